What follows belongs to an exercise in optimizing a design on an open flow for small area and a short achievable clock period; a production flow would make more cautious choices.
At most, simulation tests tie the RTL to the original design; equivalence was not proved.
The runs stand in the order in which they began. Some may have run side by side, so a run need not build on the results above it, and the first need not be the original design.
The series may have gaps, and a smaller design here may also do less where the tests do not look.
For runs 1 to 9 and 11 to 14, only the layout was checked, not whether the RTL still works.
Power is estimated from default activity; no workload was simulated.

File: design.v
`timescale 1ns / 1ps
module LabFPGA2 #(
	parameter int WIDTH = 24,
	parameter int DIVIDER = 40
)(
	input		logic					clk_i,
										rst_i,
										en_reg_i,
										sw_reg_b_i,
										slct_op_i,
										slct_byte_i,
										slct_sb_i,
	input		logic	[3:0]			cntrl_alu_i,
	input		logic	[3:0]			op_i,		
	output	logic	[3:0]			flag_o,
	output	logic	[41:0]		display_o,
	output	logic	[1:0]			counter_slct_op_o,
										counter_slct_byte_o,
	output 	logic					sb_op_o
);
	logic	[WIDTH-1:0]	reg_a, reg_b, result;
	logic [23:0] display;
	logic [1:0] counter_slct_byte, counter_slct_op;
	logic en_reg, slct_sb, sb_op, slct_byte, slct_op;
	logic en_slct_sb, en_slct_byte;
	assign counter_slct_op_o = counter_slct_op;
	assign counter_slct_byte_o = counter_slct_byte;
	assign sb_op_o = sb_op;
	always_ff @(posedge clk_i) begin
		if(!rst_i) begin counter_slct_byte <= 0; en_slct_sb <= 0; end
		else begin
			if(en_slct_byte) counter_slct_byte <= 0;
			else begin
				if(slct_byte) begin
					en_slct_sb <= 1;
					if(counter_slct_byte == 2) counter_slct_byte <= 0;
					else counter_slct_byte <= counter_slct_byte + 1;
				end else en_slct_sb <= 0;
			end	
		end
	end
	always_ff @(posedge clk_i) begin
		if(!rst_i) begin counter_slct_op <= 0;	en_slct_byte <= 0; end
		else begin
			if(slct_op) begin
				en_slct_byte <=1;
				if(counter_slct_op == 2) counter_slct_op <= 0;
				else counter_slct_op <= counter_slct_op + 1;
			end else en_slct_byte <= 0;
		end
	end
	always_ff @(posedge clk_i) begin
		if(!rst_i) sb_op <= 0;
		else begin
			if(en_slct_sb) sb_op <= 0;
			else if(slct_sb) sb_op <= ~sb_op;
		end
	end
	always_comb begin
		case(counter_slct_op) 
			2'b00: display = reg_a;
			2'b01: display = reg_b;
			2'b10: display = result;
			default: display = 0;
		endcase
	end
	always_ff @(posedge clk_i) begin
		if(!rst_i) begin
			reg_a <= 0;
			reg_b <= 0;
		end else begin
			if(en_reg && counter_slct_op[0] == 1'b0) begin
				case(counter_slct_byte)
					2'b00: reg_a <= sb_op ? {reg_a[23:8], op_i, reg_a[3:0]} : {reg_a[23:4], op_i};
					2'b01: reg_a <= sb_op ? {reg_a[23:16], op_i, reg_a[11:0]} : {reg_a[23:12], op_i, reg_a[7:0]};
					2'b10: reg_a <= sb_op ? {op_i, reg_a[19:0]} : {reg_a[23:20], op_i, reg_a[15:0]};
					default: reg_a <= 0;
				endcase
			end	
			if(en_reg && counter_slct_op[0] == 1'b1) begin
				if(!sw_reg_b_i) begin 
					case(counter_slct_byte)
						2'b00: reg_b <= sb_op ? {reg_b[23:8], op_i, reg_b[3:0]} : {reg_b[23:4], op_i};
						2'b01: reg_b <= sb_op ? {reg_b[23:16], op_i, reg_b[11:0]} : {reg_b[23:12], op_i, reg_b[7:0]};
						2'b10: reg_b <= sb_op ? {op_i, reg_b[19:0]} : {reg_b[23:20], op_i, reg_b[15:0]};
						default: reg_b <= 0;
					endcase
				end else reg_b <= result;
			end
		end
	end
	ALU_DUT #(
		.WIDTH(WIDTH)
	) ALU (
		.cntrl_alu_i(cntrl_alu_i),
		.reg_a_i(reg_a),
		.reg_b_i(reg_b),
		.flag_o(flag_o),
		.result_o(result)	
	);
	seg7_control seg7_crtl (
      .display_i(display),
      .display_o(display_o)
   );
	genvar i;
	generate
	  for (i = 0; i < 4; i++) begin : gen_debounce
		 logic btn_in, btn_out;
		 always_comb begin
			case (i)
			  0: begin btn_in = en_reg_i;      en_reg      = btn_out; end
			  1: begin btn_in = slct_op_i;     slct_op     = btn_out; end
			  2: begin btn_in = slct_byte_i;   slct_byte   = btn_out; end
			  3: begin btn_in = slct_sb_i;     slct_sb     = btn_out; end
			  default: begin btn_in = 1'b0;          end
			endcase
		 end
		 debounce #(.DIVIDER(DIVIDER)) debouncer (
			.clk_i(clk_i),
			.rst_i(rst_i),
			.btn_i(btn_in),
			.btn_o(btn_out)
		 );
	  end
	endgenerate
endmodule
module ALU_DUT #(
	parameter int WIDTH = 8
)(
	input		logic	[3:0]			cntrl_alu_i,
	input		logic	[WIDTH-1:0]	reg_a_i,
										reg_b_i,
	output	logic	[3:0]			flag_o,
	output	logic	[WIDTH-1:0]	result_o								
);
	logic	[WIDTH:0] result;
	always_comb begin
		case(cntrl_alu_i)
			0:	result = reg_a_i + reg_b_i;				 
			1: result = reg_a_i - reg_b_i;             
			2: result = reg_a_i + 1;            		 
			3: result = reg_a_i - 1;						 
         4: result = reg_a_i & reg_b_i;             
         5: result = reg_a_i || reg_b_i;            
			6: result = ~(~reg_a_i);						 
			7: result = ~(reg_b_i);							 
			8:	result = ~(reg_a_i & reg_b_i);			 
			9:	result = reg_a_i ^ reg_b_i;				 
			10: result = reg_a_i ~^ ~reg_b_i;			 
         11: result = reg_a_i << reg_b_i;     		 
         12: result = reg_a_i >> reg_b_i;     		 
         13: begin                              	 
					if(reg_a_i < reg_b_i) result = 1;
               else result = 0;
            end
         14: begin                                
               if(reg_b_i <= reg_a_i ) result = 1;
               else result = 0;
               end
         default : result = 'b0;
		endcase
	end
	always_comb begin
		flag_o[0] = (result == 0);
		flag_o[1] = result[WIDTH-1];   
		flag_o[2] = result[WIDTH];
		flag_o[3] = result[WIDTH];
	end
	always_comb begin
		result_o = result[WIDTH-1:0];
	end
endmodule
module seg7_control(
    input  logic [23:0] display_i,       
    output logic [41:0] display_o        
);
    logic [6:0] segments [5:0];   
    genvar i;
    generate
        for (i = 0; i < 6; i++) begin : display_gen
            seg7_digit decoder (
                .digit_i    (display_i[i*4 +: 4]),
                .segments_o (segments[i])
            );
        end
    endgenerate
    always_comb begin
        display_o = {
            segments[5],
            segments[4],
            segments[3],
            segments[2],
            segments[1],
            segments[0]
        };
    end
endmodule
module seg7_digit(
    input  logic [3:0] digit_i,
    output logic [6:0] segments_o
);
    always_comb begin
        case (digit_i)
			4'h0: segments_o = 7'b100_0000;     
			4'h1: segments_o = 7'b111_1001;     
			4'h2: segments_o = 7'b010_0100;     
			4'h3: segments_o = 7'b011_0000;     
			4'h4: segments_o = 7'b001_1001;     
			4'h5: segments_o = 7'b001_0010;     
			4'h6: segments_o = 7'b000_0010;     
			4'h7: segments_o = 7'b111_1000;     
			4'h8: segments_o = 7'b000_0000;     
			4'h9: segments_o = 7'b001_1000;     
			4'ha: segments_o = 7'b000_1000;     
			4'hb: segments_o = 7'b000_0011;     
			4'hc: segments_o = 7'b100_0110;     
			4'hd: segments_o = 7'b010_0001;     
			4'he: segments_o = 7'b000_0110;     
			4'hf: segments_o = 7'b000_1110;     
			default: segments_o = 7'b100_0000;     
        endcase
    end
endmodule
module debounce #(
	 parameter int DIVIDER = 40
	 )(
    input   logic   clk_i,
                    rst_i,
                    btn_i,
    output  logic   btn_o
 ); 
    logic   [32 : 0]    counter;
    logic               start, send;
    always_ff @(posedge clk_i) begin
        if(!rst_i) begin
            counter	<= 0;
            start		<= 0;
				send		<= 0;
        end else begin
            if(!btn_i && !start) begin
					start	<= 1;
					send	<= 1;	
				end        
            if(start) begin 
                if(counter  == (DIVIDER - 1)) begin
                    counter <= 0;
                    start   <= 0;           
                end else counter <= counter + 1;
					 send	<= 0;	
            end
        end
	 end
    assign btn_o = send;
endmodule
File: run.sh
#!/bin/bash
# synth_recipe.tcl (not shown) runs the flow's synth.tcl, then flattens the netlist and writes it again
# the make line also repeats each setting of config.mk as NAME=value (left out here)
make -C /OpenROAD-flow-scripts/flow DESIGN_CONFIG=/design/flow/config.mk WORK_HOME=/design/flow/orfs CLKGATE_MAP_FILE= SYNTH_SCRIPT=/design/flow/synth_recipe.tcl finish
File: config.mk
export PLATFORM = sky130hd
export DESIGN_NAME = LabFPGA2
export DESIGN_NICKNAME = LabFPGA2
export VERILOG_FILES = /design/flow/design.v
export SDC_FILE = /design/flow/constraint.sdc
export NUM_CORES = 4
export LEC_CHECK = 0
export CAP_MARGIN = 20
export CORE_MARGIN = 2
export CORE_UTILIZATION = 40
export SLEW_MARGIN = 20
File: constraint.sdc
create_clock -name core_clock -period 12.0 [get_ports {clk_i}]
set_input_delay 2.4000 -clock core_clock [delete_from_list [all_inputs] [get_ports {clk_i}]]
set_output_delay 2.4000 -clock core_clock [all_outputs]
set_load 0.01 [all_outputs]
==> run notes, run 1 <==
* Status: timing/DRC/antenna clean
* Worst skew pair latency at 0.51 ns
* Post-cts sizing count at 0
* Static Leakage at 7.62 nW
* Detail Route Antenna Nets at 0
* Synth top area cells: dfxtp_1, ha_1, nor2_1
* Worst Hold Launch: en_slct_sb$_SDFFE_PN0N_
* Final nets at 2569
* Async SR Flop Fraction at 0
* Final WS setup at 0.881 ns
* Clock Sinks at 195
* Number of synthesized flops with an enable pin at 0
* Final hold viol count at 0
* Total wire length at 72700 um
* Setup tns final at 0 ns
* DPL Wire Length at 53000 um
* Peak Freq at 89.9 MHz
* Post-Layout Cell Count at 3066
* CP Capture Type: output port
* Num rows at 79
* Critical Path Source Type: primary input
* Synth Flop Type: dfxtp_1
* Clock transition at the registers of the reported paths at 0.08 ns
* Synth-to-layout area growth at 9.60%
* All-Layer GR Usage at 0.301
* Clock skew at 0.0125 ns
* Tcrit/Tclk final at 0.927
* First-pass GRT wire length at 111000 um
* Max Root-Sink Buffers at 2
* DR DRC count at 0
* Avg Inst Size Synth at 7.53 sq um
* Share of layout cells above drive strength 1 at 0.0777
* Synth unique cells at 92
* # IOs at 66
* Total power at 1.85 mW
* Setup-failing EPs final at 0
* Yosys warning total at 6
* Post-synth top area share at 0.210
* Critical path origin: cntrl_alu_i[2]
* Largest net degree at the start of global routing at 55
* Slew at the pin closest to its max-slew limit at 1.23 ns
* Antenna violations before repair at 3
* Seq/Total Area, Yosys at 0.210
* Largest delay contributor family on the critical path: compound AO/OA/AOI/OAI gates
* WL/cell at 23.7 um
* CTS Hold Bufs at 0
* Worst-path maximum fanout at 24
* Via Count at 19800
* Critical-path cell with the highest stage delay: a211oi_1
* Die Area at 48300 sq um
* Global route overflow at 0
* Core area at 46300 sq um
* PortBufs at 65
* TritonCTS Buffers at 17
* Max H-tree Level at 4
* Max_slew headroom at 0.172
* Gpl congestion at 1.04
* Psw at 0.699 mW
* TritonCTS clock tree: done
* Syn Inst Count at 2473
* Kind of critical path: in2out
* Vias in the first global route at 18500
* Worst EP required at 9.60 ns
* Worst path max stage delay at 0.85 ns
* Internal at 1.15 mW
* CTS root buffer: clkbuf_16
* Clk network pwr share at 0.343
* Tmin final at 11.12 ns
* P per Cell Area at 90.4 nW/um^2
* Worst reg2reg startpoint: reg_b[1]$_SDFFE_PN0P_
* RSZ-0062 raised after global routing: false
* Crit path DAT at 8.72 ns
* Hold crit path type: reg2reg
* Final count of pins violating max slew at 0
* Most frequent cell after synthesis: nor2_1
* Switching portion of total power at 0.379
* VDD IR max at 86.7 uV
* Placed insts at 3033
* Setup Buffers After CTS at 0
* DIE WIDTH at 220 um
* Maxcap violations at 0
* Post-synthesis instance area at 18600 sq um
* Top cells by count, synth: nor2_1, nand2_1, dfxtp_1
* Comb pwr share at 0.292
* Die height at 220 um
* Synth area leader: dfxtp_1
* Initial DRC count at 2078
* Reg power frac at 0.365
* Vias/cell at 6.47
* Pre-CTS setup slack at 1.16 ns
* Initial Utilization at 0.403
* Crit path cell chain: clkdlybuf4s50_1 -> buf_4 -> nor2_1 -> nand3_1 -> o21ai_0 -> ha_1 -> nor2b_1 -> o31a_1 -> nor2_1 -> xor2_1 -> o21ai_0 -> a211oi_1 -> o22ai_1 -> inv_1 -> ha_1 -> inv_1 -> o21ai_0 -> nor2_1 -> a211oi_1 -> clkdlybuf4s50_1
* Router iterations before antenna repair at 5
* Buffers and inverters on the worst path at 5
* Yosys reg bits at 195
## kinds of logic (layout without fill, tap and decap cells)
logic type      after synthesis  count (layout)  synth area share
other cells                   0               1                 0
mux                         147             147             0.107
simple gates                989             989             0.259
compound gates              664             664             0.236
flops                       195             195             0.210
xor+xnor                    125             125            0.0588
buf+inv                     244             229            0.0549
fa+ha+maj                   109             109            0.0740
## worst register-to-register path: stages (launching register included)
cell	delay, ns
dfxtp_4	0.48
nor4_4	0.60
nand3_1	0.35
nor3_1	0.37
nand2_1	0.14
nor4_1	0.35
nand2_1	0.13
nor4_1	0.27
xnor2_1	0.15
o21ai_0	0.11
ha_1	0.36
nor3b_1	0.15
a21oi_1	0.25
o22ai_1	0.12
a211o_1	0.28
a21oi_1	0.16
o211ai_1	0.20
a211o_1	0.39
a21oi_1	0.16
a21oi_1	0.08
## per-stage QoR
stage	util	area (sq um)	hold WS [ns]
6_report	0.441	20400	0.437
5_1_grt	0.441	20400	0.454
4_1_cts	0.441	20400	0.431
3_5_place_dp	0.427	19800	0.417
3_3_place_gp	0.427	19800	0.410
2_1_floorplan	-	18600	0.398
## area by class of cell
type,count,area (sq um)
antenna,1,2.50
clock buffer,17,425
clock inverter,15,228
fill,4823,25800
inverter,78,293
multi-input combinational,2034,13700
sequential,195,3910
tap,607,759
timing repair buffer,119,1060
## final timing paths
path | to | slack (ns) | cells after the start
worst max-delay path | display_o[10] | 0.88 | 20
worst min-delay path | sb_op$_SDFFE_PP0P_ | 0.44 | 1
worst max register to register | reg_b[23]$_SDFFE_PN0P_ | 6.75 | 19
worst min register to register | sb_op$_SDFFE_PP0P_ | 0.44 | 1
## layout by cell type (no fill, tap or decap), types with 44 or more instances in the layout
cell type,Yosys,final
o21ai_0,168,168
dfxtp_1,195,191
inv_1,74,74
nor3_1,53,52
xnor2_1,58,58
and3_1,49,49
nor2_1,288,288
mux2i_1,86,86
clkdlybuf4s50_1,0,65
nand2_1,230,230
xor2_1,67,67
nor4_1,44,44
buf_4,7,54
ha_1,107,107
nand3_1,117,117
a21oi_1,143,141
## state kept, by name, summed over array words and instances, names as in the netlist
register / flops
en_slct_byte: 1
counter_slct_op: 2
en_slct_sb: 1
reg_a: 24
sb_op: 1
counter_slct_byte: 2
gen_debounce.debouncer.start: 4
gen_debounce.debouncer.send: 4
reg_b: 24
gen_debounce.debouncer.counter: 132
## routing by layer
| layer | vias to the layer above | wire, um | global-route usage |
|---|---|---|---|
| met5 | - | 32 | 0 |
| met4 | 4 | 3340 | 0.144 |
| met3 | 199 | 7610 | 0.0709 |
| met2 | 1042 | 30700 | 0.442 |
| met1 | 9526 | 31100 | 0.412 |
| li1 | 9069 | - | - |
## power by group through the flow
stage	registers, mW	logic [mW]	clock network [mW]
2_1_floorplan	0.679	0.358	0
3_3_place_gp	0.688	0.520	0
3_5_place_dp	0.689	0.521	0
4_1_cts	0.674	0.524	0.648
5_1_grt	0.676	0.578	0.670
6_report	0.674	0.540	0.633
==> run 2: changes to the inputs <==
==> design.v (replaced) <==
`timescale 1ns / 1ps
module LabFPGA2 #(
	parameter int WIDTH = 24,
	parameter int DIVIDER = 40
)(
	input		logic					clk_i,
										rst_i,
										en_reg_i,
										sw_reg_b_i,
										slct_op_i,
										slct_byte_i,
										slct_sb_i,
	input		logic	[3:0]			cntrl_alu_i,
	input		logic	[3:0]			op_i,
	output	logic	[3:0]			flag_o,
	output	logic	[41:0]		display_o,
	output	logic	[1:0]			counter_slct_op_o,
										counter_slct_byte_o,
	output 	logic					sb_op_o
);
	logic [23:0] reg_a, reg_b, result, display;
	logic [1:0]  counter_slct_byte, counter_slct_op;
	logic        en_reg, slct_sb, sb_op, slct_byte, slct_op;
	logic        en_slct_sb, en_slct_byte;
	assign counter_slct_op_o   = counter_slct_op;
	assign counter_slct_byte_o = counter_slct_byte;
	assign sb_op_o             = sb_op;
	debounce #(.DIVIDER(DIVIDER)) db_en   (.clk_i(clk_i), .rst_i(rst_i), .btn_i(en_reg_i),    .btn_o(en_reg));
	debounce #(.DIVIDER(DIVIDER)) db_op   (.clk_i(clk_i), .rst_i(rst_i), .btn_i(slct_op_i),   .btn_o(slct_op));
	debounce #(.DIVIDER(DIVIDER)) db_byte (.clk_i(clk_i), .rst_i(rst_i), .btn_i(slct_byte_i), .btn_o(slct_byte));
	debounce #(.DIVIDER(DIVIDER)) db_sb   (.clk_i(clk_i), .rst_i(rst_i), .btn_i(slct_sb_i),   .btn_o(slct_sb));
	always_ff @(posedge clk_i) begin
		if (!rst_i) begin
			counter_slct_byte <= 2'd0;
			en_slct_sb        <= 1'b0;
		end else if (en_slct_byte) begin
			counter_slct_byte <= 2'd0;
		end else if (slct_byte) begin
			en_slct_sb        <= 1'b1;
			counter_slct_byte <= {counter_slct_byte[0], ~counter_slct_byte[1] & ~counter_slct_byte[0]};
		end else begin
			en_slct_sb        <= 1'b0;
		end
	end
	always_ff @(posedge clk_i) begin
		if (!rst_i) begin
			counter_slct_op <= 2'd0;
			en_slct_byte    <= 1'b0;
		end else begin
			en_slct_byte <= slct_op;
			if (slct_op)
				counter_slct_op <= {counter_slct_op[0], ~counter_slct_op[1] & ~counter_slct_op[0]};
		end
	end
	always_ff @(posedge clk_i) begin
		if (!rst_i)          sb_op <= 1'b0;
		else if (en_slct_sb) sb_op <= 1'b0;
		else if (slct_sb)    sb_op <= ~sb_op;
	end
	logic [5:0] nib_sel;
	always_comb begin
		nib_sel[0] = ~counter_slct_byte[1] & ~counter_slct_byte[0] & ~sb_op;
		nib_sel[1] = ~counter_slct_byte[1] & ~counter_slct_byte[0] &  sb_op;
		nib_sel[2] =  counter_slct_byte[0] & ~sb_op;
		nib_sel[3] =  counter_slct_byte[0] &  sb_op;
		nib_sel[4] =  counter_slct_byte[1] & ~sb_op;
		nib_sel[5] =  counter_slct_byte[1] &  sb_op;
	end
	wire we_a  = en_reg & ~counter_slct_op[0];
	wire we_b  = en_reg &  counter_slct_op[0];
	wire ld_br = we_b & sw_reg_b_i;
	always_ff @(posedge clk_i) begin
		if (!rst_i) begin
			reg_a <= 24'd0;
			reg_b <= 24'd0;
		end else begin
			for (int n = 0; n < 6; n++) begin
				if (we_a & nib_sel[n]) reg_a[4*n +: 4] <= op_i;
				if (ld_br)                       reg_b[4*n +: 4] <= result[4*n +: 4];
				else if (we_b & nib_sel[n])      reg_b[4*n +: 4] <= op_i;
			end
		end
	end
	ALU_DUT ALU (
		.cntrl_alu_i(cntrl_alu_i),
		.reg_a_i(reg_a),
		.reg_b_i(reg_b),
		.flag_o(flag_o),
		.result_o(result)
	);
	always_comb begin
		case (counter_slct_op[1:0])
			2'b00:   display = reg_a;
			2'b01:   display = reg_b;
			default: display = result;
		endcase
	end
	genvar i;
	generate
		for (i = 0; i < 6; i++) begin : gen_seg
			seg7_digit decoder (
				.digit_i   (display[i*4 +: 4]),
				.segments_o(display_o[i*7 +: 7])
			);
		end
	endgenerate
endmodule
module ALU_DUT (
	input		logic	[3:0]			cntrl_alu_i,
	input		logic	[23:0]		reg_a_i,
										reg_b_i,
	output	logic	[3:0]			flag_o,
	output	logic	[23:0]		result_o
);
	logic [24:0] r;
	logic [24:0] add, sub, inc, dec, shl, shr;
	logic [23:0] a, b;
	assign a = reg_a_i;
	assign b = reg_b_i;
	assign add = {1'b0, a} + {1'b0, b};
	assign sub = {1'b0, a} - {1'b0, b};
	assign inc = {1'b0, a} + 25'd1;
	assign dec = {1'b0, a} - 25'd1;
	wire big = |b[23:5];
	assign shl = big ? 25'd0 : ({1'b0, a} << b[4:0]);
	assign shr = big ? 25'd0 : ({1'b0, a} >> b[4:0]);
	always_comb begin
		case (cntrl_alu_i)
			4'd0:  r = add;
			4'd1:  r = sub;
			4'd2:  r = inc;
			4'd3:  r = dec;
			4'd4:  r = {1'b0, a & b};
			4'd5:  r = {24'd0, (|a) | (|b)};
			4'd6:  r = {1'b0, a};
			4'd7:  r = {1'b1, ~b};
			4'd8:  r = {1'b1, ~(a & b)};
			4'd9:  r = {1'b0, a ^ b};
			4'd10: r = {1'b0, a ^ b};
			4'd11: r = shl;
			4'd12: r = shr;
			4'd13: r = {24'd0, sub[24]};
			4'd14: r = {24'd0, ~sub[24]};
			default: r = 25'd0;
		endcase
	end
	assign flag_o[0] = (r == 25'd0);
	assign flag_o[1] = r[23];
	assign flag_o[2] = r[24];
	assign flag_o[3] = r[24];
	assign result_o  = r[23:0];
endmodule
module seg7_digit (
	input  logic [3:0] digit_i,
	output logic [6:0] segments_o
);
	always_comb begin
		case (digit_i)
			4'h0: segments_o = 7'b100_0000;
			4'h1: segments_o = 7'b111_1001;
			4'h2: segments_o = 7'b010_0100;
			4'h3: segments_o = 7'b011_0000;
			4'h4: segments_o = 7'b001_1001;
			4'h5: segments_o = 7'b001_0010;
			4'h6: segments_o = 7'b000_0010;
			4'h7: segments_o = 7'b111_1000;
			4'h8: segments_o = 7'b000_0000;
			4'h9: segments_o = 7'b001_1000;
			4'ha: segments_o = 7'b000_1000;
			4'hb: segments_o = 7'b000_0011;
			4'hc: segments_o = 7'b100_0110;
			4'hd: segments_o = 7'b010_0001;
			4'he: segments_o = 7'b000_0110;
			default: segments_o = 7'b000_1110;
		endcase
	end
endmodule
module debounce #(
	parameter int DIVIDER = 40
)(
	input  logic clk_i,
	             rst_i,
	             btn_i,
	output logic btn_o
);
	logic [5:0] cnt;
	wire idle = &cnt;
	always_ff @(posedge clk_i) begin
		if (!rst_i)               cnt <= 6'h3f;
		else if (!idle)           cnt <= cnt - 6'd1;
		else if (!btn_i)          cnt <= 6'(DIVIDER - 1);
	end
	assign btn_o = (cnt == 6'(DIVIDER - 1));
endmodule
==> run 2 against run 1 <==
Routed wire length shrank 17%. Register-to-register slack lost 0.33 ns. Synthesized cell count shrank 24%. Clock power shrank 51%. Still clean on timing, DRC and antenna. Critical path depth shrank 3. Sequential share of layout area shrank 8.4 points. Hold slack lost 0.012 ns.
==> run notes, run 2 <==
* Clock transition at the registers of the reported paths at 0.06 ns (-0.02 ns)
* Psw at 0.437 mW (-37%)
* Tmin final at 11.08 ns (-0.0338 ns)
* Post-cts sizing count at 0 (unchanged)
* Num rows at 67 (-15%)
* Final WS setup at 0.915 ns (+0.0338 ns)
* Total wire length at 60100 um (-17%)
* Worst reg2reg startpoint: reg_b[0]$_SDFFE_PN0P_
* Critical path origin: cntrl_alu_i[2]
* Pre-CTS setup slack at 1.16 ns (+0.0000500 ns)
* Final hold viol count at 0 (unchanged)
* Ant diodes at 0 (-1)
* Kind of critical path: in2out
* Number of synthesized flops with an enable pin at 0 (unchanged)
* VDD IR max at 107 uV (+23%)
* Initial DRC count at 1938 (-6.7%)
* Clock Sinks at 79 (-59%)
* Comb pwr share at 0.409 (+0.117)
* Critical-path cell with the highest stage delay: clkdlybuf4s50_1
* Max H-tree Level at 3 (-1)
* Worst-path maximum fanout at 26 (+8.3%)
* Commonest non-fill, non-tap cell in the layout: nand2_1
* Tcrit/Tclk final at 0.924 (-0.00282)
* Area of the multi-input gates at 11000 sq um (-20%)
* Vias/cell at 6.71 (+3.8%)
* Gpl congestion at 1.04 (-0.18%)
* DIE WIDTH at 188 um (-15%)
* CTS root buffer: clkbuf_16
* TritonCTS clock tree: done
* Synth top area cells: dfxtp_1, ha_1, mux4_2
* Setup-failing EPs final at 0 (unchanged)
* Internal at 0.644 mW (-44%)
* Most frequent cell after synthesis: nand2_1
* Antenna violations before repair at 1 (-2)
* Maxcap violations at 0 (unchanged)
* Fillers at 3501 (-27%)
* Largest net degree at the start of global routing at 56 (+1.8%)
* Post-synthesis instance area at 13500 sq um (-28%)
* Top Registers: reg_a: 24 flops, reg_b: 24 flops
* WL/cell at 26.3 um (+11%)
* Clk network pwr share at 0.285 (-0.058)
* Yosys warning total at 4 (-2)
* Final count of pins violating max slew at 0 (unchanged)
* TritonCTS Buffers at 9 (-8)
* P per Cell Area at 73.2 nW/um^2 (-19%)
* Async SR Flop Fraction at 0 (unchanged)
* Die height at 188 um (-15%)
* Yosys reg bits at 79 (-59%)
* Switching portion of total power at 0.404 (+0.0256)
* Max_slew headroom at 0.248 (+0.0760)
* CP Capture Type: output port
* Final nets at 1959 (-24%)
* # IOs at 66 (unchanged)
* Share of layout cells above drive strength 1 at 0.0838 (+0.00608)
* Via Count at 15400 (-23%)
* Crit path cell chain: clkdlybuf4s50_1 -> buf_4 -> nor2_1 -> nand3_1 -> o21ai_0 -> fa_1 -> a21o_1 -> a221o_1 -> a31o_2 -> o2111ai_1 -> a21boi_1 -> o21ai_0 -> mux2_2 -> o21ai_0 -> nand3_1 -> nor4_1 -> clkdlybuf4s50_1
* Router iterations before antenna repair at 6 (+1)
* Max Root-Sink Buffers at 2 (unchanged)
* Die Area at 35200 sq um (-27%)
* Crit path DAT at 8.68 ns (-0.04 ns)
* Setup Buffers After CTS at 0 (unchanged)
* Synth area leader: dfxtp_1
* CTS Hold Bufs at 0 (unchanged)
* Post-synth top area share at 0.117 (-0.0924)
* All-Layer GR Usage at 0.329 (+0.0285)
* Initial Utilization at 0.405 (+0.00187)
* PortBufs at 65 (unchanged)
* Static Leakage at 5.81 nW (-24%)
* Syn Inst Count at 1871 (-24%)
* Commonest cells after routing, fill and taps aside: nand2_1, a21oi_1, nor2_1, o21ai_0, ha_1
* Global route overflow at 0 (unchanged)
* Seq/Total Area, Yosys at 0.117 (-0.0924)
* Worst Hold Launch: en_slct_sb$_SDFFE_PN0N_
* Avg Inst Size Synth at 7.22 sq um (-4.2%)
* Peak Freq at 90.2 MHz (+0.30%)
* Clock skew at 0.0104 ns (-0.00215 ns)
* Top cells by count, synth: nand2_1, a21oi_1, nor2_1
* First-pass GRT wire length at 89100 um (-20%)
* Worst skew pair latency at 0.34 ns (-0.17 ns)
* DPL Wire Length at 45000 um (-15%)
* Reg power frac at 0.306 (-0.059)
* Synth unique cells at 94 (+2.2%)
* Storage element area at 1590 sq um (-59%)
* Critical Path Source Type: primary input
* Synth-to-layout area growth at 9.40%
* Setup tns final at 0 ns (unchanged)
* Synth Flop Type: dfxtp_1
* DR DRC count at 0 (unchanged)
* Slew at the pin closest to its max-slew limit at 1.12 ns (-0.115 ns)
* Worst EP required at 9.60 ns (about the same)
* Detail Route Antenna Nets at 0 (unchanged)
* Crit-path most repeated cell: o21ai_0
* RSZ-0062 raised after global routing: false
* Worst path max stage delay at 0.65 ns (-0.20 ns)
* Core area at 33400 sq um (-28%)
* Hold crit path type: reg2reg
* Vias in the first global route at 14200 (-23%)
* Status: timing/DRC/antenna clean
==> run 2: cell types whose count changed after synthesis, sizes merged, moves of 33 or more <==
cell / delta
nor2: -136
dfxtp: -116
xor2: -51
nand3: -41
o21ai: -39
nand2: -33
==> run 2: final timing paths <==
check | end | slack, ns | cells past startpoint
worst max-delay path | flag_o[0] | 0.92 | 17
worst min-delay path | sb_op$_SDFFE_PP0N_ | 0.42 | 1
worst max register to register | reg_b[15]$_SDFFE_PN0P_ | 6.42 | 17
worst min register to register | sb_op$_SDFFE_PP0N_ | 0.42 | 1
==> run 2: cell type report <==
cell class                      count  area share
Multi-Input combinational cell   1553       0.744
Sequential cell                    79       0.108
Timing Repair Buffer              109      0.0664
Tap cell                          448      0.0380
Inverter                           81      0.0206
Clock buffer                        9      0.0152
Clock inverter                      7     0.00771
==> run 2: critical path, delay by kind of cell <==
| family | cells | cell delay (ns) |
|---|---|---|
| AO/OA/AOI/OAI | 8 | 2.28 |
| adder cells (fa/ha/maj) | 1 | 0.50 |
| buffers and inverters | 3 | 1.39 |
| multiplexers | 1 | 0.37 |
| AND/OR/NAND/NOR | 4 | 1.75 |
==> run 2: logic make-up after synthesis <==
kind of cell | count (synthesis) | share of synthesized area
buffers and inverters | 239 | 0.0707
AND/OR/NAND/NOR | 662 | 0.236
multiplexers | 160 | 0.162
AO/OA/AOI/OAI | 570 | 0.277
adder cells (fa/ha/maj) | 111 | 0.104
flip-flops | 79 | 0.117
XOR/XNOR | 50 | 0.0324
==> run 2: routing by layer <==
layer,GRT usage,wire (um)
met3,0.0532,6550
met5,0,0
met2,0.498,25500
met4,0.138,2830
met1,0.463,25200
==> run 2: through the flow <==
step | cell area [sq um] | total power [mW] | utilization | std cells | hold WS [ns]
floorplan | 13500 | 0.627 | - | 1871 | 0.402
global placement | 14400 | 0.760 | 0.432 | 2270 | 0.412
detailed placement | 14400 | 0.766 | 0.432 | 2270 | 0.423
CTS | 14800 | 1.08 | 0.442 | 2286 | 0.432
global route | 14800 | 1.15 | 0.443 | 2286 | 0.462
finish | 14800 | 1.08 | 0.443 | 2286 | 0.425
==> run 2: power by group through the flow <==
stage | sequential (mW) | combinational [mW] | clock (mW)
finish | 0.331 | 0.442 | 0.308
global route | 0.337 | 0.484 | 0.325
CTS | 0.330 | 0.432 | 0.313
detailed placement | 0.336 | 0.430 | 0
global placement | 0.336 | 0.425 | 0
floorplan | 0.320 | 0.307 | 0
==> run 3: changes to the inputs <==
--- a/design.v
+++ b/design.v
@@ -115,6 +115,7 @@
 	logic [24:0] r;
 	logic [24:0] add, sub, inc, dec, shl, shr;
 	logic [23:0] a, b;
+	logic [15:0] s;
 	assign a = reg_a_i;
 	assign b = reg_b_i;
 	assign add = {1'b0, a} + {1'b0, b};
@@ -124,26 +125,21 @@
 	wire big = |b[23:5];
 	assign shl = big ? 25'd0 : ({1'b0, a} << b[4:0]);
 	assign shr = big ? 25'd0 : ({1'b0, a} >> b[4:0]);
-	always_comb begin
-		case (cntrl_alu_i)
-			4'd0:  r = add;
-			4'd1:  r = sub;
-			4'd2:  r = inc;
-			4'd3:  r = dec;
-			4'd4:  r = {1'b0, a & b};
-			4'd5:  r = {24'd0, (|a) | (|b)};
-			4'd6:  r = {1'b0, a};
-			4'd7:  r = {1'b1, ~b};
-			4'd8:  r = {1'b1, ~(a & b)};
-			4'd9:  r = {1'b0, a ^ b};
-			4'd10: r = {1'b0, a ^ b};
-			4'd11: r = shl;
-			4'd12: r = shr;
-			4'd13: r = {24'd0, sub[24]};
-			4'd14: r = {24'd0, ~sub[24]};
-			default: r = 25'd0;
-		endcase
-	end
+	always_comb for (int k = 0; k < 16; k++) s[k] = (cntrl_alu_i == k);
+	assign r = ({25{s[0]}} & add)
+	         | ({25{s[1]}} & sub)
+	         | ({25{s[2]}} & inc)
+	         | ({25{s[3]}} & dec)
+	         | ({25{s[4]}} & {1'b0, a & b})
+	         | {24'd0, s[5] & ((|a) | (|b))}
+	         | ({25{s[6]}} & {1'b0, a})
+	         | ({25{s[7]}} & {1'b1, ~b})
+	         | ({25{s[8]}} & {1'b1, ~(a & b)})
+	         | ({25{s[9] | s[10]}} & {1'b0, a ^ b})
+	         | ({25{s[11]}} & shl)
+	         | ({25{s[12]}} & shr)
+	         | {24'd0, s[13] & sub[24]}
+	         | {24'd0, s[14] & ~sub[24]};
 	assign flag_o[0] = (r == 25'd0);
 	assign flag_o[1] = r[23];
 	assign flag_o[2] = r[24];
==> run 3 against run 2 <==
Worst setup slack better by 0.47 ns. Largest cell class unchanged. Critical endpoint unchanged. Register-to-register slack better by 0.58 ns. Fmax is 4.4% higher.
==> run notes, run 3 <==
* Status: timing/DRC/antenna clean
* Share of layout cells above drive strength 1 at 0.0954 (+0.0116)
* Post-cts sizing count at 0 (unchanged)
* TritonCTS Buffers at 9 (unchanged)
* Vias/cell at 6.69 (-0.40%)
* Synth area leader: dfxtp_1
* Post-synthesis adder-cell area fraction at 0.0840 (-0.0199)
* Initial Utilization at 0.406 (+0.00131)
* Crit. path cell count at 12 (-5)
* Mux cell area share after synthesis at 0.148 (-0.0145)
* DPL Wire Length at 43500 um (-3.5%)
* Tcrit/Tclk final at 0.885 (-0.0390)
* R2R cell count at 13 (-4)
* Final core utilization at 0.443 (about the same)
* TritonCTS clock tree: done
* Clock skew at 0.00950 ns (-0.000871 ns)
* Worst R2R Setup Slack at 7.00 ns (+0.58 ns)
* Yosys warning total at 4 (unchanged)
* Largest delay contributor family on the critical path: simple AND/OR/NAND/NOR gates
* Antenna violations before repair at 2 (+1)
* Via Count at 15600 (+1.3%)
* R2r endpoint: reg_b[21]$_SDFFE_PN0P_
* Core area at 33400 sq um (+0.25%)
* Synth unique cells at 87 (-7.4%)
* CTS root buffer: clkbuf_16
* Largest net degree at the start of global routing at 63 (+13%)
* RSZ-0062 raised after global routing: false
* Min Hold Slack at 0.430 ns (+0.00535 ns)
* Post-synthesis instance area at 13600 sq um (+0.57%)
* Hold path depth at 1 (unchanged)
* Final nets at 1977 (+0.92%)
* CP Capture Type: output port
* Synth Flop Type: dfxtp_1
* Buffers and inverters on the worst path at 2 (-1)
* Die height at 188 um (+0.28%)
* CTS Hold Bufs at 0 (unchanged)
* Max H-tree Level at 3 (unchanged)
* Final count of pins violating max slew at 0 (unchanged)
* DR DRC count at 0 (unchanged)
* VDD IR max at 96.3 uV (-9.6%)
* Total wire length at 58900 um (-1.9%)
* Setup tns final at 0 ns (unchanged)
* Max Root-Sink Buffers at 2 (unchanged)
* Slew at the pin closest to its max-slew limit at 1.05 ns (-0.0704 ns)
* Max_slew headroom at 0.295 (+0.0464)
* Total power at 0.921 mW (-15%)
* First-pass GRT wire length at 89500 um (+0.39%)
* Critical Path Source Type: primary input
* Vias in the first global route at 14500 (+2.4%)
* Most frequent cell after synthesis: nand2_1
* Worst Hold Launch: en_slct_sb$_SDFFE_PN0N_
* Hold crit path type: reg2reg
* Top cells by count, synth: nand2_1, nor2_1, a21oi_1
* Post-synth top area share at 0.116 (-0.000669)
* Peak Freq at 94.2 MHz (+4.4%)
* DIE WIDTH at 188 um (+0.28%)
* Gpl congestion at 1.03 (-1.4%)
* Setup-failing EPs final at 0 (unchanged)
* Syn Inst Count at 1911 (+2.1%)
* Worst reg2reg startpoint: reg_b[3]$_SDFFE_PN0P_
* Detail Route Antenna Nets at 0 (unchanged)
* Final design area excluding fillers at 14800 sq um (+0.24%)
* Worst EP required at 9.60 ns (about the same)
* Synth top area cells: dfxtp_1, ha_1, mux4_2
* Top Registers: reg_a: 24 flops, reg_b: 24 flops
* Maxcap violations at 0 (unchanged)
* Clock Sinks at 79 (unchanged)
* Seq/Total Area, Yosys at 0.116 (-0.000669)
* Critical-path cell with the highest stage delay: clkdlybuf4s50_1
* Pre-CTS setup slack at 1.64 ns (+0.476 ns)
* Global route overflow at 0 (unchanged)
* Synth-to-layout area growth at 9.03%
* WHS Endpoint: sb_op$_SDFFE_PP0N_
* Placement Cell Area at 14500 sq um (+0.53%)
* PortBufs at 65 (unchanged)
* # IOs at 66 (unchanged)
* Static Leakage at 5.59 nW (-3.8%)
* Xor/xnor cell area share of the yosys netlist at 0.0271 (-0.00535)
* Placed insts at 2309 (+1.7%)
* Tmin final at 10.62 ns (-0.468 ns)
* Final hold viol count at 0 (unchanged)
* Post-Layout Cell Count at 2326 (+1.7%)
* Num rows at 67 (unchanged)
* Worst skew pair latency at 0.34 ns (about the same)
* Yosys reg bits at 79 (unchanged)
* Die Area at 35400 sq um (+0.56%)
* Avg Inst Size Synth at 7.11 sq um (-1.5%)
* Async SR Flop Fraction at 0 (unchanged)
* Worst-path maximum fanout at 26 (unchanged)
* Worst path max stage delay at 1.09 ns (+0.44 ns)
* WL/cell at 25.3 um (-3.6%)
* Number of synthesized flops with an enable pin at 0 (unchanged)
* Kind of critical path: in2out
* Post-Synth Simple-Gate Area at 0.261 (+0.0245)
* Clock transition at the registers of the reported paths at 0.06 ns (about the same)
* Final WS setup at 1.38 ns (+0.468 ns)
* Crit path DAT at 8.22 ns (-0.46 ns)
* Setup Buffers After CTS at 0 (unchanged)
* Commonest cells after routing, fill and taps aside: nand2_1, nor2_1, a21oi_1, o21ai_0, ha_1
* Largest family of logic cells by synthesized area: compound AO/OA/AOI/OAI gates
* Initial DRC count at 1892 (-2.4%)
* Crit path cell chain: clkdlybuf4s50_1 -> nor2b_1 -> nand2b_1 -> o211ai_1 -> a221o_1 -> a221o_1 -> a211oi_1 -> and4_1 -> nand4_1 -> or4_1 -> nor2_1 -> clkdlybuf4s50_1
* Synth Area in Compound Gates at 0.287 (+0.00938)
* All-Layer GR Usage at 0.324 (-0.00558)
* Router iterations before antenna repair at 5 (-1)
* Commonest non-fill, non-tap cell in the layout: nand2_1
* P per Cell Area at 62.2 nW/um^2 (-15%)
[run 3: layer usage]
metal	vias up	track usage	part of all wire
met5	-	0	0
met4	0	0.148	0.050
met2	920	0.497	0.43
met3	175	0.0514	0.094
met1	7398	0.446	0.42
li1	7063	-	-
[run 3: how the worst max path moves through the flow]
stage	from	end
after floorplan	cntrl_alu_i[2]	display_o[3]
after global placement	cntrl_alu_i[2]	flag_o[0]
after detailed placement	cntrl_alu_i[2]	flag_o[0]
after CTS	cntrl_alu_i[2]	flag_o[0]
after global routing	cntrl_alu_i[0]	display_o[3]
final	cntrl_alu_i[2]	flag_o[0]
[run 3: cell families (layout without fill, tap and decap cells)]
group / Yosys count / after routing
AOI/OAI and AO/OA: 584 / 584
xor gates and xnor gates: 42 / 42
adders and majority gates: 90 / 90
buffers and inverters: 259 / 225
DFF: 79 / 79
muxes: 144 / 144
other: 0 / 1
and+or+nand+nor: 713 / 713
[run 3: layout make-up]
class | instances | area, sq um
Inverter | 90 | 338
Tap cell | 448 | 561
Sequential cell | 79 | 1590
Clock inverter | 6 | 51.3
Antenna cell | 1 | 2.50
Multi-Input combinational cell | 1573 | 11000
Fill cell | 3370 | 18600
Timing Repair Buffer | 119 | 1060
Clock buffer | 10 | 239
[run 3: power breakdown]
part,leakage [nW],internal (mW),switching (mW),total [mW]
combinational,4.81,0.126,0.204,0.330
sequential,0.643,0.290,0.0328,0.322
clock,0.134,0.149,0.120,0.269
total,5.59,0.565,0.357,0.921
==> run 4: changes to the inputs <==
--- a/config.mk
+++ b/config.mk
@@ -8,4 +8,5 @@
 export CAP_MARGIN = 20
 export CORE_MARGIN = 2
 export CORE_UTILIZATION = 40
+export SETUP_SLACK_MARGIN = 3
 export SLEW_MARGIN = 20
==> run 4 against run 3 <==
Highest routed layer unchanged. Combinational power increased by 4%. Sequential share of layout area shrank 0.25 points. Still clean on timing, DRC and antenna. Critical endpoint unchanged. Largest power group unchanged. Final cell count grew 0.73%.
==> run notes, run 4 <==
* Clock Sinks at 79 (unchanged)
* WL/cell at 25.3 um (about the same)
* Post-synthesis instance area at 13600 sq um (unchanged)
* Worst path max stage delay at 0.61 ns (-0.48 ns)
* Clk network pwr share at 0.287 (-0.005)
* R2R cell count at 13 (unchanged)
* Gpl congestion at 1.03 (unchanged)
* Setup tns final at 0 ns (unchanged)
* Synth-to-layout area growth at 11.6%
* Worst skew pair latency at 0.34 ns (about the same)
* Final hold viol count at 0 (unchanged)
* Critical path origin: cntrl_alu_i[3]
* Max Root-Sink Buffers at 2 (unchanged)
* Top cells by count, synth: nand2_1, nor2_1, a21oi_1
* Vias in the first global route at 14500 (+0.29%)
* DPL Wire Length at 43500 um (unchanged)
* Yosys warning total at 4 (unchanged)
* Tcrit/Tclk final at 0.746 (-0.139)
* Psw at 0.361 mW (+1.3%)
* Initial Utilization at 0.406 (unchanged)
* First-pass GRT wire length at 89700 um (+0.24%)
* Synth area leader: dfxtp_1
* Commonest cells after routing, fill and taps aside: nand2_1, nor2_1, a21oi_1, o21ai_0, ha_1
* Number of synthesized flops with an enable pin at 0 (unchanged)
* Synth Flop Type: dfxtp_1
* Worst R2R Setup Slack at 7.02 ns (+0.02 ns)
* Slew at the pin closest to its max-slew limit at 1.03 ns (-0.0197 ns)
* TritonCTS Buffers at 9 (unchanged)
* Vias/cell at 6.71 (+0.37%)
* Fillers at 3367 (-0.089%)
* Reg power frac at 0.346 (-0.004)
* Core area at 33400 sq um (unchanged)
* # IOs at 66 (unchanged)
* Detail Route Antenna Nets at 0 (unchanged)
* Worst Setup EP: flag_o[0]
* Synth top area cells: dfxtp_1, ha_1, mux4_2
* Avg Inst Size Synth at 7.11 sq um (unchanged)
* Router iterations before antenna repair at 6 (+1)
* Tmin final at 8.95 ns (-1.66 ns)
* CTS root buffer: clkbuf_16
* Worst EP required at 9.60 ns (about the same)
* P per Cell Area at 61.5 nW/um^2 (-1.2%)
* Kind of critical path: in2out
* Global route overflow at 0 (unchanged)
* Crit path DAT at 6.55 ns (-1.67 ns)
* Maxcap violations at 0 (unchanged)
* Max_slew headroom at 0.308 (+0.0132)
* All-Layer GR Usage at 0.325 (+0.000929)
* Switching portion of total power at 0.387 (about the same)
* Via Count at 15700 (+1.1%)
* Die Area at 35400 sq um (unchanged)
* Top Registers: reg_a: 24 flops, reg_b: 24 flops
* Num rows at 67 (unchanged)
* Total wire length at 59300 um (+0.66%)
* Crit path cell chain: clkdlybuf4s50_1 -> buf_12 -> nor2b_1 -> a2bb2oi_1 -> a2bb2oi_1 -> o221ai_1 -> or3_1 -> or4_1 -> nor2_1 -> nand4_1 -> or4_1 -> nor2_1 -> clkdlybuf4s50_1
* Final count of pins violating max slew at 0 (unchanged)
* Initial DRC count at 2023 (+6.9%)
* Worst-path maximum fanout at 35 (+35%)
* Most frequent cell after synthesis: nand2_1
* Share of layout cells above drive strength 1 at 0.121 (+0.0255)
* Seq/Total Area, Yosys at 0.116 (unchanged)
* Post-synth top area share at 0.116 (unchanged)
* DR DRC count at 0 (unchanged)
* Final nets at 1994 (+0.86%)
* Commonest non-fill, non-tap cell in the layout: nand2_1
* DIE WIDTH at 188 um (unchanged)
* Peak Freq at 112 MHz (+19%)
* Clock transition at the registers of the reported paths at 0.06 ns (about the same)
* Largest net degree at the start of global routing at 63 (unchanged)
* Syn Inst Count at 1911 (unchanged)
* VDD IR max at 96.4 uV (about the same)
* Synth unique cells at 87 (unchanged)
* RSZ-0062 raised after global routing: true
* Total power at 0.932 mW (+1.2%)
* Status: timing/DRC/antenna clean
* PortBufs at 65 (unchanged)
* Hold crit path type: reg2reg
* Max H-tree Level at 3 (unchanged)
* Critical Path Source Type: primary input
* R2r endpoint: reg_b[23]$_SDFFE_PN0P_
* TritonCTS clock tree: done
* Setup-failing EPs final at 0 (unchanged)
* CTS Hold Bufs at 0 (unchanged)
* Critical-path cell with the highest stage delay: or4_1
* CP Capture Type: output port
* Async SR Flop Fraction at 0 (unchanged)
* Static Leakage at 5.74 nW (+2.8%)
* Die height at 188 um (unchanged)
* Yosys reg bits at 79 (unchanged)
* Worst reg2reg startpoint: reg_b[3]$_SDFFE_PN0P_
* Clock skew at 0.00946 ns (-0.0000389 ns)
* Comb pwr share at 0.367 (+0.008)
* Antenna violations before repair at 1 (-1)
* Internal at 0.571 mW (+1.2%)
-- run 4: cell count changes in the layout (fill, tap and decap cells not counted), moves of 3 or more --
cell,delta
o21ai_0,-5
a21oi_1,-6
a21oi_2,+4
a211oi_1,-4
a211oi_4,+3
clkdlybuf4s50_1,-4
a2111oi_0,-4
o21ai_2,+3
buf_4,+13
-- run 4: per-layer routing --
layer | vias up | GRT usage | part of all wire | routed length (um)
li1 | 7106 | - | - | -
met1 | 7556 | 0.449 | 0.42 | 25200
met2 | 893 | 0.501 | 0.43 | 25600
met3 | 173 | 0.0466 | 0.092 | 5440
met4 | 0 | 0.145 | 0.052 | 3100
met5 | - | 0 | 0 | 0
-- run 4: worst min path at each step --
stage / from / to / slack, ns / cells after the start
final: en_slct_sb$_SDFFE_PN0N_ / sb_op$_SDFFE_PP0N_ / 0.43 / 1
after global routing: en_slct_sb$_SDFFE_PN0N_ / sb_op$_SDFFE_PP0N_ / 0.47 / 1
after global placement: en_slct_sb$_SDFFE_PN0N_ / sb_op$_SDFFE_PP0N_ / 0.41 / 1
after floorplan: en_slct_sb$_SDFFE_PN0N_ / sb_op$_SDFFE_PP0N_ / 0.40 / 1
after detailed placement: en_slct_sb$_SDFFE_PN0N_ / sb_op$_SDFFE_PP0N_ / 0.43 / 1
after CTS: en_slct_sb$_SDFFE_PN0N_ / sb_op$_SDFFE_PP0N_ / 0.43 / 1
-- run 4: power groups by stage --
stage | clock network [mW] | logic, mW | registers [mW]
6_report | 0.268 | 0.342 | 0.322
5_1_grt | 0.285 | 0.378 | 0.326
4_1_cts | 0.274 | 0.331 | 0.322
3_5_place_dp | 0 | 0.321 | 0.328
3_3_place_gp | 0 | 0.319 | 0.327
2_1_floorplan | 0 | 0.228 | 0.319
-- run 4: worst max-delay path: cells and delay by family --
kind,cells,cell delay (ns)
compound gates,3,0.67
simple gates,7,2.18
buf+inv,3,1.30
-- run 4: kinds of logic (layout without fill, tap and decap cells) --
group                      count (synthesis)  in the layout  synth area share
and+or+nand+nor                          713            714             0.261
other                                      0              1                 0
DFF                                       79             79             0.116
muxes                                    144            144             0.148
buffers and inverters                    259            241            0.0772
xor gates and xnor gates                  42             42            0.0271
adders and majority gates                 90             90            0.0840
AOI/OAI and AO/OA                        584            584             0.287
-- run 4: what timing repair did --
action                                  CTS  global route
endpoints found under the hold margin     0             0
resized for setup                        42            36
pin swaps                                 3             6
endpoints found under the setup margin   43            29
cloned                                    0             1
buffers inserted                         14             2
-- run 4: stage by stage --
stage               setup WS (ns)  hold slack, ns  cells   util  area (sq um)
finish                       3.05           0.432   2343  0.453         15200
global route                 2.95           0.473   2342  0.453         15200
CTS                          2.99           0.431   2339  0.449         15000
detailed placement           1.64           0.427   2309  0.434         14500
global placement             1.68           0.410   2309  0.434         14500
floorplan                    3.89           0.402   1911      -         13600
-- run 4: cell type report --
class                   instances  area, sq um  share of cell area
diodes                          1         2.50            0.000165
clock buffers                  10          239              0.0158
clock inverters                 6         51.3             0.00338
inverters                      90          343              0.0226
multi-input cells            1574        11200               0.738
flip-flops and latches         79         1590               0.105
well taps                     448          561              0.0370
repair buffers                135         1190              0.0783
==> run 5: changes to the inputs <==
--- a/design.v
+++ b/design.v
@@ -112,24 +112,413 @@
 	output	logic	[3:0]			flag_o,
 	output	logic	[23:0]		result_o
 );
-	logic [24:0] r;
-	logic [24:0] add, sub, inc, dec, shl, shr;
 	logic [23:0] a, b;
 	logic [15:0] s;
+	logic [24:0] r, shl, shr;
 	assign a = reg_a_i;
 	assign b = reg_b_i;
-	assign add = {1'b0, a} + {1'b0, b};
-	assign sub = {1'b0, a} - {1'b0, b};
-	assign inc = {1'b0, a} + 25'd1;
-	assign dec = {1'b0, a} - 25'd1;
+	always_comb for (int k = 0; k < 16; k++) s[k] = (cntrl_alu_i == k);
+	wire [23:0] nb = ~b;
+	wire [23:0] na = ~a;
+	wire ad_g0 = a[0] & b[0];
+	wire ad_g1 = a[1] & b[1];
+	wire ad_g2 = a[2] & b[2];
+	wire ad_g3 = a[3] & b[3];
+	wire ad_g4 = a[4] & b[4];
+	wire ad_g5 = a[5] & b[5];
+	wire ad_g6 = a[6] & b[6];
+	wire ad_g7 = a[7] & b[7];
+	wire ad_g8 = a[8] & b[8];
+	wire ad_g9 = a[9] & b[9];
+	wire ad_g10 = a[10] & b[10];
+	wire ad_g11 = a[11] & b[11];
+	wire ad_g12 = a[12] & b[12];
+	wire ad_g13 = a[13] & b[13];
+	wire ad_g14 = a[14] & b[14];
+	wire ad_g15 = a[15] & b[15];
+	wire ad_g16 = a[16] & b[16];
+	wire ad_g17 = a[17] & b[17];
+	wire ad_g18 = a[18] & b[18];
+	wire ad_g19 = a[19] & b[19];
+	wire ad_g20 = a[20] & b[20];
+	wire ad_g21 = a[21] & b[21];
+	wire ad_g22 = a[22] & b[22];
+	wire ad_g23 = a[23] & b[23];
+	wire ad_p0 = a[0] ^ b[0];
+	wire ad_p1 = a[1] ^ b[1];
+	wire ad_p2 = a[2] ^ b[2];
+	wire ad_p3 = a[3] ^ b[3];
+	wire ad_p4 = a[4] ^ b[4];
+	wire ad_p5 = a[5] ^ b[5];
+	wire ad_p6 = a[6] ^ b[6];
+	wire ad_p7 = a[7] ^ b[7];
+	wire ad_p8 = a[8] ^ b[8];
+	wire ad_p9 = a[9] ^ b[9];
+	wire ad_p10 = a[10] ^ b[10];
+	wire ad_p11 = a[11] ^ b[11];
+	wire ad_p12 = a[12] ^ b[12];
+	wire ad_p13 = a[13] ^ b[13];
+	wire ad_p14 = a[14] ^ b[14];
+	wire ad_p15 = a[15] ^ b[15];
+	wire ad_p16 = a[16] ^ b[16];
+	wire ad_p17 = a[17] ^ b[17];
+	wire ad_p18 = a[18] ^ b[18];
+	wire ad_p19 = a[19] ^ b[19];
+	wire ad_p20 = a[20] ^ b[20];
+	wire ad_p21 = a[21] ^ b[21];
+	wire ad_p22 = a[22] ^ b[22];
+	wire ad_p23 = a[23] ^ b[23];
+	wire n0 = ad_g1 | (ad_p1 & ad_g0);
+	wire n1 = ad_p1 & ad_p0;
+	wire n2 = ad_g3 | (ad_p3 & ad_g2);
+	wire n3 = ad_p3 & ad_p2;
+	wire n4 = ad_g5 | (ad_p5 & ad_g4);
+	wire n5 = ad_p5 & ad_p4;
+	wire n6 = ad_g7 | (ad_p7 & ad_g6);
+	wire n7 = ad_p7 & ad_p6;
+	wire n8 = ad_g9 | (ad_p9 & ad_g8);
+	wire n9 = ad_p9 & ad_p8;
+	wire n10 = ad_g11 | (ad_p11 & ad_g10);
+	wire n11 = ad_p11 & ad_p10;
+	wire n12 = ad_g13 | (ad_p13 & ad_g12);
+	wire n13 = ad_p13 & ad_p12;
+	wire n14 = ad_g15 | (ad_p15 & ad_g14);
+	wire n15 = ad_p15 & ad_p14;
+	wire n16 = ad_g17 | (ad_p17 & ad_g16);
+	wire n17 = ad_p17 & ad_p16;
+	wire n18 = ad_g19 | (ad_p19 & ad_g18);
+	wire n19 = ad_p19 & ad_p18;
+	wire n20 = ad_g21 | (ad_p21 & ad_g20);
+	wire n21 = ad_p21 & ad_p20;
+	wire n22 = ad_g23 | (ad_p23 & ad_g22);
+	wire n23 = ad_p23 & ad_p22;
+	wire n24 = n2 | (n3 & n0);
+	wire n25 = n3 & n1;
+	wire n26 = n6 | (n7 & n4);
+	wire n27 = n7 & n5;
+	wire n28 = n10 | (n11 & n8);
+	wire n29 = n11 & n9;
+	wire n30 = n14 | (n15 & n12);
+	wire n31 = n15 & n13;
+	wire n32 = n18 | (n19 & n16);
+	wire n33 = n19 & n17;
+	wire n34 = n22 | (n23 & n20);
+	wire n35 = n23 & n21;
+	wire n36 = n26 | (n27 & n24);
+	wire n37 = n27 & n25;
+	wire n38 = n30 | (n31 & n28);
+	wire n39 = n31 & n29;
+	wire n40 = n34 | (n35 & n32);
+	wire n41 = n35 & n33;
+	wire n42 = n38 | (n39 & n36);
+	wire n43 = n39 & n37;
+	wire n44 = n40 | (n41 & n42);
+	wire n45 = n41 & n43;
+	wire n46 = n28 | (n29 & n36);
+	wire n47 = n29 & n37;
+	wire n48 = n32 | (n33 & n42);
+	wire n49 = n33 & n43;
+	wire n50 = n4 | (n5 & n24);
+	wire n51 = n5 & n25;
+	wire n52 = n8 | (n9 & n36);
+	wire n53 = n9 & n37;
+	wire n54 = n12 | (n13 & n46);
+	wire n55 = n13 & n47;
+	wire n56 = n16 | (n17 & n42);
+	wire n57 = n17 & n43;
+	wire n58 = n20 | (n21 & n48);
+	wire n59 = n21 & n49;
+	wire n60 = ad_g2 | (ad_p2 & n0);
+	wire n61 = ad_p2 & n1;
+	wire n62 = ad_g4 | (ad_p4 & n24);
+	wire n63 = ad_p4 & n25;
+	wire n64 = ad_g6 | (ad_p6 & n50);
+	wire n65 = ad_p6 & n51;
+	wire n66 = ad_g8 | (ad_p8 & n36);
+	wire n67 = ad_p8 & n37;
+	wire n68 = ad_g10 | (ad_p10 & n52);
+	wire n69 = ad_p10 & n53;
+	wire n70 = ad_g12 | (ad_p12 & n46);
+	wire n71 = ad_p12 & n47;
+	wire n72 = ad_g14 | (ad_p14 & n54);
+	wire n73 = ad_p14 & n55;
+	wire n74 = ad_g16 | (ad_p16 & n42);
+	wire n75 = ad_p16 & n43;
+	wire n76 = ad_g18 | (ad_p18 & n56);
+	wire n77 = ad_p18 & n57;
+	wire n78 = ad_g20 | (ad_p20 & n48);
+	wire n79 = ad_p20 & n49;
+	wire n80 = ad_g22 | (ad_p22 & n58);
+	wire n81 = ad_p22 & n59;
+	wire ad_s0 = ad_p0 ^ 1'b0;
+	wire ad_s1 = ad_p1 ^ ad_g0;
+	wire ad_s2 = ad_p2 ^ n0;
+	wire ad_s3 = ad_p3 ^ n60;
+	wire ad_s4 = ad_p4 ^ n24;
+	wire ad_s5 = ad_p5 ^ n62;
+	wire ad_s6 = ad_p6 ^ n50;
+	wire ad_s7 = ad_p7 ^ n64;
+	wire ad_s8 = ad_p8 ^ n36;
+	wire ad_s9 = ad_p9 ^ n66;
+	wire ad_s10 = ad_p10 ^ n52;
+	wire ad_s11 = ad_p11 ^ n68;
+	wire ad_s12 = ad_p12 ^ n46;
+	wire ad_s13 = ad_p13 ^ n70;
+	wire ad_s14 = ad_p14 ^ n54;
+	wire ad_s15 = ad_p15 ^ n72;
+	wire ad_s16 = ad_p16 ^ n42;
+	wire ad_s17 = ad_p17 ^ n74;
+	wire ad_s18 = ad_p18 ^ n56;
+	wire ad_s19 = ad_p19 ^ n76;
+	wire ad_s20 = ad_p20 ^ n48;
+	wire ad_s21 = ad_p21 ^ n78;
+	wire ad_s22 = ad_p22 ^ n58;
+	wire ad_s23 = ad_p23 ^ n80;
+	wire sb_g0 = a[0] & nb[0];
+	wire sb_g1 = a[1] & nb[1];
+	wire sb_g2 = a[2] & nb[2];
+	wire sb_g3 = a[3] & nb[3];
+	wire sb_g4 = a[4] & nb[4];
+	wire sb_g5 = a[5] & nb[5];
+	wire sb_g6 = a[6] & nb[6];
+	wire sb_g7 = a[7] & nb[7];
+	wire sb_g8 = a[8] & nb[8];
+	wire sb_g9 = a[9] & nb[9];
+	wire sb_g10 = a[10] & nb[10];
+	wire sb_g11 = a[11] & nb[11];
+	wire sb_g12 = a[12] & nb[12];
+	wire sb_g13 = a[13] & nb[13];
+	wire sb_g14 = a[14] & nb[14];
+	wire sb_g15 = a[15] & nb[15];
+	wire sb_g16 = a[16] & nb[16];
+	wire sb_g17 = a[17] & nb[17];
+	wire sb_g18 = a[18] & nb[18];
+	wire sb_g19 = a[19] & nb[19];
+	wire sb_g20 = a[20] & nb[20];
+	wire sb_g21 = a[21] & nb[21];
+	wire sb_g22 = a[22] & nb[22];
+	wire sb_g23 = a[23] & nb[23];
+	wire sb_p0 = a[0] ^ nb[0];
+	wire sb_p1 = a[1] ^ nb[1];
+	wire sb_p2 = a[2] ^ nb[2];
+	wire sb_p3 = a[3] ^ nb[3];
+	wire sb_p4 = a[4] ^ nb[4];
+	wire sb_p5 = a[5] ^ nb[5];
+	wire sb_p6 = a[6] ^ nb[6];
+	wire sb_p7 = a[7] ^ nb[7];
+	wire sb_p8 = a[8] ^ nb[8];
+	wire sb_p9 = a[9] ^ nb[9];
+	wire sb_p10 = a[10] ^ nb[10];
+	wire sb_p11 = a[11] ^ nb[11];
+	wire sb_p12 = a[12] ^ nb[12];
+	wire sb_p13 = a[13] ^ nb[13];
+	wire sb_p14 = a[14] ^ nb[14];
+	wire sb_p15 = a[15] ^ nb[15];
+	wire sb_p16 = a[16] ^ nb[16];
+	wire sb_p17 = a[17] ^ nb[17];
+	wire sb_p18 = a[18] ^ nb[18];
+	wire sb_p19 = a[19] ^ nb[19];
+	wire sb_p20 = a[20] ^ nb[20];
+	wire sb_p21 = a[21] ^ nb[21];
+	wire sb_p22 = a[22] ^ nb[22];
+	wire sb_p23 = a[23] ^ nb[23];
+	wire sb_g0c = sb_g0 | (sb_p0 & 1'b1);
+	wire n82 = sb_g1 | (sb_p1 & sb_g0c);
+	wire n83 = sb_p1 & sb_p0;
+	wire n84 = sb_g3 | (sb_p3 & sb_g2);
+	wire n85 = sb_p3 & sb_p2;
+	wire n86 = sb_g5 | (sb_p5 & sb_g4);
+	wire n87 = sb_p5 & sb_p4;
+	wire n88 = sb_g7 | (sb_p7 & sb_g6);
+	wire n89 = sb_p7 & sb_p6;
+	wire n90 = sb_g9 | (sb_p9 & sb_g8);
+	wire n91 = sb_p9 & sb_p8;
+	wire n92 = sb_g11 | (sb_p11 & sb_g10);
+	wire n93 = sb_p11 & sb_p10;
+	wire n94 = sb_g13 | (sb_p13 & sb_g12);
+	wire n95 = sb_p13 & sb_p12;
+	wire n96 = sb_g15 | (sb_p15 & sb_g14);
+	wire n97 = sb_p15 & sb_p14;
+	wire n98 = sb_g17 | (sb_p17 & sb_g16);
+	wire n99 = sb_p17 & sb_p16;
+	wire n100 = sb_g19 | (sb_p19 & sb_g18);
+	wire n101 = sb_p19 & sb_p18;
+	wire n102 = sb_g21 | (sb_p21 & sb_g20);
+	wire n103 = sb_p21 & sb_p20;
+	wire n104 = sb_g23 | (sb_p23 & sb_g22);
+	wire n105 = sb_p23 & sb_p22;
+	wire n106 = n84 | (n85 & n82);
+	wire n107 = n85 & n83;
+	wire n108 = n88 | (n89 & n86);
+	wire n109 = n89 & n87;
+	wire n110 = n92 | (n93 & n90);
+	wire n111 = n93 & n91;
+	wire n112 = n96 | (n97 & n94);
+	wire n113 = n97 & n95;
+	wire n114 = n100 | (n101 & n98);
+	wire n115 = n101 & n99;
+	wire n116 = n104 | (n105 & n102);
+	wire n117 = n105 & n103;
+	wire n118 = n108 | (n109 & n106);
+	wire n119 = n109 & n107;
+	wire n120 = n112 | (n113 & n110);
+	wire n121 = n113 & n111;
+	wire n122 = n116 | (n117 & n114);
+	wire n123 = n117 & n115;
+	wire n124 = n120 | (n121 & n118);
+	wire n125 = n121 & n119;
+	wire n126 = n122 | (n123 & n124);
+	wire n127 = n123 & n125;
+	wire n128 = n110 | (n111 & n118);
+	wire n129 = n111 & n119;
+	wire n130 = n114 | (n115 & n124);
+	wire n131 = n115 & n125;
+	wire n132 = n86 | (n87 & n106);
+	wire n133 = n87 & n107;
+	wire n134 = n90 | (n91 & n118);
+	wire n135 = n91 & n119;
+	wire n136 = n94 | (n95 & n128);
+	wire n137 = n95 & n129;
+	wire n138 = n98 | (n99 & n124);
+	wire n139 = n99 & n125;
+	wire n140 = n102 | (n103 & n130);
+	wire n141 = n103 & n131;
+	wire n142 = sb_g2 | (sb_p2 & n82);
+	wire n143 = sb_p2 & n83;
+	wire n144 = sb_g4 | (sb_p4 & n106);
+	wire n145 = sb_p4 & n107;
+	wire n146 = sb_g6 | (sb_p6 & n132);
+	wire n147 = sb_p6 & n133;
+	wire n148 = sb_g8 | (sb_p8 & n118);
+	wire n149 = sb_p8 & n119;
+	wire n150 = sb_g10 | (sb_p10 & n134);
+	wire n151 = sb_p10 & n135;
+	wire n152 = sb_g12 | (sb_p12 & n128);
+	wire n153 = sb_p12 & n129;
+	wire n154 = sb_g14 | (sb_p14 & n136);
+	wire n155 = sb_p14 & n137;
+	wire n156 = sb_g16 | (sb_p16 & n124);
+	wire n157 = sb_p16 & n125;
+	wire n158 = sb_g18 | (sb_p18 & n138);
+	wire n159 = sb_p18 & n139;
+	wire n160 = sb_g20 | (sb_p20 & n130);
+	wire n161 = sb_p20 & n131;
+	wire n162 = sb_g22 | (sb_p22 & n140);
+	wire n163 = sb_p22 & n141;
+	wire sb_s0 = sb_p0 ^ 1'b1;
+	wire sb_s1 = sb_p1 ^ sb_g0c;
+	wire sb_s2 = sb_p2 ^ n82;
+	wire sb_s3 = sb_p3 ^ n142;
+	wire sb_s4 = sb_p4 ^ n106;
+	wire sb_s5 = sb_p5 ^ n144;
+	wire sb_s6 = sb_p6 ^ n132;
+	wire sb_s7 = sb_p7 ^ n146;
+	wire sb_s8 = sb_p8 ^ n118;
+	wire sb_s9 = sb_p9 ^ n148;
+	wire sb_s10 = sb_p10 ^ n134;
+	wire sb_s11 = sb_p11 ^ n150;
+	wire sb_s12 = sb_p12 ^ n128;
+	wire sb_s13 = sb_p13 ^ n152;
+	wire sb_s14 = sb_p14 ^ n136;
+	wire sb_s15 = sb_p15 ^ n154;
+	wire sb_s16 = sb_p16 ^ n124;
+	wire sb_s17 = sb_p17 ^ n156;
+	wire sb_s18 = sb_p18 ^ n138;
+	wire sb_s19 = sb_p19 ^ n158;
+	wire sb_s20 = sb_p20 ^ n130;
+	wire sb_s21 = sb_p21 ^ n160;
+	wire sb_s22 = sb_p22 ^ n140;
+	wire sb_s23 = sb_p23 ^ n162;
+	wire n164 = a[1] & a[0];
+	wire n165 = a[3] & a[2];
+	wire n166 = a[5] & a[4];
+	wire n167 = a[7] & a[6];
+	wire n168 = a[9] & a[8];
+	wire n169 = a[11] & a[10];
+	wire n170 = a[13] & a[12];
+	wire n171 = a[15] & a[14];
+	wire n172 = a[17] & a[16];
+	wire n173 = a[19] & a[18];
+	wire n174 = a[21] & a[20];
+	wire n175 = a[23] & a[22];
+	wire n176 = n165 & n164;
+	wire n177 = n167 & n166;
+	wire n178 = n169 & n168;
+	wire n179 = n171 & n170;
+	wire n180 = n173 & n172;
+	wire n181 = n175 & n174;
+	wire n182 = n177 & n176;
+	wire n183 = n179 & n178;
+	wire n184 = n181 & n180;
+	wire n185 = n183 & n182;
+	wire n186 = n184 & n185;
+	wire n187 = n178 & n182;
+	wire n188 = n180 & n185;
+	wire n189 = n166 & n176;
+	wire n190 = n168 & n182;
+	wire n191 = n170 & n187;
+	wire n192 = n172 & n185;
+	wire n193 = n174 & n188;
+	wire n194 = a[2] & n164;
+	wire n195 = a[4] & n176;
+	wire n196 = a[6] & n189;
+	wire n197 = a[8] & n182;
+	wire n198 = a[10] & n190;
+	wire n199 = a[12] & n187;
+	wire n200 = a[14] & n191;
+	wire n201 = a[16] & n185;
+	wire n202 = a[18] & n192;
+	wire n203 = a[20] & n188;
+	wire n204 = a[22] & n193;
+	wire n205 = na[1] & na[0];
+	wire n206 = na[3] & na[2];
+	wire n207 = na[5] & na[4];
+	wire n208 = na[7] & na[6];
+	wire n209 = na[9] & na[8];
+	wire n210 = na[11] & na[10];
+	wire n211 = na[13] & na[12];
+	wire n212 = na[15] & na[14];
+	wire n213 = na[17] & na[16];
+	wire n214 = na[19] & na[18];
+	wire n215 = na[21] & na[20];
+	wire n216 = na[23] & na[22];
+	wire n217 = n206 & n205;
+	wire n218 = n208 & n207;
+	wire n219 = n210 & n209;
+	wire n220 = n212 & n211;
+	wire n221 = n214 & n213;
+	wire n222 = n216 & n215;
+	wire n223 = n218 & n217;
+	wire n224 = n220 & n219;
+	wire n225 = n222 & n221;
+	wire n226 = n224 & n223;
+	wire n227 = n225 & n226;
+	wire n228 = n219 & n223;
+	wire n229 = n221 & n226;
+	wire n230 = n207 & n217;
+	wire n231 = n209 & n223;
+	wire n232 = n211 & n228;
+	wire n233 = n213 & n226;
+	wire n234 = n215 & n229;
+	wire n235 = na[2] & n205;
+	wire n236 = na[4] & n217;
+	wire n237 = na[6] & n230;
+	wire n238 = na[8] & n223;
+	wire n239 = na[10] & n231;
+	wire n240 = na[12] & n228;
+	wire n241 = na[14] & n232;
+	wire n242 = na[16] & n226;
+	wire n243 = na[18] & n233;
+	wire n244 = na[20] & n229;
+	wire n245 = na[22] & n234;
+	wire [24:0] add = {n44, ad_s23, ad_s22, ad_s21, ad_s20, ad_s19, ad_s18, ad_s17, ad_s16, ad_s15, ad_s14, ad_s13, ad_s12, ad_s11, ad_s10, ad_s9, ad_s8, ad_s7, ad_s6, ad_s5, ad_s4, ad_s3, ad_s2, ad_s1, ad_s0};
+	wire [24:0] sub = {~n126, sb_s23, sb_s22, sb_s21, sb_s20, sb_s19, sb_s18, sb_s17, sb_s16, sb_s15, sb_s14, sb_s13, sb_s12, sb_s11, sb_s10, sb_s9, sb_s8, sb_s7, sb_s6, sb_s5, sb_s4, sb_s3, sb_s2, sb_s1, sb_s0};
+	wire [24:0] inc = {n186, a ^ {n204, n193, n203, n188, n202, n192, n201, n185, n200, n191, n199, n187, n198, n190, n197, n182, n196, n189, n195, n176, n194, n164, a[0], 1'b1}};
+	wire [24:0] dec = {n227, a ^ {n245, n234, n244, n229, n243, n233, n242, n226, n241, n232, n240, n228, n239, n231, n238, n223, n237, n230, n236, n217, n235, n205, na[0], 1'b1}};
 	wire big = |b[23:5];
 	assign shl = big ? 25'd0 : ({1'b0, a} << b[4:0]);
 	assign shr = big ? 25'd0 : ({1'b0, a} >> b[4:0]);
-	always_comb for (int k = 0; k < 16; k++) s[k] = (cntrl_alu_i == k);
-	assign r = ({25{s[0]}} & add)
-	         | ({25{s[1]}} & sub)
-	         | ({25{s[2]}} & inc)
-	         | ({25{s[3]}} & dec)
+	assign r = ({25{s[0]}} & add) | ({25{s[1]}} & sub) | ({25{s[2]}} & inc) | ({25{s[3]}} & dec)
 	         | ({25{s[4]}} & {1'b0, a & b})
 	         | {24'd0, s[5] & ((|a) | (|b))}
 	         | ({25{s[6]}} & {1'b0, a})
--- a/config.mk
+++ b/config.mk
@@ -8,5 +8,5 @@
 export CAP_MARGIN = 20
 export CORE_MARGIN = 2
 export CORE_UTILIZATION = 40
-export SETUP_SLACK_MARGIN = 3
+export SETUP_SLACK_MARGIN = 4
 export SLEW_MARGIN = 20
==> run 5 against run 4 <==
Synthesized area fell by 5.7%. Flip-flop and latch count did not move. Clock power is 3% higher. Core utilization grew 4.6 points. Synthesized cell count fell by 13%.
==> run notes, run 5 <==
* Status: timing/DRC/antenna clean
* Die Area at 33500 sq um (-5.5%)
* Detail Route Antenna Nets at 0 (unchanged)
* Kind of critical path: reg2out
* Vias in the first global route at 13600 (-6.7%)
* Commonest non-fill, non-tap cell in the layout: nand2_1
* Worst Hold Launch: en_slct_sb$_SDFFE_PN0N_
* VDD IR max at 95.1 uV (-1.4%)
* Clock Sinks at 79 (unchanged)
* Antenna violations before repair at 0 (-1)
* CTS Hold Bufs at 0 (unchanged)
* Placed insts at 2047 (-11%)
* Num rows at 65 (-3.0%)
* PortBufs at 65 (unchanged)
* All-Layer GR Usage at 0.334 (+0.00967)
* Seq/Total Area, Yosys at 0.123 (+0.00700)
* Global route overflow at 0 (unchanged)
* WHS Endpoint: sb_op$_SDFFE_PP0N_
* Hold path depth at 1 (unchanged)
* Pre-CTS setup slack at 2.25 ns (+0.610 ns)
* Gpl congestion at 1.01 (-1.6%)
* P per Cell Area at 61.8 nW/um^2 (+0.46%)
* Top cells by count, synth: nand2_1, nor2_1, a21oi_1, ha_1, inv_1
* TritonCTS clock tree: done
* Post-Layout Cell Count at 2147 (-8.4%)
* CP Capture Type: output port
* R2r endpoint: reg_b[22]$_SDFFE_PN0P_
* Post-synth top area share at 0.123 (+0.00700)
* WL/cell at 26.9 um (+6.1%)
* Maxcap violations at 0 (unchanged)
* RSZ-0062 raised after global routing: true
* Synth area leader: dfxtp_1
* Largest net degree at the start of global routing at 52 (-17%)
* # IOs at 66 (unchanged)
* Synth-to-layout area growth at 23.0%
* Max_slew headroom at 0.275 (-0.0328)
* Max Root-Sink Buffers at 2 (unchanged)
* Share of layout cells above drive strength 1 at 0.214 (+0.0928)
* Yosys reg bits at 79 (unchanged)
* Worst skew pair latency at 0.35 ns (about the same)
* Number of synthesized flops with an enable pin at 0 (unchanged)
* Vias/cell at 6.78 (+1.1%)
* Most frequent cell after synthesis: nand2_1
* Worst reg2reg startpoint: reg_b[6]$_SDFFE_PN0P_
* Via Count at 14600 (-7.4%)
* Ant diodes at 0 (-1)
* Crit path DAT at 5.67 ns (-0.88 ns)
* DR DRC count at 0 (unchanged)
* R2R cell count at 17 (+4)
* Synth top area cells: dfxtp_1, ha_1, mux4_2
* Max H-tree Level at 3 (unchanged)
* Fillers at 3063 (-9.0%)
* Setup-failing EPs final at 0 (unchanged)
* Final hold viol count at 0 (unchanged)
* Setup tns final at 0 ns (unchanged)
* Critical Path Source Type: flip-flop
* Post-synthesis instance area at 12800 sq um (-5.7%)
* Final WS setup at 3.93 ns (+0.888 ns)
* Worst R2R Setup Slack at 7.15 ns (+0.13 ns)
* Final count of pins violating max slew at 0 (unchanged)
* Placement Cell Area at 13700 sq um (-5.3%)
* Initial Utilization at 0.406 (about the same)
* Worst EP required at 9.60 ns (about the same)
* Peak Freq at 124 MHz (+11%)
* Worst-path maximum fanout at 8 (-77%)
* Synth unique cells at 93 (+6.9%)
* Hold crit path type: reg2reg
* Commonest cells after routing, fill and taps aside: nand2_1, nor2_1, buf_4, inv_1, a21oi_1
* Async SR Flop Fraction at 0 (unchanged)
* Clock transition at the registers of the reported paths at 0.06 ns (about the same)
* DIE WIDTH at 183 um (-2.8%)
* Clock skew at 0.00817 ns (-0.00129 ns)
* Final nets at 1889 (-5.3%)
* Core area at 31600 sq um (-5.7%)
* Tcrit/Tclk final at 0.672 (-0.0740)
* Top Registers: reg_a: 24 flops, reg_b: 24 flops
* Die height at 183 um (-2.8%)
* DPL Wire Length at 39900 um (-8.3%)
* Slew at the pin closest to its max-slew limit at 1.08 ns (+0.0569 ns)
* Synth Flop Type: dfxtp_1
* Syn Inst Count at 1661 (-13%)
* Min Hold Slack at 0.429 ns (-0.00279 ns)
* Avg Inst Size Synth at 7.71 sq um (+8.5%)
* TritonCTS Buffers at 9 (unchanged)
* Final design area excluding fillers at 15800 sq um (+3.9%)
* Tmin final at 8.07 ns (-0.888 ns)
* Yosys warning total at 4 (unchanged)
* Router iterations before antenna repair at 6 (unchanged)
* Initial DRC count at 1830 (-9.5%)
* CTS root buffer: clkbuf_16
* Total wire length at 57700 um (-2.8%)
* Static Leakage at 6.36 nW (+11%)
* First-pass GRT wire length at 84900 um (-5.4%)
-- run 5: what timing repair did --
action                     in CTS  in global routing
setup endpoints to repair      46                 38
cloned                          4                  3
pin swaps                      30                 29
setup buffers                  54                 24
gates resized for setup       189                 95
-- run 5: how the worst max path moves through the flow --
stage / cells past startpoint / slack [ns] / endpoint / startpoint
floorplan: 14 / 4.24 / display_o[31] / cntrl_alu_i[1]
global placement: 13 / 2.41 / display_o[31] / cntrl_alu_i[2]
detailed placement: 13 / 2.25 / display_o[31] / cntrl_alu_i[2]
CTS: 15 / 3.85 / display_o[10] / cntrl_alu_i[1]
global route: 21 / 3.81 / display_o[38] / reg_a[1]$_SDFFE_PN0P_
finish: 18 / 3.93 / display_o[38] / reg_b[6]$_SDFFE_PN0P_
-- run 5: final cells by class --
type                    count  area [sq um]  area share
multi-input cells        1340         11000       0.699
repair buffers            201          1920       0.122
flip-flops and latches     79          1600       0.102
well taps                 402           503      0.0319
inverters                 109           419      0.0266
clock buffers              10           229      0.0145
clock inverters             5          57.6     0.00365
repair inverters            1          5.00    0.000318
-- run 5: cell families (layout without fill, tap and decap cells) --
group	after synthesis	after routing	synth area share
AND/OR/NAND/NOR	560	560	0.216
AO/OA/AOI/OAI	491	491	0.266
buffers and inverters	242	326	0.0813
multiplexers	146	146	0.162
adder cells (fa/ha/maj)	133	133	0.144
flip-flops	79	79	0.123
XOR/XNOR	10	10	0.00684
-- run 5: metal layers --
metal | track usage | vias to the layer above | wire [um]
met3 | 0.0693 | 261 | 6470
met2 | 0.508 | 986 | 24600
met5 | 0 | - | 0
met4 | 0.217 | 0 | 4480
met1 | 0.431 | 6916 | 22100
li1 | - | 6404 | -
-- run 5: worst max-delay path, stage by stage (launching register included) --
cell and delay (ns):
dfxtp_2 0.49, inv_1 0.18, ha_1 0.31, a2111oi_4 0.47, o211ai_1 0.29, buf_4 0.22
nand4b_1 0.12, nand3_2 0.21, a21o_1 0.24, a21oi_1 0.20, fa_1 0.45, a2111oi_2 0.47
o21bai_1 0.21, o2111a_1 0.24, nand2_1 0.13, o21bai_2 0.14, a211o_1 0.34, o211a_1 0.11
clkdlybuf4s50_1 0.47
-- run 5: report_power, final --
part	internal, mW	switching (mW)
registers	0.289	0.0340
clock network	0.161	0.115
logic	0.157	0.218
total	0.607	0.367
-- run 5: metrics by stage --
| stage | total power, mW | util |
|---|---|---|
| after floorplan | 0.548 | - |
| after global placement | 0.642 | 0.435 |
| after detailed placement | 0.649 | 0.435 |
| after CTS | 0.955 | 0.482 |
| after global routing | 1.03 | 0.499 |
| final | 0.973 | 0.499 |
==> run 6: changes to the inputs <==
--- a/config.mk
+++ b/config.mk
@@ -8,5 +8,5 @@
 export CAP_MARGIN = 20
 export CORE_MARGIN = 2
 export CORE_UTILIZATION = 40
-export SETUP_SLACK_MARGIN = 4
+export SETUP_SLACK_MARGIN = 5
 export SLEW_MARGIN = 20
==> run 6 against run 5 <==
Clock power decreased by 2%. Routed wire length up 9.7%. Final cell count rose by 5.9%. Fmax grew 4.3%. Combinational power up 15%. Count of clock-buffer cells in the layout down 1.
==> run notes, run 6 <==
* Max Root-Sink Buffers at 2 (unchanged)
* Pre-CTS setup slack at 2.59 ns (+0.340 ns)
* Clock Sinks at 79 (unchanged)
* Number of synthesized flops with an enable pin at 0 (unchanged)
* Largest net degree at the start of global routing at 50 (-3.8%)
* Critical-path cell with the highest stage delay: or4b_1
* Router iterations before antenna repair at 6 (unchanged)
* Met3 GRT Util at 0.107 (+0.0379)
* Avg Inst Size Synth at 7.71 sq um (unchanged)
* Crit-path most repeated cell: buf_6
* DPL Wire Length at 39800 um (-0.13%)
* Status: timing/DRC/antenna clean
* Global route overflow at 0 (unchanged)
* First-pass GRT wire length at 94900 um (+12%)
* Placed insts at 2044 (-0.15%)
* Maxcap violations at 0 (unchanged)
* Yosys reg bits at 79 (unchanged)
* Setup-failing EPs final at 0 (unchanged)
* Commonest cells after routing, fill and taps aside: buf_4, nand2_1, nor2_1, a21oi_1, inv_1
* Via Count at 15700 (+7.8%)
* Fillers at 2765 (-9.7%)
* Post-Layout Cell Count at 2274 (+5.9%)
* Kind of critical path: in2out
* Syn Inst Count at 1661 (unchanged)
* Static Leakage at 6.98 nW (+9.8%)
* Share of layout cells above drive strength 1 at 0.352 (+0.138)
* Gpl congestion at 1.07 (+5.9%)
* Slew at the pin closest to its max-slew limit at 1.03 ns (-0.0533 ns)
* TritonCTS Buffers at 9 (unchanged)
* Most frequent cell after synthesis: nand2_1
* WL/cell at 27.8 um (+3.6%)
* Critical Path Source Type: primary input
* Crit path cell chain: buf_6 -> buf_12 -> or4b_4 -> buf_6 -> buf_6 -> o22ai_2 -> or3_1 -> a211oi_2 -> o211ai_1 -> or4b_1 -> nor4_2 -> and4b_1 -> buf_2
* TritonCTS clock tree: done
* Largest family of logic cells by synthesized area: compound AO/OA/AOI/OAI gates
* Synth unique cells at 93 (unchanged)
* Storage element area at 1610 sq um (+0.86%)
* P per Cell Area at 57.8 nW/um^2 (-6.5%)
* Post-synth top area share at 0.123 (unchanged)
* DR DRC count at 0 (unchanged)
* Max H-tree Level at 3 (unchanged)
* Clock transition at the registers of the reported paths at 0.07 ns (about the same)
* VDD IR max at 102 uV (+6.8%)
* Num rows at 65 (unchanged)
* Crit path DAT at 5.33 ns (-0.34 ns)
* Synth Flop Type: dfxtp_1
* Vias in the first global route at 15200 (+12%)
* Final nets at 2015 (+6.7%)
* Post-synthesis instance area at 12800 sq um (unchanged)
* Antenna violations before repair at 1 (+1)
* Final design area excluding fillers at 17700 sq um (+13%)
* Final hold viol count at 0 (unchanged)
* Max_slew headroom at 0.311 (+0.0358)
* Met1 usage at 0.451 (+0.0205)
* Synth-to-layout area growth at 38.5%
* Vias/cell at 6.91 (+1.8%)
* Area of the multi-input gates at 11900 sq um (+7.8%)
* Post-synthesis adder-cell area fraction at 0.144 (unchanged)
* Clock skew at 0.0107 ns (+0.00258 ns)
* Final WS setup at 4.27 ns (+0.331 ns)
* Synth area leader: dfxtp_1
* Die Area at 33500 sq um (unchanged)
* # IOs at 66 (unchanged)
* Synth top area cells: dfxtp_1, ha_1, mux4_2
* Commonest non-fill, non-tap cell in the layout: buf_4
* Yosys warning total at 4 (unchanged)
* Detail Route Antenna Nets at 0 (unchanged)
* Met2 usage at 0.557 (+0.0491)
* Setup tns final at 0 ns (unchanged)
* Peak Freq at 129 MHz (+4.3%)
* Initial DRC count at 2060 (+13%)
* Tmin final at 7.73 ns (-0.331 ns)
* Core area at 31600 sq um (unchanged)
* Seq/Total Area, Yosys at 0.123 (unchanged)
* Mux cell area share after synthesis at 0.162 (unchanged)
* Tcrit/Tclk final at 0.644 (-0.0276)
* Top cells by count, synth: nand2_1, nor2_1, a21oi_1, ha_1, inv_1
* Xor/xnor cell area share of the yosys netlist at 0.00684 (unchanged)
* Async SR Flop Fraction at 0 (unchanged)
* Placement Cell Area at 13900 sq um (+0.90%)
* Top Registers: reg_a: 24 flops, reg_b: 24 flops
* Worst skew pair latency at 0.35 ns (about the same)
* GRT Max-Usage Layer: met2
* Die height at 183 um (unchanged)
* All-Layer GR Usage at 0.369 (+0.0351)
* RSZ-0062 raised after global routing: true
* Worst path max stage delay at 0.60 ns (+0.11 ns)
* Total wire length at 63300 um (+9.7%)
* Final count of pins violating max slew at 0 (unchanged)
* Ant diodes at 0 (unchanged)
* Worst EP required at 9.60 ns (about the same)
* Initial Utilization at 0.406 (unchanged)
* CTS Hold Bufs at 0 (unchanged)
* CP Capture Type: output port
* Post-Synth Simple-Gate Area at 0.216 (unchanged)
* Worst-path maximum fanout at 8 (unchanged)
* Hold crit path type: reg2reg
* Total power at 1.02 mW (+5.3%)
* Synth Area in Compound Gates at 0.266 (unchanged)
* CTS root buffer: clkbuf_16
* PortBufs at 65 (unchanged)
* DIE WIDTH at 183 um (unchanged)
[run 6: cell type report]
type,instances,share of cell area
multi-input combinational,1341,0.669
tap,402,0.0283
sequential,79,0.0909
inverter,109,0.0252
timing repair buffer,326,0.170
timing repair inverter,1,0.000282
clock buffer,9,0.0127
clock inverter,7,0.00345
[run 6: stage by stage]
| step | hold WS, ns | utilization |
|---|---|---|
| after floorplan | 0.402 | - |
| after global placement | 0.417 | 0.439 |
| after detailed placement | 0.414 | 0.439 |
| after CTS | 0.433 | 0.539 |
| after global routing | 0.468 | 0.562 |
| final | 0.444 | 0.562 |
[run 6: layer usage]
metal  wire (um)  vias to the layer above
met5          16                        -
met3        7550                      356
met2       26900                     1152
met1       23200                     7550
li1            -                     6646
met4        5600                        2
[run 6: worst max-delay path: cells and delay by family]
| kind | cells | cell delay [ns] |
|---|---|---|
| buffers and inverters | 5 | 0.65 |
| AOI/OAI and AO/OA | 3 | 0.54 |
| and+or+nand+nor | 5 | 1.74 |
[run 6: final timing paths]
check	from	end	slack (ns)	cells after the start
worst min-delay path	en_slct_sb$_SDFFE_PN0N_	sb_op$_SDFFE_PP0N_	0.44	1
worst max-delay path	cntrl_alu_i[0]	flag_o[0]	4.27	13
worst min register to register	en_slct_sb$_SDFFE_PN0N_	sb_op$_SDFFE_PP0N_	0.44	1
worst max register to register	reg_b[0]$_SDFFE_PN0P_	reg_b[22]$_SDFFE_PN0P_	7.45	19
[run 6: logic make-up (layout without fill, tap and decap cells)]
| family | count (synthesis) | in the layout |
|---|---|---|
| AO/OA/AOI/OAI | 491 | 491 |
| XOR/XNOR | 10 | 10 |
| adder cells (fa/ha/maj) | 133 | 133 |
| buffers and inverters | 242 | 452 |
| flip-flops | 79 | 79 |
| multiplexers | 146 | 146 |
| AND/OR/NAND/NOR | 560 | 561 |
[run 6: timing repair]
| item | in CTS | in global routing |
|---|---|---|
| gates resized for setup | 517 | 115 |
| gates cloned | 14 | 0 |
| endpoints found under the setup margin | 46 | 46 |
| pin swaps | 111 | 84 |
| buffers inserted | 158 | 41 |
[run 6: power by group]
part | internal [mW] | switching, mW | total [mW]
clock network | 0.145 | 0.125 | 0.270
logic | 0.188 | 0.245 | 0.433
registers | 0.288 | 0.0337 | 0.322
==> run 7: changes to the inputs <==
==> design.v (replaced) <==
`timescale 1ns / 1ps
module LabFPGA2 #(
	parameter int WIDTH = 24,
	parameter int DIVIDER = 40
)(
	input		logic					clk_i,
										rst_i,
										en_reg_i,
										sw_reg_b_i,
										slct_op_i,
										slct_byte_i,
										slct_sb_i,
	input		logic	[3:0]			cntrl_alu_i,
	input		logic	[3:0]			op_i,
	output	logic	[3:0]			flag_o,
	output	logic	[41:0]		display_o,
	output	logic	[1:0]			counter_slct_op_o,
										counter_slct_byte_o,
	output 	logic					sb_op_o
);
	logic [23:0] reg_a, reg_b, result, display;
	logic [1:0]  counter_slct_byte, counter_slct_op;
	logic        en_reg, slct_sb, sb_op, slct_byte, slct_op;
	logic        en_slct_sb, en_slct_byte;
	assign counter_slct_op_o   = counter_slct_op;
	assign counter_slct_byte_o = counter_slct_byte;
	assign sb_op_o             = sb_op;
	debounce #(.DIVIDER(DIVIDER)) db_en   (.clk_i(clk_i), .rst_i(rst_i), .btn_i(en_reg_i),    .btn_o(en_reg));
	debounce #(.DIVIDER(DIVIDER)) db_op   (.clk_i(clk_i), .rst_i(rst_i), .btn_i(slct_op_i),   .btn_o(slct_op));
	debounce #(.DIVIDER(DIVIDER)) db_byte (.clk_i(clk_i), .rst_i(rst_i), .btn_i(slct_byte_i), .btn_o(slct_byte));
	debounce #(.DIVIDER(DIVIDER)) db_sb   (.clk_i(clk_i), .rst_i(rst_i), .btn_i(slct_sb_i),   .btn_o(slct_sb));
	always_ff @(posedge clk_i) begin
		if (!rst_i) begin
			counter_slct_byte <= 2'd0;
			en_slct_sb        <= 1'b0;
		end else if (en_slct_byte) begin
			counter_slct_byte <= 2'd0;
		end else if (slct_byte) begin
			en_slct_sb        <= 1'b1;
			counter_slct_byte <= {counter_slct_byte[0], ~counter_slct_byte[1] & ~counter_slct_byte[0]};
		end else begin
			en_slct_sb        <= 1'b0;
		end
	end
	always_ff @(posedge clk_i) begin
		if (!rst_i) begin
			counter_slct_op <= 2'd0;
			en_slct_byte    <= 1'b0;
		end else begin
			en_slct_byte <= slct_op;
			if (slct_op)
				counter_slct_op <= {counter_slct_op[0], ~counter_slct_op[1] & ~counter_slct_op[0]};
		end
	end
	always_ff @(posedge clk_i) begin
		if (!rst_i)          sb_op <= 1'b0;
		else if (en_slct_sb) sb_op <= 1'b0;
		else if (slct_sb)    sb_op <= ~sb_op;
	end
	logic [5:0] nib_sel;
	always_comb begin
		nib_sel[0] = ~counter_slct_byte[1] & ~counter_slct_byte[0] & ~sb_op;
		nib_sel[1] = ~counter_slct_byte[1] & ~counter_slct_byte[0] &  sb_op;
		nib_sel[2] =  counter_slct_byte[0] & ~sb_op;
		nib_sel[3] =  counter_slct_byte[0] &  sb_op;
		nib_sel[4] =  counter_slct_byte[1] & ~sb_op;
		nib_sel[5] =  counter_slct_byte[1] &  sb_op;
	end
	wire we_a  = en_reg & ~counter_slct_op[0];
	wire we_b  = en_reg &  counter_slct_op[0];
	wire ld_br = we_b & sw_reg_b_i;
	always_ff @(posedge clk_i) begin
		if (!rst_i) begin
			reg_a <= 24'd0;
			reg_b <= 24'd0;
		end else begin
			for (int n = 0; n < 6; n++) begin
				if (we_a & nib_sel[n]) reg_a[4*n +: 4] <= op_i;
				if (ld_br)                       reg_b[4*n +: 4] <= result[4*n +: 4];
				else if (we_b & nib_sel[n])      reg_b[4*n +: 4] <= op_i;
			end
		end
	end
	ALU_DUT ALU (
		.cntrl_alu_i(cntrl_alu_i),
		.reg_a_i(reg_a),
		.reg_b_i(reg_b),
		.flag_o(flag_o),
		.result_o(result)
	);
	always_comb begin
		case (counter_slct_op[1:0])
			2'b00:   display = reg_a;
			2'b01:   display = reg_b;
			default: display = result;
		endcase
	end
	genvar i;
	generate
		for (i = 0; i < 6; i++) begin : gen_seg
			seg7_digit decoder (
				.digit_i   (display[i*4 +: 4]),
				.segments_o(display_o[i*7 +: 7])
			);
		end
	endgenerate
endmodule
module ALU_DUT (
	input		logic	[3:0]			cntrl_alu_i,
	input		logic	[23:0]		reg_a_i,
										reg_b_i,
	output	logic	[3:0]			flag_o,
	output	logic	[23:0]		result_o
);
	logic [23:0] a, b;
	logic [15:0] s;
	logic [24:0] r, shl, shr;
	assign a = reg_a_i;
	assign b = reg_b_i;
	always_comb for (int k = 0; k < 16; k++) s[k] = (cntrl_alu_i == k);
	wire ga0 = a[0] & b[0];
	wire ga1 = a[1] & b[1];
	wire ga2 = a[2] & b[2];
	wire ga3 = a[3] & b[3];
	wire ga4 = a[4] & b[4];
	wire ga5 = a[5] & b[5];
	wire ga6 = a[6] & b[6];
	wire ga7 = a[7] & b[7];
	wire ga8 = a[8] & b[8];
	wire ga9 = a[9] & b[9];
	wire ga10 = a[10] & b[10];
	wire ga11 = a[11] & b[11];
	wire ga12 = a[12] & b[12];
	wire ga13 = a[13] & b[13];
	wire ga14 = a[14] & b[14];
	wire ga15 = a[15] & b[15];
	wire ga16 = a[16] & b[16];
	wire ga17 = a[17] & b[17];
	wire ga18 = a[18] & b[18];
	wire ga19 = a[19] & b[19];
	wire ga20 = a[20] & b[20];
	wire ga21 = a[21] & b[21];
	wire ga22 = a[22] & b[22];
	wire ga23 = a[23] & b[23];
	wire pa0 = a[0] ^ b[0];
	wire pa1 = a[1] ^ b[1];
	wire pa2 = a[2] ^ b[2];
	wire pa3 = a[3] ^ b[3];
	wire pa4 = a[4] ^ b[4];
	wire pa5 = a[5] ^ b[5];
	wire pa6 = a[6] ^ b[6];
	wire pa7 = a[7] ^ b[7];
	wire pa8 = a[8] ^ b[8];
	wire pa9 = a[9] ^ b[9];
	wire pa10 = a[10] ^ b[10];
	wire pa11 = a[11] ^ b[11];
	wire pa12 = a[12] ^ b[12];
	wire pa13 = a[13] ^ b[13];
	wire pa14 = a[14] ^ b[14];
	wire pa15 = a[15] ^ b[15];
	wire pa16 = a[16] ^ b[16];
	wire pa17 = a[17] ^ b[17];
	wire pa18 = a[18] ^ b[18];
	wire pa19 = a[19] ^ b[19];
	wire pa20 = a[20] ^ b[20];
	wire pa21 = a[21] ^ b[21];
	wire pa22 = a[22] ^ b[22];
	wire pa23 = a[23] ^ b[23];
	wire t0 = ga1 | (pa1 & ga0);
	wire t1 = pa1 & pa0;
	wire t2 = ga2 | (pa2 & t0);
	wire t3 = pa2 & t1;
	wire t4 = ga3 | (pa3 & t2);
	wire t5 = pa3 & t3;
	wire t6 = ga4 | (pa4 & t4);
	wire t7 = pa4 & t5;
	wire t8 = ga5 | (pa5 & t6);
	wire t9 = pa5 & t7;
	wire t10 = ga6 | (pa6 & t8);
	wire t11 = pa6 & t9;
	wire t12 = ga7 | (pa7 & t10);
	wire t13 = pa7 & t11;
	wire t14 = ga8 | (pa8 & t12);
	wire t15 = pa8 & t13;
	wire t16 = ga9 | (pa9 & t14);
	wire t17 = pa9 & t15;
	wire t18 = ga10 | (pa10 & t16);
	wire t19 = pa10 & t17;
	wire t20 = ga11 | (pa11 & t18);
	wire t21 = pa11 & t19;
	wire t22 = ga12 | (pa12 & t20);
	wire t23 = pa12 & t21;
	wire t24 = ga13 | (pa13 & t22);
	wire t25 = pa13 & t23;
	wire t26 = ga14 | (pa14 & t24);
	wire t27 = pa14 & t25;
	wire t28 = ga15 | (pa15 & t26);
	wire t29 = pa15 & t27;
	wire t30 = ga16 | (pa16 & t28);
	wire t31 = pa16 & t29;
	wire t32 = ga17 | (pa17 & t30);
	wire t33 = pa17 & t31;
	wire t34 = ga18 | (pa18 & t32);
	wire t35 = pa18 & t33;
	wire t36 = ga19 | (pa19 & t34);
	wire t37 = pa19 & t35;
	wire t38 = ga20 | (pa20 & t36);
	wire t39 = pa20 & t37;
	wire t40 = ga21 | (pa21 & t38);
	wire t41 = pa21 & t39;
	wire t42 = ga22 | (pa22 & t40);
	wire t43 = pa22 & t41;
	wire t44 = ga23 | (pa23 & t42);
	wire t45 = pa23 & t43;
	wire gs0 = a[0] | ~b[0];
	wire gs1 = a[1] & ~b[1];
	wire gs2 = a[2] & ~b[2];
	wire gs3 = a[3] & ~b[3];
	wire gs4 = a[4] & ~b[4];
	wire gs5 = a[5] & ~b[5];
	wire gs6 = a[6] & ~b[6];
	wire gs7 = a[7] & ~b[7];
	wire gs8 = a[8] & ~b[8];
	wire gs9 = a[9] & ~b[9];
	wire gs10 = a[10] & ~b[10];
	wire gs11 = a[11] & ~b[11];
	wire gs12 = a[12] & ~b[12];
	wire gs13 = a[13] & ~b[13];
	wire gs14 = a[14] & ~b[14];
	wire gs15 = a[15] & ~b[15];
	wire gs16 = a[16] & ~b[16];
	wire gs17 = a[17] & ~b[17];
	wire gs18 = a[18] & ~b[18];
	wire gs19 = a[19] & ~b[19];
	wire gs20 = a[20] & ~b[20];
	wire gs21 = a[21] & ~b[21];
	wire gs22 = a[22] & ~b[22];
	wire gs23 = a[23] & ~b[23];
	wire ps0 = ~pa0;
	wire ps1 = ~pa1;
	wire ps2 = ~pa2;
	wire ps3 = ~pa3;
	wire ps4 = ~pa4;
	wire ps5 = ~pa5;
	wire ps6 = ~pa6;
	wire ps7 = ~pa7;
	wire ps8 = ~pa8;
	wire ps9 = ~pa9;
	wire ps10 = ~pa10;
	wire ps11 = ~pa11;
	wire ps12 = ~pa12;
	wire ps13 = ~pa13;
	wire ps14 = ~pa14;
	wire ps15 = ~pa15;
	wire ps16 = ~pa16;
	wire ps17 = ~pa17;
	wire ps18 = ~pa18;
	wire ps19 = ~pa19;
	wire ps20 = ~pa20;
	wire ps21 = ~pa21;
	wire ps22 = ~pa22;
	wire ps23 = ~pa23;
	wire t46 = gs1 | (ps1 & gs0);
	wire t47 = ps1 & ps0;
	wire t48 = gs2 | (ps2 & t46);
	wire t49 = ps2 & t47;
	wire t50 = gs3 | (ps3 & t48);
	wire t51 = ps3 & t49;
	wire t52 = gs4 | (ps4 & t50);
	wire t53 = ps4 & t51;
	wire t54 = gs5 | (ps5 & t52);
	wire t55 = ps5 & t53;
	wire t56 = gs6 | (ps6 & t54);
	wire t57 = ps6 & t55;
	wire t58 = gs7 | (ps7 & t56);
	wire t59 = ps7 & t57;
	wire t60 = gs8 | (ps8 & t58);
	wire t61 = ps8 & t59;
	wire t62 = gs9 | (ps9 & t60);
	wire t63 = ps9 & t61;
	wire t64 = gs10 | (ps10 & t62);
	wire t65 = ps10 & t63;
	wire t66 = gs11 | (ps11 & t64);
	wire t67 = ps11 & t65;
	wire t68 = gs12 | (ps12 & t66);
	wire t69 = ps12 & t67;
	wire t70 = gs13 | (ps13 & t68);
	wire t71 = ps13 & t69;
	wire t72 = gs14 | (ps14 & t70);
	wire t73 = ps14 & t71;
	wire t74 = gs15 | (ps15 & t72);
	wire t75 = ps15 & t73;
	wire t76 = gs16 | (ps16 & t74);
	wire t77 = ps16 & t75;
	wire t78 = gs17 | (ps17 & t76);
	wire t79 = ps17 & t77;
	wire t80 = gs18 | (ps18 & t78);
	wire t81 = ps18 & t79;
	wire t82 = gs19 | (ps19 & t80);
	wire t83 = ps19 & t81;
	wire t84 = gs20 | (ps20 & t82);
	wire t85 = ps20 & t83;
	wire t86 = gs21 | (ps21 & t84);
	wire t87 = ps21 & t85;
	wire t88 = gs22 | (ps22 & t86);
	wire t89 = ps22 & t87;
	wire t90 = gs23 | (ps23 & t88);
	wire t91 = ps23 & t89;
	wire t92 = a[1] & a[0];
	wire t93 = a[2] & t92;
	wire t94 = a[3] & t93;
	wire t95 = a[4] & t94;
	wire t96 = a[5] & t95;
	wire t97 = a[6] & t96;
	wire t98 = a[7] & t97;
	wire t99 = a[8] & t98;
	wire t100 = a[9] & t99;
	wire t101 = a[10] & t100;
	wire t102 = a[11] & t101;
	wire t103 = a[12] & t102;
	wire t104 = a[13] & t103;
	wire t105 = a[14] & t104;
	wire t106 = a[15] & t105;
	wire t107 = a[16] & t106;
	wire t108 = a[17] & t107;
	wire t109 = a[18] & t108;
	wire t110 = a[19] & t109;
	wire t111 = a[20] & t110;
	wire t112 = a[21] & t111;
	wire t113 = a[22] & t112;
	wire t114 = a[23] & t113;
	wire t115 = ~a[1] & ~a[0];
	wire t116 = ~a[2] & t115;
	wire t117 = ~a[3] & t116;
	wire t118 = ~a[4] & t117;
	wire t119 = ~a[5] & t118;
	wire t120 = ~a[6] & t119;
	wire t121 = ~a[7] & t120;
	wire t122 = ~a[8] & t121;
	wire t123 = ~a[9] & t122;
	wire t124 = ~a[10] & t123;
	wire t125 = ~a[11] & t124;
	wire t126 = ~a[12] & t125;
	wire t127 = ~a[13] & t126;
	wire t128 = ~a[14] & t127;
	wire t129 = ~a[15] & t128;
	wire t130 = ~a[16] & t129;
	wire t131 = ~a[17] & t130;
	wire t132 = ~a[18] & t131;
	wire t133 = ~a[19] & t132;
	wire t134 = ~a[20] & t133;
	wire t135 = ~a[21] & t134;
	wire t136 = ~a[22] & t135;
	wire t137 = ~a[23] & t136;
	wire [24:0] c_add = {t44, t42, t40, t38, t36, t34, t32, t30, t28, t26, t24, t22, t20, t18, t16, t14, t12, t10, t8, t6, t4, t2, t0, ga0, 1'b0};
	wire [24:0] c_sub = {t90, t88, t86, t84, t82, t80, t78, t76, t74, t72, t70, t68, t66, t64, t62, t60, t58, t56, t54, t52, t50, t48, t46, gs0, 1'b1};
	wire [24:0] c_inc = {t114, t113, t112, t111, t110, t109, t108, t107, t106, t105, t104, t103, t102, t101, t100, t99, t98, t97, t96, t95, t94, t93, t92, a[0], 1'b1};
	wire [24:0] c_dec = ~{t137, t136, t135, t134, t133, t132, t131, t130, t129, t128, t127, t126, t125, t124, t123, t122, t121, t120, t119, t118, t117, t116, t115, ~a[0], 1'b1};
	wire big = |b[23:5];
	logic [24:0] ain, arev, sh0, shrev;
	always_comb for (int k = 0; k < 25; k++) arev[k] = (k == 0) ? 1'b0 : a[24 - k];
	assign ain = s[12] ? arev : {1'b0, a};
	assign sh0 = big ? 25'd0 : (ain << b[4:0]);
	always_comb for (int k = 0; k < 25; k++) shrev[k] = sh0[24 - k];
	assign shl = sh0;
	assign shr = shrev;
	logic [3:0] tt;
	always_comb begin
		case (cntrl_alu_i)
			4'd0, 4'd9, 4'd10: tt = 4'b0110;    
			4'd1:              tt = 4'b1001;    
			4'd2, 4'd6:        tt = 4'b1100;    
			4'd3:              tt = 4'b0011;    
			4'd4:              tt = 4'b1000;    
			4'd7:              tt = 4'b0101;    
			4'd8:              tt = 4'b0111;    
			default:           tt = 4'b0000;
		endcase
	end
	logic [23:0] x, y;
	always_comb for (int k = 0; k < 24; k++) x[k] = tt[{a[k], b[k]}];
	assign y = ({24{s[0]}} & c_add[23:0]) | ({24{s[1]}} & c_sub[23:0])
	         | ({24{s[2]}} & c_inc[23:0]) | ({24{s[3]}} & c_dec[23:0]);
	wire r24 = (s[0] & c_add[24]) | (s[1] & ~c_sub[24]) | (s[2] & c_inc[24]) | (s[3] & ~c_dec[24])
	         | s[7] | s[8] | (s[11] & shl[24]);
	wire lt = ~c_sub[24];
	wire bit0x = (s[5] & ((|a) | (|b))) | (s[13] & lt) | (s[14] & ~lt);
	assign r = {r24, (x ^ y) | ({24{s[11]}} & shl[23:0]) | ({24{s[12]}} & shr[23:0]) | {23'd0, bit0x}};
	assign flag_o[0] = (r == 25'd0);
	assign flag_o[1] = r[23];
	assign flag_o[2] = r[24];
	assign flag_o[3] = r[24];
	assign result_o  = r[23:0];
endmodule
module seg7_digit (
	input  logic [3:0] digit_i,
	output logic [6:0] segments_o
);
	always_comb begin
		case (digit_i)
			4'h0: segments_o = 7'b100_0000;
			4'h1: segments_o = 7'b111_1001;
			4'h2: segments_o = 7'b010_0100;
			4'h3: segments_o = 7'b011_0000;
			4'h4: segments_o = 7'b001_1001;
			4'h5: segments_o = 7'b001_0010;
			4'h6: segments_o = 7'b000_0010;
			4'h7: segments_o = 7'b111_1000;
			4'h8: segments_o = 7'b000_0000;
			4'h9: segments_o = 7'b001_1000;
			4'ha: segments_o = 7'b000_1000;
			4'hb: segments_o = 7'b000_0011;
			4'hc: segments_o = 7'b100_0110;
			4'hd: segments_o = 7'b010_0001;
			4'he: segments_o = 7'b000_0110;
			default: segments_o = 7'b000_1110;
		endcase
	end
endmodule
module debounce #(
	parameter int DIVIDER = 40
)(
	input  logic clk_i,
	             rst_i,
	             btn_i,
	output logic btn_o
);
	logic [5:0] cnt;
	wire idle = &cnt;
	always_ff @(posedge clk_i) begin
		if (!rst_i)               cnt <= 6'h3f;
		else if (!idle)           cnt <= cnt - 6'd1;
		else if (!btn_i)          cnt <= 6'(DIVIDER - 1);
	end
	assign btn_o = (cnt == 6'(DIVIDER - 1));
endmodule
--- a/config.mk
+++ b/config.mk
@@ -5,8 +5,9 @@
 export SDC_FILE = /design/flow/constraint.sdc
 export NUM_CORES = 4
 export LEC_CHECK = 0
+export ABC_AREA = 1
 export CAP_MARGIN = 20
 export CORE_MARGIN = 2
 export CORE_UTILIZATION = 40
-export SETUP_SLACK_MARGIN = 5
+export SETUP_SLACK_MARGIN = 4
 export SLEW_MARGIN = 20
==> run 7 against run 6 <==
Routed wire length is 30% lower. Synthesized area is 22% lower. Largest power group unchanged. Flip-flop and latch count stayed put. Final cell count is 2.8% lower.
==> run notes, run 7 <==
* WL/cell at 19.9 um (-28%)
* Final design area excluding fillers at 13700 sq um (-23%)
* Commonest non-fill, non-tap cell in the layout: nand2_1
* Critical Path Source Type: primary input
* Largest family of logic cells by synthesized area: simple AND/OR/NAND/NOR gates
* Kind of critical path: in2out
* Synth area leader: nand2_1
* Die Area at 26100 sq um (-22%)
* Tmin final at 8.80 ns (+1.07 ns)
* First-pass GRT wire length at 65100 um (-31%)
* Total wire length at 44000 um (-30%)
* Max Root-Sink Buffers at 2 (unchanged)
* Detail Route Antenna Nets at 0 (unchanged)
* Synth Area in Compound Gates at 0.261 (-0.00507)
* Tcrit/Tclk final at 0.733 (+0.0889)
* Worst-path maximum fanout at 15 (+7)
* P per Cell Area at 103 nW/um^2 (+78%)
* Yosys reg bits at 79 (unchanged)
* Final count of pins violating max slew at 0 (unchanged)
* Synth unique cells at 50 (-46%)
* Setup-failing EPs final at 0 (unchanged)
* Num rows at 57 (-12%)
* Share of layout cells above drive strength 1 at 0.268 (-0.0841)
* Commonest cells after routing, fill and taps aside: nand2_1, inv_1, o21ai_0, buf_4, nor2_1
* Final WS setup at 3.20 ns (-1.07 ns)
* Crit path DAT at 6.40 ns (+1.07 ns)
* Vias/cell at 5.77 (-16%)
* Die height at 162 um (-12%)
* Post-Synth Simple-Gate Area at 0.318 (+0.102)
* Status: timing/DRC/antenna clean
* DR DRC count at 0 (unchanged)
* Top cells by count, synth: nand2_1, inv_1, o21ai_0
* CP Capture Type: output port
* Largest net degree at the start of global routing at 68 (+36%)
* Pre-CTS setup slack at 1.60 ns (-0.995 ns)
* Xor/xnor cell area share of the yosys netlist at 0.0229 (+0.0161)
* Avg Inst Size Synth at 5.80 sq um (-25%)
* TritonCTS Buffers at 9 (unchanged)
* Syn Inst Count at 1711 (+3.0%)
* Post-synthesis instance area at 9930 sq um (-22%)
* # IOs at 66 (unchanged)
* DIE WIDTH at 162 um (-12%)
* Worst skew pair latency at 0.35 ns (about the same)
* All-Layer GR Usage at 0.318 (-0.0512)
* Synth Flop Type: dfxtp_1
* Maxcap violations at 0 (unchanged)
* PortBufs at 65 (unchanged)
* RSZ-0062 raised after global routing: true
* Final nets at 1986 (-1.4%)
* Vias in the first global route at 11700 (-23%)
* Clock Sinks at 79 (unchanged)
* Critical-path cell with the highest stage delay: nor4_4
* Synth-to-layout area growth at 37.8%
* Initial Utilization at 0.408 (+0.00233)
* Yosys warning total at 4 (unchanged)
* Placement Cell Area at 10900 sq um (-21%)
* Seq/Total Area, Yosys at 0.159 (+0.0358)
* Max_slew headroom at 0.315 (+0.00392)
* Global route overflow at 0 (unchanged)
* Hold crit path type: reg2reg
* Gpl congestion at 1.06 (-0.82%)
* Worst EP required at 9.60 ns (about the same)
* VDD IR max at 95.1 uV (-6.4%)
* Most frequent cell after synthesis: nand2_1
* Worst path max stage delay at 0.25 ns (-0.35 ns)
* Post-synth top area share at 0.183 (+0.0595)
* Router iterations before antenna repair at 6 (unchanged)
* Clock skew at 0.00914 ns (-0.00161 ns)
* Setup tns final at 0 ns (unchanged)
* CTS root buffer: clkbuf_16
* Post-synthesis adder-cell area fraction at 0.115 (-0.0293)
* Static Leakage at 6.54 nW (-6.4%)
* DPL Wire Length at 29700 um (-26%)
* Worst R2R Setup Slack at 7.02 ns (-0.43 ns)
* Initial DRC count at 1425 (-31%)
* Peak Freq at 114 MHz (-12%)
* Antenna violations before repair at 0 (-1)
* Number of synthesized flops with an enable pin at 0 (unchanged)
* Final hold viol count at 0 (unchanged)
* Mux cell area share after synthesis at 0.00403 (-0.158)
* Clock transition at the registers of the reported paths at 0.06 ns (about the same)
* Via Count at 12800 (-19%)
* Async SR Flop Fraction at 0 (unchanged)
* TritonCTS clock tree: done
* Top Registers: reg_a: 24 flops, reg_b: 24 flops
* Synth top area cells: nand2_1, dfxtp_1, ha_1
* Core area at 24300 sq um (-23%)
* Max H-tree Level at 3 (unchanged)
* Slew at the pin closest to its max-slew limit at 1.02 ns (-0.0117 ns)
[run 7: cell families (layout without fill, tap and decap cells)]
group | after synthesis | after routing
other | 0 | 1
AO/OA/AOI/OAI | 441 | 441
flip-flops | 79 | 79
adder cells (fa/ha/maj) | 91 | 91
XOR/XNOR | 26 | 26
multiplexers | 4 | 4
AND/OR/NAND/NOR | 760 | 760
buffers and inverters | 310 | 484
[run 7: metal layers]
metal,routed length (um),track usage
met1,17500,0.403
met2,19600,0.506
met3,4560,0.0637
met4,2370,0.177
met5,0,0
[run 7: final timing paths]
| kind | start | end | cells after the start |
|---|---|---|---|
| max | cntrl_alu_i[1] | flag_o[0] | 30 |
| min | en_slct_sb$_SDFFE_PN0N_ | en_slct_sb$_SDFFE_PN0N_ | 2 |
| max reg2reg | reg_b[2]$_SDFFE_PN0P_ | reg_b[23]$_SDFFE_PN0P_ | 54 |
| min reg2reg | en_slct_sb$_SDFFE_PN0N_ | en_slct_sb$_SDFFE_PN0N_ | 2 |
[run 7: metrics by stage]
stage | hold slack (ns) | power, mW | util | instances
after floorplan | 0.436 | 0.715 | - | 1711
after global placement | 0.457 | 0.940 | 0.447 | 2055
after detailed placement | 0.457 | 0.944 | 0.447 | 2055
after CTS | 0.465 | 1.31 | 0.510 | 2149
after global routing | 0.496 | 1.49 | 0.563 | 2209
final | 0.462 | 1.40 | 0.563 | 2210
[run 7: worst max-delay path: cells and delay by family]
kind / cells / cell delay (ns)
and+or+nand+nor: 15 / 2.11
muxes: 1 / 0.23
adders and majority gates: 1 / 0.13
buffers and inverters: 7 / 0.76
AOI/OAI and AO/OA: 6 / 0.79
[run 7: cell type report]
class | count | area [sq um]
clock buffer | 10 | 229
multi-input combinational | 1322 | 8420
timing repair buffer | 219 | 1890
fill | 2372 | 10600
timing repair inverter | 4 | 45.0
sequential | 79 | 1590
clock inverter | 6 | 91.3
tap | 324 | 405
inverter | 245 | 1010
antenna | 1 | 2.50
[run 7: report_power, final]
part / internal (mW) / total [mW] / switching [mW]
clock network: 0.184 / 0.308 / 0.124
logic: 0.297 / 0.770 / 0.473
registers: 0.294 / 0.326 / 0.0322
[run 7: what timing repair did]
| action | CTS | global route |
|---|---|---|
| hold buffers | 0 | 0 |
| endpoints found under the setup margin | 46 | 46 |
| gates resized for setup | 395 | 256 |
| pin swaps | 57 | 91 |
| buffers inserted | 71 | 59 |
| gates cloned | 7 | 1 |
==> run 8: changes to the inputs <==
==> flow/run.sh (new file) <==
#!/bin/bash
# Own layout flow: the standard ORFS flow (standard.sh) with
#  - the standard synthesis script (synth_recipe.tcl), but ABC's mapping run with
#    flow/abc_area.script and no full/half-adder cell extraction;
#  - port buffers of type buf_2;
#  - extra ORFS settings from flow/knobs.txt (one VAR=value per line).
# The make output goes to flow_make.log; ORFS keeps each step's log under orfs/logs.
set -euo pipefail
W=$(pwd)
cat > "$W/my_synth.tcl" <<EOT
proc abc {args} {
  set i [lsearch -exact \$args -script]
  if {\$i >= 0} { set args [lreplace \$args [expr {\$i+1}] [expr {\$i+1}] $W/flow/abc_area.script] }
  yosys abc {*}\$args
}
source $W/synth_recipe.tcl
EOT
KNOBS=()
while IFS= read -r line; do
  [[ -z "$line" || "$line" == \#* ]] && continue
  KNOBS+=("$line")
done < "$W/flow/knobs.txt"
bash "$W/standard.sh" \
  "SYNTH_SCRIPT=$W/my_synth.tcl" \
  "ADDER_MAP_FILE=" \
  "BUFFER_PORTS_ARGS=-buffer_cell sky130_fd_sc_hd__buf_2" \
  "${KNOBS[@]}" \
  finish > "$W/flow_make.log" 2>&1
==> flow/abc_area.script (new file) <==
strash
&get -n
&st
&dch -f
&nf -R 1000 -p
&put
mfs2
strash
&get -n
&dch -f
&nf -R 1000 -p
&put
topo
stime -c
buffer -c
upsize -c
dnsize -c
==> flow/knobs.txt (new file) <==
ABC_AREA=1
SETUP_SLACK_MARGIN=4
==> standard.sh (new file) <==
#!/bin/bash
# synth_recipe.tcl (not shown) runs the flow's synth.tcl, then flattens the netlist and writes it again
# the make line also repeats each setting of config.mk as NAME=value (left out here)
make -C /OpenROAD-flow-scripts/flow DESIGN_CONFIG=/design/flow/config.mk WORK_HOME=/design/flow/orfs CLKGATE_MAP_FILE= SYNTH_SCRIPT=/design/flow/synth_recipe.tcl "${@:-finish}"
--- a/config.mk
+++ b/config.mk
@@ -5,9 +5,7 @@
 export SDC_FILE = /design/flow/constraint.sdc
 export NUM_CORES = 4
 export LEC_CHECK = 0
-export ABC_AREA = 1
 export CAP_MARGIN = 20
 export CORE_MARGIN = 2
 export CORE_UTILIZATION = 40
-export SETUP_SLACK_MARGIN = 4
 export SLEW_MARGIN = 20
removed: run.sh
==> run 8 against run 7 <==
Still clean. Routed wire length shrank 20%. Clock skew rose by 0.0073 ns. Via count decreased by 17%. Hold slack got worse by 0.035 ns. Synthesized cell count is 24% lower. Clock power is essentially flat. Power down 6.7%. Combinational power down 14%. Critical endpoint is now display_o[41]. Largest cell class unchanged. Largest power group unchanged.
==> run notes, run 8 <==
* Status: timing/DRC/antenna clean
* Peak Freq at 96.8 MHz (-15%)
* Setup tns final at 0 ns (unchanged)
* DR DRC count at 0 (unchanged)
* Top cells by count, synth: nand2_1, nor2_1, o21ai_0
* Clock transition at the registers of the reported paths at 0.07 ns (about the same)
* Total power at 1.31 mW (-6.7%)
* Worst EP required at 9.60 ns (about the same)
* Synth-to-layout area growth at 27.8%
* Vias/cell at 6.37 (+10%)
* Most frequent cell after synthesis: nand2_1
* Max Root-Sink Buffers at 2 (unchanged)
* RSZ-0062 raised after global routing: true
* Ant diodes at 0 (-1)
* Worst path max stage delay at 0.36 ns (+0.11 ns)
* Internal at 0.748 mW (-3.5%)
* VDD IR max at 130 uV (+37%)
* Kind of critical path: reg2out
* Metal-1 WL at 14300 um (-18%)
* Slew at the pin closest to its max-slew limit at 1.10 ns (+0.0796 ns)
* Static Leakage at 4.11 nW (-37%)
* Vias in the first global route at 9382 (-20%)
* Clock Sinks at 79 (unchanged)
* Router iterations before antenna repair at 6 (unchanged)
* Detail Route Antenna Nets at 0 (unchanged)
* Critical path origin: reg_a[0]$_SDFFE_PN0P_
* Antenna violations before repair at 0 (unchanged)
* Yosys reg bits at 79 (unchanged)
* Psw at 0.562 mW (-11%)
* PortBufs at 65 (unchanged)
* Via Count at 10600 (-17%)
* Met2 Wirelength at 15200 um (-22%)
* Area of the multi-input gates at 7070 sq um (-16%)
* # IOs at 66 (unchanged)
* Largest net degree at the start of global routing at 79 (+16%)
* P per Cell Area at 121 nW/um^2 (+18%)
* Commonest non-fill, non-tap cell in the layout: nand2_1
* Share of layout cells above drive strength 1 at 0.266 (-0.00176)
* Post-synth top area share at 0.187 (+0.00408)
* Storage element area at 1600 sq um (+0.71%)
* Crit-path most repeated cell: o21ai_2
* Total wire length at 35300 um (-20%)
* Reg power frac at 0.262 (+0.030)
* Worst Hold Launch: en_slct_sb$_SDFFE_PN0N_
* Initial Utilization at 0.405 (-0.00351)
* CTS Hold Bufs at 0 (unchanged)
* Crit path DAT at 7.93 ns (+1.53 ns)
* Comb pwr share at 0.504 (-0.045)
* Final count of pins violating max slew at 0 (unchanged)
* Worst skew pair latency at 0.36 ns (about the same)
* Commonest cells after routing, fill and taps aside: nand2_1, nor2_1, o21ai_0, a21oi_1, dfxtp_1
* Worst R2R Setup Slack at 4.75 ns (-2.27 ns)
* Seq/Total Area, Yosys at 0.187 (+0.0278)
* Avg Inst Size Synth at 6.47 sq um (+11%)
* Global route overflow at 0 (unchanged)
* Synth top area cells: dfxtp_1, nand2_1, o21ai_0
* WHS Endpoint: sb_op$_SDFFE_PP0N_
* CP Capture Type: output port
* Top Registers: reg_a: 24 flops, reg_b: 24 flops
* Maxcap violations at 0 (unchanged)
* Tmin final at 10.33 ns (+1.52 ns)
* Critical Path Source Type: flip-flop
* Number of synthesized flops with an enable pin at 0 (unchanged)
* Synth Flop Type: dfxtp_1
* Critical-path cell with the highest stage delay: dfxtp_4
* Yosys warning total at 4 (unchanged)
* Synth unique cells at 72 (+44%)
* Top layer in use: met4
* First-pass GRT wire length at 52900 um (-19%)
* Post-synthesis instance area at 8450 sq um (-15%)
* TritonCTS Buffers at 9 (unchanged)
* Setup-failing EPs final at 0 (unchanged)
* Initial DRC count at 1345 (-5.6%)
* Hold crit path type: reg2reg
* Max H-tree Level at 3 (unchanged)
* Gpl congestion at 0.976 (-8.2%)
* Async SR Flop Fraction at 0 (unchanged)
* Max_slew headroom at 0.265 (-0.0500)
* CTS root buffer: clkbuf_16
* Core area at 20900 sq um (-14%)
* Min Hold Slack at 0.427 ns (-0.0350 ns)
* All-Layer GR Usage at 0.306 (-0.0118)
* Clock skew at 0.0164 ns (+0.00730 ns)
* Detail Route met3 WL at 3740 um (-18%)
* Final hold viol count at 0 (unchanged)
* Synth area leader: dfxtp_1
* Tcrit/Tclk final at 0.860 (+0.127)
* WL/cell at 21.1 um (+6.2%)
* Die height at 149 um (-7.5%)
* TritonCTS clock tree: done
* R2R cell count at 47 (-13%)
* DIE WIDTH at 149 um (-7.5%)
* Worst-path maximum fanout at 3 (-12)
* Clk network pwr share at 0.234 (+0.015)
* Die Area at 22300 sq um (-14%)
* Syn Inst Count at 1307 (-24%)
* Final nets at 1404 (-29%)
* R2r endpoint: reg_b[23]$_SDFFE_PN0P_
* Num rows at 53 (-7.0%)
* Fillers at 2069 (-13%)
* Hold path depth at 1 (-1)
* Switching portion of total power at 0.429 (-0.0192)
* DPL Wire Length at 24200 um (-18%)
* Worst reg2reg startpoint: reg_a[0]$_SDFFE_PN0P_
## run 8: cell type report
cell class | count | share of cell area
clock buffers | 10 | 0.0221
clock inverters | 6 | 0.00695
inverters | 34 | 0.0136
multi-input cells | 1094 | 0.655
flip-flops and latches | 79 | 0.148
well taps | 275 | 0.0319
repair buffers | 171 | 0.123
## run 8: timing repair
action | CTS | global route
setup buffers | 79 | 13
endpoints found under the setup margin | 46 | 46
pin swaps | 28 | 23
gates cloned | 0 | 1
gates resized for setup | 131 | 57
## run 8: layer usage
metal,global-route usage,up-vias
met5,0,-
met4,0.159,0
met3,0.0526,153
met2,0.474,698
met1,0.408,4897
li1,-,4885
## run 8: worst max-delay path by stage
stage	cells after the start	to
after floorplan	40	display_o[41]
after global placement	44	display_o[6]
after detailed placement	44	display_o[6]
after CTS	45	display_o[3]
after global routing	45	display_o[3]
final	49	display_o[41]
## run 8: cells by family after synthesis
group,share of synthesized area
flops,0.187
simple gates,0.278
buf+inv,0.0633
xor+xnor,0.0363
fa+ha+maj,0.0163
mux,0.0815
compound gates,0.337
## run 8: per-stage QoR
stage	area (sq um)	std cells	setup WS [ns]	util
6_report	10800	1669	1.67	0.517
3_3_place_gp	9010	1559	1.75	0.431
3_5_place_dp	9010	1559	1.65	0.431
4_1_cts	10500	1654	1.96	0.501
2_1_floorplan	8650	1307	2.97	-
5_1_grt	10800	1669	1.35	0.517
## run 8: critical path: cells and delay by family (launching register included)
family	cells	cell delay [ns]
AOI/OAI and AO/OA	24	2.68
DFF	1	0.36
buffers and inverters	9	0.99
and+or+nand+nor	6	0.72
xor gates and xnor gates	1	0.26
adders and majority gates	9	2.55
## run 8: power groups by stage
stage          logic, mW  clock network [mW]  registers [mW]
2_1_floorplan      0.407                   0           0.329
3_3_place_gp       0.538                   0           0.350
3_5_place_dp       0.543                   0           0.350
4_1_cts            0.615               0.307           0.343
5_1_grt            0.719               0.315           0.349
6_report           0.660               0.306           0.344
==> run 9: changes to the inputs <==
==> design.v (replaced) <==
`timescale 1ns / 1ps
module LabFPGA2 #(
	parameter int WIDTH = 24,
	parameter int DIVIDER = 40
)(
	input		logic					clk_i,
										rst_i,
										en_reg_i,
										sw_reg_b_i,
										slct_op_i,
										slct_byte_i,
										slct_sb_i,
	input		logic	[3:0]			cntrl_alu_i,
	input		logic	[3:0]			op_i,
	output	logic	[3:0]			flag_o,
	output	logic	[41:0]		display_o,
	output	logic	[1:0]			counter_slct_op_o,
										counter_slct_byte_o,
	output 	logic					sb_op_o
);
	logic [23:0] reg_a, reg_b;
	logic [1:0]  counter_slct_byte, counter_slct_op;
	logic        sb_op, en_slct_sb, en_slct_byte;
	assign counter_slct_op_o   = counter_slct_op;
	assign counter_slct_byte_o = counter_slct_byte;
	assign sb_op_o             = sb_op;
	logic [3:0] btn_n;
	logic [5:0] db_cnt [4];
	logic [3:0] pulse;
	assign btn_n = {slct_sb_i, slct_byte_i, slct_op_i, en_reg_i};
	always_ff @(posedge clk_i) begin
		for (int k = 0; k < 4; k++) begin
			if (!rst_i)              db_cnt[k] <= 6'h3f;
			else if (~&db_cnt[k])    db_cnt[k] <= db_cnt[k] - 6'd1;
			else if (!btn_n[k])      db_cnt[k] <= 6'(DIVIDER - 1);
		end
	end
	always_comb for (int k = 0; k < 4; k++) pulse[k] = (db_cnt[k] == 6'(DIVIDER - 1));
	wire en_reg    = pulse[0];
	wire slct_op   = pulse[1];
	wire slct_byte = pulse[2];
	wire slct_sb   = pulse[3];
	always_ff @(posedge clk_i) begin
		if (!rst_i) begin
			counter_slct_byte <= 2'd0;
			en_slct_sb        <= 1'b0;
		end else if (en_slct_byte) begin
			counter_slct_byte <= 2'd0;
		end else if (slct_byte) begin
			en_slct_sb        <= 1'b1;
			counter_slct_byte <= {counter_slct_byte[0], ~counter_slct_byte[1] & ~counter_slct_byte[0]};
		end else begin
			en_slct_sb        <= 1'b0;
		end
	end
	always_ff @(posedge clk_i) begin
		if (!rst_i) begin
			counter_slct_op <= 2'd0;
			en_slct_byte    <= 1'b0;
		end else begin
			en_slct_byte <= slct_op;
			if (slct_op)
				counter_slct_op <= {counter_slct_op[0], ~counter_slct_op[1] & ~counter_slct_op[0]};
		end
	end
	always_ff @(posedge clk_i) begin
		if (!rst_i)          sb_op <= 1'b0;
		else if (en_slct_sb) sb_op <= 1'b0;
		else if (slct_sb)    sb_op <= ~sb_op;
	end
	logic [5:0] nib_sel;
	always_comb begin
		nib_sel[0] = ~counter_slct_byte[1] & ~counter_slct_byte[0] & ~sb_op;
		nib_sel[1] = ~counter_slct_byte[1] & ~counter_slct_byte[0] &  sb_op;
		nib_sel[2] =  counter_slct_byte[0] & ~sb_op;
		nib_sel[3] =  counter_slct_byte[0] &  sb_op;
		nib_sel[4] =  counter_slct_byte[1] & ~sb_op;
		nib_sel[5] =  counter_slct_byte[1] &  sb_op;
	end
	wire we_a  = en_reg & ~counter_slct_op[0];
	wire we_b  = en_reg &  counter_slct_op[0];
	wire ld_br = we_b & sw_reg_b_i;
	logic [24:0] r;
	always_ff @(posedge clk_i) begin
		if (!rst_i) begin
			reg_a <= 24'd0;
			reg_b <= 24'd0;
		end else begin
			for (int n = 0; n < 6; n++) begin
				if (we_a & nib_sel[n])      reg_a[4*n +: 4] <= op_i;
				if (ld_br)                  reg_b[4*n +: 4] <= r[4*n +: 4];
				else if (we_b & nib_sel[n]) reg_b[4*n +: 4] <= op_i;
			end
		end
	end
	logic [23:0] a, b;
	logic [15:0] s;
	logic [24:0] shl, shr, c_add, c_sub, c_inc, c_dec;
	assign a = reg_a;
	assign b = reg_b;
	always_comb for (int k = 0; k < 16; k++) s[k] = (cntrl_alu_i == k);
	wire ga0 = a[0] & b[0];
	wire ga1 = a[1] & b[1];
	wire ga2 = a[2] & b[2];
	wire ga3 = a[3] & b[3];
	wire ga4 = a[4] & b[4];
	wire ga5 = a[5] & b[5];
	wire ga6 = a[6] & b[6];
	wire ga7 = a[7] & b[7];
	wire ga8 = a[8] & b[8];
	wire ga9 = a[9] & b[9];
	wire ga10 = a[10] & b[10];
	wire ga11 = a[11] & b[11];
	wire ga12 = a[12] & b[12];
	wire ga13 = a[13] & b[13];
	wire ga14 = a[14] & b[14];
	wire ga15 = a[15] & b[15];
	wire ga16 = a[16] & b[16];
	wire ga17 = a[17] & b[17];
	wire ga18 = a[18] & b[18];
	wire ga19 = a[19] & b[19];
	wire ga20 = a[20] & b[20];
	wire ga21 = a[21] & b[21];
	wire ga22 = a[22] & b[22];
	wire ga23 = a[23] & b[23];
	wire pa0 = a[0] ^ b[0];
	wire pa1 = a[1] ^ b[1];
	wire pa2 = a[2] ^ b[2];
	wire pa3 = a[3] ^ b[3];
	wire pa4 = a[4] ^ b[4];
	wire pa5 = a[5] ^ b[5];
	wire pa6 = a[6] ^ b[6];
	wire pa7 = a[7] ^ b[7];
	wire pa8 = a[8] ^ b[8];
	wire pa9 = a[9] ^ b[9];
	wire pa10 = a[10] ^ b[10];
	wire pa11 = a[11] ^ b[11];
	wire pa12 = a[12] ^ b[12];
	wire pa13 = a[13] ^ b[13];
	wire pa14 = a[14] ^ b[14];
	wire pa15 = a[15] ^ b[15];
	wire pa16 = a[16] ^ b[16];
	wire pa17 = a[17] ^ b[17];
	wire pa18 = a[18] ^ b[18];
	wire pa19 = a[19] ^ b[19];
	wire pa20 = a[20] ^ b[20];
	wire pa21 = a[21] ^ b[21];
	wire pa22 = a[22] ^ b[22];
	wire pa23 = a[23] ^ b[23];
	wire t0 = ga1 | (pa1 & ga0);
	wire t1 = pa1 & pa0;
	wire t2 = ga3 | (pa3 & ga2);
	wire t3 = pa3 & pa2;
	wire t4 = ga5 | (pa5 & ga4);
	wire t5 = pa5 & pa4;
	wire t6 = ga7 | (pa7 & ga6);
	wire t7 = pa7 & pa6;
	wire t8 = ga9 | (pa9 & ga8);
	wire t9 = pa9 & pa8;
	wire t10 = ga11 | (pa11 & ga10);
	wire t11 = pa11 & pa10;
	wire t12 = ga13 | (pa13 & ga12);
	wire t13 = pa13 & pa12;
	wire t14 = ga15 | (pa15 & ga14);
	wire t15 = pa15 & pa14;
	wire t16 = ga17 | (pa17 & ga16);
	wire t17 = pa17 & pa16;
	wire t18 = ga19 | (pa19 & ga18);
	wire t19 = pa19 & pa18;
	wire t20 = ga21 | (pa21 & ga20);
	wire t21 = pa21 & pa20;
	wire t22 = ga23 | (pa23 & ga22);
	wire t23 = pa23 & pa22;
	wire t24 = ga2 | (pa2 & t0);
	wire t25 = pa2 & t1;
	wire t26 = t2 | (t3 & t0);
	wire t27 = t3 & t1;
	wire t28 = ga6 | (pa6 & t4);
	wire t29 = pa6 & t5;
	wire t30 = t6 | (t7 & t4);
	wire t31 = t7 & t5;
	wire t32 = ga10 | (pa10 & t8);
	wire t33 = pa10 & t9;
	wire t34 = t10 | (t11 & t8);
	wire t35 = t11 & t9;
	wire t36 = ga14 | (pa14 & t12);
	wire t37 = pa14 & t13;
	wire t38 = t14 | (t15 & t12);
	wire t39 = t15 & t13;
	wire t40 = ga18 | (pa18 & t16);
	wire t41 = pa18 & t17;
	wire t42 = t18 | (t19 & t16);
	wire t43 = t19 & t17;
	wire t44 = ga22 | (pa22 & t20);
	wire t45 = pa22 & t21;
	wire t46 = t22 | (t23 & t20);
	wire t47 = t23 & t21;
	wire t48 = ga4 | (pa4 & t26);
	wire t49 = pa4 & t27;
	wire t50 = t4 | (t5 & t26);
	wire t51 = t5 & t27;
	wire t52 = t28 | (t29 & t26);
	wire t53 = t29 & t27;
	wire t54 = t30 | (t31 & t26);
	wire t55 = t31 & t27;
	wire t56 = ga12 | (pa12 & t34);
	wire t57 = pa12 & t35;
	wire t58 = t12 | (t13 & t34);
	wire t59 = t13 & t35;
	wire t60 = t36 | (t37 & t34);
	wire t61 = t37 & t35;
	wire t62 = t38 | (t39 & t34);
	wire t63 = t39 & t35;
	wire t64 = ga20 | (pa20 & t42);
	wire t65 = pa20 & t43;
	wire t66 = t20 | (t21 & t42);
	wire t67 = t21 & t43;
	wire t68 = t44 | (t45 & t42);
	wire t69 = t45 & t43;
	wire t70 = t46 | (t47 & t42);
	wire t71 = t47 & t43;
	wire t72 = ga8 | (pa8 & t54);
	wire t73 = pa8 & t55;
	wire t74 = t8 | (t9 & t54);
	wire t75 = t9 & t55;
	wire t76 = t32 | (t33 & t54);
	wire t77 = t33 & t55;
	wire t78 = t34 | (t35 & t54);
	wire t79 = t35 & t55;
	wire t80 = t56 | (t57 & t54);
	wire t81 = t57 & t55;
	wire t82 = t58 | (t59 & t54);
	wire t83 = t59 & t55;
	wire t84 = t60 | (t61 & t54);
	wire t85 = t61 & t55;
	wire t86 = t62 | (t63 & t54);
	wire t87 = t63 & t55;
	wire t88 = ga16 | (pa16 & t86);
	wire t89 = pa16 & t87;
	wire t90 = t16 | (t17 & t86);
	wire t91 = t17 & t87;
	wire t92 = t40 | (t41 & t86);
	wire t93 = t41 & t87;
	wire t94 = t42 | (t43 & t86);
	wire t95 = t43 & t87;
	wire t96 = t64 | (t65 & t86);
	wire t97 = t65 & t87;
	wire t98 = t66 | (t67 & t86);
	wire t99 = t67 & t87;
	wire t100 = t68 | (t69 & t86);
	wire t101 = t69 & t87;
	wire t102 = t70 | (t71 & t86);
	wire t103 = t71 & t87;
	wire gs0 = a[0] | ~b[0];
	wire gs1 = a[1] & ~b[1];
	wire gs2 = a[2] & ~b[2];
	wire gs3 = a[3] & ~b[3];
	wire gs4 = a[4] & ~b[4];
	wire gs5 = a[5] & ~b[5];
	wire gs6 = a[6] & ~b[6];
	wire gs7 = a[7] & ~b[7];
	wire gs8 = a[8] & ~b[8];
	wire gs9 = a[9] & ~b[9];
	wire gs10 = a[10] & ~b[10];
	wire gs11 = a[11] & ~b[11];
	wire gs12 = a[12] & ~b[12];
	wire gs13 = a[13] & ~b[13];
	wire gs14 = a[14] & ~b[14];
	wire gs15 = a[15] & ~b[15];
	wire gs16 = a[16] & ~b[16];
	wire gs17 = a[17] & ~b[17];
	wire gs18 = a[18] & ~b[18];
	wire gs19 = a[19] & ~b[19];
	wire gs20 = a[20] & ~b[20];
	wire gs21 = a[21] & ~b[21];
	wire gs22 = a[22] & ~b[22];
	wire gs23 = a[23] & ~b[23];
	wire ps0 = ~pa0;
	wire ps1 = ~pa1;
	wire ps2 = ~pa2;
	wire ps3 = ~pa3;
	wire ps4 = ~pa4;
	wire ps5 = ~pa5;
	wire ps6 = ~pa6;
	wire ps7 = ~pa7;
	wire ps8 = ~pa8;
	wire ps9 = ~pa9;
	wire ps10 = ~pa10;
	wire ps11 = ~pa11;
	wire ps12 = ~pa12;
	wire ps13 = ~pa13;
	wire ps14 = ~pa14;
	wire ps15 = ~pa15;
	wire ps16 = ~pa16;
	wire ps17 = ~pa17;
	wire ps18 = ~pa18;
	wire ps19 = ~pa19;
	wire ps20 = ~pa20;
	wire ps21 = ~pa21;
	wire ps22 = ~pa22;
	wire ps23 = ~pa23;
	wire t104 = gs1 | (ps1 & gs0);
	wire t105 = ps1 & ps0;
	wire t106 = gs3 | (ps3 & gs2);
	wire t107 = ps3 & ps2;
	wire t108 = gs5 | (ps5 & gs4);
	wire t109 = ps5 & ps4;
	wire t110 = gs7 | (ps7 & gs6);
	wire t111 = ps7 & ps6;
	wire t112 = gs9 | (ps9 & gs8);
	wire t113 = ps9 & ps8;
	wire t114 = gs11 | (ps11 & gs10);
	wire t115 = ps11 & ps10;
	wire t116 = gs13 | (ps13 & gs12);
	wire t117 = ps13 & ps12;
	wire t118 = gs15 | (ps15 & gs14);
	wire t119 = ps15 & ps14;
	wire t120 = gs17 | (ps17 & gs16);
	wire t121 = ps17 & ps16;
	wire t122 = gs19 | (ps19 & gs18);
	wire t123 = ps19 & ps18;
	wire t124 = gs21 | (ps21 & gs20);
	wire t125 = ps21 & ps20;
	wire t126 = gs23 | (ps23 & gs22);
	wire t127 = ps23 & ps22;
	wire t128 = gs2 | (ps2 & t104);
	wire t129 = ps2 & t105;
	wire t130 = t106 | (t107 & t104);
	wire t131 = t107 & t105;
	wire t132 = gs6 | (ps6 & t108);
	wire t133 = ps6 & t109;
	wire t134 = t110 | (t111 & t108);
	wire t135 = t111 & t109;
	wire t136 = gs10 | (ps10 & t112);
	wire t137 = ps10 & t113;
	wire t138 = t114 | (t115 & t112);
	wire t139 = t115 & t113;
	wire t140 = gs14 | (ps14 & t116);
	wire t141 = ps14 & t117;
	wire t142 = t118 | (t119 & t116);
	wire t143 = t119 & t117;
	wire t144 = gs18 | (ps18 & t120);
	wire t145 = ps18 & t121;
	wire t146 = t122 | (t123 & t120);
	wire t147 = t123 & t121;
	wire t148 = gs22 | (ps22 & t124);
	wire t149 = ps22 & t125;
	wire t150 = t126 | (t127 & t124);
	wire t151 = t127 & t125;
	wire t152 = gs4 | (ps4 & t130);
	wire t153 = ps4 & t131;
	wire t154 = t108 | (t109 & t130);
	wire t155 = t109 & t131;
	wire t156 = t132 | (t133 & t130);
	wire t157 = t133 & t131;
	wire t158 = t134 | (t135 & t130);
	wire t159 = t135 & t131;
	wire t160 = gs12 | (ps12 & t138);
	wire t161 = ps12 & t139;
	wire t162 = t116 | (t117 & t138);
	wire t163 = t117 & t139;
	wire t164 = t140 | (t141 & t138);
	wire t165 = t141 & t139;
	wire t166 = t142 | (t143 & t138);
	wire t167 = t143 & t139;
	wire t168 = gs20 | (ps20 & t146);
	wire t169 = ps20 & t147;
	wire t170 = t124 | (t125 & t146);
	wire t171 = t125 & t147;
	wire t172 = t148 | (t149 & t146);
	wire t173 = t149 & t147;
	wire t174 = t150 | (t151 & t146);
	wire t175 = t151 & t147;
	wire t176 = gs8 | (ps8 & t158);
	wire t177 = ps8 & t159;
	wire t178 = t112 | (t113 & t158);
	wire t179 = t113 & t159;
	wire t180 = t136 | (t137 & t158);
	wire t181 = t137 & t159;
	wire t182 = t138 | (t139 & t158);
	wire t183 = t139 & t159;
	wire t184 = t160 | (t161 & t158);
	wire t185 = t161 & t159;
	wire t186 = t162 | (t163 & t158);
	wire t187 = t163 & t159;
	wire t188 = t164 | (t165 & t158);
	wire t189 = t165 & t159;
	wire t190 = t166 | (t167 & t158);
	wire t191 = t167 & t159;
	wire t192 = gs16 | (ps16 & t190);
	wire t193 = ps16 & t191;
	wire t194 = t120 | (t121 & t190);
	wire t195 = t121 & t191;
	wire t196 = t144 | (t145 & t190);
	wire t197 = t145 & t191;
	wire t198 = t146 | (t147 & t190);
	wire t199 = t147 & t191;
	wire t200 = t168 | (t169 & t190);
	wire t201 = t169 & t191;
	wire t202 = t170 | (t171 & t190);
	wire t203 = t171 & t191;
	wire t204 = t172 | (t173 & t190);
	wire t205 = t173 & t191;
	wire t206 = t174 | (t175 & t190);
	wire t207 = t175 & t191;
	wire t208 = a[1] & a[0];
	wire t209 = a[3] & a[2];
	wire t210 = a[5] & a[4];
	wire t211 = a[7] & a[6];
	wire t212 = a[9] & a[8];
	wire t213 = a[11] & a[10];
	wire t214 = a[13] & a[12];
	wire t215 = a[15] & a[14];
	wire t216 = a[17] & a[16];
	wire t217 = a[19] & a[18];
	wire t218 = a[21] & a[20];
	wire t219 = a[23] & a[22];
	wire t220 = a[2] & t208;
	wire t221 = t209 & t208;
	wire t222 = a[6] & t210;
	wire t223 = t211 & t210;
	wire t224 = a[10] & t212;
	wire t225 = t213 & t212;
	wire t226 = a[14] & t214;
	wire t227 = t215 & t214;
	wire t228 = a[18] & t216;
	wire t229 = t217 & t216;
	wire t230 = a[22] & t218;
	wire t231 = t219 & t218;
	wire t232 = a[4] & t221;
	wire t233 = t210 & t221;
	wire t234 = t222 & t221;
	wire t235 = t223 & t221;
	wire t236 = a[12] & t225;
	wire t237 = t214 & t225;
	wire t238 = t226 & t225;
	wire t239 = t227 & t225;
	wire t240 = a[20] & t229;
	wire t241 = t218 & t229;
	wire t242 = t230 & t229;
	wire t243 = t231 & t229;
	wire t244 = a[8] & t235;
	wire t245 = t212 & t235;
	wire t246 = t224 & t235;
	wire t247 = t225 & t235;
	wire t248 = t236 & t235;
	wire t249 = t237 & t235;
	wire t250 = t238 & t235;
	wire t251 = t239 & t235;
	wire t252 = a[16] & t251;
	wire t253 = t216 & t251;
	wire t254 = t228 & t251;
	wire t255 = t229 & t251;
	wire t256 = t240 & t251;
	wire t257 = t241 & t251;
	wire t258 = t242 & t251;
	wire t259 = t243 & t251;
	wire t260 = ~a[1] & ~a[0];
	wire t261 = ~a[3] & ~a[2];
	wire t262 = ~a[5] & ~a[4];
	wire t263 = ~a[7] & ~a[6];
	wire t264 = ~a[9] & ~a[8];
	wire t265 = ~a[11] & ~a[10];
	wire t266 = ~a[13] & ~a[12];
	wire t267 = ~a[15] & ~a[14];
	wire t268 = ~a[17] & ~a[16];
	wire t269 = ~a[19] & ~a[18];
	wire t270 = ~a[21] & ~a[20];
	wire t271 = ~a[23] & ~a[22];
	wire t272 = ~a[2] & t260;
	wire t273 = t261 & t260;
	wire t274 = ~a[6] & t262;
	wire t275 = t263 & t262;
	wire t276 = ~a[10] & t264;
	wire t277 = t265 & t264;
	wire t278 = ~a[14] & t266;
	wire t279 = t267 & t266;
	wire t280 = ~a[18] & t268;
	wire t281 = t269 & t268;
	wire t282 = ~a[22] & t270;
	wire t283 = t271 & t270;
	wire t284 = ~a[4] & t273;
	wire t285 = t262 & t273;
	wire t286 = t274 & t273;
	wire t287 = t275 & t273;
	wire t288 = ~a[12] & t277;
	wire t289 = t266 & t277;
	wire t290 = t278 & t277;
	wire t291 = t279 & t277;
	wire t292 = ~a[20] & t281;
	wire t293 = t270 & t281;
	wire t294 = t282 & t281;
	wire t295 = t283 & t281;
	wire t296 = ~a[8] & t287;
	wire t297 = t264 & t287;
	wire t298 = t276 & t287;
	wire t299 = t277 & t287;
	wire t300 = t288 & t287;
	wire t301 = t289 & t287;
	wire t302 = t290 & t287;
	wire t303 = t291 & t287;
	wire t304 = ~a[16] & t303;
	wire t305 = t268 & t303;
	wire t306 = t280 & t303;
	wire t307 = t281 & t303;
	wire t308 = t292 & t303;
	wire t309 = t293 & t303;
	wire t310 = t294 & t303;
	wire t311 = t295 & t303;
	assign c_add = {t102, t100, t98, t96, t94, t92, t90, t88, t86, t84, t82, t80, t78, t76, t74, t72, t54, t52, t50, t48, t26, t24, t0, ga0, 1'b0};
	assign c_sub = {t206, t204, t202, t200, t198, t196, t194, t192, t190, t188, t186, t184, t182, t180, t178, t176, t158, t156, t154, t152, t130, t128, t104, gs0, 1'b1};
	assign c_inc = {t259, t258, t257, t256, t255, t254, t253, t252, t251, t250, t249, t248, t247, t246, t245, t244, t235, t234, t233, t232, t221, t220, t208, a[0], 1'b1};
	assign c_dec = ~{t311, t310, t309, t308, t307, t306, t305, t304, t303, t302, t301, t300, t299, t298, t297, t296, t287, t286, t285, t284, t273, t272, t260, ~a[0], 1'b1};
	wire big = |b[23:5];
	assign shl = big ? 25'd0 : ({1'b0, a} << b[4:0]);
	assign shr = big ? 25'd0 : ({1'b0, a} >> b[4:0]);
	logic [3:0] tt;
	always_comb begin
		case (cntrl_alu_i)
			4'd0, 4'd9, 4'd10: tt = 4'b0110;    
			4'd1:              tt = 4'b1001;    
			4'd2, 4'd6:        tt = 4'b1100;    
			4'd3:              tt = 4'b0011;    
			4'd4:              tt = 4'b1000;    
			4'd7:              tt = 4'b0101;    
			4'd8:              tt = 4'b0111;    
			default:           tt = 4'b0000;
		endcase
	end
	logic [23:0] x, y;
	always_comb for (int k = 0; k < 24; k++) x[k] = tt[{a[k], b[k]}];
	assign y = ({24{s[0]}} & c_add[23:0]) | ({24{s[1]}} & c_sub[23:0])
	         | ({24{s[2]}} & c_inc[23:0]) | ({24{s[3]}} & c_dec[23:0]);
	wire r24 = (s[0] & c_add[24]) | (s[1] & ~c_sub[24]) | (s[2] & c_inc[24]) | (s[3] & ~c_dec[24])
	         | s[7] | s[8] | (s[11] & shl[24]);
	wire lt = ~c_sub[24];
	wire bit0x = (s[5] & ((|a) | (|b))) | (s[13] & lt) | (s[14] & ~lt);
	assign r = {r24, (x ^ y) | ({24{s[11]}} & shl[23:0]) | ({24{s[12]}} & shr[23:0]) | {23'd0, bit0x}};
	assign flag_o[0] = (r == 25'd0);
	assign flag_o[1] = r[23];
	assign flag_o[2] = r[24];
	assign flag_o[3] = r[24];
	logic [23:0] display;
	always_comb begin
		case (counter_slct_op)
			2'b00:   display = reg_a;
			2'b01:   display = reg_b;
			default: display = r[23:0];
		endcase
	end
	always_comb begin
		for (int i = 0; i < 6; i++) begin
			case (display[4*i +: 4])
				4'h0: display_o[7*i +: 7] = 7'b100_0000;
				4'h1: display_o[7*i +: 7] = 7'b111_1001;
				4'h2: display_o[7*i +: 7] = 7'b010_0100;
				4'h3: display_o[7*i +: 7] = 7'b011_0000;
				4'h4: display_o[7*i +: 7] = 7'b001_1001;
				4'h5: display_o[7*i +: 7] = 7'b001_0010;
				4'h6: display_o[7*i +: 7] = 7'b000_0010;
				4'h7: display_o[7*i +: 7] = 7'b111_1000;
				4'h8: display_o[7*i +: 7] = 7'b000_0000;
				4'h9: display_o[7*i +: 7] = 7'b001_1000;
				4'ha: display_o[7*i +: 7] = 7'b000_1000;
				4'hb: display_o[7*i +: 7] = 7'b000_0011;
				4'hc: display_o[7*i +: 7] = 7'b100_0110;
				4'hd: display_o[7*i +: 7] = 7'b010_0001;
				4'he: display_o[7*i +: 7] = 7'b000_0110;
				default: display_o[7*i +: 7] = 7'b000_1110;
			endcase
		end
	end
endmodule
==> run 9 against run 8 <==
Global-route usage up 0.74 points. Sequential power is essentially flat. Synthesized cell count rose by 15%. Power fell by 12%. Final cell count is 12% higher. First-iteration DRC count up 22%. Combinational power fell by 28%. Clock power grew 7.8%. Worst setup slack gained 1.8 ns. Flip-flop and latch count unchanged. Register-to-register slack improved by 2.0 ns. Sequential share of layout area decreased by 0.91 points. Critical path type is now in2out.
==> run notes, run 9 <==
* Status: timing/DRC/antenna clean
* Die height at 157 um (+5.2%)
* Clock transition at the registers of the reported paths at 0.07 ns (about the same)
* Initial DRC count at 1640 (+22%)
* RSZ-0062 raised after global routing: true
* Final design area excluding fillers at 11400 sq um (+5.8%)
* R2R cell count at 22 (-53%)
* Final WS setup at 3.45 ns (+1.77 ns)
* Worst-path maximum fanout at 6 (+3)
* Total wire length at 40100 um (+14%)
* Hold path depth at 1 (unchanged)
* VDD IR max at 78.5 uV (-40%)
* Synth-to-layout area growth at 21.8%
* Num rows at 56 (+5.7%)
* Kind of critical path: in2out
* Most frequent cell after synthesis: nand2_1
* Critical Path Source Type: primary input
* CTS Hold Bufs at 0 (unchanged)
* Commonest non-fill, non-tap cell in the layout: nand2_1
* Peak Freq at 117 MHz (+21%)
* Vias/cell at 6.42 (+0.70%)
* CTS root buffer: clkbuf_16
* Global route overflow at 0 (unchanged)
* Critical-path cell with the highest stage delay: or4_4
* Avg Inst Size Synth at 6.23 sq um (-3.6%)
* Commonest cells after routing, fill and taps aside: nand2_1, nor2_1, o21ai_0, a21oi_1, dfxtp_1
* Antenna violations before repair at 0 (unchanged)
* Crit path DAT at 6.15 ns (-1.78 ns)
* Syn Inst Count at 1506 (+15%)
* TritonCTS Buffers at 9 (unchanged)
* Buffers and inverters on the worst path at 3 (-6)
* Clock skew at 0.0108 ns (-0.00564 ns)
* TritonCTS clock tree: done
* Synth unique cells at 77 (+6.9%)
* # IOs at 66 (unchanged)
* Fillers at 2419 (+17%)
* Share of layout cells above drive strength 1 at 0.205 (-0.0615)
* First-pass GRT wire length at 60200 um (+14%)
* CP Capture Type: output port
* DPL Wire Length at 28800 um (+19%)
* Post-synth top area share at 0.168 (-0.0186)
* DR DRC count at 0 (unchanged)
* All-Layer GR Usage at 0.314 (+0.00743)
* Final nets at 1559 (+11%)
* Tcrit/Tclk final at 0.713 (-0.148)
* Number of synthesized flops with an enable pin at 0 (unchanged)
* Vias in the first global route at 10500 (+12%)
* Worst Hold Launch: en_slct_sb$_SDFFE_PN0N_
* Final hold viol count at 0 (unchanged)
* Initial Utilization at 0.404 (-0.00117)
* Max H-tree Level at 3 (unchanged)
* Synth top area cells: dfxtp_1, nand2_1, o21ai_0
* Slew at the pin closest to its max-slew limit at 1.07 ns (-0.0260 ns)
* Crit path cell chain: buf_12 -> and2_4 -> o21ai_4 -> o211ai_1 -> buf_6 -> a21oi_2 -> o22ai_1 -> a31oi_1 -> xnor2_1 -> o21ai_1 -> a31oi_1 -> nand3_1 -> or4_4 -> nor4bb_4 -> and3_4 -> nand4_1 -> nor4_1 -> nand3_1 -> nor4_4 -> buf_2
* Synth Flop Type: dfxtp_1
* Async SR Flop Fraction at 0 (unchanged)
* Maxcap violations at 0 (unchanged)
* Core area at 23300 sq um (+11%)
* Largest delay contributor family on the critical path: simple AND/OR/NAND/NOR gates
* Final count of pins violating max slew at 0 (unchanged)
* Largest net degree at the start of global routing at 94 (+19%)
* Hold crit path type: reg2reg
* Detail Route Antenna Nets at 0 (unchanged)
* Yosys warning total at 2 (-2)
* P per Cell Area at 100 nW/um^2 (-17%)
* Ant diodes at 0 (unchanged)
* Post-synthesis instance area at 9390 sq um (+11%)
* Static Leakage at 4.35 nW (+6.0%)
* Synth area leader: dfxtp_1
* Pre-CTS setup slack at 3.12 ns (+1.47 ns)
* Top Registers: db_cnt: 24 flops, reg_a: 24 flops, reg_b: 24 flops
* Max Root-Sink Buffers at 2 (unchanged)
* Tmin final at 8.55 ns (-1.77 ns)
* Area of the multi-input gates at 7830 sq um (+11%)
* Worst skew pair latency at 0.34 ns (-0.02 ns)
* Seq/Total Area, Yosys at 0.168 (-0.0186)
* Total power at 1.15 mW (-12%)
* Worst path max stage delay at 0.44 ns (+0.08 ns)
* WL/cell at 21.5 um (+1.6%)
* WHS Endpoint: sb_op$_SDFFE_PP0N_
* Worst R2R Setup Slack at 6.75 ns (+2.00 ns)
* Setup-failing EPs final at 0 (unchanged)
* Via Count at 12000 (+13%)
* PortBufs at 65 (unchanged)
* Top cells by count, synth: nand2_1, nor2_1, o21ai_0
* Storage element area at 1590 sq um (-0.70%)
* Clock Sinks at 79 (unchanged)
* Setup tns final at 0 ns (unchanged)
* Placement Cell Area at 9870 sq um (+9.6%)
* Worst EP required at 9.60 ns (about the same)
* Yosys reg bits at 79 (unchanged)
* Router iterations before antenna repair at 7 (+1)
* Worst reg2reg startpoint: reg_b[0]$_SDFFE_PN0P_
* Max_slew headroom at 0.283 (+0.0183)
* Die Area at 24700 sq um (+11%)
* R2r endpoint: reg_b[23]$_SDFFE_PN0P_
* DIE WIDTH at 157 um (+5.2%)
* Gpl congestion at 1.03 (+5.2%)
-- run 9: cell count changes after synthesis, sizes merged, moves of 8 or more --
cell | before | now
a21oi | 125 | 146
a221oi | 5 | 20
a31oi | 24 | 34
and2 | 8 | 16
clkbuf | 83 | 97
maj3 | 13 | 5
mux2i | 34 | 18
nand2 | 199 | 234
nand2b | 28 | 38
nand3 | 38 | 47
nor2b | 12 | 33
nor3 | 15 | 34
o221ai | 7 | 17
o22ai | 13 | 29
-- run 9: layout make-up --
class	count	share of cell area
multi-input combinational	1271	0.685
sequential	79	0.139
timing repair buffer	149	0.0988
tap	319	0.0349
clock buffer	9	0.0197
clock inverter	7	0.0113
inverter	34	0.0113
-- run 9: cell families (layout without fill, tap and decap cells) --
kind of cell | after synthesis | in the layout | synth area share
xor+xnor | 36 | 36 | 0.0336
mux | 30 | 30 | 0.0432
flops | 79 | 79 | 0.168
fa+ha+maj | 5 | 5 | 0.00560
buf+inv | 156 | 199 | 0.0649
simple gates | 663 | 663 | 0.329
compound gates | 537 | 537 | 0.355
-- run 9: worst max path at each step --
| stage | start | to | slack, ns | depth (start not counted) |
|---|---|---|---|---|
| floorplan | cntrl_alu_i[3] | display_o[31] | 3.99 | 19 |
| global placement | cntrl_alu_i[1] | display_o[36] | 3.19 | 22 |
| detailed placement | cntrl_alu_i[1] | display_o[28] | 3.12 | 21 |
| CTS | cntrl_alu_i[2] | display_o[41] | 3.54 | 22 |
| global route | cntrl_alu_i[1] | flag_o[0] | 3.30 | 20 |
| finish | cntrl_alu_i[1] | flag_o[0] | 3.45 | 20 |
-- run 9: power by group --
part	internal [mW]	switching (mW)	leakage (nW)
sequential	0.295	0.0466	0.644
clock	0.207	0.123	0.170
combinational	0.195	0.281	3.54
total	0.697	0.450	4.35
-- run 9: what timing repair did --
action / in CTS / in global routing
resized for setup: 63 / 112
gates cloned: 1 / 2
pin swaps: 33 / 49
endpoints found under the setup margin: 43 / 42
endpoints found under the hold margin: 0 / 0
setup buffers: 33 / 28
-- run 9: per-stage QoR --
step / hold slack [ns] / std cells / utilization
6_report: 0.420 / 1868 / 0.491
5_1_grt: 0.442 / 1868 / 0.491
4_1_cts: 0.418 / 1838 / 0.460
3_5_place_dp: 0.407 / 1788 / 0.424
3_3_place_gp: 0.405 / 1788 / 0.424
2_1_floorplan: 0.391 / 1506 / -
-- run 9: layer usage --
metal	global-route usage	routed length, um	vias to the layer above
met2	0.486	17500	775
met3	0.0551	4710	122
li1	-	-	5550
met1	0.434	16300	5535
met5	0	50	-
met4	0.118	1570	2
==> run 10: changes to the inputs <==
--- a/design.v
+++ b/design.v
@@ -99,6 +99,74 @@
 	assign a = reg_a;
 	assign b = reg_b;
 	always_comb for (int k = 0; k < 16; k++) s[k] = (cntrl_alu_i == k);
+	alu_dp u_dp (.a(a), .b(b), .c_add(c_add), .c_sub(c_sub), .c_inc(c_inc), .c_dec(c_dec), .shl(shl), .shr(shr));
+	logic [3:0] tt;
+	always_comb begin
+		case (cntrl_alu_i)
+			4'd0, 4'd9, 4'd10: tt = 4'b0110;    
+			4'd1:              tt = 4'b1001;    
+			4'd2, 4'd6:        tt = 4'b1100;    
+			4'd3:              tt = 4'b0011;    
+			4'd4:              tt = 4'b1000;    
+			4'd7:              tt = 4'b0101;    
+			4'd8:              tt = 4'b0111;    
+			default:           tt = 4'b0000;
+		endcase
+	end
+	logic [23:0] x, y;
+	always_comb for (int k = 0; k < 24; k++) x[k] = tt[{a[k], b[k]}];
+	assign y = ({24{s[0]}} & c_add[23:0]) | ({24{s[1]}} & c_sub[23:0])
+	         | ({24{s[2]}} & c_inc[23:0]) | ({24{s[3]}} & c_dec[23:0]);
+	wire r24 = (s[0] & c_add[24]) | (s[1] & ~c_sub[24]) | (s[2] & c_inc[24]) | (s[3] & ~c_dec[24])
+	         | s[7] | s[8] | (s[11] & shl[24]);
+	wire lt = ~c_sub[24];
+	wire bit0x = (s[5] & ((|a) | (|b))) | (s[13] & lt) | (s[14] & ~lt);
+	assign r = {r24, (x ^ y) | ({24{s[11]}} & shl[23:0]) | ({24{s[12]}} & shr[23:0]) | {23'd0, bit0x}};
+	assign flag_o[0] = (r == 25'd0);
+	assign flag_o[1] = r[23];
+	assign flag_o[2] = r[24];
+	assign flag_o[3] = r[24];
+	logic [23:0] display;
+	always_comb begin
+		case (counter_slct_op)
+			2'b00:   display = reg_a;
+			2'b01:   display = reg_b;
+			default: display = r[23:0];
+		endcase
+	end
+	always_comb begin
+		for (int i = 0; i < 6; i++) begin
+			case (display[4*i +: 4])
+				4'h0: display_o[7*i +: 7] = 7'b100_0000;
+				4'h1: display_o[7*i +: 7] = 7'b111_1001;
+				4'h2: display_o[7*i +: 7] = 7'b010_0100;
+				4'h3: display_o[7*i +: 7] = 7'b011_0000;
+				4'h4: display_o[7*i +: 7] = 7'b001_1001;
+				4'h5: display_o[7*i +: 7] = 7'b001_0010;
+				4'h6: display_o[7*i +: 7] = 7'b000_0010;
+				4'h7: display_o[7*i +: 7] = 7'b111_1000;
+				4'h8: display_o[7*i +: 7] = 7'b000_0000;
+				4'h9: display_o[7*i +: 7] = 7'b001_1000;
+				4'ha: display_o[7*i +: 7] = 7'b000_1000;
+				4'hb: display_o[7*i +: 7] = 7'b000_0011;
+				4'hc: display_o[7*i +: 7] = 7'b100_0110;
+				4'hd: display_o[7*i +: 7] = 7'b010_0001;
+				4'he: display_o[7*i +: 7] = 7'b000_0110;
+				default: display_o[7*i +: 7] = 7'b000_1110;
+			endcase
+		end
+	end
+endmodule
+module alu_dp (
+	input  logic [23:0] a,
+	input  logic [23:0] b,
+	output logic [24:0] c_add,
+	output logic [24:0] c_sub,
+	output logic [24:0] c_inc,
+	output logic [24:0] c_dec,
+	output logic [24:0] shl,
+	output logic [24:0] shr
+);
 	wire ga0 = a[0] & b[0];
 	wire ga1 = a[1] & b[1];
 	wire ga2 = a[2] & b[2];
@@ -514,60 +582,4 @@
 	wire big = |b[23:5];
 	assign shl = big ? 25'd0 : ({1'b0, a} << b[4:0]);
 	assign shr = big ? 25'd0 : ({1'b0, a} >> b[4:0]);
-	logic [3:0] tt;
-	always_comb begin
-		case (cntrl_alu_i)
-			4'd0, 4'd9, 4'd10: tt = 4'b0110;    
-			4'd1:              tt = 4'b1001;    
-			4'd2, 4'd6:        tt = 4'b1100;    
-			4'd3:              tt = 4'b0011;    
-			4'd4:              tt = 4'b1000;    
-			4'd7:              tt = 4'b0101;    
-			4'd8:              tt = 4'b0111;    
-			default:           tt = 4'b0000;
-		endcase
-	end
-	logic [23:0] x, y;
-	always_comb for (int k = 0; k < 24; k++) x[k] = tt[{a[k], b[k]}];
-	assign y = ({24{s[0]}} & c_add[23:0]) | ({24{s[1]}} & c_sub[23:0])
-	         | ({24{s[2]}} & c_inc[23:0]) | ({24{s[3]}} & c_dec[23:0]);
-	wire r24 = (s[0] & c_add[24]) | (s[1] & ~c_sub[24]) | (s[2] & c_inc[24]) | (s[3] & ~c_dec[24])
-	         | s[7] | s[8] | (s[11] & shl[24]);
-	wire lt = ~c_sub[24];
-	wire bit0x = (s[5] & ((|a) | (|b))) | (s[13] & lt) | (s[14] & ~lt);
-	assign r = {r24, (x ^ y) | ({24{s[11]}} & shl[23:0]) | ({24{s[12]}} & shr[23:0]) | {23'd0, bit0x}};
-	assign flag_o[0] = (r == 25'd0);
-	assign flag_o[1] = r[23];
-	assign flag_o[2] = r[24];
-	assign flag_o[3] = r[24];
-	logic [23:0] display;
-	always_comb begin
-		case (counter_slct_op)
-			2'b00:   display = reg_a;
-			2'b01:   display = reg_b;
-			default: display = r[23:0];
-		endcase
-	end
-	always_comb begin
-		for (int i = 0; i < 6; i++) begin
-			case (display[4*i +: 4])
-				4'h0: display_o[7*i +: 7] = 7'b100_0000;
-				4'h1: display_o[7*i +: 7] = 7'b111_1001;
-				4'h2: display_o[7*i +: 7] = 7'b010_0100;
-				4'h3: display_o[7*i +: 7] = 7'b011_0000;
-				4'h4: display_o[7*i +: 7] = 7'b001_1001;
-				4'h5: display_o[7*i +: 7] = 7'b001_0010;
-				4'h6: display_o[7*i +: 7] = 7'b000_0010;
-				4'h7: display_o[7*i +: 7] = 7'b111_1000;
-				4'h8: display_o[7*i +: 7] = 7'b000_0000;
-				4'h9: display_o[7*i +: 7] = 7'b001_1000;
-				4'ha: display_o[7*i +: 7] = 7'b000_1000;
-				4'hb: display_o[7*i +: 7] = 7'b000_0011;
-				4'hc: display_o[7*i +: 7] = 7'b100_0110;
-				4'hd: display_o[7*i +: 7] = 7'b010_0001;
-				4'he: display_o[7*i +: 7] = 7'b000_0110;
-				default: display_o[7*i +: 7] = 7'b000_1110;
-			endcase
-		end
-	end
 endmodule
--- a/config.mk
+++ b/config.mk
@@ -9,3 +9,4 @@
 export CORE_MARGIN = 2
 export CORE_UTILIZATION = 40
 export SLEW_MARGIN = 20
+export SYNTH_HIERARCHICAL = 1
==> run 10 against run 9 <==
Power increased by 6.3%. Still clean. Cell area increased by 0.11%. Clock power decreased by 17%. Routed wire length shrank 1.0%. Critical path depth is 8 higher. Hold slack better by 0.0055 ns. Count of clock-buffer cells in the layout did not move. Sequential share of layout area grew 0.061 points. Sequential power down 1%.
==> run notes, run 10 <==
* R2R cell count at 17 (-23%)
* Via Count at 12300 (+3.0%)
* Largest net degree at the start of global routing at 79 (-16%)
* R2r endpoint: reg_b[21]$_SDFFE_PN0P_
* Total wire length at 39700 um (-1.0%)
* Hold path depth at 1 (unchanged)
* Num rows at 59 (+5.4%)
* Commonest non-fill, non-tap cell in the layout: nor2_1
* Yosys warning total at 8 (+6)
* Critical path origin: reg_a[0]$_SDFFE_PN0P_
* First-pass GRT wire length at 61000 um (+1.4%)
* Initial Utilization at 0.405 (+0.00148)
* Met2 Wirelength at 17200 um (-1.6%)
* Worst skew pair latency at 0.35 ns (about the same)
* Top Registers: db_cnt: 24 flops, reg_a: 24 flops, reg_b: 24 flops
* Final count of pins violating max slew at 0 (unchanged)
* Die height at 166 um (+5.4%)
* Clock skew at 0.00997 ns (-0.000830 ns)
* Static Leakage at 4.78 nW (+9.8%)
* RSZ-0062 raised after global routing: true
* Ant diodes at 0 (unchanged)
* Post-synthesis instance area at 10500 sq um (+11%)
* Critical Path Source Type: flip-flop
* Initial DRC count at 1691 (+3.1%)
* Final WS setup at 3.98 ns (+0.537 ns)
* Synth-to-layout area growth at 9.36%
* Vias in the first global route at 11000 (+5.3%)
* CP Capture Type: output port
* P per Cell Area at 107 nW/um^2 (+6.2%)
* Share of layout cells above drive strength 1 at 0.167 (-0.0380)
* DR DRC count at 0 (unchanged)
* Avg Inst Size Synth at 6.37 sq um (+2.2%)
* Commonest cells after routing, fill and taps aside: nor2_1, nand2_1, o21ai_0, a21oi_1, dfxtp_1
* Setup-failing EPs final at 0 (unchanged)
* Hold crit path type: reg2reg
* Crit path DAT at 5.62 ns (-0.53 ns)
* Min Hold Slack at 0.426 ns (+0.00550 ns)
* Critical-path cell with the highest stage delay: a222oi_1
* Syn Inst Count at 1643 (+9.1%)
* Peak Freq at 125 MHz (+6.7%)
* Kind of critical path: reg2out
* Router iterations before antenna repair at 9 (+2)
* Max_slew headroom at 0.410 (+0.127)
* Worst-path maximum fanout at 6 (unchanged)
* Detail Route Antenna Nets at 0 (unchanged)
* Status: timing/DRC/antenna clean
* Detail Route met3 WL at 4120 um (-13%)
* # IOs at 66 (unchanged)
* Worst Hold Launch: en_slct_sb$_SDFFE_PN0N_
* DIE WIDTH at 166 um (+5.4%)
* Final nets at 1624 (+4.2%)
* Worst reg2reg startpoint: reg_a[2]$_SDFFE_PN0P_
* All-Layer GR Usage at 0.272 (-0.0416)
* Tmin final at 8.02 ns (-0.537 ns)
* CTS root buffer: clkbuf_16
* Max Root-Sink Buffers at 2 (unchanged)
* Vias/cell at 6.34 (-1.3%)
* Top layer in use: met4
* Setup tns final at 0 ns (unchanged)
* VDD IR max at 114 uV (+45%)
* Global route overflow at 0 (unchanged)
* Worst path max stage delay at 0.38 ns (-0.06 ns)
* Worst EP required at 9.60 ns (about the same)
* Clock transition at the registers of the reported paths at 0.07 ns (about the same)
* TritonCTS clock tree: done
* PortBufs at 65 (unchanged)
* Antenna violations before repair at 0 (unchanged)
* Gpl congestion at 1.01 (-1.3%)
* Metal-1 WL at 16200 um (-0.37%)
* Worst R2R Setup Slack at 7.15 ns (+0.40 ns)
* Clock Sinks at 79 (unchanged)
* WL/cell at 20.4 um (-5.2%)
* TritonCTS Buffers at 9 (unchanged)
* Core area at 25800 sq um (+11%)
* Final hold viol count at 0 (unchanged)
* Maxcap violations at 0 (unchanged)
* WHS Endpoint: sb_op$_SDFFE_PP0N_
* DPL Wire Length at 27600 um (-4.1%)
* Total power at 1.22 mW (+6.3%)
* Slew at the pin closest to its max-slew limit at 0.883 ns (-0.190 ns)
* Pre-CTS setup slack at 3.40 ns (+0.272 ns)
* Max H-tree Level at 3 (unchanged)
* Tcrit/Tclk final at 0.668 (-0.0447)
* Die Area at 27500 sq um (+11%)
## run 10: cell types whose count changed in the layout (fill, tap and decap cells not counted), moves of 10 or more
cell	change
maj3_1	+17
and2_1	+15
a211oi_1	+20
and3_1	+27
nor2b_1	-10
o21a_1	-11
a222oi_1	+19
xor2_1	+11
a31oi_1	-16
o211ai_1	-10
buf_4	-12
nor2_1	+76
## run 10: worst max path at each step
| stage | to | slack [ns] | cells past startpoint |
|---|---|---|---|
| after floorplan | display_o[31] | 4.59 | 19 |
| after global placement | display_o[36] | 3.50 | 27 |
| after detailed placement | display_o[2] | 3.40 | 29 |
| after CTS | display_o[36] | 3.95 | 28 |
| after global routing | display_o[36] | 3.81 | 28 |
| final | display_o[36] | 3.98 | 28 |
## run 10: metrics by stage
stage,std cells,utilization,cell area (sq um)
floorplan,1645,-,10500
global placement,1893,0.402,10400
detailed placement,1893,0.402,10400
CTS,1922,0.423,10900
global route,1949,0.443,11400
finish,1949,0.443,11400
## run 10: routing by layer
layer | vias up | track usage
met5 | - | 0
met4 | 0 | 0.137
met3 | 136 | 0.0400
met2 | 718 | 0.423
met1 | 5685 | 0.367
li1 | 5808 | -
## run 10: worst max-delay path: cells and delay by family, from the launching register on
kind,cells,cell delay [ns]
simple gates,18,3.12
flops,1,0.37
compound gates,6,1.22
xor+xnor,1,0.19
buf+inv,3,0.34
## run 10: power breakdown
group | internal (mW) | leakage (nW) | switching [mW] | total [mW]
clock network | 0.147 | 0.144 | 0.128 | 0.275
logic | 0.251 | 3.99 | 0.356 | 0.607
registers | 0.295 | 0.645 | 0.0416 | 0.337
## run 10: area by class of cell
cell class	instances	area, sq um
Sequential cell	79	1600
Clock buffer	9	225
Timing Repair Buffer	129	911
Clock inverter	7	72.6
Tap cell	335	419
Inverter	33	135
Multi-Input combinational cell	1357	8090
Fill cell	2766	14400
## run 10: repair_timing
| action | CTS | global route |
|---|---|---|
| pin swaps | 4 | 25 |
| endpoints found under the setup margin | 44 | 40 |
| cloned | 2 | 0 |
| buffers inserted | 11 | 27 |
| gates resized for setup | 30 | 66 |
| hold buffers | 0 | 0 |
==> run 11: changes to the inputs <==
--- a/design.v
+++ b/design.v
@@ -26,16 +26,20 @@
 	assign sb_op_o             = sb_op;
 	logic [3:0] btn_n;
 	logic [5:0] db_cnt [4];
-	logic [3:0] pulse;
+	logic [3:0] pulse, idle, last;
 	assign btn_n = {slct_sb_i, slct_byte_i, slct_op_i, en_reg_i};
 	always_ff @(posedge clk_i) begin
 		for (int k = 0; k < 4; k++) begin
-			if (!rst_i)              db_cnt[k] <= 6'h3f;
-			else if (~&db_cnt[k])    db_cnt[k] <= db_cnt[k] - 6'd1;
-			else if (!btn_n[k])      db_cnt[k] <= 6'(DIVIDER - 1);
+			if (!rst_i || last[k])               db_cnt[k] <= 6'd0;
+			else if (idle[k])                    db_cnt[k] <= btn_n[k] ? 6'd0 : 6'd24;
+			else db_cnt[k] <= {db_cnt[k][4:0], db_cnt[k][5] ^ db_cnt[k][4]};
 		end
 	end
-	always_comb for (int k = 0; k < 4; k++) pulse[k] = (db_cnt[k] == 6'(DIVIDER - 1));
+	always_comb for (int k = 0; k < 4; k++) begin
+		idle[k]  = ~|db_cnt[k][3:0];
+		pulse[k] = ~db_cnt[k][0] & ~db_cnt[k][1] & ~db_cnt[k][2] & db_cnt[k][4];
+		last[k]  = ~db_cnt[k][1] & db_cnt[k][2] & db_cnt[k][3] & ~db_cnt[k][4] & ~db_cnt[k][5];
+	end
 	wire en_reg    = pulse[0];
 	wire slct_op   = pulse[1];
 	wire slct_byte = pulse[2];
==> flow/knobs.txt (replaced) <==
ABC_AREA=1
SETUP_SLACK_MARGIN=5
==> run 11 against run 10 <==
Clock power about the same. Synthesized area is 3.6% lower. Hold slack worse by 0.013 ns. Critical path depth is 6 lower. Sequential share of layout area decreased by 0.52 points. Critical endpoint unchanged.
==> run notes, run 11 <==
* Hold crit path type: reg2reg
* Area of the multi-input gates at 8280 sq um (+2.4%)
* Die Area at 26500 sq um (-3.5%)
* DPL Wire Length at 27000 um (-2.1%)
* WL/cell at 22.0 um (+8.2%)
* Final nets at 1515 (-6.7%)
* Storage element area at 1600 sq um (+0.39%)
* First-pass GRT wire length at 61000 um (about the same)
* Crit path DAT at 5.82 ns (+0.20 ns)
* Syn Inst Count at 1502 (-8.6%)
* Avg Inst Size Synth at 6.71 sq um (+5.4%)
* Worst-path maximum fanout at 4 (-2)
* Global route overflow at 0 (unchanged)
* Metal-1 WL at 16000 um (-1.1%)
* Met2 Wirelength at 17800 um (+3.3%)
* WHS Endpoint: sb_op$_SDFFE_PP0P_
* Die height at 163 um (-1.8%)
* # IOs at 66 (unchanged)
* Initial Utilization at 0.404 (-0.00102)
* Top layer in use: met4
* Final count of pins violating max slew at 0 (unchanged)
* TritonCTS Buffers at 9 (unchanged)
* Tmin final at 8.22 ns (+0.208 ns)
* Fillers at 2550 (-7.8%)
* R2r endpoint: reg_b[23]$_SDFFE_PN0P_
* Hold path depth at 1 (unchanged)
* PortBufs at 65 (unchanged)
* Worst reg2reg startpoint: reg_a[2]$_SDFFE_PN0P_
* Core area at 25000 sq um (-3.4%)
* Largest net degree at the start of global routing at 70 (-11%)
* Commonest cells after routing, fill and taps aside: nand2_1, nor2_1, a21oi_1, o21ai_0, buf_4
* CTS root buffer: clkbuf_16
* Status: timing/DRC/antenna clean
* Max_slew headroom at 0.276 (-0.135)
* Via Count at 11900 (-4.0%)
* Clock transition at the registers of the reported paths at 0.06 ns (about the same)
* Setup-failing EPs final at 0 (unchanged)
* Share of layout cells above drive strength 1 at 0.245 (+0.0779)
* Synth-to-layout area growth at 18.3%
* Worst R2R Setup Slack at 7.05 ns (-0.10 ns)
* RSZ-0062 raised after global routing: true
* Max H-tree Level at 3 (unchanged)
* Initial DRC count at 1610 (-4.8%)
* Vias in the first global route at 10700 (-3.4%)
* P per Cell Area at 109 nW/um^2 (+2.5%)
* Commonest non-fill, non-tap cell in the layout: nand2_1
* Clock Sinks at 79 (unchanged)
* DR DRC count at 0 (unchanged)
* TritonCTS clock tree: done
* Total wire length at 40500 um (+1.9%)
* Post-synthesis instance area at 10100 sq um (-3.6%)
* R2R cell count at 20 (+3)
* Router iterations before antenna repair at 9 (unchanged)
* Ant diodes at 0 (unchanged)
* Gpl congestion at 0.987 (-2.6%)
* Static Leakage at 4.83 nW (+1.1%)
* Max Root-Sink Buffers at 2 (unchanged)
* DIE WIDTH at 163 um (-1.8%)
* Num rows at 58 (-1.7%)
* CP Capture Type: output port
* Final WS setup at 3.78 ns (-0.208 ns)
* Placement Cell Area at 10300 sq um (-0.78%)
* Peak Freq at 122 MHz (-2.5%)
* Critical path origin: reg_a[2]$_SDFFE_PN0P_
* CTS Hold Bufs at 0 (unchanged)
* Setup tns final at 0 ns (unchanged)
* Pre-CTS setup slack at 2.95 ns (-0.441 ns)
* Vias/cell at 6.46 (+2.0%)
* Kind of critical path: reg2out
* Clock skew at 0.00979 ns (-0.000181 ns)
* Detail Route Antenna Nets at 0 (unchanged)
* Worst skew pair latency at 0.35 ns (about the same)
* Final hold viol count at 0 (unchanged)
* Slew at the pin closest to its max-slew limit at 1.09 ns (+0.203 ns)
* Top Registers: db_cnt: 24 flops, reg_a: 24 flops, reg_b: 24 flops
* Tcrit/Tclk final at 0.685 (+0.0173)
* Detail Route met3 WL at 4900 um (+19%)
* VDD IR max at 90.3 uV (-20%)
* Final design area excluding fillers at 11900 sq um (+4.3%)
* Worst Hold Launch: en_slct_sb$_SDFFE_PN0N_
* Antenna violations before repair at 0 (unchanged)
* All-Layer GR Usage at 0.294 (+0.0215)
* Yosys warning total at 8 (unchanged)
* Maxcap violations at 0 (unchanged)
* Worst EP required at 9.60 ns (about the same)
* Critical Path Source Type: flip-flop
## run 11: cell type report
| class | instances | area share |
|---|---|---|
| Sequential cell | 79 | 0.134 |
| Tap cell | 330 | 0.0346 |
| Inverter | 32 | 0.0126 |
| Multi-Input combinational cell | 1220 | 0.694 |
| Clock inverter | 5 | 0.00493 |
| Timing Repair Buffer | 158 | 0.100 |
| Clock buffer | 11 | 0.0195 |
## run 11: per-stage QoR
stage	utilization	std cells	hold slack [ns]	power, mW
after floorplan	-	1504	0.392	0.765
after global placement	0.413	1747	0.405	0.878
after detailed placement	0.413	1747	0.403	0.881
after CTS	0.465	1819	0.415	1.25
after global routing	0.478	1835	0.433	1.37
final	0.478	1835	0.413	1.30
## run 11: timing repair
item                       4_1_cts  5_1_grt
gates cloned                     4        1
pin swaps                       20        9
gates resized for setup        103       37
setup buffers                   52       15
setup endpoints to repair       46       46
## run 11: worst max-delay path by stage
stage	end	cells past startpoint	slack (ns)
floorplan	display_o[36]	21	4.55
global placement	display_o[4]	30	3.03
detailed placement	display_o[4]	30	2.95
CTS	display_o[36]	22	3.90
global route	display_o[36]	24	3.61
finish	display_o[36]	22	3.78
## run 11: worst max-delay path, stage by stage, from the launching register on
cell and delay, ns:
dfxtp_4 0.37, or3_4 0.40, or2_4 0.25, or3_4 0.34, or2_4 0.24, or3_4 0.36
or3_4 0.34, or3_4 0.34, or3_4 0.36, nor2_4 0.14, nand3_4 0.10, or3_1 0.32
a22o_1 0.25, a221oi_4 0.26, a21oi_1 0.13, o21ai_1 0.15, nand2b_4 0.18, o221ai_4 0.12
or2b_1 0.25, nand2_2 0.08, a32o_2 0.25, o22ai_2 0.09, buf_2 0.15
## run 11: routing by layer
metal / track usage / vias up
met4: 0.109 / 0
li1: - / 5373
met1: 0.397 / 5535
met5: 0 / -
met3: 0.0675 / 147
met2: 0.455 / 804
## run 11: power by group
group          leakage [nW]  switching, mW  total [mW]  internal (mW)
sequential            0.646         0.0260       0.299          0.273
clock                 0.136          0.115       0.277          0.161
combinational          4.05          0.421       0.727          0.306
==> run 12: changes to the inputs <==
==> flow/run.sh (replaced) <==
#!/bin/bash
# Own layout flow: the standard ORFS flow (standard.sh) with
#  - the standard synthesis script (synth_recipe.tcl, hierarchical), but ABC's mapping run
#    with flow/abc_dp.script (delay oriented) on the operand datapath module alu_dp and
#    with flow/abc_area.script (area oriented) on the top module, and no full/half-adder
#    cell extraction;
#  - port buffers of type buf_2;
#  - extra ORFS settings from flow/knobs.txt (one VAR=value per line).
# The make output goes to flow_make.log; ORFS keeps each step's log under orfs/logs.
set -euo pipefail
W=$(pwd)
cat > "$W/my_synth.tcl" <<EOT
proc abc {args} {
  set i [lsearch -exact \$args -script]
  set a_top [lreplace \$args [expr {\$i+1}] [expr {\$i+1}] $W/flow/abc_area.script]
  set a_dp  [lreplace \$args [expr {\$i+1}] [expr {\$i+1}] $W/flow/abc_dp.script]
  yosys abc {*}\$a_dp alu_dp
  yosys abc {*}\$a_top LabFPGA2
}
source $W/synth_recipe.tcl
EOT
KNOBS=()
while IFS= read -r line; do
  [[ -z "$line" || "$line" == \#* ]] && continue
  KNOBS+=("$line")
done < "$W/flow/knobs.txt"
bash "$W/standard.sh" \
  "SYNTH_SCRIPT=$W/my_synth.tcl" \
  "ADDER_MAP_FILE=" \
  "BUFFER_PORTS_ARGS=-buffer_cell sky130_fd_sc_hd__buf_2" \
  "${KNOBS[@]}" \
  finish > "$W/flow_make.log" 2>&1
==> flow/abc_dp.script (new file) <==
&get -n
&st
&dch
&nf
&st
&syn2
&if -g -K 6
&synch2
&nf
&st
&syn2
&if -g -K 6
&synch2
&nf
&st
&syn2
&if -g -K 6
&synch2
&nf
&st
&syn2
&if -g -K 6
&synch2
&nf
&st
&syn2
&if -g -K 6
&synch2
&nf
&put
buffer -c
topo
stime -c
upsize -c
dnsize -c
==> run 12 against run 11 <==
Critical path depth down 4. Worst setup slack better by 0.46 ns. Via count up 3.2%. Non-clock buffer count up 65. Synthesized area up 3.7%. First-iteration DRC count up 26%. Flip-flop and latch count unchanged. Still clean on timing, DRC and antenna. Core utilization up 4.3 points.
==> run notes, run 12 <==
* Clock skew at 0.00718 ns (-0.00261 ns)
* WL/cell at 22.9 um (+3.8%)
* Peak Freq at 129 MHz (+5.9%)
* Maxcap violations at 0 (unchanged)
* Yosys warning total at 8 (unchanged)
* Worst skew pair latency at 0.34 ns (about the same)
* Internal at 0.800 mW (+8.0%)
* # IOs at 66 (unchanged)
* DPL Wire Length at 27600 um (+2.2%)
* Static Leakage at 5.22 nW (+7.9%)
* Setup-failing EPs final at 0 (unchanged)
* Critical-path cell with the highest stage delay: mux4_2
* Crit. path cell count at 18 (-18%)
* Comb pwr share at 0.603 (+0.045)
* Initial Utilization at 0.405 (+0.000678)
* Gpl congestion at 0.968 (-1.9%)
* Final hold viol count at 0 (unchanged)
* Largest delay contributor family on the critical path: simple AND/OR/NAND/NOR gates
* Reg power frac at 0.209 (-0.021)
* TritonCTS Buffers at 9 (unchanged)
* Via Count at 12200 (+3.2%)
* Commonest cells after routing, fill and taps aside: nor2_1, nand2_1, buf_4, o21ai_0, buf_2
* Largest net degree at the start of global routing at 70 (unchanged)
* Initial DRC count at 2029 (+26%)
* Crit path cell chain: buf_12 -> or2_4 -> a21oi_4 -> buf_6 -> nor2_4 -> buf_12 -> buf_6 -> nor2_4 -> buf_6 -> mux4_2 -> xnor2_2 -> a221o_2 -> nand2b_4 -> o221ai_4 -> nand2b_4 -> nand2_1 -> a32o_1 -> buf_2
* WHS Endpoint: sb_op$_SDFFE_PP0P_
* Slew at the pin closest to its max-slew limit at 1.02 ns (-0.0709 ns)
* Tcrit/Tclk final at 0.647 (-0.0382)
* Tmin final at 7.77 ns (-0.459 ns)
* Commonest non-fill, non-tap cell in the layout: nor2_1
* Vias in the first global route at 10900 (+2.6%)
* Worst-path maximum fanout at 7 (+3)
* Final nets at 1560 (+3.0%)
* DIE WIDTH at 166 um (+1.8%)
* Die Area at 27400 sq um (+3.6%)
* Max Root-Sink Buffers at 2 (unchanged)
* Top Registers: db_cnt: 24 flops, reg_a: 24 flops, reg_b: 24 flops
* Router iterations before antenna repair at 8 (-1)
* Ant diodes at 0 (unchanged)
* Core area at 25800 sq um (+3.5%)
* Psw at 0.631 mW (+12%)
* CTS root buffer: clkbuf_16
* Final count of pins violating max slew at 0 (unchanged)
* Die height at 166 um (+1.8%)
* Worst Hold Launch: en_slct_sb$_SDFFE_PN0N_
* Num rows at 59 (+1.7%)
* Clk network pwr share at 0.188 (-0.024)
* Syn Inst Count at 1489 (-0.87%)
* Antenna violations before repair at 0 (unchanged)
* DR DRC count at 0 (unchanged)
* Placed insts at 1736 (-0.63%)
* Post-synthesis instance area at 10500 sq um (+3.7%)
* Setup tns final at 0 ns (unchanged)
* Vias/cell at 6.49 (+0.49%)
* Critical Path Source Type: primary input
* CP Capture Type: output port
* Worst reg2reg startpoint: reg_a[4]$_SDFFE_PN0P_
* All-Layer GR Usage at 0.285 (-0.00859)
* Total wire length at 43100 um (+6.6%)
* Worst EP required at 9.60 ns (about the same)
* Crit path DAT at 5.37 ns (-0.45 ns)
* Switching portion of total power at 0.441 (+0.00955)
* Fillers at 2424 (-4.9%)
* TritonCTS clock tree: done
* P per Cell Area at 106 nW/um^2 (-2.7%)
* Clock transition at the registers of the reported paths at 0.07 ns (about the same)
* VDD IR max at 83.9 uV (-7.1%)
* Worst path max stage delay at 0.49 ns (+0.09 ns)
* Worst R2R Setup Slack at 7.73 ns (+0.68 ns)
* Status: timing/DRC/antenna clean
* Final design area excluding fillers at 13500 sq um (+13%)
* R2R cell count at 17 (-15%)
* Avg Inst Size Synth at 7.02 sq um (+4.6%)
* Placement Cell Area at 10900 sq um (+6.1%)
* Total power at 1.43 mW (+9.8%)
* Max H-tree Level at 3 (unchanged)
* R2r endpoint: reg_b[18]$_SDFFE_PN0P_
* Post-Layout Cell Count at 1885 (+2.7%)
* Crit-path most repeated cell: buf_6
* Clock Sinks at 79 (unchanged)
* Synth-to-layout area growth at 28.9%
* Detail Route Antenna Nets at 0 (unchanged)
* Max_slew headroom at 0.323 (+0.0473)
* Hold crit path type: reg2reg
* Hold path depth at 1 (unchanged)
* Share of layout cells above drive strength 1 at 0.344 (+0.0994)
* PortBufs at 65 (unchanged)
* CTS Hold Bufs at 0 (unchanged)
* Kind of critical path: in2out
* RSZ-0062 raised after global routing: true
* Global route overflow at 0 (unchanged)
* Buffers and inverters on the worst path at 6 (+5)
* First-pass GRT wire length at 63000 um (+3.3%)
-- run 12: what timing repair did --
action | CTS | global route
setup endpoints to repair | 46 | 46
setup buffers | 76 | 47
pin swaps | 37 | 65
gates resized for setup | 139 | 131
gates cloned | 6 | 4
-- run 12: layer usage --
metal	routed length, um	GRT usage	vias to the layer above
li1	-	-	5499
met1	17200	0.380	5756
met2	18900	0.445	818
met3	4930	0.0631	169
met4	2100	0.121	0
met5	0	0	-
-- run 12: worst max-delay path by stage --
stage	from	endpoint	slack, ns
final	cntrl_alu_i[0]	display_o[28]	4.23
after global routing	cntrl_alu_i[1]	display_o[35]	4.11
after global placement	cntrl_alu_i[0]	display_o[4]	3.22
after floorplan	cntrl_alu_i[1]	display_o[36]	4.68
after CTS	cntrl_alu_i[0]	display_o[10]	4.38
after detailed placement	cntrl_alu_i[0]	display_o[4]	3.50
-- run 12: cell type report --
class	count	area, sq um	area share
sequential	79	1630	0.121
timing repair buffer	223	1830	0.135
clock buffer	9	225	0.0167
multi-input combinational	1182	9120	0.677
tap	335	419	0.0311
clock inverter	7	70.1	0.00520
inverter	50	188	0.0139
-- run 12: metrics by stage --
stage / utilization / worst slack, ns / hold slack (ns)
global placement: 0.423 / 3.22 / 0.406
finish: 0.522 / 4.23 / 0.416
floorplan: - / 4.68 / 0.392
detailed placement: 0.423 / 3.50 / 0.403
CTS: 0.484 / 4.38 / 0.418
global route: 0.522 / 4.11 / 0.454
-- run 12: power groups by stage --
stage / Combinational, mW / Clock, mW / Sequential (mW)
after detailed placement: 0.623 / 0 / 0.306
after CTS: 0.742 / 0.272 / 0.302
after global placement: 0.620 / 0 / 0.306
after global routing: 0.911 / 0.286 / 0.300
final: 0.863 / 0.269 / 0.299
after floorplan: 0.510 / 0 / 0.292
==> run 13: changes to the inputs <==
--- a/design.v
+++ b/design.v
@@ -103,6 +103,7 @@
 	assign a = reg_a;
 	assign b = reg_b;
 	always_comb for (int k = 0; k < 16; k++) s[k] = (cntrl_alu_i == k);
+	wire big = |b[23:5];
 	alu_dp u_dp (.a(a), .b(b), .c_add(c_add), .c_sub(c_sub), .c_inc(c_inc), .c_dec(c_dec), .shl(shl), .shr(shr));
 	logic [3:0] tt;
 	always_comb begin
@@ -122,10 +123,10 @@
 	assign y = ({24{s[0]}} & c_add[23:0]) | ({24{s[1]}} & c_sub[23:0])
 	         | ({24{s[2]}} & c_inc[23:0]) | ({24{s[3]}} & c_dec[23:0]);
 	wire r24 = (s[0] & c_add[24]) | (s[1] & ~c_sub[24]) | (s[2] & c_inc[24]) | (s[3] & ~c_dec[24])
-	         | s[7] | s[8] | (s[11] & shl[24]);
+	         | s[7] | s[8] | (s[11] & ~big & shl[24]);
 	wire lt = ~c_sub[24];
 	wire bit0x = (s[5] & ((|a) | (|b))) | (s[13] & lt) | (s[14] & ~lt);
-	assign r = {r24, (x ^ y) | ({24{s[11]}} & shl[23:0]) | ({24{s[12]}} & shr[23:0]) | {23'd0, bit0x}};
+	assign r = {r24, (x ^ y) | ({24{s[11] & ~big}} & shl[23:0]) | ({24{s[12] & ~big}} & shr[23:0]) | {23'd0, bit0x}};
 	assign flag_o[0] = (r == 25'd0);
 	assign flag_o[1] = r[23];
 	assign flag_o[2] = r[24];
@@ -583,7 +584,6 @@
 	assign c_sub = {t206, t204, t202, t200, t198, t196, t194, t192, t190, t188, t186, t184, t182, t180, t178, t176, t158, t156, t154, t152, t130, t128, t104, gs0, 1'b1};
 	assign c_inc = {t259, t258, t257, t256, t255, t254, t253, t252, t251, t250, t249, t248, t247, t246, t245, t244, t235, t234, t233, t232, t221, t220, t208, a[0], 1'b1};
 	assign c_dec = ~{t311, t310, t309, t308, t307, t306, t305, t304, t303, t302, t301, t300, t299, t298, t297, t296, t287, t286, t285, t284, t273, t272, t260, ~a[0], 1'b1};
-	wire big = |b[23:5];
-	assign shl = big ? 25'd0 : ({1'b0, a} << b[4:0]);
-	assign shr = big ? 25'd0 : ({1'b0, a} >> b[4:0]);
+	assign shl = {1'b0, a} << b[4:0];
+	assign shr = {1'b0, a} >> b[4:0];
 endmodule
==> flow/knobs.txt (replaced) <==
ABC_AREA=1
SETUP_SLACK_MARGIN=4
==> run 13 against run 12 <==
Die area grew 1.8%. Final cell count down 5.6%. Core utilization is 8.4 points lower. Power decreased by 18%. Critical endpoint is now flag_o[0]. Count of clock-buffer cells in the layout unchanged. Clock skew grew 0.0071 ns. Combinational power shrank 31%. Global-route usage shrank 1.9 points.
==> run notes, run 13 <==
* Num rows at 59 (unchanged)
* RSZ-0062 raised after global routing: true
* Status: timing/DRC/antenna clean
* VDD IR max at 120 uV (+43%)
* Die Area at 27900 sq um (+1.8%)
* Avg Inst Size Synth at 7.11 sq um (+1.3%)
* Core area at 26100 sq um (+0.86%)
* Worst EP required at 9.60 ns (about the same)
* First-pass GRT wire length at 59600 um (-5.4%)
* Max Root-Sink Buffers at 2 (unchanged)
* CTS root buffer: clkbuf_16
* Max_slew headroom at 0.114 (-0.209)
* Detail Route Antenna Nets at 0 (unchanged)
* Total wire length at 39100 um (-9.2%)
* Antenna violations before repair at 0 (unchanged)
* Share of layout cells above drive strength 1 at 0.208 (-0.136)
* Fillers at 2682 (+11%)
* DPL Wire Length at 27700 um (+0.29%)
* Placed insts at 1735 (-0.058%)
* Synth-to-layout area growth at 7.03%
* TritonCTS clock tree: done
* Post-synthesis instance area at 10600 sq um (+1.8%)
* Gpl congestion at 0.971 (+0.34%)
* Crit path DAT at 5.62 ns (+0.25 ns)
* Yosys warning total at 8 (unchanged)
* Final count of pins violating max slew at 0 (unchanged)
* Final nets at 1455 (-6.7%)
* Final hold viol count at 0 (unchanged)
* Peak Freq at 125 MHz (-3.2%)
* Setup-failing EPs final at 0 (unchanged)
* Top Registers: db_cnt: 24 flops, reg_a: 24 flops, reg_b: 24 flops
* Tmin final at 8.02 ns (+0.257 ns)
* Kind of critical path: reg2out
* P per Cell Area at 103 nW/um^2 (-3.4%)
* Vias in the first global route at 10400 (-4.8%)
* DIE WIDTH at 167 um (+0.88%)
* Commonest non-fill, non-tap cell in the layout: nor2_1
* CP Capture Type: output port
* Clock Sinks at 79 (unchanged)
* Detail Route met3 WL at 4020 um (-18%)
* Setup tns final at 0 ns (unchanged)
* TritonCTS Buffers at 9 (unchanged)
* WL/cell at 22.0 um (-3.9%)
* Static Leakage at 4.51 nW (-13%)
* Clock skew at 0.0142 ns (+0.00706 ns)
* Post-Layout Cell Count at 1780 (-5.6%)
* DR DRC count at 0 (unchanged)
* # IOs at 66 (unchanged)
* Commonest cells after routing, fill and taps aside: nor2_1, nand2_1, a21oi_1, o21ai_0, dfxtp_1
* Clock transition at the registers of the reported paths at 0.07 ns (about the same)
* Critical Path Source Type: flip-flop
* Worst-path maximum fanout at 5 (-2)
* Largest net degree at the start of global routing at 72 (+2.9%)
* Metal-1 WL at 15700 um (-8.6%)
* Die height at 167 um (+0.88%)
* Global route overflow at 0 (unchanged)
* All-Layer GR Usage at 0.266 (-0.0186)
* Hold crit path type: reg2reg
* Syn Inst Count at 1497 (+0.54%)
* Initial DRC count at 1700 (-16%)
* Worst skew pair latency at 0.36 ns (+0.02 ns)
* Maxcap violations at 0 (unchanged)
* Via Count at 11600 (-4.9%)
* Vias/cell at 6.54 (+0.70%)
* Max H-tree Level at 3 (unchanged)
* Ant diodes at 0 (unchanged)
* Slew at the pin closest to its max-slew limit at 1.33 ns (+0.314 ns)
* Met2 Wirelength at 17800 um (-5.7%)
* Top layer in use: met4
* Initial Utilization at 0.409 (+0.00381)
* Tcrit/Tclk final at 0.669 (+0.0214)
* PortBufs at 65 (unchanged)
* Router iterations before antenna repair at 10 (+2)
==> run 13: area by class of cell <==
type | instances | area (sq um) | share of cell area
Clock buffer | 9 | 225 | 0.0198
Clock inverter | 7 | 62.6 | 0.00549
Inverter | 37 | 139 | 0.0122
Multi-Input combinational cell | 1193 | 8150 | 0.716
Sequential cell | 79 | 1610 | 0.141
Tap cell | 335 | 419 | 0.0368
Timing Repair Buffer | 120 | 787 | 0.0691
==> run 13: per-layer routing <==
metal / GRT usage / up-vias
met5: 0 / -
met4: 0.117 / 0
met3: 0.0388 / 118
met2: 0.421 / 688
met1: 0.363 / 5499
li1: - / 5336
==> run 13: repair_timing <==
item	4_1_cts	5_1_grt
buffers inserted	5	23
endpoints found under the setup margin	33	33
resized for setup	36	64
cloned	0	1
hold buffers	0	0
pin swaps	4	12
==> run 13: path summary, 6_finish.rpt <==
kind                           start                      to  slack [ns]  cells past startpoint
max            reg_a[1]$_SDFFE_PN0P_               flag_o[0]        3.98                     19
min          en_slct_sb$_SDFFE_PN0N_      sb_op$_SDFFE_PP0P_        0.41                      1
max reg2reg    reg_a[1]$_SDFFE_PN0P_  reg_b[23]$_SDFFE_PN0P_        7.05                     18
min reg2reg  en_slct_sb$_SDFFE_PN0N_      sb_op$_SDFFE_PP0P_        0.41                      1
==> run 13: where the power goes <==
| part | switching, mW | total, mW | internal, mW |
|---|---|---|---|
| combinational | 0.352 | 0.596 | 0.244 |
| clock | 0.131 | 0.276 | 0.146 |
| sequential | 0.0234 | 0.297 | 0.273 |
==> run 13: worst max-delay path, stage by stage, from the launching register on <==
cell and delay (ns):
dfxtp_4 0.35, buf_12 0.12, or4_4 0.48, or3_4 0.36, nand2b_4 0.15, or3_4 0.34
or4_4 0.44, or3_4 0.34, nand2b_4 0.16, or4_4 0.45, or4_4 0.46, or3_1 0.34
nand2_2 0.09, a21oi_2 0.06, a21oi_1 0.15, nand2_2 0.15, nor4b_2 0.32, nand4_1 0.19
nor2_2 0.16, buf_2 0.15
==> run 13: stage by stage <==
stage / setup WS [ns] / util / area (sq um) / hold WS, ns / power, mW
after floorplan: 4.63 / - / 10700 / 0.393 / 0.715
after global placement: 3.57 / 0.402 / 10500 / 0.409 / 0.822
after detailed placement: 3.55 / 0.402 / 10500 / 0.408 / 0.826
after CTS: 4.00 / 0.420 / 10900 / 0.410 / 1.11
after global routing: 3.89 / 0.437 / 11400 / 0.429 / 1.22
final: 3.98 / 0.437 / 11400 / 0.413 / 1.17
==> run 14: changes to the inputs <==
==> flow/knobs.txt (replaced) <==
ABC_AREA=1
SETUP_SLACK_MARGIN=4
CORE_UTILIZATION=65
CTS_BUF_LIST=sky130_fd_sc_hd__clkbuf_8
CTS_CLUSTER_SIZE=40
==> run 14 against run 13 <==
Still clean. Synthesized area stayed put. Global-route usage is 15 points higher. Count of clock-buffer cells in the layout stayed put. Hold slack better by 0.032 ns. Die area is 38% lower. Sequential share of layout area is 0.38 points higher. Routed wire length is 0.35% lower. Critical path type unchanged. Critical endpoint unchanged. Largest power group unchanged.
==> run notes, run 14 <==
* Area of the multi-input gates at 8120 sq um (-0.46%)
* Final design area excluding fillers at 11200 sq um (-1.8%)
* Status: timing/DRC/antenna clean
* Crit-path most repeated cell: or4_4
* WL/cell at 23.4 um (+6.6%)
* Commonest non-fill, non-tap cell in the layout: nor2_1
* Setup-failing EPs final at 0 (unchanged)
* Commonest cells after routing, fill and taps aside: nor2_1, nand2_1, a21oi_1, o21ai_0, buf_2
* Setup tns final at 0 ns (unchanged)
* Synth-to-layout area growth at 5.09%
* Share of layout cells above drive strength 1 at 0.206 (-0.00181)
* CTS root buffer: clkbuf_8
* Final hold viol count at 0 (unchanged)
* Router iterations before antenna repair at 11 (+1)
* Initial Utilization at 0.668 (+0.259)
* P per Cell Area at 102 nW/um^2 (-0.95%)
* Core area at 15900 sq um (-39%)
* Clock transition at the registers of the reported paths at 0.10 ns (+0.03 ns)
* Worst-path maximum fanout at 8 (+3)
* TritonCTS clock tree: done
* Clock skew at 0.0136 ns (-0.000667 ns)
* PortBufs at 65 (unchanged)
* DPL Wire Length at 26800 um (-3.2%)
* TritonCTS Buffers at 9 (unchanged)
* Num rows at 46 (-22%)
* Die height at 132 um (-21%)
* Total wire length at 39000 um (-0.35%)
* Maxcap violations at 0 (unchanged)
* Detail Route Antenna Nets at 0 (unchanged)
* CP Capture Type: output port
* Fillers at 1399 (-48%)
* Yosys warning total at 8 (unchanged)
* Max Root-Sink Buffers at 2 (unchanged)
* Met1 usage at 0.539 (+0.177)
* Critical path origin: reg_a[0]$_SDFFE_PN0P_
* Static Leakage at 4.50 nW (-0.21%)
* Placement Cell Area at 10300 sq um (-1.4%)
* Worst Hold Launch: en_slct_sb$_SDFFE_PN0N_
* Global route overflow at 0 (unchanged)
* DR DRC count at 0 (unchanged)
* Antenna violations before repair at 0 (unchanged)
* First-pass GRT wire length at 58600 um (-1.7%)
* RSZ-0062 raised after global routing: true
* Die Area at 17400 sq um (-38%)
* Gpl congestion at 1.01 (+3.5%)
* Syn Inst Count at 1497 (unchanged)
* Top Registers: db_cnt: 24 flops, reg_a: 24 flops, reg_b: 24 flops
* Critical-path cell with the highest stage delay: or4_1
* Critical Path Source Type: flip-flop
* Worst EP required at 9.60 ns (about the same)
* Peak Freq at 125 MHz (+0.36%)
* Met3 GRT Util at 0.0846 (+0.0458)
* Final nets at 1458 (+0.21%)
* Max_slew headroom at 0.136 (+0.0225)
* Worst path max stage delay at 0.52 ns (+0.04 ns)
* Tmin final at 7.99 ns (-0.0288 ns)
* Crit path cell chain: buf_8 -> or4_4 -> or3_4 -> nand2b_4 -> or3_4 -> or4_4 -> or3_4 -> nand2b_4 -> or4_4 -> or4_4 -> or4_1 -> nor2b_1 -> nor3_1 -> a221oi_1 -> nand3_1 -> nor3_1 -> nand3_1 -> nor2_2 -> buf_2
* Slew at the pin closest to its max-slew limit at 1.30 ns (-0.0337 ns)
* Via Count at 12100 (+4.1%)
* CTS Hold Bufs at 0 (unchanged)
* Vias/cell at 7.28 (+11%)
* VDD IR max at 89.0 uV (-26%)
* Post-synthesis instance area at 10600 sq um (unchanged)
* Initial DRC count at 2033 (+20%)
* Tcrit/Tclk final at 0.666 (-0.00240)
* Vias in the first global route at 10500 (+0.49%)
* Worst skew pair latency at 0.38 ns (+0.02 ns)
* Largest net degree at the start of global routing at 70 (-2.8%)
* Kind of critical path: reg2out
* Final count of pins violating max slew at 0 (unchanged)
* DIE WIDTH at 132 um (-21%)
* All-Layer GR Usage at 0.419 (+0.153)
* Hold crit path type: reg2reg
* Max H-tree Level at 3 (unchanged)
* Ant diodes at 0 (unchanged)
* Storage element area at 1620 sq um (+0.86%)
* GRT Max-Usage Layer: met2
* # IOs at 66 (unchanged)
* Worst reg2reg startpoint: reg_a[0]$_SDFFE_PN0P_
* Clock Sinks at 79 (unchanged)
* Met2 usage at 0.650 (+0.229)
* Crit path DAT at 5.59 ns (-0.03 ns)
* Avg Inst Size Synth at 7.11 sq um (unchanged)
* Final core utilization at 0.702 (+0.264)
run 14: critical path, delay by kind of cell (launching register included):
kind	cells	cell delay [ns]
AO/OA/AOI/OAI	1	0.10
buffers and inverters	2	0.28
flip-flops	1	0.38
AND/OR/NAND/NOR	16	4.47
run 14: power breakdown:
group | internal [mW] | switching, mW
clock | 0.123 | 0.120
combinational | 0.244 | 0.353
sequential | 0.273 | 0.0245
total | 0.639 | 0.497
run 14: metal layers:
layer  part of all wire  wire length (um)  vias to the layer above
li1                   -                 -                     5330
met1               0.36             14100                     5592
met2               0.44             17000                      956
met3               0.13              5040                      242
met4              0.073              2860                        0
met5                  0                 0                        -
run 14: final cells by class:
class / count / area share
Clock buffer: 9 / 0.0111
Tap cell: 216 / 0.0242
Sequential cell: 79 / 0.145
Clock inverter: 7 / 0.00995
Multi-Input combinational cell: 1193 / 0.725
Inverter: 37 / 0.0124
Timing Repair Buffer: 123 / 0.0720
run 14: final timing paths:
kind / endpoint / slack (ns) / depth (start not counted)
max: flag_o[0] / 4.01 / 19
max reg2reg: reg_b[22]$_SDFFE_PN0P_ / 7.12 / 19
min: sb_op$_SDFFE_PP0P_ / 0.44 / 1
min reg2reg: sb_op$_SDFFE_PP0P_ / 0.44 / 1
run 14: timing repair:
item                                    CTS  global route
gates resized for setup                  28            64
pin swaps                                 5             9
buffers inserted                          8            23
cloned                                    0             1
endpoints found under the setup margin   35            34
run 14: metrics by stage:
stage / worst slack (ns) / hold WS [ns] / total power [mW] / std cells
6_report: 4.01 / 0.445 / 1.14 / 1664
5_1_grt: 3.93 / 0.480 / 1.18 / 1664
4_1_cts: 3.98 / 0.449 / 1.07 / 1640
3_5_place_dp: 3.66 / 0.435 / 0.821 / 1616
3_3_place_gp: 3.80 / 0.415 / 0.817 / 1616
2_1_floorplan: 4.63 / 0.393 / 0.715 / 1499
==> run 15: changes to the inputs <==
--- a/design.v
+++ b/design.v
@@ -98,69 +98,13 @@
 		end
 	end
 	logic [23:0] a, b;
-	logic [15:0] s;
 	logic [24:0] shl, shr, c_add, c_sub, c_inc, c_dec;
 	assign a = reg_a;
 	assign b = reg_b;
-	always_comb for (int k = 0; k < 16; k++) s[k] = (cntrl_alu_i == k);
-	wire big = |b[23:5];
 	alu_dp u_dp (.a(a), .b(b), .c_add(c_add), .c_sub(c_sub), .c_inc(c_inc), .c_dec(c_dec), .shl(shl), .shr(shr));
-	logic [3:0] tt;
-	always_comb begin
-		case (cntrl_alu_i)
-			4'd0, 4'd9, 4'd10: tt = 4'b0110;    
-			4'd1:              tt = 4'b1001;    
-			4'd2, 4'd6:        tt = 4'b1100;    
-			4'd3:              tt = 4'b0011;    
-			4'd4:              tt = 4'b1000;    
-			4'd7:              tt = 4'b0101;    
-			4'd8:              tt = 4'b0111;    
-			default:           tt = 4'b0000;
-		endcase
-	end
-	logic [23:0] x, y;
-	always_comb for (int k = 0; k < 24; k++) x[k] = tt[{a[k], b[k]}];
-	assign y = ({24{s[0]}} & c_add[23:0]) | ({24{s[1]}} & c_sub[23:0])
-	         | ({24{s[2]}} & c_inc[23:0]) | ({24{s[3]}} & c_dec[23:0]);
-	wire r24 = (s[0] & c_add[24]) | (s[1] & ~c_sub[24]) | (s[2] & c_inc[24]) | (s[3] & ~c_dec[24])
-	         | s[7] | s[8] | (s[11] & ~big & shl[24]);
-	wire lt = ~c_sub[24];
-	wire bit0x = (s[5] & ((|a) | (|b))) | (s[13] & lt) | (s[14] & ~lt);
-	assign r = {r24, (x ^ y) | ({24{s[11] & ~big}} & shl[23:0]) | ({24{s[12] & ~big}} & shr[23:0]) | {23'd0, bit0x}};
-	assign flag_o[0] = (r == 25'd0);
-	assign flag_o[1] = r[23];
-	assign flag_o[2] = r[24];
-	assign flag_o[3] = r[24];
-	logic [23:0] display;
-	always_comb begin
-		case (counter_slct_op)
-			2'b00:   display = reg_a;
-			2'b01:   display = reg_b;
-			default: display = r[23:0];
-		endcase
-	end
-	always_comb begin
-		for (int i = 0; i < 6; i++) begin
-			case (display[4*i +: 4])
-				4'h0: display_o[7*i +: 7] = 7'b100_0000;
-				4'h1: display_o[7*i +: 7] = 7'b111_1001;
-				4'h2: display_o[7*i +: 7] = 7'b010_0100;
-				4'h3: display_o[7*i +: 7] = 7'b011_0000;
-				4'h4: display_o[7*i +: 7] = 7'b001_1001;
-				4'h5: display_o[7*i +: 7] = 7'b001_0010;
-				4'h6: display_o[7*i +: 7] = 7'b000_0010;
-				4'h7: display_o[7*i +: 7] = 7'b111_1000;
-				4'h8: display_o[7*i +: 7] = 7'b000_0000;
-				4'h9: display_o[7*i +: 7] = 7'b001_1000;
-				4'ha: display_o[7*i +: 7] = 7'b000_1000;
-				4'hb: display_o[7*i +: 7] = 7'b000_0011;
-				4'hc: display_o[7*i +: 7] = 7'b100_0110;
-				4'hd: display_o[7*i +: 7] = 7'b010_0001;
-				4'he: display_o[7*i +: 7] = 7'b000_0110;
-				default: display_o[7*i +: 7] = 7'b000_1110;
-			endcase
-		end
-	end
+	alu_out u_out (.cntrl_alu_i(cntrl_alu_i), .a(a), .b(b), .view(counter_slct_op),
+		.c_add(c_add), .c_sub(c_sub), .c_inc(c_inc), .c_dec(c_dec), .shl(shl), .shr(shr),
+		.r(r), .flag_o(flag_o), .display_o(display_o));
 endmodule
 module alu_dp (
 	input  logic [23:0] a,
@@ -587,3 +531,78 @@
 	assign shl = {1'b0, a} << b[4:0];
 	assign shr = {1'b0, a} >> b[4:0];
 endmodule
+module alu_out (
+	input  logic [3:0]  cntrl_alu_i,
+	input  logic [23:0] a,
+	input  logic [23:0] b,
+	input  logic [1:0]  view,
+	input  logic [24:0] c_add,
+	input  logic [24:0] c_sub,
+	input  logic [24:0] c_inc,
+	input  logic [24:0] c_dec,
+	input  logic [24:0] shl,
+	input  logic [24:0] shr,
+	output logic [24:0] r,
+	output logic [3:0]  flag_o,
+	output logic [41:0] display_o
+);
+	logic [15:0] s;
+	always_comb for (int k = 0; k < 16; k++) s[k] = (cntrl_alu_i == k);
+	wire big = |b[23:5];
+	logic [3:0] tt;
+	always_comb begin
+		case (cntrl_alu_i)
+			4'd0, 4'd9, 4'd10: tt = 4'b0110;    
+			4'd1:              tt = 4'b1001;    
+			4'd2, 4'd6:        tt = 4'b1100;    
+			4'd3:              tt = 4'b0011;    
+			4'd4:              tt = 4'b1000;    
+			4'd7:              tt = 4'b0101;    
+			4'd8:              tt = 4'b0111;    
+			default:           tt = 4'b0000;
+		endcase
+	end
+	logic [23:0] x, y;
+	always_comb for (int k = 0; k < 24; k++) x[k] = tt[{a[k], b[k]}];
+	assign y = ({24{s[0]}} & c_add[23:0]) | ({24{s[1]}} & c_sub[23:0])
+	         | ({24{s[2]}} & c_inc[23:0]) | ({24{s[3]}} & c_dec[23:0]);
+	wire r24 = (s[0] & c_add[24]) | (s[1] & ~c_sub[24]) | (s[2] & c_inc[24]) | (s[3] & ~c_dec[24])
+	         | s[7] | s[8] | (s[11] & ~big & shl[24]);
+	wire lt = ~c_sub[24];
+	wire bit0x = (s[5] & ((|a) | (|b))) | (s[13] & lt) | (s[14] & ~lt);
+	assign r = {r24, (x ^ y) | ({24{s[11] & ~big}} & shl[23:0]) | ({24{s[12] & ~big}} & shr[23:0]) | {23'd0, bit0x}};
+	assign flag_o[0] = (r == 25'd0);
+	assign flag_o[1] = r[23];
+	assign flag_o[2] = r[24];
+	assign flag_o[3] = r[24];
+	logic [23:0] display;
+	always_comb begin
+		case (view)
+			2'b00:   display = a;
+			2'b01:   display = b;
+			default: display = r[23:0];
+		endcase
+	end
+	always_comb begin
+		for (int i = 0; i < 6; i++) begin
+			case (display[4*i +: 4])
+				4'h0: display_o[7*i +: 7] = 7'b100_0000;
+				4'h1: display_o[7*i +: 7] = 7'b111_1001;
+				4'h2: display_o[7*i +: 7] = 7'b010_0100;
+				4'h3: display_o[7*i +: 7] = 7'b011_0000;
+				4'h4: display_o[7*i +: 7] = 7'b001_1001;
+				4'h5: display_o[7*i +: 7] = 7'b001_0010;
+				4'h6: display_o[7*i +: 7] = 7'b000_0010;
+				4'h7: display_o[7*i +: 7] = 7'b111_1000;
+				4'h8: display_o[7*i +: 7] = 7'b000_0000;
+				4'h9: display_o[7*i +: 7] = 7'b001_1000;
+				4'ha: display_o[7*i +: 7] = 7'b000_1000;
+				4'hb: display_o[7*i +: 7] = 7'b000_0011;
+				4'hc: display_o[7*i +: 7] = 7'b100_0110;
+				4'hd: display_o[7*i +: 7] = 7'b010_0001;
+				4'he: display_o[7*i +: 7] = 7'b000_0110;
+				default: display_o[7*i +: 7] = 7'b000_1110;
+			endcase
+		end
+	end
+endmodule
==> flow/run.sh (replaced) <==
#!/bin/bash
# Own layout flow: the standard ORFS flow (standard.sh) with
#  - the standard synthesis script (synth_recipe.tcl, hierarchical), but ABC's mapping run
#    per module: flow/abc_dp.script on the operand datapath alu_dp, flow/abc_out.script
#    on the result/display logic alu_out and flow/abc_area.script on the top module;
#    no full/half-adder cell extraction;
#  - port buffers of type buf_2;
#  - extra ORFS settings from flow/knobs.txt (one VAR=value per line).
# The make output goes to flow_make.log; ORFS keeps each step's log under orfs/logs.
set -euo pipefail
W=$(pwd)
cat > "$W/my_synth.tcl" <<EOT
proc abc {args} {
  set i [lsearch -exact \$args -script]
  set j [expr {\$i + 1}]
  yosys abc {*}[lreplace \$args \$j \$j $W/flow/abc_dp.script] alu_dp
  yosys abc {*}[lreplace \$args \$j \$j $W/flow/abc_out.script] alu_out
  yosys abc {*}[lreplace \$args \$j \$j $W/flow/abc_area.script] LabFPGA2
}
source $W/synth_recipe.tcl
EOT
KNOBS=()
while IFS= read -r line; do
  [[ -z "$line" || "$line" == \#* ]] && continue
  KNOBS+=("$line")
done < "$W/flow/knobs.txt"
bash "$W/standard.sh" \
  "SYNTH_SCRIPT=$W/my_synth.tcl" \
  "ADDER_MAP_FILE=" \
  "BUFFER_PORTS_ARGS=-buffer_cell sky130_fd_sc_hd__buf_2" \
  "${KNOBS[@]}" \
  finish > "$W/flow_make.log" 2>&1
==> flow/abc_dp.script (replaced) <==
strash
dch
map
topo
stime -c
buffer -c
upsize -c
dnsize -c
==> flow/abc_out.script (new file) <==
strash
&get -n
&st
&dch -f
&nf -R 1000 -p
&put
mfs2
strash
&get -n
&dch -f
&nf -R 1000 -p
&put
topo
stime -c
buffer -c
upsize -c
dnsize -c
==> flow/knobs.txt (replaced) <==
ABC_AREA=1
SETUP_SLACK_MARGIN=4
==> run 15 against run 14 <==
Final cell count rose by 20%. First-iteration DRC count fell by 12%. Non-clock buffer count fell by 13. Power fell by 4.3%. Critical endpoint unchanged. Fmax rose by 0.90%. Core utilization fell by 27 points. Hold slack got worse by 0.021 ns. Worst setup slack improved by 0.071 ns. Flip-flop and latch count did not move. Critical path depth fell by 4. Routed wire length rose by 8.4%. Via count rose by 4.4%.
==> run notes, run 15 <==
* Global route overflow at 0 (unchanged)
* Core area at 26200 sq um (+64%)
* Detail Route Antenna Nets at 0 (unchanged)
* Placed insts at 1962 (+21%)
* Switching portion of total power at 0.450 (+0.0126)
* WHS Endpoint: sb_op$_SDFFE_PP0P_
* Vias/cell at 6.31 (-13%)
* CP Capture Type: output port
* Clock skew at 0.00692 ns (-0.00665 ns)
* Synth-to-layout area growth at 5.90%
* Hold crit path type: reg2reg
* Largest net degree at the start of global routing at 74 (+5.7%)
* Final count of pins violating max slew at 0 (unchanged)
* Syn Inst Count at 1718 (+15%)
* Ant diodes at 0 (unchanged)
* Setup-failing EPs final at 0 (unchanged)
* DIE WIDTH at 168 um (+27%)
* Buffers and inverters on the worst path at 4 (+2)
* Placement Cell Area at 10600 sq um (+3.1%)
* Internal at 0.598 mW (-6.5%)
* Maxcap violations at 0 (unchanged)
* Final hold viol count at 0 (unchanged)
* Die height at 168 um (+27%)
* VDD IR max at 100 uV (+13%)
* Comb pwr share at 0.469 (-0.056)
* Die Area at 28100 sq um (+62%)
* Commonest cells after routing, fill and taps aside: nand2_1, nor2_1, o21ai_0, inv_1, dfxtp_1
* Share of layout cells above drive strength 1 at 0.133 (-0.0735)
* RSZ-0062 raised after global routing: false
* Static Leakage at 4.71 nW (+4.6%)
* Worst Hold Launch: en_slct_sb$_SDFFE_PN0N_
* Tmin final at 7.92 ns (-0.0714 ns)
* R2R cell count at 13 (-6)
* CTS root buffer: clkbuf_16
* Worst skew pair latency at 0.35 ns (-0.03 ns)
* Max H-tree Level at 3 (unchanged)
* Initial Utilization at 0.409 (-0.258)
* # IOs at 66 (unchanged)
* Commonest non-fill, non-tap cell in the layout: nand2_1
* Post-synthesis instance area at 10700 sq um (+0.76%)
* Via Count at 12600 (+4.4%)
* Peak Freq at 126 MHz (+0.90%)
* Clock transition at the registers of the reported paths at 0.07 ns (-0.03 ns)
* All-Layer GR Usage at 0.284 (-0.135)
* Avg Inst Size Synth at 6.24 sq um (-12%)
* Slew at the pin closest to its max-slew limit at 1.13 ns (-0.166 ns)
* Kind of critical path: in2out
* Final design area excluding fillers at 11400 sq um (+1.5%)
* Initial DRC count at 1797 (-12%)
* Max Root-Sink Buffers at 2 (unchanged)
* Worst path max stage delay at 0.60 ns (+0.08 ns)
* Clock Sinks at 79 (unchanged)
* Setup tns final at 0 ns (unchanged)
* Crit path cell chain: buf_4 -> inv_4 -> nand2_4 -> nor2_2 -> a21oi_1 -> nor2_1 -> a211oi_1 -> o31ai_1 -> a211oi_2 -> inv_1 -> nor4_1 -> nand4_1 -> nor2_1 -> and3_1 -> buf_2
* Worst EP required at 9.60 ns (about the same)
* Worst reg2reg startpoint: reg_b[2]$_SDFFE_PN0P_
* Status: timing/DRC/antenna clean
* P per Cell Area at 95.7 nW/um^2 (-5.8%)
* Yosys warning total at 9 (+1)
* Worst-path maximum fanout at 9 (+1)
* First-pass GRT wire length at 63400 um (+8.2%)
* Tcrit/Tclk final at 0.660 (-0.00595)
* Worst R2R Setup Slack at 7.79 ns (+0.67 ns)
* Post-Layout Cell Count at 2004 (+20%)
* Critical Path Source Type: primary input
* R2r endpoint: reg_b[22]$_SDFFE_PN0P_
* Top Registers: db_cnt: 24 flops, reg_a: 24 flops, reg_b: 24 flops
* TritonCTS clock tree: done
* Reg power frac at 0.276 (+0.015)
* Total wire length at 42300 um (+8.4%)
* Max_slew headroom at 0.243 (+0.107)
* Largest delay contributor family on the critical path: compound AO/OA/AOI/OAI gates
* Gpl congestion at 1.01 (+0.70%)
* DR DRC count at 0 (unchanged)
* Crit-path most repeated cell: nor2_1
* DPL Wire Length at 30200 um (+13%)
* Crit path DAT at 5.52 ns (-0.07 ns)
* Psw at 0.489 mW (-1.6%)
* Num rows at 59 (+28%)
* Router iterations before antenna repair at 7 (-4)
* TritonCTS Buffers at 9 (unchanged)
* PortBufs at 65 (unchanged)
* Antenna violations before repair at 0 (unchanged)
* Clk network pwr share at 0.255 (+0.042)
* Final nets at 1679 (+15%)
* Hold path depth at 1 (unchanged)
* Critical-path cell with the highest stage delay: a21oi_1
* WL/cell at 21.1 um (-10%)
* Final core utilization at 0.433 (-0.268)
* Vias in the first global route at 11200 (+6.7%)
run 15: cell type report:
type	instances	area, sq um
clock buffers	9	225
clock inverters	7	72.6
fillers	2798	14800
inverters	100	380
multi-input cells	1364	7980
flip-flops and latches	79	1590
well taps	335	419
repair buffers	110	694
run 15: worst max-delay path by stage:
stage                        start       endpoint  cells after the start
floorplan           cntrl_alu_i[0]   display_o[6]                     13
global placement    cntrl_alu_i[2]   display_o[6]                     14
detailed placement  cntrl_alu_i[2]   display_o[6]                     14
CTS                 cntrl_alu_i[1]  display_o[41]                     17
global route        cntrl_alu_i[0]   display_o[1]                     16
finish              cntrl_alu_i[0]      flag_o[0]                     15
run 15: routing by layer:
metal / share of wire / vias to the layer above / track usage
li1: - / 5936 / -
met1: 0.39 / 5779 / 0.365
met2: 0.44 / 766 / 0.455
met3: 0.11 / 168 / 0.0565
met4: 0.064 / 0 / 0.140
met5: 0 / - / 0
run 15: per-stage QoR:
step	worst slack [ns]	power (mW)	hold WS [ns]
6_report	4.08	1.09	0.423
5_1_grt	4.00	1.14	0.441
4_1_cts	3.96	1.06	0.427
3_5_place_dp	3.36	0.770	0.414
3_3_place_gp	3.48	0.766	0.408
2_1_floorplan	4.17	0.679	0.392
run 15: power by group through the flow:
stage / sequential (mW) / clock [mW] / combinational [mW]
after floorplan: 0.292 / 0 / 0.387
after global placement: 0.305 / 0 / 0.462
after detailed placement: 0.305 / 0 / 0.466
after CTS: 0.299 / 0.281 / 0.476
after global routing: 0.301 / 0.292 / 0.551
final: 0.300 / 0.278 / 0.509
run 15: what timing repair did:
action,CTS,global route
gates cloned,1,5
setup endpoints to repair,42,35
buffers inserted,13,7
pin swaps,8,13
resized for setup,10,38
hold buffers,0,0
==> run 16: changes to the inputs <==
==> flow/run.sh (replaced) <==
#!/bin/bash
# Own layout flow: the standard ORFS flow (standard.sh) with
#  - the standard synthesis script (synth_recipe.tcl, hierarchical), but ABC's mapping run
#    on each module separately: flow/abc_dp.script (delay oriented) on the operand
#    datapath alu_dp, flow/abc_area.script on alu_out and the top module, without the
#    slow cells listed in flow/dont_use.txt; and no full/half-adder cell extraction;
#  - port buffers of type buf_2;
#  - extra ORFS settings from flow/knobs.txt (one VAR=value per line).
# The make output goes to flow_make.log; ORFS keeps each step's log under orfs/logs.
set -euo pipefail
W=$(pwd)
cat > "$W/my_synth.tcl" <<EOT
proc abc {args} {
  set i [lsearch -exact \$args -script]
  set j [expr {\$i + 1}]
  set a [lreplace \$args \$j \$j $W/flow/abc_area.script]
  set f [open $W/flow/dont_use.txt r]
  foreach c [split [string trim [read \$f]]] { if {\$c ne ""} { lappend a -dont_use \$c } }
  close \$f
  set d [lreplace \$a \$j \$j $W/flow/abc_dp.script]
  yosys abc {*}\$d alu_dp
  yosys abc {*}\$a alu_out
  yosys abc {*}\$a LabFPGA2
}
source $W/synth_recipe.tcl
EOT
KNOBS=()
while IFS= read -r line; do
  [[ -z "$line" || "$line" == \#* ]] && continue
  KNOBS+=("$line")
done < "$W/flow/knobs.txt"
bash "$W/standard.sh" \
  "SYNTH_SCRIPT=$W/my_synth.tcl" \
  "ADDER_MAP_FILE=" \
  "BUFFER_PORTS_ARGS=-buffer_cell sky130_fd_sc_hd__buf_2" \
  "${KNOBS[@]}" \
  finish > "$W/flow_make.log" 2>&1
==> flow/dont_use.txt (new file) <==
sky130_fd_sc_hd__a222oi_1 sky130_fd_sc_hd__or4_1 sky130_fd_sc_hd__or4_2 sky130_fd_sc_hd__or4_4 sky130_fd_sc_hd__or4b_1 sky130_fd_sc_hd__or4b_2 sky130_fd_sc_hd__or4b_4 sky130_fd_sc_hd__or4bb_1 sky130_fd_sc_hd__or4bb_2 sky130_fd_sc_hd__or4bb_4 sky130_fd_sc_hd__or3_1 sky130_fd_sc_hd__or3_2 sky130_fd_sc_hd__or3_4 sky130_fd_sc_hd__or3b_1 sky130_fd_sc_hd__or3b_2 sky130_fd_sc_hd__or3b_4 sky130_fd_sc_hd__mux4_1 sky130_fd_sc_hd__mux4_2 sky130_fd_sc_hd__mux4_4 sky130_fd_sc_hd__nor4_1 sky130_fd_sc_hd__nor4_2 sky130_fd_sc_hd__nor4_4 sky130_fd_sc_hd__nor4b_1 sky130_fd_sc_hd__nor4b_2 sky130_fd_sc_hd__nor4b_4 sky130_fd_sc_hd__nor4bb_1 sky130_fd_sc_hd__nor4bb_2 sky130_fd_sc_hd__nor4bb_4 sky130_fd_sc_hd__a2111oi_0 sky130_fd_sc_hd__a2111oi_1 sky130_fd_sc_hd__a2111oi_2 sky130_fd_sc_hd__a2111oi_4 sky130_fd_sc_hd__o2111ai_1 sky130_fd_sc_hd__o2111ai_2 sky130_fd_sc_hd__o2111ai_4 sky130_fd_sc_hd__a2111o_1 sky130_fd_sc_hd__a2111o_2 sky130_fd_sc_hd__a2111o_4 sky130_fd_sc_hd__o2111a_1 sky130_fd_sc_hd__o2111a_2 sky130_fd_sc_hd__o2111a_4
==> flow/knobs.txt (replaced) <==
ABC_AREA=1
SETUP_SLACK_MARGIN=4.5
CORE_UTILIZATION=65
CTS_BUF_LIST=sky130_fd_sc_hd__clkbuf_8
CTS_CLUSTER_SIZE=40
removed: flow/abc_out.script
==> run 16 against run 15 <==
Still clean. Routed wire length is 7.9% higher. Register-to-register slack better by 0.18 ns. Critical path depth is 1 higher. Core utilization is 32 points higher. Combinational power is 4.3% higher. First-iteration DRC count is 40% higher. Cell area is 9.0% higher. Critical path type unchanged. Critical endpoint is now display_o[21]. Largest power group unchanged.
==> run notes, run 16 <==
* Reg power frac at 0.286 (+0.010)
* Max_slew headroom at 0.321 (+0.0780)
* Final count of pins violating max slew at 0 (unchanged)
* Pre-CTS setup slack at 3.71 ns (+0.354 ns)
* Final nets at 1854 (+10%)
* Tmin final at 7.72 ns (-0.207 ns)
* Die Area at 17900 sq um (-37%)
* Max Root-Sink Buffers at 2 (unchanged)
* Switching portion of total power at 0.445 (-0.00566)
* Total power at 1.06 mW (-2.4%)
* Crit path cell chain: buf_16 -> buf_4 -> nor2_1 -> and2_4 -> a21o_4 -> nor2_1 -> a211oi_1 -> a21oi_1 -> xor2_1 -> a221o_1 -> nand2_2 -> nand2_4 -> nor2_4 -> a211oi_2 -> a31o_2 -> buf_2
* Vias/cell at 6.95 (+10%)
* CTS root buffer: clkbuf_8
* Kind of critical path: in2out
* Num rows at 47 (-20%)
* Hold crit path type: reg2reg
* Static Leakage at 5.18 nW (+10%)
* Avg Inst Size Synth at 5.99 sq um (-4.1%)
* Largest delay contributor family on the critical path: compound AO/OA/AOI/OAI gates
* Clock Sinks at 79 (unchanged)
* VDD IR max at 116 uV (+16%)
* Router iterations before antenna repair at 10 (+3)
* DIE WIDTH at 134 um (-20%)
* Tcrit/Tclk final at 0.643 (-0.0172)
* Final WS setup at 4.28 ns (+0.207 ns)
* CTS Hold Bufs at 0 (unchanged)
* WL/cell at 22.1 um (+4.8%)
* Metal-1 WL at 16900 um (+3.5%)
* Critical Path Source Type: primary input
* P per Cell Area at 85.7 nW/um^2 (-10%)
* Detail Route met3 WL at 6910 um (+52%)
* Worst EP required at 9.60 ns (about the same)
* Gpl congestion at 1.10 (+8.6%)
* Slew at the pin closest to its max-slew limit at 1.02 ns (-0.111 ns)
* Worst path max stage delay at 0.34 ns (-0.26 ns)
* Initial Utilization at 0.661 (+0.252)
* Total wire length at 45600 um (+7.9%)
* Commonest non-fill, non-tap cell in the layout: nand2_1
* Setup tns final at 0 ns (unchanged)
* RSZ-0062 raised after global routing: true
* Psw at 0.471 mW (-3.7%)
* TritonCTS clock tree: done
* Internal at 0.589 mW (-1.4%)
* Ant diodes at 0 (unchanged)
* Clock transition at the registers of the reported paths at 0.08 ns (about the same)
* Largest net degree at the start of global routing at 73 (-1.4%)
* All-Layer GR Usage at 0.462 (+0.178)
* Peak Freq at 130 MHz (+2.7%)
* Crit-path most repeated cell: nor2_1
* Worst-path maximum fanout at 10 (+1)
* Clock skew at 0.0169 ns (+0.00994 ns)
* Met2 Wirelength at 18300 um (-2.4%)
* Final hold viol count at 0 (unchanged)
* Comb pwr share at 0.500 (+0.031)
* Placed insts at 1962 (unchanged)
* PortBufs at 65 (unchanged)
* Synth-to-layout area growth at 13.2%
* Antenna violations before repair at 0 (unchanged)
* Clk network pwr share at 0.213 (-0.042)
* Max H-tree Level at 3 (unchanged)
* Detail Route Antenna Nets at 0 (unchanged)
* TritonCTS Buffers at 9 (unchanged)
* DPL Wire Length at 29400 um (-2.7%)
* Top layer in use: met4
* Maxcap violations at 0 (unchanged)
* Share of layout cells above drive strength 1 at 0.204 (+0.0709)
* Crit path DAT at 5.32 ns (-0.20 ns)
* Critical-path cell with the highest stage delay: a221o_1
* Die height at 134 um (-20%)
* Worst skew pair latency at 0.36 ns (about the same)
* Global route overflow at 0 (unchanged)
* Via Count at 14300 (+13%)
* # IOs at 66 (unchanged)
* Status: timing/DRC/antenna clean
* First-pass GRT wire length at 65400 um (+3.2%)
* Final core utilization at 0.749 (+0.316)
* Top Registers: db_cnt: 24 flops, reg_a: 24 flops, reg_b: 24 flops
* Buffers and inverters on the worst path at 3 (-1)
* Vias in the first global route at 12100 (+8.7%)
* Post-Layout Cell Count at 2064 (+3.0%)
* Post-synthesis instance area at 10900 sq um (+1.9%)
* Worst R2R Setup Slack at 7.97 ns (+0.18 ns)
* Yosys warning total at 9 (unchanged)
* Setup-failing EPs final at 0 (unchanged)
* DR DRC count at 0 (unchanged)
* Core area at 16500 sq um (-37%)
* Initial DRC count at 2511 (+40%)
* Commonest cells after routing, fill and taps aside: nand2_1, nor2_1, o21ai_0, buf_4, inv_1
* CP Capture Type: output port
* Syn Inst Count at 1826 (+6.3%)
-- run 16: final timing paths --
path                           startpoint                      end  cells after the start
setup / recovery           cntrl_alu_i[0]            display_o[21]                     16
hold / removal    db_cnt[2][0]$_SDFF_PP0_  db_cnt[2][1]$_SDFF_PP0_                      1
setup reg to reg    reg_b[2]$_SDFFE_PN0P_   reg_b[18]$_SDFFE_PN0P_                     14
hold reg to reg   db_cnt[2][0]$_SDFF_PP0_  db_cnt[2][1]$_SDFF_PP0_                      1
-- run 16: layout make-up --
cell class	count	area, sq um
inverter	95	372
multi-input combinational	1484	8650
sequential	79	1590
clock inverter	6	92.6
fill	1348	4150
clock buffer	10	138
tap	220	275
timing repair buffer	170	1260
-- run 16: power groups by stage --
stage	logic [mW]	clock network, mW	registers (mW)
after CTS	0.457	0.225	0.300
after global routing	0.559	0.237	0.303
final	0.531	0.226	0.304
after floorplan	0.357	0	0.294
after detailed placement	0.415	0	0.306
after global placement	0.410	0	0.305
-- run 16: worst register-to-register path, cell delays in order (launching register included) --
cell      delay, ns
dfxtp_2        0.37
buf_4          0.51
and2_2         0.30
nor2_1         0.08
a41oi_2        0.27
o221ai_4       0.19
a21oi_2        0.57
o21bai_1       0.12
a22o_1         0.26
a221oi_2       0.34
xnor2_1        0.14
a221o_1        0.38
buf_4          0.20
nand2_1        0.09
a31oi_1        0.09
-- run 16: routing by layer --
layer / track usage / vias up
li1: - / 6356
met1: 0.613 / 6425
met2: 0.672 / 1244
met3: 0.128 / 321
met4: 0.262 / 0
met5: 0 / -
-- run 16: per-stage QoR --
step | area (sq um) | hold WS (ns)
2_1_floorplan | 10900 | 0.435
3_3_place_gp | 10700 | 0.450
3_5_place_dp | 10700 | 0.457
4_1_cts | 11600 | 0.468
5_1_grt | 12400 | 0.480
6_report | 12400 | 0.470
-- run 16: timing repair --
item	CTS	global route
cloned	3	2
endpoints found under the hold margin	0	0
pin swaps	28	59
endpoints found under the setup margin	43	43
buffers inserted	43	38
gates resized for setup	88	120
==> run 17: changes to the inputs <==
==> flow/run.sh (replaced) <==
#!/bin/bash
# Own layout flow: the standard ORFS flow (standard.sh) with
#  - the standard synthesis script (synth_recipe.tcl, hierarchical), but ABC's mapping run
#    per module: flow/abc_dp.script on the operand datapath alu_dp, flow/abc_out.script
#    on the result/display logic alu_out and flow/abc_area.script on the top module;
#    no full/half-adder cell extraction;
#  - port buffers of type buf_2;
#  - extra ORFS settings from flow/knobs.txt (one VAR=value per line).
# The make output goes to flow_make.log; ORFS keeps each step's log under orfs/logs.
set -euo pipefail
W=$(pwd)
cat > "$W/my_synth.tcl" <<EOT
proc abc {args} {
  set i [lsearch -exact \$args -script]
  set j [expr {\$i + 1}]
  yosys abc {*}[lreplace \$args \$j \$j $W/flow/abc_dp.script] alu_dp
  yosys abc {*}[lreplace \$args \$j \$j $W/flow/abc_out.script] alu_out
  yosys abc {*}[lreplace \$args \$j \$j $W/flow/abc_area.script] LabFPGA2
}
source $W/synth_recipe.tcl
EOT
KNOBS=()
while IFS= read -r line; do
  [[ -z "$line" || "$line" == \#* ]] && continue
  KNOBS+=("$line")
done < "$W/flow/knobs.txt"
bash "$W/standard.sh" \
  "SYNTH_SCRIPT=$W/my_synth.tcl" \
  "ADDER_MAP_FILE=" \
  "BUFFER_PORTS_ARGS=-buffer_cell sky130_fd_sc_hd__buf_2" \
  "${KNOBS[@]}" \
  finish > "$W/flow_make.log" 2>&1
==> flow/abc_out.script (new file) <==
strash
&get -n
&st
&dch -f
&nf -R 1000 -p
&put
mfs2
strash
&get -n
&dch -f
&nf -R 1000 -p
&put
topo
stime -c
buffer -c
upsize -c
dnsize -c
==> flow/knobs.txt (replaced) <==
ABC_AREA=1
SETUP_SLACK_MARGIN=5
removed: flow/dont_use.txt
==> run 17 against run 16 <==
Highest routed layer unchanged. Die area grew 57%. Synthesized area shrank 1.9%. Flip-flop and latch count is the same. First-iteration DRC count shrank 21%. Worst setup slack gained 0.035 ns.
==> run notes, run 17 <==
* Status: timing/DRC/antenna clean
* All-Layer GR Usage at 0.294 (-0.168)
* # IOs at 66 (unchanged)
* VDD IR max at 112 uV (-4.1%)
* P per Cell Area at 96.6 nW/um^2 (+13%)
* Final hold viol count at 0 (unchanged)
* Antenna violations before repair at 0 (unchanged)
* Largest net degree at the start of global routing at 74 (+1.4%)
* Final nets at 1715 (-7.5%)
* Hold crit path type: reg2reg
* RSZ-0062 raised after global routing: true
* DIE WIDTH at 168 um (+25%)
* Maxcap violations at 0 (unchanged)
* Placement Cell Area at 10900 sq um (+1.7%)
* CTS root buffer: clkbuf_16
* Die height at 168 um (+25%)
* Final design area excluding fillers at 12200 sq um (-1.2%)
* First-pass GRT wire length at 65500 um (+0.23%)
* Clock transition at the registers of the reported paths at 0.06 ns (-0.02 ns)
* Via Count at 12900 (-10%)
* DR DRC count at 0 (unchanged)
* Critical Path Source Type: primary input
* Avg Inst Size Synth at 6.24 sq um (+4.3%)
* Top Registers: db_cnt: 24 flops, reg_a: 24 flops, reg_b: 24 flops
* Clock skew at 0.00831 ns (-0.00856 ns)
* TritonCTS clock tree: done
* Yosys warning total at 9 (unchanged)
* Detail Route Antenna Nets at 0 (unchanged)
* PortBufs at 65 (unchanged)
* Ant diodes at 0 (unchanged)
* Commonest cells after routing, fill and taps aside: nand2_1, nor2_1, o21ai_0, inv_1, dfxtp_1
* Synth-to-layout area growth at 14.0%
* Initial DRC count at 1972 (-21%)
* Post-Layout Cell Count at 2040 (-1.2%)
* Setup-failing EPs final at 0 (unchanged)
* Post-synthesis instance area at 10700 sq um (-1.9%)
* CP Capture Type: output port
* Syn Inst Count at 1718 (-5.9%)
* Max_slew headroom at 0.291 (-0.0304)
* Tcrit/Tclk final at 0.640 (-0.00294)
* Kind of critical path: in2out
* Core area at 26200 sq um (+59%)
* Share of layout cells above drive strength 1 at 0.201 (-0.00332)
* WL/cell at 21.1 um (-4.8%)
* Clock Sinks at 79 (unchanged)
* Total wire length at 43000 um (-5.9%)
* Vias/cell at 6.31 (-9.2%)
* Final core utilization at 0.467 (-0.282)
* Initial Utilization at 0.409 (-0.252)
* Placed insts at 1965 (+0.15%)
* Max H-tree Level at 3 (unchanged)
* Peak Freq at 130 MHz (+0.46%)
* Final count of pins violating max slew at 0 (unchanged)
* Static Leakage at 5.06 nW (-2.4%)
* Max Root-Sink Buffers at 2 (unchanged)
* Die Area at 28100 sq um (+57%)
* Fillers at 2672 (+98%)
* Worst EP required at 9.60 ns (about the same)
* TritonCTS Buffers at 9 (unchanged)
* Worst skew pair latency at 0.34 ns (-0.02 ns)
* Tmin final at 7.68 ns (-0.0353 ns)
* Vias in the first global route at 11600 (-4.6%)
* Setup tns final at 0 ns (unchanged)
* Crit path DAT at 5.28 ns (-0.04 ns)
* Commonest non-fill, non-tap cell in the layout: nand2_1
* Total power at 1.18 mW (+11%)
* DPL Wire Length at 30100 um (+2.5%)
* Global route overflow at 0 (unchanged)
* Router iterations before antenna repair at 10 (unchanged)
* Worst-path maximum fanout at 6 (-4)
* Gpl congestion at 1.00 (-8.6%)
* Num rows at 59 (+26%)
* Slew at the pin closest to its max-slew limit at 1.06 ns (+0.0456 ns)
## run 17: cell types whose count changed in the layout (fill, tap and decap cells not counted), moves of 20 or more
cell / previous run / this run
a21oi_1: 85 / 65
a222oi_1: 0 / 32
a22o_1: 24 / 2
a22oi_1: 27 / 6
nor2_1: 263 / 201
nor4_1: 0 / 27
## run 17: worst max-delay path, stage by stage
cell and delay, ns:
buf_12 0.09, clkinv_8 0.06, nand2_4 0.11, nor3_4 0.08
buf_6 0.16, a222oi_1 0.43, nand2_1 0.21, xor2_2 0.24
a221o_2 0.41, nand2_1 0.13, and2_1 0.24, nor2_2 0.08
or4_1 0.40, nand3_1 0.09, buf_2 0.13
## run 17: cell type report
cell class	instances	area [sq um]	area share
flip-flops and latches	79	1590	0.130
inverters	100	390	0.0319
well taps	335	419	0.0343
repair buffers	149	1060	0.0869
clock inverters	6	75.1	0.00614
multi-input cells	1361	8460	0.692
clock buffers	10	239	0.0195
## run 17: what timing repair did
item,in CTS,in global routing
resized for setup,93,44
cloned,7,2
buffers inserted,34,16
endpoints found under the setup margin,44,43
hold buffers,0,0
pin swaps,28,15
## run 17: worst paths after layout
kind | startpoint | endpoint | slack [ns] | depth (start not counted)
max | cntrl_alu_i[1] | display_o[24] | 4.32 | 15
min | en_slct_sb$_SDFFE_PN0N_ | sb_op$_SDFFE_PP0P_ | 0.43 | 1
max reg2reg | reg_b[2]$_SDFFE_PN0P_ | reg_b[20]$_SDFFE_PN0P_ | 8.06 | 14
min reg2reg | en_slct_sb$_SDFFE_PN0N_ | sb_op$_SDFFE_PP0P_ | 0.43 | 1
## run 17: metrics by stage
stage | hold slack (ns) | worst slack (ns)
final | 0.429 | 4.32
after global routing | 0.442 | 4.18
after global placement | 0.408 | 3.36
after floorplan | 0.392 | 4.37
after detailed placement | 0.414 | 3.24
after CTS | 0.428 | 4.38
## run 17: power breakdown
group / internal, mW / total [mW] / switching [mW]
combinational: 0.225 / 0.588 / 0.362
sequential: 0.273 / 0.301 / 0.0281
clock: 0.170 / 0.293 / 0.122
total: 0.668 / 1.18 / 0.513
## run 17: per-layer routing
layer,global-route usage,vias to the layer above,part of all wire
met5,0,-,0
met3,0.0548,171,0.10
met2,0.457,788,0.44
met4,0.174,0,0.071
li1,-,5993,-
met1,0.380,5916,0.39
==> run 18: changes to the inputs <==
==> flow/run.sh (replaced) <==
#!/bin/bash
# Own layout flow: the standard ORFS flow (standard.sh) with
#  - the standard synthesis script (synth_recipe.tcl, hierarchical), but ABC's mapping run
#    on each module (alu_dp, alu_out, top) separately with flow/abc_area.script, without
#    the slow cells listed in flow/dont_use.txt, and no full/half-adder cell extraction;
#  - port buffers of type buf_2;
#  - extra ORFS settings from flow/knobs.txt (one VAR=value per line).
# The make output goes to flow_make.log; ORFS keeps each step's log under orfs/logs.
set -euo pipefail
W=$(pwd)
cat > "$W/my_synth.tcl" <<EOT
proc abc {args} {
  set i [lsearch -exact \$args -script]
  set j [expr {\$i + 1}]
  set a [lreplace \$args \$j \$j $W/flow/abc_area.script]
  set f [open $W/flow/dont_use.txt r]
  foreach c [split [string trim [read \$f]]] { if {\$c ne ""} { lappend a -dont_use \$c } }
  close \$f
  yosys abc {*}\$a alu_dp
  yosys abc {*}\$a alu_out
  yosys abc {*}\$a LabFPGA2
}
source $W/synth_recipe.tcl
EOT
KNOBS=()
while IFS= read -r line; do
  [[ -z "$line" || "$line" == \#* ]] && continue
  KNOBS+=("$line")
done < "$W/flow/knobs.txt"
bash "$W/standard.sh" \
  "SYNTH_SCRIPT=$W/my_synth.tcl" \
  "ADDER_MAP_FILE=" \
  "BUFFER_PORTS_ARGS=-buffer_cell sky130_fd_sc_hd__buf_2" \
  "${KNOBS[@]}" \
  finish > "$W/flow_make.log" 2>&1
==> flow/dont_use.txt (new file) <==
sky130_fd_sc_hd__a222oi_1 sky130_fd_sc_hd__or4_1 sky130_fd_sc_hd__or4_2 sky130_fd_sc_hd__or4_4 sky130_fd_sc_hd__or4b_1 sky130_fd_sc_hd__or4b_2 sky130_fd_sc_hd__or4b_4 sky130_fd_sc_hd__or4bb_1 sky130_fd_sc_hd__or4bb_2 sky130_fd_sc_hd__or4bb_4 sky130_fd_sc_hd__or3_1 sky130_fd_sc_hd__or3_2 sky130_fd_sc_hd__or3_4 sky130_fd_sc_hd__or3b_1 sky130_fd_sc_hd__or3b_2 sky130_fd_sc_hd__or3b_4 sky130_fd_sc_hd__mux4_1 sky130_fd_sc_hd__mux4_2 sky130_fd_sc_hd__mux4_4 sky130_fd_sc_hd__nor4_1 sky130_fd_sc_hd__nor4_2 sky130_fd_sc_hd__nor4_4 sky130_fd_sc_hd__nor4b_1 sky130_fd_sc_hd__nor4b_2 sky130_fd_sc_hd__nor4b_4 sky130_fd_sc_hd__nor4bb_1 sky130_fd_sc_hd__nor4bb_2 sky130_fd_sc_hd__nor4bb_4 sky130_fd_sc_hd__a2111oi_0 sky130_fd_sc_hd__a2111oi_1 sky130_fd_sc_hd__a2111oi_2 sky130_fd_sc_hd__a2111oi_4 sky130_fd_sc_hd__o2111ai_1 sky130_fd_sc_hd__o2111ai_2 sky130_fd_sc_hd__o2111ai_4 sky130_fd_sc_hd__a2111o_1 sky130_fd_sc_hd__a2111o_2 sky130_fd_sc_hd__a2111o_4 sky130_fd_sc_hd__o2111a_1 sky130_fd_sc_hd__o2111a_2 sky130_fd_sc_hd__o2111a_4
==> flow/knobs.txt (replaced) <==
ABC_AREA=1
SETUP_SLACK_MARGIN=3.5
CORE_UTILIZATION=65
CTS_BUF_LIST=sky130_fd_sc_hd__clkbuf_8
CTS_CLUSTER_SIZE=40
removed: flow/abc_dp.script
removed: flow/abc_out.script
==> run 18 against run 17 <==
Count of clock-buffer cells in the layout is 1 lower. Clock power down 27%. Sequential power barely moved. Via count down 6.9%. Synthesized cell count shrank 6.7%. First-iteration DRC count down 1.2%. Die area decreased by 41%. Worst setup slack worse by 0.62 ns. Sequential share of layout area grew 2.4 points. Global-route usage increased by 13 points. Flip-flop and latch count unchanged. Clock skew rose by 0.0038 ns. Largest cell class unchanged. Largest power group unchanged. Highest routed layer unchanged.
==> run notes, run 18 <==
* Status: timing/DRC/antenna clean
* Commonest non-fill, non-tap cell in the layout: nor2_1
* Final count of pins violating max slew at 0 (unchanged)
* Top Registers: db_cnt: 24 flops, reg_a: 24 flops, reg_b: 24 flops
* Kind of critical path: reg2out
* Static Leakage at 4.09 nW (-19%)
* Antenna violations before repair at 0 (unchanged)
* Router iterations before antenna repair at 10 (unchanged)
* Worst EP required at 9.60 ns (about the same)
* Setup-failing EPs final at 0 (unchanged)
* Syn Inst Count at 1603 (-6.7%)
* Initial Utilization at 0.669 (+0.259)
* CTS root buffer: clkbuf_8
* VDD IR max at 90.7 uV (-19%)
* CTS Hold Bufs at 0 (unchanged)
* # IOs at 66 (unchanged)
* Yosys warning total at 9 (unchanged)
* Area of the multi-input gates at 7560 sq um (-11%)
* Tcrit/Tclk final at 0.692 (+0.0518)
* Total power at 0.941 mW (-20%)
* Num rows at 45 (-24%)
* PortBufs at 65 (unchanged)
* Gpl congestion at 1.08 (+7.4%)
* Critical-path cell with the highest stage delay: dfxtp_4
* Min Hold Slack at 0.459 ns (+0.0291 ns)
* P per Cell Area at 91.3 nW/um^2 (-5.5%)
* Avg Inst Size Synth at 6.37 sq um (+1.9%)
* Max Root-Sink Buffers at 2 (unchanged)
* Crit path cell chain: buf_12 -> nand2b_1 -> maj3_1 -> maj3_1 -> a21oi_1 -> a21oi_1 -> maj3_1 -> a21oi_2 -> o21ai_1 -> a21oi_2 -> o21ai_1 -> maj3_1 -> a22o_1 -> a221oi_1 -> xnor2_1 -> a221o_1 -> a21oi_2 -> inv_1 -> nor2_1 -> nor2_1 -> xor2_1 -> o22ai_1 -> buf_2
* RSZ-0062 raised after global routing: true
* WL/cell at 21.1 um (about the same)
* Setup tns final at 0 ns (unchanged)
* Slew at the pin closest to its max-slew limit at 1.13 ns (+0.0711 ns)
* All-Layer GR Usage at 0.425 (+0.131)
* Detail Route Antenna Nets at 0 (unchanged)
* Via Count at 12000 (-6.9%)
* Vias/cell at 6.81 (+8.0%)
* Crit. path cell count at 23 (+8)
* Hold path depth at 1 (unchanged)
* Maxcap violations at 0 (unchanged)
* Peak Freq at 120 MHz (-7.5%)
* Clock skew at 0.0121 ns (+0.00376 ns)
* TritonCTS Buffers at 9 (unchanged)
* Crit-path most repeated cell: maj3_1
* Clock transition at the registers of the reported paths at 0.10 ns (+0.04 ns)
* Max_slew headroom at 0.244 (-0.0474)
* Global route overflow at 0 (unchanged)
* Storage element area at 1590 sq um (+0.16%)
* Largest delay contributor family on the critical path: compound AO/OA/AOI/OAI gates
* Clock Sinks at 79 (unchanged)
* DPL Wire Length at 26500 um (-12%)
* Worst-path maximum fanout at 38 (+32)
* Largest net degree at the start of global routing at 73 (-1.4%)
* Post-synthesis instance area at 10200 sq um (-4.9%)
* Commonest cells after routing, fill and taps aside: nor2_1, nand2_1, o21ai_0, a21oi_1, dfxtp_1
* R2R cell count at 24 (+10)
* Share of layout cells above drive strength 1 at 0.118 (-0.0829)
* Hold crit path type: reg2reg
* Initial DRC count at 1949 (-1.2%)
* TritonCTS clock tree: done
* Worst path max stage delay at 0.46 ns (+0.03 ns)
* Tmin final at 8.30 ns (+0.622 ns)
* Fillers at 1404 (-47%)
* Worst skew pair latency at 0.36 ns (+0.02 ns)
* Total wire length at 37000 um (-14%)
* Synth-to-layout area growth at 1.03%
* Max H-tree Level at 3 (unchanged)
* Core area at 15300 sq um (-42%)
* Critical Path Source Type: flip-flop
* Final hold viol count at 0 (unchanged)
* Die height at 129 um (-23%)
* DR DRC count at 0 (unchanged)
* CP Capture Type: output port
* Ant diodes at 0 (unchanged)
* First-pass GRT wire length at 55200 um (-16%)
* Vias in the first global route at 9968 (-14%)
* Buffers and inverters on the worst path at 3 (-1)
* Die Area at 16700 sq um (-41%)
* Crit path DAT at 5.90 ns (+0.62 ns)
* DIE WIDTH at 129 um (-23%)
* Final nets at 1557 (-9.2%)
## run 18: power by group
| part | total (mW) | leakage [nW] | switching, mW | internal [mW] |
|---|---|---|---|---|
| clock network | 0.213 | 0.107 | 0.112 | 0.101 |
| logic | 0.426 | 3.34 | 0.274 | 0.152 |
| registers | 0.302 | 0.643 | 0.0297 | 0.272 |
## run 18: path summary, 6_finish.rpt
check                                               end               startpoint  slack, ns
worst max-delay path                      display_o[29]    reg_b[0]$_SDFFE_PN0P_       3.70
worst max register to register   reg_b[21]$_SDFFE_PN0P_    reg_a[1]$_SDFFE_PN0P_       7.10
worst min-delay path            db_cnt[1][1]$_SDFF_PP0_  db_cnt[1][0]$_SDFF_PP0_       0.46
worst min register to register  db_cnt[1][1]$_SDFF_PP0_  db_cnt[1][0]$_SDFF_PP0_       0.46
## run 18: layer usage
metal	global-route usage	vias up	part of all wire
met4	0.152	0	0.040
met5	0	-	0
met2	0.624	905	0.41
met1	0.595	5434	0.40
met3	0.117	134	0.15
li1	-	5503	-
## run 18: metrics by stage
stage	util	std cells	instance area, sq um	worst slack, ns
3_5_place_dp	0.656	1736	10000	3.72
4_1_cts	0.670	1752	10200	3.51
2_1_floorplan	-	1605	10200	4.58
5_1_grt	0.676	1758	10300	3.42
3_3_place_gp	0.656	1736	10000	3.82
6_report	0.676	1758	10300	3.70
## run 18: what timing repair did
action	CTS	global route
setup endpoints to repair	11	31
setup buffers	0	6
gates cloned	0	0
resized for setup	1	10
## run 18: final cells by class
| class | count | area share |
|---|---|---|
| clock inverter | 7 | 0.00825 |
| tap | 211 | 0.0256 |
| sequential | 79 | 0.154 |
| multi-input combinational | 1322 | 0.733 |
| inverter | 39 | 0.0146 |
| timing repair buffer | 91 | 0.0524 |
| clock buffer | 9 | 0.0120 |
==> run 19: changes to the inputs <==
==> flow/knobs.txt (replaced) <==
ABC_AREA=1
SETUP_SLACK_MARGIN=4
CORE_UTILIZATION=65
CTS_BUF_LIST=sky130_fd_sc_hd__clkbuf_8
CTS_CLUSTER_SIZE=40
RECOVER_POWER=100
==> run 19 against run 18 <==
The layout now fails its checks (capacitance limit, slew limit). Worst setup slack lost 0.31 ns. Via count grew 2.5%. Die area is the same. Sequential power is essentially flat. Clock power is essentially flat. Global-route usage grew 0.36 points. First-iteration DRC count shrank 3.8%. Clock skew shrank 0.0011 ns. Core utilization grew 2.4 points. Non-clock buffer count grew 28. Power grew 2.8%. Count of clock-buffer cells in the layout is the same. Critical path type is now in2out. Largest power group unchanged.
==> run notes, run 19 <==
* Final hold viol count at 0 (unchanged)
* Area of the multi-input gates at 7710 sq um (+2.1%)
* Antenna violations before repair at 0 (unchanged)
* Tmin final at 8.61 ns (+0.309 ns)
* Detail Route Antenna Nets at 0 (unchanged)
* Post-Layout Cell Count at 1787 (+1.6%)
* Clk network pwr share at 0.221 (-0.005)
* Critical Path Source Type: primary input
* VDD IR max at 91.3 uV (+0.70%)
* Fillers at 1407 (+0.21%)
* DIE WIDTH at 129 um (unchanged)
* Top Registers: db_cnt: 24 flops, reg_a: 24 flops, reg_b: 24 flops
* R2R cell count at 19 (-21%)
* RSZ-0062 raised after global routing: true
* Peak Freq at 116 MHz (-3.6%)
* First-pass GRT wire length at 55700 um (+0.81%)
* Ant diodes at 0 (unchanged)
* Maxcap violations at 1 (+1)
* Worst EP required at 9.60 ns (about the same)
* All-Layer GR Usage at 0.428 (+0.00356)
* Avg Inst Size Synth at 6.37 sq um (unchanged)
* Switching portion of total power at 0.443 (+0.00106)
* TritonCTS Buffers at 9 (unchanged)
* Initial DRC count at 1875 (-3.8%)
* Crit path DAT at 6.21 ns (+0.31 ns)
* Max Root-Sink Buffers at 2 (unchanged)
* Max H-tree Level at 3 (unchanged)
* Worst skew pair latency at 0.36 ns (about the same)
* Num rows at 45 (unchanged)
* Comb pwr share at 0.468 (+0.015)
* # IOs at 66 (unchanged)
* Layout check faults: capacitance limit, slew limit
* Total wire length at 38300 um (+3.4%)
* Static Leakage at 4.15 nW (+1.4%)
* Die Area at 16700 sq um (unchanged)
* Commonest non-fill, non-tap cell in the layout: nor2_1
* Via Count at 12300 (+2.5%)
* CP Capture Type: output port
* Vias/cell at 6.87 (+0.80%)
* Storage element area at 1600 sq um (+0.71%)
* Tcrit/Tclk final at 0.718 (+0.0257)
* Hold crit path type: reg2reg
* Share of layout cells above drive strength 1 at 0.129 (+0.0112)
* PortBufs at 65 (unchanged)
* Internal at 0.539 mW (+2.6%)
* TritonCTS clock tree: done
* Syn Inst Count at 1603 (unchanged)
* DR DRC count at 0 (unchanged)
* Max_slew headroom at -0.595 (-0.838)
* Setup-failing EPs final at 0 (unchanged)
* Yosys warning total at 9 (unchanged)
* Largest net degree at the start of global routing at 73 (unchanged)
* Kind of critical path: in2out
* Status: failed layout checks
* Final count of pins violating max slew at 68 (+68)
* Final nets at 1586 (+1.9%)
* Worst-path maximum fanout at 15 (-61%)
* DPL Wire Length at 26500 um (unchanged)
* Synth-to-layout area growth at 4.68%
* Clock transition at the registers of the reported paths at 0.09 ns (about the same)
* P per Cell Area at 90.5 nW/um^2 (-0.82%)
* Post-synthesis instance area at 10200 sq um (unchanged)
* CTS root buffer: clkbuf_8
* Gpl congestion at 1.08 (unchanged)
* Initial Utilization at 0.669 (unchanged)
* WL/cell at 21.4 um (+1.7%)
* Commonest cells after routing, fill and taps aside: nor2_1, nand2_1, o21ai_0, a21oi_1, dfxtp_1
* Total power at 0.967 mW (+2.8%)
* Hold path depth at 1 (unchanged)
* Slew at the pin closest to its max-slew limit at 2.39 ns (+1.26 ns)
* Psw at 0.428 mW (+3.0%)
* Global route overflow at 0 (unchanged)
* Clock skew at 0.0109 ns (-0.00115 ns)
* Router iterations before antenna repair at 10 (unchanged)
* Setup tns final at 0 ns (unchanged)
* Vias in the first global route at 10100 (+1.1%)
* Die height at 129 um (unchanged)
* Clock Sinks at 79 (unchanged)
* Core area at 15300 sq um (unchanged)
* Placed insts at 1736 (unchanged)
* Reg power frac at 0.312 (-0.009)
run 19: cell types whose count changed in the layout (fill, tap and decap cells not counted), moves of 5 or more:
| cell | before | now |
|---|---|---|
| a221oi_1 | 24 | 18 |
| o21ai_1 | 25 | 14 |
| and2_0 | 0 | 5 |
| clkbuf_1 | 0 | 39 |
| dfxtp_1 | 76 | 71 |
| buf_4 | 23 | 44 |
| and2_1 | 28 | 21 |
| a221oi_2 | 1 | 7 |
| buf_2 | 65 | 27 |
| nor2_2 | 1 | 6 |
| o21ai_0 | 132 | 142 |
run 19: final cells by class:
class,count,share of cell area
Inverter,39,0.0144
Timing Repair Buffer,119,0.0696
Multi-Input combinational cell,1323,0.722
Tap cell,211,0.0247
Clock buffer,9,0.0116
Sequential cell,79,0.150
Clock inverter,7,0.00797
run 19: critical path, stage by stage:
cell	delay, ns
clkbuf_1	0.45
nand2_1	0.35
nand2_1	0.18
nand2_1	0.39
o21ai_0	0.30
a21oi_1	0.11
xnor2_1	0.20
a221oi_1	0.60
o21ai_0	0.46
nor2_1	0.31
xnor2_1	0.11
o22ai_1	0.17
clkbuf_1	0.18
run 19: timing repair:
action                                  in CTS  in global routing
setup buffers                                4                 29
gates resized for setup                     16                 51
endpoints found under the setup margin      39                 42
gates cloned                                 0                  2
pin swaps                                    1                 12
hold buffers                                 0                  0
run 19: path summary, 6_finish.rpt:
path,start,end,slack (ns)
hold / removal,db_cnt[1][0]$_SDFF_PP0_,db_cnt[1][1]$_SDFF_PP0_,0.46
hold reg to reg,db_cnt[1][0]$_SDFF_PP0_,db_cnt[1][1]$_SDFF_PP0_,0.46
setup reg to reg,reg_b[2]$_SDFFE_PN0P_,reg_b[0]$_SDFFE_PN0P_,7.38
setup / recovery,cntrl_alu_i[0],display_o[7],3.39
run 19: through the flow:
stage          cell area, sq um  setup WS, ns  utilization  hold WS (ns)
3_3_place_gp              10000          3.82        0.656         0.443
2_1_floorplan             10200          4.58            -         0.435
4_1_cts                   10300          3.98        0.676         0.464
5_1_grt                   10700          3.20        0.700         0.472
3_5_place_dp              10000          3.72        0.656         0.457
6_report                  10700          3.39        0.700         0.458
run 19: power by group through the flow:
stage	clock network (mW)	registers (mW)	logic [mW]
after floorplan	0	0.295	0.343
after global placement	0	0.307	0.396
after detailed placement	0	0.307	0.400
after CTS	0.212	0.300	0.409
after global routing	0.224	0.302	0.478
final	0.213	0.302	0.452
run 19: layer usage:
metal  part of all wire  wire length (um)  track usage
met1               0.39             14900        0.587
met2               0.41             15500        0.628
met3               0.15              5880        0.135
met4              0.050              1910        0.162
met5                  0                 0            0
==> run 20: changes to the inputs <==
==> flow/knobs.txt (replaced) <==
ABC_AREA=1
SETUP_SLACK_MARGIN=4
CORE_UTILIZATION=65
CTS_BUF_LIST=sky130_fd_sc_hd__clkbuf_8
CTS_CLUSTER_SIZE=40
==> run 20 against run 19 <==
Now clean on timing, DRC and antenna. Combinational power rose by 0.9%. Cell area rose by 0.84%. Global-route usage did not move. Power rose by 0.42%. Count of clock-buffer cells in the layout did not move. Clock skew barely moved. Critical endpoint is now display_o[40]. Hold slack improved by 0.0078 ns. First-iteration DRC count fell by 0.16%. Sequential share of layout area fell by 0.13 points. Largest power group unchanged. Core utilization rose by 0.59 points.
==> run notes, run 20 <==
* Min Hold Slack at 0.466 ns (+0.00779 ns)
* Placement Cell Area at 10000 sq um (unchanged)
* Router iterations before antenna repair at 7 (-3)
* Num rows at 45 (unchanged)
* Total wire length at 38200 um (-0.29%)
* Final nets at 1586 (unchanged)
* Synth-to-layout area growth at 5.57%
* TritonCTS clock tree: done
* Area of the multi-input gates at 7750 sq um (+0.50%)
* Worst R2R Setup Slack at 7.41 ns (+0.03 ns)
* Slew at the pin closest to its max-slew limit at 1.22 ns (-1.17 ns)
* Final WS setup at 4.11 ns (+0.717 ns)
* Worst path max stage delay at 0.40 ns (-0.20 ns)
* First-pass GRT wire length at 55700 um (unchanged)
* Setup tns final at 0 ns (unchanged)
* Reg power frac at 0.311 (about the same)
* Setup-failing EPs final at 0 (unchanged)
* Vias/cell at 6.84 (-0.44%)
* Via Count at 12200 (-0.38%)
* R2R cell count at 18 (-1)
* Initial Utilization at 0.669 (unchanged)
* Post-synthesis instance area at 10200 sq um (unchanged)
* Share of layout cells above drive strength 1 at 0.161 (+0.0317)
* Top Registers: db_cnt: 24 flops, reg_a: 24 flops, reg_b: 24 flops
* Hold path depth at 1 (unchanged)
* Crit path DAT at 5.49 ns (-0.72 ns)
* Core area at 15300 sq um (unchanged)
* Clock Sinks at 79 (unchanged)
* CP Capture Type: output port
* DR DRC count at 0 (unchanged)
* Tmin final at 7.89 ns (-0.717 ns)
* Crit-path most repeated cell: or2_4
* Commonest cells after routing, fill and taps aside: nor2_1, nand2_1, o21ai_0, a21oi_1, dfxtp_1
* Switching portion of total power at 0.441 (-0.00214)
* RSZ-0062 raised after global routing: true
* Gpl congestion at 1.08 (unchanged)
* TritonCTS Buffers at 9 (unchanged)
* Antenna violations before repair at 0 (unchanged)
* Comb pwr share at 0.469 (about the same)
* Fillers at 1366 (-2.9%)
* Total power at 0.971 mW (+0.42%)
* P per Cell Area at 90.1 nW/um^2 (-0.42%)
* Vias in the first global route at 10100 (unchanged)
* Pre-CTS setup slack at 3.72 ns (unchanged)
* CTS root buffer: clkbuf_8
* Global route overflow at 0 (unchanged)
* Die Area at 16700 sq um (unchanged)
* Clock transition at the registers of the reported paths at 0.09 ns (about the same)
* Yosys warning total at 9 (unchanged)
* Max H-tree Level at 3 (unchanged)
* Final hold viol count at 0 (unchanged)
* Static Leakage at 4.31 nW (+4.0%)
* Psw at 0.428 mW (about the same)
* Clock skew at 0.0110 ns (+0.0000404 ns)
* Largest net degree at the start of global routing at 73 (unchanged)
* Worst-path maximum fanout at 8 (-7)
* WL/cell at 21.3 um (-0.34%)
* Commonest non-fill, non-tap cell in the layout: nor2_1
* Clk network pwr share at 0.220 (about the same)
* Kind of critical path: reg2out
* Detail Route Antenna Nets at 0 (unchanged)
* Syn Inst Count at 1603 (unchanged)
* DPL Wire Length at 26500 um (unchanged)
* PortBufs at 65 (unchanged)
* Critical Path Source Type: flip-flop
* VDD IR max at 91.4 uV (about the same)
* All-Layer GR Usage at 0.428 (unchanged)
* Status: timing/DRC/antenna clean
* Die height at 129 um (unchanged)
* Max Root-Sink Buffers at 2 (unchanged)
* Placed insts at 1736 (unchanged)
* Tcrit/Tclk final at 0.658 (-0.0597)
* Critical-path cell with the highest stage delay: dfxtp_4
* Final design area excluding fillers at 10800 sq um (+0.84%)
* Post-Layout Cell Count at 1788 (+0.056%)
* Storage element area at 1600 sq um (unchanged)
* Avg Inst Size Synth at 6.37 sq um (unchanged)
* # IOs at 66 (unchanged)
* Worst EP required at 9.60 ns (about the same)
* Hold crit path type: reg2reg
* Final core utilization at 0.706 (+0.00590)
* Max_slew headroom at 0.187 (+0.782)
* Internal at 0.543 mW (+0.80%)
* Final count of pins violating max slew at 0 (-100%)
* Peak Freq at 127 MHz (+9.1%)
* DIE WIDTH at 129 um (unchanged)
* Initial DRC count at 1872 (-0.16%)
* Worst skew pair latency at 0.36 ns (about the same)
* Maxcap violations at 0 (-1)
## run 20: cell type report
cell class / count / area share
Multi-Input combinational cell: 1323 / 0.720
Sequential cell: 79 / 0.148
Timing Repair Buffer: 119 / 0.0735
Tap cell: 211 / 0.0245
Inverter: 39 / 0.0143
Clock buffer: 9 / 0.0115
Clock inverter: 7 / 0.00790
Antenna cell: 1 / 0.000232
## run 20: repair_timing
action | in CTS | in global routing
buffers inserted | 4 | 29
resized for setup | 16 | 51
cloned | 0 | 2
endpoints found under the setup margin | 39 | 42
pin swaps | 1 | 12
hold buffers | 0 | 0
## run 20: critical path, delay by kind of cell (launching register included)
kind | cells | cell delay (ns)
flip-flops | 1 | 0.40
buffers and inverters | 2 | 0.19
AO/OA/AOI/OAI | 4 | 1.03
AND/OR/NAND/NOR | 21 | 3.36
XOR/XNOR | 1 | 0.15
## run 20: worst paths after layout
kind,startpoint,to
setup / recovery,reg_a[1]$_SDFFE_PN0P_,display_o[40]
hold / removal,db_cnt[1][0]$_SDFF_PP0_,db_cnt[1][1]$_SDFF_PP0_
setup reg to reg,reg_b[2]$_SDFFE_PN0P_,reg_b[10]$_SDFFE_PN0P_
hold reg to reg,db_cnt[1][0]$_SDFF_PP0_,db_cnt[1][1]$_SDFF_PP0_
## run 20: metal layers
| layer | wire (um) | track usage | vias to the layer above |
|---|---|---|---|
| met5 | 0 | 0 | - |
| met2 | 15600 | 0.628 | 933 |
| met1 | 14900 | 0.587 | 5571 |
| met3 | 5890 | 0.135 | 160 |
| li1 | - | - | 5560 |
| met4 | 1790 | 0.162 | 0 |
## run 20: power by group through the flow
stage / clock network (mW) / logic, mW / registers (mW)
floorplan: 0 / 0.343 / 0.295
global placement: 0 / 0.396 / 0.307
detailed placement: 0 / 0.400 / 0.307
CTS: 0.212 / 0.409 / 0.300
global route: 0.224 / 0.484 / 0.302
finish: 0.213 / 0.456 / 0.302
==> run 21: changes to the inputs <==
--- a/flow/run.sh
+++ b/flow/run.sh
@@ -1,8 +1,9 @@
 #!/bin/bash
 # Own layout flow: the standard ORFS flow (standard.sh) with
 #  - the standard synthesis script (synth_recipe.tcl, hierarchical), but ABC's mapping run
-#    on each module (alu_dp, alu_out, top) separately with flow/abc_area.script, without
-#    the slow cells listed in flow/dont_use.txt, and no full/half-adder cell extraction;
+#    on each module separately: flow/abc_dp.script on the operand
+#    datapath alu_dp, flow/abc_area.script on alu_out and the top module, without the
+#    slow cells listed in flow/dont_use.txt; and no full/half-adder cell extraction;
 #  - port buffers of type buf_2;
 #  - extra ORFS settings from flow/knobs.txt (one VAR=value per line).
 # The make output goes to flow_make.log; ORFS keeps each step's log under orfs/logs.
@@ -16,7 +17,8 @@
   set f [open $W/flow/dont_use.txt r]
   foreach c [split [string trim [read \$f]]] { if {\$c ne ""} { lappend a -dont_use \$c } }
   close \$f
-  yosys abc {*}\$a alu_dp
+  set d [lreplace \$a \$j \$j $W/flow/abc_dp.script]
+  yosys abc {*}\$d alu_dp
   yosys abc {*}\$a alu_out
   yosys abc {*}\$a LabFPGA2
 }
==> flow/abc_area.script (replaced) <==
strash
&get -n
&st
&dch -f
&nf -R 1000 -p
&put
mfs2
strash
&get -n
&dch -f
&nf -R 1000 -p
&put
topo
stime -c
dnsize -c
==> flow/abc_dp.script (new file) <==
strash
&get -n
&st
&dch -f
&nf -R 1000 -p
&put
mfs2
strash
&get -n
&dch -f
&nf -R 1000 -p
&put
topo
stime -c
dnsize -c
==> run 21 against run 20 <==
Final cell count fell by 2.1%. Synthesized area decreased by 6.3%. First-iteration DRC count fell by 0.53%. Combinational power fell by 2%. Synthesized cell count fell by 5.3%. Routed wire length fell by 4.4%. Still clean on timing, DRC and antenna. Critical path depth is 13 lower. Core utilization is 1.6 points higher. Fmax fell by 1.2%. Register-to-register slack worse by 0.15 ns. Non-clock buffer count fell by 9. Hold slack is essentially flat.
==> run notes, run 21 <==
* Tmin final at 7.99 ns (+0.0987 ns)
* Psw at 0.411 mW (-3.9%)
* Post-synthesis instance area at 9560 sq um (-6.3%)
* Status: timing/DRC/antenna clean
* Reg power frac at 0.317 (+0.006)
* Worst path max stage delay at 0.46 ns (+0.06 ns)
* Synth-to-layout area growth at 8.98%
* Worst skew pair latency at 0.36 ns (about the same)
* Crit path cell chain: buf_2 -> clkinv_1 -> nor2_1 -> nor3_2 -> a211o_2 -> nand2_1 -> o21ai_0 -> a21oi_1 -> xnor2_1 -> a221oi_2 -> clkinv_1 -> nor3_1 -> nand4_1 -> nor3_1 -> buf_2
* Final core utilization at 0.722 (+0.0164)
* Largest net degree at the start of global routing at 68 (-6.8%)
* Pre-CTS setup slack at 3.21 ns (-0.514 ns)
* Num rows at 44 (-2.2%)
* Via Count at 12200 (+0.0082%)
* Switching portion of total power at 0.435 (-0.00557)
* VDD IR max at 120 uV (+32%)
* Final WS setup at 4.01 ns (-0.0987 ns)
* Fillers at 1334 (-2.3%)
* Commonest non-fill, non-tap cell in the layout: nor2_1
* Top Registers: db_cnt: 24 flops, reg_a: 24 flops, reg_b: 24 flops
* Final hold viol count at 0 (unchanged)
* Total wire length at 36500 um (-4.4%)
* First-pass GRT wire length at 56400 um (+1.4%)
* Gpl congestion at 1.04 (-3.2%)
* Clock skew at 0.00903 ns (-0.00192 ns)
* Internal at 0.533 mW (-1.7%)
* All-Layer GR Usage at 0.441 (+0.0126)
* Max_slew headroom at 0.342 (+0.155)
* Maxcap violations at 0 (unchanged)
* Critical-path cell with the highest stage delay: a211o_2
* Global route overflow at 0 (unchanged)
* Crit path DAT at 5.59 ns (+0.10 ns)
* CTS root buffer: clkbuf_8
* Antenna violations before repair at 0 (unchanged)
* Yosys warning total at 9 (unchanged)
* RSZ-0062 raised after global routing: true
* Slew at the pin closest to its max-slew limit at 0.987 ns (-0.230 ns)
* Worst-path maximum fanout at 15 (+7)
* Worst EP required at 9.60 ns (about the same)
* CP Capture Type: output port
* Comb pwr share at 0.472 (+0.003)
* Router iterations before antenna repair at 9 (+2)
* Die height at 125 um (-3.1%)
* Final design area excluding fillers at 10400 sq um (-3.3%)
* TritonCTS Buffers at 9 (unchanged)
* Static Leakage at 4.06 nW (-5.8%)
* Avg Inst Size Synth at 6.30 sq um (-1.1%)
* Setup-failing EPs final at 0 (unchanged)
* DPL Wire Length at 24700 um (-6.8%)
* Max H-tree Level at 3 (unchanged)
* DR DRC count at 0 (unchanged)
* Clock Sinks at 79 (unchanged)
* WL/cell at 20.8 um (-2.3%)
* Vias/cell at 6.99 (+2.2%)
* DIE WIDTH at 125 um (-3.1%)
* Setup tns final at 0 ns (unchanged)
* Kind of critical path: in2out
* Worst R2R Setup Slack at 7.26 ns (-0.15 ns)
* Clock transition at the registers of the reported paths at 0.08 ns (about the same)
* Vias in the first global route at 10800 (+6.7%)
* Hold crit path type: reg2reg
* Ant diodes at 0 (-1)
* Initial DRC count at 1862 (-0.53%)
* Share of layout cells above drive strength 1 at 0.121 (-0.0398)
* PortBufs at 65 (unchanged)
* Tcrit/Tclk final at 0.666 (+0.00823)
* Detail Route Antenna Nets at 0 (unchanged)
* Clk network pwr share at 0.211 (-0.009)
* Commonest cells after routing, fill and taps aside: nor2_1, nand2_1, o21ai_0, a21oi_1, dfxtp_1
* Final nets at 1576 (-0.63%)
* P per Cell Area at 90.7 nW/um^2 (+0.58%)
* Peak Freq at 125 MHz (-1.2%)
* Min Hold Slack at 0.466 ns (+0.0000250 ns)
* Syn Inst Count at 1518 (-5.3%)
* Initial Utilization at 0.663 (-0.00590)
* Max Root-Sink Buffers at 2 (unchanged)
* # IOs at 66 (unchanged)
* Die Area at 15700 sq um (-6.1%)
* Final count of pins violating max slew at 0 (unchanged)
* Core area at 14400 sq um (-5.5%)
* Placement Cell Area at 9670 sq um (-3.4%)
* Critical Path Source Type: primary input
* TritonCTS clock tree: done
[run 21: path summary, 6_finish.rpt]
kind                                               from                      end  depth (start not counted)
worst max-delay path                     cntrl_alu_i[1]                flag_o[0]                         15
worst min-delay path            db_cnt[0][0]$_SDFF_PP0_  db_cnt[0][1]$_SDFF_PP0_                          1
worst max register to register    reg_a[1]$_SDFFE_PN0P_   reg_b[21]$_SDFFE_PN0P_                         25
worst min register to register  db_cnt[0][0]$_SDFF_PP0_  db_cnt[0][1]$_SDFF_PP0_                          1
[run 21: area by class of cell]
| cell class | instances | area, sq um | share of cell area |
|---|---|---|---|
| clock inverters | 6 | 60.1 | 0.00576 |
| well taps | 184 | 230 | 0.0221 |
| flip-flops and latches | 79 | 1600 | 0.154 |
| repair buffers | 110 | 712 | 0.0683 |
| inverters | 39 | 153 | 0.0147 |
| clock buffers | 10 | 138 | 0.0132 |
| multi-input cells | 1322 | 7530 | 0.722 |
[run 21: repair_timing]
action | 4_1_cts | 5_1_grt
hold buffers | 0 | 0
pin swaps | 3 | 19
setup buffers | 12 | 17
setup endpoints to repair | 39 | 43
resized for setup | 22 | 67
[run 21: power groups by stage]
| stage | clock [mW] | sequential [mW] | combinational (mW) |
|---|---|---|---|
| global route | 0.211 | 0.301 | 0.474 |
| floorplan | 0 | 0.303 | 0.293 |
| detailed placement | 0 | 0.312 | 0.364 |
| CTS | 0.200 | 0.298 | 0.394 |
| global placement | 0 | 0.311 | 0.360 |
| finish | 0.200 | 0.299 | 0.446 |
[run 21: critical path: cells and delay by family]
family | cells | cell delay (ns)
and+or+nand+nor | 6 | 1.25
xor gates and xnor gates | 1 | 0.13
AOI/OAI and AO/OA | 4 | 1.11
buffers and inverters | 4 | 0.69
[run 21: layer usage]
metal / GRT usage / vias to the layer above / wire length [um]
met2: 0.651 / 955 / 15400
met5: 0 / - / 0
met4: 0.227 / 0 / 2060
li1: - / 5546 / -
met3: 0.133 / 200 / 5300
met1: 0.582 / 5524 / 13700
[run 21: through the flow]
| step | instances | total power, mW |
|---|---|---|
| floorplan | 1520 | 0.596 |
| global placement | 1705 | 0.671 |
| detailed placement | 1705 | 0.676 |
| CTS | 1733 | 0.892 |
| global route | 1750 | 0.986 |
| finish | 1750 | 0.945 |
==> run 22: changes to the inputs <==
--- a/flow/abc_dp.script
+++ b/flow/abc_dp.script
@@ -12,4 +12,6 @@
 &put
 topo
 stime -c
+buffer -c
+upsize -c
 dnsize -c
==> run 22 against run 21 <==
Cell area about the same. Sequential share of layout area about the same. Fmax increased by 1.0%. Global-route usage decreased by 2.1 points. Critical endpoint is now display_o[29]. Largest power group unchanged. Highest routed layer unchanged.
==> run notes, run 22 <==
* Status: timing/DRC/antenna clean
* Ant diodes at 0 (unchanged)
* Pre-CTS setup slack at 3.41 ns (+0.209 ns)
* VDD IR max at 109 uV (-9.3%)
* WL/cell at 20.3 um (-2.8%)
* DPL Wire Length at 24600 um (-0.21%)
* Met3 GRT Util at 0.0900 (-0.0426)
* Kind of critical path: reg2out
* Core area at 14600 sq um (+1.5%)
* Hold crit path type: reg2reg
* Worst R2R Setup Slack at 7.41 ns (+0.15 ns)
* P per Cell Area at 87.8 nW/um^2 (-3.2%)
* Met1 usage at 0.552 (-0.0297)
* Worst path max stage delay at 0.40 ns (-0.06 ns)
* Vias/cell at 6.80 (-2.6%)
* Total power at 0.915 mW (-3.1%)
* Global route overflow at 0 (unchanged)
* CTS Hold Bufs at 0 (unchanged)
* Die height at 127 um (+1.4%)
* Critical-path cell with the highest stage delay: dfxtp_4
* Max_slew headroom at 0.398 (+0.0563)
* Total wire length at 35400 um (-3.0%)
* Max H-tree Level at 3 (unchanged)
* Critical Path Source Type: flip-flop
* Num rows at 44 (unchanged)
* Yosys warning total at 9 (unchanged)
* TritonCTS clock tree: done
* Clock skew at 0.0102 ns (+0.00120 ns)
* Min Hold Slack at 0.466 ns (+0.000502 ns)
* Top Registers: db_cnt: 24 flops, reg_a: 24 flops, reg_b: 24 flops
* Setup tns final at 0 ns (unchanged)
* GRT Max-Usage Layer: met2
* Worst skew pair latency at 0.36 ns (about the same)
* Vias in the first global route at 10400 (-3.3%)
* Gpl congestion at 1.03 (-1.2%)
* Crit-path most repeated cell: maj3_1
* PortBufs at 65 (unchanged)
* DIE WIDTH at 127 um (+1.4%)
* Buffers and inverters on the worst path at 4 (unchanged)
* Max Root-Sink Buffers at 2 (unchanged)
* CP Capture Type: output port
* Maxcap violations at 0 (unchanged)
* Static Leakage at 4.15 nW (+2.2%)
* Clock Sinks at 79 (unchanged)
* All-Layer GR Usage at 0.420 (-0.0214)
* Detail Route Antenna Nets at 0 (unchanged)
* Die Area at 16100 sq um (+2.8%)
* Worst EP required at 9.60 ns (about the same)
* Router iterations before antenna repair at 6 (-3)
* Initial DRC count at 1599 (-14%)
* Final nets at 1571 (-0.32%)
* Avg Inst Size Synth at 6.30 sq um (about the same)
* TritonCTS Buffers at 9 (unchanged)
* Commonest cells after routing, fill and taps aside: nor2_1, nand2_1, o21ai_0, a21oi_1, dfxtp_1
* Clock transition at the registers of the reported paths at 0.08 ns (about the same)
* Slew at the pin closest to its max-slew limit at 0.893 ns (-0.0939 ns)
* DR DRC count at 0 (unchanged)
* Via Count at 11900 (-2.9%)
* Final design area excluding fillers at 10400 sq um (about the same)
* Final hold viol count at 0 (unchanged)
* RSZ-0062 raised after global routing: true
* Met2 usage at 0.641 (-0.00953)
* Largest delay contributor family on the critical path: compound AO/OA/AOI/OAI gates
* Crit path DAT at 5.51 ns (-0.08 ns)
* Crit path cell chain: buf_12 -> clkinvlp_4 -> maj3_1 -> maj3_1 -> a21oi_1 -> a21oi_1 -> maj3_1 -> a21oi_2 -> o21ai_2 -> a21oi_2 -> buf_4 -> o21ai_2 -> maj3_1 -> a22o_1 -> a221oi_2 -> xnor2_1 -> a221o_1 -> a21oi_4 -> xor2_1 -> o21ai_1 -> xor2_1 -> o22ai_1 -> buf_2
* Share of layout cells above drive strength 1 at 0.132 (+0.0113)
* # IOs at 66 (unchanged)
* Placed insts at 1710 (+0.29%)
* Initial Utilization at 0.672 (+0.00909)
* Post-synthesis instance area at 9840 sq um (+2.9%)
* Antenna violations before repair at 0 (unchanged)
* Synth-to-layout area growth at 5.96%
* Final WS setup at 4.09 ns (+0.0793 ns)
* Syn Inst Count at 1562 (+2.9%)
* Final count of pins violating max slew at 0 (unchanged)
* Setup-failing EPs final at 0 (unchanged)
* First-pass GRT wire length at 54900 um (-2.7%)
* Tmin final at 7.91 ns (-0.0793 ns)
* Peak Freq at 126 MHz (+1.0%)
* Tcrit/Tclk final at 0.659 (-0.00661)
* Placement Cell Area at 9800 sq um (+1.3%)
* Final core utilization at 0.712 (-0.0103)
* Worst-path maximum fanout at 18 (+3)
* Commonest non-fill, non-tap cell in the layout: nor2_1
* Post-Layout Cell Count at 1745 (-0.29%)
* CTS root buffer: clkbuf_8
* Largest net degree at the start of global routing at 73 (+7.4%)
## run 22: timing repair
action,in CTS,in global routing
buffers inserted,4,12
pin swaps,2,12
endpoints found under the hold margin,0,0
resized for setup,22,49
setup endpoints to repair,41,40
cloned,2,1
## run 22: final timing paths
check | cells past startpoint | start | endpoint
hold reg to reg | 1 | db_cnt[2][0]$_SDFF_PP0_ | db_cnt[2][1]$_SDFF_PP0_
setup / recovery | 23 | reg_b[1]$_SDFFE_PN0P_ | display_o[29]
setup reg to reg | 24 | reg_a[0]$_SDFFE_PN0P_ | reg_b[21]$_SDFFE_PN0P_
hold / removal | 1 | db_cnt[2][0]$_SDFF_PP0_ | db_cnt[2][1]$_SDFF_PP0_
## run 22: power breakdown
part	internal, mW	total (mW)	switching, mW
logic	0.164	0.436	0.273
registers	0.273	0.299	0.0267
clock network	0.0842	0.179	0.0951
## run 22: cell type report
type                       instances  area, sq um
multi-input combinational       1322         7540
fill                            1353         4220
sequential                        79         1600
timing repair buffer             105          722
tap                              184          230
inverter                          39          158
clock buffer                      11          151
clock inverter                     5         23.8
## run 22: per-layer routing
metal,vias to the layer above,share of wire
met2,846,0.42
met5,-,0
li1,5531,-
met1,5320,0.39
met3,175,0.12
met4,0,0.065
==> run 23: changes to the inputs <==
==> flow/knobs.txt (replaced) <==
ABC_AREA=1
SETUP_SLACK_MARGIN=4.3
CORE_UTILIZATION=65
CTS_BUF_LIST=sky130_fd_sc_hd__clkbuf_8
CTS_CLUSTER_SIZE=40
==> run 23 against run 22 <==
Clock skew down 0.0023 ns. Non-clock buffer count rose by 23. Sequential share of layout area is 0.64 points lower. Final cell count increased by 1.4%. Combinational power up 8.9%. Clock power up about 10%. Worst setup slack improved by 0.21 ns. Global-route usage rose by 0.17 points. Synthesized cell count unchanged. Die area unchanged. Cell area up 4.5%. Largest power group unchanged. Highest routed layer unchanged.
==> run notes, run 23 <==
* Status: timing/DRC/antenna clean
* All-Layer GR Usage at 0.421 (+0.00173)
* Reg power frac at 0.307 (-0.020)
* Worst EP required at 9.60 ns (about the same)
* Core area at 14600 sq um (unchanged)
* Ant diodes at 0 (unchanged)
* WL/cell at 20.4 um (+0.75%)
* Maxcap violations at 0 (unchanged)
* DPL Wire Length at 24200 um (-1.6%)
* Max H-tree Level at 3 (unchanged)
* Switching portion of total power at 0.420 (-0.0109)
* Detail Route Antenna Nets at 0 (unchanged)
* VDD IR max at 126 uV (+16%)
* TritonCTS Buffers at 9 (unchanged)
* Final count of pins violating max slew at 0 (unchanged)
* Crit path cell chain: clkbuf_4 -> or2_4 -> nor3_4 -> buf_4 -> a22o_1 -> a221oi_1 -> xnor2_1 -> a221o_1 -> nand2_1 -> nand2_1 -> nand4_1 -> and2_0 -> nor2_1 -> xnor2_1 -> buf_2
* Top Registers: db_cnt: 24 flops, reg_a: 24 flops, reg_b: 24 flops
* Tcrit/Tclk final at 0.642 (-0.0178)
* DR DRC count at 0 (unchanged)
* R2r endpoint: reg_b[21]$_SDFFE_PN0P_
* First-pass GRT wire length at 55300 um (+0.69%)
* Worst-path maximum fanout at 25 (+7)
* Worst Hold Launch: db_cnt[3][0]$_SDFF_PP0_
* Critical Path Source Type: primary input
* RSZ-0062 raised after global routing: true
* Internal at 0.562 mW (+8.0%)
* CTS Hold Bufs at 0 (unchanged)
* CTS root buffer: clkbuf_8
* Vias in the first global route at 10700 (+2.8%)
* DIE WIDTH at 127 um (unchanged)
* Fillers at 1262 (-6.7%)
* Synth-to-layout area growth at 10.7%
* Initial Utilization at 0.672 (unchanged)
* Clock transition at the registers of the reported paths at 0.08 ns (about the same)
* Vias/cell at 6.89 (+1.3%)
* Tmin final at 7.70 ns (-0.214 ns)
* Worst R2R Setup Slack at 7.42 ns (about the same)
* Max Root-Sink Buffers at 2 (unchanged)
* R2R cell count at 25 (+4.2%)
* Critical-path cell with the highest stage delay: a221oi_1
* Post-synthesis instance area at 9840 sq um (unchanged)
* Commonest non-fill, non-tap cell in the layout: nor2_1
* Setup tns final at 0 ns (unchanged)
* PortBufs at 65 (unchanged)
* Psw at 0.408 mW (+3.3%)
* Initial DRC count at 1853 (+16%)
* Peak Freq at 130 MHz (+2.8%)
* Total wire length at 36100 um (+2.1%)
* Die Area at 16100 sq um (unchanged)
* WHS Endpoint: db_cnt[3][1]$_SDFF_PP0_
* TritonCTS clock tree: done
* Kind of critical path: in2out
* Placement Cell Area at 9810 sq um (+0.11%)
* Clock Sinks at 79 (unchanged)
* Worst reg2reg startpoint: reg_a[0]$_SDFFE_PN0P_
* Final hold viol count at 0 (unchanged)
* Slew at the pin closest to its max-slew limit at 0.966 ns (+0.0733 ns)
* Avg Inst Size Synth at 6.30 sq um (unchanged)
* Via Count at 12200 (+2.6%)
* Yosys warning total at 9 (unchanged)
* Largest net degree at the start of global routing at 73 (unchanged)
* Setup-failing EPs final at 0 (unchanged)
* # IOs at 66 (unchanged)
* Final nets at 1595 (+1.5%)
* Clk network pwr share at 0.204 (+0.008)
* Crit path DAT at 5.30 ns (-0.21 ns)
* Global route overflow at 0 (unchanged)
* Worst path max stage delay at 0.45 ns (+0.05 ns)
* Final core utilization at 0.744 (+0.0320)
* CP Capture Type: output port
* Router iterations before antenna repair at 8 (+2)
* Worst skew pair latency at 0.35 ns (about the same)
* Clock skew at 0.00789 ns (-0.00235 ns)
* Gpl congestion at 1.08 (+4.4%)
* Hold crit path type: reg2reg
* Comb pwr share at 0.490 (+0.013)
* Hold path depth at 1 (unchanged)
* Share of layout cells above drive strength 1 at 0.171 (+0.0390)
* Max_slew headroom at 0.349 (-0.0494)
* Syn Inst Count at 1562 (unchanged)
* P per Cell Area at 89.0 nW/um^2 (+1.4%)
* Commonest cells after routing, fill and taps aside: nor2_1, nand2_1, o21ai_0, a21oi_1, dfxtp_1
* Die height at 127 um (unchanged)
* Static Leakage at 4.35 nW (+4.9%)
* Antenna violations before repair at 0 (unchanged)
* Num rows at 44 (unchanged)
* Final design area excluding fillers at 10900 sq um (+4.5%)
run 23: area by class of cell:
| cell class | count | area [sq um] | share of cell area |
|---|---|---|---|
| Clock buffer | 10 | 138 | 0.0126 |
| Clock inverter | 6 | 60.1 | 0.00551 |
| Inverter | 39 | 166 | 0.0153 |
| Sequential cell | 79 | 1600 | 0.147 |
| Timing Repair Buffer | 128 | 938 | 0.0861 |
| Multi-Input combinational cell | 1323 | 7760 | 0.712 |
| Tap cell | 184 | 230 | 0.0211 |
run 23: worst max-delay path by stage:
stage	start	to	slack, ns	cells after the start
final	cntrl_alu_i[2]	display_o[10]	4.30	15
after detailed placement	reg_b[1]$_SDFFE_PN0P_	display_o[29]	3.47	23
after floorplan	cntrl_alu_i[2]	display_o[29]	4.24	11
after global routing	reg_a[0]$_SDFFE_PN0P_	display_o[35]	4.06	29
after CTS	reg_b[1]$_SDFFE_PN0P_	display_o[29]	4.28	22
after global placement	reg_b[1]$_SDFFE_PN0P_	display_o[29]	3.56	23
run 23: per-layer routing:
| layer | global-route usage | up-vias | wire (um) |
|---|---|---|---|
| li1 | - | 5576 | - |
| met1 | 0.550 | 5466 | 13800 |
| met2 | 0.650 | 922 | 15400 |
| met3 | 0.106 | 222 | 4630 |
| met4 | 0.207 | 0 | 2300 |
| met5 | 0 | - | 0 |
run 23: repair_timing:
action | CTS | global route
cloned | 4 | 1
endpoints found under the setup margin | 43 | 43
pin swaps | 5 | 34
setup buffers | 11 | 27
gates resized for setup | 54 | 85
run 23: critical path: cells and delay by family:
kind | cells | cell delay [ns]
AOI/OAI and AO/OA | 3 | 1.01
and+or+nand+nor | 7 | 0.98
buffers and inverters | 3 | 0.59
xor gates and xnor gates | 2 | 0.30
run 23: stage by stage:
| stage | setup slack (ns) | std cells | power, mW | hold slack [ns] |
|---|---|---|---|---|
| 2_1_floorplan | 4.24 | 1564 | 0.621 | 0.428 |
| 3_3_place_gp | 3.56 | 1710 | 0.684 | 0.455 |
| 3_5_place_dp | 3.47 | 1710 | 0.688 | 0.453 |
| 4_1_cts | 4.28 | 1741 | 0.906 | 0.473 |
| 5_1_grt | 4.06 | 1769 | 1.01 | 0.493 |
| 6_report | 4.30 | 1769 | 0.970 | 0.470 |
run 23: power groups by stage:
| stage | logic [mW] | clock network (mW) | registers [mW] |
|---|---|---|---|
| detailed placement | 0.386 | 0 | 0.302 |
| global route | 0.508 | 0.208 | 0.299 |
| global placement | 0.382 | 0 | 0.302 |
| floorplan | 0.326 | 0 | 0.295 |
| finish | 0.475 | 0.197 | 0.297 |
| CTS | 0.412 | 0.198 | 0.296 |
==> run 24: changes to the inputs <==
--- a/design.v
+++ b/design.v
@@ -570,7 +570,7 @@
 	         | s[7] | s[8] | (s[11] & ~big & shl[24]);
 	wire lt = ~c_sub[24];
 	wire bit0x = (s[5] & ((|a) | (|b))) | (s[13] & lt) | (s[14] & ~lt);
-	assign r = {r24, (x ^ y) | ({24{s[11] & ~big}} & shl[23:0]) | ({24{s[12] & ~big}} & shr[23:0]) | {23'd0, bit0x}};
+	assign r = {r24, (x ^ (y | ({24{s[11] & ~big}} & shl[23:0]) | ({24{s[12] & ~big}} & shr[23:0]))) | {23'd0, bit0x}};
 	assign flag_o[0] = (r == 25'd0);
 	assign flag_o[1] = r[23];
 	assign flag_o[2] = r[24];
==> flow/knobs.txt (replaced) <==
ABC_AREA=1
SETUP_SLACK_MARGIN=4
CORE_UTILIZATION=65
CTS_BUF_LIST=sky130_fd_sc_hd__clkbuf_8
CTS_CLUSTER_SIZE=40
==> run 24 against run 23 <==
Combinational power down 11%. Still clean on timing, DRC and antenna. Synthesized area about the same. Non-clock buffer count shrank 25.
==> run notes, run 24 <==
* Status: timing/DRC/antenna clean
* Final nets at 1584 (-0.69%)
* Crit path DAT at 5.42 ns (+0.12 ns)
* Gpl congestion at 1.01 (-5.9%)
* Maxcap violations at 0 (unchanged)
* Synth-to-layout area growth at 5.13%
* Post-Layout Cell Count at 1757 (-0.68%)
* Kind of critical path: reg2out
* Initial DRC count at 1775 (-4.2%)
* Router iterations before antenna repair at 7 (-1)
* Static Leakage at 4.15 nW (-4.8%)
* VDD IR max at 88.2 uV (-30%)
* Via Count at 11800 (-3.1%)
* Peak Freq at 128 MHz (-1.5%)
* Commonest non-fill, non-tap cell in the layout: nor2_1
* Max Root-Sink Buffers at 2 (unchanged)
* DIE WIDTH at 127 um (about the same)
* Worst reg2reg startpoint: reg_a[1]$_SDFFE_PN0P_
* Vias/cell at 6.72 (-2.5%)
* Tmin final at 7.82 ns (+0.119 ns)
* Worst path max stage delay at 0.41 ns (-0.04 ns)
* Avg Inst Size Synth at 6.24 sq um (-0.89%)
* TritonCTS clock tree: done
* Core area at 14600 sq um (unchanged)
* Clock skew at 0.00910 ns (+0.00122 ns)
* Antenna violations before repair at 0 (unchanged)
* Top layer in use: met4
* DR DRC count at 0 (unchanged)
* Vias in the first global route at 10200 (-4.4%)
* Initial Utilization at 0.672 (about the same)
* TritonCTS Buffers at 9 (unchanged)
* Commonest cells after routing, fill and taps aside: nor2_1, nand2_1, o21ai_0, a21oi_1, dfxtp_1
* Setup tns final at 0 ns (unchanged)
* Clock transition at the registers of the reported paths at 0.09 ns (about the same)
* Global route overflow at 0 (unchanged)
* Die height at 127 um (about the same)
* Ant diodes at 0 (unchanged)
* Worst EP required at 9.60 ns (about the same)
* Share of layout cells above drive strength 1 at 0.125 (-0.0457)
* Max_slew headroom at 0.394 (+0.0451)
* Total wire length at 34300 um (-5.1%)
* Largest net degree at the start of global routing at 72 (-1.4%)
* PortBufs at 65 (unchanged)
* CTS Hold Bufs at 0 (unchanged)
* Post-synthesis instance area at 9850 sq um (about the same)
* P per Cell Area at 86.9 nW/um^2 (-2.3%)
* Critical path origin: reg_a[1]$_SDFFE_PN0P_
* Detail Route Antenna Nets at 0 (unchanged)
* R2R cell count at 25 (unchanged)
* Worst skew pair latency at 0.36 ns (about the same)
* Die Area at 16100 sq um (about the same)
* Critical Path Source Type: flip-flop
* Hold crit path type: reg2reg
* Min Hold Slack at 0.462 ns (-0.00887 ns)
* First-pass GRT wire length at 53700 um (-3.0%)
* Final count of pins violating max slew at 0 (unchanged)
* Clock Sinks at 79 (unchanged)
* WL/cell at 19.5 um (-4.4%)
* DPL Wire Length at 24200 um (-0.21%)
* Top Registers: db_cnt: 24 flops, reg_a: 24 flops, reg_b: 24 flops
* Total power at 0.900 mW (-7.2%)
* Worst-path maximum fanout at 13 (-48%)
* CP Capture Type: output port
* All-Layer GR Usage at 0.408 (-0.0129)
* Final hold viol count at 0 (unchanged)
* Placed insts at 1726 (+0.94%)
* RSZ-0062 raised after global routing: false
* Tcrit/Tclk final at 0.652 (+0.00990)
* Critical-path cell with the highest stage delay: dfxtp_4
* Setup-failing EPs final at 0 (unchanged)
* Syn Inst Count at 1577 (+0.96%)
* Worst Setup EP: display_o[38]
* Max H-tree Level at 3 (unchanged)
* CTS root buffer: clkbuf_8
* Largest delay contributor family on the critical path: simple AND/OR/NAND/NOR gates
* # IOs at 66 (unchanged)
* Slew at the pin closest to its max-slew limit at 0.907 ns (-0.0596 ns)
* Yosys warning total at 9 (unchanged)
* Buffers and inverters on the worst path at 2 (-1)
* Metal-1 WL at 13500 um (-2.3%)
* Met2 Wirelength at 14500 um (-5.8%)
* Crit. path cell count at 28 (+13)
* Num rows at 44 (unchanged)
* Detail Route met3 WL at 4690 um (+1.3%)
* Worst R2R Setup Slack at 7.56 ns (+0.14 ns)
* R2r endpoint: reg_b[21]$_SDFFE_PN0P_
* Crit-path most repeated cell: or2_4
run 24: per-layer routing:
metal / vias to the layer above / global-route usage
li1: 5550 / -
met1: 5253 / 0.542
met2: 836 / 0.622
met3: 165 / 0.127
met4: 0 / 0.158
met5: - / 0
run 24: area by class of cell:
cell class / count / area [sq um]
fill: 1360 / 4290
sequential: 79 / 1600
clock buffer: 9 / 124
tap: 184 / 230
inverter: 34 / 131
timing repair buffer: 103 / 644
multi-input combinational: 1342 / 7580
clock inverter: 6 / 46.3
run 24: timing repair:
action,in CTS,in global routing
gates cloned,0,1
setup endpoints to repair,38,39
resized for setup,9,42
pin swaps,2,9
buffers inserted,6,9
run 24: metrics by stage:
stage | instance area [sq um] | util | worst slack, ns
after detailed placement | 9830 | 0.671 | 3.52
after global routing | 10400 | 0.707 | 3.95
after CTS | 10100 | 0.688 | 4.01
final | 10400 | 0.707 | 4.18
after global placement | 9830 | 0.671 | 3.68
after floorplan | 9860 | - | 4.11
run 24: worst min-delay path by stage:
stage | from | end | slack (ns) | cells after the start
floorplan | en_slct_byte$_SDFF_PN0_ | en_slct_sb$_SDFFE_PN0N_ | 0.43 | 2
finish | db_cnt[1][0]$_SDFF_PP0_ | db_cnt[1][1]$_SDFF_PP0_ | 0.46 | 1
global placement | db_cnt[1][0]$_SDFF_PP0_ | db_cnt[1][1]$_SDFF_PP0_ | 0.45 | 1
CTS | db_cnt[1][0]$_SDFF_PP0_ | db_cnt[1][1]$_SDFF_PP0_ | 0.46 | 1
detailed placement | db_cnt[3][0]$_SDFF_PP0_ | db_cnt[3][1]$_SDFF_PP0_ | 0.46 | 1
global route | db_cnt[1][0]$_SDFF_PP0_ | db_cnt[1][1]$_SDFF_PP0_ | 0.48 | 1
run 24: where the power goes:
part | switching [mW] | internal (mW)
clock network | 0.101 | 0.0749
registers | 0.0269 | 0.272
logic | 0.266 | 0.159
total | 0.393 | 0.506
==> run 25: changes to the inputs <==
==> flow/knobs.txt (replaced) <==
ABC_AREA=1
SETUP_SLACK_MARGIN=4
CORE_UTILIZATION=70
CTS_BUF_LIST=sky130_fd_sc_hd__clkbuf_8
CTS_CLUSTER_SIZE=40
==> run 25 against run 24 <==
Clock skew rose by 0.0055 ns. Combinational power down 1%. Flip-flop and latch count stayed put. Routed wire length decreased by 2.0%. Power up 0.46%. Count of clock-buffer cells in the layout is 1 higher. Global-route usage grew 2.2 points. Hold slack gained 0.0063 ns. Critical endpoint is now display_o[7]. Largest cell class unchanged.
==> run notes, run 25 <==
* Status: timing/DRC/antenna clean
* Critical Path Source Type: primary input
* Initial Utilization at 0.712 (+0.0397)
* Router iterations before antenna repair at 8 (+1)
* First-pass GRT wire length at 51500 um (-4.0%)
* CTS root buffer: clkbuf_8
* Total wire length at 33600 um (-2.0%)
* Peak Freq at 126 MHz (-1.1%)
* Avg Inst Size Synth at 6.24 sq um (unchanged)
* CTS Hold Bufs at 0 (unchanged)
* Global route overflow at 0 (unchanged)
* DR DRC count at 0 (unchanged)
* Worst skew pair latency at 0.37 ns (about the same)
* Gpl congestion at 0.977 (-3.6%)
* Clock skew at 0.0146 ns (+0.00550 ns)
* Via Count at 11900 (+0.86%)
* Final hold viol count at 0 (unchanged)
* RSZ-0062 raised after global routing: true
* Final nets at 1579 (-0.32%)
* Setup-failing EPs final at 0 (unchanged)
* Vias/cell at 6.81 (+1.3%)
* Yosys warning total at 9 (unchanged)
* Antenna violations before repair at 0 (unchanged)
* VDD IR max at 89.8 uV (+1.8%)
* Commonest non-fill, non-tap cell in the layout: nor2_1
* All-Layer GR Usage at 0.431 (+0.0223)
* Slew at the pin closest to its max-slew limit at 1.00 ns (+0.0939 ns)
* DPL Wire Length at 23400 um (-3.1%)
* Core area at 13800 sq um (-5.6%)
* Initial DRC count at 1951 (+9.9%)
* Max_slew headroom at 0.333 (-0.0611)
* Hold crit path type: reg2reg
* TritonCTS Buffers at 9 (unchanged)
* Tcrit/Tclk final at 0.659 (+0.00738)
* Num rows at 43 (-2.3%)
* Max H-tree Level at 3 (unchanged)
* Share of layout cells above drive strength 1 at 0.113 (-0.0118)
* Top Registers: db_cnt: 24 flops, reg_a: 24 flops, reg_b: 24 flops
* Die Area at 15000 sq um (-6.9%)
* P per Cell Area at 88.1 nW/um^2 (+1.4%)
* Min Hold Slack at 0.468 ns (+0.00631 ns)
* Kind of critical path: in2out
* CP Capture Type: output port
* Max Root-Sink Buffers at 2 (unchanged)
* DIE WIDTH at 123 um (-3.5%)
* Final count of pins violating max slew at 0 (unchanged)
* Ant diodes at 0 (unchanged)
* Post-synthesis instance area at 9850 sq um (unchanged)
* Commonest cells after routing, fill and taps aside: nor2_1, nand2_1, a21oi_1, o21ai_0, dfxtp_1
* Worst-path maximum fanout at 25 (+12)
* Clock transition at the registers of the reported paths at 0.08 ns (about the same)
* Tmin final at 7.91 ns (+0.0886 ns)
* Syn Inst Count at 1577 (unchanged)
* PortBufs at 65 (unchanged)
* # IOs at 66 (unchanged)
* Worst EP required at 9.60 ns (about the same)
* Setup tns final at 0 ns (unchanged)
* Static Leakage at 4.12 nW (-0.63%)
* Die height at 123 um (-3.5%)
* Clock Sinks at 79 (unchanged)
* Largest net degree at the start of global routing at 73 (+1.4%)
* Crit path DAT at 5.51 ns (+0.09 ns)
* WL/cell at 19.2 um (-1.5%)
* Vias in the first global route at 9802 (-4.1%)
* Maxcap violations at 0 (unchanged)
* TritonCTS clock tree: done
* Synth-to-layout area growth at 4.18%
* Detail Route Antenna Nets at 0 (unchanged)
## run 25: path summary, 6_finish.rpt
check | startpoint | endpoint | slack, ns | cells past startpoint
worst max-delay path | cntrl_alu_i[1] | display_o[7] | 4.09 | 13
worst min-delay path | db_cnt[3][0]$_SDFF_PP0_ | db_cnt[3][1]$_SDFF_PP0_ | 0.47 | 1
worst max register to register | reg_a[1]$_SDFFE_PN0P_ | reg_b[23]$_SDFFE_PN0P_ | 7.39 | 25
worst min register to register | db_cnt[3][0]$_SDFF_PP0_ | db_cnt[3][1]$_SDFF_PP0_ | 0.47 | 1
## run 25: what timing repair did
action | CTS | global route
setup buffers | 3 | 11
endpoints found under the setup margin | 22 | 38
pin swaps | 1 | 10
gates cloned | 0 | 0
resized for setup | 11 | 29
## run 25: routing by layer
metal	up-vias	routed length, um	track usage
met5	-	0	0
li1	5534	-	-
met4	0	1780	0.190
met2	912	14100	0.655
met1	5299	13000	0.579
met3	161	4700	0.102
## run 25: cell type report
cell class	instances	area, sq um
multi-input cells	1342	7520
inverters	34	135
clock inverters	6	45.0
repair buffers	98	602
well taps	180	225
fillers	1249	3570
flip-flops and latches	79	1600
clock buffers	10	138
## run 25: power breakdown
| part | switching, mW | internal, mW | leakage [nW] |
|---|---|---|---|
| clock | 0.103 | 0.0818 | 0.0907 |
| sequential | 0.0263 | 0.273 | 0.644 |
| combinational | 0.262 | 0.158 | 3.38 |
## run 25: worst max-delay path, cell delays in order
cell      delay, ns
buf_2          0.17
or2_1          0.21
nor3_2         0.05
buf_4          0.24
a22o_1         0.21
a221o_1        0.30
a221oi_1       0.45
xor2_1         0.41
a21oi_1        0.27
o21bai_1       0.29
nand3_1        0.13
a31oi_1        0.19
buf_2          0.15
## run 25: per-stage QoR
step	worst slack, ns	cell area [sq um]	instances	utilization	total power, mW
after floorplan	4.11	9860	1579	-	0.620
final	4.09	10300	1749	0.742	0.904
after global placement	4.06	9800	1719	0.709	0.680
after detailed placement	3.93	9800	1719	0.709	0.686
after global routing	3.94	10300	1749	0.742	0.949
after CTS	4.02	10000	1738	0.727	0.868
==> run 26: changes to the inputs <==
==> flow/dont_use.txt (replaced) <==
sky130_fd_sc_hd__a222oi_1 sky130_fd_sc_hd__or4_1 sky130_fd_sc_hd__or4_2 sky130_fd_sc_hd__or4_4 sky130_fd_sc_hd__or4b_1 sky130_fd_sc_hd__or4b_2 sky130_fd_sc_hd__or4b_4 sky130_fd_sc_hd__or4bb_1 sky130_fd_sc_hd__or4bb_2 sky130_fd_sc_hd__or4bb_4 sky130_fd_sc_hd__or3_1 sky130_fd_sc_hd__or3_2 sky130_fd_sc_hd__or3_4 sky130_fd_sc_hd__or3b_1 sky130_fd_sc_hd__or3b_2 sky130_fd_sc_hd__or3b_4 sky130_fd_sc_hd__mux4_1 sky130_fd_sc_hd__mux4_2 sky130_fd_sc_hd__mux4_4 sky130_fd_sc_hd__nor4_1 sky130_fd_sc_hd__nor4_2 sky130_fd_sc_hd__nor4_4 sky130_fd_sc_hd__nor4b_1 sky130_fd_sc_hd__nor4b_2 sky130_fd_sc_hd__nor4b_4 sky130_fd_sc_hd__nor4bb_1 sky130_fd_sc_hd__nor4bb_2 sky130_fd_sc_hd__nor4bb_4 sky130_fd_sc_hd__a2111oi_0 sky130_fd_sc_hd__a2111oi_1 sky130_fd_sc_hd__a2111oi_2 sky130_fd_sc_hd__a2111oi_4 sky130_fd_sc_hd__o2111ai_1 sky130_fd_sc_hd__o2111ai_2 sky130_fd_sc_hd__o2111ai_4 sky130_fd_sc_hd__a2111o_1 sky130_fd_sc_hd__a2111o_2 sky130_fd_sc_hd__a2111o_4 sky130_fd_sc_hd__o2111a_1 sky130_fd_sc_hd__o2111a_2 sky130_fd_sc_hd__o2111a_4 sky130_fd_sc_hd__or2_0 sky130_fd_sc_hd__or2_1 sky130_fd_sc_hd__or2_2 sky130_fd_sc_hd__or2_4 sky130_fd_sc_hd__and2_0 sky130_fd_sc_hd__and2_1 sky130_fd_sc_hd__and2_2 sky130_fd_sc_hd__and2_4
==> flow/knobs.txt (replaced) <==
ABC_AREA=1
SETUP_SLACK_MARGIN=4
CORE_UTILIZATION=65
CTS_BUF_LIST=sky130_fd_sc_hd__clkbuf_8
CTS_CLUSTER_SIZE=40
==> run 26 against run 25 <==
Register-to-register slack got worse by 0.07 ns. Sequential share of layout area decreased by 0.34 points. Flip-flop and latch count did not move. First-iteration DRC count increased by 7.2%. Synthesized area grew 0.42%. Count of clock-buffer cells in the layout shrank 1. Largest power group unchanged. Combinational power grew 2%. Hold slack better by 0.0039 ns. Sequential power hardly changed. Worst setup slack gained 0.036 ns. Final cell count increased by 2.6%.
==> run notes, run 26 <==
* Synth-to-layout area growth at 6.04%
* Met1 usage at 0.567 (-0.0127)
* Clock transition at the registers of the reported paths at 0.08 ns (about the same)
* Total wire length at 35500 um (+5.5%)
* Final hold viol count at 0 (unchanged)
* Crit path cell chain: buf_2 -> nor2_1 -> and3b_2 -> a22o_1 -> a221o_1 -> a221oi_2 -> xnor2_1 -> nor2_1 -> nand2_1 -> nor3_1 -> nand3_1 -> nor3_1 -> buf_2
* CTS root buffer: clkbuf_8
* CP Capture Type: output port
* Met3 GRT Util at 0.117 (+0.0150)
* Maxcap violations at 0 (unchanged)
* # IOs at 66 (unchanged)
* Tcrit/Tclk final at 0.656 (-0.00300)
* Crit path DAT at 5.47 ns (-0.04 ns)
* Yosys warning total at 9 (unchanged)
* Share of layout cells above drive strength 1 at 0.116 (+0.00292)
* Kind of critical path: in2out
* Vias/cell at 6.74 (-0.94%)
* Largest net degree at the start of global routing at 77 (+5.5%)
* Critical Path Source Type: primary input
* Global route overflow at 0 (unchanged)
* TritonCTS Buffers at 9 (unchanged)
* Total power at 0.950 mW (+5.1%)
* Storage element area at 1600 sq um (unchanged)
* Worst path max stage delay at 0.42 ns (-0.03 ns)
* Vias in the first global route at 10500 (+7.4%)
* Setup tns final at 0 ns (unchanged)
* Hold crit path type: reg2reg
* Max H-tree Level at 3 (unchanged)
* Setup-failing EPs final at 0 (unchanged)
* GRT Max-Usage Layer: met2
* Tmin final at 7.87 ns (-0.0360 ns)
* Clock Sinks at 79 (unchanged)
* Gpl congestion at 1.03 (+5.7%)
* Area of the multi-input gates at 7520 sq um (about the same)
* Worst skew pair latency at 0.37 ns (about the same)
* Slew at the pin closest to its max-slew limit at 1.06 ns (+0.0584 ns)
* Static Leakage at 4.40 nW (+6.9%)
* Core area at 15000 sq um (+8.7%)
* Ant diodes at 0 (unchanged)
* Antenna violations before repair at 0 (unchanged)
* Met2 usage at 0.626 (-0.0285)
* Detail Route Antenna Nets at 0 (unchanged)
* Die Area at 16200 sq um (+7.9%)
* Status: timing/DRC/antenna clean
* Post-synthesis instance area at 9890 sq um (+0.42%)
* Max_slew headroom at 0.291 (-0.0415)
* Peak Freq at 127 MHz (+0.46%)
* Worst EP required at 9.60 ns (about the same)
* Pre-CTS setup slack at 3.32 ns (-0.608 ns)
* Clock skew at 0.00790 ns (-0.00670 ns)
* CTS Hold Bufs at 0 (unchanged)
* Final count of pins violating max slew at 0 (unchanged)
* Critical-path cell with the highest stage delay: and3b_2
* DR DRC count at 0 (unchanged)
* First-pass GRT wire length at 55700 um (+8.1%)
* Die height at 127 um (+3.9%)
* TritonCTS clock tree: done
* WL/cell at 19.8 um (+2.8%)
* DIE WIDTH at 127 um (+3.9%)
* PortBufs at 65 (unchanged)
* RSZ-0062 raised after global routing: false
* Fillers at 1415 (+13%)
* Avg Inst Size Synth at 6.12 sq um (-1.9%)
* Final nets at 1617 (+2.4%)
* Initial Utilization at 0.658 (-0.0544)
* Top Registers: db_cnt: 24 flops, reg_a: 24 flops, reg_b: 24 flops
* DPL Wire Length at 24700 um (+5.5%)
* Num rows at 45 (+4.7%)
* Max Root-Sink Buffers at 2 (unchanged)
* Router iterations before antenna repair at 7 (-1)
* Syn Inst Count at 1615 (+2.4%)
* All-Layer GR Usage at 0.424 (-0.00676)
* Final WS setup at 4.13 ns (+0.0360 ns)
* Worst R2R Setup Slack at 7.32 ns (-0.07 ns)
* Commonest cells after routing, fill and taps aside: nand2_1, nor2_1, a21oi_1, o21ai_0, dfxtp_1
* P per Cell Area at 90.6 nW/um^2 (+2.8%)
* Via Count at 12100 (+1.7%)
* Initial DRC count at 2091 (+7.2%)
* VDD IR max at 81.8 uV (-8.9%)
* Worst-path maximum fanout at 25 (unchanged)
run 26: layer usage:
metal / vias up / share of wire
met5: - / 0
met4: 0 / 0.052
met3: 169 / 0.14
met2: 894 / 0.42
met1: 5353 / 0.39
li1: 5688 / -
run 26: layout make-up:
class,count,share of cell area
Multi-Input combinational cell,1348,0.718
Clock inverter,7,0.00931
Clock buffer,9,0.0118
Inverter,59,0.0217
Sequential cell,79,0.152
Timing Repair Buffer,105,0.0650
Tap cell,188,0.0224
run 26: timing repair:
action / in CTS / in global routing
buffers inserted: 7 / 9
gates resized for setup: 15 / 44
pin swaps: 3 / 14
endpoints found under the setup margin: 43 / 41
gates cloned: 1 / 1
run 26: through the flow:
step	cell area, sq um	hold WS, ns	instances	util
6_report	10500	0.472	1795	0.697
5_1_grt	10500	0.486	1795	0.697
4_1_cts	10200	0.470	1785	0.679
3_5_place_dp	9850	0.423	1761	0.655
3_3_place_gp	9850	0.432	1761	0.655
2_1_floorplan	9900	0.411	1617	-
run 26: critical path: cells and delay by family:
kind	cells	cell delay [ns]
AO/OA/AOI/OAI	3	0.90
buffers and inverters	2	0.37
AND/OR/NAND/NOR	7	1.56
XOR/XNOR	1	0.22
run 26: path summary, 6_finish.rpt:
kind,to,cells after the start,start
setup / recovery,flag_o[0],13,cntrl_alu_i[2]
hold reg to reg,db_cnt[1][2]$_SDFF_PP0_,2,db_cnt[1][1]$_SDFF_PP0_
setup reg to reg,reg_b[22]$_SDFFE_PN0P_,22,reg_b[1]$_SDFFE_PN0P_
hold / removal,db_cnt[1][2]$_SDFF_PP0_,2,db_cnt[1][1]$_SDFF_PP0_
run 26: report_power, final:
| part | total (mW) | internal (mW) | leakage, nW | switching, mW |
|---|---|---|---|---|
| Sequential | 0.301 | 0.272 | 0.644 | 0.0285 |
| Clock | 0.221 | 0.117 | 0.105 | 0.104 |
| Combinational | 0.428 | 0.150 | 3.65 | 0.278 |
| Total | 0.950 | 0.540 | 4.40 | 0.411 |
==> run 27: changes to the inputs <==
==> flow/dont_use.txt (replaced) <==
sky130_fd_sc_hd__a222oi_1 sky130_fd_sc_hd__or4_1 sky130_fd_sc_hd__or4_2 sky130_fd_sc_hd__or4_4 sky130_fd_sc_hd__or4b_1 sky130_fd_sc_hd__or4b_2 sky130_fd_sc_hd__or4b_4 sky130_fd_sc_hd__or4bb_1 sky130_fd_sc_hd__or4bb_2 sky130_fd_sc_hd__or4bb_4 sky130_fd_sc_hd__or3_1 sky130_fd_sc_hd__or3_2 sky130_fd_sc_hd__or3_4 sky130_fd_sc_hd__or3b_1 sky130_fd_sc_hd__or3b_2 sky130_fd_sc_hd__or3b_4 sky130_fd_sc_hd__mux4_1 sky130_fd_sc_hd__mux4_2 sky130_fd_sc_hd__mux4_4 sky130_fd_sc_hd__nor4_1 sky130_fd_sc_hd__nor4_2 sky130_fd_sc_hd__nor4_4 sky130_fd_sc_hd__nor4b_1 sky130_fd_sc_hd__nor4b_2 sky130_fd_sc_hd__nor4b_4 sky130_fd_sc_hd__nor4bb_1 sky130_fd_sc_hd__nor4bb_2 sky130_fd_sc_hd__nor4bb_4 sky130_fd_sc_hd__a2111oi_0 sky130_fd_sc_hd__a2111oi_1 sky130_fd_sc_hd__a2111oi_2 sky130_fd_sc_hd__a2111oi_4 sky130_fd_sc_hd__o2111ai_1 sky130_fd_sc_hd__o2111ai_2 sky130_fd_sc_hd__o2111ai_4 sky130_fd_sc_hd__a2111o_1 sky130_fd_sc_hd__a2111o_2 sky130_fd_sc_hd__a2111o_4 sky130_fd_sc_hd__o2111a_1 sky130_fd_sc_hd__o2111a_2 sky130_fd_sc_hd__o2111a_4
==> flow/knobs.txt (replaced) <==
ABC_AREA=1
SETUP_SLACK_MARGIN=3.8
CORE_UTILIZATION=65
CTS_BUF_LIST=sky130_fd_sc_hd__clkbuf_8
CTS_CLUSTER_SIZE=40
==> run 27 against run 26 <==
Critical path depth grew 15. Synthesized area is 0.42% lower. Sequential power barely moved. Flip-flop and latch count did not move. Sequential share of layout area increased by 0.36 points. Critical endpoint is now display_o[35]. Critical path type is now reg2out. Still clean. Clock power down 5%.
==> run notes, run 27 <==
* Critical-path cell with the highest stage delay: dfxtp_2
* All-Layer GR Usage at 0.411 (-0.0127)
* RSZ-0062 raised after global routing: true
* Max H-tree Level at 3 (unchanged)
* Maxcap violations at 0 (unchanged)
* Via Count at 11800 (-2.3%)
* Avg Inst Size Synth at 6.24 sq um (+2.0%)
* Worst path max stage delay at 0.42 ns (about the same)
* Worst skew pair latency at 0.36 ns (about the same)
* Final hold viol count at 0 (unchanged)
* Commonest non-fill, non-tap cell in the layout: nor2_1
* Initial Utilization at 0.672 (+0.0147)
* Worst EP required at 9.60 ns (about the same)
* Status: timing/DRC/antenna clean
* Final count of pins violating max slew at 0 (unchanged)
* PortBufs at 65 (unchanged)
* P per Cell Area at 90.2 nW/um^2 (-0.42%)
* Core area at 14600 sq um (-2.6%)
* Hold crit path type: reg2reg
* Vias/cell at 6.74 (about the same)
* Share of layout cells above drive strength 1 at 0.109 (-0.00688)
* Ant diodes at 0 (unchanged)
* Slew at the pin closest to its max-slew limit at 0.969 ns (-0.0899 ns)
* Total power at 0.924 mW (-2.7%)
* Die Area at 16100 sq um (-0.40%)
* Setup-failing EPs final at 0 (unchanged)
* TritonCTS clock tree: done
* Max_slew headroom at 0.354 (+0.0625)
* Static Leakage at 4.10 nW (-7.0%)
* Gpl congestion at 1.04 (+0.41%)
* Vias in the first global route at 10300 (-2.5%)
* Tcrit/Tclk final at 0.664 (+0.00788)
* Clock Sinks at 79 (unchanged)
* Top Registers: db_cnt: 24 flops, reg_a: 24 flops, reg_b: 24 flops
* Worst-path maximum fanout at 13 (-48%)
* Peak Freq at 126 MHz (-1.2%)
* DIE WIDTH at 127 um (-0.20%)
* Detail Route Antenna Nets at 0 (unchanged)
* Worst Hold Launch: db_cnt[2][0]$_SDFF_PP0_
* R2R cell count at 24 (+9.1%)
* Global route overflow at 0 (unchanged)
* Synth-to-layout area growth at 4.02%
* WL/cell at 19.6 um (-0.87%)
* Tmin final at 7.97 ns (+0.0946 ns)
* Crit path DAT at 5.57 ns (+0.10 ns)
* Critical Path Source Type: flip-flop
* Area of the multi-input gates at 7450 sq um (-0.93%)
* Yosys warning total at 9 (unchanged)
* CTS root buffer: clkbuf_8
* Total wire length at 34400 um (-3.1%)
* Max Root-Sink Buffers at 2 (unchanged)
* TritonCTS Buffers at 9 (unchanged)
* DR DRC count at 0 (unchanged)
* Clock transition at the registers of the reported paths at 0.08 ns (about the same)
* Fillers at 1390 (-1.8%)
* Antenna violations before repair at 0 (unchanged)
* CP Capture Type: output port
* Syn Inst Count at 1577 (-2.4%)
* Crit-path most repeated cell: or2_4
* Num rows at 44 (-2.2%)
* WHS Endpoint: db_cnt[2][1]$_SDFF_PP0_
* Die height at 127 um (-0.20%)
* Final nets at 1581 (-2.2%)
* Storage element area at 1600 sq um (unchanged)
* Clock skew at 0.00606 ns (-0.00184 ns)
* VDD IR max at 108 uV (+32%)
* DPL Wire Length at 24300 um (-1.8%)
* First-pass GRT wire length at 53900 um (-3.2%)
* Hold path depth at 1 (-1)
* # IOs at 66 (unchanged)
* Largest net degree at the start of global routing at 72 (-6.5%)
* Final core utilization at 0.699 (+0.00196)
* Worst reg2reg startpoint: reg_a[0]$_SDFFE_PN0P_
* Setup tns final at 0 ns (unchanged)
* Worst R2R Setup Slack at 7.48 ns (+0.16 ns)
* R2r endpoint: reg_b[21]$_SDFFE_PN0P_
* Router iterations before antenna repair at 12 (+5)
* Initial DRC count at 1970 (-5.8%)
* Commonest cells after routing, fill and taps aside: nor2_1, nand2_1, a21oi_1, o21ai_0, dfxtp_1
* Kind of critical path: reg2out
* Post-synthesis instance area at 9850 sq um (-0.42%)
-- run 27: cell count changes in the layout (fill, tap and decap cells not counted), sizes merged, moves of 7 or more --
cell	change
clkinv	-13
mux2i	+8
a221oi	-17
nand2	-26
inv	-13
nor2	-7
and2	+22
o21ai	+12
or2	+17
nor2b	+10
nand3	-10
-- run 27: power breakdown --
| part | leakage [nW] | total, mW | switching (mW) | internal (mW) |
|---|---|---|---|---|
| Clock | 0.103 | 0.209 | 0.101 | 0.109 |
| Sequential | 0.644 | 0.299 | 0.0269 | 0.272 |
| Combinational | 3.35 | 0.416 | 0.262 | 0.154 |
-- run 27: cell type report --
type	instances	share of cell area
Tap cell	184	0.0225
Clock inverter	5	0.00611
Clock buffer	11	0.0148
Timing Repair Buffer	100	0.0604
Sequential cell	79	0.156
Multi-Input combinational cell	1342	0.728
Inverter	34	0.0128
-- run 27: worst max-delay path by stage --
stage / startpoint / endpoint / slack, ns / depth (start not counted)
after floorplan: cntrl_alu_i[0] / display_o[5] / 3.96 / 11
after global placement: reg_b[1]$_SDFFE_PN0P_ / display_o[36] / 3.66 / 24
after detailed placement: reg_b[1]$_SDFFE_PN0P_ / display_o[40] / 3.48 / 23
after CTS: reg_b[1]$_SDFFE_PN0P_ / display_o[35] / 3.81 / 24
after global routing: reg_b[1]$_SDFFE_PN0P_ / display_o[31] / 3.77 / 22
final: reg_a[0]$_SDFFE_PN0P_ / display_o[35] / 4.03 / 28
-- run 27: what timing repair did --
action / in CTS / in global routing
endpoints found under the setup margin: 33 / 26
pin swaps: 1 / 5
resized for setup: 7 / 15
hold endpoints to repair: 0 / 0
cloned: 0 / 1
buffers inserted: 3 / 10
hold buffers: 0 / 0
-- run 27: layer usage --
metal / track usage / up-vias / wire [um]
li1: - / 5542 / -
met1: 0.543 / 5308 / 13600
met2: 0.640 / 842 / 14800
met3: 0.111 / 138 / 4460
met4: 0.165 / 0 / 1550
met5: 0 / - / 0
-- run 27: critical path, delay by kind of cell, from the launching register on --
kind | cells | cell delay (ns)
xor gates and xnor gates | 1 | 0.19
buffers and inverters | 2 | 0.23
and+or+nand+nor | 19 | 3.13
AOI/OAI and AO/OA | 6 | 1.22
DFF | 1 | 0.42
-- run 27: through the flow --
step           setup slack [ns]  hold WS, ns  cells  cell area [sq um]
6_report                   4.03        0.466   1755              10200
5_1_grt                    3.77        0.490   1755              10200
4_1_cts                    3.81        0.467   1744              10100
3_5_place_dp               3.48        0.447   1725               9820
3_3_place_gp               3.66        0.445   1725               9820
2_1_floorplan              3.96        0.428   1579               9850
==> run 28: changes to the inputs <==
==> flow/knobs.txt (replaced) <==
ABC_AREA=1
SETUP_SLACK_MARGIN=4
CORE_UTILIZATION=65
CTS_BUF_LIST=sky130_fd_sc_hd__clkbuf_8
CTS_CLUSTER_SIZE=40
BUFFER_PORTS_ARGS=-buffer_cell sky130_fd_sc_hd__buf_1
==> run 28 against run 27 <==
Critical endpoint is now display_o[38]. Critical path type unchanged. Routed wire length increased by 3.3%. Hold slack improved by 0.0052 ns. Sequential share of layout area decreased by 0.18 points. Highest routed layer unchanged.
==> run notes, run 28 <==
* Post-synthesis instance area at 9850 sq um (unchanged)
* Commonest cells after routing, fill and taps aside: nor2_1, nand2_1, a21oi_1, o21ai_0, dfxtp_1
* Final hold viol count at 0 (unchanged)
* Hold crit path type: reg2reg
* All-Layer GR Usage at 0.413 (+0.00212)
* # IOs at 66 (unchanged)
* Clock Sinks at 79 (unchanged)
* WL/cell at 20.1 um (+2.4%)
* P per Cell Area at 92.4 nW/um^2 (+2.4%)
* Peak Freq at 126 MHz (+0.27%)
* Antenna violations before repair at 0 (unchanged)
* Critical path origin: reg_b[4]$_SDFFE_PN0P_
* Syn Inst Count at 1577 (unchanged)
* Avg Inst Size Synth at 6.24 sq um (unchanged)
* Final nets at 1597 (+1.0%)
* Total power at 0.959 mW (+3.7%)
* WHS Endpoint: db_cnt[3][1]$_SDFF_PP0_
* Worst Hold Launch: db_cnt[3][0]$_SDFF_PP0_
* Vias in the first global route at 10300 (+0.59%)
* CP Capture Type: output port
* Clock transition at the registers of the reported paths at 0.09 ns (about the same)
* Worst reg2reg startpoint: reg_b[4]$_SDFFE_PN0P_
* Slew at the pin closest to its max-slew limit at 0.963 ns (-0.00656 ns)
* Final core utilization at 0.709 (+0.00948)
* Worst skew pair latency at 0.37 ns (about the same)
* Hold path depth at 1 (unchanged)
* DR DRC count at 0 (unchanged)
* TritonCTS clock tree: done
* Via Count at 12200 (+2.9%)
* Largest net degree at the start of global routing at 72 (unchanged)
* Router iterations before antenna repair at 9 (-3)
* Commonest non-fill, non-tap cell in the layout: nor2_1
* Num rows at 44 (unchanged)
* PortBufs at 65 (unchanged)
* Gpl congestion at 1.03 (-1.1%)
* Maxcap violations at 0 (unchanged)
* Setup-failing EPs final at 0 (unchanged)
* CTS root buffer: clkbuf_8
* Die height at 127 um (unchanged)
* TritonCTS Buffers at 9 (unchanged)
* Min Hold Slack at 0.471 ns (+0.00517 ns)
* Core area at 14600 sq um (unchanged)
* First-pass GRT wire length at 54200 um (+0.54%)
* Top Registers: db_cnt: 24 flops, reg_a: 24 flops, reg_b: 24 flops
* Die Area at 16100 sq um (unchanged)
* Final count of pins violating max slew at 0 (unchanged)
* Total wire length at 35500 um (+3.3%)
* R2r endpoint: reg_b[21]$_SDFFE_PN0P_
* DPL Wire Length at 24400 um (+0.35%)
* Max H-tree Level at 3 (unchanged)
* R2R cell count at 16 (-33%)
* Initial Utilization at 0.672 (unchanged)
* CTS Hold Bufs at 0 (unchanged)
* Initial DRC count at 1878 (-4.7%)
* RSZ-0062 raised after global routing: true
* Max Root-Sink Buffers at 2 (unchanged)
* Tcrit/Tclk final at 0.662 (-0.00182)
* Max_slew headroom at 0.351 (-0.00241)
* Yosys warning total at 9 (unchanged)
* Share of layout cells above drive strength 1 at 0.0933 (-0.0162)
* Critical Path Source Type: flip-flop
* Vias/cell at 6.87 (+1.9%)
* Static Leakage at 4.01 nW (-2.2%)
* Clock skew at 0.0173 ns (+0.0112 ns)
* Status: timing/DRC/antenna clean
* Synth-to-layout area growth at 5.43%
* Crit path DAT at 5.54 ns (-0.03 ns)
* Detail Route Antenna Nets at 0 (unchanged)
* Worst R2R Setup Slack at 7.47 ns (about the same)
* Tmin final at 7.94 ns (-0.0218 ns)
* Setup tns final at 0 ns (unchanged)
* Worst-path maximum fanout at 17 (+4)
* VDD IR max at 119 uV (+10%)
* DIE WIDTH at 127 um (unchanged)
* Kind of critical path: reg2out
* Worst EP required at 9.60 ns (about the same)
* Ant diodes at 0 (unchanged)
* Global route overflow at 0 (unchanged)
[run 28: changes by cell type in the layout (fill, tap and decap cells not counted), sizes merged]
cell,change
buf,+9
bufinv,+1
clkbuf,+5
clkinv,+1
clkinvlp,-2
inv,+2
[run 28: routing by layer]
metal  part of all wire  vias to the layer above  GRT usage
met4              0.053                        0      0.194
met5                  0                        -          0
met3               0.14                      197      0.101
met1               0.38                     5427      0.552
li1                   -                     5593          -
met2               0.43                      951      0.629
[run 28: timing repair]
action	in CTS	in global routing
endpoints found under the setup margin	41	38
setup buffers	7	23
pin swaps	4	11
resized for setup	12	41
[run 28: how the worst max path moves through the flow]
stage | to | slack [ns]
after floorplan | display_o[7] | 4.11
after global placement | display_o[35] | 3.83
after detailed placement | display_o[36] | 3.67
after CTS | display_o[36] | 4.00
after global routing | display_o[38] | 3.89
final | display_o[38] | 4.06
[run 28: critical path, stage by stage (launching register included)]
cell	delay, ns
dfxtp_1	0.92
clkinv_1	0.60
maj3_1	0.54
a21oi_2	0.20
o21ai_1	0.15
a21oi_2	0.35
o21ai_2	0.13
and3_1	0.20
nor2b_2	0.15
o21ai_0	0.12
a22oi_2	0.16
nand3_1	0.10
a21oi_2	0.23
xnor2_2	0.15
a221o_1	0.41
a21oi_2	0.19
nor2_1	0.10
a21oi_1	0.15
xor2_1	0.15
buf_2	0.15
[run 28: stage by stage]
| step | instances | setup WS (ns) | instance area, sq um |
|---|---|---|---|
| after detailed placement | 1725 | 3.67 | 9740 |
| after global routing | 1771 | 3.89 | 10400 |
| after CTS | 1748 | 4.00 | 10100 |
| after global placement | 1725 | 3.83 | 9740 |
| after floorplan | 1579 | 4.11 | 9860 |
| final | 1771 | 4.06 | 10400 |
[run 28: layout make-up]
cell class,instances,area [sq um]
Clock buffer,9,124
Clock inverter,7,109
Fill cell,1317,4260
Inverter,34,131
Multi-Input combinational cell,1342,7530
Sequential cell,79,1600
Tap cell,184,230
Timing Repair Buffer,116,653
[run 28: where the power goes]
part | internal (mW) | switching [mW]
Sequential | 0.272 | 0.0255
Combinational | 0.157 | 0.271
Clock | 0.122 | 0.111
Total | 0.552 | 0.407

[afterwards: timing with drivers on the ports]
The flow's constraints put no driver on any port. The routed layouts listed below were extracted and timed again, unchanged, in two steps.
Step 1 sets driving cells, clkbuf_16 on the clock port and buf_2 on the other inputs (assumed; they add their load-dependent delay and slew).
Step 2 times the ports against the registers' clock, not the clock port: input delays grow and output delays shrink by t, the midpoint of the rising clock arrivals with the driver on.
a / b / c = no drivers / after step 1 / after step 2; a / b = the first two.
run | shift t [ns] | setup slack, ns | worst register clock-pin slew, ns
run 1 | 0.557 | 0.881 / 0.860 / 0.860 | 0.09 / 0.09
run 2 | 0.373 | 0.915 / 0.883 / 0.883 | 0.07 / 0.07
run 3 | 0.368 | 1.383 / 1.358 / 1.358 | 0.07 / 0.07
run 4 | 0.367 | 3.047 / 3.018 / 3.018 | 0.07 / 0.07
run 5 | 0.386 | 3.935 / 3.896 / 3.913 | 0.06 / 0.06
run 6 | 0.384 | 4.266 / 4.220 / 4.220 | 0.07 / 0.07
run 7 | 0.394 | 3.199 / 3.157 / 3.157 | 0.07 / 0.07
run 8 | 0.400 | 1.674 / 1.626 / 2.026 | 0.08 / 0.08
run 9 | 0.379 | 3.447 / 3.372 / 3.372 | 0.07 / 0.07
run 10 | 0.377 | 3.983 / 3.947 / 4.120 | 0.07 / 0.07
run 11 | 0.379 | 3.776 / 3.737 / 4.075 | 0.07 / 0.07
run 12 | 0.370 | 4.234 / 4.167 / 4.167 | 0.07 / 0.07
run 13 | 0.399 | 3.977 / 3.930 / 4.116 | 0.08 / 0.08
run 14 | 0.413 | 4.006 / 3.967 / 4.118 | 0.10 / 0.10
run 15 | 0.384 | 4.077 / 4.054 / 4.054 | 0.07 / 0.07
run 16 | 0.386 | 4.284 / 4.225 / 4.225 | 0.10 / 0.10
run 17 | 0.377 | 4.319 / 4.258 / 4.258 | 0.07 / 0.07
run 18 | 0.390 | 3.698 / 3.659 / 3.712 | 0.10 / 0.10
run 19 | 0.391 | 3.389 / 3.364 / 3.364 | 0.10 / 0.10
run 20 | 0.388 | 4.106 / 4.070 / 4.139 | 0.10 / 0.10
run 21 | 0.394 | 4.007 / 3.983 / 3.983 | 0.08 / 0.08
run 22 | 0.387 | 4.086 / 4.055 / 4.088 | 0.08 / 0.08
run 23 | 0.375 | 4.300 / 4.272 / 4.273 | 0.08 / 0.08
run 24 | 0.383 | 4.181 / 4.151 / 4.233 | 0.09 / 0.09
run 25 | 0.394 | 4.092 / 4.069 / 4.069 | 0.09 / 0.09
run 26 | 0.403 | 4.129 / 4.107 / 4.107 | 0.09 / 0.09
run 27 | 0.394 | 4.034 / 4.000 / 4.023 | 0.08 / 0.08
run 28 | 0.395 | 4.056 / 4.020 / 4.097 | 0.10 / 0.10
The setup slack of run 9, which loses most, moves by -0.075 ns with the drivers and by -0.075 ns with both steps.
